From an optimization exercise on the open Yosys and OpenROAD flow, aimed at small area and a short achievable clock period; shortcuts taken in it are not production practice.
RTL that was checked went through simulation tests only; none was proved equivalent to the original.
Order is by start time. A run may have started before the one above it ended, and the first run may already hold edits.
The series may have gaps, and a smaller design here may also do less where the tests do not look.
No functional check of the RTL was part of runs 3 to 8, 10, 11, 19 and 22.
The clock cells of runs 15 to 32 come from the design's own scripts or RTL, not from TritonCTS.
No driver is modelled on the clock port, so clock power and skew are understated where the tree is cut down; a real chip needs a root buffer or a tree.

===== flow/config.mk =====
export PLATFORM = sky130hd
export DESIGN_NAME = router_top
export DESIGN_NICKNAME = router_top
export VERILOG_FILES = /design/flow/design.v
export SDC_FILE = /design/flow/constraint.sdc
export NUM_CORES = 4
export LEC_CHECK = 0
export CAP_MARGIN = 20
export CORE_MARGIN = 2
export CORE_UTILIZATION = 40
export SLEW_MARGIN = 20

===== flow/constraint.sdc =====
create_clock -name core_clock -period 5.0 [get_ports {clk}]
set_input_delay 1.0000 -clock core_clock [delete_from_list [all_inputs] [get_ports {clk}]]
set_output_delay 1.0000 -clock core_clock [all_outputs]
set_load 0.01 [all_outputs]

===== flow/design.v =====
module fifo #(parameter D=16, W=9,A=4,T=7)
	(input clk,rstn,sftrst,we,re,lfd_state,
	input[W-2:0]data_in,
	output reg [W-2:0]data_out,
	output full,empty); 
reg[W-1:0] mem [0:D-1];
reg [A-1:0]wptr,rptr;
reg[T-1:0]temp;
integer i;
reg lfd;
always@(posedge clk)
begin
	if(!rstn)
		lfd<=0;
	else
		lfd<=lfd_state;
end
always@(posedge clk)
begin
	if(~rstn)
	begin
		for(i=0;i<D;i=i+1)
		begin
			mem[i]<=0;
		   wptr<=0;
		end	
	end
	else if(sftrst)
	begin
		for(i=0;i<D;i=i+1)
		begin
			mem[i]<=0; 
		end	
		wptr<=0;
	end
	else if(we && !full)
	begin
		mem[wptr]<={lfd,data_in};
		wptr<=wptr+1'b1;
	end
end
always@(posedge clk)
begin
	if(~rstn)
	begin
		data_out<=0;
		rptr<=0;
	end
	else if(sftrst)
	begin
		data_out<=8'b0;
		rptr<=0;
	end
   else if(temp == 0 && data_out!=0)
		data_out<=8'b0;
	else if(re && !empty)
	begin
		data_out<=mem[rptr[A-1:0]][7:0];
		rptr<=rptr+1'b1;
	end
end
always@(posedge clk)
begin
	if(~rstn)
	begin
		temp<=0;
	end
	else if(sftrst)
	begin
		temp<=0;
	end
   else if(re && ~empty)
       	       begin
	       	       if(mem[rptr[A-1:0]][W-1] == 1'b1)
						 temp<=mem[rptr[A-1:0]][7:2]+1'b1;
						 else 
						 begin
						 if(temp!= 0)
						 temp<=temp-1'b1;
						 else
						 temp<=temp; 
						 end
					 end
	       else
		       temp<=temp;
end
assign empty=(wptr==rptr);
assign full=(wptr+1==rptr);
endmodule 
module fsm(input clk,rstn,pkt_valid,parity_done,sft_rst_0,sft_rst_1,sft_rst_2,fifo_full,low_pkt_valid,empty_0,empty_1,empty_2,
	      input[1:0] data_in,
	      output detect_addr,ld_state,laf_state,full_state,we_reg,rst_int_reg,lfd_state,busy);
parameter DECODE_ADDRESS=3'b000,
	  LOAD_FRST_DATA=3'b001,
	  WAIT_TILL_EMPTY=3'b010,
	  LOAD_DATA=3'b011,
	  FIFO_FULL_STATE=3'b100,
	  LOAD_PARITY=3'b101,
	  LOAD_AFTER_FULL=3'b110,
	  CHECK_PARITY_ERROR=3'b111;
reg[2:0]s,ns;
reg[1:0]addr;
always@(posedge clk)
begin
	if(~rstn)
		s<= DECODE_ADDRESS;
	else if(sft_rst_0||sft_rst_1||sft_rst_2)
		s<= DECODE_ADDRESS;
	else 
		s<=ns;
end
always@(posedge clk)
begin
	if(~rstn)
		addr<=0;
	else
		addr<=data_in;
end
always@(*)
begin
	case(s)
		 DECODE_ADDRESS:
			 if((pkt_valid && data_in[1:0]==0 && empty_0)|
			   (pkt_valid && data_in[1:0]==1 && empty_1)|
			   (pkt_valid && data_in[1:0]==2 && empty_2))
			   ns=LOAD_FRST_DATA;
			 else if((pkt_valid && data_in[1:0]==0 && !empty_0)|
			   (pkt_valid && data_in[1:0]==1 && !empty_1)|
			   (pkt_valid && data_in[1:0]==2 && !empty_2))
			   ns= WAIT_TILL_EMPTY;
			 else
				 ns=DECODE_ADDRESS;
		LOAD_FRST_DATA:
			ns=LOAD_DATA;
		WAIT_TILL_EMPTY:
			 if((empty_0 && (addr==0))||
			   (empty_1 && (addr==1))||
			   (empty_2 && (addr==2)))
			   ns=LOAD_FRST_DATA;
			 else
				 ns=WAIT_TILL_EMPTY;
		 LOAD_DATA:
			if(fifo_full)
				ns=FIFO_FULL_STATE;
			else if(!fifo_full && !pkt_valid)
				ns=LOAD_PARITY;
			else
				ns= LOAD_DATA;
		FIFO_FULL_STATE: 
			if(!fifo_full)
				ns=LOAD_AFTER_FULL;
			else
				ns=FIFO_FULL_STATE;
		LOAD_PARITY:
			ns=CHECK_PARITY_ERROR;
		LOAD_AFTER_FULL:
			if(!parity_done && !low_pkt_valid)
				ns= LOAD_DATA;
			else if(!parity_done && low_pkt_valid)
				ns=LOAD_PARITY;
			else if(parity_done)
				ns=DECODE_ADDRESS;
			else 
				ns=LOAD_AFTER_FULL;
		CHECK_PARITY_ERROR:
			if(!fifo_full)
				ns= DECODE_ADDRESS;
			else if(fifo_full)
				ns=FIFO_FULL_STATE;
			else 
				ns=CHECK_PARITY_ERROR;
		default:
					ns= DECODE_ADDRESS;
	endcase
end
assign detect_addr=(s==DECODE_ADDRESS);
assign ld_state=(s==LOAD_DATA);
assign laf_state=(s==LOAD_AFTER_FULL);
assign full_state=(s==FIFO_FULL_STATE);
assign we_reg=(s==LOAD_DATA || s==LOAD_PARITY || s==LOAD_AFTER_FULL);
assign rst_int_reg=(s==CHECK_PARITY_ERROR);
assign lfd_state=(s==LOAD_FRST_DATA);
assign busy=(s== LOAD_FRST_DATA || s== WAIT_TILL_EMPTY || s== FIFO_FULL_STATE || s==LOAD_PARITY || s==LOAD_AFTER_FULL || s==CHECK_PARITY_ERROR);
endmodule
module register(input clk,rstn,pkt_valid,fifo_full,detect_addr,ld_state,laf_state,full_state,rst_int_reg,lfd_state,
		input [7:0] data_in,
		output reg parity_done,low_pkt_valid,err,
		output reg [7:0] data_out);
reg [7:0] header,fifo_full_st_byte,int_parity,pkt_parity;
always@(posedge clk)
begin
	if(!rstn)
		header<=0;
	else if(detect_addr && pkt_valid && data_in[1:0]!=2'd3)
		header<=data_in;
	else
		header<=header;
end
always@(posedge clk)
begin
	if(!rstn)
		fifo_full_st_byte<=0;
   else if(fifo_full)
		fifo_full_st_byte<=data_in;
	else
		fifo_full_st_byte<=fifo_full_st_byte;
end
always@(posedge clk)
begin
	if(!rstn)
		int_parity<=0;
	else if(detect_addr)
		int_parity<=0;
	else
	begin
		if(lfd_state)
			int_parity<=int_parity^header;
		else
		begin
			if(pkt_valid && ld_state && !full_state)
				int_parity<=int_parity ^ data_in;
			else
				int_parity<=int_parity;
		end
	end
end
always@(posedge clk)
begin
	if(!rstn)
		pkt_parity<=0;
	else if(detect_addr)
		pkt_parity<=0;
	else
	begin
		if(ld_state && !pkt_valid)
			pkt_parity<=data_in;
		else
			pkt_parity<=pkt_parity;
	end
end
always@(posedge clk)
begin
	if(!rstn)
		parity_done<=0;
		else if(detect_addr)
		parity_done <= 0;
	else if(laf_state && low_pkt_valid && !parity_done)
		parity_done<=1'b1;
	else if(ld_state && !fifo_full && !pkt_valid)
		parity_done<=1'b1;
end
always@(posedge clk)
begin
	if(!rstn || rst_int_reg)
		low_pkt_valid<=0;
	else if(ld_state && !pkt_valid)
		low_pkt_valid<=1;
end
always@(posedge clk)
begin
	if(!rstn)
		err<=0;
		else if(rst_int_reg)
		begin
	 if(pkt_parity !=int_parity)
			err<=1;
	else
			err<=0;  end
end
always@(posedge clk)
begin
	if(!rstn)
		data_out<=0;
	else if(detect_addr && pkt_valid && data_in[1:0]!=2'd3)
		data_out<=data_out;
	else if(lfd_state)
		data_out<=header;
	else if(ld_state && !fifo_full)
		data_out<=data_in;
	else if(ld_state && fifo_full)
		data_out<=data_out;
	else if(laf_state)
		data_out<=fifo_full_st_byte;
	else
		data_out<=data_out;
end
endmodule
module synchronizer(input clk,rstn,detect_addr,we_reg,re_0,re_1,re_2,empty_0,empty_1,empty_2,full_0,full_1,full_2,
			input[1:0]data_in,
			output vld_out_0,vld_out_1,vld_out_2,
			output reg sft_rst_0,sft_rst_1,sft_rst_2,fifo_full,
			output reg[2:0]we);
reg[1:0]addr;
reg[4:0]cnt_0,cnt_1,cnt_2;
always@(posedge clk)
begin
	if(~rstn)
		addr<=0;
	else if(detect_addr)
		addr<=data_in;
end
always@(*)
begin
	if(we_reg)
	begin
		case(addr)
			2'b00:we=3'b1;
			2'b01:we=3'b10;
			2'b10:we=3'b100;
			default:we=3'b0;
		endcase
	end
	else
		we=3'b0;
end
always@(*)
begin
	case(addr)
		2'b00:fifo_full=full_0;
		2'b01:fifo_full=full_1;
		2'b10:fifo_full=full_2;
		default:fifo_full=0;
	endcase
end
assign vld_out_0= ~empty_0;
assign vld_out_1= ~empty_1;
assign vld_out_2= ~empty_2;
always@(posedge clk)
begin
	if(~rstn)
	begin
		cnt_0<=5'b1;
		sft_rst_0<=0;
	end
	else if(~vld_out_0)
	begin
		cnt_0<=5'b1;
		sft_rst_0<=0;
	end
	else if(re_0)
	begin
		cnt_0<=5'b1;
		sft_rst_0<=0;
	end
	else
	begin
		if(cnt_0==5'd30)
		begin
			cnt_0<=5'b1;
			sft_rst_0<=1'b1;
		end
		else
		begin
			sft_rst_0<=0;
			cnt_0<=cnt_0+1'b1;
		end
	end
end
always@(posedge clk)
begin
	if(~rstn)
	begin
		cnt_1<=5'b1;
		sft_rst_1<=0;
	end
	else if(~vld_out_1)
	begin
		cnt_1<=5'b1;
		sft_rst_1<=0;
	end
	else if(re_1)
	begin
		cnt_1<=5'b1;
		sft_rst_1<=0;
	end
	else
	begin
		if(cnt_1==5'd30)
		begin
			cnt_1<=5'b1;
			sft_rst_1<=1'b1;
		end
		else
		begin
			sft_rst_1<=0;
			cnt_1<=cnt_1+1'b1;
		end
	end
end
always@(posedge clk)
begin
	if(~rstn)
	begin
		cnt_2<=5'b1;
		sft_rst_2<=0;
	end
	else if(~vld_out_2)
	begin
		cnt_2<=5'b1;
		sft_rst_2<=0;
	end
	else if(re_2)
	begin
		cnt_2<=5'b1;
		sft_rst_2<=0;
	end
	else
	begin
		if(cnt_2==5'd30)
		begin
			cnt_2<=5'b1;
			sft_rst_2<=1'b1;
		end
		else
		begin
			sft_rst_2<=0;
			cnt_2<=cnt_2+1'b1;
		end
	end
end
endmodule
module router_top(input clk,rstn,re_0,re_1,re_2,pkt_valid,
	      input[7:0]data_in,
	      output vld_out_0,vld_out_1,vld_out_2,err,busy,
	      output[7:0]data_out_0,data_out_1,data_out_2);
wire [2:0]wri_enb;
wire[7:0]reg_dout;
wire sft_rst_0,sft_rst_1,sft_rst_2,lfd_state,full_0,full_1,full_2,empty_0,empty_1,empty_2,fifo_full;
wire detect_addr,ld_state,laf_state,full_state,rst_int_reg,parity_done,low_pkt_valid;
wire we_reg;
fifo z0(clk,rstn,sft_rst_0,wri_enb[0],re_0,lfd_state,reg_dout,data_out_0,full_0,empty_0);
fifo z2(clk,rstn,sft_rst_1,wri_enb[1],re_1,lfd_state,reg_dout,data_out_1,full_1,empty_1);
fifo z3(clk,rstn,sft_rst_2,wri_enb[2],re_2,lfd_state,reg_dout,data_out_2,full_2,empty_2);
register z4(clk,rstn,pkt_valid,fifo_full,detect_addr,ld_state,laf_state,full_state,rst_int_reg,lfd_state,data_in,parity_done,low_pkt_valid,err,reg_dout);
synchronizer z5(clk,rstn,detect_addr,we_reg,re_0,re_1,re_2,empty_0,empty_1,empty_2,full_0,full_1,full_2,data_in[1:0],vld_out_0,vld_out_1,vld_out_2,
			sft_rst_0,sft_rst_1,sft_rst_2,fifo_full,wri_enb);
fsm z6(clk,rstn,pkt_valid,parity_done,sft_rst_0,sft_rst_1,sft_rst_2,fifo_full,low_pkt_valid,empty_0,empty_1,empty_2,data_in[1:0],detect_addr,ld_state,
		laf_state,full_state,we_reg,rst_int_reg,lfd_state,busy);
endmodule

===== flow/run.sh =====
#!/bin/bash
# synth_recipe.tcl (not shown) runs the flow's synth.tcl, then flattens the netlist and writes it again
# the make line also repeats each setting of config.mk as NAME=value (left out here)
make -C /OpenROAD-flow-scripts/flow DESIGN_CONFIG=/design/flow/config.mk WORK_HOME=/design/flow/orfs CLKGATE_MAP_FILE= SYNTH_SCRIPT=/design/flow/synth_recipe.tcl finish

==> results of run 1 <==
[layer usage]
layer	global-route usage, %	part of all wire [%]	vias up	wire length, um
met4	5.01	2.3	0	1540
met1	26.6	45	8386	29800
li1	-	-	7636	-
met3	2.63	4.6	95	3040
met5	0	0	-	0
met2	31.4	48	450	31300
[logic make-up after synthesis]
| kind of cell | synth area share, % |
|---|---|
| multiplexers | 11.3 |
| buffers and inverters | 2.26 |
| XOR/XNOR | 2.46 |
| AND/OR/NAND/NOR | 18.0 |
| adder cells (fa/ha/maj) | 1.39 |
| AO/OA/AOI/OAI | 5.45 |
| flip-flops | 59.1 |
[synthesized netlist by cell type, types with 5 or more instances]
library cell  count
a211o_1           9
a211oi_1          5
a21boi_0          8
a21oi_1          52
a221oi_1          7
a22oi_1          29
a32o_1            8
and2_1          439
and3_1            7
buf_1             7
buf_2            20
clkbuf_1         95
dfxtp_1         150
edfxtp_1        432
ha_1             30
inv_1            25
mux2i_1          26
mux4_2          124
nand2_1         107
nand2b_1         35
nand3_1          30
nand3b_1          5
nand4_1          16
nor2_1          131
nor2_2           12
nor2b_1          18
nor3_1           20
nor4_1           10
o21a_1           10
o21ai_0          64
or3_1            13
xnor2_1          40
xor2_1           36
[final timing paths]
kind | startpoint | endpoint | slack (ns) | depth (start not counted)
hold reg to reg | z4.data_out[4]$_SDFFE_PN0P_ | z4.data_out[4]$_SDFFE_PN0P_ | 0.46 | 1
setup / recovery | z3.wptr[3]$_SDFFE_PP0N_ | z3.mem[1][3]$_SDFFCE_PN0P_ | 1.18 | 7
hold / removal | z4.data_out[4]$_SDFFE_PN0P_ | z4.data_out[4]$_SDFFE_PN0P_ | 0.46 | 1
setup reg to reg | z3.wptr[3]$_SDFFE_PP0N_ | z3.mem[1][3]$_SDFFCE_PN0P_ | 1.18 | 7
[stage by stage]
step | area (um2) | instances | hold slack, ns | util, % | setup WS [ns]
global route | 30600 | 3050 | 0.472 | 45.6 | 0.851
detailed placement | 28600 | 2936 | 0.453 | 42.6 | 1.13
global placement | 28600 | 2936 | 0.447 | 42.6 | 1.20
floorplan | 27000 | 2077 | 0.441 | - | 1.89
CTS | 30600 | 3050 | 0.468 | 45.6 | 1.12
finish | 30600 | 3050 | 0.460 | 45.6 | 1.18
[cell type report]
type | count | share of cell area [%]
sequential | 582 | 52.3
timing repair buffer | 112 | 3.14
inverter | 25 | 0.307
clock buffer | 84 | 5.65
tap | 873 | 3.57
multi-input combinational | 1344 | 34.2
clock inverter | 30 | 0.823
==> metrics.csv, run 1 <==
stage,metric,value,unit
outcome,status,timing/DRC/antenna clean,
worst_setup_path,CP Max Fanout,10,
synth,number of synthesized register bits,582,
sta,clk_skew,0.0161,ns
worst_setup_path,Crit path buffers/inverters,0,
synth,Ys Warns,4,
clock_tree,CTS tree,yes,
synth,post-synth top area share,48.0,%
sta,RSZ-0062 raised after global routing,false,
sta,pins over their slew limit,0,
synth,syn avg cell area,13.0,um2
sta,final setup vio count,0,
clock_tree,post-CTS resize count,0,
synth,post-synthesis net count,2121,
layout,layout cell share with drive strength beyond 1,14.9,%
grt,largest net degree at the start of global routing,50,
sta,Slew @ Worst Pin,1.13,ns
drt,Detail Route Antenna Nets,0,
floorplanning,Die Wd,264,um
drt,DR DRC count,0,
synth,"Top FF cell, synth",edfxtp_1,
grt,global-route wire length before repair,101,mm
hold_path,min-delay worst type,register to register,
drt,starting DRC count in detailed routing,1522,
sta,Period minus WS final,3.82,ns
drt,WL/cell,21.5,um
layout,synthesis-to-layout area growth,13.1,%
floorplanning,Initial Util,40.3,%
placement,Routability Congestion,0.822,
grt,total gr overflow,0,
drt,number of detailed-route iterations in the first pass,5,
clock_tree,CTS root buffer,clkbuf_16,
layout,area occupied by multi-input gates,10400,um2
layout,sequential cell area,16000,um2
layout,"most common cell after layout, fill and taps aside",and2_1,
worst_setup_path,cell family with most CP delay,simple AND/OR/NAND/NOR gates,
clock_tree,clock sink count,582,
drt,routed wire length,65.7,mm
floorplanning,die area,69700,um2
synth,register area share after synthesis,59.1,%
sta,Setup TNS,0,ns
synth,Mapped Area,27000,um2
drt,routed vias,16567,
grt,Total GRT Usage,19.0,%
floorplanning,Chip Height,264,um
job,MaxCap Viol Count,0,
worst_setup_path,worst path arrival time,4.10,ns
worst_setup_path,Worst setup EP type,register,
clock_tree,CTS hold repair buffers,0,
clock_tree,post-CTS setup buffers,0,
synth,largest area contributor in the netlist,edfxtp_1,
grt,vias in the first global route,16811,
worst_setup_path,critical-path cell list,"nand2b_1, mux2i_1, o2111a_1, nor4b_4, nand3_4, nor3_4, nand2b_1",
clock_tree,clock tree buffer depth,3,
drt,vias per inst,5.43,
floorplanning,Std-Cell Rows,95,
synth,asr flop ratio synth,0,%
synth,post-synthesis cell type count,66,
worst_setup_path,slowest CP cell,nor4b_4,
floorplanning,core area,67000,um2
clock_tree,Num CTS Buffers,61,
layout,Fillers,5998,
sta,Max-slew headroom,24.4,%
sta,"Period Utilization, post-route",76.3,%
floorplanning,num ports,43,
synth,Synth Instances,2077,
worst_setup_path,"Data required, critical path",5.28,ns
worst_setup_path,critical setup path kind,register to register,
clock_tree,H-Tree Level Count,2,
worst_setup_path,crit path launch type,register,
synth,"EDFF count, synth",432,
placement,Detail Placement HPWL,43.8,mm
placement,Port Buffers,42,
synth,"top cells by area, synth","edfxtp_1, dfxtp_1, mux4_2, and2_1, nor2_1",
worst_setup_path,slowest cell delay on critical path,0.86,ns
layout,most frequent cells in the layout,"and2_1, edfxtp_1, dfxtp_1, nor2_1, mux4_2",
grt,initial antenna violation count,1,
layout,Final nets,2170,
sta,fmax,262,MHz
layout,top flop regs,"z0.mem x144, z2.mem x144, z3.mem x144",
layout,ANT cells,0,
worst_setup_path,Most common cell on crit path,nand2b_1,
sta,Final Hold Fails,0,
clock_tree,worst skew pair latency,0.63,ns
clock_tree,Clock transition at path regs,0.06,ns
Power of run 1 is not shown: the default activity estimate is doubtful for this run.
==> run 2: changes to the inputs <==
==> flow/design.v (replaced) <==
module router_top(input clk,rstn,re_0,re_1,re_2,pkt_valid,
	      input[7:0]data_in,
	      output vld_out_0,vld_out_1,vld_out_2,err,busy,
	      output[7:0]data_out_0,data_out_1,data_out_2);
reg st_da, st_lfd, st_wte, st_ld, st_ffs, st_lp, st_laf, st_cpe;
reg [1:0] addr_q;       
reg [1:0] dst;          
reg       lfd;          
reg [7:0] rdata;        
reg [7:0] fbyte;        
reg [7:0] par;          
reg       parity_done, low_pkt_valid, err_q;
wire [2:0] sft;
wire [2:0] vld;
wire [2:0] full;
wire fifo_full = (dst == 2'd0) ? full[0] : (dst == 2'd1) ? full[1] : (dst == 2'd2) ? full[2] : 1'b0;
wire we_reg = st_ld | st_lp | st_laf;
wire rst_all = ~rstn | (|sft);
wire hdr_ok = pkt_valid & ~(data_in[1] & data_in[0]);
wire hdr_empty = (data_in[1:0] == 2'd0) ? ~vld[0] : (data_in[1:0] == 2'd1) ? ~vld[1] : ~vld[2];
wire wait_empty = (addr_q == 2'd0) ? ~vld[0] : (addr_q == 2'd1) ? ~vld[1] : (addr_q == 2'd2) ? ~vld[2] : 1'b0;
always @(posedge clk) begin
	if (rst_all) begin
		st_da <= 1'b1; st_lfd <= 1'b0; st_wte <= 1'b0; st_ld <= 1'b0;
		st_ffs <= 1'b0; st_lp <= 1'b0; st_laf <= 1'b0; st_cpe <= 1'b0;
	end else begin
		st_da  <= (st_da & ~hdr_ok) | (st_laf & parity_done) | (st_cpe & ~fifo_full);
		st_lfd <= (st_da & hdr_ok & hdr_empty) | (st_wte & wait_empty);
		st_wte <= (st_da & hdr_ok & ~hdr_empty) | (st_wte & ~wait_empty);
		st_ld  <= st_lfd | (st_ld & ~fifo_full & pkt_valid) | (st_laf & ~parity_done & ~low_pkt_valid);
		st_ffs <= fifo_full & (st_ld | st_ffs | st_cpe);
		st_lp  <= (st_ld & ~fifo_full & ~pkt_valid) | (st_laf & ~parity_done & low_pkt_valid);
		st_laf <= st_ffs & ~fifo_full;
		st_cpe <= st_lp;
	end
end
assign busy = ~(st_da | st_ld);
always @(posedge clk) begin
	if (~rstn) begin
		addr_q <= 2'd0;
		dst <= 2'd0;
		lfd <= 1'b0;
	end else begin
		addr_q <= data_in[1:0];
		if (st_da) dst <= data_in[1:0];
		lfd <= st_lfd;
	end
end
always @(posedge clk) begin
	if (~rstn) begin
		rdata <= 8'd0;
		fbyte <= 8'd0;
		par <= 8'd0;
		parity_done <= 1'b0;
		low_pkt_valid <= 1'b0;
		err_q <= 1'b0;
	end else begin
		if (st_da | (st_ld & ~fifo_full))
			rdata <= data_in;
		else if (st_laf)
			rdata <= fbyte;
		if (fifo_full)
			fbyte <= data_in;
		if (st_da)
			par <= data_in;
		else if (st_ld)
			par <= par ^ data_in;
		if (st_da)
			parity_done <= 1'b0;
		else if ((st_laf & low_pkt_valid & ~parity_done) | (st_ld & ~fifo_full & ~pkt_valid))
			parity_done <= 1'b1;
		if (st_cpe)
			low_pkt_valid <= 1'b0;
		else if (st_ld & ~pkt_valid)
			low_pkt_valid <= 1'b1;
		if (st_cpe)
			err_q <= |par;
	end
end
assign err = err_q;
wire [2:0] re = {re_2, re_1, re_0};
wire [7:0] dout [0:2];
genvar g;
generate for (g = 0; g < 3; g = g + 1) begin : q
	reg [134:0] mem;         
	reg [3:0]   idx;         
	reg [3:0]   wptr;        
	reg         nempty, nfull;
	reg [7:0]   data_out;
	reg [5:0]   cnt;         
	reg         cnt_zero;    
	reg [4:0]   tmo;         
	reg         sft_rst;
	reg [8:0] head;
	integer k;
	always @(*) begin
		head = mem[8:0];
		for (k = 1; k < 15; k = k + 1)
			if (idx == k) head = mem[9*k +: 9];
	end
	wire rd_try = re[g] & nempty;
	wire clr = cnt_zero & (|data_out);
	wire rd = rd_try & ~clr & ~sft_rst;
	wire wr = we_reg & (dst == g) & ~nfull & ~sft_rst;
	always @(posedge clk)
		if (wr) mem <= {mem[125:0], lfd, rdata};
	always @(posedge clk) begin
		if (~rstn | sft_rst) begin
			idx <= 4'd15;
			wptr <= 4'd0;
			nempty <= 1'b0;
			nfull <= 1'b0;
		end else begin
			if (wr)
				wptr <= wptr + 4'd1;
			if (wr & ~rd) begin
				idx <= idx + 4'd1;
				nempty <= (idx != 4'd14);
				nfull <= (idx == 4'd13) & (wptr != 4'd14);
			end else if (rd & ~wr) begin
				idx <= idx - 4'd1;
				nempty <= (idx != 4'd0);
				nfull <= 1'b0;
			end else if (rd & wr) begin
				nfull <= (idx == 4'd14) & (wptr != 4'd14);
			end
		end
	end
	always @(posedge clk) begin
		if (~rstn | sft_rst)
			data_out <= 8'd0;
		else if (clr)
			data_out <= 8'd0;
		else if (rd_try)
			data_out <= head[7:0];
	end
	always @(posedge clk) begin
		if (~rstn | sft_rst) begin
			cnt <= 6'd0;
			cnt_zero <= 1'b1;
		end else if (rd_try) begin
			if (head[8]) begin
				cnt <= head[7:2];
				cnt_zero <= 1'b0;
			end else if (~cnt_zero) begin
				cnt <= cnt - 6'd1;
				cnt_zero <= (cnt == 6'd0);
			end
		end
	end
	always @(posedge clk) begin
		if (~rstn | ~nempty | re[g]) begin
			tmo <= 5'd1;
			sft_rst <= 1'b0;
		end else if (tmo == 5'd30) begin
			tmo <= 5'd1;
			sft_rst <= 1'b1;
		end else begin
			tmo <= tmo + 5'd1;
			sft_rst <= 1'b0;
		end
	end
	assign vld[g] = nempty;
	assign full[g] = nfull;
	assign sft[g] = sft_rst;
	assign dout[g] = data_out;
end endgenerate
assign vld_out_0 = vld[0];
assign vld_out_1 = vld[1];
assign vld_out_2 = vld[2];
assign data_out_0 = dout[0];
assign data_out_1 = dout[1];
assign data_out_2 = dout[2];
endmodule
==> metrics.csv, run 2 <==
stage,metric,value,unit,change
placement,Port Buffers,42,,unchanged
drt,number of detailed-route iterations in the first pass,7,,+2
sta,Period minus WS final,3.35,ns,-0.463 ns
grt,vias in the first global route,15605,,-7.2%
clock_tree,Num CTS Buffers,57,,-6.6%
layout,top flop regs,"q.mem x405, q.data_out x24, q.cnt x18",,
grt,global-route wire length before repair,88.8,mm,-12%
grt,initial antenna violation count,2,,+1
floorplanning,Chip Height,247,um,-6.4%
clock_tree,post-CTS resize count,0,,unchanged
synth,most common cell in the synthesized netlist,edfxtp_1,,
drt,vias per inst,5.77,,+6.2%
sta,"Period Utilization, post-route",67.0,%,-9.3 points
synth,Mapped Area,23600,um2,-13%
job,MaxCap Viol Count,0,,unchanged
sta,fmax,298,MHz,+14%
synth,post-synth top area share,51.4,%,+3.4 points
sta,final setup vio count,0,,unchanged
clock_tree,clock sink count,538,,-7.6%
clock_tree,post-CTS setup buffers,0,,unchanged
synth,number of synthesized register bits,538,,-7.6%
worst_setup_path,CP Max Fanout,29,,+19
sta,Slew @ Worst Pin,1.10,ns,-0.0362 ns
drt,WL/cell,20.4,um,-5.1%
grt,largest net degree at the start of global routing,136,,+170%
synth,"top cells by area, synth","edfxtp_1, dfxtp_1, nand2_1, a21oi_1, nor2_1",,
clock_tree,Clock transition at path regs,0.06,ns,about the same
floorplanning,num ports,43,,unchanged
synth,Synth Instances,1975,,-4.9%
layout,Final nets,2027,,-6.6%
synth,post-synthesis cell type count,101,,+53%
layout,Largest register FFs,405,,
floorplanning,Std-Cell Rows,89,,-6.3%
drt,starting DRC count in detailed routing,1680,,+10%
layout,layout cell share with drive strength beyond 1,8.43,%,-6.5 points
synth,largest area contributor in the netlist,edfxtp_1,,
clock_tree,H-Tree Level Count,2,,unchanged
synth,syn avg cell area,12.0,um2,-8.0%
synth,"EDFF count, synth",405,,-6.3%
synth,Ys Warns,1,,-3
clock_tree,CTS root buffer,clkbuf_16,,
placement,dpl ws,1.49,ns,+0.354 ns
placement,Detail Placement HPWL,37.4,mm,-15%
synth,Synth top cells by count,"edfxtp_1, nand2_1, nor2_1, dfxtp_1, a21oi_1",,
worst_setup_path,crit path launch type,register,,
synth,"Top FF cell, synth",edfxtp_1,,
layout,"most common cell after layout, fill and taps aside",edfxtp_1,,
synth,register area share after synthesis,62.7,%,+3.6 points
synth,asr flop ratio synth,0,%,unchanged
layout,most frequent cells in the layout,"edfxtp_1, nand2_1, nor2_1, dfxtp_1, a21oi_1",,
floorplanning,core area,58700,um2,-12%
placement,Routability Congestion,0.846,,+2.9%
sta,RSZ-0062 raised after global routing,false,,
layout,largest register by flop count,q.mem,,
sta,post-route setup slack,1.65,ns,+0.463 ns
sta,pins over their slew limit,0,,unchanged
drt,routed wire length,57.0,mm,-13%
hold_path,min-delay worst type,register to register,,
outcome,status,timing/DRC/antenna clean,,
worst_setup_path,Worst setup EP type,register,,
worst_setup_path,critical setup path kind,register to register,,
drt,routed vias,16090,,-2.9%
synth,post-synthesis net count,2028,,-4.4%
clock_tree,clock tree buffer depth,3,,unchanged
sta,clk_skew,0.0464,ns,+0.0303 ns
floorplanning,die area,61100,um2,-12%
floorplanning,Die Wd,247,um,-6.4%
sta,Final Hold Fails,0,,unchanged
clock_tree,CTS tree,yes,,
sta,Max-slew headroom,26.8,%,+2.4 points
clock_tree,worst skew pair latency,0.63,ns,about the same
floorplanning,Initial Util,40.3,%,about the same
worst_setup_path,worst path arrival time,3.87,ns,-0.23 ns
drt,DR DRC count,0,,unchanged
grt,Total GRT Usage,18.4,%,-0.66 points
grt,total gr overflow,0,,unchanged
layout,synthesis-to-layout area growth,12.2,%,
layout,Fillers,5267,,-12%
drt,Detail Route Antenna Nets,0,,unchanged
clock_tree,CTS hold repair buffers,0,,unchanged
worst_setup_path,"Data required, critical path",5.52,ns,+0.24 ns
-- run 2: changes by cell type in the layout (fill, tap and decap cells not counted), moves of 41 or more --
cell	before	now
and2_1	439	11
buf_4	69	28
a21oi_1	52	110
nand2_1	107	159
mux4_2	124	0
-- run 2: final timing paths --
kind | from | endpoint | slack [ns] | cells past startpoint
setup / recovery | q[2].idx[0]$_SDFFE_PP1P_ | q[2].cnt[5]$_SDFFE_PP0P_ | 1.65 | 9
hold / removal | q[2].mem[48]$_DFFE_PP_ | q[2].mem[57]$_DFFE_PP_ | 0.41 | 0
setup reg to reg | q[2].idx[0]$_SDFFE_PP1P_ | q[2].cnt[5]$_SDFFE_PP0P_ | 1.65 | 9
hold reg to reg | q[2].mem[48]$_DFFE_PP_ | q[2].mem[57]$_DFFE_PP_ | 0.41 | 0
-- run 2: worst max-delay path, cell delays in order, from the launching register on --
cell and delay, ns:
dfxtp_1 0.36, inv_1 0.12, ha_1 0.63, buf_12 0.27, or3b_4 0.48, and3_1 0.18, o32a_1 0.37, o21ai_1 0.40
mux2i_1 0.15, a221oi_1 0.29
-- run 2: kinds of logic after synthesis --
family / Yosys count / synth area share [%]
buf+inv: 185 / 3.58
simple gates: 608 / 13.2
fa+ha+maj: 39 / 2.06
xor+xnor: 27 / 1.00
compound gates: 538 / 15.7
mux: 40 / 1.74
flops: 538 / 62.7
-- run 2: layout make-up --
cell class	instances	area, um2	share of cell area [%]
repair buffers	73	691	2.60
flip-flops and latches	538	14800	55.9
clock inverters	25	262	0.986
multi-input cells	1252	8040	30.3
diodes	1	2.50	0.00943
well taps	773	967	3.65
inverters	52	195	0.736
clock buffers	76	1550	5.84
-- run 2: metal layers --
layer / vias up / GRT usage, % / share of wire (%) / wire, um
met3: 103 / 3.28 / 6.6 / 3780
met1: 7920 / 26.1 / 46 / 26200
met5: - / 0 / 0.047 / 27
met2: 567 / 28.5 / 45 / 25400
li1: 7496 / - / - / -
met4: 4 / 5.88 / 2.8 / 1580
-- run 2: metrics by stage --
stage,area (um2),utilization (%),TNS (ns),hold slack (ns),instances
4_1_cts,26500,45.2,0,0.413,2789
2_1_floorplan,23700,-,-136.93,0.417,1975
5_1_grt,26500,45.2,0,0.437,2789
3_3_place_gp,24700,42.1,0,0.423,2688
3_5_place_dp,24700,42.1,0,0.430,2688
6_report,26500,45.2,0,0.405,2790
Power of run 2 is not shown: the default activity estimate is doubtful for this run.
==> run 3: changes to the inputs <==
==> flow/design.v (replaced) <==
module fifo(input clk, rstn, re, we_reg, sel, lfd,
	input [7:0] rdata,
	output vld, full, sft,
	output [7:0] dout);
	reg [134:0] mem;         
	reg [3:0]   idx;         
	reg [3:0]   wptr;        
	reg         nempty, nfull;
	reg [7:0]   data_out;
	reg [5:0]   cnt;         
	reg         cnt_zero;    
	reg [4:0]   tmo;         
	reg         sft_rst;
	reg [8:0] head;
	integer k;
	always @(*) begin
		head = 9'd0;
		for (k = 0; k < 15; k = k + 1)
			head = head | ({9{idx == k}} & mem[9*k +: 9]);
	end
	wire rd_try = re & nempty;
	wire clr = cnt_zero & (|data_out);
	wire rd = rd_try & ~clr & ~sft_rst;
	wire wr = we_reg & sel & ~nfull & ~sft_rst;
	always @(posedge clk)
		if (wr) mem <= {mem[125:0], lfd, rdata};
	always @(posedge clk) begin
		if (~rstn | sft_rst) begin
			idx <= 4'd15;
			wptr <= 4'd0;
			nempty <= 1'b0;
			nfull <= 1'b0;
		end else begin
			if (wr)
				wptr <= wptr + 4'd1;
			if (wr & ~rd) begin
				idx <= idx + 4'd1;
				nempty <= (idx != 4'd14);
				nfull <= (idx == 4'd13) & (wptr != 4'd14);
			end else if (rd & ~wr) begin
				idx <= idx - 4'd1;
				nempty <= (idx != 4'd0);
				nfull <= 1'b0;
			end else if (rd & wr) begin
				nfull <= (idx == 4'd14) & (wptr != 4'd14);
			end
		end
	end
	always @(posedge clk) begin
		if (~rstn | sft_rst)
			data_out <= 8'd0;
		else if (clr)
			data_out <= 8'd0;
		else if (rd_try)
			data_out <= head[7:0];
	end
	always @(posedge clk) begin
		if (~rstn | sft_rst) begin
			cnt <= 6'd0;
			cnt_zero <= 1'b1;
		end else if (rd_try) begin
			if (head[8]) begin
				cnt <= head[7:2];
				cnt_zero <= 1'b0;
			end else if (~cnt_zero) begin
				cnt <= cnt - 6'd1;
				cnt_zero <= (cnt == 6'd0);
			end
		end
	end
	always @(posedge clk) begin
		if (~rstn | ~nempty | re) begin
			tmo <= 5'd1;
			sft_rst <= 1'b0;
		end else if (tmo == 5'd30) begin
			tmo <= 5'd1;
			sft_rst <= 1'b1;
		end else begin
			tmo <= tmo + 5'd1;
			sft_rst <= 1'b0;
		end
	end
	assign vld = nempty;
	assign full = nfull;
	assign sft = sft_rst;
	assign dout = data_out;
endmodule
module router_top(input clk,rstn,re_0,re_1,re_2,pkt_valid,
	      input[7:0]data_in,
	      output vld_out_0,vld_out_1,vld_out_2,err,busy,
	      output[7:0]data_out_0,data_out_1,data_out_2);
reg st_da, st_lfd, st_wte, st_ld, st_ffs, st_lp, st_laf, st_cpe;
reg [1:0] addr_q;       
reg [1:0] dst;          
reg       lfd;          
reg [7:0] rdata;        
reg [7:0] fbyte;        
reg [7:0] par;          
reg       parity_done, low_pkt_valid, err_q;
wire [2:0] sft;
wire [2:0] vld;
wire [2:0] full;
wire fifo_full = (dst == 2'd0) ? full[0] : (dst == 2'd1) ? full[1] : (dst == 2'd2) ? full[2] : 1'b0;
wire we_reg = st_ld | st_lp | st_laf;
wire rst_all = ~rstn | (|sft);
wire hdr_ok = pkt_valid & ~(data_in[1] & data_in[0]);
wire hdr_empty = (data_in[1:0] == 2'd0) ? ~vld[0] : (data_in[1:0] == 2'd1) ? ~vld[1] : ~vld[2];
wire wait_empty = (addr_q == 2'd0) ? ~vld[0] : (addr_q == 2'd1) ? ~vld[1] : (addr_q == 2'd2) ? ~vld[2] : 1'b0;
always @(posedge clk) begin
	if (rst_all) begin
		st_da <= 1'b1; st_lfd <= 1'b0; st_wte <= 1'b0; st_ld <= 1'b0;
		st_ffs <= 1'b0; st_lp <= 1'b0; st_laf <= 1'b0; st_cpe <= 1'b0;
	end else begin
		st_da  <= (st_da & ~hdr_ok) | (st_laf & parity_done) | (st_cpe & ~fifo_full);
		st_lfd <= (st_da & hdr_ok & hdr_empty) | (st_wte & wait_empty);
		st_wte <= (st_da & hdr_ok & ~hdr_empty) | (st_wte & ~wait_empty);
		st_ld  <= st_lfd | (st_ld & ~fifo_full & pkt_valid) | (st_laf & ~parity_done & ~low_pkt_valid);
		st_ffs <= fifo_full & (st_ld | st_ffs | st_cpe);
		st_lp  <= (st_ld & ~fifo_full & ~pkt_valid) | (st_laf & ~parity_done & low_pkt_valid);
		st_laf <= st_ffs & ~fifo_full;
		st_cpe <= st_lp;
	end
end
assign busy = ~(st_da | st_ld);
always @(posedge clk) begin
	if (~rstn) begin
		addr_q <= 2'd0;
		dst <= 2'd0;
		lfd <= 1'b0;
	end else begin
		addr_q <= data_in[1:0];
		if (st_da) dst <= data_in[1:0];
		lfd <= st_lfd;
	end
end
always @(posedge clk) begin
	if (~rstn) begin
		rdata <= 8'd0;
		fbyte <= 8'd0;
		par <= 8'd0;
		parity_done <= 1'b0;
		low_pkt_valid <= 1'b0;
		err_q <= 1'b0;
	end else begin
		if (st_da | (st_ld & ~fifo_full))
			rdata <= data_in;
		else if (st_laf)
			rdata <= fbyte;
		if (fifo_full)
			fbyte <= data_in;
		if (st_da)
			par <= data_in;
		else if (st_ld)
			par <= par ^ data_in;
		if (st_da)
			parity_done <= 1'b0;
		else if ((st_laf & low_pkt_valid & ~parity_done) | (st_ld & ~fifo_full & ~pkt_valid))
			parity_done <= 1'b1;
		if (st_cpe)
			low_pkt_valid <= 1'b0;
		else if (st_ld & ~pkt_valid)
			low_pkt_valid <= 1'b1;
		if (st_cpe)
			err_q <= |par;
	end
end
assign err = err_q;
fifo q0(.clk(clk), .rstn(rstn), .re(re_0), .we_reg(we_reg), .sel(dst == 2'd0), .lfd(lfd),
	.rdata(rdata), .vld(vld[0]), .full(full[0]), .sft(sft[0]), .dout(data_out_0));
fifo q1(.clk(clk), .rstn(rstn), .re(re_1), .we_reg(we_reg), .sel(dst == 2'd1), .lfd(lfd),
	.rdata(rdata), .vld(vld[1]), .full(full[1]), .sft(sft[1]), .dout(data_out_1));
fifo q2(.clk(clk), .rstn(rstn), .re(re_2), .we_reg(we_reg), .sel(dst == 2'd2), .lfd(lfd),
	.rdata(rdata), .vld(vld[2]), .full(full[2]), .sft(sft[2]), .dout(data_out_2));
assign vld_out_0 = vld[0];
assign vld_out_1 = vld[1];
assign vld_out_2 = vld[2];
endmodule
--- a/flow/config.mk
+++ b/flow/config.mk
@@ -8,4 +8,5 @@
 export CAP_MARGIN = 20
 export CORE_MARGIN = 2
 export CORE_UTILIZATION = 40
+export SETUP_SLACK_MARGIN = 3.0
 export SLEW_MARGIN = 20
==> metrics.csv, run 3 <==
stage,metric,value,unit,change
drt,WL/cell,22.0,um,+7.6%
layout,most frequent cells in the layout,"edfxtp_1, nand2_1, buf_4, dfxtp_1, nor2_1",,
grt,vias in the first global route,14033,,-10%
clock_tree,worst skew pair latency,0.61,ns,-0.02 ns
drt,vias per inst,5.80,,+0.58%
worst_setup_path,worst path arrival time,2.75,ns,-1.12 ns
floorplanning,Die Wd,238,um,-3.8%
synth,post-synth top area share,55.7,%,+4.2 points
synth,Synth Instances,1620,,-18%
layout,layout cell share with drive strength beyond 1,29.0,%,+21 points
sta,Final Hold Fails,0,,unchanged
layout,Finished Layout Cells,2534,,-9.2%
synth,syn avg cell area,13.5,um2,+13%
worst_setup_path,Crit path depth,8,,-1
drt,routed wire length,55.7,mm,-2.2%
sta,pins over their slew limit,0,,unchanged
clock_tree,H-Tree Level Count,2,,unchanged
clock_tree,Num CTS Buffers,54,,-5.3%
synth,"EDFF count, synth",405,,unchanged
placement,dpl cells,2270,,-16%
grt,largest net degree at the start of global routing,72,,-47%
sta,clk_skew,0.0241,ns,-0.0223 ns
worst_setup_path,Worst Setup SP,q1.idx[0]$_SDFFE_PP1P_,,
worst_setup_path,slowest CP cell,a2111oi_4,,
worst_setup_path,critical setup path kind,register to register,,
synth,post-synthesis net count,1676,,-17%
worst_setup_path,worst flop-to-flop path startpoint,q1.idx[0]$_SDFFE_PP1P_,,
synth,number of synthesized register bits,538,,unchanged
synth,register area share after synthesis,67.9,%,+5.1 points
sta,RSZ-0062 raised after global routing,true,,
layout,ANT cells,0,,-1
floorplanning,Initial Util,40.5,%,+0.23 points
grt,initial antenna violation count,2,,unchanged
worst_setup_path,critical-path cell list,"inv_6, ha_4, a222oi_1, o211ai_1, a2111oi_4, buf_6, mux2i_1, o32ai_2",,
clock_tree,clock tree buffer depth,3,,unchanged
placement,Routability Congestion,0.798,,-5.8%
worst_setup_path,Worst setup EP type,register,,
sta,"Period Utilization, post-route",45.3,%,-22 points
sta,final setup vio count,0,,unchanged
placement,Detail Placement HPWL,27.8,mm,-26%
clock_tree,CTS tree,yes,,
synth,post-synthesis cell type count,78,,-23%
clock_tree,CTS hold repair buffers,0,,unchanged
drt,starting DRC count in detailed routing,1386,,-18%
worst_setup_path,slowest cell delay on critical path,0.44,ns,-0.19 ns
outcome,status,timing/DRC/antenna clean,,
layout,Final nets,1851,,-8.7%
grt,global-route wire length before repair,83.3,mm,-6.2%
worst_setup_path,Crit path buffers/inverters,2,,unchanged
layout,top flop regs,"q0.mem x135, q1.mem x135, q2.mem x135",,
synth,largest area contributor in the netlist,edfxtp_1,,
clock_tree,CTS root buffer,clkbuf_16,,
drt,routed vias,14699,,-8.6%
job,MaxCap Viol Count,0,,unchanged
layout,synthesis-to-layout area growth,27.2,%,
sta,fmax,442,MHz,+48%
floorplanning,num ports,43,,unchanged
floorplanning,core area,53900,um2,-8.1%
hold_path,min-delay src,q0.mem[78]$_DFFE_PP_,,
synth,most common cell in the synthesized netlist,edfxtp_1,,
floorplanning,Std-Cell Rows,85,,-4.5%
sta,Max-slew headroom,45.5,%,+19 points
worst_setup_path,cell family with most CP delay,compound AO/OA/AOI/OAI gates,,
synth,Mapped Area,21800,um2,-7.6%
synth,asr flop ratio synth,0,%,unchanged
grt,total gr overflow,0,,unchanged
hold_path,hold path depth,0,,unchanged
worst_setup_path,crit path launch type,register,,
layout,"most common cell after layout, fill and taps aside",edfxtp_1,,
synth,"top cells by area, synth","edfxtp_1, dfxtp_1, ha_1, a22oi_1, nand2_1",,
clock_tree,Clock transition at path regs,0.07,ns,about the same
drt,Detail Route Antenna Nets,0,,unchanged
drt,DR DRC count,0,,unchanged
worst_setup_path,"Data required, critical path",5.49,ns,-0.03 ns
synth,Synth top cells by count,"edfxtp_1, dfxtp_1, nand2_1, nor2_1, a21oi_1",,
grt,Total GRT Usage,19.0,%,+0.57 points
synth,Ys Warns,2,,+1
hold_path,min-delay worst type,register to register,,
worst_setup_path,Reg2Reg Depth,8,,-1
floorplanning,die area,56500,um2,-7.5%
floorplanning,Chip Height,238,um,-3.8%
clock_tree,clock sink count,538,,unchanged
placement,Port Buffers,42,,unchanged
synth,"Top FF cell, synth",edfxtp_1,,
sta,Period minus WS final,2.26,ns,-1.09 ns
sta,Slew @ Worst Pin,0.817,ns,-0.281 ns
worst_setup_path,CP Max Fanout,5,,-83%
drt,number of detailed-route iterations in the first pass,8,,+1
==> run 3: cell count changes in the layout (fill, tap and decap cells not counted), sizes merged, moves of 32 or more <==
cell           before  now
buf                31  206
nand2             159  121
clkdlybuf4s50      42    9
nor2              141   92
a22oi              23   67
o21ai             104   57
nor2b              54   22
o22ai              41    9
a21oi             113   74
==> run 3: cell type report <==
type / count / area, um2
multi-input combinational: 945 / 7440
clock inverter: 28 / 335
inverter: 31 / 146
timing repair buffer: 225 / 2460
clock buffer: 71 / 1570
tap: 696 / 871
sequential: 538 / 15000
fill: 4414 / 26100
==> run 3: stage by stage <==
step                utilization [%]  cell area, um2  hold slack (ns)  TNS (ns)  worst slack (ns)
finish                         51.5           27800            0.444         0              2.74
global route                   51.5           27800            0.451         0              2.68
CTS                            50.0           26900            0.442         0              2.76
detailed placement             42.8           23100            0.431         0              1.59
global placement               42.8           23100            0.425         0              1.68
floorplan                         -           22200            0.418   -144.58             -1.38
==> run 3: kinds of logic after synthesis <==
kind of cell	count (synthesis)	synth area share (%)
fa+ha+maj	42	2.41
simple gates	421	9.55
mux	51	2.66
compound gates	402	13.5
flops	538	67.9
buf+inv	139	2.94
xor+xnor	27	1.08
==> run 3: path summary, 6_finish.rpt <==
kind	to	slack (ns)
setup / recovery	q1.cnt[0]$_SDFFE_PP0P_	2.74
setup reg to reg	q1.cnt[0]$_SDFFE_PP0P_	2.74
hold reg to reg	q0.mem[87]$_DFFE_PP_	0.44
hold / removal	q0.mem[87]$_DFFE_PP_	0.44
==> run 3: routing by layer <==
layer | track usage [%] | wire length [um] | vias to the layer above
met3 | 3.40 | 3740 | 98
met1 | 27.5 | 25300 | 7389
li1 | - | - | 6647
met4 | 6.69 | 1520 | 0
met5 | 0 | 0 | -
met2 | 28.6 | 25100 | 565
==> run 3: timing repair <==
item,in CTS,in global routing
setup buffers,109,41
gates cloned,13,2
endpoints found under the setup margin,533,96
gates resized for setup,340,140
pin swaps,64,82
Power of run 3 is not shown: the default activity estimate is doubtful for this run.
==> run 4: changes to the inputs <==
--- a/flow/config.mk
+++ b/flow/config.mk
@@ -8,5 +8,5 @@
 export CAP_MARGIN = 20
 export CORE_MARGIN = 2
 export CORE_UTILIZATION = 40
-export SETUP_SLACK_MARGIN = 3.0
+export SETUP_SLACK_MARGIN = 2.5
 export SLEW_MARGIN = 20
==> metrics.csv, run 4 <==
stage,metric,value,unit,change
worst_setup_path,CP Max Fanout,6,,+1
synth,Post-Synth Adder-Cell Area,2.41,%,unchanged
clock_tree,CTS root buffer,clkbuf_16,,
layout,Final nets,1735,,-6.3%
sta,Final Hold Fails,0,,unchanged
floorplanning,core area,53900,um2,unchanged
sta,Slew @ Worst Pin,0.861,ns,+0.0438 ns
layout,top flop regs,"q0.mem x135, q1.mem x135, q2.mem x135",,
synth,register area share after synthesis,67.9,%,unchanged
worst_setup_path,crit path launch type,register,,
sta,pins over their slew limit,0,,unchanged
synth,"Top FF cell, synth",edfxtp_1,,
synth,asr flop ratio synth,0,%,unchanged
floorplanning,Initial Util,40.5,%,unchanged
drt,number of detailed-route iterations in the first pass,6,,-2
sta,RSZ-0062 raised after global routing,true,,
synth,Synth Instances,1620,,unchanged
worst_setup_path,Crit path depth,2,,-6
grt,initial antenna violation count,3,,+1
synth,post-synthesis net count,1676,,unchanged
sta,post-route setup slack,2.54,ns,-0.194 ns
synth,most common cell in the synthesized netlist,edfxtp_1,,
worst_setup_path,Worst Setup EP,vld_out_2,,
floorplanning,die area,56500,um2,unchanged
synth,syn avg cell area,13.5,um2,unchanged
clock_tree,CTS hold repair buffers,0,,unchanged
drt,vias per inst,5.73,,-1.3%
floorplanning,Die Wd,238,um,unchanged
drt,Detail Route Antenna Nets,0,,unchanged
worst_setup_path,critical-path cell list,"buf_6, dlygate4sd2_1",,
synth,"top cells by area, synth","edfxtp_1, dfxtp_1, ha_1, a22oi_1, nand2_1",,
sta,Period minus WS final,2.46,ns,+0.194 ns
worst_setup_path,"Data required, critical path",4.00,ns,-1.49 ns
layout,synthesis-to-layout area growth,16.5,%,
layout,"most common cell after layout, fill and taps aside",edfxtp_1,,
worst_setup_path,Worst R2R Setup Slack,2.58,ns,-0.16 ns
worst_setup_path,Crit path buffers/inverters,2,,unchanged
clock_tree,clock sink count,538,,unchanged
synth,Synth top cells by count,"edfxtp_1, dfxtp_1, nand2_1, nor2_1, a21oi_1",,
clock_tree,clock tree buffer depth,3,,unchanged
grt,total gr overflow,0,,unchanged
grt,global-route wire length before repair,76.8,mm,-7.8%
layout,layout cell share with drive strength beyond 1,15.0,%,-14 points
synth,Post-Synth Simple-Gate Area,9.55,%,unchanged
sta,clk_skew,0.0164,ns,-0.00768 ns
grt,vias in the first global route,13366,,-4.8%
drt,DR DRC count,0,,unchanged
job,MaxCap Viol Count,0,,unchanged
floorplanning,Chip Height,238,um,unchanged
layout,most frequent cells in the layout,"edfxtp_1, nand2_1, dfxtp_1, nor2_1, a21oi_1",,
synth,Mapped Area,21800,um2,unchanged
outcome,status,timing/DRC/antenna clean,,
placement,Detail Placement HPWL,28.5,mm,+2.7%
sta,Setup TNS,0,ns,unchanged
hold_path,min-delay worst type,register to register,,
placement,Port Buffers,42,,unchanged
worst_setup_path,cell family with most CP delay,buffers and inverters,,
grt,largest net degree at the start of global routing,136,,+89%
placement,Routability Congestion,0.787,,-1.3%
synth,post-synthesis mux area share,2.66,%,unchanged
sta,"Period Utilization, post-route",49.2,%,+3.9 points
worst_setup_path,worst path arrival time,1.46,ns,-1.29 ns
drt,starting DRC count in detailed routing,1408,,+1.6%
drt,routed wire length,49.6,mm,-11%
worst_setup_path,Reg2Reg Capture Point,q2.cnt[1]$_SDFFE_PP0P_,,
synth,Synth Area in Compound Gates,13.5,%,unchanged
worst_setup_path,Worst Setup SP,q2.nempty$_SDFFE_PP0P_,,
worst_setup_path,worst flop-to-flop path startpoint,q2.idx[0]$_SDFFE_PP1P_,,
synth,largest area contributor in the netlist,edfxtp_1,,
synth,post-synth top area share,55.7,%,unchanged
layout,ANT cells,0,,unchanged
synth,post-synthesis cell type count,78,,unchanged
drt,DRT met1 WL,23.4,mm,-7.7%
worst_setup_path,Reg2Reg Depth,9,,+1
clock_tree,H-Tree Level Count,2,,unchanged
grt,Total GRT Usage,17.1,%,-1.8 points
clock_tree,Clock transition at path regs,0.06,ns,about the same
sta,Max-slew headroom,42.6,%,-2.9 points
drt,Max Used Layer,met4,,
synth,XOR/XNOR Fraction of Synth Area,1.08,%,unchanged
drt,met2 wire len,21.9,mm,-13%
worst_setup_path,Worst setup EP type,output pin,,
placement,dpl ws,1.62,ns,+0.0244 ns
drt,routed vias,13849,,-5.8%
synth,largest family of logic cells by synthesized area,compound AO/OA/AOI/OAI gates,,
synth,Ys Warns,2,,unchanged
drt,WL/cell,20.5,um,-6.8%
synth,"EDFF count, synth",405,,unchanged
clock_tree,worst skew pair latency,0.61,ns,about the same
synth,number of synthesized register bits,538,,unchanged
clock_tree,CTS tree,yes,,
sta,final setup vio count,0,,unchanged
floorplanning,num ports,43,,unchanged
clock_tree,Num CTS Buffers,55,,+1.9%
worst_setup_path,slowest CP cell,dfxtp_1,,
sta,fmax,407,MHz,-7.9%
drt,met3 wire length,3.09,mm,-18%
floorplanning,Std-Cell Rows,85,,unchanged
worst_setup_path,slowest cell delay on critical path,0.38,ns,-0.06 ns
worst_setup_path,critical setup path kind,register to output pin,,
## run 4: cell counts after synthesis
Identical to the previous run, type by type.
## run 4: final cells by class
cell class / count / area [um2]
Clock inverter: 25 / 269
Sequential cell: 538 / 14900
Multi-Input combinational cell: 945 / 6760
Fill cell: 4662 / 28500
Tap cell: 696 / 871
Inverter: 31 / 131
Clock buffer: 76 / 1550
Timing Repair Buffer: 108 / 998
## run 4: logic make-up (layout without fill, tap and decap cells)
group / count (synthesis) / after routing
adder cells (fa/ha/maj): 42 / 42
XOR/XNOR: 27 / 27
buffers and inverters: 139 / 240
flip-flops: 538 / 538
multiplexers: 51 / 51
AO/OA/AOI/OAI: 402 / 402
AND/OR/NAND/NOR: 421 / 423
## run 4: worst min path at each step
stage,start,to,cells past startpoint
floorplan,q0.mem[26]$_DFFE_PP_,q0.mem[35]$_DFFE_PP_,0
global placement,q1.mem[115]$_DFFE_PP_,q1.mem[124]$_DFFE_PP_,0
detailed placement,q0.mem[42]$_DFFE_PP_,q0.mem[51]$_DFFE_PP_,0
CTS,q0.mem[42]$_DFFE_PP_,q0.mem[51]$_DFFE_PP_,0
global route,q0.mem[42]$_DFFE_PP_,q0.mem[51]$_DFFE_PP_,0
finish,q2.mem[26]$_DFFE_PP_,q2.mem[35]$_DFFE_PP_,0
## run 4: per-layer routing
metal	track usage, %	up-vias
li1	-	6388
met1	25.3	6975
met2	25.7	398
met3	2.76	88
met4	5.64	0
met5	0	-
## run 4: through the flow
step                      hold WS, ns  instance area [um2]  cells  util [%]
after detailed placement        0.430                22900   2278      42.5
after floorplan                 0.418                22000   1620         -
after CTS                       0.439                25100   2393      46.6
after global routing            0.445                25500   2419      47.2
after global placement          0.426                22900   2278      42.5
final                           0.435                25500   2419      47.2
## run 4: what timing repair did
| item | in CTS | in global routing |
|---|---|---|
| endpoints found under the setup margin | 160 | 161 |
| buffers inserted | 10 | 25 |
| cloned | 4 | 1 |
| gates resized for setup | 92 | 36 |
| pin swaps | 3 | 10 |
## run 4: worst reg2reg max path: cells and delay by family, from the launching register on
family                   cells  cell delay [ns]
adder cells (fa/ha/maj)      1             0.27
flip-flops                   1             0.40
buffers and inverters        2             0.40
AND/OR/NAND/NOR              1             0.30
AO/OA/AOI/OAI                5             0.93
Power of run 4 is not shown: the default activity estimate is doubtful for this run.
==> run 5: changes to the inputs <==
==> flow/design.v (replaced) <==
module fifo(input clk, rstn, re, we_reg, sel, lfd,
	input [7:0] rdata,
	output vld, vo, full, sft,
	output [7:0] dout);
	reg [134:0] mem;         
	reg [3:0]   idx;         
	reg [3:0]   wptr;        
	reg         nempty, nfull;
	reg         vld_q;       
	reg [7:0]   data_out;
	reg [5:0]   cnt;         
	reg         cnt_zero;    
	reg [4:0]   tmo;         
	reg         sft_rst;
	wire [3:0] lo = 4'b0001 << idx[1:0];
	wire [3:0] hi = 4'b0001 << idx[3:2];
	reg [8:0] head;
	integer k;
	always @(*) begin
		head = 9'd0;
		for (k = 0; k < 15; k = k + 1)
			head = head | ({9{lo[k % 4] & hi[k / 4]}} & mem[9*k +: 9]);
	end
	wire clr = cnt_zero & (|data_out);
	wire kill = ~rstn | sft_rst;
	wire wr = we_reg & sel & ~nfull & ~sft_rst;
	wire rd_ok = nempty & ~clr;
	always @(posedge clk)
		if (wr) mem <= {mem[125:0], lfd, rdata};
	wire [3:0] idx_nr = wr ? idx + 4'd1 : idx;
	wire       ne_nr  = wr ? (idx != 4'd14) : nempty;
	wire       nf_nr  = wr ? (idx == 4'd13) & (wptr != 4'd14) : nfull;
	wire [3:0] idx_r  = rd_ok ? (wr ? idx : idx - 4'd1) : idx_nr;
	wire       ne_r   = rd_ok ? (wr | (idx != 4'd0)) : ne_nr;
	wire       nf_r   = rd_ok ? (wr & (idx == 4'd14) & (wptr != 4'd14)) : nf_nr;
	always @(posedge clk) begin
		if (kill) begin
			idx <= 4'd15;
			wptr <= 4'd0;
			nempty <= 1'b0;
			vld_q <= 1'b0;
			nfull <= 1'b0;
		end else begin
			if (wr)
				wptr <= wptr + 4'd1;
			idx <= re ? idx_r : idx_nr;
			nempty <= re ? ne_r : ne_nr;
			vld_q <= re ? (rd_ok ? (wr | (idx != 4'd0)) : (wr ? (idx != 4'd14) : vld_q))
			            : (wr ? (idx != 4'd14) : vld_q);
			nfull <= re ? nf_r : nf_nr;
		end
	end
	always @(posedge clk) begin
		if (kill | clr)
			data_out <= 8'd0;
		else if (re & nempty)
			data_out <= head[7:0];
	end
	wire [5:0] cnt_h = head[8] ? head[7:2] : (cnt_zero ? cnt : cnt - 6'd1);
	wire       cz_h  = head[8] ? 1'b0 : (cnt_zero | (cnt == 6'd0));
	always @(posedge clk) begin
		if (kill) begin
			cnt <= 6'd0;
			cnt_zero <= 1'b1;
		end else if (re & nempty) begin
			cnt <= cnt_h;
			cnt_zero <= cz_h;
		end
	end
	always @(posedge clk) begin
		if (~rstn | ~nempty | re) begin
			tmo <= 5'd1;
			sft_rst <= 1'b0;
		end else if (tmo == 5'd30) begin
			tmo <= 5'd1;
			sft_rst <= 1'b1;
		end else begin
			tmo <= tmo + 5'd1;
			sft_rst <= 1'b0;
		end
	end
	assign vld = nempty;
	assign vo = vld_q;
	assign full = nfull;
	assign sft = sft_rst;
	assign dout = data_out;
endmodule
module router_top(input clk,rstn,re_0,re_1,re_2,pkt_valid,
	      input[7:0]data_in,
	      output vld_out_0,vld_out_1,vld_out_2,err,busy,
	      output[7:0]data_out_0,data_out_1,data_out_2);
reg st_da, st_lfd, st_wte, st_ld, st_ffs, st_lp, st_laf, st_cpe;
reg [1:0] addr_q;       
reg [1:0] dst;          
reg       lfd;          
reg [7:0] rdata;        
reg [7:0] fbyte;        
reg [7:0] par;          
reg       parity_done, low_pkt_valid, err_q;
wire [2:0] sft;
wire [2:0] vld;
wire [2:0] vo;
wire [2:0] full;
wire fifo_full = (dst == 2'd0) ? full[0] : (dst == 2'd1) ? full[1] : (dst == 2'd2) ? full[2] : 1'b0;
wire we_reg = st_ld | st_lp | st_laf;
wire rst_all = ~rstn | (|sft);
wire hdr_ok = pkt_valid & ~(data_in[1] & data_in[0]);
wire hdr_empty = (data_in[1:0] == 2'd0) ? ~vld[0] : (data_in[1:0] == 2'd1) ? ~vld[1] : ~vld[2];
wire wait_empty = (addr_q == 2'd0) ? ~vld[0] : (addr_q == 2'd1) ? ~vld[1] : (addr_q == 2'd2) ? ~vld[2] : 1'b0;
wire da_n  = (st_da & ~hdr_ok) | (st_laf & parity_done) | (st_cpe & ~fifo_full);
wire lfd_n = (st_da & hdr_ok & hdr_empty) | (st_wte & wait_empty);
wire wte_n = (st_da & hdr_ok & ~hdr_empty) | (st_wte & ~wait_empty);
wire ld_n  = st_lfd | (st_ld & ~fifo_full & pkt_valid) | (st_laf & ~parity_done & ~low_pkt_valid);
wire ffs_n = fifo_full & (st_ld | st_ffs | st_cpe);
wire lp_n  = (st_ld & ~fifo_full & ~pkt_valid) | (st_laf & ~parity_done & low_pkt_valid);
reg busy_q;              
always @(posedge clk) begin
	if (rst_all) begin
		st_da <= 1'b1; st_lfd <= 1'b0; st_wte <= 1'b0; st_ld <= 1'b0;
		st_ffs <= 1'b0; st_lp <= 1'b0; st_laf <= 1'b0; st_cpe <= 1'b0;
		busy_q <= 1'b0;
	end else begin
		st_da  <= da_n;
		st_lfd <= lfd_n;
		st_wte <= wte_n;
		st_ld  <= ld_n;
		st_ffs <= ffs_n;
		st_lp  <= lp_n;
		st_laf <= st_ffs & ~fifo_full;
		st_cpe <= st_lp;
		busy_q <= ~(da_n | ld_n);
	end
end
assign busy = busy_q;
always @(posedge clk) begin
	if (~rstn) begin
		addr_q <= 2'd0;
		dst <= 2'd0;
		lfd <= 1'b0;
	end else begin
		addr_q <= data_in[1:0];
		if (st_da) dst <= data_in[1:0];
		lfd <= st_lfd;
	end
end
always @(posedge clk) begin
	if (~rstn) begin
		rdata <= 8'd0;
		fbyte <= 8'd0;
		par <= 8'd0;
		parity_done <= 1'b0;
		low_pkt_valid <= 1'b0;
		err_q <= 1'b0;
	end else begin
		if (st_da | (st_ld & ~fifo_full))
			rdata <= data_in;
		else if (st_laf)
			rdata <= fbyte;
		if (fifo_full)
			fbyte <= data_in;
		if (st_da)
			par <= data_in;
		else if (st_ld)
			par <= par ^ data_in;
		if (st_da)
			parity_done <= 1'b0;
		else if ((st_laf & low_pkt_valid & ~parity_done) | (st_ld & ~fifo_full & ~pkt_valid))
			parity_done <= 1'b1;
		if (st_cpe)
			low_pkt_valid <= 1'b0;
		else if (st_ld & ~pkt_valid)
			low_pkt_valid <= 1'b1;
		if (st_cpe)
			err_q <= |par;
	end
end
assign err = err_q;
fifo q0(.clk(clk), .rstn(rstn), .re(re_0), .we_reg(we_reg), .sel(dst == 2'd0), .lfd(lfd),
	.rdata(rdata), .vld(vld[0]), .vo(vo[0]), .full(full[0]), .sft(sft[0]), .dout(data_out_0));
fifo q1(.clk(clk), .rstn(rstn), .re(re_1), .we_reg(we_reg), .sel(dst == 2'd1), .lfd(lfd),
	.rdata(rdata), .vld(vld[1]), .vo(vo[1]), .full(full[1]), .sft(sft[1]), .dout(data_out_1));
fifo q2(.clk(clk), .rstn(rstn), .re(re_2), .we_reg(we_reg), .sel(dst == 2'd2), .lfd(lfd),
	.rdata(rdata), .vld(vld[2]), .vo(vo[2]), .full(full[2]), .sft(sft[2]), .dout(data_out_2));
assign vld_out_0 = vo[0];
assign vld_out_1 = vo[1];
assign vld_out_2 = vo[2];
endmodule
--- a/flow/config.mk
+++ b/flow/config.mk
@@ -7,6 +7,6 @@
 export LEC_CHECK = 0
 export CAP_MARGIN = 20
 export CORE_MARGIN = 2
-export CORE_UTILIZATION = 40
-export SETUP_SLACK_MARGIN = 2.5
+export CORE_UTILIZATION = 60
+export SETUP_SLACK_MARGIN = 3.0
 export SLEW_MARGIN = 20
==> metrics.csv, run 5 <==
stage,metric,value,unit,change
outcome,status,timing/DRC/antenna clean,,
floorplanning,die area,37900,um2,-33%
synth,"EDFF count, synth",405,,unchanged
synth,"Top FF cell, synth",edfxtp_1,,
synth,Mapped Area,21800,um2,-0.18%
layout,most frequent cells in the layout,"edfxtp_1, nand2_1, buf_4, dfxtp_1, nor2_1",,
layout,"Core Util, Final",77.3,%,+30 points
synth,number of synthesized register bits,542,,+0.74%
hold_path,hold path depth,0,,unchanged
drt,number of detailed-route iterations in the first pass,5,,-1
hold_path,min-delay worst type,register to register,,
layout,Final nets,1874,,+8.0%
sta,Max-slew headroom,48.4,%,+5.7 points
layout,"most common cell after layout, fill and taps aside",edfxtp_1,,
placement,Detail Placement HPWL,28.7,mm,+0.42%
grt,initial antenna violation count,2,,-1
worst_setup_path,Crit path depth,11,,+9
grt,total gr overflow,0,,unchanged
grt,Total GRT Usage,28.4,%,+11 points
clock_tree,H-Tree Level Count,2,,unchanged
worst_setup_path,Worst setup EP type,register,,
synth,asr flop ratio synth,0,%,unchanged
synth,largest area contributor in the netlist,edfxtp_1,,
placement,Routability Congestion,0.841,,+6.8%
hold_path,Worst Hold End,q2.mem[83]$_DFFE_PP_,,
floorplanning,num ports,43,,unchanged
worst_setup_path,Reg2Reg Depth,11,,+2
sta,hold_ws,0.437,ns,+0.00232 ns
synth,register area share after synthesis,68.3,%,+0.49 points
drt,routed wire length,55.1,mm,+11%
sta,Period minus WS final,2.20,ns,-0.261 ns
sta,post-route setup slack,2.80,ns,+0.261 ns
layout,top flop regs,"q0.mem x135, q1.mem x135, q2.mem x135",,
clock_tree,CTS tree,yes,,
sta,RSZ-0062 raised after global routing,true,,
worst_setup_path,"Data required, critical path",5.49,ns,+1.49 ns
worst_setup_path,Worst R2R Setup Slack,2.80,ns,+0.22 ns
grt,vias in the first global route,14344,,+7.3%
layout,ANT cells,0,,unchanged
sta,pins over their slew limit,0,,unchanged
worst_setup_path,CP Max Fanout,5,,-1
worst_setup_path,Reg2Reg Capture Point,q1.cnt[0]$_SDFFE_PP0P_,,
floorplanning,Die Wd,195,um,-18%
placement,Port Buffers,42,,unchanged
clock_tree,clock tree buffer depth,3,,unchanged
drt,routed vias,14970,,+8.1%
synth,Synth top cells by count,"edfxtp_1, dfxtp_1, nand2_1, nor2_1, a22oi_1",,
worst_setup_path,crit path launch type,register,,
layout,layout cell share with drive strength beyond 1,29.3,%,+14 points
drt,Detail Route Antenna Nets,0,,unchanged
floorplanning,Initial Util,61.2,%,+21 points
floorplanning,core area,35700,um2,-34%
synth,post-synth top area share,55.8,%,+0.099 points
hold_path,min-delay src,q2.mem[74]$_DFFE_PP_,,
synth,syn avg cell area,13.5,um2,-0.24%
drt,DR DRC count,0,,unchanged
clock_tree,clock sink count,542,,+0.74%
placement,dpl ws,1.48,ns,-0.135 ns
job,MaxCap Viol Count,0,,unchanged
sta,fmax,455,MHz,+12%
worst_setup_path,worst flop-to-flop path startpoint,q1.idx[0]$_SDFFE_PP1P_,,
worst_setup_path,critical-path cell list,"inv_6, ha_4, buf_12, buf_4, buf_6, nor2b_4, a21o_1, o22ai_1, a32oi_2, or3b_1, o311ai_1",,
synth,most common cell in the synthesized netlist,edfxtp_1,,
sta,"Period Utilization, post-route",43.9,%,-5.2 points
clock_tree,CTS root buffer,clkbuf_16,,
drt,starting DRC count in detailed routing,1864,,+32%
synth,Synth Instances,1621,,+0.062%
sta,final setup vio count,0,,unchanged
floorplanning,Std-Cell Rows,69,,-19%
synth,post-synthesis net count,1668,,-0.48%
synth,Ys Warns,2,,unchanged
drt,vias per inst,6.41,,+12%
drt,WL/cell,23.6,um,+15%
sta,clk_skew,0.0182,ns,+0.00184 ns
synth,"top cells by area, synth","edfxtp_1, dfxtp_1, a22oi_1, nand2_1, ha_1",,
clock_tree,Clock transition at path regs,0.07,ns,about the same
worst_setup_path,slowest cell delay on critical path,0.38,ns,about the same
clock_tree,worst skew pair latency,0.60,ns,about the same
grt,largest net degree at the start of global routing,113,,-17%
sta,Setup TNS,0,ns,unchanged
worst_setup_path,cell family with most CP delay,compound AO/OA/AOI/OAI gates,,
worst_setup_path,slowest CP cell,dfxtp_4,,
grt,global-route wire length before repair,83.2,mm,+8.3%
worst_setup_path,Crit path buffers/inverters,4,,+2
layout,synthesis-to-layout area growth,26.3,%,
floorplanning,Chip Height,195,um,-18%
clock_tree,Num CTS Buffers,54,,-1.8%
sta,Final Hold Fails,0,,unchanged
sta,Slew @ Worst Pin,0.774,ns,-0.0869 ns
worst_setup_path,worst path arrival time,2.68,ns,+1.22 ns
synth,post-synthesis cell type count,78,,unchanged
worst_setup_path,critical setup path kind,register to register,,
run 5: cell types whose count changed after synthesis, moves of 9 or more:
cell,previous run,this run
ha_1,42,33
nor2b_1,22,31
nand2_1,121,133
a31oi_1,8,20
a22o_1,27,14
nand3b_1,16,4
a21boi_0,20,8
run 5: final cells by class:
cell class | instances | area, um2
flip-flops and latches | 542 | 15000
fillers | 2136 | 8100
multi-input cells | 948 | 7270
repair buffers | 243 | 2730
clock buffers | 80 | 1570
well taps | 461 | 577
inverters | 34 | 193
clock inverters | 22 | 169
repair inverters | 4 | 40.0
run 5: cells by family after synthesis:
family                   count (synthesis)  share of synthesized area, %
AO/OA/AOI/OAI                          395                          13.2
multiplexers                            59                          3.09
AND/OR/NAND/NOR                        424                          9.47
XOR/XNOR                                30                          1.20
flip-flops                             542                          68.3
adder cells (fa/ha/maj)                 37                          2.08
buffers and inverters                  134                          2.63
run 5: through the flow:
step | cell area, um2 | instances
after floorplan | 22100 | 1621
after global placement | 22700 | 2047
after detailed placement | 22700 | 2047
after CTS | 26700 | 2292
after global routing | 27600 | 2334
final | 27600 | 2334
run 5: repair_timing:
action	CTS	global route
hold buffers	0	0
cloned	16	4
setup endpoints to repair	536	275
resized for setup	405	109
pin swaps	84	76
setup buffers	127	38
run 5: worst max path at each step:
| stage | startpoint | to | slack [ns] |
|---|---|---|---|
| 3_5_place_dp | rstn | q2.cnt[1]$_SDFFE_PP0P_ | 1.48 |
| 6_report | q1.idx[0]$_SDFFE_PP1P_ | q1.cnt[0]$_SDFFE_PP0P_ | 2.80 |
| 5_1_grt | q1.idx[1]$_SDFFE_PP1P_ | q1.cnt[5]$_SDFFE_PP0P_ | 2.71 |
| 4_1_cts | q1.idx[0]$_SDFFE_PP1P_ | q1.cnt[3]$_SDFFE_PP0P_ | 2.81 |
| 2_1_floorplan | dst[0]$_SDFFE_PN0P_ | q0.wptr[3]$_SDFFE_PP0P_ | 2.96 |
| 3_3_place_gp | rstn | q2.data_out[1]$_SDFFE_PP0P_ | 1.53 |
run 5: worst reg2reg max path, delay by kind of cell (launching register included):
kind	cells	cell delay (ns)
buffers and inverters	4	0.41
AO/OA/AOI/OAI	4	0.62
AND/OR/NAND/NOR	2	0.54
flip-flops	1	0.38
adder cells (fa/ha/maj)	1	0.14
run 5: routing by layer:
layer | part of all wire (%) | routed length, um | GRT usage [%] | vias to the layer above
li1 | - | - | - | 6721
met1 | 43 | 23800 | 41.6 | 7431
met2 | 45 | 25000 | 42.5 | 700
met3 | 8.6 | 4760 | 6.54 | 114
met4 | 2.9 | 1580 | 9.03 | 4
met5 | 0.054 | 30 | 0 | -
Power of run 5 is not shown: the default activity estimate is doubtful for this run.
==> run 6: changes to the inputs <==
--- a/flow/config.mk
+++ b/flow/config.mk
@@ -8,5 +8,7 @@
 export CAP_MARGIN = 20
 export CORE_MARGIN = 2
 export CORE_UTILIZATION = 60
+export CTS_CLUSTER_DIAMETER = 60
+export CTS_CLUSTER_SIZE = 30
 export SETUP_SLACK_MARGIN = 3.0
 export SLEW_MARGIN = 20
==> metrics.csv, run 6 <==
stage,metric,value,unit,change
outcome,status,timing/DRC/antenna clean,,
synth,post-synth top area share,55.8,%,unchanged
synth,Post-Synth Adder-Cell Area,2.08,%,unchanged
grt,largest net degree at the start of global routing,113,,unchanged
synth,largest area contributor in the netlist,edfxtp_1,,
floorplanning,Initial Util,61.2,%,unchanged
clock_tree,CTS hold repair buffers,0,,unchanged
sta,final setup vio count,0,,unchanged
placement,Routability Congestion,0.841,,unchanged
synth,post-synthesis net count,1668,,unchanged
synth,largest family of logic cells by synthesized area,compound AO/OA/AOI/OAI gates,,
floorplanning,num ports,43,,unchanged
layout,Final nets,1870,,-0.21%
sta,Setup TNS,0,ns,unchanged
floorplanning,Die Wd,195,um,unchanged
worst_setup_path,Crit path buffers/inverters,3,,-1
synth,syn avg cell area,13.5,um2,unchanged
worst_setup_path,critical setup path kind,register to register,,
synth,Synth top cells by count,"edfxtp_1, dfxtp_1, nand2_1, nor2_1, a22oi_1",,
clock_tree,clock tree buffer depth,3,,unchanged
floorplanning,Chip Height,195,um,unchanged
clock_tree,clock sink count,542,,unchanged
drt,vias per inst,6.41,,about the same
worst_setup_path,worst path arrival time,2.66,ns,-0.02 ns
worst_setup_path,worst flop-to-flop path startpoint,q1.idx[0]$_SDFFE_PP1P_,,
sta,clk_skew,0.0186,ns,+0.000319 ns
synth,Synth Instances,1621,,unchanged
clock_tree,Num CTS Buffers,37,,-31%
worst_setup_path,Worst Setup EP,q1.cnt[0]$_SDFFE_PP0P_,,
layout,Finished Layout Cells,2311,,-0.99%
synth,Synth Area in Compound Gates,13.2,%,unchanged
worst_setup_path,Worst setup EP type,register,,
sta,"Period Utilization, post-route",43.9,%,-0.047 points
floorplanning,die area,37900,um2,unchanged
worst_setup_path,"Data required, critical path",5.47,ns,-0.02 ns
layout,top flop regs,"q0.mem x135, q1.mem x135, q2.mem x135",,
worst_setup_path,CP Max Fanout,5,,unchanged
synth,post-synthesis cell type count,78,,unchanged
synth,"EDFF count, synth",405,,unchanged
sta,Period minus WS final,2.19,ns,-0.00237 ns
clock_tree,CTS tree,yes,,
grt,vias in the first global route,14177,,-1.2%
sta,Final Hold Fails,0,,unchanged
worst_setup_path,critical-path cell list,"inv_6, ha_4, buf_12, buf_4, nor2b_2, a21o_1, o22ai_1, a32oi_2, or3b_1, o311ai_1",,
layout,synthesis-to-layout area growth,24.3,%,
synth,post-synthesis mux area share,3.09,%,unchanged
synth,number of synthesized register bits,542,,unchanged
synth,asr flop ratio synth,0,%,unchanged
layout,"most common cell after layout, fill and taps aside",edfxtp_1,,
sta,hold_ws,0.441,ns,+0.00314 ns
drt,routed wire length,53.8,mm,-2.5%
placement,Port Buffers,42,,unchanged
synth,XOR/XNOR Fraction of Synth Area,1.20,%,unchanged
sta,Max-slew headroom,49.4,%,+1.1 points
worst_setup_path,cell family with most CP delay,compound AO/OA/AOI/OAI gates,,
drt,WL/cell,23.3,um,-1.5%
worst_setup_path,Reg2Reg Depth,10,,-1
grt,global-route wire length before repair,82.2,mm,-1.3%
sta,RSZ-0062 raised after global routing,true,,
worst_setup_path,Worst Setup SP,q1.idx[0]$_SDFFE_PP1P_,,
clock_tree,Clock transition at path regs,0.10,ns,+0.03 ns
worst_setup_path,slowest CP cell,dfxtp_4,,
layout,layout cell share with drive strength beyond 1,29.6,%,+0.38 points
grt,initial antenna violation count,3,,+1
worst_setup_path,Worst R2R Setup Slack,2.81,ns,about the same
clock_tree,H-Tree Level Count,2,,unchanged
drt,Detail Route Antenna Nets,0,,unchanged
synth,"Top FF cell, synth",edfxtp_1,,
synth,Post-Synth Simple-Gate Area,9.47,%,unchanged
drt,starting DRC count in detailed routing,1692,,-9.2%
worst_setup_path,crit path launch type,register,,
sta,fmax,456,MHz,+0.11%
grt,total gr overflow,0,,unchanged
worst_setup_path,Crit path depth,10,,-1
clock_tree,CTS root buffer,clkbuf_16,,
floorplanning,core area,35700,um2,unchanged
hold_path,min-delay worst type,register to register,,
job,MaxCap Viol Count,0,,unchanged
placement,Detail Placement HPWL,28.7,mm,unchanged
sta,pins over their slew limit,0,,unchanged
placement,dpl cells,2047,,unchanged
synth,most common cell in the synthesized netlist,edfxtp_1,,
floorplanning,Std-Cell Rows,69,,unchanged
drt,DR DRC count,0,,unchanged
synth,Ys Warns,2,,unchanged
drt,routed vias,14821,,-1.0%
grt,Total GRT Usage,27.9,%,-0.56 points
layout,"Core Util, Final",76.0,%,-1.3 points
worst_setup_path,Reg2Reg Capture Point,q1.cnt[0]$_SDFFE_PP0P_,,
layout,most frequent cells in the layout,"edfxtp_1, buf_4, nand2_1, dfxtp_1, nor2_1",,
synth,"top cells by area, synth","edfxtp_1, dfxtp_1, a22oi_1, nand2_1, ha_1",,
synth,register area share after synthesis,68.3,%,unchanged
clock_tree,worst skew pair latency,0.57,ns,-0.03 ns
sta,Slew @ Worst Pin,0.758,ns,-0.0161 ns
synth,Mapped Area,21800,um2,unchanged
worst_setup_path,slowest cell delay on critical path,0.38,ns,about the same
drt,number of detailed-route iterations in the first pass,6,,+1
-- run 6: layout make-up --
type | instances | area, um2
Fill cell | 2199 | 8550
Inverter | 34 | 195
Clock inverter | 27 | 338
Clock buffer | 38 | 930
Sequential cell | 542 | 15000
Tap cell | 461 | 577
Antenna cell | 1 | 2.50
Multi-Input combinational cell | 948 | 7260
Timing Repair Buffer | 255 | 2750
Timing Repair inverter | 5 | 48.8
-- run 6: repair_timing --
action                     in CTS  in global routing
cloned                         15                  4
pin swaps                      76                 77
setup endpoints to repair     537                222
buffers inserted              134                 45
resized for setup             387                112
-- run 6: cell families after synthesis --
logic type,count (synthesis)
AO/OA/AOI/OAI,395
multiplexers,59
adder cells (fa/ha/maj),37
AND/OR/NAND/NOR,424
flip-flops,542
XOR/XNOR,30
buffers and inverters,134
-- run 6: worst min path at each step --
stage	slack, ns	from	to	depth (start not counted)
global route	0.45	q1.mem[102]$_DFFE_PP_	q1.mem[111]$_DFFE_PP_	0
CTS	0.44	q1.mem[102]$_DFFE_PP_	q1.mem[111]$_DFFE_PP_	0
floorplan	0.42	q1.mem[11]$_DFFE_PP_	q1.mem[20]$_DFFE_PP_	0
detailed placement	0.43	q1.mem[52]$_DFFE_PP_	q1.mem[61]$_DFFE_PP_	0
finish	0.44	q1.mem[97]$_DFFE_PP_	q1.mem[106]$_DFFE_PP_	0
global placement	0.42	q1.mem[124]$_DFFE_PP_	q1.mem[133]$_DFFE_PP_	0
-- run 6: layer usage --
metal	GRT usage, %	vias up	part of all wire [%]
li1	-	6696	-
met1	42.0	7389	44
met2	42.3	628	45
met3	4.89	106	8.1
met4	7.26	2	3.0
met5	0	-	0.030
-- run 6: metrics by stage --
| step | setup WS [ns] | area [um2] |
|---|---|---|
| 6_report | 2.81 | 27100 |
| 5_1_grt | 2.70 | 27100 |
| 4_1_cts | 2.84 | 26200 |
| 3_5_place_dp | 1.48 | 22700 |
| 3_3_place_gp | 1.53 | 22700 |
| 2_1_floorplan | 2.96 | 22100 |
Power of run 6 is not shown: the default activity estimate is doubtful for this run.
==> run 7: changes to the inputs <==
--- a/flow/design.v
+++ b/flow/design.v
@@ -3,7 +3,7 @@
 	output vld, vo, full, sft,
 	output [7:0] dout);
 	reg [134:0] mem;         
-	reg [3:0]   idx;         
+	reg [15:0]  pos;         
 	reg [3:0]   wptr;        
 	reg         nempty, nfull;
 	reg         vld_q;       
@@ -12,14 +12,12 @@
 	reg         cnt_zero;    
 	reg [4:0]   tmo;         
 	reg         sft_rst;
-	wire [3:0] lo = 4'b0001 << idx[1:0];
-	wire [3:0] hi = 4'b0001 << idx[3:2];
 	reg [8:0] head;
 	integer k;
 	always @(*) begin
 		head = 9'd0;
 		for (k = 0; k < 15; k = k + 1)
-			head = head | ({9{lo[k % 4] & hi[k / 4]}} & mem[9*k +: 9]);
+			head = head | ({9{pos[k]}} & mem[9*k +: 9]);
 	end
 	wire clr = cnt_zero & (|data_out);
 	wire kill = ~rstn | sft_rst;
@@ -27,15 +25,17 @@
 	wire rd_ok = nempty & ~clr;
 	always @(posedge clk)
 		if (wr) mem <= {mem[125:0], lfd, rdata};
-	wire [3:0] idx_nr = wr ? idx + 4'd1 : idx;
-	wire       ne_nr  = wr ? (idx != 4'd14) : nempty;
-	wire       nf_nr  = wr ? (idx == 4'd13) & (wptr != 4'd14) : nfull;
-	wire [3:0] idx_r  = rd_ok ? (wr ? idx : idx - 4'd1) : idx_nr;
-	wire       ne_r   = rd_ok ? (wr | (idx != 4'd0)) : ne_nr;
-	wire       nf_r   = rd_ok ? (wr & (idx == 4'd14) & (wptr != 4'd14)) : nf_nr;
+	wire [15:0] up = {pos[14:0], pos[15]};
+	wire [15:0] dn = {pos[0], pos[15:1]};
+	wire [15:0] pos_nr = wr ? up : pos;
+	wire        ne_nr  = wr ? ~pos[14] : nempty;
+	wire        nf_nr  = wr ? pos[13] & (wptr != 4'd14) : nfull;
+	wire [15:0] pos_r  = rd_ok ? (wr ? pos : dn) : pos_nr;
+	wire        ne_r   = rd_ok ? (wr | ~pos[0]) : ne_nr;
+	wire        nf_r   = rd_ok ? (wr & pos[14] & (wptr != 4'd14)) : nf_nr;
 	always @(posedge clk) begin
 		if (kill) begin
-			idx <= 4'd15;
+			pos <= 16'h8000;
 			wptr <= 4'd0;
 			nempty <= 1'b0;
 			vld_q <= 1'b0;
@@ -43,10 +43,10 @@
 		end else begin
 			if (wr)
 				wptr <= wptr + 4'd1;
-			idx <= re ? idx_r : idx_nr;
+			pos <= re ? pos_r : pos_nr;
 			nempty <= re ? ne_r : ne_nr;
-			vld_q <= re ? (rd_ok ? (wr | (idx != 4'd0)) : (wr ? (idx != 4'd14) : vld_q))
-			            : (wr ? (idx != 4'd14) : vld_q);
+			vld_q <= re ? (rd_ok ? (wr | ~pos[0]) : (wr ? ~pos[14] : vld_q))
+			            : (wr ? ~pos[14] : vld_q);
 			nfull <= re ? nf_r : nf_nr;
 		end
 	end
--- a/flow/config.mk
+++ b/flow/config.mk
@@ -8,7 +8,5 @@
 export CAP_MARGIN = 20
 export CORE_MARGIN = 2
 export CORE_UTILIZATION = 60
-export CTS_CLUSTER_DIAMETER = 60
-export CTS_CLUSTER_SIZE = 30
 export SETUP_SLACK_MARGIN = 3.0
 export SLEW_MARGIN = 20
==> metrics.csv, run 7 <==
stage,metric,value,unit,change
outcome,status,timing/DRC/antenna clean,,
floorplanning,die area,38200,um2,+0.77%
worst_setup_path,CP Max Fanout,5,,unchanged
placement,Routability Congestion,0.895,,+6.4%
sta,Setup TNS,0,ns,unchanged
floorplanning,num ports,43,,unchanged
grt,initial antenna violation count,1,,-2
synth,syn avg cell area,14.0,um2,+3.9%
drt,number of detailed-route iterations in the first pass,8,,+2
grt,largest net degree at the start of global routing,75,,-34%
clock_tree,H-Tree Level Count,2,,unchanged
synth,"EDFF count, synth",405,,unchanged
layout,most frequent cells in the layout,"edfxtp_1, a22oi_1, dfxtp_1, nand2_1, nor2_1",,
synth,asr flop ratio synth,0,%,unchanged
layout,layout cell share with drive strength beyond 1,22.0,%,-7.6 points
worst_setup_path,critical setup path kind,register to register,,
sta,pins over their slew limit,0,,unchanged
job,MaxCap Viol Count,0,,unchanged
grt,global-route wire length before repair,80.4,mm,-2.2%
worst_setup_path,"Data required, critical path",5.47,ns,about the same
worst_setup_path,Worst setup EP type,register,,
placement,Detail Placement HPWL,31.0,mm,+8.1%
synth,Synth top cells by count,"edfxtp_1, dfxtp_1, a22oi_1, nand2_1, nor2_1",,
drt,routed vias,14478,,-2.3%
sta,Max-slew headroom,49.5,%,+0.10 points
clock_tree,clock tree buffer depth,3,,unchanged
floorplanning,Std-Cell Rows,70,,+1.4%
synth,Synth Instances,1572,,-3.0%
synth,most common cell in the synthesized netlist,edfxtp_1,,
drt,vias per inst,6.63,,+3.3%
sta,"Period Utilization, post-route",43.1,%,-0.74 points
layout,top flop regs,"q0.mem x135, q1.mem x135, q2.mem x135",,
drt,starting DRC count in detailed routing,1771,,+4.7%
floorplanning,core area,36300,um2,+1.9%
worst_setup_path,worst path arrival time,2.63,ns,-0.03 ns
placement,dpl cells,2010,,-1.8%
clock_tree,CTS root buffer,clkbuf_16,,
synth,post-synth top area share,55.3,%,-0.43 points
sta,Slew @ Worst Pin,0.756,ns,-0.00152 ns
clock_tree,Clock transition at path regs,0.06,ns,-0.04 ns
sta,Final Hold Fails,0,,unchanged
grt,total gr overflow,0,,unchanged
synth,largest area contributor in the netlist,edfxtp_1,,
placement,dpl ws,1.73,ns,+0.251 ns
sta,final setup vio count,0,,unchanged
sta,RSZ-0062 raised after global routing,true,,
hold_path,min-delay worst type,register to register,,
layout,"most common cell after layout, fill and taps aside",edfxtp_1,,
layout,Finished Layout Cells,2185,,-5.5%
floorplanning,Die Wd,195,um,+0.39%
drt,WL/cell,24.7,um,+6.2%
sta,Period minus WS final,2.16,ns,-0.0368 ns
floorplanning,Chip Height,195,um,+0.39%
drt,DR DRC count,0,,unchanged
synth,"top cells by area, synth","edfxtp_1, dfxtp_1, a22oi_1, nand2_1, nand3_1",,
worst_setup_path,crit path launch type,register,,
synth,Mapped Area,22000,um2,+0.79%
synth,post-synthesis net count,1604,,-3.8%
layout,Final nets,1701,,-9.0%
clock_tree,CTS tree,yes,,
clock_tree,CTS hold repair buffers,0,,unchanged
synth,register area share after synthesis,71.1,%,+2.7 points
placement,Port Buffers,42,,unchanged
grt,vias in the first global route,13497,,-4.8%
sta,hold_ws,0.436,ns,-0.00414 ns
drt,Detail Route Antenna Nets,0,,unchanged
synth,Ys Warns,2,,unchanged
layout,Fillers,2355,,+7.1%
drt,routed wire length,54.0,mm,+0.41%
sta,post-route setup slack,2.84,ns,+0.0368 ns
synth,number of synthesized register bits,578,,+6.6%
synth,"Top FF cell, synth",edfxtp_1,,
clock_tree,worst skew pair latency,0.61,ns,+0.04 ns
clock_tree,clock sink count,578,,+6.6%
layout,ANT cells,0,,-1
layout,synthesis-to-layout area growth,18.7,%,
synth,post-synthesis cell type count,68,,-13%
sta,clk_skew,0.0186,ns,+0.0000495 ns
clock_tree,Num CTS Buffers,57,,+54%
grt,Total GRT Usage,27.7,%,-0.14 points
floorplanning,Initial Util,60.5,%,-0.69 points
sta,fmax,464,MHz,+1.7%
## run 7: metal layers
layer	vias to the layer above	track usage, %	part of all wire [%]
met5	-	0	0
met4	0	10.9	3.2
met3	116	4.72	8.4
met2	670	42.1	46
met1	7261	40.3	42
li1	6431	-	-
## run 7: critical path: stages (launching register included)
cell	delay (ns)
dfxtp_2	0.33
buf_6	0.11
or4_4	0.52
o21a_4	0.23
or3_4	0.45
buf_6	0.15
nand4_1	0.10
o221ai_1	0.13
## run 7: worst paths after layout
check | startpoint | endpoint | slack, ns | cells past startpoint
min reg2reg | st_ffs$_SDFF_PP0_ | st_laf$_SDFF_PP0_ | 0.44 | 2
max | q0.data_out[1]$_SDFFE_PP0P_ | q0.pos[0]$_SDFFE_PP0P_ | 2.84 | 7
min | st_ffs$_SDFF_PP0_ | st_laf$_SDFF_PP0_ | 0.44 | 2
max reg2reg | q0.data_out[1]$_SDFFE_PP0P_ | q0.pos[0]$_SDFFE_PP0P_ | 2.84 | 7
## run 7: cells by family (layout without fill, tap and decap cells)
kind of cell,Yosys count,count (layout),share of synthesized area [%]
DFF,578,578,71.1
and+or+nand+nor,421,426,9.57
AOI/OAI and AO/OA,387,387,13.7
buffers and inverters,114,254,2.28
muxes,36,36,1.67
adders and majority gates,18,18,1.02
xor gates and xnor gates,18,18,0.717
## run 7: what timing repair did
item,CTS,global route
pin swaps,14,40
cloned,6,4
setup buffers,44,14
setup endpoints to repair,542,200
gates resized for setup,258,82
## run 7: per-stage QoR
stage / utilization (%) / area (um2)
after floorplan: - / 22100
after global placement: 62.8 / 22800
after detailed placement: 62.8 / 22800
after CTS: 70.4 / 25600
after global routing: 71.8 / 26100
final: 71.8 / 26100
## run 7: cell type report
cell class | count | area (um2) | area share [%]
Inverter | 19 | 87.6 | 0.336
Clock buffer | 80 | 1580 | 6.07
Sequential cell | 578 | 15700 | 60.3
Timing Repair Buffer | 126 | 1390 | 5.31
Timing Repair inverter | 2 | 20.0 | 0.0767
Clock inverter | 27 | 288 | 1.10
Multi-Input combinational cell | 885 | 6420 | 24.6
Tap cell | 468 | 586 | 2.24
Power of run 7 is not shown: the default activity estimate is doubtful for this run.
==> run 8: changes to the inputs <==
--- a/flow/config.mk
+++ b/flow/config.mk
@@ -5,8 +5,9 @@
 export SDC_FILE = /design/flow/constraint.sdc
 export NUM_CORES = 4
 export LEC_CHECK = 0
-export CAP_MARGIN = 20
+export CAP_MARGIN = 0
 export CORE_MARGIN = 2
 export CORE_UTILIZATION = 60
+export CTS_BUF_LIST = sky130_fd_sc_hd__clkbuf_8
 export SETUP_SLACK_MARGIN = 3.0
-export SLEW_MARGIN = 20
+export SLEW_MARGIN = 0
==> metrics.csv, run 8 <==
stage,metric,value,unit,change
job,MaxCap Viol Count,0,,unchanged
worst_setup_path,worst path arrival time,2.67,ns,+0.04 ns
synth,Ys Warns,2,,unchanged
sta,Slew @ Worst Pin,0.770,ns,+0.0138 ns
sta,Final Hold Fails,0,,unchanged
sta,clk_skew,0.0204,ns,+0.00174 ns
drt,routed wire length,53.9,mm,-0.26%
synth,"Top FF cell, synth",edfxtp_1,,
layout,Fillers,2435,,+3.4%
drt,WL/cell,24.0,um,-3.0%
clock_tree,H-Tree Level Count,3,,+1
drt,number of detailed-route iterations in the first pass,5,,-3
grt,vias in the first global route,13860,,+2.7%
clock_tree,Clock transition at path regs,0.06,ns,about the same
drt,vias per inst,6.45,,-2.6%
placement,Routability Congestion,0.895,,unchanged
drt,DR DRC count,0,,unchanged
layout,layout cell share with drive strength beyond 1,21.9,%,-0.15 points
layout,top flop regs,"q0.mem x135, q1.mem x135, q2.mem x135",,
synth,number of synthesized register bits,578,,unchanged
worst_setup_path,Reg2Reg Depth,7,,unchanged
layout,area occupied by multi-input gates,6360,um2,-0.97%
floorplanning,die area,38200,um2,unchanged
layout,ANT cells,0,,unchanged
synth,Synth top cells by count,"edfxtp_1, dfxtp_1, a22oi_1, nand2_1, nor2_1",,
clock_tree,Num CTS Buffers,92,,+61%
floorplanning,Chip Height,195,um,unchanged
worst_setup_path,Worst setup EP type,register,,
synth,syn avg cell area,14.0,um2,unchanged
floorplanning,Initial Util,60.5,%,unchanged
sta,fmax,461,MHz,-0.54%
worst_setup_path,worst flop-to-flop path startpoint,q0.data_out[7]$_SDFFE_PP0P_,,
floorplanning,Die Wd,195,um,unchanged
synth,post-synthesis cell type count,68,,unchanged
sta,final setup vio count,0,,unchanged
placement,Port Buffers,42,,unchanged
floorplanning,num ports,43,,unchanged
layout,Final nets,1734,,+1.9%
synth,post-synthesis net count,1604,,unchanged
layout,most frequent cells in the layout,"edfxtp_1, a22oi_1, dfxtp_1, nand2_1, clkbuf_8",,
outcome,status,timing/DRC/antenna clean,,
grt,total gr overflow,0,,unchanged
worst_setup_path,crit path launch type,register,,
drt,routed vias,14503,,+0.17%
sta,pins over their slew limit,0,,unchanged
grt,initial antenna violation count,1,,unchanged
synth,largest area contributor in the netlist,edfxtp_1,,
layout,sequential cell area,15700,um2,about the same
floorplanning,Std-Cell Rows,70,,unchanged
clock_tree,CTS root buffer,clkbuf_8,,
sta,"Period Utilization, post-route",43.4,%,+0.23 points
synth,asr flop ratio synth,0,%,unchanged
worst_setup_path,Worst R2R Setup Slack,2.83,ns,about the same
drt,Detail Route Antenna Nets,0,,unchanged
hold_path,min-delay src,st_ffs$_SDFF_PP0_,,
grt,largest net degree at the start of global routing,75,,unchanged
hold_path,min-delay worst type,register to register,,
layout,synthesis-to-layout area growth,17.5,%,
grt,global-route wire length before repair,81.1,mm,+0.87%
worst_setup_path,CP Max Fanout,8,,+3
synth,most common cell in the synthesized netlist,edfxtp_1,,
worst_setup_path,Reg2Reg Capture Point,q0.pos[9]$_SDFFE_PP0P_,,
placement,Detail Placement HPWL,31.0,mm,unchanged
worst_setup_path,Worst Setup EP,q0.pos[9]$_SDFFE_PP0P_,,
sta,Period minus WS final,2.17,ns,+0.0117 ns
grt,Total GRT Usage,28.0,%,+0.30 points
worst_setup_path,"Data required, critical path",5.50,ns,+0.03 ns
drt,starting DRC count in detailed routing,1590,,-10%
clock_tree,clock sink count,578,,unchanged
clock_tree,clock tree buffer depth,3,,unchanged
synth,register area share after synthesis,71.1,%,unchanged
sta,Setup TNS,0,ns,unchanged
synth,Synth Instances,1572,,unchanged
worst_setup_path,Worst Setup SP,q0.data_out[7]$_SDFFE_PP0P_,,
synth,"top cells by area, synth","edfxtp_1, dfxtp_1, a22oi_1, nand2_1, nand3_1",,
synth,Mapped Area,22000,um2,unchanged
clock_tree,CTS hold repair buffers,0,,unchanged
worst_setup_path,critical setup path kind,register to register,,
synth,"EDFF count, synth",405,,unchanged
sta,RSZ-0062 raised after global routing,true,,
synth,post-synth top area share,55.3,%,unchanged
sta,Max-slew headroom,48.6,%,-0.92 points
clock_tree,CTS tree,yes,,
clock_tree,worst skew pair latency,0.65,ns,+0.04 ns
floorplanning,core area,36300,um2,unchanged
layout,"most common cell after layout, fill and taps aside",edfxtp_1,,
run 8: cell types whose count changed in the layout (fill, tap and decap cells not counted), moves of 6 or more:
cell / previous run / this run
clkinv_1: 6 / 22
clkbuf_16: 57 / 2
clkbuf_8: 7 / 101
clkinv_2: 11 / 4
dfxtp_2: 53 / 47
bufinv_16: 6 / 0
inv_1: 18 / 61
clkbuf_1: 16 / 0
run 8: kinds of logic (layout without fill, tap and decap cells):
logic type,Yosys count,in the layout,share of synthesized area [%]
AOI/OAI and AO/OA,387,387,13.7
xor gates and xnor gates,18,18,0.717
adders and majority gates,18,18,1.02
buffers and inverters,114,319,2.28
DFF,578,578,71.1
muxes,36,36,1.67
and+or+nand+nor,421,423,9.57
run 8: area by class of cell:
cell class / count / area share, %
clock buffers: 101 / 5.38
clock inverters: 70 / 1.05
inverters: 19 / 0.339
multi-input cells: 882 / 24.6
flip-flops and latches: 578 / 60.9
well taps: 468 / 2.27
repair buffers: 127 / 5.39
repair inverters: 2 / 0.0969
run 8: what timing repair did:
action	in CTS	in global routing
endpoints found under the setup margin	540	265
cloned	6	3
resized for setup	259	70
setup buffers	37	20
hold endpoints to repair	0	0
pin swaps	11	32
run 8: metrics by stage:
| stage | cell area, um2 | instances | setup slack, ns | hold slack [ns] | utilization, % |
|---|---|---|---|---|---|
| floorplan | 22100 | 1572 | 2.97 | 0.400 | - |
| global placement | 22800 | 2010 | 1.72 | 0.408 | 62.8 |
| detailed placement | 22800 | 2010 | 1.73 | 0.426 | 62.8 |
| CTS | 25300 | 2224 | 2.82 | 0.424 | 69.6 |
| global route | 25800 | 2247 | 2.79 | 0.442 | 71.0 |
| finish | 25800 | 2247 | 2.83 | 0.427 | 71.0 |
run 8: per-layer routing:
metal | up-vias | track usage [%] | part of all wire, %
met2 | 673 | 41.7 | 46
li1 | 6516 | - | -
met4 | 0 | 13.1 | 3.5
met5 | - | 0 | 0
met1 | 7187 | 40.2 | 42
met3 | 127 | 5.42 | 8.6
run 8: worst min-delay path by stage:
stage / to / slack (ns) / cells after the start
6_report: st_laf$_SDFF_PP0_ / 0.43 / 2
3_3_place_gp: st_laf$_SDFF_PP0_ / 0.41 / 2
2_1_floorplan: st_laf$_SDFF_PP0_ / 0.40 / 2
4_1_cts: q0.mem[49]$_DFFE_PP_ / 0.42 / 0
3_5_place_dp: st_laf$_SDFF_PP0_ / 0.43 / 2
5_1_grt: q0.mem[31]$_DFFE_PP_ / 0.44 / 0
run 8: worst max-delay path, stage by stage (launching register included):
cell	delay [ns]
dfxtp_2	0.34
buf_6	0.11
or4_4	0.51
o21a_4	0.23
or3_4	0.46
buf_6	0.18
nand4_1	0.09
o221ai_1	0.11
Power of run 8 is not shown: the default activity estimate is doubtful for this run.
==> run 9: changes to the inputs <==
--- a/flow/design.v
+++ b/flow/design.v
@@ -12,6 +12,7 @@
 	reg         cnt_zero;    
 	reg [4:0]   tmo;         
 	reg         sft_rst;
+	reg         clr;         
 	reg [8:0] head;
 	integer k;
 	always @(*) begin
@@ -19,7 +20,6 @@
 		for (k = 0; k < 15; k = k + 1)
 			head = head | ({9{pos[k]}} & mem[9*k +: 9]);
 	end
-	wire clr = cnt_zero & (|data_out);
 	wire kill = ~rstn | sft_rst;
 	wire wr = we_reg & sel & ~nfull & ~sft_rst;
 	wire rd_ok = nempty & ~clr;
@@ -56,6 +56,8 @@
 		else if (re & nempty)
 			data_out <= head[7:0];
 	end
+	always @(posedge clk)
+		clr <= ~kill & ~clr & re & nempty & ~head[8] & (cnt_zero | (cnt == 6'd0)) & (|head[7:0]);
 	wire [5:0] cnt_h = head[8] ? head[7:2] : (cnt_zero ? cnt : cnt - 6'd1);
 	wire       cz_h  = head[8] ? 1'b0 : (cnt_zero | (cnt == 6'd0));
 	always @(posedge clk) begin
--- a/flow/config.mk
+++ b/flow/config.mk
@@ -8,6 +8,5 @@
 export CAP_MARGIN = 0
 export CORE_MARGIN = 2
 export CORE_UTILIZATION = 60
-export CTS_BUF_LIST = sky130_fd_sc_hd__clkbuf_8
-export SETUP_SLACK_MARGIN = 3.0
+export SETUP_SLACK_MARGIN = 3.3
 export SLEW_MARGIN = 0
==> metrics.csv, run 9 <==
stage,metric,value,unit,change
synth,number of synthesized register bits,581,,+0.52%
placement,dpl ws,1.77,ns,+0.0341 ns
clock_tree,CTS root buffer,clkbuf_16,,
floorplanning,num ports,43,,unchanged
worst_setup_path,Worst setup EP type,register,,
synth,post-synthesis cell type count,66,,-2.9%
synth,largest area contributor in the netlist,edfxtp_1,,
floorplanning,Chip Height,195,um,about the same
sta,"Period Utilization, post-route",42.4,%,-0.97 points
worst_setup_path,worst path arrival time,2.66,ns,about the same
drt,number of detailed-route iterations in the first pass,9,,+4
layout,synthesis-to-layout area growth,32.6,%,
sta,Max-slew headroom,47.7,%,-0.88 points
sta,post-route setup slack,2.88,ns,+0.0487 ns
drt,starting DRC count in detailed routing,1763,,+11%
placement,Port Buffers,42,,unchanged
floorplanning,Die Wd,195,um,about the same
worst_setup_path,Reg2Reg Depth,9,,+2
grt,vias in the first global route,14483,,+4.5%
layout,Final nets,1883,,+8.6%
clock_tree,Clock transition at path regs,0.07,ns,about the same
floorplanning,core area,36300,um2,unchanged
placement,Detail Placement HPWL,30.0,mm,-3.1%
grt,Total GRT Usage,29.4,%,+1.4 points
sta,hold_ws,0.432,ns,+0.00504 ns
layout,top flop regs,"q0.mem x135, q1.mem x135, q2.mem x135",,
worst_setup_path,crit path launch type,register,,
sta,Period minus WS final,2.12,ns,-0.0487 ns
grt,global-route wire length before repair,85.2,mm,+5.2%
drt,WL/cell,26.3,um,+9.9%
synth,post-synthesis net count,1623,,+1.2%
sta,final setup vio count,0,,unchanged
job,MaxCap Viol Count,0,,unchanged
drt,DR DRC count,0,,unchanged
floorplanning,die area,38200,um2,about the same
synth,Synth top cells by count,"edfxtp_1, a22oi_1, dfxtp_1, nand2_1, nor2_1",,
hold_path,min-delay worst type,register to register,,
sta,pins over their slew limit,0,,unchanged
layout,most frequent cells in the layout,"edfxtp_1, a22oi_1, buf_4, nand2_1, dfxtp_1",,
clock_tree,H-Tree Level Count,2,,-1
drt,vias per inst,6.65,,+3.0%
sta,Setup TNS,0,ns,unchanged
floorplanning,Std-Cell Rows,70,,unchanged
sta,clk_skew,0.0305,ns,+0.0102 ns
hold_path,hold path depth,0,,-2
layout,"Core Util, Final",80.2,%,+9.2 points
drt,Detail Route Antenna Nets,0,,unchanged
clock_tree,clock sink count,581,,+0.52%
drt,routed vias,15733,,+8.5%
sta,Slew @ Worst Pin,0.784,ns,+0.0143 ns
layout,layout cell share with drive strength beyond 1,34.3,%,+12 points
clock_tree,CTS tree,yes,,
worst_setup_path,critical setup path kind,register to register,,
synth,register area share after synthesis,71.3,%,+0.22 points
synth,Mapped Area,22000,um2,about the same
grt,total gr overflow,0,,unchanged
synth,Ys Warns,2,,unchanged
placement,Routability Congestion,0.818,,-8.6%
clock_tree,Num CTS Buffers,57,,-38%
worst_setup_path,CP Max Fanout,4,,-4
synth,"Top FF cell, synth",edfxtp_1,,
synth,post-synth top area share,55.3,%,about the same
clock_tree,CTS hold repair buffers,0,,unchanged
synth,asr flop ratio synth,0,%,unchanged
outcome,status,timing/DRC/antenna clean,,
synth,"EDFF count, synth",405,,unchanged
synth,syn avg cell area,13.8,um2,-1.1%
sta,Final Hold Fails,0,,unchanged
grt,largest net degree at the start of global routing,73,,-2.7%
synth,most common cell in the synthesized netlist,edfxtp_1,,
floorplanning,Initial Util,60.5,%,about the same
worst_setup_path,"Data required, critical path",5.54,ns,+0.04 ns
clock_tree,worst skew pair latency,0.63,ns,-0.02 ns
sta,RSZ-0062 raised after global routing,true,,
drt,routed wire length,62.4,mm,+16%
layout,"most common cell after layout, fill and taps aside",edfxtp_1,,
sta,fmax,472,MHz,+2.3%
synth,Synth Instances,1591,,+1.2%
synth,"top cells by area, synth","edfxtp_1, dfxtp_1, a22oi_1, nand2_1, mux2i_1",,
grt,initial antenna violation count,2,,+1
clock_tree,clock tree buffer depth,3,,unchanged
run 9: cell types whose count changed after synthesis, moves of 9 or more:
cell | previous run | this run
a22oi_1 | 165 | 205
o221ai_1 | 36 | 1
nand2_1 | 112 | 122
nand3_1 | 67 | 35
nand4_1 | 37 | 24
o22ai_1 | 12 | 3
a21oi_1 | 23 | 62
o221ai_2 | 10 | 0
run 9: critical path: stages, from the launching register on:
cell and delay [ns]:
dfxtp_4 0.36, buf_6 0.12, buf_6 0.11, or4b_4 0.52, nor3_4 0.31, buf_4 0.17, buf_6 0.10, buf_16 0.11
a22oi_2 0.07, a21oi_1 0.17
run 9: routing by layer:
layer  track usage (%)  routed length [um]  vias up
li1                  -                   -     6772
met5                 0                   0        -
met1              41.9               23800     7844
met4              11.2                2440        0
met2              45.8               29600      938
met3              5.22                6450      179
run 9: cells by family after synthesis:
logic type / Yosys count / share of synthesized area [%]
buffers and inverters: 117 / 2.22
AOI/OAI and AO/OA: 422 / 13.9
xor gates and xnor gates: 18 / 0.717
adders and majority gates: 18 / 1.02
and+or+nand+nor: 397 / 9.06
DFF: 581 / 71.3
muxes: 38 / 1.75
run 9: worst paths after layout:
kind	from	end	slack [ns]
max	dst[0]$_SDFFE_PN0P_	q2.pos[11]$_SDFFE_PP0P_	2.88
min	q2.mem[17]$_DFFE_PP_	q2.mem[26]$_DFFE_PP_	0.43
max reg2reg	dst[0]$_SDFFE_PN0P_	q2.pos[11]$_SDFFE_PP0P_	2.88
min reg2reg	q2.mem[17]$_DFFE_PP_	q2.mem[26]$_DFFE_PP_	0.43
run 9: per-stage QoR:
stage / area [um2] / instances
finish: 29200 / 2367
detailed placement: 23000 / 2006
floorplan: 22600 / 1591
global route: 29200 / 2366
CTS: 27000 / 2240
global placement: 23000 / 2006
run 9: timing repair:
item,CTS,global route
gates resized for setup,414,213
setup buffers,95,81
gates cloned,33,45
setup endpoints to repair,575,506
pin swaps,77,79
run 9: area by class of cell:
cell class              count  area, um2
inverters                  20        154
diodes                      1       2.50
clock inverters            19        164
flip-flops and latches    581      15900
clock buffers              87       1640
repair inverters           64       1160
repair buffers            229       2590
multi-input cells         898       6970
fillers                  1869       7180
well taps                 468        586
Power of run 9 is not shown: the default activity estimate is doubtful for this run.
==> run 10: changes to the inputs <==
--- a/flow/design.v
+++ b/flow/design.v
@@ -58,29 +58,22 @@
 	end
 	always @(posedge clk)
 		clr <= ~kill & ~clr & re & nempty & ~head[8] & (cnt_zero | (cnt == 6'd0)) & (|head[7:0]);
-	wire [5:0] cnt_h = head[8] ? head[7:2] : (cnt_zero ? cnt : cnt - 6'd1);
-	wire       cz_h  = head[8] ? 1'b0 : (cnt_zero | (cnt == 6'd0));
+	always @(posedge clk)
+		if (re & nempty)
+			cnt <= head[8] ? head[7:2] : cnt - 6'd1;
 	always @(posedge clk) begin
-		if (kill) begin
-			cnt <= 6'd0;
+		if (kill)
 			cnt_zero <= 1'b1;
-		end else if (re & nempty) begin
-			cnt <= cnt_h;
-			cnt_zero <= cz_h;
-		end
+		else if (re & nempty)
+			cnt_zero <= ~head[8] & (cnt_zero | (cnt == 6'd0));
 	end
-	always @(posedge clk) begin
-		if (~rstn | ~nempty | re) begin
+	always @(posedge clk)
+		if (~nempty | re | (tmo == 5'd30))
 			tmo <= 5'd1;
-			sft_rst <= 1'b0;
-		end else if (tmo == 5'd30) begin
-			tmo <= 5'd1;
-			sft_rst <= 1'b1;
-		end else begin
+		else
 			tmo <= tmo + 5'd1;
-			sft_rst <= 1'b0;
-		end
-	end
+	always @(posedge clk)
+		sft_rst <= rstn & nempty & ~re & (tmo == 5'd30);
 	assign vld = nempty;
 	assign vo = vld_q;
 	assign full = nfull;
@@ -135,39 +128,31 @@
 end
 assign busy = busy_q;
 always @(posedge clk) begin
-	if (~rstn) begin
-		addr_q <= 2'd0;
-		dst <= 2'd0;
-		lfd <= 1'b0;
-	end else begin
-		addr_q <= data_in[1:0];
-		if (st_da) dst <= data_in[1:0];
-		lfd <= st_lfd;
-	end
+	addr_q <= data_in[1:0];
+	if (st_da) dst <= data_in[1:0];
+	lfd <= st_lfd;
+end
+always @(posedge clk) begin
+	if (st_da | (st_ld & ~fifo_full))
+		rdata <= data_in;
+	else if (st_laf)
+		rdata <= fbyte;
+	if (fifo_full)
+		fbyte <= data_in;
+	if (st_da)
+		par <= data_in;
+	else if (st_ld)
+		par <= par ^ data_in;
+	if (st_da)
+		parity_done <= 1'b0;
+	else if ((st_laf & low_pkt_valid & ~parity_done) | (st_ld & ~fifo_full & ~pkt_valid))
+		parity_done <= 1'b1;
 end
 always @(posedge clk) begin
 	if (~rstn) begin
-		rdata <= 8'd0;
-		fbyte <= 8'd0;
-		par <= 8'd0;
-		parity_done <= 1'b0;
 		low_pkt_valid <= 1'b0;
 		err_q <= 1'b0;
 	end else begin
-		if (st_da | (st_ld & ~fifo_full))
-			rdata <= data_in;
-		else if (st_laf)
-			rdata <= fbyte;
-		if (fifo_full)
-			fbyte <= data_in;
-		if (st_da)
-			par <= data_in;
-		else if (st_ld)
-			par <= par ^ data_in;
-		if (st_da)
-			parity_done <= 1'b0;
-		else if ((st_laf & low_pkt_valid & ~parity_done) | (st_ld & ~fifo_full & ~pkt_valid))
-			parity_done <= 1'b1;
 		if (st_cpe)
 			low_pkt_valid <= 1'b0;
 		else if (st_ld & ~pkt_valid)
--- a/flow/config.mk
+++ b/flow/config.mk
@@ -8,5 +8,5 @@
 export CAP_MARGIN = 0
 export CORE_MARGIN = 2
 export CORE_UTILIZATION = 60
-export SETUP_SLACK_MARGIN = 3.3
+export SETUP_SLACK_MARGIN = 3.0
 export SLEW_MARGIN = 0
==> metrics.csv, run 10 <==
stage,metric,value,unit,change
synth,"Top FF cell, synth",edfxtp_1,,
synth,"top cells by area, synth","edfxtp_1, dfxtp_1, a22oi_1, nor2_1, nand2_1",,
drt,routed wire length,51.2,mm,-18%
layout,top flop regs,"q0.mem x135, q1.mem x135, q2.mem x135",,
placement,dpl cell area,22400,um2,-2.5%
synth,post-synthesis net count,1475,,-9.1%
worst_setup_path,cell family with most CP delay,flip-flops,,
job,MaxCap Viol Count,0,,unchanged
layout,Fillers,2238,,+20%
worst_setup_path,critical setup path kind,register to output pin,,
drt,DR DRC count,0,,unchanged
layout,"most common cell after layout, fill and taps aside",edfxtp_1,,
synth,post-synth top area share,62.4,%,+7.1 points
grt,initial antenna violation count,1,,-1
hold_path,hold path depth,0,,unchanged
drt,Detail Route Antenna Nets,0,,unchanged
synth,number of synthesized register bits,581,,unchanged
hold_path,min-delay src,st_lfd$_SDFF_PP0_,,
sta,pins over their slew limit,0,,unchanged
sta,Slew @ Worst Pin,0.847,ns,+0.0631 ns
worst_setup_path,slowest CP cell,dfxtp_4,,
clock_tree,CTS root buffer,clkbuf_16,,
clock_tree,H-Tree Level Count,2,,unchanged
sta,Final Hold Fails,0,,unchanged
floorplanning,Chip Height,194,um,-0.87%
grt,global-route wire length before repair,77.4,mm,-9.2%
sta,"Period Utilization, post-route",41.6,%,-0.80 points
worst_setup_path,Reg2Reg Depth,7,,-2
synth,largest area contributor in the netlist,edfxtp_1,,
layout,most frequent cells in the layout,"edfxtp_1, a22oi_1, dfxtp_1, nor2_1, nand2_1",,
layout,Final nets,1581,,-16%
placement,Port Buffers,42,,unchanged
clock_tree,worst skew pair latency,0.61,ns,-0.02 ns
floorplanning,Initial Util,60.9,%,+0.38 points
clock_tree,clock sink count,581,,unchanged
synth,Synth Instances,1443,,-9.3%
synth,"EDFF count, synth",449,,+11%
clock_tree,clock tree buffer depth,3,,unchanged
sta,Period minus WS final,2.08,ns,-0.0401 ns
worst_setup_path,CP Max Fanout,2,,-2
floorplanning,core area,35500,um2,-2.4%
layout,"Core Util, Final",72.4,%,-7.8 points
drt,WL/cell,24.9,um,-5.6%
synth,syn avg cell area,15.0,um2,+8.3%
grt,largest net degree at the start of global routing,72,,-1.4%
worst_setup_path,Worst setup EP type,output pin,,
floorplanning,die area,37500,um2,-1.7%
worst_setup_path,Crit path buffers/inverters,1,,-4
sta,Setup TNS,0,ns,unchanged
worst_setup_path,worst flop-to-flop path startpoint,dst[1]$_DFFE_PP_,,
worst_setup_path,"Data required, critical path",4.00,ns,-1.54 ns
worst_setup_path,worst path arrival time,1.08,ns,-1.58 ns
sta,Max-slew headroom,43.4,%,-4.3 points
drt,vias per inst,6.49,,-2.3%
grt,vias in the first global route,13037,,-10%
worst_setup_path,Worst R2R Setup Slack,2.96,ns,+0.08 ns
layout,cell area after layout,25700,um2,-12%
sta,hold_ws,0.362,ns,-0.0697 ns
sta,clk_skew,0.0119,ns,-0.0186 ns
synth,Mapped Area,21600,um2,-1.8%
synth,register area share after synthesis,74.6,%,+3.3 points
synth,most common cell in the synthesized netlist,edfxtp_1,,
sta,final setup vio count,0,,unchanged
clock_tree,CTS tree,yes,,
floorplanning,Std-Cell Rows,69,,-1.4%
worst_setup_path,crit path launch type,register,,
synth,post-synthesis cell type count,59,,-11%
drt,number of detailed-route iterations in the first pass,6,,-3
drt,routed vias,13365,,-15%
synth,asr flop ratio synth,0,%,unchanged
layout,synthesis-to-layout area growth,19.0,%,
clock_tree,Num CTS Buffers,57,,unchanged
synth,Synth top cells by count,"edfxtp_1, a22oi_1, dfxtp_1, nor2_1, nand2_1",,
grt,total gr overflow,0,,unchanged
hold_path,min-delay worst type,register to register,,
hold_path,Worst Hold End,lfd$_DFF_P_,,
placement,Detail Placement HPWL,28.4,mm,-5.4%
worst_setup_path,critical-path cell list,buf_6,,
worst_setup_path,Crit path depth,1,,-8
grt,Total GRT Usage,26.9,%,-2.5 points
drt,starting DRC count in detailed routing,1469,,-17%
floorplanning,Die Wd,194,um,-0.87%
layout,ANT cells,0,,-1
clock_tree,Clock transition at path regs,0.06,ns,about the same
layout,layout cell share with drive strength beyond 1,20.5,%,-14 points
synth,Ys Warns,2,,unchanged
floorplanning,num ports,43,,unchanged
placement,Routability Congestion,0.789,,-3.6%
worst_setup_path,Reg2Reg Capture Point,q0.pos[6]$_SDFFE_PP0P_,,
outcome,status,timing/DRC/antenna clean,,
sta,fmax,481,MHz,+1.9%
worst_setup_path,slowest cell delay on critical path,0.36,ns,-0.16 ns
sta,RSZ-0062 raised after global routing,true,,
## run 10: cell types whose count changed in the layout (fill, tap and decap cells not counted), moves of 19 or more
cell / previous run / this run
buf_4: 111 / 41
edfxtp_1: 405 / 449
dfxtp_4: 45 / 2
clkinv_8: 44 / 3
a22oi_1: 171 / 193
nand2_1: 95 / 73
o21ai_0: 25 / 4
buf_12: 34 / 14
a22oi_2: 34 / 15
## run 10: routing by layer
layer	vias up	wire [um]	GRT usage, %
li1	5916	-	-
met1	6758	22400	41.5
met2	611	23000	39.7
met3	80	4610	4.61
met4	0	1140	7.75
met5	-	0	0
## run 10: cell families (layout without fill, tap and decap cells)
logic type / Yosys count / count (layout) / synth area share [%]
XOR/XNOR: 38 / 38 / 1.54
AO/OA/AOI/OAI: 361 / 361 / 12.2
buffers and inverters: 102 / 256 / 2.03
adder cells (fa/ha/maj): 18 / 18 / 1.04
AND/OR/NAND/NOR: 312 / 313 / 7.07
multiplexers: 31 / 31 / 1.49
flip-flops: 581 / 581 / 74.6
## run 10: area by class of cell
type	count	area, um2	area share [%]
multi-input cells	761	5380	20.9
flip-flops and latches	581	16200	62.9
well taps	461	577	2.24
clock inverters	35	344	1.34
repair buffers	119	1400	5.43
clock buffers	73	1580	6.14
inverters	24	146	0.570
repair inverters	5	109	0.423
## run 10: worst max path at each step
stage | from | end
global placement | rstn | q0.clr$_DFF_P_
CTS | q2.vld_q$_SDFF_PP0_ | vld_out_2
finish | q2.vld_q$_SDFF_PP0_ | vld_out_2
global route | q2.vld_q$_SDFF_PP0_ | vld_out_2
detailed placement | rstn | q0.clr$_DFF_P_
floorplan | dst[1]$_DFFE_PP_ | q0.wptr[3]$_SDFFE_PP0P_
## run 10: timing repair
action / 4_1_cts / 5_1_grt
hold buffers: 0 / 0
cloned: 9 / 7
buffers inserted: 44 / 17
pin swaps: 19 / 40
endpoints found under the setup margin: 566 / 432
resized for setup: 224 / 63
## run 10: stage by stage
step	cells	setup WS (ns)
4_1_cts	2035	2.89
3_5_place_dp	1874	1.80
6_report	2059	2.92
2_1_floorplan	1443	0.0843
5_1_grt	2059	2.89
3_3_place_gp	1874	1.89
Power of run 10 is not shown: the default activity estimate is doubtful for this run.
==> run 11: changes to the inputs <==
--- a/flow/config.mk
+++ b/flow/config.mk
@@ -8,5 +8,5 @@
 export CAP_MARGIN = 0
 export CORE_MARGIN = 2
 export CORE_UTILIZATION = 60
-export SETUP_SLACK_MARGIN = 3.0
+export SETUP_SLACK_MARGIN = 2.8
 export SLEW_MARGIN = 0
==> metrics.csv, run 11 <==
stage,metric,value,unit,change
outcome,status,timing/DRC/antenna clean,,
drt,DRT met1 WL,21.1,mm,-5.8%
sta,RSZ-0062 raised after global routing,true,,
grt,total gr overflow,0,,unchanged
drt,WL/cell,23.9,um,-3.8%
sta,hold_ws,0.361,ns,-0.00145 ns
sta,pins over their slew limit,0,,unchanged
clock_tree,Num CTS Buffers,55,,-3.5%
layout,"most common cell after layout, fill and taps aside",edfxtp_1,,
grt,vias in the first global route,12278,,-5.8%
clock_tree,Clock transition at path regs,0.06,ns,about the same
drt,met3 wire length,3.85,mm,-16%
sta,final setup vio count,0,,unchanged
worst_setup_path,Crit path buffers/inverters,1,,unchanged
drt,met2 wire len,21.5,mm,-6.7%
floorplanning,Chip Height,194,um,unchanged
sta,Period minus WS final,2.15,ns,+0.0727 ns
synth,Ys Warns,2,,unchanged
grt,largest net degree at the start of global routing,144,,+100%
synth,post-synthesis cell type count,59,,unchanged
layout,layout cell share with drive strength beyond 1,12.1,%,-8.4 points
worst_setup_path,critical setup path kind,register to output pin,,
sta,Final Hold Fails,0,,unchanged
synth,"EDFF count, synth",449,,unchanged
worst_setup_path,CP Max Fanout,2,,unchanged
floorplanning,core area,35500,um2,unchanged
drt,DR DRC count,0,,unchanged
worst_setup_path,worst path arrival time,1.15,ns,+0.07 ns
drt,starting DRC count in detailed routing,1488,,+1.3%
worst_setup_path,crit path launch type,register,,
worst_setup_path,Worst setup EP type,output pin,,
worst_setup_path,slowest CP cell,dfxtp_2,,
layout,synthesis-to-layout area growth,13.4,%,
synth,number of synthesized register bits,581,,unchanged
grt,Total GRT Usage,25.3,%,-1.6 points
sta,Setup TNS,0,ns,unchanged
layout,Final nets,1525,,-3.5%
sta,clk_skew,0.0203,ns,+0.00840 ns
sta,fmax,465,MHz,-3.4%
clock_tree,CTS root buffer,clkbuf_16,,
placement,Detail Placement HPWL,27.5,mm,-3.3%
floorplanning,Std-Cell Rows,69,,unchanged
synth,largest area contributor in the netlist,edfxtp_1,,
clock_tree,H-Tree Level Count,2,,unchanged
synth,Mapped Area,21600,um2,unchanged
floorplanning,Initial Util,60.9,%,unchanged
grt,global-route wire length before repair,72.6,mm,-6.2%
layout,Fillers,2426,,+8.4%
sta,Slew @ Worst Pin,0.840,ns,-0.00734 ns
drt,number of detailed-route iterations in the first pass,8,,+2
layout,sequential cell area,16100,um2,-0.23%
synth,"top cells by area, synth","edfxtp_1, dfxtp_1, a22oi_1, nor2_1, nand2_1",,
drt,Detail Route Antenna Nets,0,,unchanged
hold_path,Worst Hold End,lfd$_DFF_P_,,
worst_setup_path,critical-path cell list,clkdlybuf4s15_2,,
sta,"Period Utilization, post-route",43.1,%,+1.5 points
clock_tree,worst skew pair latency,0.59,ns,-0.02 ns
synth,most common cell in the synthesized netlist,edfxtp_1,,
worst_setup_path,Worst R2R Setup Slack,2.85,ns,-0.11 ns
floorplanning,Die Wd,194,um,unchanged
sta,Max-slew headroom,43.7,%,+0.26 points
synth,syn avg cell area,15.0,um2,unchanged
job,MaxCap Viol Count,0,,unchanged
worst_setup_path,Reg2Reg Depth,3,,-4
layout,area occupied by multi-input gates,5200,um2,-3.4%
synth,Synth Instances,1443,,unchanged
clock_tree,clock tree buffer depth,3,,unchanged
clock_tree,clock sink count,581,,unchanged
drt,Max Used Layer,met4,,
synth,Synth top cells by count,"edfxtp_1, a22oi_1, dfxtp_1, nor2_1, nand2_1",,
worst_setup_path,"Data required, critical path",4.00,ns,about the same
synth,post-synth top area share,62.4,%,unchanged
synth,asr flop ratio synth,0,%,unchanged
floorplanning,die area,37500,um2,unchanged
worst_setup_path,worst flop-to-flop path startpoint,dst[1]$_DFFE_PP_,,
layout,top flop regs,"q0.mem x135, q1.mem x135, q2.mem x135",,
hold_path,min-delay worst type,register to register,,
synth,"Top FF cell, synth",edfxtp_1,,
worst_setup_path,cell family with most CP delay,flip-flops,,
synth,post-synthesis net count,1475,,unchanged
clock_tree,CTS tree,yes,,
drt,routed vias,12753,,-4.6%
hold_path,hold path depth,0,,unchanged
layout,most frequent cells in the layout,"edfxtp_1, a22oi_1, dfxtp_1, nor2_1, nand2_1",,
placement,Port Buffers,42,,unchanged
drt,routed wire length,47.9,mm,-6.4%
synth,register area share after synthesis,74.6,%,unchanged
grt,initial antenna violation count,2,,+1
floorplanning,num ports,43,,unchanged
clock_tree,CTS hold repair buffers,0,,unchanged
hold_path,min-delay src,st_lfd$_SDFF_PP0_,,
drt,vias per inst,6.37,,-1.9%
worst_setup_path,Reg2Reg Capture Point,q2.mem[76]$_DFFE_PP_,,
worst_setup_path,slowest cell delay on critical path,0.34,ns,-0.02 ns
placement,Routability Congestion,0.787,,-0.23%
==> run 11: cell counts after synthesis <==
Identical to the previous run, type by type.
==> run 11: kinds of logic after synthesis <==
family / Yosys count / share of synthesized area [%]
flops: 581 / 74.6
compound gates: 361 / 12.2
simple gates: 312 / 7.07
buf+inv: 102 / 2.03
xor+xnor: 38 / 1.54
mux: 31 / 1.49
fa+ha+maj: 18 / 1.04
==> run 11: timing repair <==
action / in CTS / in global routing
setup buffers: 8 / 5
endpoints found under the setup margin: 512 / 166
pin swaps: 5 / 5
gates cloned: 4 / 3
gates resized for setup: 89 / 32
==> run 11: worst max path at each step <==
| stage | from | endpoint | slack (ns) | cells after the start |
|---|---|---|---|---|
| after detailed placement | rstn | q0.clr$_DFF_P_ | 1.71 | 5 |
| after global routing | dst[1]$_DFFE_PP_ | q2.wptr[1]$_SDFFE_PP0P_ | 2.74 | 5 |
| after global placement | rstn | q0.clr$_DFF_P_ | 1.78 | 5 |
| final | q1.data_out[6]$_SDFFE_PP0P_ | data_out_1[6] | 2.85 | 1 |
| after floorplan | dst[1]$_DFFE_PP_ | q0.wptr[3]$_SDFFE_PP0P_ | 0.08 | 5 |
| after CTS | re_1 | q1.pos[12]$_SDFFE_PP0P_ | 2.72 | 6 |
==> run 11: through the flow <==
step,worst slack [ns],instances,instance area (um2),util [%]
3_5_place_dp,1.71,1877,22400,63.1
5_1_grt,2.74,2002,24500,69.0
6_report,2.85,2002,24500,69.0
4_1_cts,2.72,1992,24400,68.8
2_1_floorplan,0.0843,1443,21700,-
3_3_place_gp,1.78,1877,22400,63.1
==> run 11: area by class of cell <==
| class | instances | area share [%] |
|---|---|---|
| Antenna cell | 2 | 0.0204 |
| Clock buffer | 77 | 6.37 |
| Clock inverter | 26 | 0.986 |
| Inverter | 24 | 0.628 |
| Multi-Input combinational cell | 765 | 21.2 |
| Sequential cell | 581 | 65.9 |
| Tap cell | 461 | 2.35 |
| Timing Repair Buffer | 64 | 2.38 |
| Timing Repair inverter | 2 | 0.169 |
==> run 11: metal layers <==
metal	vias up	GRT usage, %
li1	5805	-
met5	-	0
met2	507	37.1
met1	6370	37.5
met3	71	5.67
met4	0	9.61
Power of run 11 is not shown: the default activity estimate is doubtful for this run.
==> run 12: changes to the inputs <==
==> flow/design.v: back to that of run 9 <==
--- a/flow/config.mk
+++ b/flow/config.mk
@@ -8,5 +8,5 @@
 export CAP_MARGIN = 0
 export CORE_MARGIN = 2
 export CORE_UTILIZATION = 60
-export SETUP_SLACK_MARGIN = 2.8
+export SETUP_SLACK_MARGIN = 3.0
 export SLEW_MARGIN = 0
==> metrics.csv, run 12 <==
stage,metric,value,unit,change
outcome,status,timing/DRC/antenna clean,,
sta,Period minus WS final,2.08,ns,-0.0727 ns
clock_tree,Clock transition at path regs,0.06,ns,about the same
synth,Ys Warns,2,,unchanged
clock_tree,H-Tree Level Count,2,,unchanged
floorplanning,num ports,43,,unchanged
synth,"top cells by area, synth","edfxtp_1, dfxtp_1, a22oi_1, nand2_1, mux2i_1",,
clock_tree,Num CTS Buffers,57,,+3.6%
floorplanning,Std-Cell Rows,70,,+1.4%
worst_setup_path,Crit path buffers/inverters,1,,unchanged
drt,DR DRC count,0,,unchanged
worst_setup_path,worst path arrival time,1.08,ns,-0.07 ns
sta,"Period Utilization, post-route",41.6,%,-1.5 points
layout,ANT cells,0,,-2
hold_path,min-delay worst type,register to register,,
layout,synthesis-to-layout area growth,15.9,%,
grt,global-route wire length before repair,78.7,mm,+8.4%
layout,layout cell share with drive strength beyond 1,18.5,%,+6.4 points
clock_tree,CTS tree,yes,,
clock_tree,clock tree buffer depth,3,,unchanged
grt,initial antenna violation count,4,,+2
layout,top flop regs,"q0.mem x135, q1.mem x135, q2.mem x135",,
grt,vias in the first global route,13400,,+9.1%
synth,register area share after synthesis,71.3,%,-3.3 points
worst_setup_path,critical-path cell list,buf_6,,
worst_setup_path,Worst setup EP type,output pin,,
placement,dpl cells,2010,,+7.1%
synth,asr flop ratio synth,0,%,unchanged
drt,vias per inst,6.50,,+2.1%
worst_setup_path,CP Max Fanout,2,,unchanged
floorplanning,Initial Util,60.5,%,-0.38 points
floorplanning,die area,38200,um2,+1.8%
layout,"Core Util, Final",70.1,%,+1.1 points
layout,Fillers,2503,,+3.2%
grt,total gr overflow,0,,unchanged
synth,"Top FF cell, synth",edfxtp_1,,
worst_setup_path,critical setup path kind,register to output pin,,
sta,fmax,481,MHz,+3.5%
placement,Port Buffers,42,,unchanged
clock_tree,clock sink count,581,,unchanged
sta,Max-slew headroom,50.5,%,+6.8 points
clock_tree,CTS root buffer,clkbuf_16,,
worst_setup_path,slowest CP cell,dfxtp_2,,
worst_setup_path,Worst R2R Setup Slack,3.04,ns,+0.19 ns
worst_setup_path,crit path launch type,register,,
worst_setup_path,"Data required, critical path",4.00,ns,about the same
layout,Final nets,1679,,+10%
synth,post-synth top area share,55.3,%,-7.1 points
placement,Detail Placement HPWL,29.8,mm,+8.4%
sta,clk_skew,0.0157,ns,-0.00456 ns
synth,Synth Instances,1591,,+10%
synth,most common cell in the synthesized netlist,edfxtp_1,,
layout,"most common cell after layout, fill and taps aside",edfxtp_1,,
drt,number of detailed-route iterations in the first pass,6,,-2
clock_tree,worst skew pair latency,0.61,ns,+0.02 ns
synth,Mapped Area,22000,um2,+1.8%
sta,Final Hold Fails,0,,unchanged
floorplanning,core area,36300,um2,+2.4%
synth,syn avg cell area,13.8,um2,-7.7%
worst_setup_path,cell family with most CP delay,flip-flops,,
drt,routed wire length,51.8,mm,+8.0%
worst_setup_path,slowest cell delay on critical path,0.36,ns,+0.02 ns
placement,Routability Congestion,0.848,,+7.7%
placement,dpl ws,1.69,ns,-0.0214 ns
floorplanning,Chip Height,195,um,+0.88%
sta,Slew @ Worst Pin,0.741,ns,-0.0990 ns
synth,post-synthesis cell type count,66,,+12%
synth,"EDFF count, synth",405,,-9.8%
clock_tree,CTS hold repair buffers,0,,unchanged
synth,Synth top cells by count,"edfxtp_1, a22oi_1, dfxtp_1, nand2_1, nor2_1",,
synth,largest area contributor in the netlist,edfxtp_1,,
drt,routed vias,14076,,+10%
synth,post-synthesis net count,1623,,+10%
layout,most frequent cells in the layout,"edfxtp_1, a22oi_1, nand2_1, dfxtp_1, nor2_1",,
grt,largest net degree at the start of global routing,73,,-49%
sta,RSZ-0062 raised after global routing,true,,
drt,Detail Route Antenna Nets,0,,unchanged
job,MaxCap Viol Count,0,,unchanged
floorplanning,Die Wd,195,um,+0.88%
synth,number of synthesized register bits,581,,unchanged
drt,WL/cell,23.9,um,about the same
sta,Setup TNS,0,ns,unchanged
sta,post-route setup slack,2.92,ns,+0.0727 ns
drt,starting DRC count in detailed routing,1578,,+6.0%
sta,pins over their slew limit,0,,unchanged
grt,Total GRT Usage,27.2,%,+1.8 points
layout,Finished Layout Cells,2164,,+8.1%
sta,final setup vio count,0,,unchanged
## run 12: cell types whose count changed after synthesis, moves of 15 or more
cell	previous run	this run
dfxtp_1	132	176
edfxtp_1	449	405
nand2_1	81	122
o21ai_0	4	32
clkbuf_1	49	74
nor3_1	13	29
a32o_1	0	15
## run 12: final timing paths
path,from,endpoint,cells past startpoint
setup / recovery,q0.vld_q$_SDFF_PP0_,vld_out_0,1
hold / removal,st_ffs$_SDFF_PP0_,st_laf$_SDFF_PP0_,2
setup reg to reg,q0.pos[7]$_SDFFE_PP0P_,q0.clr$_DFF_P_,5
hold reg to reg,st_ffs$_SDFF_PP0_,st_laf$_SDFF_PP0_,2
## run 12: worst register-to-register path, delay by kind of cell, from the launching register on
family	cells	cell delay, ns
compound gates	2	0.67
simple gates	3	0.66
flops	1	0.52
## run 12: cell type report
cell class	count	area [um2]	share of cell area [%]
Sequential cell	581	15800	61.9
Multi-Input combinational cell	893	6060	23.8
Clock buffer	81	1670	6.56
Timing Repair Buffer	88	860	3.37
Tap cell	468	586	2.30
Clock inverter	27	260	1.02
Inverter	20	154	0.604
Timing Repair inverter	6	108	0.422
## run 12: routing by layer
layer | vias up | wire (um) | track usage (%)
li1 | 6329 | - | -
met2 | 612 | 24100 | 42.4
met3 | 92 | 4180 | 4.97
met1 | 7043 | 22100 | 38.8
met4 | 0 | 1350 | 9.53
met5 | - | 0 | 0
## run 12: cell families after synthesis
kind of cell               share of synthesized area (%)
DFF                                                 71.3
AOI/OAI and AO/OA                                   13.9
and+or+nand+nor                                     9.06
xor gates and xnor gates                           0.717
adders and majority gates                           1.02
buffers and inverters                               2.22
muxes                                               1.75
## run 12: per-stage QoR
stage | hold slack, ns | area, um2
4_1_cts | 0.425 | 25300
2_1_floorplan | 0.409 | 22200
6_report | 0.423 | 25500
5_1_grt | 0.444 | 25500
3_3_place_gp | 0.413 | 22800
3_5_place_dp | 0.429 | 22800
## run 12: repair_timing
action                                 CTS  global route
pin swaps                               11             5
cloned                                   5             1
gates resized for setup                242            36
setup buffers                           27            13
endpoints found under the hold margin    0             0
setup endpoints to repair              575           153
Power of run 12 is not shown: the default activity estimate is doubtful for this run.
==> run 13: changes to the inputs <==
==> flow/flow/run.sh (new file) <==
#!/bin/bash
# The standard layout, with clock tree synthesis using larger sink clusters
# and no dummy balancing loads. Each tool's output goes to its own log here.
set -euo pipefail
export CTS_ARGS="-sink_clustering_enable -repair_clock_nets -sink_clustering_size 30 -sink_clustering_max_diameter 60 -dont_use_dummy_load"
bash standard.sh > standard.log 2>&1
==> flow/standard.sh (new file) <==
#!/bin/bash
# synth_recipe.tcl (not shown) runs the flow's synth.tcl, then flattens the netlist and writes it again
# the make line also repeats each setting of config.mk as NAME=value (left out here)
make -C /OpenROAD-flow-scripts/flow DESIGN_CONFIG=/design/flow/config.mk WORK_HOME=/design/flow/orfs CLKGATE_MAP_FILE= SYNTH_SCRIPT=/design/flow/synth_recipe.tcl "${@:-finish}"
removed: flow/run.sh
==> metrics.csv, run 13 <==
stage,metric,value,unit,change
job,MaxCap Viol Count,0,,unchanged
drt,Detail Route Antenna Nets,0,,unchanged
worst_setup_path,Crit path buffers/inverters,1,,unchanged
sta,Slew @ Worst Pin,0.834,ns,+0.0927 ns
synth,largest area contributor in the netlist,edfxtp_1,,
sta,fmax,502,MHz,+4.3%
placement,Routability Congestion,0.848,,unchanged
layout,top flop regs,"q0.mem x135, q1.mem x135, q2.mem x135",,
drt,routed wire length,51.0,mm,-1.4%
hold_path,min-delay src,q2.mem[42]$_DFFE_PP_,,
synth,post-synthesis net count,1623,,unchanged
drt,starting DRC count in detailed routing,1561,,-1.1%
worst_setup_path,critical-path cell list,buf_6,,
worst_setup_path,cell family with most CP delay,flip-flops,,
layout,synthesis-to-layout area growth,11.4,%,
layout,ANT cells,0,,unchanged
drt,number of detailed-route iterations in the first pass,7,,+1
floorplanning,Initial Util,60.5,%,unchanged
placement,Detail Placement HPWL,29.8,mm,unchanged
clock_tree,CTS root buffer,clkbuf_16,,
floorplanning,core area,36300,um2,unchanged
worst_setup_path,worst path arrival time,0.99,ns,-0.09 ns
worst_setup_path,CP Max Fanout,2,,unchanged
drt,routed vias,13767,,-2.2%
hold_path,hold path depth,0,,-2
clock_tree,worst skew pair latency,0.56,ns,-0.05 ns
synth,most common cell in the synthesized netlist,edfxtp_1,,
sta,"Period Utilization, post-route",39.9,%,-1.7 points
drt,WL/cell,24.4,um,+2.1%
worst_setup_path,worst flop-to-flop path startpoint,q1.pos[7]$_SDFFE_PP0P_,,
worst_setup_path,slowest cell delay on critical path,0.35,ns,about the same
sta,Final Hold Fails,0,,unchanged
layout,"most common cell after layout, fill and taps aside",edfxtp_1,,
grt,Total GRT Usage,26.7,%,-0.45 points
clock_tree,clock tree buffer depth,3,,unchanged
hold_path,Worst Hold End,q2.mem[51]$_DFFE_PP_,,
synth,Synth top cells by count,"edfxtp_1, a22oi_1, dfxtp_1, nand2_1, nor2_1",,
layout,most frequent cells in the layout,"edfxtp_1, a22oi_1, nand2_1, dfxtp_1, nor2_1",,
hold_path,min-delay worst type,register to register,,
drt,DR DRC count,0,,unchanged
sta,clk_skew,0.0447,ns,+0.0290 ns
synth,"Top FF cell, synth",edfxtp_1,,
sta,pins over their slew limit,0,,unchanged
sta,Period minus WS final,1.99,ns,-0.0867 ns
grt,initial antenna violation count,4,,unchanged
layout,layout cell share with drive strength beyond 1,15.8,%,-2.7 points
worst_setup_path,Worst setup EP type,output pin,,
outcome,status,timing/DRC/antenna clean,,
worst_setup_path,slowest CP cell,dfxtp_2,,
synth,register area share after synthesis,71.3,%,unchanged
synth,post-synth top area share,55.3,%,unchanged
grt,total gr overflow,0,,unchanged
synth,post-synthesis cell type count,66,,unchanged
synth,syn avg cell area,13.8,um2,unchanged
synth,"top cells by area, synth","edfxtp_1, dfxtp_1, a22oi_1, nand2_1, mux2i_1",,
worst_setup_path,Reg2Reg Capture Point,q1.cnt[2]$_SDFFE_PP0P_,,
synth,Synth Instances,1591,,unchanged
synth,"EDFF count, synth",405,,unchanged
clock_tree,H-Tree Level Count,2,,unchanged
worst_setup_path,Worst R2R Setup Slack,3.04,ns,about the same
grt,largest net degree at the start of global routing,73,,unchanged
clock_tree,CTS hold repair buffers,0,,unchanged
grt,global-route wire length before repair,77.5,mm,-1.6%
placement,Port Buffers,42,,unchanged
worst_setup_path,"Data required, critical path",4.00,ns,about the same
drt,vias per inst,6.59,,+1.3%
clock_tree,CTS tree,yes,,
synth,number of synthesized register bits,581,,unchanged
synth,Mapped Area,22000,um2,unchanged
clock_tree,clock sink count,581,,unchanged
floorplanning,num ports,43,,unchanged
sta,RSZ-0062 raised after global routing,true,,
clock_tree,Num CTS Buffers,37,,-35%
floorplanning,Chip Height,195,um,unchanged
sta,final setup vio count,0,,unchanged
floorplanning,Die Wd,195,um,unchanged
floorplanning,die area,38200,um2,unchanged
worst_setup_path,Reg2Reg Depth,5,,unchanged
sta,Max-slew headroom,44.4,%,-6.2 points
worst_setup_path,crit path launch type,register,,
sta,Setup TNS,0,ns,unchanged
synth,asr flop ratio synth,0,%,unchanged
floorplanning,Std-Cell Rows,70,,unchanged
clock_tree,Clock transition at path regs,0.10,ns,+0.04 ns
worst_setup_path,critical setup path kind,register to output pin,,
grt,vias in the first global route,13003,,-3.0%
layout,Final nets,1655,,-1.4%
synth,Ys Warns,2,,unchanged
## run 13: cell counts after synthesis
Identical to the previous run, type by type.
## run 13: kinds of logic after synthesis
logic type               Yosys count  share of synthesized area [%]
buffers and inverters            117                           2.22
AO/OA/AOI/OAI                    422                           13.9
XOR/XNOR                          18                          0.717
multiplexers                      38                           1.75
adder cells (fa/ha/maj)           18                           1.02
flip-flops                       581                           71.3
AND/OR/NAND/NOR                  397                           9.06
## run 13: stage by stage
stage	setup slack [ns]	hold WS (ns)	utilization [%]	cells	instance area, um2
2_1_floorplan	2.80	0.409	-	1591	22200
3_3_place_gp	1.76	0.413	62.7	2010	22800
3_5_place_dp	1.69	0.429	62.7	2010	22800
4_1_cts	2.92	0.426	66.8	2076	24300
5_1_grt	2.95	0.429	67.4	2089	24500
6_report	3.01	0.424	67.4	2089	24500
## run 13: how the worst max path moves through the flow
| stage | cells past startpoint | from | slack (ns) | to |
|---|---|---|---|---|
| floorplan | 6 | re_0 | 2.80 | q0.pos[11]$_SDFFE_PP0P_ |
| global placement | 5 | rstn | 1.76 | q1.clr$_DFF_P_ |
| detailed placement | 5 | rstn | 1.69 | q1.clr$_DFF_P_ |
| CTS | 5 | rstn | 2.92 | q1.clr$_DFF_P_ |
| global route | 5 | q1.pos[13]$_SDFFE_PP0P_ | 2.95 | q1.clr$_DFF_P_ |
| finish | 1 | q2.vld_q$_SDFF_PP0_ | 3.01 | vld_out_2 |
## run 13: final cells by class
class	count	area [um2]
Sequential cell	581	15800
Fill cell	2570	11800
Multi-Input combinational cell	894	6080
Clock buffer	37	926
Timing Repair Buffer	82	860
Tap cell	468	586
Inverter	20	154
Timing Repair inverter	7	110
## run 13: per-layer routing
layer	vias up	track usage, %	routed length, um
li1	6225	-	-
met1	6895	39.0	22200
met2	569	42.4	23800
met3	78	4.32	3970
met4	0	6.79	1080
met5	-	0	0
## run 13: timing repair
| item | CTS | global route |
|---|---|---|
| pin swaps | 10 | 4 |
| buffers inserted | 22 | 12 |
| hold endpoints to repair | 0 | 0 |
| endpoints found under the setup margin | 581 | 268 |
| gates cloned | 7 | 1 |
| resized for setup | 245 | 36 |
Power of run 13 is not shown: the default activity estimate is doubtful for this run.
==> run 14: changes to the inputs <==
--- a/flow/design.v
+++ b/flow/design.v
@@ -69,17 +69,13 @@
 			cnt_zero <= cz_h;
 		end
 	end
+	wire tmo_end = (tmo == 5'd8);
 	always @(posedge clk) begin
-		if (~rstn | ~nempty | re) begin
+		if (~rstn | ~nempty | re | tmo_end)
 			tmo <= 5'd1;
-			sft_rst <= 1'b0;
-		end else if (tmo == 5'd30) begin
-			tmo <= 5'd1;
-			sft_rst <= 1'b1;
-		end else begin
-			tmo <= tmo + 5'd1;
-			sft_rst <= 1'b0;
-		end
+		else
+			tmo <= {tmo[3:0], tmo[4] ^ tmo[2]};
+		sft_rst <= rstn & nempty & ~re & tmo_end;
 	end
 	assign vld = nempty;
 	assign vo = vld_q;
--- a/flow/config.mk
+++ b/flow/config.mk
@@ -10,3 +10,4 @@
 export CORE_UTILIZATION = 60
 export SETUP_SLACK_MARGIN = 3.0
 export SLEW_MARGIN = 0
+export TNS_END_PERCENT = 5
==> metrics.csv, run 14 <==
stage,metric,value,unit,change
floorplanning,Initial Util,61.2,%,+0.69 points
clock_tree,worst skew pair latency,0.58,ns,+0.02 ns
layout,cell area after layout,24100,um2,-1.7%
layout,Fillers,2570,,unchanged
drt,Detail Route Antenna Nets,0,,unchanged
clock_tree,Clock transition at path regs,0.10,ns,about the same
synth,largest family of logic cells by synthesized area,compound AO/OA/AOI/OAI gates,,
synth,Synth top cells by count,"edfxtp_1, a22oi_1, dfxtp_1, nand2_1, clkbuf_1",,
sta,"Period Utilization, post-route",41.5,%,+1.6 points
worst_setup_path,CP Max Fanout,2,,unchanged
layout,layout cell share with drive strength beyond 1,13.6,%,-2.2 points
sta,pins over their slew limit,0,,unchanged
synth,XOR/XNOR Fraction of Synth Area,0.480,%,-0.24 points
synth,syn avg cell area,13.9,um2,+0.41%
worst_setup_path,crit path launch type,register,,
clock_tree,clock sink count,581,,unchanged
sta,Final Hold Fails,0,,unchanged
placement,dpl cell area,22600,um2,-0.78%
placement,dpl cells,1987,,-1.1%
placement,Routability Congestion,0.848,,about the same
worst_setup_path,Worst R2R Setup Slack,2.99,ns,-0.05 ns
worst_setup_path,critical-path cell list,buf_6,,
grt,busiest grt layer,met2,,
grt,initial antenna violation count,2,,-2
floorplanning,die area,38000,um2,-0.53%
hold_path,min-delay worst type,register to register,,
worst_setup_path,cell family with most CP delay,flip-flops,,
synth,largest area contributor in the netlist,edfxtp_1,,
drt,number of detailed-route iterations in the first pass,8,,+1
layout,synthesis-to-layout area growth,10.1,%,
synth,"Top FF cell, synth",edfxtp_1,,
layout,most frequent cells in the layout,"edfxtp_1, a22oi_1, nand2_1, dfxtp_1, nor2_1",,
drt,vias per inst,6.59,,about the same
layout,Final nets,1628,,-1.6%
worst_setup_path,"Data required, critical path",4.00,ns,about the same
grt,global-route wire length before repair,77.7,mm,+0.24%
grt,met3 Track Usage GR,3.38,%,-0.93 points
floorplanning,num ports,43,,unchanged
sta,fmax,482,MHz,-3.9%
synth,Post-Synth Adder-Cell Area,0.686,%,-0.34 points
floorplanning,core area,35700,um2,-1.7%
sta,Setup TNS,0,ns,unchanged
synth,Synth Area in Compound Gates,14.0,%,+0.093 points
clock_tree,H-Tree Level Count,2,,unchanged
clock_tree,Num CTS Buffers,37,,unchanged
job,MaxCap Viol Count,0,,unchanged
sta,Max-slew headroom,46.9,%,+2.5 points
layout,top flop regs,"q0.mem x135, q1.mem x135, q2.mem x135",,
sta,final setup vio count,0,,unchanged
grt,vias in the first global route,13176,,+1.3%
placement,Port Buffers,42,,unchanged
synth,register area share after synthesis,71.7,%,+0.39 points
worst_setup_path,slowest CP cell,dfxtp_4,,
worst_setup_path,slowest cell delay on critical path,0.37,ns,+0.02 ns
synth,"EDFF count, synth",405,,unchanged
worst_setup_path,Worst setup EP type,output pin,,
synth,Synth Instances,1576,,-0.94%
grt,Total GRT Usage,26.6,%,-0.14 points
synth,post-synth top area share,55.6,%,+0.30 points
drt,routed wire length,50.4,mm,-1.2%
synth,Mapped Area,21900,um2,-0.54%
drt,DR DRC count,0,,unchanged
clock_tree,CTS root buffer,clkbuf_16,,
synth,asr flop ratio synth,0,%,unchanged
synth,Ys Warns,2,,unchanged
drt,WL/cell,24.5,um,+0.13%
worst_setup_path,Reg2Reg Capture Point,q2.pos[7]$_SDFFE_PP0P_,,
sta,Period minus WS final,2.07,ns,+0.0801 ns
worst_setup_path,Reg2Reg Depth,5,,unchanged
clock_tree,CTS tree,yes,,
grt,largest net degree at the start of global routing,73,,unchanged
floorplanning,Die Wd,195,um,-0.27%
layout,"most common cell after layout, fill and taps aside",edfxtp_1,,
drt,starting DRC count in detailed routing,1547,,-0.90%
synth,"top cells by area, synth","edfxtp_1, dfxtp_1, a22oi_1, nand2_1, mux2i_1",,
synth,post-synthesis mux area share,1.76,%,+0.0095 points
placement,Detail Placement HPWL,29.3,mm,-1.5%
layout,ANT cells,0,,unchanged
worst_setup_path,critical setup path kind,register to output pin,,
grt,met2 global-route usage,42.3,%,-0.066 points
synth,most common cell in the synthesized netlist,edfxtp_1,,
outcome,status,timing/DRC/antenna clean,,
worst_setup_path,Worst Setup SP,q1.data_out[3]$_SDFFE_PP0P_,,
worst_setup_path,worst flop-to-flop path startpoint,q2.sft_rst$_DFF_P_,,
synth,number of synthesized register bits,581,,unchanged
worst_setup_path,Crit path depth,1,,unchanged
synth,Post-Synth Simple-Gate Area,9.20,%,+0.14 points
floorplanning,Std-Cell Rows,69,,-1.4%
clock_tree,clock tree buffer depth,3,,unchanged
floorplanning,Chip Height,195,um,-0.27%
worst_setup_path,Worst Setup EP,data_out_1[3],,
worst_setup_path,Crit path buffers/inverters,1,,unchanged
sta,clk_skew,0.0389,ns,-0.00582 ns
layout,Finished Layout Cells,2061,,-1.3%
sta,Slew @ Worst Pin,0.796,ns,-0.0375 ns
grt,total gr overflow,0,,unchanged
worst_setup_path,worst path arrival time,1.07,ns,+0.08 ns
synth,post-synthesis cell type count,65,,-1.5%
drt,routed vias,13587,,-1.3%
grt,met1 GRT Util,38.3,%,-0.65 points
synth,post-synthesis net count,1602,,-1.3%
sta,RSZ-0062 raised after global routing,true,,
## run 14: per-stage QoR
stage	utilization (%)	hold WS [ns]	worst slack (ns)
after CTS	66.9	0.435	2.89
after floorplan	-	0.409	2.79
final	67.4	0.433	2.93
after global routing	67.4	0.446	2.88
after global placement	63.2	0.417	1.80
after detailed placement	63.2	0.434	1.73
## run 14: final cells by class
| type | count | area [um2] | share of cell area (%) |
|---|---|---|---|
| tap | 461 | 577 | 2.39 |
| multi-input combinational | 881 | 5930 | 24.6 |
| clock buffer | 37 | 926 | 3.84 |
| inverter | 17 | 133 | 0.550 |
| sequential | 581 | 15800 | 65.4 |
| timing repair inverter | 7 | 73.8 | 0.306 |
| timing repair buffer | 77 | 698 | 2.90 |
## run 14: logic make-up (layout without fill, tap and decap cells)
group / after synthesis / in the layout
flip-flops: 581 / 581
AO/OA/AOI/OAI: 422 / 422
AND/OR/NAND/NOR: 397 / 397
buffers and inverters: 114 / 138
multiplexers: 38 / 38
adder cells (fa/ha/maj): 12 / 12
XOR/XNOR: 12 / 12
## run 14: worst min-delay path by stage
stage / startpoint / to / slack [ns] / cells past startpoint
final: q0.tmo[3]$_SDFF_PP0_ / q0.tmo[4]$_SDFF_PP0_ / 0.43 / 1
after global routing: q0.mem[6]$_DFFE_PP_ / q0.mem[15]$_DFFE_PP_ / 0.45 / 0
after CTS: q0.tmo[3]$_SDFF_PP0_ / q0.tmo[4]$_SDFF_PP0_ / 0.44 / 1
after detailed placement: q1.mem[116]$_DFFE_PP_ / q1.mem[125]$_DFFE_PP_ / 0.43 / 0
after global placement: st_ffs$_SDFF_PP0_ / st_laf$_SDFF_PP0_ / 0.42 / 2
after floorplan: st_ffs$_SDFF_PP0_ / st_laf$_SDFF_PP0_ / 0.41 / 2
## run 14: timing repair
item,CTS,global route
setup buffers,21,7
pin swaps,8,3
gates cloned,8,1
resized for setup,197,33
endpoints found under the setup margin,562,119
hold buffers,0,0
## run 14: layer usage
metal,part of all wire (%),vias to the layer above
met4,2.7,0
met5,0,-
met1,43,6764
met3,7.9,85
li1,-,6153
met2,46,585
Power of run 14 is not shown: the default activity estimate is doubtful for this run.
==> run 15: changes to the inputs <==
==> flow/flow/run.sh (replaced) <==
#!/bin/bash
# The standard layout, except that the clock tree is built by flow/manual_cts.tcl:
# the clock port drives four root buffers, each driving the leaf buffers of
# about 28 flip-flops apiece. Each tool's output goes to its own log here.
set -euo pipefail
export PRE_CTS_TCL="$PWD/flow/pre_cts.tcl"
export MCTS_PER=28
export MCTS_ROOTS=4
bash standard.sh > standard.log 2>&1
==> flow/flow/manual_cts.tcl (new file) <==
# Two-level clock tree: the clock port drives one root buffer, which drives
# one leaf buffer per cluster of about 28 flip-flops (k-means on position).
proc mcts_build {} {
  set block [ord::get_db_block]
  set db [ord::get_db]
  set clk [$block findNet clk]
  set master [$db findMaster sky130_fd_sc_hd__clkbuf_16]
  set sinks {}
  foreach it [$clk getITerms] {
    if {[$it isInputSignal] || [[$it getMTerm] getSigType] eq "CLOCK" || [[$it getMTerm] getName] eq "CLK"} {
      set inst [$it getInst]
      set b [$inst getBBox]
      lappend sinks [list $it [expr {([$b xMin]+[$b xMax])/2.0}] [expr {([$b yMin]+[$b yMax])/2.0}]]
    }
  }
  set n [llength $sinks]
  set per $::env(MCTS_PER)
  set k [expr {int(ceil(double($n)/$per))}]
  # k-means, seeded along a serpentine order
  set sorted [lsort -real -index 2 $sinks]
  set cx {}; set cy {}
  for {set i 0} {$i < $k} {incr i} {
    set s [lindex $sorted [expr {int(($i + 0.5) * $n / $k)}]]
    lappend cx [lindex $s 1]; lappend cy [lindex $s 2]
  }
  set cap [expr {int(ceil(double($n)/$k * 1.15))}]
  for {set iter 0} {$iter < 30} {incr iter} {
    # capacity-limited assignment: sinks in order of their best distance
    set pairs {}
    set si 0
    foreach s $sinks {
      set x [lindex $s 1]; set y [lindex $s 2]
      for {set c 0} {$c < $k} {incr c} {
        set d [expr {abs($x - [lindex $cx $c]) + abs($y - [lindex $cy $c])}]
        lappend pairs [list $d $si $c]
      }
      incr si
    }
    set pairs [lsort -real -index 0 $pairs]
    set assign [lrepeat $n -1]
    set cnt [lrepeat $k 0]
    foreach p $pairs {
      lassign $p d si c
      if {[lindex $assign $si] >= 0} continue
      if {[lindex $cnt $c] >= $cap} continue
      lset assign $si $c
      lset cnt $c [expr {[lindex $cnt $c] + 1}]
    }
    set sx [lrepeat $k 0.0]; set sy [lrepeat $k 0.0]
    for {set si 0} {$si < $n} {incr si} {
      set c [lindex $assign $si]
      lset sx $c [expr {[lindex $sx $c] + [lindex $sinks $si 1]}]
      lset sy $c [expr {[lindex $sy $c] + [lindex $sinks $si 2]}]
    }
    for {set c 0} {$c < $k} {incr c} {
      if {[lindex $cnt $c] > 0} {
        lset cx $c [expr {[lindex $sx $c] / [lindex $cnt $c]}]
        lset cy $c [expr {[lindex $sy $c] / [lindex $cnt $c]}]
      }
    }
  }
  puts "MCTS: $n sinks, $k clusters, sizes $cnt"
  set xs [lsort -real $cx]; set ys [lsort -real $cy]
  set mxc [lindex $xs [expr {$k / 2}]]; set myc [lindex $ys [expr {$k / 2}]]
  set groups [dict create]
  for {set c 0} {$c < $k} {incr c} {
    set g [expr {([lindex $cx $c] >= $mxc ? 1 : 0) + ([lindex $cy $c] >= $myc ? 2 : 0)}]
    if {$::env(MCTS_ROOTS) == 1} { set g 0 }
    dict lappend groups $g $c
  }
  set leaves [lrepeat $k {}]
  foreach g [dict keys $groups] {
    set cl [dict get $groups $g]
    set rx 0.0; set ry 0.0
    foreach c $cl { set rx [expr {$rx + [lindex $cx $c]}]; set ry [expr {$ry + [lindex $cy $c]}] }
    set rx [expr {int($rx / [llength $cl])}]; set ry [expr {int($ry / [llength $cl])}]
    set root [odb::dbInst_create $block $master clkbuf_root_$g]
    $root setLocation $rx $ry
    $root setPlacementStatus PLACED
    set rnet [odb::dbNet_create $block clknet_root_$g]
    $rnet setSigType CLOCK
    [$root findITerm A] connect $clk
    [$root findITerm X] connect $rnet
    foreach c $cl {
      set leaf [odb::dbInst_create $block $master clkbuf_leaf_$c]
      $leaf setLocation [expr {int([lindex $cx $c])}] [expr {int([lindex $cy $c])}]
      $leaf setPlacementStatus PLACED
      set lnet [odb::dbNet_create $block clknet_leaf_$c]
      $lnet setSigType CLOCK
      [$leaf findITerm A] connect $rnet
      [$leaf findITerm X] connect $lnet
      lset leaves $c $lnet
    }
  }
  for {set si 0} {$si < $n} {incr si} {
    set it [lindex $sinks $si 0]
    $it disconnect
    $it connect [lindex $leaves [lindex $assign $si]]
  }
  $clk setSigType CLOCK
}
==> flow/flow/pre_cts.tcl (new file) <==
# Runs before ORFS's clock tree synthesis step: builds the clock tree by hand
# (manual_cts.tcl) and turns clock_tree_synthesis into a no-op for this step.
source [file join [file dirname [info script]] manual_cts.tcl]
mcts_build
set_propagated_clock [all_clocks]
proc clock_tree_synthesis {args} { puts "clock tree already built by manual_cts.tcl" }
--- a/flow/config.mk
+++ b/flow/config.mk
@@ -8,6 +8,5 @@
 export CAP_MARGIN = 0
 export CORE_MARGIN = 2
 export CORE_UTILIZATION = 60
-export SETUP_SLACK_MARGIN = 3.0
+export SETUP_SLACK_MARGIN = 3.25
 export SLEW_MARGIN = 0
-export TNS_END_PERCENT = 5
==> metrics.csv, run 15 <==
stage,metric,value,unit,change
synth,post-synth top area share,55.6,%,unchanged
layout,cell area after layout,26700,um2,+11%
worst_setup_path,"Data required, critical path",5.27,ns,+1.27 ns
worst_setup_path,crit path launch type,register,,
placement,dpl cell area,22700,um2,+0.47%
clock_tree,Clock transition at path regs,0.11,ns,about the same
sta,"Period Utilization, post-route",38.7,%,-2.8 points
synth,register area share after synthesis,71.7,%,unchanged
hold_path,Worst Hold End,st_laf$_SDFF_PP0_,,
synth,asr flop ratio synth,0,%,unchanged
grt,global-route wire length before repair,83.0,mm,+6.8%
sta,fmax,517,MHz,+7.1%
synth,syn avg cell area,13.9,um2,unchanged
grt,Total GRT Usage,28.1,%,+1.5 points
worst_setup_path,critical-path cell list,"or3_4, buf_6, buf_6, nor4_4, buf_12, buf_12, a22oi_1, a21oi_1",,
sta,RSZ-0062 raised after global routing,true,,
synth,"Top FF cell, synth",edfxtp_1,,
worst_setup_path,worst flop-to-flop path startpoint,q0.sft_rst$_DFF_P_,,
grt,initial antenna violation count,0,,-2
layout,synthesis-to-layout area growth,22.0,%,
synth,"EDFF count, synth",405,,unchanged
layout,Final nets,1766,,+8.5%
drt,met3 wire length,4.48,mm,+13%
drt,WL/cell,25.7,um,+5.2%
layout,ANT cells,0,,unchanged
worst_setup_path,Reg2Reg Depth,8,,+3
drt,Max Used Layer,met4,,
layout,Fillers,2249,,-12%
synth,post-synthesis cell type count,65,,unchanged
sta,final setup vio count,0,,unchanged
floorplanning,die area,38000,um2,unchanged
layout,top flop regs,"q0.mem x135, q1.mem x135, q2.mem x135",,
job,MaxCap Viol Count,0,,unchanged
synth,Mapped Area,21900,um2,unchanged
sta,Slew @ Worst Pin,0.680,ns,-0.116 ns
sta,hold_ws,0.425,ns,-0.00739 ns
worst_setup_path,critical setup path kind,register to register,,
sta,Period minus WS final,1.94,ns,-0.138 ns
hold_path,min-delay src,st_ffs$_SDFF_PP0_,,
drt,Detail Route Antenna Nets,0,,unchanged
floorplanning,num ports,43,,unchanged
outcome,status,timing/DRC/antenna clean,,
drt,DR DRC count,0,,unchanged
sta,Final Hold Fails,0,,unchanged
layout,"Core Util, Final",74.7,%,+7.3 points
hold_path,min-delay worst type,register to register,,
synth,Synth top cells by count,"edfxtp_1, a22oi_1, dfxtp_1, nand2_1, clkbuf_1",,
worst_setup_path,slowest CP cell,dfxtp_2,,
sta,pins over their slew limit,0,,unchanged
floorplanning,Chip Height,195,um,unchanged
floorplanning,Std-Cell Rows,69,,unchanged
drt,vias per inst,6.65,,+0.82%
grt,largest net degree at the start of global routing,73,,unchanged
worst_setup_path,CP Max Fanout,6,,+4
clock_tree,worst skew pair latency,0.37,ns,-0.21 ns
floorplanning,Die Wd,195,um,unchanged
sta,Max-slew headroom,54.6,%,+7.8 points
worst_setup_path,slowest cell delay on critical path,0.38,ns,about the same
synth,number of synthesized register bits,581,,unchanged
synth,most common cell in the synthesized netlist,edfxtp_1,,
worst_setup_path,cell family with most CP delay,simple AND/OR/NAND/NOR gates,,
worst_setup_path,Crit path buffers/inverters,4,,+3
drt,number of detailed-route iterations in the first pass,6,,-2
worst_setup_path,Worst R2R Setup Slack,3.06,ns,+0.07 ns
worst_setup_path,Crit path depth,8,,+7
placement,Routability Congestion,0.826,,-2.6%
synth,"top cells by area, synth","edfxtp_1, dfxtp_1, a22oi_1, nand2_1, mux2i_1",,
synth,Ys Warns,2,,unchanged
drt,routed wire length,56.6,mm,+12%
floorplanning,Initial Util,61.2,%,unchanged
drt,DRT met1 WL,23.1,mm,+6.4%
synth,Synth Instances,1576,,unchanged
drt,routed vias,14616,,+7.6%
layout,most frequent cells in the layout,"edfxtp_1, a22oi_1, nand2_1, dfxtp_1, buf_4",,
sta,Setup TNS,0,ns,unchanged
worst_setup_path,worst path arrival time,2.21,ns,+1.14 ns
grt,vias in the first global route,13994,,+6.2%
worst_setup_path,Worst setup EP type,register,,
synth,largest area contributor in the netlist,edfxtp_1,,
placement,Detail Placement HPWL,30.3,mm,+3.3%
worst_setup_path,Reg2Reg Capture Point,q0.pos[3]$_SDFFE_PP0P_,,
layout,layout cell share with drive strength beyond 1,28.7,%,+15 points
layout,"most common cell after layout, fill and taps aside",edfxtp_1,,
placement,Port Buffers,42,,unchanged
sta,clk_skew,0.0466,ns,+0.00769 ns
synth,post-synthesis net count,1602,,unchanged
grt,total gr overflow,0,,unchanged
drt,starting DRC count in detailed routing,1662,,+7.4%
floorplanning,core area,35700,um2,unchanged
hold_path,hold path depth,2,,+1
drt,met2 wire len,27.1,mm,+16%
run 15: cell counts after synthesis:
No cell type changed its count.
run 15: worst register-to-register path, cell delays in order (launching register included):
cell	delay, ns
dfxtp_2	0.38
or3_4	0.35
buf_6	0.13
buf_6	0.11
nor4_4	0.30
buf_12	0.17
buf_12	0.11
a22oi_1	0.07
a21oi_1	0.21
run 15: worst max-delay path by stage:
stage                        from  slack, ns                      end
6_report       q0.sft_rst$_DFF_P_       3.06   q0.pos[3]$_SDFFE_PP0P_
5_1_grt        q0.sft_rst$_DFF_P_       3.02  q0.pos[14]$_SDFFE_PP0P_
4_1_cts                      re_0       3.09  q0.pos[13]$_SDFFE_PP0P_
3_5_place_dp                 rstn       1.66   q0.cnt[5]$_SDFFE_PP0P_
3_3_place_gp                 rstn       1.73   q0.cnt[4]$_SDFFE_PP0P_
2_1_floorplan                re_0       2.80   q0.pos[8]$_SDFFE_PP0P_
run 15: final cells by class:
type / instances / area, um2 / area share [%]
Buffer: 25 / 626 / 2.34
Inverter: 17 / 133 / 0.497
Multi-Input combinational cell: 882 / 6580 / 24.7
Sequential cell: 581 / 15900 / 59.5
Tap cell: 461 / 577 / 2.16
Timing Repair Buffer: 200 / 2320 / 8.68
Timing Repair inverter: 33 / 581 / 2.17
run 15: kinds of logic (layout without fill, tap and decap cells):
kind of cell | Yosys count | in the layout | share of synthesized area (%)
compound gates | 422 | 422 | 14.0
simple gates | 397 | 398 | 9.20
flops | 581 | 581 | 71.7
mux | 38 | 38 | 1.76
buf+inv | 114 | 275 | 2.17
fa+ha+maj | 12 | 12 | 0.686
xor+xnor | 12 | 12 | 0.480
run 15: what timing repair did:
action	CTS	global route
cloned	32	12
pin swaps	71	79
buffers inserted	96	49
endpoints found under the setup margin	609	416
gates resized for setup	459	126
hold buffers	0	0
run 15: stage by stage:
step           worst slack (ns)  cells
3_5_place_dp               1.66   1985
2_1_floorplan              2.80   1576
6_report                   3.06   2199
5_1_grt                    3.02   2199
4_1_cts                    3.09   2138
3_3_place_gp               1.73   1985
run 15: metal layers:
layer	global-route usage, %	vias to the layer above
met4	8.26	0
li1	-	6471
met2	46.2	706
met5	0	-
met3	2.59	100
met1	40.4	7339
Power of run 15 is not shown: the default activity estimate is doubtful for this run.
==> run 16: changes to the inputs <==
--- a/flow/config.mk
+++ b/flow/config.mk
@@ -8,5 +8,5 @@
 export CAP_MARGIN = 0
 export CORE_MARGIN = 2
 export CORE_UTILIZATION = 60
-export SETUP_SLACK_MARGIN = 3.25
+export SETUP_SLACK_MARGIN = 3.4
 export SLEW_MARGIN = 0
==> metrics.csv, run 16 <==
stage,metric,value,unit,change
drt,routed wire length,58.4,mm,+3.2%
synth,XOR/XNOR Fraction of Synth Area,0.480,%,unchanged
clock_tree,worst skew pair latency,0.38,ns,about the same
sta,Setup TNS,0,ns,unchanged
hold_path,min-delay src,q2.mem[92]$_DFFE_PP_,,
sta,clk_skew,0.0502,ns,+0.00365 ns
drt,DR DRC count,0,,unchanged
layout,most frequent cells in the layout,"edfxtp_1, a22oi_1, buf_4, dfxtp_1, nand2_1",,
placement,dpl ws,1.63,ns,-0.0336 ns
floorplanning,core area,35700,um2,unchanged
drt,WL/cell,25.9,um,+0.64%
floorplanning,num ports,43,,unchanged
worst_setup_path,Worst Setup SP,dst[0]$_SDFFE_PN0P_,,
layout,Final nets,1820,,+3.1%
grt,global-route wire length before repair,82.8,mm,-0.24%
job,MaxCap Viol Count,0,,unchanged
layout,Fillers,2060,,-8.4%
layout,Finished Layout Cells,2254,,+2.5%
floorplanning,Std-Cell Rows,69,,unchanged
synth,"top cells by area, synth","edfxtp_1, dfxtp_1, a22oi_1, nand2_1, mux2i_1",,
layout,layout cell share with drive strength beyond 1,35.1,%,+6.4 points
layout,"most common cell after layout, fill and taps aside",edfxtp_1,,
placement,Routability Congestion,0.834,,+0.96%
synth,Ys Warns,2,,unchanged
placement,Port Buffers,42,,unchanged
worst_setup_path,Worst setup EP type,register,,
sta,fmax,516,MHz,-0.15%
drt,Detail Route Antenna Nets,0,,unchanged
synth,largest family of logic cells by synthesized area,compound AO/OA/AOI/OAI gates,,
sta,Final Hold Fails,0,,unchanged
worst_setup_path,CP Max Fanout,8,,+2
synth,largest area contributor in the netlist,edfxtp_1,,
worst_setup_path,crit path launch type,register,,
worst_setup_path,worst path arrival time,2.18,ns,-0.03 ns
sta,post-route setup slack,3.06,ns,-0.00296 ns
drt,routed vias,14967,,+2.4%
sta,final setup vio count,0,,unchanged
grt,vias in the first global route,14092,,+0.70%
synth,asr flop ratio synth,0,%,unchanged
synth,Post-Synth Simple-Gate Area,9.20,%,unchanged
outcome,status,timing/DRC/antenna clean,,
synth,post-synthesis cell type count,65,,unchanged
grt,initial antenna violation count,1,,+1
grt,Total GRT Usage,28.2,%,+0.063 points
sta,pins over their slew limit,0,,unchanged
sta,RSZ-0062 raised after global routing,true,,
synth,post-synthesis mux area share,1.76,%,unchanged
synth,Synth Area in Compound Gates,14.0,%,unchanged
drt,starting DRC count in detailed routing,1625,,-2.2%
sta,"Period Utilization, post-route",38.8,%,+0.059 points
drt,number of detailed-route iterations in the first pass,6,,unchanged
hold_path,min-delay worst type,register to register,,
placement,dpl cells,1985,,unchanged
placement,dpl cell area,23000,um2,+1.2%
floorplanning,die area,38000,um2,unchanged
floorplanning,Initial Util,61.2,%,unchanged
synth,Synth top cells by count,"edfxtp_1, a22oi_1, dfxtp_1, nand2_1, clkbuf_1",,
synth,post-synth top area share,55.6,%,unchanged
worst_setup_path,critical setup path kind,register to register,,
placement,Detail Placement HPWL,29.3,mm,-3.3%
synth,register area share after synthesis,71.7,%,unchanged
synth,"EDFF count, synth",405,,unchanged
worst_setup_path,"Data required, critical path",5.24,ns,-0.03 ns
synth,post-synthesis net count,1602,,unchanged
grt,largest net degree at the start of global routing,72,,-1.4%
layout,cell area after layout,27800,um2,+4.2%
synth,number of synthesized register bits,581,,unchanged
synth,"Top FF cell, synth",edfxtp_1,,
sta,Max-slew headroom,55.2,%,+0.61 points
synth,Post-Synth Adder-Cell Area,0.686,%,unchanged
synth,most common cell in the synthesized netlist,edfxtp_1,,
floorplanning,Chip Height,195,um,unchanged
drt,vias per inst,6.64,,about the same
floorplanning,Die Wd,195,um,unchanged
sta,Slew @ Worst Pin,0.670,ns,-0.00914 ns
sta,Period minus WS final,1.94,ns,+0.00296 ns
grt,total gr overflow,0,,unchanged
synth,syn avg cell area,13.9,um2,unchanged
layout,top flop regs,"q0.mem x135, q1.mem x135, q2.mem x135",,
synth,Synth Instances,1576,,unchanged
layout,synthesis-to-layout area growth,27.1,%,
synth,Mapped Area,21900,um2,unchanged
clock_tree,Clock transition at path regs,0.11,ns,about the same
worst_setup_path,worst flop-to-flop path startpoint,dst[0]$_SDFFE_PN0P_,,
[run 16: changes by cell type in the layout (fill, tap and decap cells not counted), sizes merged]
| cell | change |
|---|---|
| clkdlybuf4s18 | +1 |
| inv | -1 |
| buf | +49 |
| nand2 | +1 |
| diode | +1 |
| clkdlybuf4s50 | -1 |
| clkinv | +4 |
| dlymetal6s2s | +1 |
| clkbuf | -3 |
| bufbuf | +1 |
| o21a | +1 |
| nor2 | +1 |
[run 16: final timing paths]
path / end / slack [ns] / cells past startpoint
setup / recovery: q1.pos[3]$_SDFFE_PP0P_ / 3.06 / 9
setup reg to reg: q1.pos[3]$_SDFFE_PP0P_ / 3.06 / 9
hold / removal: q2.mem[101]$_DFFE_PP_ / 0.44 / 0
hold reg to reg: q2.mem[101]$_DFFE_PP_ / 0.44 / 0
[run 16: repair_timing]
item                       CTS  global route
pin swaps                   79           101
setup buffers              121            71
hold buffers                 0             0
cloned                      26            25
hold endpoints to repair     0             0
gates resized for setup    476           201
setup endpoints to repair  610           551
[run 16: logic make-up (layout without fill, tap and decap cells)]
family	after synthesis	after routing
other cells	0	1
buf+inv	114	326
compound gates	422	423
simple gates	397	400
fa+ha+maj	12	12
xor+xnor	12	12
mux	38	38
flops	581	581
[run 16: cell type report]
| type | instances | area [um2] | area share [%] |
|---|---|---|---|
| flip-flops and latches | 581 | 15900 | 57.1 |
| well taps | 461 | 577 | 2.07 |
| multi-input cells | 885 | 7050 | 25.4 |
| inverters | 17 | 113 | 0.405 |
| repair buffers | 248 | 2850 | 10.3 |
| plain buffers | 25 | 626 | 2.25 |
| repair inverters | 36 | 701 | 2.52 |
| diodes | 1 | 2.50 | 0.00900 |
[run 16: metal layers]
| metal | wire length, um | track usage [%] | up-vias |
|---|---|---|---|
| li1 | - | - | 6575 |
| met1 | 23400 | 39.5 | 7489 |
| met2 | 27700 | 45.4 | 812 |
| met3 | 5900 | 5.99 | 91 |
| met4 | 1390 | 7.10 | 0 |
| met5 | 0 | 0 | - |
[run 16: worst max-delay path, cell delays in order (launching register included)]
cell and delay, ns:
dfxtp_4 0.40, buf_6 0.10, or4b_4 0.47, nor3_4 0.26, buf_6 0.14, buf_6 0.10, nor2_4 0.04, buf_12 0.16
nand2_2 0.08, a21oi_2 0.06
[run 16: through the flow]
step | util (%) | hold WS [ns]
final | 77.8 | 0.437
after global routing | 77.8 | 0.453
after CTS | 72.7 | 0.435
after detailed placement | 64.3 | 0.428
after global placement | 64.3 | 0.416
after floorplan | - | 0.409
Power of run 16 is not shown: the default activity estimate is doubtful for this run.
==> run 17: changes to the inputs <==
--- a/flow/config.mk
+++ b/flow/config.mk
@@ -8,5 +8,5 @@
 export CAP_MARGIN = 0
 export CORE_MARGIN = 2
 export CORE_UTILIZATION = 60
-export SETUP_SLACK_MARGIN = 3.4
+export SETUP_SLACK_MARGIN = 3.15
 export SLEW_MARGIN = 0
==> metrics.csv, run 17 <==
stage,metric,value,unit,change
grt,Total GRT Usage,26.1,%,-2.1 points
floorplanning,num ports,43,,unchanged
synth,Mapped Area,21900,um2,unchanged
outcome,status,timing/DRC/antenna clean,,
synth,register area share after synthesis,71.7,%,unchanged
synth,syn avg cell area,13.9,um2,unchanged
worst_setup_path,Worst Setup SP,re_2,,
synth,largest area contributor in the netlist,edfxtp_1,,
job,MaxCap Viol Count,0,,unchanged
drt,number of detailed-route iterations in the first pass,5,,-1
drt,routed vias,13848,,-7.5%
synth,post-synthesis cell type count,65,,unchanged
hold_path,min-delay worst type,register to register,,
layout,Finished Layout Cells,2111,,-6.3%
drt,routed wire length,51.1,mm,-12%
grt,vias in the first global route,13182,,-6.5%
grt,largest net degree at the start of global routing,73,,+1.4%
worst_setup_path,critical setup path kind,input pin to register,,
layout,most frequent cells in the layout,"edfxtp_1, a22oi_1, nand2_1, dfxtp_1, nor2_1",,
placement,Routability Congestion,0.793,,-4.9%
drt,Detail Route Antenna Nets,0,,unchanged
sta,"Period Utilization, post-route",37.2,%,-1.6 points
layout,synthesis-to-layout area growth,13.8,%,
drt,WL/cell,24.2,um,-6.5%
worst_setup_path,Reg2Reg Capture Point,q2.cnt[1]$_SDFFE_PP0P_,,
worst_setup_path,Worst setup EP type,register,,
drt,DR DRC count,0,,unchanged
worst_setup_path,Worst Setup EP,q2.pos[6]$_SDFFE_PP0P_,,
worst_setup_path,Reg2Reg Depth,5,,-4
worst_setup_path,CP Max Fanout,11,,+3
synth,"Top FF cell, synth",edfxtp_1,,
synth,Synth Instances,1576,,unchanged
synth,post-synthesis net count,1602,,unchanged
sta,RSZ-0062 raised after global routing,true,,
drt,starting DRC count in detailed routing,1527,,-6.0%
synth,"top cells by area, synth","edfxtp_1, dfxtp_1, a22oi_1, nand2_1, mux2i_1",,
worst_setup_path,"Data required, critical path",5.28,ns,+0.04 ns
layout,ANT cells,0,,-1
sta,pins over their slew limit,0,,unchanged
worst_setup_path,crit path launch type,input pin,,
grt,initial antenna violation count,2,,+1
floorplanning,core area,35700,um2,unchanged
layout,Final nets,1678,,-7.8%
sta,hold_ws,0.439,ns,+0.00206 ns
sta,clk_skew,0.0392,ns,-0.0110 ns
synth,"EDFF count, synth",405,,unchanged
sta,Period minus WS final,1.86,ns,-0.0797 ns
drt,vias per inst,6.56,,-1.2%
sta,Setup TNS,0,ns,unchanged
synth,asr flop ratio synth,0,%,unchanged
clock_tree,Clock transition at path regs,0.11,ns,about the same
sta,Max-slew headroom,56.4,%,+1.2 points
synth,most common cell in the synthesized netlist,edfxtp_1,,
sta,fmax,538,MHz,+4.3%
synth,Ys Warns,2,,unchanged
worst_setup_path,worst path arrival time,2.14,ns,-0.04 ns
layout,"Core Util, Final",69.7,%,-8.1 points
synth,number of synthesized register bits,581,,unchanged
floorplanning,die area,38000,um2,unchanged
placement,Port Buffers,42,,unchanged
floorplanning,Die Wd,195,um,unchanged
floorplanning,Initial Util,61.2,%,unchanged
grt,global-route wire length before repair,77.2,mm,-6.8%
floorplanning,Chip Height,195,um,unchanged
sta,Final Hold Fails,0,,unchanged
layout,layout cell share with drive strength beyond 1,21.6,%,-13 points
synth,post-synth top area share,55.6,%,unchanged
layout,top flop regs,"q0.mem x135, q1.mem x135, q2.mem x135",,
synth,Synth top cells by count,"edfxtp_1, a22oi_1, dfxtp_1, nand2_1, clkbuf_1",,
placement,Detail Placement HPWL,29.2,mm,-0.42%
clock_tree,worst skew pair latency,0.36,ns,-0.02 ns
floorplanning,Std-Cell Rows,69,,unchanged
grt,total gr overflow,0,,unchanged
placement,dpl cells,1985,,unchanged
sta,Slew @ Worst Pin,0.652,ns,-0.0181 ns
layout,Fillers,2442,,+19%
sta,final setup vio count,0,,unchanged
worst_setup_path,worst flop-to-flop path startpoint,q2.pos[9]$_SDFFE_PP0P_,,
layout,"most common cell after layout, fill and taps aside",edfxtp_1,,
worst_setup_path,Worst R2R Setup Slack,3.15,ns,+0.09 ns
[run 17: logic make-up (layout without fill, tap and decap cells)]
logic type | after synthesis | after routing | synth area share [%]
compound gates | 422 | 423 | 14.0
fa+ha+maj | 12 | 12 | 0.686
simple gates | 397 | 399 | 9.20
xor+xnor | 12 | 12 | 0.480
mux | 38 | 38 | 1.76
flops | 581 | 581 | 71.7
buf+inv | 114 | 185 | 2.17
[run 17: repair_timing]
| action | 4_1_cts | 5_1_grt |
|---|---|---|
| endpoints found under the setup margin | 609 | 281 |
| setup buffers | 62 | 24 |
| resized for setup | 304 | 90 |
| hold buffers | 0 | 0 |
| pin swaps | 21 | 24 |
| cloned | 14 | 1 |
[run 17: per-layer routing]
layer	wire length (um)	vias to the layer above	global-route usage (%)
met4	1220	0	5.71
li1	-	6268	-
met3	3550	81	2.59
met5	0	-	0
met1	22400	6964	38.8
met2	23900	535	42.2
[run 17: layout make-up]
class                   instances  area, um2  area share (%)
repair inverters                9        171           0.689
well taps                     461        577            2.32
inverters                      17        123           0.493
plain buffers                  25        626            2.51
repair buffers                134       1300            5.22
flip-flops and latches        581      15900            63.7
multi-input cells             884       6240            25.1
[run 17: worst min-delay path by stage]
stage                              start  slack [ns]  cells past startpoint              endpoint
finish              q0.mem[63]$_DFFE_PP_        0.44                      0  q0.mem[72]$_DFFE_PP_
global route         q2.mem[9]$_DFFE_PP_        0.46                      0  q2.mem[18]$_DFFE_PP_
CTS                 q0.mem[63]$_DFFE_PP_        0.44                      0  q0.mem[72]$_DFFE_PP_
detailed placement   q1.mem[6]$_DFFE_PP_        0.44                      0  q1.mem[15]$_DFFE_PP_
global placement       st_ffs$_SDFF_PP0_        0.42                      2     st_laf$_SDFF_PP0_
floorplan              st_ffs$_SDFF_PP0_        0.41                      2     st_laf$_SDFF_PP0_
[run 17: worst max-delay path: stages]
cell and delay, ns:
buf_8 0.08, and3b_2 0.23, buf_6 0.12, a21boi_4 0.30
buf_12 0.18, a22oi_1 0.07, a21oi_1 0.16
[run 17: per-stage QoR]
step	cell area, um2	setup slack (ns)
6_report	24900	3.14
5_1_grt	24900	3.10
4_1_cts	24300	3.12
3_5_place_dp	22700	1.82
3_3_place_gp	22700	1.86
2_1_floorplan	22100	2.80
Power of run 17 is not shown: the default activity estimate is doubtful for this run.
==> run 18: changes to the inputs <==
--- a/flow/config.mk
+++ b/flow/config.mk
@@ -8,5 +8,5 @@
 export CAP_MARGIN = 0
 export CORE_MARGIN = 2
 export CORE_UTILIZATION = 60
-export SETUP_SLACK_MARGIN = 3.15
+export SETUP_SLACK_MARGIN = 3.1
 export SLEW_MARGIN = 0
==> metrics.csv, run 18 <==
stage,metric,value,unit,change
worst_setup_path,Worst R2R Setup Slack,3.12,ns,-0.03 ns
worst_setup_path,critical-path cell list,"buf_12, buf_12, nand2b_4, buf_12, or3_4, a21oi_2, o221ai_2, nor2_1",,
grt,initial antenna violation count,2,,unchanged
drt,starting DRC count in detailed routing,1675,,+9.7%
drt,DR DRC count,0,,unchanged
synth,Synth top cells by count,"edfxtp_1, a22oi_1, dfxtp_1, nand2_1, clkbuf_1",,
synth,"Top FF cell, synth",edfxtp_1,,
outcome,status,timing/DRC/antenna clean,,
layout,Final nets,1660,,-1.1%
synth,largest area contributor in the netlist,edfxtp_1,,
floorplanning,Std-Cell Rows,69,,unchanged
worst_setup_path,Reg2Reg Depth,4,,-1
floorplanning,Initial Util,61.2,%,unchanged
synth,most common cell in the synthesized netlist,edfxtp_1,,
synth,post-synthesis cell type count,65,,unchanged
worst_setup_path,CP Max Fanout,8,,-3
synth,number of synthesized register bits,581,,unchanged
grt,global-route wire length before repair,79.8,mm,+3.4%
worst_setup_path,Worst Setup SP,rstn,,
worst_setup_path,worst path arrival time,2.16,ns,+0.02 ns
worst_setup_path,Reg2Reg Capture Point,q0.mem[125]$_DFFE_PP_,,
layout,synthesis-to-layout area growth,12.0,%,
synth,syn avg cell area,13.9,um2,unchanged
worst_setup_path,"Data required, critical path",5.27,ns,about the same
worst_setup_path,Worst setup EP type,register,,
drt,routed wire length,52.7,mm,+3.1%
worst_setup_path,Crit path buffers/inverters,3,,unchanged
layout,most frequent cells in the layout,"edfxtp_1, a22oi_1, nand2_1, dfxtp_1, nor2_1",,
layout,top flop regs,"q0.mem x135, q1.mem x135, q2.mem x135",,
layout,Fillers,2529,,+3.6%
worst_setup_path,critical setup path kind,input pin to register,,
job,MaxCap Viol Count,0,,unchanged
drt,WL/cell,25.2,um,+4.0%
placement,dpl cells,1985,,unchanged
worst_setup_path,Most common cell on crit path,buf_12,,
worst_setup_path,slowest CP cell,or3_4,,
grt,Total GRT Usage,27.3,%,+1.2 points
sta,final setup vio count,0,,unchanged
placement,Port Buffers,42,,unchanged
layout,layout cell share with drive strength beyond 1,19.1,%,-2.5 points
clock_tree,worst skew pair latency,0.37,ns,about the same
clock_tree,CTS hold repair buffers,0,,unchanged
sta,fmax,528,MHz,-1.9%
hold_path,min-delay worst type,register to register,,
sta,RSZ-0062 raised after global routing,true,,
synth,"EDFF count, synth",405,,unchanged
layout,Finished Layout Cells,2094,,-0.81%
floorplanning,die area,38000,um2,unchanged
sta,pins over their slew limit,0,,unchanged
drt,routed vias,13847,,-0.0072%
synth,asr flop ratio synth,0,%,unchanged
sta,Max-slew headroom,57.6,%,+1.1 points
floorplanning,Die Wd,195,um,unchanged
worst_setup_path,worst flop-to-flop path startpoint,dst[0]$_SDFFE_PN0P_,,
placement,Detail Placement HPWL,30.8,mm,+5.5%
placement,Routability Congestion,0.845,,+6.6%
drt,Detail Route Antenna Nets,0,,unchanged
layout,"most common cell after layout, fill and taps aside",edfxtp_1,,
synth,Ys Warns,2,,unchanged
sta,Final Hold Fails,0,,unchanged
worst_setup_path,Crit path depth,8,,+1
floorplanning,core area,35700,um2,unchanged
drt,number of detailed-route iterations in the first pass,6,,+1
synth,post-synth top area share,55.6,%,unchanged
synth,Synth Instances,1576,,unchanged
grt,largest net degree at the start of global routing,73,,unchanged
sta,Setup TNS,0,ns,unchanged
sta,clk_skew,0.0600,ns,+0.0207 ns
clock_tree,Clock transition at path regs,0.11,ns,about the same
sta,Slew @ Worst Pin,0.635,ns,-0.0172 ns
grt,total gr overflow,0,,unchanged
worst_setup_path,slowest cell delay on critical path,0.39,ns,+0.09 ns
floorplanning,Chip Height,195,um,unchanged
sta,Period minus WS final,1.89,ns,+0.0355 ns
sta,"Period Utilization, post-route",37.9,%,+0.71 points
drt,vias per inst,6.61,,+0.80%
sta,hold_ws,0.428,ns,-0.0110 ns
synth,Mapped Area,21900,um2,unchanged
grt,vias in the first global route,13268,,+0.65%
synth,"top cells by area, synth","edfxtp_1, dfxtp_1, a22oi_1, nand2_1, mux2i_1",,
worst_setup_path,crit path launch type,input pin,,
worst_setup_path,cell family with most CP delay,simple AND/OR/NAND/NOR gates,,
floorplanning,num ports,43,,unchanged
synth,post-synthesis net count,1602,,unchanged
worst_setup_path,Worst Setup EP,busy_q$_SDFF_PP0_,,
synth,register area share after synthesis,71.7,%,unchanged
==> run 18: cell counts after synthesis <==
Identical to the previous run, type by type.
==> run 18: kinds of logic after synthesis <==
group | Yosys count | synth area share (%)
buffers and inverters | 114 | 2.17
multiplexers | 38 | 1.76
adder cells (fa/ha/maj) | 12 | 0.686
AO/OA/AOI/OAI | 422 | 14.0
AND/OR/NAND/NOR | 397 | 9.20
XOR/XNOR | 12 | 0.480
flip-flops | 581 | 71.7
==> run 18: layer usage <==
| metal | part of all wire (%) | track usage, % | up-vias | routed length (um) |
|---|---|---|---|---|
| li1 | - | - | 6227 | - |
| met1 | 42 | 39.5 | 6949 | 22000 |
| met2 | 47 | 44.7 | 602 | 25000 |
| met3 | 8.4 | 3.77 | 69 | 4420 |
| met4 | 2.5 | 5.48 | 0 | 1320 |
| met5 | 0 | 0 | - | 0 |
==> run 18: cell type report <==
cell class / count / area (um2) / area share, %
Antenna cell: 1 / 2.50 / 0.0102
Buffer: 25 / 626 / 2.55
Inverter: 17 / 133 / 0.541
Multi-Input combinational cell: 881 / 6120 / 25.0
Sequential cell: 581 / 15800 / 64.5
Tap cell: 461 / 577 / 2.35
Timing Repair Buffer: 117 / 1100 / 4.50
Timing Repair inverter: 11 / 146 / 0.597
==> run 18: worst min-delay path by stage <==
| stage | end | slack, ns | cells after the start | startpoint |
|---|---|---|---|---|
| 4_1_cts | q1.mem[64]$_DFFE_PP_ | 0.43 | 0 | q1.mem[55]$_DFFE_PP_ |
| 6_report | q1.mem[64]$_DFFE_PP_ | 0.43 | 0 | q1.mem[55]$_DFFE_PP_ |
| 5_1_grt | q1.mem[64]$_DFFE_PP_ | 0.44 | 0 | q1.mem[55]$_DFFE_PP_ |
| 3_5_place_dp | st_laf$_SDFF_PP0_ | 0.43 | 2 | st_ffs$_SDFF_PP0_ |
| 3_3_place_gp | st_laf$_SDFF_PP0_ | 0.42 | 2 | st_ffs$_SDFF_PP0_ |
| 2_1_floorplan | st_laf$_SDFF_PP0_ | 0.41 | 2 | st_ffs$_SDFF_PP0_ |
==> run 18: stage by stage <==
stage	utilization [%]	cell area, um2	setup slack, ns
2_1_floorplan	-	22100	2.80
3_3_place_gp	63.4	22700	1.54
3_5_place_dp	63.4	22700	1.46
4_1_cts	67.8	24200	3.08
5_1_grt	68.6	24500	3.03
6_report	68.6	24500	3.11
==> run 18: repair_timing <==
item                       in CTS  in global routing
pin swaps                      16                 16
setup endpoints to repair     609                166
gates cloned                   14                  0
buffers inserted               46                 23
resized for setup             300                 40
Power of run 18 is not shown: the default activity estimate is doubtful for this run.
==> run 19: changes to the inputs <==
--- a/flow/design.v
+++ b/flow/design.v
@@ -3,7 +3,7 @@
 	output vld, vo, full, sft,
 	output [7:0] dout);
 	reg [134:0] mem;         
-	reg [15:0]  pos;         
+	reg [3:0]   plo, phi;    
 	reg [3:0]   wptr;        
 	reg         nempty, nfull;
 	reg         vld_q;       
@@ -13,6 +13,11 @@
 	reg [4:0]   tmo;         
 	reg         sft_rst;
 	reg         clr;         
+	wire [15:0] pos;         
+	genvar gi;
+	generate for (gi = 0; gi < 16; gi = gi + 1) begin : dec
+		assign pos[gi] = plo[gi % 4] & phi[gi / 4];
+	end endgenerate
 	reg [8:0] head;
 	integer k;
 	always @(*) begin
@@ -25,17 +30,22 @@
 	wire rd_ok = nempty & ~clr;
 	always @(posedge clk)
 		if (wr) mem <= {mem[125:0], lfd, rdata};
-	wire [15:0] up = {pos[14:0], pos[15]};
-	wire [15:0] dn = {pos[0], pos[15:1]};
-	wire [15:0] pos_nr = wr ? up : pos;
+	wire [3:0] lo_up = {plo[2:0], plo[3]};
+	wire [3:0] lo_dn = {plo[0], plo[3:1]};
+	wire [3:0] hi_up = plo[3] ? {phi[2:0], phi[3]} : phi;
+	wire [3:0] hi_dn = plo[0] ? {phi[0], phi[3:1]} : phi;
+	wire [3:0] lo_nr = wr ? lo_up : plo;
+	wire [3:0] hi_nr = wr ? hi_up : phi;
+	wire [3:0] lo_r  = rd_ok ? (wr ? plo : lo_dn) : lo_nr;
+	wire [3:0] hi_r  = rd_ok ? (wr ? phi : hi_dn) : hi_nr;
 	wire        ne_nr  = wr ? ~pos[14] : nempty;
 	wire        nf_nr  = wr ? pos[13] & (wptr != 4'd14) : nfull;
-	wire [15:0] pos_r  = rd_ok ? (wr ? pos : dn) : pos_nr;
 	wire        ne_r   = rd_ok ? (wr | ~pos[0]) : ne_nr;
 	wire        nf_r   = rd_ok ? (wr & pos[14] & (wptr != 4'd14)) : nf_nr;
 	always @(posedge clk) begin
 		if (kill) begin
-			pos <= 16'h8000;
+			plo <= 4'b1000;
+			phi <= 4'b1000;
 			wptr <= 4'd0;
 			nempty <= 1'b0;
 			vld_q <= 1'b0;
@@ -43,7 +53,8 @@
 		end else begin
 			if (wr)
 				wptr <= wptr + 4'd1;
-			pos <= re ? pos_r : pos_nr;
+			plo <= re ? lo_r : lo_nr;
+			phi <= re ? hi_r : hi_nr;
 			nempty <= re ? ne_r : ne_nr;
 			vld_q <= re ? (rd_ok ? (wr | ~pos[0]) : (wr ? ~pos[14] : vld_q))
 			            : (wr ? ~pos[14] : vld_q);
==> metrics.csv, run 19 <==
stage,metric,value,unit,change
outcome,status,timing/DRC/antenna clean,,
drt,routed wire length,52.4,mm,-0.62%
floorplanning,Chip Height,195,um,about the same
sta,Setup TNS,0,ns,unchanged
sta,pins over their slew limit,0,,unchanged
sta,Final Hold Fails,0,,unchanged
worst_setup_path,Reg2Reg Depth,8,,+4
synth,Synth top cells by count,"edfxtp_1, dfxtp_1, nor2_1, a22oi_1, a22o_1",,
sta,Max-slew headroom,50.7,%,-6.9 points
synth,Ys Warns,2,,unchanged
layout,Fillers,2436,,-3.7%
sta,RSZ-0062 raised after global routing,true,,
sta,final setup vio count,0,,unchanged
synth,number of synthesized register bits,557,,-4.1%
synth,asr flop ratio synth,0,%,unchanged
floorplanning,Std-Cell Rows,69,,unchanged
synth,"top cells by area, synth","edfxtp_1, dfxtp_1, a22o_1, a22oi_1, nor2_1",,
grt,initial antenna violation count,1,,-1
synth,Synth Instances,1630,,+3.4%
floorplanning,Die Wd,195,um,about the same
floorplanning,num ports,43,,unchanged
layout,area occupied by multi-input gates,6690,um2,+9.4%
drt,Detail Route Antenna Nets,0,,unchanged
placement,dpl ws,1.63,ns,+0.177 ns
sta,Slew @ Worst Pin,0.739,ns,+0.104 ns
clock_tree,Clock transition at path regs,0.12,ns,about the same
sta,fmax,454,MHz,-14%
synth,register area share after synthesis,69.6,%,-2.1 points
grt,vias in the first global route,13649,,+2.9%
synth,"Top FF cell, synth",edfxtp_1,,
layout,layout cell share with drive strength beyond 1,21.5,%,+2.4 points
sta,"Period Utilization, post-route",44.1,%,+6.2 points
sta,clk_skew,0.0685,ns,+0.00855 ns
floorplanning,Initial Util,61.1,%,-0.063 points
worst_setup_path,crit path launch type,register,,
synth,most common cell in the synthesized netlist,edfxtp_1,,
drt,WL/cell,23.7,um,-5.8%
drt,vias per inst,6.55,,-0.92%
drt,starting DRC count in detailed routing,1373,,-18%
sta,hold_ws,0.421,ns,-0.00711 ns
floorplanning,core area,35700,um2,unchanged
placement,Routability Congestion,0.855,,+1.1%
worst_setup_path,Worst Setup SP,q2.plo[2]$_SDFFE_PP0P_,,
layout,most frequent cells in the layout,"edfxtp_1, dfxtp_1, nor2_1, a22o_1",,
worst_setup_path,CP Max Fanout,10,,+2
worst_setup_path,slowest cell delay on critical path,0.62,ns,+0.23 ns
layout,sequential cell area,15300,um2,-3.2%
grt,largest net degree at the start of global routing,73,,unchanged
worst_setup_path,slowest CP cell,or4_4,,
layout,synthesis-to-layout area growth,16.1,%,
synth,syn avg cell area,13.4,um2,-3.4%
drt,routed vias,14473,,+4.5%
synth,post-synthesis net count,1656,,+3.4%
clock_tree,CTS hold repair buffers,0,,unchanged
floorplanning,die area,38000,um2,-0.10%
grt,Total GRT Usage,26.1,%,-1.1 points
clock_tree,worst skew pair latency,0.37,ns,about the same
worst_setup_path,worst flop-to-flop path startpoint,q2.plo[2]$_SDFFE_PP0P_,,
worst_setup_path,Worst setup EP type,register,,
grt,global-route wire length before repair,79.1,mm,-0.98%
synth,Mapped Area,21900,um2,-0.10%
placement,Detail Placement HPWL,29.0,mm,-5.7%
hold_path,min-delay worst type,register to register,,
synth,largest area contributor in the netlist,edfxtp_1,,
worst_setup_path,critical setup path kind,register to register,,
grt,total gr overflow,0,,unchanged
sta,post-route setup slack,2.80,ns,-0.309 ns
synth,post-synth top area share,55.6,%,+0.057 points
job,MaxCap Viol Count,0,,unchanged
drt,number of detailed-route iterations in the first pass,6,,unchanged
drt,DR DRC count,0,,unchanged
worst_setup_path,worst path arrival time,2.43,ns,+0.27 ns
placement,Port Buffers,42,,unchanged
worst_setup_path,"Data required, critical path",5.23,ns,-0.04 ns
worst_setup_path,Worst Setup EP,q2.cnt[5]$_SDFFE_PP0P_,,
sta,Period minus WS final,2.20,ns,+0.309 ns
synth,"EDFF count, synth",405,,unchanged
synth,post-synthesis cell type count,66,,+1.5%
layout,top flop regs,"q0.mem x135, q1.mem x135, q2.mem x135",,
worst_setup_path,critical-path cell list,"buf_12, a222oi_1, nor2_1, or4_4, buf_6, mux2_2, nand2_1, a21oi_1",,
worst_setup_path,Worst R2R Setup Slack,2.80,ns,-0.32 ns
layout,"most common cell after layout, fill and taps aside",edfxtp_1,,
worst_setup_path,Reg2Reg Capture Point,q2.cnt[5]$_SDFFE_PP0P_,,
layout,Final nets,1774,,+6.9%
==> run 19: cell count changes after synthesis, moves of 13 or more <==
cell and change:
a22oi_1 -103, a22o_1 +95, nand2_1 -51, nor2_1 +39
dfxtp_1 -24, nand3_1 +23, o21ai_0 +21, inv_1 +18
a32o_1 -15, and3_1 +14, nor2b_1 +13
==> run 19: how the worst min path moves through the flow <==
stage	end	startpoint	cells past startpoint
after floorplan	st_laf$_SDFF_PP0_	st_ffs$_SDFF_PP0_	2
after global placement	st_laf$_SDFF_PP0_	st_ffs$_SDFF_PP0_	2
after detailed placement	st_laf$_SDFF_PP0_	st_ffs$_SDFF_PP0_	2
after CTS	q2.mem[13]$_DFFE_PP_	q2.mem[4]$_DFFE_PP_	0
after global routing	q2.mem[13]$_DFFE_PP_	q2.mem[4]$_DFFE_PP_	0
final	q2.mem[13]$_DFFE_PP_	q2.mem[4]$_DFFE_PP_	0
==> run 19: logic make-up after synthesis <==
kind of cell,after synthesis,share of synthesized area [%]
AO/OA/AOI/OAI,435,14.7
XOR/XNOR,12,0.481
flip-flops,557,69.6
multiplexers,36,1.74
adder cells (fa/ha/maj),12,0.687
AND/OR/NAND/NOR,437,10.2
buffers and inverters,141,2.64
==> run 19: final cells by class <==
| cell class | count | area share, % |
|---|---|---|
| Buffer | 24 | 2.37 |
| Inverter | 35 | 0.730 |
| Antenna cell | 2 | 0.0197 |
| Timing Repair Buffer | 189 | 7.65 |
| Sequential cell | 557 | 60.3 |
| Tap cell | 461 | 2.27 |
| Multi-Input combinational cell | 936 | 26.4 |
| Timing Repair inverter | 5 | 0.276 |
==> run 19: critical path: cells and delay by family, from the launching register on <==
| family | cells | cell delay [ns] |
|---|---|---|
| and+or+nand+nor | 3 | 0.76 |
| muxes | 1 | 0.26 |
| AOI/OAI and AO/OA | 2 | 0.36 |
| buffers and inverters | 2 | 0.32 |
| DFF | 1 | 0.37 |
==> run 19: layer usage <==
layer / up-vias / share of wire (%) / global-route usage [%]
li1: 6539 / - / -
met1: 7237 / 43 / 39.0
met5: - / 0 / 0
met2: 612 / 48 / 42.4
met3: 85 / 6.7 / 2.05
met4: 0 / 2.6 / 6.08
==> run 19: what timing repair did <==
action	in CTS	in global routing
pin swaps	33	58
resized for setup	299	116
gates cloned	11	9
setup endpoints to repair	584	193
buffers inserted	61	46
==> run 19: through the flow <==
stage	cell area, um2	utilization (%)	instances
6_report	25400	71.0	2209
3_5_place_dp	22800	63.7	2056
4_1_cts	24500	68.5	2152
3_3_place_gp	22800	63.7	2056
5_1_grt	25400	71.0	2207
2_1_floorplan	22100	-	1630
Power of run 19 is not shown: the default activity estimate is doubtful for this run.
==> run 20: changes to the inputs <==
--- a/flow/design.v
+++ b/flow/design.v
@@ -3,7 +3,7 @@
 	output vld, vo, full, sft,
 	output [7:0] dout);
 	reg [134:0] mem;         
-	reg [3:0]   plo, phi;    
+	reg [15:0]  pos;         
 	reg [3:0]   wptr;        
 	reg         nempty, nfull;
 	reg         vld_q;       
@@ -13,11 +13,6 @@
 	reg [4:0]   tmo;         
 	reg         sft_rst;
 	reg         clr;         
-	wire [15:0] pos;         
-	genvar gi;
-	generate for (gi = 0; gi < 16; gi = gi + 1) begin : dec
-		assign pos[gi] = plo[gi % 4] & phi[gi / 4];
-	end endgenerate
 	reg [8:0] head;
 	integer k;
 	always @(*) begin
@@ -30,22 +25,17 @@
 	wire rd_ok = nempty & ~clr;
 	always @(posedge clk)
 		if (wr) mem <= {mem[125:0], lfd, rdata};
-	wire [3:0] lo_up = {plo[2:0], plo[3]};
-	wire [3:0] lo_dn = {plo[0], plo[3:1]};
-	wire [3:0] hi_up = plo[3] ? {phi[2:0], phi[3]} : phi;
-	wire [3:0] hi_dn = plo[0] ? {phi[0], phi[3:1]} : phi;
-	wire [3:0] lo_nr = wr ? lo_up : plo;
-	wire [3:0] hi_nr = wr ? hi_up : phi;
-	wire [3:0] lo_r  = rd_ok ? (wr ? plo : lo_dn) : lo_nr;
-	wire [3:0] hi_r  = rd_ok ? (wr ? phi : hi_dn) : hi_nr;
+	wire [15:0] up = {pos[14:0], pos[15]};
+	wire [15:0] dn = {pos[0], pos[15:1]};
+	wire [15:0] pos_nr = wr ? up : pos;
 	wire        ne_nr  = wr ? ~pos[14] : nempty;
 	wire        nf_nr  = wr ? pos[13] & (wptr != 4'd14) : nfull;
+	wire [15:0] pos_r  = rd_ok ? (wr ? pos : dn) : pos_nr;
 	wire        ne_r   = rd_ok ? (wr | ~pos[0]) : ne_nr;
 	wire        nf_r   = rd_ok ? (wr & pos[14] & (wptr != 4'd14)) : nf_nr;
 	always @(posedge clk) begin
 		if (kill) begin
-			plo <= 4'b1000;
-			phi <= 4'b1000;
+			pos <= 16'h8000;
 			wptr <= 4'd0;
 			nempty <= 1'b0;
 			vld_q <= 1'b0;
@@ -53,8 +43,7 @@
 		end else begin
 			if (wr)
 				wptr <= wptr + 4'd1;
-			plo <= re ? lo_r : lo_nr;
-			phi <= re ? hi_r : hi_nr;
+			pos <= re ? pos_r : pos_nr;
 			nempty <= re ? ne_r : ne_nr;
 			vld_q <= re ? (rd_ok ? (wr | ~pos[0]) : (wr ? ~pos[14] : vld_q))
 			            : (wr ? ~pos[14] : vld_q);
--- a/flow/config.mk
+++ b/flow/config.mk
@@ -7,6 +7,7 @@
 export LEC_CHECK = 0
 export CAP_MARGIN = 0
 export CORE_MARGIN = 2
-export CORE_UTILIZATION = 60
+export CORE_UTILIZATION = 70
+export PLACE_DENSITY = 0.75
 export SETUP_SLACK_MARGIN = 3.1
 export SLEW_MARGIN = 0
==> metrics.csv, run 20 <==
stage,metric,value,unit,change
drt,starting DRC count in detailed routing,2128,,+55%
sta,pins over their slew limit,0,,unchanged
worst_setup_path,crit path launch type,input pin,,
floorplanning,Chip Height,181,um,-7.2%
floorplanning,die area,32700,um2,-14%
placement,dpl ws,1.71,ns,+0.0747 ns
worst_setup_path,Worst setup EP type,register,,
sta,Period minus WS final,1.91,ns,-0.291 ns
synth,post-synth top area share,55.6,%,-0.057 points
drt,DR DRC count,0,,unchanged
sta,"Period Utilization, post-route",38.2,%,-5.8 points
outcome,status,timing/DRC/antenna clean,,
floorplanning,num ports,43,,unchanged
worst_setup_path,cell family with most CP delay,simple AND/OR/NAND/NOR gates,,
worst_setup_path,Crit path depth,6,,-2
grt,Total GRT Usage,30.0,%,+3.9 points
synth,Synth top cells by count,"edfxtp_1, a22oi_1, dfxtp_1, nand2_1, clkbuf_1",,
hold_path,hold path depth,0,,unchanged
layout,top flop regs,"q0.mem x135, q1.mem x135, q2.mem x135",,
worst_setup_path,CP Max Fanout,7,,-3
worst_setup_path,slowest CP cell,nor4_4,,
placement,dpl cell area,22600,um2,-0.86%
drt,vias per inst,6.96,,+6.3%
floorplanning,core area,30700,um2,-14%
placement,Routability Congestion,0.873,,+2.1%
grt,vias in the first global route,13373,,-2.0%
worst_setup_path,Crit path buffers/inverters,2,,unchanged
layout,"most common cell after layout, fill and taps aside",edfxtp_1,,
synth,largest area contributor in the netlist,edfxtp_1,,
worst_setup_path,critical setup path kind,input pin to register,,
synth,syn avg cell area,13.9,um2,+3.5%
synth,"EDFF count, synth",405,,unchanged
worst_setup_path,Reg2Reg Depth,6,,-2
sta,final setup vio count,0,,unchanged
synth,register area share after synthesis,71.7,%,+2.1 points
hold_path,min-delay worst type,register to register,,
placement,dpl cells,1921,,-6.6%
floorplanning,Std-Cell Rows,64,,-7.2%
layout,most frequent cells in the layout,"edfxtp_1, a22oi_1, nand2_1, dfxtp_1, nor2_1",,
drt,number of detailed-route iterations in the first pass,6,,unchanged
grt,global-route wire length before repair,77.0,mm,-2.6%
placement,Port Buffers,42,,unchanged
synth,Ys Warns,2,,unchanged
sta,Slew @ Worst Pin,0.769,ns,+0.0305 ns
layout,synthesis-to-layout area growth,10.8,%,
layout,ANT cells,0,,-2
floorplanning,Initial Util,71.3,%,+10 points
layout,Final nets,1654,,-6.8%
sta,clk_skew,0.0597,ns,-0.00882 ns
sta,fmax,523,MHz,+15%
layout,cell area after layout,24200,um2,-4.4%
drt,Detail Route Antenna Nets,0,,unchanged
sta,post-route setup slack,3.09,ns,+0.291 ns
synth,asr flop ratio synth,0,%,unchanged
sta,Max-slew headroom,48.6,%,-2.0 points
grt,largest net degree at the start of global routing,73,,unchanged
layout,Finished Layout Cells,2022,,-8.5%
synth,Mapped Area,21900,um2,+0.10%
sta,Final Hold Fails,0,,unchanged
grt,initial antenna violation count,1,,unchanged
synth,post-synthesis cell type count,65,,-1.5%
layout,layout cell share with drive strength beyond 1,18.6,%,-2.9 points
worst_setup_path,"Data required, critical path",5.26,ns,+0.03 ns
placement,Detail Placement HPWL,29.1,mm,+0.42%
drt,routed vias,14076,,-2.7%
synth,"top cells by area, synth","edfxtp_1, dfxtp_1, a22oi_1, nand2_1, mux2i_1",,
grt,total gr overflow,0,,unchanged
sta,RSZ-0062 raised after global routing,true,,
worst_setup_path,slowest cell delay on critical path,0.28,ns,-0.34 ns
synth,number of synthesized register bits,581,,+4.3%
sta,Setup TNS,0,ns,unchanged
job,MaxCap Viol Count,0,,unchanged
synth,most common cell in the synthesized netlist,edfxtp_1,,
synth,Synth Instances,1576,,-3.3%
clock_tree,worst skew pair latency,0.37,ns,about the same
synth,post-synthesis net count,1602,,-3.3%
worst_setup_path,worst path arrival time,2.17,ns,-0.26 ns
worst_setup_path,critical-path cell list,"buf_2, and3b_2, nor4_4, buf_6, a22oi_1, a21oi_1",,
drt,WL/cell,25.3,um,+6.9%
floorplanning,Die Wd,181,um,-7.2%
drt,routed wire length,51.3,mm,-2.2%
clock_tree,Clock transition at path regs,0.10,ns,-0.02 ns
synth,"Top FF cell, synth",edfxtp_1,,
[run 20: area by class of cell]
class                   instances  area [um2]
plain buffers                  25         626
fillers                      1732        6430
inverters                      17         133
multi-input cells             882        6120
flip-flops and latches        581       15800
well taps                     396         495
repair buffers                112         926
repair inverters                9         108
[run 20: layer usage]
| metal | GRT usage (%) | vias up | share of wire, % |
|---|---|---|---|
| met5 | 0 | - | 0 |
| met4 | 7.68 | 0 | 2.9 |
| met3 | 4.13 | 107 | 11 |
| met2 | 48.1 | 874 | 47 |
| met1 | 44.3 | 6886 | 40 |
| li1 | - | 6209 | - |
[run 20: kinds of logic (layout without fill, tap and decap cells)]
kind of cell               after synthesis  count (layout)  share of synthesized area [%]
adders and majority gates               12              12                          0.686
DFF                                    581             581                           71.7
muxes                                   38              38                           1.76
AOI/OAI and AO/OA                      422             422                           14.0
and+or+nand+nor                        397             398                           9.20
buffers and inverters                  114             163                           2.17
xor gates and xnor gates                12              12                          0.480
[run 20: worst register-to-register path, cell delays in order (launching register included)]
cell	delay, ns
dfxtp_2	0.57
a22oi_1	0.16
and4_1	0.26
nand4_1	0.21
buf_4	0.19
o21ai_1	0.07
a32o_1	0.28
[run 20: path summary, 6_finish.rpt]
kind,startpoint,end,slack (ns)
worst max-delay path,re_0,q0.pos[11]$_SDFFE_PP0P_,3.09
worst min-delay path,q1.mem[4]$_DFFE_PP_,q1.mem[13]$_DFFE_PP_,0.43
worst max register to register,q1.pos[3]$_SDFFE_PP0P_,q1.cnt[4]$_SDFFE_PP0P_,3.11
worst min register to register,q1.mem[4]$_DFFE_PP_,q1.mem[13]$_DFFE_PP_,0.43
[run 20: timing repair]
item,CTS,global route
pin swaps,13,17
resized for setup,253,68
setup buffers,39,26
endpoints found under the setup margin,606,256
gates cloned,11,0
hold buffers,0,0
[run 20: per-stage QoR]
stage,hold WS (ns),utilization [%]
2_1_floorplan,0.409,-
3_3_place_gp,0.416,73.6
3_5_place_dp,0.434,73.6
4_1_cts,0.429,77.9
5_1_grt,0.446,79.0
6_report,0.431,79.0
Power of run 20 is not shown: the default activity estimate is doubtful for this run.
==> run 21: changes to the inputs <==
==> flow/flow/run.sh (replaced) <==
#!/bin/bash
# The standard layout, except that the clock tree is built by flow/manual_cts.tcl:
# the clock port drives four root buffers, each driving the leaf buffers of
# about 22 flip-flops apiece. Each tool's output goes to its own log here.
set -euo pipefail
export PRE_CTS_TCL="$PWD/flow/pre_cts.tcl"
export MCTS_PER=22
export MCTS_ROOTS=4
bash standard.sh > standard.log 2>&1
--- a/flow/config.mk
+++ b/flow/config.mk
@@ -7,7 +7,6 @@
 export LEC_CHECK = 0
 export CAP_MARGIN = 0
 export CORE_MARGIN = 2
-export CORE_UTILIZATION = 70
-export PLACE_DENSITY = 0.75
+export CORE_UTILIZATION = 60
 export SETUP_SLACK_MARGIN = 3.1
 export SLEW_MARGIN = 0
==> metrics.csv, run 21 <==
stage,metric,value,unit,change
outcome,status,timing/DRC/antenna clean,,
grt,total gr overflow,0,,unchanged
grt,largest net degree at the start of global routing,73,,unchanged
placement,dpl cell area,22700,um2,+0.33%
drt,number of detailed-route iterations in the first pass,5,,-1
clock_tree,Clock transition at path regs,0.09,ns,about the same
worst_setup_path,Most common cell on crit path,buf_12,,
placement,Routability Congestion,0.845,,-3.1%
clock_tree,worst skew pair latency,0.38,ns,about the same
sta,RSZ-0062 raised after global routing,true,,
synth,Synth Instances,1576,,unchanged
grt,vias in the first global route,13401,,+0.21%
synth,"EDFF count, synth",405,,unchanged
placement,Port Buffers,42,,unchanged
drt,DR DRC count,0,,unchanged
hold_path,Worst Hold End,q0.mem[63]$_DFFE_PP_,,
drt,DRT met1 WL,22.5,mm,+11%
sta,"Period Utilization, post-route",40.4,%,+2.2 points
synth,"top cells by area, synth","edfxtp_1, dfxtp_1, a22oi_1, nand2_1, mux2i_1",,
drt,met2 wire len,24.8,mm,+3.3%
synth,XOR/XNOR Fraction of Synth Area,0.480,%,unchanged
worst_setup_path,critical-path cell list,"buf_12, buf_8, or4b_4, nor3_4, buf_12, nor2_4, clkbuf_16, nand2_2, a21oi_1",,
placement,Detail Placement HPWL,30.8,mm,+5.6%
synth,number of synthesized register bits,581,,unchanged
synth,Ys Warns,2,,unchanged
sta,final setup vio count,0,,unchanged
worst_setup_path,slowest cell delay on critical path,0.52,ns,+0.24 ns
layout,top flop regs,"q0.mem x135, q1.mem x135, q2.mem x135",,
synth,post-synth top area share,55.6,%,unchanged
drt,Max Used Layer,met4,,
synth,Synth Area in Compound Gates,14.0,%,unchanged
sta,Slew @ Worst Pin,0.665,ns,-0.104 ns
sta,fmax,495,MHz,-5.4%
drt,vias per inst,6.66,,-4.3%
sta,Max-slew headroom,55.6,%,+6.9 points
drt,routed vias,13975,,-0.72%
synth,register area share after synthesis,71.7,%,unchanged
sta,Final Hold Fails,0,,unchanged
floorplanning,Chip Height,195,um,+7.8%
layout,Final nets,1662,,+0.48%
synth,largest family of logic cells by synthesized area,compound AO/OA/AOI/OAI gates,,
worst_setup_path,Reg2Reg Capture Point,q2.pos[5]$_SDFFE_PP0P_,,
grt,initial antenna violation count,1,,unchanged
floorplanning,num ports,43,,unchanged
synth,asr flop ratio synth,0,%,unchanged
sta,Period minus WS final,2.02,ns,+0.110 ns
worst_setup_path,Worst setup EP type,register,,
worst_setup_path,"Data required, critical path",5.24,ns,-0.02 ns
synth,post-synthesis net count,1602,,unchanged
sta,clk_skew,0.0558,ns,-0.00385 ns
worst_setup_path,worst path arrival time,2.27,ns,+0.10 ns
layout,"most common cell after layout, fill and taps aside",edfxtp_1,,
layout,area occupied by multi-input gates,6290,um2,+2.8%
drt,met3 wire length,4.43,mm,-19%
synth,post-synthesis cell type count,65,,unchanged
layout,cell area after layout,24800,um2,+2.5%
sta,Setup TNS,0,ns,unchanged
drt,starting DRC count in detailed routing,1812,,-15%
synth,"Top FF cell, synth",edfxtp_1,,
hold_path,hold path depth,0,,unchanged
layout,Fillers,2478,,+43%
worst_setup_path,Worst R2R Setup Slack,2.98,ns,-0.13 ns
floorplanning,Initial Util,61.2,%,-10 points
worst_setup_path,CP Max Fanout,8,,+1
drt,Detail Route Antenna Nets,0,,unchanged
layout,layout cell share with drive strength beyond 1,21.4,%,+2.8 points
synth,Mapped Area,21900,um2,unchanged
hold_path,min-delay worst type,register to register,,
worst_setup_path,Reg2Reg Depth,9,,+3
worst_setup_path,worst flop-to-flop path startpoint,dst[0]$_SDFFE_PN0P_,,
job,MaxCap Viol Count,0,,unchanged
layout,most frequent cells in the layout,"edfxtp_1, a22oi_1, nand2_1, dfxtp_1, nor2_1",,
synth,post-synthesis mux area share,1.76,%,unchanged
layout,synthesis-to-layout area growth,13.6,%,
drt,WL/cell,25.4,um,about the same
synth,largest area contributor in the netlist,edfxtp_1,,
hold_path,min-delay src,q0.mem[54]$_DFFE_PP_,,
worst_setup_path,slowest CP cell,or4b_4,,
drt,routed wire length,53.2,mm,+3.7%
layout,sequential cell area,15800,um2,-0.17%
synth,Post-Synth Adder-Cell Area,0.686,%,unchanged
floorplanning,Std-Cell Rows,69,,+7.8%
worst_setup_path,Crit path buffers/inverters,4,,+2
worst_setup_path,cell family with most CP delay,simple AND/OR/NAND/NOR gates,,
synth,Synth top cells by count,"edfxtp_1, a22oi_1, dfxtp_1, nand2_1, clkbuf_1",,
floorplanning,core area,35700,um2,+17%
synth,most common cell in the synthesized netlist,edfxtp_1,,
worst_setup_path,crit path launch type,register,,
synth,syn avg cell area,13.9,um2,unchanged
grt,global-route wire length before repair,80.1,mm,+4.1%
sta,pins over their slew limit,0,,unchanged
floorplanning,die area,38000,um2,+16%
grt,Total GRT Usage,27.4,%,-2.7 points
worst_setup_path,critical setup path kind,register to register,,
floorplanning,Die Wd,195,um,+7.8%
synth,Post-Synth Simple-Gate Area,9.20,%,unchanged
-- run 21: cell counts after synthesis --
Identical to the previous run, type by type.
-- run 21: what timing repair did --
action                                 in CTS  in global routing
setup endpoints to repair                 609                202
hold buffers                                0                  0
gates cloned                               12                  1
pin swaps                                  17                 35
buffers inserted                           51                 15
endpoints found under the hold margin       0                  0
resized for setup                         282                107
-- run 21: metrics by stage --
stage	instances	hold WS, ns	util (%)	setup WS, ns
2_1_floorplan	1576	0.409	-	2.80
3_3_place_gp	1985	0.418	63.4	1.54
3_5_place_dp	1985	0.428	63.4	1.46
4_1_cts	2079	0.423	68.1	3.08
5_1_grt	2095	0.437	69.5	2.93
6_report	2097	0.427	69.5	2.98
-- run 21: how the worst max path moves through the flow --
stage                              startpoint  cells past startpoint  slack, ns                      to
after floorplan                          re_0                      6       2.80  q0.pos[8]$_SDFFE_PP0P_
after global placement                   rstn                      5       1.54  q0.cnt[5]$_SDFFE_PP0P_
after detailed placement                 rstn                      5       1.46  q2.cnt[1]$_SDFFE_PP0P_
after CTS                 dst[0]$_SDFFE_PN0P_                      7       3.08  q0.pos[5]$_SDFFE_PP0P_
after global routing      dst[0]$_SDFFE_PN0P_                      9       2.93  q2.pos[5]$_SDFFE_PP0P_
final                     dst[0]$_SDFFE_PN0P_                      9       2.98  q2.pos[5]$_SDFFE_PP0P_
-- run 21: cell families (layout without fill, tap and decap cells) --
family	after synthesis	count (layout)
AO/OA/AOI/OAI	422	422
other	0	2
multiplexers	38	38
adder cells (fa/ha/maj)	12	12
buffers and inverters	114	172
AND/OR/NAND/NOR	397	397
flip-flops	581	581
XOR/XNOR	12	12
-- run 21: per-layer routing --
layer,track usage [%],vias up
met2,43.5,634
met3,3.83,86
met4,7.80,0
met5,0,-
li1,-,6239
met1,39.9,7016
-- run 21: cell type report --
type	instances	area share, %
sequential	581	63.6
timing repair inverter	8	0.443
multi-input combinational	881	25.3
inverter	17	0.453
antenna	2	0.0201
tap	461	2.32
timing repair buffer	116	4.70
buffer	31	3.12
Power of run 21 is not shown: the default activity estimate is doubtful for this run.
==> run 22: changes to the inputs <==
--- a/flow/design.v
+++ b/flow/design.v
@@ -5,7 +5,7 @@
 	reg [134:0] mem;         
 	reg [15:0]  pos;         
 	reg [3:0]   wptr;        
-	reg         nempty, nfull;
+	reg         nfull;
 	reg         vld_q;       
 	reg [7:0]   data_out;
 	reg [5:0]   cnt;         
@@ -20,6 +20,7 @@
 		for (k = 0; k < 15; k = k + 1)
 			head = head | ({9{pos[k]}} & mem[9*k +: 9]);
 	end
+	wire nempty = ~pos[15];
 	wire kill = ~rstn | sft_rst;
 	wire wr = we_reg & sel & ~nfull & ~sft_rst;
 	wire rd_ok = nempty & ~clr;
@@ -28,23 +29,19 @@
 	wire [15:0] up = {pos[14:0], pos[15]};
 	wire [15:0] dn = {pos[0], pos[15:1]};
 	wire [15:0] pos_nr = wr ? up : pos;
-	wire        ne_nr  = wr ? ~pos[14] : nempty;
 	wire        nf_nr  = wr ? pos[13] & (wptr != 4'd14) : nfull;
 	wire [15:0] pos_r  = rd_ok ? (wr ? pos : dn) : pos_nr;
-	wire        ne_r   = rd_ok ? (wr | ~pos[0]) : ne_nr;
 	wire        nf_r   = rd_ok ? (wr & pos[14] & (wptr != 4'd14)) : nf_nr;
 	always @(posedge clk) begin
 		if (kill) begin
 			pos <= 16'h8000;
 			wptr <= 4'd0;
-			nempty <= 1'b0;
 			vld_q <= 1'b0;
 			nfull <= 1'b0;
 		end else begin
 			if (wr)
 				wptr <= wptr + 4'd1;
 			pos <= re ? pos_r : pos_nr;
-			nempty <= re ? ne_r : ne_nr;
 			vld_q <= re ? (rd_ok ? (wr | ~pos[0]) : (wr ? ~pos[14] : vld_q))
 			            : (wr ? ~pos[14] : vld_q);
 			nfull <= re ? nf_r : nf_nr;
@@ -71,7 +68,7 @@
 	end
 	wire tmo_end = (tmo == 5'd8);
 	always @(posedge clk) begin
-		if (~rstn | ~nempty | re | tmo_end)
+		if (~nempty | re | tmo_end)
 			tmo <= 5'd1;
 		else
 			tmo <= {tmo[3:0], tmo[4] ^ tmo[2]};
@@ -131,15 +128,14 @@
 end
 assign busy = busy_q;
 always @(posedge clk) begin
-	if (~rstn) begin
-		addr_q <= 2'd0;
+	addr_q <= data_in[1:0];
+	lfd <= st_lfd;
+end
+always @(posedge clk) begin
+	if (~rstn)
 		dst <= 2'd0;
-		lfd <= 1'b0;
-	end else begin
-		addr_q <= data_in[1:0];
-		if (st_da) dst <= data_in[1:0];
-		lfd <= st_lfd;
-	end
+	else if (st_da)
+		dst <= data_in[1:0];
 end
 always @(posedge clk) begin
 	if (~rstn) begin
==> flow/flow/run.sh (replaced) <==
#!/bin/bash
# The standard layout, except that the clock tree is built by flow/manual_cts.tcl:
# the clock port drives four root buffers, each driving the leaf buffers of
# about 28 flip-flops apiece. Each tool's output goes to its own log here.
set -euo pipefail
export PRE_CTS_TCL="$PWD/flow/pre_cts.tcl"
export MCTS_PER=28
export MCTS_ROOTS=4
bash standard.sh > standard.log 2>&1
==> metrics.csv, run 22 <==
stage,metric,value,unit,change
clock_tree,Clock transition at path regs,0.11,ns,+0.02 ns
worst_setup_path,Most common cell on crit path,buf_12,,
synth,post-synth top area share,56.0,%,+0.45 points
worst_setup_path,cell family with most CP delay,simple AND/OR/NAND/NOR gates,,
worst_setup_path,critical setup path kind,register to register,,
hold_path,min-delay worst type,register to register,,
synth,post-synthesis net count,1567,,-2.2%
floorplanning,Chip Height,194,um,-0.39%
layout,Fillers,2422,,-2.3%
sta,Final Hold Fails,0,,unchanged
placement,Routability Congestion,0.827,,-2.2%
layout,"most common cell after layout, fill and taps aside",edfxtp_1,,
drt,number of detailed-route iterations in the first pass,6,,+1
drt,starting DRC count in detailed routing,1643,,-9.3%
synth,Synth top cells by count,"edfxtp_1, a22oi_1, dfxtp_1, nand2_1, nor2_1",,
synth,most common cell in the synthesized netlist,edfxtp_1,,
synth,number of synthesized register bits,578,,-0.52%
sta,pins over their slew limit,0,,unchanged
sta,Period minus WS final,1.92,ns,-0.104 ns
worst_setup_path,Reg2Reg Depth,5,,-4
clock_tree,worst skew pair latency,0.38,ns,about the same
worst_setup_path,Crit path buffers/inverters,3,,-1
floorplanning,Std-Cell Rows,69,,unchanged
drt,Detail Route Antenna Nets,0,,unchanged
layout,Final nets,1642,,-1.2%
layout,layout cell share with drive strength beyond 1,20.6,%,-0.85 points
sta,clk_skew,0.0624,ns,+0.00657 ns
worst_setup_path,critical-path cell list,"or4b_4, nor2_4, buf_12, buf_12, buf_16",,
synth,largest area contributor in the netlist,edfxtp_1,,
hold_path,hold path depth,0,,unchanged
worst_setup_path,Reg2Reg Capture Point,q2.mem[92]$_DFFE_PP_,,
worst_setup_path,worst path arrival time,1.97,ns,-0.30 ns
worst_setup_path,Worst setup EP type,register,,
placement,Detail Placement HPWL,30.2,mm,-1.8%
drt,DR DRC count,0,,unchanged
sta,Slew @ Worst Pin,0.671,ns,+0.00552 ns
sta,Setup TNS,0,ns,unchanged
drt,WL/cell,24.8,um,-2.2%
worst_setup_path,worst flop-to-flop path startpoint,dst[0]$_SDFFE_PN0P_,,
grt,total gr overflow,0,,unchanged
worst_setup_path,slowest cell delay on critical path,0.58,ns,+0.06 ns
sta,fmax,522,MHz,+5.4%
sta,final setup vio count,0,,unchanged
grt,Total GRT Usage,26.1,%,-1.2 points
hold_path,min-delay src,st_lfd$_SDFF_PP0_,,
drt,routed wire length,51.5,mm,-3.2%
layout,top flop regs,"q0.mem x135, q1.mem x135, q2.mem x135",,
worst_setup_path,CP Max Fanout,39,,+31
floorplanning,die area,37700,um2,-0.78%
synth,register area share after synthesis,72.0,%,+0.30 points
synth,Synth Instances,1541,,-2.2%
job,MaxCap Viol Count,0,,unchanged
floorplanning,core area,35600,um2,-0.48%
synth,asr flop ratio synth,0,%,unchanged
worst_setup_path,crit path launch type,register,,
synth,"Top FF cell, synth",edfxtp_1,,
grt,vias in the first global route,12959,,-3.3%
worst_setup_path,Worst R2R Setup Slack,3.08,ns,+0.10 ns
synth,"EDFF count, synth",405,,unchanged
grt,global-route wire length before repair,76.9,mm,-4.0%
sta,Max-slew headroom,55.2,%,-0.37 points
floorplanning,Die Wd,194,um,-0.39%
placement,Port Buffers,42,,unchanged
worst_setup_path,"Data required, critical path",5.05,ns,-0.19 ns
synth,Mapped Area,21700,um2,-0.80%
worst_setup_path,slowest CP cell,or4b_4,,
drt,vias per inst,6.60,,-1.0%
synth,syn avg cell area,14.1,um2,+1.5%
layout,most frequent cells in the layout,"edfxtp_1, a22oi_1, nand2_1, dfxtp_1, nor2_1",,
grt,largest net degree at the start of global routing,62,,-15%
sta,RSZ-0062 raised after global routing,true,,
drt,routed vias,13692,,-2.0%
floorplanning,Initial Util,61.0,%,-0.20 points
layout,synthesis-to-layout area growth,13.7,%,about the same
synth,Ys Warns,2,,unchanged
sta,"Period Utilization, post-route",38.4,%,-2.1 points
hold_path,Worst Hold End,lfd$_DFF_P_,,
grt,initial antenna violation count,0,,-1
synth,"top cells by area, synth","edfxtp_1, dfxtp_1, a22oi_1, nand2_1, mux2i_1",,
floorplanning,num ports,43,,unchanged
synth,post-synthesis cell type count,62,,-4.6%
outcome,status,timing/DRC/antenna clean,,
run 22: worst max path at each step:
| stage | from | end | slack [ns] | cells past startpoint |
|---|---|---|---|---|
| global route | st_ld$_SDFF_PP0_ | q0.pos[0]$_SDFFE_PP0P_ | 3.02 | 7 |
| detailed placement | rstn | q0.cnt[3]$_SDFFE_PP0P_ | 1.58 | 4 |
| global placement | rstn | q0.cnt[4]$_SDFFE_PP0P_ | 1.67 | 4 |
| finish | dst[0]$_SDFFE_PN0P_ | q2.mem[92]$_DFFE_PP_ | 3.08 | 5 |
| floorplan | dst[0]$_SDFFE_PN0P_ | q0.pos[0]$_SDFFE_PP0P_ | 0.17 | 4 |
| CTS | re_0 | q0.pos[14]$_SDFFE_PP0P_ | 3.08 | 8 |
run 22: area by class of cell:
class | count | area, um2 | share of cell area [%]
flip-flops and latches | 578 | 15800 | 63.9
multi-input cells | 858 | 6040 | 24.5
repair buffers | 137 | 1610 | 6.52
plain buffers | 25 | 626 | 2.54
well taps | 461 | 577 | 2.34
inverters | 16 | 60.1 | 0.243
diodes | 1 | 2.50 | 0.0101
run 22: kinds of logic after synthesis:
kind of cell / Yosys count / share of synthesized area [%]
AO/OA/AOI/OAI: 411 / 13.9
XOR/XNOR: 12 / 0.484
adder cells (fa/ha/maj): 12 / 0.692
buffers and inverters: 108 / 2.13
flip-flops: 578 / 72.0
multiplexers: 39 / 1.81
AND/OR/NAND/NOR: 381 / 9.01
run 22: per-layer routing:
layer	up-vias	part of all wire (%)	track usage (%)	wire length, um
li1	6154	-	-	-
met1	6875	41	38.0	21400
met2	580	48	42.6	24500
met3	83	7.8	2.64	4030
met4	0	3.1	7.15	1600
met5	-	0	0	0
run 22: stage by stage:
step           hold slack [ns]  util, %  cells  setup slack, ns  cell area, um2
2_1_floorplan            0.331        -   1541            0.165           21900
3_3_place_gp             0.359     63.3   1964             1.67           22500
3_5_place_dp             0.358     63.3   1964             1.58           22500
4_1_cts                  0.373     67.7   2048             3.08           24100
5_1_grt                  0.380     69.4   2075             3.02           24700
6_report                 0.370     69.4   2076             3.08           24700
run 22: repair_timing:
item / CTS / global route
gates resized for setup: 274 / 78
setup buffers: 47 / 22
pin swaps: 24 / 31
hold buffers: 0 / 0
gates cloned: 12 / 5
setup endpoints to repair: 581 / 236
Power of run 22 is not shown: the default activity estimate is doubtful for this run.
==> run 23: changes to the inputs <==
--- a/flow/design.v
+++ b/flow/design.v
@@ -86,7 +86,8 @@
 	      output[7:0]data_out_0,data_out_1,data_out_2);
 reg st_da, st_lfd, st_wte, st_ld, st_ffs, st_lp, st_laf, st_cpe;
 reg [1:0] addr_q;       
-reg [1:0] dst;          
+reg [2:0] dsel;         
+reg       we_q;         
 reg       lfd;          
 reg [7:0] rdata;        
 reg [7:0] fbyte;        
@@ -96,8 +97,8 @@
 wire [2:0] vld;
 wire [2:0] vo;
 wire [2:0] full;
-wire fifo_full = (dst == 2'd0) ? full[0] : (dst == 2'd1) ? full[1] : (dst == 2'd2) ? full[2] : 1'b0;
-wire we_reg = st_ld | st_lp | st_laf;
+wire fifo_full = |(dsel & full);
+wire we_reg = we_q;
 wire rst_all = ~rstn | (|sft);
 wire hdr_ok = pkt_valid & ~(data_in[1] & data_in[0]);
 wire hdr_empty = (data_in[1:0] == 2'd0) ? ~vld[0] : (data_in[1:0] == 2'd1) ? ~vld[1] : ~vld[2];
@@ -114,6 +115,7 @@
 		st_da <= 1'b1; st_lfd <= 1'b0; st_wte <= 1'b0; st_ld <= 1'b0;
 		st_ffs <= 1'b0; st_lp <= 1'b0; st_laf <= 1'b0; st_cpe <= 1'b0;
 		busy_q <= 1'b0;
+		we_q <= 1'b0;
 	end else begin
 		st_da  <= da_n;
 		st_lfd <= lfd_n;
@@ -124,6 +126,7 @@
 		st_laf <= st_ffs & ~fifo_full;
 		st_cpe <= st_lp;
 		busy_q <= ~(da_n | ld_n);
+		we_q <= ld_n | lp_n | (st_ffs & ~fifo_full);
 	end
 end
 assign busy = busy_q;
@@ -133,9 +136,9 @@
 end
 always @(posedge clk) begin
 	if (~rstn)
-		dst <= 2'd0;
+		dsel <= 3'b001;
 	else if (st_da)
-		dst <= data_in[1:0];
+		dsel <= {data_in[1:0] == 2'd2, data_in[1:0] == 2'd1, data_in[1:0] == 2'd0};
 end
 always @(posedge clk) begin
 	if (~rstn) begin
@@ -169,11 +172,11 @@
 	end
 end
 assign err = err_q;
-fifo q0(.clk(clk), .rstn(rstn), .re(re_0), .we_reg(we_reg), .sel(dst == 2'd0), .lfd(lfd),
+fifo q0(.clk(clk), .rstn(rstn), .re(re_0), .we_reg(we_reg), .sel(dsel[0]), .lfd(lfd),
 	.rdata(rdata), .vld(vld[0]), .vo(vo[0]), .full(full[0]), .sft(sft[0]), .dout(data_out_0));
-fifo q1(.clk(clk), .rstn(rstn), .re(re_1), .we_reg(we_reg), .sel(dst == 2'd1), .lfd(lfd),
+fifo q1(.clk(clk), .rstn(rstn), .re(re_1), .we_reg(we_reg), .sel(dsel[1]), .lfd(lfd),
 	.rdata(rdata), .vld(vld[1]), .vo(vo[1]), .full(full[1]), .sft(sft[1]), .dout(data_out_1));
-fifo q2(.clk(clk), .rstn(rstn), .re(re_2), .we_reg(we_reg), .sel(dst == 2'd2), .lfd(lfd),
+fifo q2(.clk(clk), .rstn(rstn), .re(re_2), .we_reg(we_reg), .sel(dsel[2]), .lfd(lfd),
 	.rdata(rdata), .vld(vld[2]), .vo(vo[2]), .full(full[2]), .sft(sft[2]), .dout(data_out_2));
 assign vld_out_0 = vo[0];
 assign vld_out_1 = vo[1];
==> metrics.csv, run 23 <==
stage,metric,value,unit,change
outcome,status,timing/DRC/antenna clean,,
placement,Routability Congestion,0.847,,+2.4%
drt,WL/cell,24.8,um,about the same
synth,Synth Instances,1547,,+0.39%
floorplanning,Initial Util,60.9,%,-0.085 points
drt,routed wire length,50.4,mm,-2.1%
worst_setup_path,CP Max Fanout,7,,-82%
layout,layout cell share with drive strength beyond 1,16.6,%,-4.0 points
worst_setup_path,"Data required, critical path",5.28,ns,+0.23 ns
worst_setup_path,Worst R2R Setup Slack,3.16,ns,+0.08 ns
layout,Finished Layout Cells,2031,,-2.2%
synth,Ys Warns,2,,unchanged
synth,post-synthesis cell type count,58,,-6.5%
drt,routed vias,13522,,-1.2%
hold_path,Worst Hold End,lfd$_DFF_P_,,
worst_setup_path,crit path launch type,input pin,,
sta,fmax,533,MHz,+2.3%
worst_setup_path,worst path arrival time,2.15,ns,+0.18 ns
floorplanning,Die Wd,194,um,about the same
synth,Synth top cells by count,"edfxtp_1, a22oi_1, dfxtp_1, nand2_1, clkbuf_1",,
worst_setup_path,slowest cell delay on critical path,0.33,ns,-0.25 ns
hold_path,min-delay src,st_lfd$_SDFF_PP0_,,
synth,post-synthesis net count,1573,,+0.38%
sta,Setup TNS,0,ns,unchanged
sta,Period minus WS final,1.87,ns,-0.0427 ns
synth,Mapped Area,21700,um2,+0.10%
drt,number of detailed-route iterations in the first pass,20,,+14
worst_setup_path,Worst setup EP type,register,,
placement,dpl cells,1960,,-0.20%
worst_setup_path,Reg2Reg Capture Point,q2.cnt[1]$_SDFFE_PP0P_,,
sta,Final Hold Fails,0,,unchanged
worst_setup_path,worst flop-to-flop path startpoint,q2.pos[0]$_SDFFE_PP0P_,,
floorplanning,core area,35700,um2,+0.24%
synth,asr flop ratio synth,0,%,unchanged
sta,RSZ-0062 raised after global routing,true,,
sta,Max-slew headroom,43.3,%,-12 points
sta,Slew @ Worst Pin,0.849,ns,+0.178 ns
sta,clk_skew,0.0657,ns,+0.00328 ns
sta,pins over their slew limit,0,,unchanged
grt,global-route wire length before repair,77.0,mm,about the same
layout,"most common cell after layout, fill and taps aside",edfxtp_1,,
hold_path,hold path depth,0,,unchanged
worst_setup_path,critical setup path kind,input pin to register,,
drt,DR DRC count,0,,unchanged
drt,Detail Route Antenna Nets,0,,unchanged
floorplanning,Chip Height,194,um,about the same
worst_setup_path,critical-path cell list,"buf_2, nor3b_4, nor2_4, buf_4, a21oi_1, a21boi_0",,
worst_setup_path,Reg2Reg Depth,6,,+1
grt,vias in the first global route,12869,,-0.69%
placement,Port Buffers,42,,unchanged
synth,post-synth top area share,56.0,%,-0.058 points
sta,final setup vio count,0,,unchanged
grt,largest net degree at the start of global routing,73,,+18%
synth,"EDFF count, synth",405,,unchanged
synth,syn avg cell area,14.0,um2,-0.28%
synth,"top cells by area, synth","edfxtp_1, dfxtp_1, a22oi_1, nand2_1, mux2i_1",,
synth,"Top FF cell, synth",edfxtp_1,,
sta,"Period Utilization, post-route",37.5,%,-0.85 points
synth,most common cell in the synthesized netlist,edfxtp_1,,
drt,vias per inst,6.66,,+0.95%
grt,total gr overflow,0,,unchanged
hold_path,min-delay worst type,register to register,,
synth,register area share after synthesis,72.1,%,+0.11 points
job,MaxCap Viol Count,0,,unchanged
floorplanning,Std-Cell Rows,69,,unchanged
drt,starting DRC count in detailed routing,1449,,-12%
grt,initial antenna violation count,1,,+1
layout,Final nets,1597,,-2.7%
layout,most frequent cells in the layout,"edfxtp_1, a22oi_1, nand2_1, dfxtp_1, dfxtp_2",,
clock_tree,worst skew pair latency,0.37,ns,about the same
layout,synthesis-to-layout area growth,9.81,%,
synth,largest area contributor in the netlist,edfxtp_1,,
floorplanning,num ports,43,,unchanged
worst_setup_path,slowest CP cell,nor3b_4,,
grt,Total GRT Usage,26.2,%,+0.057 points
placement,Detail Placement HPWL,29.5,mm,-2.4%
floorplanning,die area,37700,um2,+0.10%
clock_tree,Clock transition at path regs,0.11,ns,about the same
synth,number of synthesized register bits,580,,+0.35%
layout,top flop regs,"q0.mem x135, q1.mem x135, q2.mem x135",,
## run 23: cell families (layout without fill, tap and decap cells)
group	count (synthesis)	count (layout)	synth area share [%]
multiplexers	39	39	1.81
AO/OA/AOI/OAI	414	414	14.1
other	0	1	0
adder cells (fa/ha/maj)	12	12	0.691
flip-flops	580	580	72.1
AND/OR/NAND/NOR	383	385	8.94
buffers and inverters	110	130	2.04
XOR/XNOR	9	9	0.363
## run 23: how the worst max path moves through the flow
stage,end,depth (start not counted),from,slack (ns)
after detailed placement,q0.cnt[5]$_SDFFE_PP0P_,4,rstn,1.42
after global routing,q2.pos[0]$_SDFFE_PP0P_,8,q2.sft_rst$_DFF_P_,3.05
after global placement,q0.cnt[5]$_SDFFE_PP0P_,4,rstn,1.47
final,q0.vld_q$_SDFF_PP0_,6,re_0,3.13
after CTS,q1.pos[0]$_SDFFE_PP0P_,6,q1.sft_rst$_DFF_P_,3.10
after floorplan,busy_q$_SDFF_PP0_,6,rstn,3.01
## run 23: area by class of cell
class	instances	area, um2
plain buffers	25	626
flip-flops and latches	580	15800
inverters	16	139
repair buffers	83	617
diodes	1	2.50
repair inverters	6	101
well taps	461	577
fillers	2502	11800
multi-input cells	859	6040
## run 23: metal layers
layer	global-route usage [%]	share of wire (%)
met1	38.1	42
met2	43.6	48
met3	1.94	7.5
met4	6.64	2.8
met5	0	0
## run 23: what timing repair did
| item | in CTS | in global routing |
|---|---|---|
| setup endpoints to repair | 321 | 74 |
| cloned | 6 | 2 |
| hold buffers | 0 | 0 |
| gates resized for setup | 252 | 34 |
| buffers inserted | 24 | 13 |
| pin swaps | 12 | 11 |
## run 23: worst max-delay path: cells and delay by family
| family | cells | cell delay, ns |
|---|---|---|
| buf+inv | 2 | 0.34 |
| compound gates | 2 | 0.36 |
| simple gates | 2 | 0.46 |
## run 23: stage by stage
stage	hold slack, ns	setup slack, ns	cell area, um2	utilization, %
CTS	0.357	3.10	23600	66.3
detailed placement	0.339	1.42	22500	63.2
finish	0.358	3.13	23900	66.9
global placement	0.338	1.47	22500	63.2
floorplan	0.331	3.01	22000	-
global route	0.371	3.05	23900	66.9
Power of run 23 is not shown: the default activity estimate is doubtful for this run.
==> run 24: changes to the inputs <==
--- a/flow/config.mk
+++ b/flow/config.mk
@@ -8,5 +8,5 @@
 export CAP_MARGIN = 0
 export CORE_MARGIN = 2
 export CORE_UTILIZATION = 60
-export SETUP_SLACK_MARGIN = 3.1
+export SETUP_SLACK_MARGIN = 3.2
 export SLEW_MARGIN = 0
==> metrics.csv, run 24 <==
stage,metric,value,unit,change
sta,pins over their slew limit,0,,unchanged
worst_setup_path,Crit path buffers/inverters,1,,-1
drt,vias per inst,6.52,,-2.1%
synth,most common cell in the synthesized netlist,edfxtp_1,,
placement,Routability Congestion,0.853,,+0.70%
layout,most frequent cells in the layout,"edfxtp_1, a22oi_1, nand2_1, dfxtp_1, buf_4",,
synth,post-synthesis cell type count,58,,unchanged
sta,fmax,540,MHz,+1.3%
clock_tree,Clock transition at path regs,0.11,ns,about the same
hold_path,hold path depth,0,,unchanged
synth,largest area contributor in the netlist,edfxtp_1,,
synth,Synth Area in Compound Gates,14.1,%,unchanged
grt,initial antenna violation count,3,,+2
worst_setup_path,Worst setup EP type,output pin,,
grt,largest net degree at the start of global routing,73,,unchanged
synth,"top cells by area, synth","edfxtp_1, dfxtp_1, a22oi_1, nand2_1, mux2i_1",,
sta,Slew @ Worst Pin,0.901,ns,+0.0526 ns
placement,Port Buffers,42,,unchanged
grt,global-route wire length before repair,77.6,mm,+0.76%
drt,routed wire length,51.9,mm,+3.0%
drt,WL/cell,24.8,um,-0.17%
worst_setup_path,critical setup path kind,register to output pin,,
layout,layout cell share with drive strength beyond 1,23.6,%,+7.0 points
drt,routed vias,13657,,+1.0%
drt,number of detailed-route iterations in the first pass,7,,-65%
sta,RSZ-0062 raised after global routing,true,,
synth,"Top FF cell, synth",edfxtp_1,,
floorplanning,Chip Height,194,um,unchanged
sta,Setup TNS,0,ns,unchanged
grt,Total GRT Usage,26.4,%,+0.17 points
worst_setup_path,worst path arrival time,0.85,ns,-1.30 ns
floorplanning,Die Wd,194,um,unchanged
synth,Synth top cells by count,"edfxtp_1, a22oi_1, dfxtp_1, nand2_1, clkbuf_1",,
worst_setup_path,Crit path depth,1,,-5
synth,XOR/XNOR Fraction of Synth Area,0.363,%,unchanged
layout,Final nets,1661,,+4.0%
outcome,status,timing/DRC/antenna clean,,
placement,Detail Placement HPWL,30.0,mm,+1.5%
worst_setup_path,critical-path cell list,buf_6,,
grt,vias in the first global route,13109,,+1.9%
synth,Post-Synth Adder-Cell Area,0.691,%,unchanged
worst_setup_path,cell family with most CP delay,flip-flops,,
layout,"most common cell after layout, fill and taps aside",edfxtp_1,,
worst_setup_path,slowest cell delay on critical path,0.37,ns,+0.04 ns
synth,post-synthesis mux area share,1.81,%,unchanged
drt,starting DRC count in detailed routing,1476,,+1.9%
synth,register area share after synthesis,72.1,%,unchanged
layout,top flop regs,"q0.mem x135, q1.mem x135, q2.mem x135",,
sta,Period minus WS final,1.85,ns,-0.0240 ns
synth,largest family of logic cells by synthesized area,compound AO/OA/AOI/OAI gates,,
synth,Synth Instances,1547,,unchanged
worst_setup_path,crit path launch type,register,,
synth,Mapped Area,21700,um2,unchanged
synth,asr flop ratio synth,0,%,unchanged
sta,clk_skew,0.0459,ns,-0.0198 ns
floorplanning,Initial Util,60.9,%,unchanged
floorplanning,die area,37700,um2,unchanged
sta,final setup vio count,0,,unchanged
synth,post-synth top area share,56.0,%,unchanged
job,MaxCap Viol Count,0,,unchanged
drt,Detail Route Antenna Nets,0,,unchanged
hold_path,min-delay worst type,register to register,,
synth,Post-Synth Simple-Gate Area,8.94,%,unchanged
drt,DR DRC count,0,,unchanged
floorplanning,Std-Cell Rows,69,,unchanged
worst_setup_path,Reg2Reg Depth,5,,-1
synth,syn avg cell area,14.0,um2,unchanged
floorplanning,num ports,43,,unchanged
synth,Ys Warns,2,,unchanged
sta,Final Hold Fails,0,,unchanged
layout,synthesis-to-layout area growth,15.4,%,
clock_tree,CTS hold repair buffers,0,,unchanged
sta,Max-slew headroom,39.8,%,-3.5 points
grt,total gr overflow,0,,unchanged
worst_setup_path,slowest CP cell,dfxtp_4,,
synth,"EDFF count, synth",405,,unchanged
clock_tree,worst skew pair latency,0.36,ns,about the same
worst_setup_path,CP Max Fanout,1,,-6
synth,number of synthesized register bits,580,,unchanged
floorplanning,core area,35700,um2,unchanged
synth,post-synthesis net count,1573,,unchanged
sta,"Period Utilization, post-route",37.0,%,-0.48 points
worst_setup_path,"Data required, critical path",4.00,ns,-1.28 ns
## run 24: cell counts after synthesis
Identical to the previous run, type by type.
## run 24: cells by family after synthesis
| kind of cell | after synthesis |
|---|---|
| simple gates | 383 |
| buf+inv | 110 |
| xor+xnor | 9 |
| compound gates | 414 |
| flops | 580 |
| fa+ha+maj | 12 |
| mux | 39 |
## run 24: final timing paths
kind | startpoint | end | slack [ns]
setup / recovery | busy_q$_SDFF_PP0_ | busy | 3.15
hold / removal | st_lfd$_SDFF_PP0_ | lfd$_DFF_P_ | 0.37
setup reg to reg | q1.mem[8]$_DFFE_PP_ | q1.cnt[1]$_SDFFE_PP0P_ | 3.19
hold reg to reg | st_lfd$_SDFF_PP0_ | lfd$_DFF_P_ | 0.37
## run 24: per-stage QoR
step,util (%),hold WS [ns],std cells,area (um2),setup WS [ns]
6_report,70.3,0.372,2095,25100,3.15
3_5_place_dp,64.0,0.356,1962,22800,1.61
5_1_grt,70.3,0.382,2095,25100,3.10
4_1_cts,68.4,0.372,2043,24400,3.14
3_3_place_gp,64.0,0.353,1962,22800,1.66
2_1_floorplan,-,0.331,1547,22300,3.01
## run 24: repair_timing
action / in CTS / in global routing
setup buffers: 46 / 47
setup endpoints to repair: 319 / 112
gates resized for setup: 312 / 85
endpoints found under the hold margin: 0 / 0
gates cloned: 10 / 4
pin swaps: 22 / 61
## run 24: per-layer routing
layer / vias up / global-route usage (%) / share of wire, %
met3: 83 / 3.23 / 6.8
met4: 0 / 7.09 / 2.8
met5: - / 0 / 0
met1: 6872 / 37.0 / 41
li1: 6185 / - / -
met2: 517 / 44.2 / 49
## run 24: layout make-up
class | instances | area (um2)
Sequential cell | 580 | 15800
Fill cell | 2359 | 10600
Multi-Input combinational cell | 862 | 6370
Timing Repair Buffer | 142 | 1390
Buffer | 25 | 626
Tap cell | 461 | 577
Inverter | 16 | 139
Timing Repair inverter | 8 | 115
Antenna cell | 1 | 2.50
Power of run 24 is not shown: the default activity estimate is doubtful for this run.
==> run 25: changes to the inputs <==
--- a/flow/design.v
+++ b/flow/design.v
@@ -55,7 +55,7 @@
 	end
 	always @(posedge clk)
 		clr <= ~kill & ~clr & re & nempty & ~head[8] & (cnt_zero | (cnt == 6'd0)) & (|head[7:0]);
-	wire [5:0] cnt_h = head[8] ? head[7:2] : (cnt_zero ? cnt : cnt - 6'd1);
+	wire [5:0] cnt_h = head[8] ? head[7:2] : cnt - 6'd1;
 	wire       cz_h  = head[8] ? 1'b0 : (cnt_zero | (cnt == 6'd0));
 	always @(posedge clk) begin
 		if (kill) begin
--- a/flow/config.mk
+++ b/flow/config.mk
@@ -8,5 +8,5 @@
 export CAP_MARGIN = 0
 export CORE_MARGIN = 2
 export CORE_UTILIZATION = 60
-export SETUP_SLACK_MARGIN = 3.2
+export SETUP_SLACK_MARGIN = 3.1
 export SLEW_MARGIN = 0
==> metrics.csv, run 25 <==
stage,metric,value,unit,change
outcome,status,timing/DRC/antenna clean,,
synth,largest area contributor in the netlist,edfxtp_1,,
hold_path,min-delay worst type,register to register,,
drt,number of detailed-route iterations in the first pass,8,,+1
sta,Final Hold Fails,0,,unchanged
layout,synthesis-to-layout area growth,9.77,%,
drt,routed wire length,48.8,mm,-5.9%
worst_setup_path,critical setup path kind,register to register,,
layout,layout cell share with drive strength beyond 1,16.0,%,-7.5 points
grt,global-route wire length before repair,74.8,mm,-3.6%
drt,vias per inst,6.54,,+0.26%
sta,Period minus WS final,1.86,ns,+0.0114 ns
floorplanning,Chip Height,194,um,-0.35%
synth,post-synthesis cell type count,54,,-6.9%
sta,Max-slew headroom,45.5,%,+5.6 points
worst_setup_path,Worst R2R Setup Slack,3.14,ns,-0.05 ns
clock_tree,worst skew pair latency,0.36,ns,about the same
worst_setup_path,Reg2Reg Depth,5,,unchanged
layout,most frequent cells in the layout,"edfxtp_1, a22oi_1, nand2_1, dfxtp_1, dfxtp_2",,
drt,starting DRC count in detailed routing,1261,,-15%
floorplanning,Initial Util,60.8,%,-0.14 points
sta,Slew @ Worst Pin,0.817,ns,-0.0845 ns
synth,asr flop ratio synth,0,%,unchanged
worst_setup_path,Reg2Reg Capture Point,q0.cnt[1]$_SDFFE_PP0P_,,
layout,Final nets,1592,,-4.2%
sta,RSZ-0062 raised after global routing,true,,
floorplanning,Std-Cell Rows,69,,unchanged
placement,Port Buffers,42,,unchanged
synth,Synth top cells by count,"edfxtp_1, a22oi_1, dfxtp_1, nand2_1, clkbuf_1",,
placement,Routability Congestion,0.788,,-7.6%
synth,"Top FF cell, synth",edfxtp_1,,
synth,syn avg cell area,14.1,um2,+0.19%
floorplanning,die area,37500,um2,-0.70%
worst_setup_path,Worst Setup SP,q0.mem[26]$_DFFE_PP_,,
grt,Total GRT Usage,25.3,%,-1.0 points
grt,largest net degree at the start of global routing,72,,-1.4%
synth,post-synth top area share,56.4,%,+0.40 points
synth,number of synthesized register bits,580,,unchanged
hold_path,hold path depth,0,,unchanged
grt,initial antenna violation count,1,,-2
worst_setup_path,crit path launch type,register,,
synth,Mapped Area,21600,um2,-0.71%
synth,"top cells by area, synth","edfxtp_1, dfxtp_1, a22oi_1, nand2_1, mux2i_1",,
hold_path,min-delay src,st_lfd$_SDFF_PP0_,,
synth,register area share after synthesis,72.6,%,+0.52 points
drt,routed vias,13261,,-2.9%
placement,Detail Placement HPWL,28.5,mm,-4.9%
sta,final setup vio count,0,,unchanged
job,MaxCap Viol Count,0,,unchanged
worst_setup_path,CP Max Fanout,3,,+2
drt,Detail Route Antenna Nets,0,,unchanged
worst_setup_path,Worst setup EP type,register,,
sta,"Period Utilization, post-route",37.2,%,+0.23 points
drt,WL/cell,24.1,um,-2.8%
sta,Setup TNS,0,ns,unchanged
floorplanning,core area,35500,um2,-0.48%
synth,post-synthesis net count,1559,,-0.89%
floorplanning,Die Wd,194,um,-0.35%
sta,fmax,537,MHz,-0.61%
clock_tree,Clock transition at path regs,0.11,ns,about the same
layout,"Core Util, Final",66.7,%,-3.6 points
worst_setup_path,"Data required, critical path",5.29,ns,+1.29 ns
hold_path,Worst Hold End,lfd$_DFF_P_,,
layout,top flop regs,"q0.mem x135, q1.mem x135, q2.mem x135",,
synth,Ys Warns,2,,unchanged
layout,"most common cell after layout, fill and taps aside",edfxtp_1,,
drt,DR DRC count,0,,unchanged
floorplanning,num ports,43,,unchanged
grt,vias in the first global route,12612,,-3.8%
synth,"EDFF count, synth",405,,unchanged
worst_setup_path,worst flop-to-flop path startpoint,q0.mem[26]$_DFFE_PP_,,
grt,total gr overflow,0,,unchanged
worst_setup_path,worst path arrival time,2.15,ns,+1.30 ns
synth,most common cell in the synthesized netlist,edfxtp_1,,
sta,pins over their slew limit,0,,unchanged
synth,Synth Instances,1533,,-0.90%
sta,clk_skew,0.0345,ns,-0.0114 ns
## run 25: cell types whose count changed after synthesis, sizes merged, moves of 4 or more
cell / delta
nor2: +5
a21oi: +8
and4: -6
o211a: +4
and3: -4
a32o: -6
buf: -4
nor3: -4
nand4: +4
## run 25: kinds of logic after synthesis
logic type | after synthesis | share of synthesized area, %
xor gates and xnor gates | 9 | 0.365
buffers and inverters | 106 | 1.94
AOI/OAI and AO/OA | 416 | 14.0
adders and majority gates | 12 | 0.696
DFF | 580 | 72.6
muxes | 36 | 1.69
and+or+nand+nor | 374 | 8.67
## run 25: layout make-up
type	count	area, um2
sequential	580	15800
fill	2538	11800
multi-input combinational	849	5860
timing repair buffer	88	651
buffer	25	626
tap	461	577
inverter	16	129
timing repair inverter	6	52.6
antenna	4	10.0
## run 25: what timing repair did
| action | 4_1_cts | 5_1_grt |
|---|---|---|
| resized for setup | 249 | 29 |
| setup endpoints to repair | 313 | 67 |
| cloned | 7 | 1 |
| pin swaps | 15 | 8 |
| setup buffers | 32 | 10 |
| hold buffers | 0 | 0 |
## run 25: routing by layer
metal / up-vias / wire length, um / GRT usage [%]
li1: 6012 / - / -
met3: 90 / 4040 / 3.21
met4: 0 / 1640 / 7.46
met2: 580 / 21600 / 38.3
met1: 6579 / 21600 / 38.9
met5: - / 0 / 0
## run 25: worst max path at each step
| stage | end | slack (ns) |
|---|---|---|
| 3_5_place_dp | q2.cnt[4]$_SDFFE_PP0P_ | 1.65 |
| 6_report | q0.cnt[1]$_SDFFE_PP0P_ | 3.14 |
| 5_1_grt | q0.cnt[1]$_SDFFE_PP0P_ | 3.06 |
| 2_1_floorplan | busy_q$_SDFF_PP0_ | 3.01 |
| 3_3_place_gp | q2.cnt[4]$_SDFFE_PP0P_ | 1.68 |
| 4_1_cts | busy_q$_SDFF_PP0_ | 3.07 |
## run 25: critical path: stages, from the launching register on
cell,delay [ns]
edfxtp_1,0.40
a222oi_1,0.37
nand3_2,0.24
or2_4,0.34
mux2_4,0.31
o21ai_2,0.12
## run 25: metrics by stage
| step | std cells | worst slack, ns | hold slack (ns) | area [um2] |
|---|---|---|---|---|
| 6_report | 2029 | 3.14 | 0.375 | 23700 |
| 5_1_grt | 2025 | 3.06 | 0.381 | 23700 |
| 4_1_cts | 2014 | 3.07 | 0.382 | 23500 |
| 3_5_place_dp | 1950 | 1.65 | 0.367 | 22400 |
| 3_3_place_gp | 1950 | 1.68 | 0.367 | 22400 |
| 2_1_floorplan | 1533 | 3.01 | 0.331 | 21800 |
Power of run 25 is not shown: the default activity estimate is doubtful for this run.
==> run 26: changes to the inputs <==
--- a/flow/config.mk
+++ b/flow/config.mk
@@ -8,5 +8,5 @@
 export CAP_MARGIN = 0
 export CORE_MARGIN = 2
 export CORE_UTILIZATION = 60
-export SETUP_SLACK_MARGIN = 3.1
+export SETUP_SLACK_MARGIN = 3.15
 export SLEW_MARGIN = 0
==> metrics.csv, run 26 <==
stage,metric,value,unit,change
outcome,status,timing/DRC/antenna clean,,
clock_tree,CTS hold repair buffers,0,,unchanged
floorplanning,Std-Cell Rows,69,,unchanged
floorplanning,Chip Height,194,um,unchanged
worst_setup_path,"Data required, critical path",5.28,ns,about the same
drt,number of detailed-route iterations in the first pass,7,,-1
sta,RSZ-0062 raised after global routing,true,,
drt,vias per inst,6.56,,+0.38%
floorplanning,num ports,43,,unchanged
synth,number of synthesized register bits,580,,unchanged
grt,met2 global-route usage,40.5,%,+2.2 points
synth,post-synthesis cell type count,54,,unchanged
placement,Detail Placement HPWL,28.9,mm,+1.6%
worst_setup_path,Worst setup EP type,register,,
sta,"Period Utilization, post-route",37.2,%,-0.039 points
floorplanning,Initial Util,60.8,%,unchanged
worst_setup_path,crit path launch type,register,,
sta,Slew @ Worst Pin,0.847,ns,+0.0306 ns
floorplanning,core area,35500,um2,unchanged
hold_path,min-delay worst type,register to register,,
synth,Mapped Area,21600,um2,unchanged
layout,synthesis-to-layout area growth,12.3,%,
grt,global-route wire length before repair,75.9,mm,+1.4%
sta,Period minus WS final,1.86,ns,-0.00197 ns
grt,total gr overflow,0,,unchanged
placement,Routability Congestion,0.804,,+2.1%
synth,most common cell in the synthesized netlist,edfxtp_1,,
grt,met3 Track Usage GR,2.67,%,-0.54 points
layout,"most common cell after layout, fill and taps aside",edfxtp_1,,
grt,largest net degree at the start of global routing,72,,unchanged
synth,largest area contributor in the netlist,edfxtp_1,,
layout,most frequent cells in the layout,"edfxtp_1, a22oi_1, nand2_1, dfxtp_1, dfxtp_2",,
layout,Final nets,1619,,+1.7%
layout,ANT cells,0,,-4
sta,final setup vio count,0,,unchanged
drt,WL/cell,24.3,um,+1.0%
worst_setup_path,worst path arrival time,2.14,ns,about the same
floorplanning,Die Wd,194,um,unchanged
grt,initial antenna violation count,2,,+1
sta,post-route setup slack,3.14,ns,+0.00197 ns
sta,clk_skew,0.0436,ns,+0.00907 ns
drt,routed vias,13462,,+1.5%
synth,post-synthesis net count,1559,,unchanged
grt,busiest grt layer,met2,,
synth,asr flop ratio synth,0,%,unchanged
layout,top flop regs,"q0.mem x135, q1.mem x135, q2.mem x135",,
synth,Synth top cells by count,"edfxtp_1, a22oi_1, dfxtp_1, nand2_1, clkbuf_1",,
layout,layout cell share with drive strength beyond 1,20.2,%,+4.2 points
drt,starting DRC count in detailed routing,1356,,+7.5%
clock_tree,worst skew pair latency,0.37,ns,about the same
placement,dpl ws,1.68,ns,+0.0337 ns
placement,Port Buffers,42,,unchanged
synth,"EDFF count, synth",405,,unchanged
synth,"Top FF cell, synth",edfxtp_1,,
grt,vias in the first global route,12879,,+2.1%
drt,DR DRC count,0,,unchanged
sta,Final Hold Fails,0,,unchanged
synth,syn avg cell area,14.1,um2,unchanged
grt,met1 GRT Util,38.0,%,-0.95 points
synth,Synth Instances,1533,,unchanged
synth,"top cells by area, synth","edfxtp_1, dfxtp_1, a22oi_1, nand2_1, mux2i_1",,
sta,pins over their slew limit,0,,unchanged
grt,Total GRT Usage,25.6,%,+0.29 points
drt,routed wire length,49.9,mm,+2.2%
floorplanning,die area,37500,um2,unchanged
clock_tree,Clock transition at path regs,0.11,ns,about the same
worst_setup_path,Worst R2R Setup Slack,3.14,ns,about the same
worst_setup_path,CP Max Fanout,4,,+1
sta,Max-slew headroom,43.4,%,-2.0 points
synth,post-synth top area share,56.4,%,unchanged
synth,register area share after synthesis,72.6,%,unchanged
worst_setup_path,critical setup path kind,register to register,,
synth,Ys Warns,2,,unchanged
sta,Setup TNS,0,ns,unchanged
drt,Detail Route Antenna Nets,0,,unchanged
sta,fmax,538,MHz,+0.11%
job,MaxCap Viol Count,0,,unchanged
==> run 26: final cells by class <==
cell class | count | area [um2]
well taps | 461 | 577
repair inverters | 8 | 70.1
plain buffers | 25 | 626
fillers | 2494 | 11300
repair buffers | 112 | 955
multi-input cells | 850 | 6100
inverters | 16 | 109
flip-flops and latches | 580 | 15800
==> run 26: metrics by stage <==
step | utilization (%) | std cells | hold WS [ns] | area (um2)
detailed placement | 63.7 | 1951 | 0.379 | 22600
CTS | 66.9 | 2011 | 0.408 | 23700
floorplan | - | 1533 | 0.331 | 22100
finish | 68.2 | 2052 | 0.399 | 24200
global placement | 63.7 | 1951 | 0.372 | 22600
global route | 68.2 | 2052 | 0.423 | 24200
==> run 26: critical path, cell delays in order, from the launching register on <==
cell	delay [ns]
edfxtp_1	0.45
a222oi_1	0.36
nand3_2	0.23
or2_4	0.32
mux2_4	0.31
o21ai_2	0.10
==> run 26: kinds of logic after synthesis <==
kind of cell | after synthesis | share of synthesized area, %
muxes | 36 | 1.69
and+or+nand+nor | 374 | 8.67
adders and majority gates | 12 | 0.696
buffers and inverters | 106 | 1.94
xor gates and xnor gates | 9 | 0.365
DFF | 580 | 72.6
AOI/OAI and AO/OA | 416 | 14.0
==> run 26: final timing paths <==
path | endpoint | cells after the start | start
worst min register to register | lfd$_DFF_P_ | 0 | st_lfd$_SDFF_PP0_
worst min-delay path | lfd$_DFF_P_ | 0 | st_lfd$_SDFF_PP0_
worst max-delay path | q0.cnt[1]$_SDFFE_PP0P_ | 5 | q0.mem[80]$_DFFE_PP_
worst max register to register | q0.cnt[1]$_SDFFE_PP0P_ | 5 | q0.mem[80]$_DFFE_PP_
==> run 26: what timing repair did <==
| item | CTS | global route |
|---|---|---|
| setup endpoints to repair | 411 | 82 |
| gates cloned | 8 | 3 |
| setup buffers | 27 | 38 |
| pin swaps | 18 | 25 |
| gates resized for setup | 273 | 45 |
==> run 26: layer usage <==
layer / vias up / wire (um)
met5: - / 11
met4: 2 / 1690
met3: 87 / 3760
met2: 536 / 23200
met1: 6768 / 21300
li1: 6069 / -
Power of run 26 is not shown: the default activity estimate is doubtful for this run.
==> run 27: changes to the inputs <==
--- a/flow/config.mk
+++ b/flow/config.mk
@@ -8,5 +8,6 @@
 export CAP_MARGIN = 0
 export CORE_MARGIN = 2
 export CORE_UTILIZATION = 60
-export SETUP_SLACK_MARGIN = 3.15
+export PLACE_DENSITY = 0.68
+export SETUP_SLACK_MARGIN = 3.1
 export SLEW_MARGIN = 0
==> metrics.csv, run 27 <==
stage,metric,value,unit,change
drt,number of detailed-route iterations in the first pass,7,,unchanged
worst_setup_path,slowest cell delay on critical path,0.31,ns,-0.14 ns
grt,initial antenna violation count,2,,unchanged
sta,hold_ws,0.401,ns,+0.00249 ns
job,MaxCap Viol Count,0,,unchanged
drt,DR DRC count,0,,unchanged
drt,WL/cell,24.1,um,-0.77%
layout,"most common cell after layout, fill and taps aside",edfxtp_1,,
synth,Ys Warns,2,,unchanged
sta,Max-slew headroom,42.3,%,-1.1 points
synth,Synth top cells by count,"edfxtp_1, a22oi_1, dfxtp_1, nand2_1, clkbuf_1",,
outcome,status,timing/DRC/antenna clean,,
clock_tree,worst skew pair latency,0.35,ns,-0.02 ns
worst_setup_path,worst path arrival time,2.15,ns,about the same
layout,"Core Util, Final",67.3,%,-0.92 points
floorplanning,Initial Util,60.8,%,unchanged
floorplanning,Std-Cell Rows,69,,unchanged
drt,starting DRC count in detailed routing,1622,,+20%
hold_path,min-delay src,st_lfd$_SDFF_PP0_,,
sta,clk_skew,0.0337,ns,-0.00986 ns
layout,cell area after layout,23900,um2,-1.3%
drt,routed vias,13294,,-1.2%
synth,largest area contributor in the netlist,edfxtp_1,,
layout,most frequent cells in the layout,"edfxtp_1, a22oi_1, nand2_1, dfxtp_1, dfxtp_2",,
clock_tree,Clock transition at path regs,0.09,ns,-0.02 ns
drt,vias per inst,6.49,,-1.1%
sta,"Period Utilization, post-route",38.8,%,+1.6 points
worst_setup_path,Crit path buffers/inverters,2,,+2
worst_setup_path,crit path launch type,input pin,,
floorplanning,core area,35500,um2,unchanged
drt,Detail Route Antenna Nets,0,,unchanged
sta,final setup vio count,0,,unchanged
worst_setup_path,Reg2Reg Depth,5,,unchanged
synth,"EDFF count, synth",405,,unchanged
grt,total gr overflow,0,,unchanged
worst_setup_path,"Data required, critical path",5.21,ns,-0.07 ns
worst_setup_path,critical setup path kind,input pin to register,,
layout,top flop regs,"q0.mem x135, q1.mem x135, q2.mem x135",,
grt,largest net degree at the start of global routing,72,,unchanged
placement,dpl cell area,22400,um2,-0.74%
hold_path,Worst Hold End,lfd$_DFF_P_,,
synth,post-synthesis cell type count,54,,unchanged
worst_setup_path,Worst R2R Setup Slack,3.11,ns,-0.03 ns
worst_setup_path,critical-path cell list,"buf_2, nand2b_4, nor3_4, nor2_4, buf_4, a222oi_1, nor2_1",,
synth,syn avg cell area,14.1,um2,unchanged
floorplanning,die area,37500,um2,unchanged
synth,most common cell in the synthesized netlist,edfxtp_1,,
placement,Routability Congestion,0.806,,+0.25%
synth,"top cells by area, synth","edfxtp_1, dfxtp_1, a22oi_1, nand2_1, mux2i_1",,
sta,RSZ-0062 raised after global routing,true,,
layout,layout cell share with drive strength beyond 1,17.7,%,-2.6 points
synth,number of synthesized register bits,580,,unchanged
worst_setup_path,Reg2Reg Capture Point,q0.cnt[1]$_SDFFE_PP0P_,,
grt,global-route wire length before repair,75.2,mm,-0.85%
sta,Final Hold Fails,0,,unchanged
worst_setup_path,worst flop-to-flop path startpoint,q0.mem[26]$_DFFE_PP_,,
placement,Detail Placement HPWL,28.5,mm,-1.4%
synth,post-synthesis net count,1559,,unchanged
floorplanning,num ports,43,,unchanged
sta,pins over their slew limit,0,,unchanged
grt,Total GRT Usage,25.5,%,-0.10 points
synth,"Top FF cell, synth",edfxtp_1,,
synth,post-synth top area share,56.4,%,unchanged
layout,Fillers,2494,,unchanged
sta,Period minus WS final,1.94,ns,+0.0783 ns
synth,register area share after synthesis,72.6,%,unchanged
drt,routed wire length,49.4,mm,-0.92%
layout,Final nets,1614,,-0.31%
layout,synthesis-to-layout area growth,10.7,%,
sta,Slew @ Worst Pin,0.864,ns,+0.0167 ns
floorplanning,Die Wd,194,um,unchanged
worst_setup_path,cell family with most CP delay,simple AND/OR/NAND/NOR gates,,
grt,vias in the first global route,12789,,-0.70%
synth,Mapped Area,21600,um2,unchanged
sta,fmax,516,MHz,-4.0%
worst_setup_path,CP Max Fanout,8,,+4
placement,Port Buffers,42,,unchanged
synth,Synth Instances,1533,,unchanged
hold_path,min-delay worst type,register to register,,
sta,Setup TNS,0,ns,unchanged
worst_setup_path,Worst setup EP type,register,,
floorplanning,Chip Height,194,um,unchanged
synth,asr flop ratio synth,0,%,unchanged
worst_setup_path,slowest CP cell,a222oi_1,,
hold_path,hold path depth,0,,unchanged
==> run 27: cells by family (layout without fill, tap and decap cells) <==
logic type,after synthesis,in the layout,share of synthesized area [%]
xor+xnor,9,9,0.365
buf+inv,106,158,1.94
fa+ha+maj,12,12,0.696
other cells,0,2,0
mux,36,36,1.69
compound gates,416,416,14.0
simple gates,374,375,8.67
flops,580,580,72.6
==> run 27: timing repair <==
item	CTS	global route
setup endpoints to repair	214	72
gates resized for setup	243	42
setup buffers	37	26
hold buffers	0	0
pin swaps	16	15
cloned	8	0
==> run 27: metrics by stage <==
step | setup WS, ns | cells
2_1_floorplan | 3.01 | 1533
3_3_place_gp | 1.91 | 1951
3_5_place_dp | 1.83 | 1951
4_1_cts | 3.10 | 2021
5_1_grt | 3.05 | 2049
6_report | 3.06 | 2049
==> run 27: worst max path at each step <==
| stage | start | endpoint | slack [ns] | cells after the start |
|---|---|---|---|---|
| floorplan | rstn | busy_q$_SDFF_PP0_ | 3.01 | 6 |
| global route | re_1 | q1.pos[0]$_SDFFE_PP0P_ | 3.05 | 7 |
| CTS | re_1 | q1.pos[0]$_SDFFE_PP0P_ | 3.10 | 7 |
| detailed placement | rstn | q0.clr$_DFF_P_ | 1.83 | 6 |
| finish | re_1 | q1.pos[0]$_SDFFE_PP0P_ | 3.06 | 7 |
| global placement | rstn | q0.clr$_DFF_P_ | 1.91 | 6 |
==> run 27: worst reg2reg max path: cells and delay by family, from the launching register on <==
family | cells | cell delay [ns]
and+or+nand+nor | 2 | 0.55
DFF | 1 | 0.40
muxes | 1 | 0.31
AOI/OAI and AO/OA | 2 | 0.54
==> run 27: area by class of cell <==
type                       count  area [um2]  share of cell area (%)
antenna                        2        5.00                  0.0210
buffer                        25         626                    2.62
inverter                      16         129                   0.539
multi-input combinational    848        5870                    24.6
sequential                   580       15800                    66.0
tap                          461         577                    2.41
timing repair buffer         111         857                    3.59
timing repair inverter         6        52.6                   0.220
==> run 27: layer usage <==
metal	vias up	GRT usage [%]	routed length (um)	share of wire, %
met5	-	0	0	0
met4	0	5.57	986	2.0
met3	58	3.71	3910	7.9
met2	519	40.7	23200	47
met1	6655	37.8	21400	43
li1	6062	-	-	-
Power of run 27 is not shown: the default activity estimate is doubtful for this run.
==> run 28: changes to the inputs <==
--- a/flow/config.mk
+++ b/flow/config.mk
@@ -8,6 +8,5 @@
 export CAP_MARGIN = 0
 export CORE_MARGIN = 2
 export CORE_UTILIZATION = 60
-export PLACE_DENSITY = 0.68
-export SETUP_SLACK_MARGIN = 3.1
+export SETUP_SLACK_MARGIN = 3.05
 export SLEW_MARGIN = 0
==> metrics.csv, run 28 <==
stage,metric,value,unit,change
drt,number of detailed-route iterations in the first pass,6,,-1
layout,synthesis-to-layout area growth,9.70,%,
floorplanning,Chip Height,194,um,unchanged
synth,largest area contributor in the netlist,edfxtp_1,,
drt,Detail Route Antenna Nets,0,,unchanged
synth,syn avg cell area,14.1,um2,unchanged
sta,Final Hold Fails,0,,unchanged
synth,post-synthesis cell type count,54,,unchanged
floorplanning,Initial Util,60.8,%,unchanged
grt,largest net degree at the start of global routing,72,,unchanged
sta,Setup TNS,0,ns,unchanged
worst_setup_path,crit path launch type,register,,
synth,Ys Warns,2,,unchanged
synth,asr flop ratio synth,0,%,unchanged
grt,Total GRT Usage,25.9,%,+0.42 points
grt,vias in the first global route,12684,,-0.82%
worst_setup_path,slowest cell delay on critical path,0.35,ns,+0.04 ns
sta,RSZ-0062 raised after global routing,false,,
layout,top flop regs,"q0.mem x135, q1.mem x135, q2.mem x135",,
layout,layout cell share with drive strength beyond 1,14.5,%,-3.1 points
drt,WL/cell,24.7,um,+2.4%
floorplanning,Die Wd,194,um,unchanged
synth,"EDFF count, synth",405,,unchanged
worst_setup_path,Worst setup EP type,output pin,,
placement,Port Buffers,42,,unchanged
clock_tree,Clock transition at path regs,0.11,ns,+0.02 ns
synth,number of synthesized register bits,580,,unchanged
drt,routed wire length,50.0,mm,+1.1%
synth,most common cell in the synthesized netlist,edfxtp_1,,
grt,total gr overflow,0,,unchanged
layout,Final nets,1585,,-1.8%
job,MaxCap Viol Count,0,,unchanged
floorplanning,core area,35500,um2,unchanged
drt,DR DRC count,0,,unchanged
synth,post-synth top area share,56.4,%,unchanged
synth,Mapped Area,21600,um2,unchanged
drt,routed vias,13226,,-0.51%
floorplanning,Std-Cell Rows,69,,unchanged
worst_setup_path,"Data required, critical path",4.00,ns,-1.21 ns
sta,post-route setup slack,3.08,ns,+0.0181 ns
layout,most frequent cells in the layout,"edfxtp_1, a22oi_1, nand2_1, dfxtp_1, nor2_1",,
floorplanning,num ports,43,,unchanged
layout,"most common cell after layout, fill and taps aside",edfxtp_1,,
worst_setup_path,worst path arrival time,0.92,ns,-1.23 ns
clock_tree,worst skew pair latency,0.36,ns,about the same
sta,clk_skew,0.0424,ns,+0.00869 ns
sta,Period minus WS final,1.92,ns,-0.0181 ns
worst_setup_path,critical-path cell list,clkdlybuf4s15_1,,
synth,"Top FF cell, synth",edfxtp_1,,
synth,Synth Instances,1533,,unchanged
sta,fmax,521,MHz,+0.94%
sta,Max-slew headroom,45.9,%,+3.5 points
grt,initial antenna violation count,4,,+2
synth,Synth top cells by count,"edfxtp_1, a22oi_1, dfxtp_1, nand2_1, clkbuf_1",,
sta,pins over their slew limit,0,,unchanged
worst_setup_path,cell family with most CP delay,flip-flops,,
placement,dpl ws,1.53,ns,-0.295 ns
grt,global-route wire length before repair,76.4,mm,+1.5%
synth,post-synthesis net count,1559,,unchanged
worst_setup_path,CP Max Fanout,1,,-7
worst_setup_path,critical setup path kind,register to output pin,,
sta,final setup vio count,0,,unchanged
outcome,status,timing/DRC/antenna clean,,
clock_tree,CTS hold repair buffers,0,,unchanged
worst_setup_path,Crit path buffers/inverters,1,,-1
synth,register area share after synthesis,72.6,%,unchanged
hold_path,min-delay worst type,register to register,,
placement,Detail Placement HPWL,29.1,mm,+1.8%
synth,"top cells by area, synth","edfxtp_1, dfxtp_1, a22oi_1, nand2_1, mux2i_1",,
drt,vias per inst,6.54,,+0.82%
sta,"Period Utilization, post-route",38.4,%,-0.36 points
placement,Routability Congestion,0.782,,-2.9%
floorplanning,die area,37500,um2,unchanged
drt,starting DRC count in detailed routing,1454,,-10%
worst_setup_path,slowest CP cell,dfxtp_1,,
sta,Slew @ Worst Pin,0.811,ns,-0.0530 ns
==> run 28: changes by cell type in the layout (fill, tap and decap cells not counted), sizes merged <==
cell           delta
buf              -49
clkbuf           +10
clkdlybuf4s15     +9
diode             +2
nor2              +2
bufbuf            -1
dlygate4sd2       -1
dlymetal6s2s      +1
==> run 28: cell type report <==
cell class | instances | area, um2
Fill cell | 2573 | 11800
Sequential cell | 580 | 15700
Tap cell | 461 | 577
Buffer | 25 | 626
Timing Repair Buffer | 80 | 672
Antenna cell | 4 | 10.0
Timing Repair inverter | 6 | 52.6
Multi-Input combinational cell | 850 | 5850
Inverter | 16 | 129
==> run 28: final timing paths <==
path,cells after the start,to,start,slack [ns]
setup / recovery,1,busy,busy_q$_SDFF_PP0_,3.08
hold / removal,1,st_cpe$_SDFF_PP0_,st_lp$_SDFF_PP0_,0.41
setup reg to reg,5,q0.cnt[4]$_SDFFE_PP0P_,q0.pos[8]$_SDFFE_PP0P_,3.13
hold reg to reg,1,st_cpe$_SDFF_PP0_,st_lp$_SDFF_PP0_,0.41
==> run 28: cell families after synthesis <==
logic type	after synthesis	share of synthesized area, %
flip-flops	580	72.6
AO/OA/AOI/OAI	416	14.0
XOR/XNOR	9	0.365
buffers and inverters	106	1.94
AND/OR/NAND/NOR	374	8.67
adder cells (fa/ha/maj)	12	0.696
multiplexers	36	1.69
==> run 28: metal layers <==
layer / GRT usage [%] / part of all wire [%]
met1: 39.3 / 44
met4: 6.45 / 2.6
met5: 0 / 0
met2: 40.1 / 45
met3: 3.68 / 8.1
==> run 28: repair_timing <==
item                       4_1_cts  5_1_grt
gates cloned                     9        0
buffers inserted                27        6
pin swaps                       13        7
setup endpoints to repair      169       88
resized for setup              182       66
==> run 28: per-stage QoR <==
step | cells | util (%) | area (um2) | hold WS [ns]
2_1_floorplan | 1533 | - | 21700 | 0.331
3_3_place_gp | 1951 | 63.1 | 22400 | 0.385
3_5_place_dp | 1951 | 63.1 | 22400 | 0.382
4_1_cts | 2012 | 66.6 | 23600 | 0.415
5_1_grt | 2018 | 66.7 | 23700 | 0.432
6_report | 2022 | 66.7 | 23700 | 0.412
Power of run 28 is not shown: the default activity estimate is doubtful for this run.
==> run 29: changes to the inputs <==
==> flow/flow/run.sh (replaced) <==
#!/bin/bash
# The standard layout, except that the clock tree is built by flow/manual_cts.tcl:
# the clock port drives four root buffers, each driving the leaf buffers of
# about 25 flip-flops apiece. Each tool's output goes to its own log here.
set -euo pipefail
export PRE_CTS_TCL="$PWD/flow/pre_cts.tcl"
export MCTS_PER=25
export MCTS_ROOTS=4
bash standard.sh > standard.log 2>&1
--- a/flow/config.mk
+++ b/flow/config.mk
@@ -8,5 +8,5 @@
 export CAP_MARGIN = 0
 export CORE_MARGIN = 2
 export CORE_UTILIZATION = 60
-export SETUP_SLACK_MARGIN = 3.05
+export SETUP_SLACK_MARGIN = 3.1
 export SLEW_MARGIN = 0
==> metrics.csv, run 29 <==
stage,metric,value,unit,change
grt,total gr overflow,0,,unchanged
synth,register area share after synthesis,72.6,%,unchanged
grt,initial antenna violation count,1,,-3
layout,layout cell share with drive strength beyond 1,16.3,%,+1.8 points
worst_setup_path,worst flop-to-flop path startpoint,q0.pos[12]$_SDFFE_PP0P_,,
synth,Synth top cells by count,"edfxtp_1, a22oi_1, dfxtp_1, nand2_1, clkbuf_1",,
worst_setup_path,critical-path cell list,"a222oi_1, nand3_1, nor3_2, nand4_1, o211a_1",,
hold_path,min-delay src,st_lfd$_SDFF_PP0_,,
worst_setup_path,"Data required, critical path",5.25,ns,+1.25 ns
sta,clk_skew,0.0282,ns,-0.0142 ns
synth,"top cells by area, synth","edfxtp_1, dfxtp_1, a22oi_1, nand2_1, mux2i_1",,
grt,vias in the first global route,12651,,-0.26%
floorplanning,Initial Util,60.8,%,unchanged
worst_setup_path,Worst setup EP type,register,,
sta,final setup vio count,0,,unchanged
synth,syn avg cell area,14.1,um2,unchanged
layout,"most common cell after layout, fill and taps aside",edfxtp_1,,
synth,Mapped Area,21600,um2,unchanged
worst_setup_path,Worst R2R Setup Slack,3.11,ns,-0.02 ns
hold_path,min-delay worst type,register to register,,
layout,area occupied by multi-input gates,5870,um2,+0.30%
layout,synthesis-to-layout area growth,10.0,%,
layout,"Core Util, Final",66.9,%,+0.19 points
sta,pins over their slew limit,0,,unchanged
sta,RSZ-0062 raised after global routing,true,,
synth,"Top FF cell, synth",edfxtp_1,,
sta,Setup TNS,0,ns,unchanged
grt,largest net degree at the start of global routing,72,,unchanged
outcome,status,timing/DRC/antenna clean,,
layout,cell area after layout,23700,um2,+0.28%
synth,post-synthesis cell type count,54,,unchanged
clock_tree,worst skew pair latency,0.36,ns,about the same
sta,hold_ws,0.376,ns,-0.0362 ns
floorplanning,Die Wd,194,um,unchanged
drt,DR DRC count,0,,unchanged
placement,dpl cell area,22400,um2,+0.22%
drt,starting DRC count in detailed routing,1418,,-2.5%
floorplanning,num ports,43,,unchanged
worst_setup_path,CP Max Fanout,12,,+11
clock_tree,Clock transition at path regs,0.09,ns,-0.02 ns
placement,Port Buffers,42,,unchanged
sta,"Period Utilization, post-route",37.8,%,-0.62 points
grt,global-route wire length before repair,74.7,mm,-2.2%
drt,routed vias,13380,,+1.2%
worst_setup_path,crit path launch type,register,,
layout,ANT cells,0,,-4
layout,Final nets,1595,,+0.63%
layout,most frequent cells in the layout,"edfxtp_1, a22oi_1, nand2_1, dfxtp_1",,
synth,"EDFF count, synth",405,,unchanged
worst_setup_path,critical setup path kind,register to register,,
floorplanning,Chip Height,194,um,unchanged
synth,Ys Warns,2,,unchanged
synth,asr flop ratio synth,0,%,unchanged
placement,Routability Congestion,0.788,,+0.69%
worst_setup_path,slowest CP cell,dfxtp_1,,
drt,routed wire length,49.0,mm,-2.0%
synth,number of synthesized register bits,580,,unchanged
clock_tree,CTS hold repair buffers,0,,unchanged
synth,Synth Instances,1533,,unchanged
worst_setup_path,Worst Setup SP,q0.pos[12]$_SDFFE_PP0P_,,
synth,post-synth top area share,56.4,%,unchanged
synth,post-synthesis net count,1559,,unchanged
placement,Detail Placement HPWL,28.5,mm,-1.9%
worst_setup_path,slowest cell delay on critical path,0.54,ns,+0.19 ns
sta,Max-slew headroom,45.3,%,-0.55 points
layout,Fillers,2523,,-1.9%
grt,Total GRT Usage,25.4,%,-0.59 points
sta,Slew @ Worst Pin,0.819,ns,+0.00823 ns
synth,most common cell in the synthesized netlist,edfxtp_1,,
floorplanning,core area,35500,um2,unchanged
drt,Detail Route Antenna Nets,0,,unchanged
worst_setup_path,worst path arrival time,2.14,ns,+1.22 ns
drt,number of detailed-route iterations in the first pass,7,,+1
floorplanning,die area,37500,um2,unchanged
synth,largest area contributor in the netlist,edfxtp_1,,
layout,sequential cell area,15800,um2,+0.15%
sta,Period minus WS final,1.89,ns,-0.0311 ns
floorplanning,Std-Cell Rows,69,,unchanged
drt,WL/cell,24.2,um,-2.3%
drt,vias per inst,6.60,,+0.87%
layout,top flop regs,"q0.mem x135, q1.mem x135, q2.mem x135",,
sta,Final Hold Fails,0,,unchanged
sta,fmax,529,MHz,+1.6%
job,MaxCap Viol Count,0,,unchanged
-- run 29: changes by cell type in the layout (fill, tap and decap cells not counted), sizes merged --
| cell | delta |
|---|---|
| nor2 | -2 |
| clkdlybuf4s15 | -10 |
| buf | +28 |
| dlymetal6s2s | -1 |
| clkbuf | -5 |
| diode | -4 |
-- run 29: layout make-up --
type | count | area share [%]
Tap cell | 461 | 2.43
Multi-Input combinational cell | 848 | 24.7
Inverter | 16 | 0.543
Timing Repair inverter | 6 | 0.221
Sequential cell | 580 | 66.4
Timing Repair Buffer | 89 | 2.66
Buffer | 28 | 2.95
-- run 29: metal layers --
metal | track usage [%] | wire (um)
met4 | 8.34 | 1740
met3 | 3.02 | 4080
met5 | 0 | 32
met1 | 38.7 | 21400
met2 | 38.3 | 21700
-- run 29: worst paths after layout --
| kind | end | cells past startpoint |
|---|---|---|
| worst max-delay path | q0.clr$_DFF_P_ | 5 |
| worst max register to register | q0.clr$_DFF_P_ | 5 |
| worst min-delay path | lfd$_DFF_P_ | 0 |
| worst min register to register | lfd$_DFF_P_ | 0 |
-- run 29: critical path: cells and delay by family, from the launching register on --
kind	cells	cell delay [ns]
flops	1	0.54
compound gates	2	0.59
simple gates	3	0.69
-- run 29: what timing repair did --
action                     4_1_cts  5_1_grt
gates resized for setup        238       40
pin swaps                       15       12
setup buffers                   29       14
cloned                           7        0
setup endpoints to repair      306      137
-- run 29: through the flow --
| step | setup WS, ns | cells |
|---|---|---|
| 3_3_place_gp | 1.68 | 1950 |
| 2_1_floorplan | 3.01 | 1533 |
| 6_report | 3.11 | 2028 |
| 3_5_place_dp | 1.65 | 1950 |
| 4_1_cts | 3.01 | 2014 |
| 5_1_grt | 3.04 | 2028 |
-- run 29: cell families after synthesis --
| family | count (synthesis) | synth area share, % |
|---|---|---|
| xor gates and xnor gates | 9 | 0.365 |
| and+or+nand+nor | 374 | 8.67 |
| AOI/OAI and AO/OA | 416 | 14.0 |
| DFF | 580 | 72.6 |
| buffers and inverters | 106 | 1.94 |
| adders and majority gates | 12 | 0.696 |
| muxes | 36 | 1.69 |
Power of run 29 is not shown: the default activity estimate is doubtful for this run.
==> run 30: changes to the inputs <==
==> flow/flow/run.sh (replaced) <==
#!/bin/bash
# The standard layout, except that the clock tree is built by flow/manual_cts.tcl:
# the clock port drives four root buffers, each driving the leaf buffers of
# about 28 flip-flops apiece. Each tool's output goes to its own log here.
set -euo pipefail
export PRE_CTS_TCL="$PWD/flow/pre_cts.tcl"
export MCTS_PER=28
export MCTS_ROOTS=4
bash standard.sh > standard.log 2>&1
--- a/flow/config.mk
+++ b/flow/config.mk
@@ -8,5 +8,6 @@
 export CAP_MARGIN = 0
 export CORE_MARGIN = 2
 export CORE_UTILIZATION = 60
+export GPL_ROUTABILITY_DRIVEN = 0
 export SETUP_SLACK_MARGIN = 3.1
 export SLEW_MARGIN = 0
==> metrics.csv, run 30 <==
stage,metric,value,unit,change
placement,Port Buffers,42,,unchanged
layout,synthesis-to-layout area growth,9.77,%,
drt,routed vias,13261,,-0.89%
synth,register area share after synthesis,72.6,%,unchanged
placement,Detail Placement HPWL,28.5,mm,unchanged
synth,post-synthesis net count,1559,,unchanged
drt,met2 wire len,21.6,mm,-0.76%
sta,pins over their slew limit,0,,unchanged
synth,"top cells by area, synth","edfxtp_1, dfxtp_1, a22oi_1, nand2_1, mux2i_1",,
drt,DR DRC count,0,,unchanged
clock_tree,CTS hold repair buffers,0,,unchanged
clock_tree,Clock transition at path regs,0.11,ns,+0.02 ns
drt,starting DRC count in detailed routing,1261,,-11%
drt,vias per inst,6.54,,-0.94%
drt,met3 wire length,4.04,mm,-0.88%
floorplanning,die area,37500,um2,unchanged
outcome,status,timing/DRC/antenna clean,,
synth,largest area contributor in the netlist,edfxtp_1,,
sta,Max-slew headroom,45.5,%,+0.17 points
floorplanning,Initial Util,60.8,%,unchanged
synth,syn avg cell area,14.1,um2,unchanged
floorplanning,Std-Cell Rows,69,,unchanged
drt,number of detailed-route iterations in the first pass,8,,+1
grt,largest net degree at the start of global routing,72,,unchanged
worst_setup_path,slowest cell delay on critical path,0.40,ns,-0.14 ns
grt,global-route wire length before repair,74.8,mm,+0.16%
sta,fmax,537,MHz,+1.5%
sta,clk_skew,0.0345,ns,+0.00631 ns
grt,Total GRT Usage,25.3,%,about the same
synth,Synth top cells by count,"edfxtp_1, a22oi_1, dfxtp_1, nand2_1, clkbuf_1",,
grt,total gr overflow,0,,unchanged
clock_tree,worst skew pair latency,0.36,ns,about the same
layout,layout cell share with drive strength beyond 1,16.0,%,-0.29 points
worst_setup_path,Worst R2R Setup Slack,3.14,ns,+0.03 ns
worst_setup_path,worst path arrival time,2.15,ns,about the same
drt,routed wire length,48.8,mm,-0.29%
worst_setup_path,critical-path cell list,"a222oi_1, nand3_2, or2_4, mux2_4, o21ai_2",,
floorplanning,core area,35500,um2,unchanged
worst_setup_path,crit path launch type,register,,
floorplanning,Chip Height,194,um,unchanged
drt,DRT met1 WL,21.6,mm,+0.87%
grt,initial antenna violation count,1,,unchanged
worst_setup_path,slowest CP cell,edfxtp_1,,
sta,"Period Utilization, post-route",37.2,%,-0.54 points
sta,RSZ-0062 raised after global routing,true,,
worst_setup_path,Worst setup EP type,register,,
layout,top flop regs,"q0.mem x135, q1.mem x135, q2.mem x135",,
hold_path,min-delay worst type,register to register,,
synth,Mapped Area,21600,um2,unchanged
sta,Final Hold Fails,0,,unchanged
worst_setup_path,"Data required, critical path",5.29,ns,+0.04 ns
worst_setup_path,critical setup path kind,register to register,,
synth,"Top FF cell, synth",edfxtp_1,,
layout,Final nets,1592,,-0.19%
sta,Slew @ Worst Pin,0.817,ns,-0.00261 ns
layout,"most common cell after layout, fill and taps aside",edfxtp_1,,
drt,Max Used Layer,met4,,
sta,Setup TNS,0,ns,unchanged
drt,WL/cell,24.1,um,-0.34%
synth,Synth Instances,1533,,unchanged
synth,post-synthesis cell type count,54,,unchanged
sta,final setup vio count,0,,unchanged
sta,Period minus WS final,1.86,ns,-0.0271 ns
synth,most common cell in the synthesized netlist,edfxtp_1,,
synth,Ys Warns,2,,unchanged
synth,number of synthesized register bits,580,,unchanged
worst_setup_path,CP Max Fanout,3,,-9
layout,most frequent cells in the layout,"edfxtp_1, a22oi_1, nand2_1, dfxtp_1, dfxtp_2",,
floorplanning,Die Wd,194,um,unchanged
synth,asr flop ratio synth,0,%,unchanged
drt,Detail Route Antenna Nets,0,,unchanged
job,MaxCap Viol Count,0,,unchanged
synth,"EDFF count, synth",405,,unchanged
synth,post-synth top area share,56.4,%,unchanged
floorplanning,num ports,43,,unchanged
grt,vias in the first global route,12612,,-0.31%
## run 30: layer usage
metal	up-vias	GRT usage [%]
met5	-	0
met4	0	7.46
met3	90	3.21
met2	580	38.3
met1	6579	38.9
li1	6012	-
## run 30: path summary, 6_finish.rpt
kind,cells past startpoint,startpoint,to
worst max-delay path,5,q0.mem[26]$_DFFE_PP_,q0.cnt[1]$_SDFFE_PP0P_
worst min register to register,0,st_lfd$_SDFF_PP0_,lfd$_DFF_P_
worst min-delay path,0,st_lfd$_SDFF_PP0_,lfd$_DFF_P_
worst max register to register,5,q0.mem[26]$_DFFE_PP_,q0.cnt[1]$_SDFFE_PP0P_
## run 30: metrics by stage
step                area [um2]  std cells  worst slack, ns  utilization, %  hold slack, ns
floorplan                21800       1533             3.01               -           0.331
global placement         22400       1950             1.68            63.2           0.367
detailed placement       22400       1950             1.65            63.2           0.367
CTS                      23500       2014             3.07            66.3           0.382
global route             23700       2025             3.06            66.7           0.381
finish                   23700       2029             3.14            66.7           0.375
## run 30: layout make-up
| class | count | area [um2] |
|---|---|---|
| Antenna cell | 4 | 10.0 |
| Tap cell | 461 | 577 |
| Sequential cell | 580 | 15800 |
| Timing Repair Buffer | 88 | 651 |
| Buffer | 25 | 626 |
| Inverter | 16 | 129 |
| Fill cell | 2538 | 11800 |
| Multi-Input combinational cell | 849 | 5860 |
| Timing Repair inverter | 6 | 52.6 |
## run 30: cells by family (layout without fill, tap and decap cells)
family	Yosys count	after routing	share of synthesized area, %
xor+xnor	9	9	0.365
other cells	0	4	0
mux	36	36	1.69
compound gates	416	416	14.0
flops	580	580	72.6
buf+inv	106	135	1.94
fa+ha+maj	12	12	0.696
simple gates	374	376	8.67
## run 30: timing repair
action | CTS | global route
setup buffers | 32 | 10
gates resized for setup | 249 | 29
pin swaps | 15 | 8
setup endpoints to repair | 313 | 67
cloned | 7 | 1
## run 30: critical path, delay by kind of cell (launching register included)
kind               cells  cell delay [ns]
and+or+nand+nor        2             0.58
AOI/OAI and AO/OA      2             0.49
DFF                    1             0.40
muxes                  1             0.31
Power of run 30 is not shown: the default activity estimate is doubtful for this run.
==> run 31: changes to the inputs <==
--- a/flow/config.mk
+++ b/flow/config.mk
@@ -7,7 +7,6 @@
 export LEC_CHECK = 0
 export CAP_MARGIN = 0
 export CORE_MARGIN = 2
-export CORE_UTILIZATION = 60
-export GPL_ROUTABILITY_DRIVEN = 0
+export CORE_UTILIZATION = 65
 export SETUP_SLACK_MARGIN = 3.1
 export SLEW_MARGIN = 0
==> metrics.csv, run 31 <==
stage,metric,value,unit,change
worst_setup_path,"Data required, critical path",5.29,ns,about the same
drt,routed vias,13369,,+0.81%
grt,total gr overflow,0,,unchanged
worst_setup_path,critical setup path kind,register to register,,
drt,DR DRC count,0,,unchanged
sta,Period minus WS final,1.88,ns,+0.0194 ns
worst_setup_path,worst path arrival time,2.18,ns,+0.03 ns
synth,"EDFF count, synth",405,,unchanged
synth,post-synthesis net count,1559,,unchanged
sta,clk_skew,0.0533,ns,+0.0188 ns
layout,ANT cells,0,,-4
grt,Total GRT Usage,27.7,%,+2.4 points
clock_tree,worst skew pair latency,0.38,ns,+0.02 ns
sta,pins over their slew limit,0,,unchanged
synth,Synth Area in Compound Gates,14.0,%,unchanged
grt,global-route wire length before repair,73.3,mm,-2.1%
hold_path,min-delay src,st_lfd$_SDFF_PP0_,,
layout,layout cell share with drive strength beyond 1,15.9,%,-0.11 points
synth,Post-Synth Adder-Cell Area,0.696,%,unchanged
clock_tree,CTS hold repair buffers,0,,unchanged
clock_tree,Clock transition at path regs,0.09,ns,-0.02 ns
sta,fmax,531,MHz,-1.0%
synth,number of synthesized register bits,580,,unchanged
synth,register area share after synthesis,72.6,%,unchanged
job,MaxCap Viol Count,0,,unchanged
sta,Max-slew headroom,42.9,%,-2.6 points
layout,Final nets,1590,,-0.13%
floorplanning,Chip Height,186,um,-3.8%
hold_path,Worst Hold End,lfd$_DFF_P_,,
layout,most frequent cells in the layout,"edfxtp_1, a22oi_1, nand2_1, dfxtp_1, dfxtp_2",,
sta,RSZ-0062 raised after global routing,true,,
floorplanning,Std-Cell Rows,66,,-4.3%
drt,starting DRC count in detailed routing,1563,,+24%
placement,Port Buffers,42,,unchanged
synth,Synth top cells by count,"edfxtp_1, a22oi_1, dfxtp_1, nand2_1, clkbuf_1",,
hold_path,hold path depth,0,,unchanged
synth,largest family of logic cells by synthesized area,compound AO/OA/AOI/OAI gates,,
worst_setup_path,Reg2Reg Capture Point,q0.cnt[4]$_SDFFE_PP0P_,,
drt,routed wire length,48.5,mm,-0.73%
drt,WL/cell,24.2,um,+0.51%
synth,post-synthesis mux area share,1.69,%,unchanged
grt,largest net degree at the start of global routing,72,,unchanged
sta,final setup vio count,0,,unchanged
worst_setup_path,worst flop-to-flop path startpoint,q0.pos[14]$_SDFFE_PP0P_,,
sta,Final Hold Fails,0,,unchanged
placement,Detail Placement HPWL,28.3,mm,-0.66%
outcome,status,timing/DRC/antenna clean,,
worst_setup_path,Worst setup EP type,register,,
synth,"top cells by area, synth","edfxtp_1, dfxtp_1, a22oi_1, nand2_1, mux2i_1",,
grt,initial antenna violation count,3,,+2
floorplanning,num ports,43,,unchanged
synth,post-synth top area share,56.4,%,unchanged
sta,"Period Utilization, post-route",37.6,%,+0.39 points
placement,Routability Congestion,0.803,,
grt,vias in the first global route,12641,,+0.23%
synth,Post-Synth Simple-Gate Area,8.67,%,unchanged
synth,Synth Instances,1533,,unchanged
floorplanning,Die Wd,186,um,-3.8%
hold_path,min-delay worst type,register to register,,
synth,XOR/XNOR Fraction of Synth Area,0.365,%,unchanged
layout,"most common cell after layout, fill and taps aside",edfxtp_1,,
synth,most common cell in the synthesized netlist,edfxtp_1,,
synth,Ys Warns,2,,unchanged
layout,Fillers,2188,,-14%
worst_setup_path,Worst R2R Setup Slack,3.12,ns,-0.02 ns
worst_setup_path,crit path launch type,register,,
synth,largest area contributor in the netlist,edfxtp_1,,
drt,vias per inst,6.67,,+2.1%
drt,Detail Route Antenna Nets,0,,unchanged
synth,"Top FF cell, synth",edfxtp_1,,
sta,Slew @ Worst Pin,0.856,ns,+0.0391 ns
floorplanning,Initial Util,66.1,%,+5.3 points
worst_setup_path,CP Max Fanout,13,,+10
floorplanning,core area,32600,um2,-8.1%
synth,Mapped Area,21600,um2,unchanged
placement,dpl cells,1931,,-0.97%
layout,Finished Layout Cells,2004,,-1.2%
floorplanning,die area,34700,um2,-7.5%
layout,top flop regs,"q0.mem x135, q1.mem x135, q2.mem x135",,
synth,asr flop ratio synth,0,%,unchanged
synth,post-synthesis cell type count,54,,unchanged
worst_setup_path,Reg2Reg Depth,5,,unchanged
drt,number of detailed-route iterations in the first pass,9,,+1
layout,synthesis-to-layout area growth,9.49,%,
sta,Setup TNS,0,ns,unchanged
synth,syn avg cell area,14.1,um2,unchanged
[run 31: cell count changes in the layout (fill, tap and decap cells not counted), sizes merged]
cell,change
buf,-3
diode,-4
dlygate4sd2,-1
dlymetal6s2s,+1
clkbuf,+1
[run 31: cell families (layout without fill, tap and decap cells)]
kind of cell	after synthesis	in the layout
AOI/OAI and AO/OA	416	416
and+or+nand+nor	374	376
adders and majority gates	12	12
buffers and inverters	106	133
xor gates and xnor gates	9	9
DFF	580	580
muxes	36	36
[run 31: worst max-delay path: stages (launching register included)]
cell	delay, ns
dfxtp_1	0.57
a22oi_1	0.33
nand3_2	0.20
nor2_4	0.27
mux2_4	0.33
o22ai_1	0.13
[run 31: through the flow]
stage	worst slack, ns	cell area [um2]	util (%)	hold slack, ns
detailed placement	1.73	22400	68.7	0.366
CTS	3.10	23400	71.9	0.378
global route	3.06	23600	72.4	0.384
global placement	1.78	22400	68.7	0.371
finish	3.12	23600	72.4	0.381
floorplan	3.01	21800	-	0.331
[run 31: worst max path at each step]
stage / start / endpoint / cells after the start
6_report: q0.pos[14]$_SDFFE_PP0P_ / q0.cnt[4]$_SDFFE_PP0P_ / 5
5_1_grt: rstn / busy_q$_SDFF_PP0_ / 5
4_1_cts: pkt_valid / busy_q$_SDFF_PP0_ / 6
3_5_place_dp: rstn / q0.clr$_DFF_P_ / 5
3_3_place_gp: rstn / q0.clr$_DFF_P_ / 5
2_1_floorplan: rstn / busy_q$_SDFF_PP0_ / 6
[run 31: layout make-up]
class / count / area (um2) / area share, %
multi-input combinational: 849 / 5860 / 24.8
inverter: 16 / 129 / 0.546
sequential: 580 / 15800 / 66.8
timing repair inverter: 6 / 55.1 / 0.233
buffer: 25 / 626 / 2.65
tap: 442 / 553 / 2.34
timing repair buffer: 86 / 629 / 2.66
[run 31: metal layers]
layer  global-route usage, %  up-vias  routed length, um
li1                        -     6014                  -
met1                    41.0     6607              20100
met2                    43.7      658              22400
met3                    3.93       90               4490
met4                    7.72        0               1510
met5                       0        -                  0
[run 31: timing repair]
action                     4_1_cts  5_1_grt
pin swaps                       15       15
resized for setup              243       34
gates cloned                     8        0
buffers inserted                28       12
setup endpoints to repair      422       51
Power of run 31 is not shown: the default activity estimate is doubtful for this run.
==> run 32: changes to the inputs <==
==> flow/flow/run.sh (replaced) <==
#!/bin/bash
# The standard layout, except that:
# - synthesis maps logic with flow/synth_abc.tcl (Yosys's default ABC script);
# - the clock tree is built by flow/manual_cts.tcl: the clock port drives four
#   root buffers, each driving the leaf buffers of about 28 flip-flops apiece.
# Each tool's output goes to its own log here (and ORFS's logs under orfs/logs).
set -euo pipefail
export PRE_CTS_TCL="$PWD/flow/pre_cts.tcl"
export MCTS_PER=28
export MCTS_ROOTS=4
sed "s#SYNTH_SCRIPT=[^ ]*#SYNTH_SCRIPT=$PWD/flow/synth_abc.tcl#" standard.sh > standard_abc.sh
grep -q "SYNTH_SCRIPT=$PWD/flow/synth_abc.tcl" standard_abc.sh
bash standard_abc.sh > standard.log 2>&1
==> flow/flow/synth_abc.tcl (new file) <==
# The standard flow's synthesis script (synth_recipe.tcl), except that ABC maps the logic
# with Yosys's default, area-oriented ABC script in place of ORFS's speed
# script, which buffers and upsizes for the 5 ns clock; the timing repair
# after placement sizes the cells instead. Registers are mapped before ABC
# runs, so they are the standard synthesis's.
proc synth {args} { yosys synth -nofsm -noshare {*}$args }
proc abc {args} {
  set kept {}
  set skip 0
  foreach a $args {
    if {$skip} { set skip 0; continue }
    if {$a in {-script -D -constr}} { set skip 1; continue }
    lappend kept $a
  }
  yosys abc {*}$kept
}
source $::env(SCRIPTS_DIR)/synth.tcl
# left out here: clear keep_hierarchy, flatten, clean up, hide names made inside functions, write 1_2_yosys.v
--- a/flow/config.mk
+++ b/flow/config.mk
@@ -7,6 +7,6 @@
 export LEC_CHECK = 0
 export CAP_MARGIN = 0
 export CORE_MARGIN = 2
-export CORE_UTILIZATION = 65
+export CORE_UTILIZATION = 60
 export SETUP_SLACK_MARGIN = 3.1
 export SLEW_MARGIN = 0
==> metrics.csv, run 32 <==
stage,metric,value,unit,change
outcome,status,timing/DRC/antenna clean,,
sta,"Period Utilization, post-route",38.4,%,+0.76 points
synth,syn avg cell area,14.8,um2,+5.3%
grt,initial antenna violation count,0,,-3
synth,Synth Instances,1428,,-6.8%
grt,largest net degree at the start of global routing,81,,+13%
clock_tree,Clock transition at path regs,0.11,ns,+0.02 ns
drt,routed vias,13293,,-0.57%
worst_setup_path,worst flop-to-flop path startpoint,q2.pos[11]$_SDFFE_PP0P_,,
sta,clk_skew,0.0503,ns,-0.00304 ns
grt,Total GRT Usage,26.0,%,-1.7 points
worst_setup_path,Reg2Reg Capture Point,q2.clr$_DFF_P_,,
grt,total gr overflow,0,,unchanged
drt,vias per inst,6.67,,about the same
synth,asr flop ratio synth,0,%,unchanged
synth,Ys Warns,2,,unchanged
synth,register area share after synthesis,74.0,%,+1.4 points
synth,post-synthesis cell type count,50,,-7.4%
synth,Mapped Area,21200,um2,-1.9%
synth,largest area contributor in the netlist,edfxtp_1,,
synth,post-synthesis net count,1454,,-6.7%
placement,Port Buffers,42,,unchanged
drt,DR DRC count,0,,unchanged
layout,"most common cell after layout, fill and taps aside",edfxtp_1,,
worst_setup_path,"Data required, critical path",5.25,ns,-0.04 ns
layout,most frequent cells in the layout,"edfxtp_1, dfxtp_1, a21oi_1, a22oi_1, a222oi_1",,
worst_setup_path,worst path arrival time,2.17,ns,about the same
drt,WL/cell,24.5,um,+1.4%
drt,Detail Route Antenna Nets,0,,unchanged
worst_setup_path,Reg2Reg Depth,6,,+1
floorplanning,Die Wd,192,um,+3.0%
layout,ANT cells,0,,unchanged
sta,Slew @ Worst Pin,0.652,ns,-0.204 ns
worst_setup_path,Worst setup EP type,register,,
hold_path,min-delay worst type,register to register,,
sta,fmax,521,MHz,-2.0%
hold_path,min-delay src,st_lfd$_SDFF_PP0_,,
sta,final setup vio count,0,,unchanged
sta,Max-slew headroom,56.4,%,+14 points
job,MaxCap Viol Count,0,,unchanged
synth,number of synthesized register bits,580,,unchanged
floorplanning,Chip Height,192,um,+3.0%
grt,global-route wire length before repair,73.3,mm,about the same
hold_path,Worst Hold End,lfd$_DFF_P_,,
sta,hold_ws,0.377,ns,-0.00363 ns
grt,vias in the first global route,12525,,-0.92%
layout,Final nets,1567,,-1.4%
clock_tree,worst skew pair latency,0.36,ns,-0.02 ns
sta,Setup TNS,0,ns,unchanged
hold_path,hold path depth,0,,unchanged
floorplanning,Std-Cell Rows,68,,+3.0%
drt,number of detailed-route iterations in the first pass,8,,-1
layout,layout cell share with drive strength beyond 1,14.9,%,-1.0 points
drt,routed wire length,48.9,mm,+0.92%
floorplanning,Initial Util,61.1,%,-5.0 points
layout,synthesis-to-layout area growth,11.3,%,
floorplanning,num ports,43,,unchanged
synth,post-synth top area share,57.5,%,+1.1 points
clock_tree,CTS hold repair buffers,0,,unchanged
sta,Final Hold Fails,0,,unchanged
synth,"Top FF cell, synth",edfxtp_1,,
worst_setup_path,Worst Setup SP,q2.pos[11]$_SDFFE_PP0P_,,
worst_setup_path,Worst R2R Setup Slack,3.08,ns,-0.04 ns
worst_setup_path,slowest cell delay on critical path,0.54,ns,-0.03 ns
worst_setup_path,critical setup path kind,register to register,,
layout,top flop regs,"q0.mem x135, q1.mem x135, q2.mem x135",,
synth,"EDFF count, synth",405,,unchanged
synth,"top cells by area, synth","edfxtp_1, dfxtp_1, a222oi_1, a22oi_1, mux2i_1",,
sta,pins over their slew limit,0,,unchanged
drt,starting DRC count in detailed routing,1788,,+14%
sta,Period minus WS final,1.92,ns,+0.0380 ns
worst_setup_path,slowest CP cell,or4_4,,
floorplanning,die area,36800,um2,+6.2%
worst_setup_path,critical-path cell list,"buf_4, a222oi_1, nand2_1, or4_4, nor4_4, a31oi_1",,
placement,Routability Congestion,0.799,,-0.47%
synth,Synth top cells by count,"edfxtp_1, dfxtp_1, a21oi_1, a22oi_1, nor2_1",,
sta,RSZ-0062 raised after global routing,true,,
worst_setup_path,crit path launch type,register,,
synth,most common cell in the synthesized netlist,edfxtp_1,,
floorplanning,core area,34600,um2,+6.2%
worst_setup_path,CP Max Fanout,11,,-2
placement,Detail Placement HPWL,28.0,mm,-1.2%
run 32: worst max-delay path, delay by kind of cell, from the launching register on:
kind | cells | cell delay [ns]
DFF | 1 | 0.32
AOI/OAI and AO/OA | 2 | 0.42
and+or+nand+nor | 3 | 0.90
buffers and inverters | 1 | 0.19
run 32: repair_timing:
| item | 4_1_cts | 5_1_grt |
|---|---|---|
| resized for setup | 219 | 52 |
| buffers inserted | 20 | 12 |
| cloned | 5 | 2 |
| endpoints found under the setup margin | 453 | 121 |
| pin swaps | 7 | 6 |
run 32: cells by family after synthesis:
group                    Yosys count  synth area share [%]
adder cells (fa/ha/maj)           12                 0.709
XOR/XNOR                           8                 0.331
AND/OR/NAND/NOR                  333                  7.86
multiplexers                      58                  2.77
AO/OA/AOI/OAI                    420                  14.0
flip-flops                       580                  74.0
buffers and inverters             17                 0.301
run 32: area by class of cell:
type | count | area, um2
multi-input cells | 835 | 5810
flip-flops and latches | 580 | 15800
fillers | 2437 | 11100
inverters | 17 | 143
repair buffers | 79 | 598
well taps | 455 | 569
repair inverters | 3 | 48.8
plain buffers | 25 | 626
run 32: metal layers:
layer / track usage [%] / share of wire, % / vias to the layer above
met5: 0 / 0 / -
met4: 8.43 / 3.2 / 0
met3: 2.91 / 7.7 / 85
met2: 40.6 / 46 / 567
met1: 38.7 / 43 / 6660
li1: - / - / 5981
run 32: how the worst max path moves through the flow:
stage / cells after the start / endpoint / slack, ns
2_1_floorplan: 4 / rdata[0]$_SDFFE_PN0P_ / 2.44
6_report: 6 / q2.clr$_DFF_P_ / 3.08
4_1_cts: 6 / q0.nfull$_SDFF_PP0_ / 3.04
3_5_place_dp: 4 / q0.vld_q$_SDFF_PP0_ / 1.78
3_3_place_gp: 4 / q0.pos[15]$_SDFFE_PP1P_ / 1.85
5_1_grt: 5 / q2.clr$_DFF_P_ / 2.96
run 32: through the flow:
stage	cells	utilization [%]	cell area (um2)	worst slack [ns]
after floorplan	1428	-	21300	2.44
after global placement	1930	64.6	22400	1.85
after detailed placement	1930	64.6	22400	1.78
after CTS	1980	67.5	23400	3.04
after global routing	1994	68.1	23600	2.96
final	1994	68.1	23600	3.08
Power of run 32 is not shown: the default activity estimate is doubtful for this run.

re-timing with driven ports:
How much do the figures lean on ideal ports? The routed layouts below were timed once more, with nothing changed but the port constraints. Step 1, drivers: a clkbuf_16 drives clk and a buf_2 each remaining input, both assumed. Step 2, shift: input delay + t, output delay - t, t = (earliest + latest rising clock arrival at the registers) / 2. This alone moves slack from input paths to output paths. Three values: ideal ports, drivers, drivers and shift; two values: the first two.
run	shift t [ns]	slack for setup (ns)	hold slack, ns	latest minus earliest clock arrival (ns)
run 1	0.686	1.184 / 1.184 / 1.084	0.460 / 0.460 / 0.460	0.017 / 0.016
run 2	0.661	1.648 / 1.648 / 1.439	0.405 / 0.405 / 0.405	0.048 / 0.047
run 3	0.655	2.736 / 2.736 / 2.322	0.444 / 0.444 / 0.444	0.028 / 0.027
run 4	0.655	2.542 / 2.486 / 1.992	0.435 / 0.435 / 0.435	0.017 / 0.017
run 5	0.645	2.804 / 2.804 / 2.397	0.437 / 0.437 / 0.437	0.018 / 0.018
run 6	0.609	2.806 / 2.806 / 2.452	0.441 / 0.441 / 0.441	0.022 / 0.023
run 7	0.653	2.843 / 2.843 / 2.239	0.436 / 0.436 / 0.436	0.021 / 0.021
run 8	0.684	2.831 / 2.817 / 2.227	0.427 / 0.427 / 0.427	0.024 / 0.024
run 9	0.666	2.880 / 2.847 / 2.322	0.432 / 0.432 / 0.432	0.033 / 0.032
run 10	0.655	2.920 / 2.866 / 2.503	0.362 / 0.362 / 0.362	0.017 / 0.017
run 11	0.643	2.847 / 2.789 / 2.241	0.361 / 0.361 / 0.361	0.020 / 0.021
run 12	0.663	2.920 / 2.862 / 2.530	0.423 / 0.423 / 0.423	0.018 / 0.017
run 13	0.593	3.007 / 2.949 / 2.532	0.424 / 0.424 / 0.424	0.052 / 0.051
run 14	0.605	2.927 / 2.871 / 2.460	0.433 / 0.433 / 0.433	0.059 / 0.059
run 15	0.470	3.065 / 3.025 / 2.668	0.425 / 0.425 / 0.425	0.048 / 0.047
run 16	0.472	3.062 / 3.026 / 2.660	0.437 / 0.437 / 0.437	0.053 / 0.052
run 17	0.469	3.141 / 3.027 / 2.743	0.439 / 0.439 / 0.439	0.047 / 0.047
run 18	0.459	3.106 / 3.012 / 2.703	0.428 / 0.428 / 0.428	0.061 / 0.061
run 19	0.456	2.797 / 2.797 / 2.653	0.421 / 0.421 / 0.421	0.069 / 0.068
run 20	0.464	3.088 / 3.010 / 2.721	0.431 / 0.431 / 0.431	0.065 / 0.065
run 21	0.477	2.978 / 2.978 / 2.640	0.427 / 0.427 / 0.427	0.056 / 0.056
run 22	0.457	3.083 / 3.022 / 2.696	0.370 / 0.370 / 0.370	0.066 / 0.066
run 23	0.452	3.125 / 3.026 / 2.765	0.358 / 0.358 / 0.358	0.071 / 0.070
run 24	0.455	3.149 / 3.036 / 2.823	0.372 / 0.372 / 0.372	0.046 / 0.046
run 25	0.459	3.138 / 3.030 / 2.791	0.375 / 0.375 / 0.375	0.035 / 0.035
run 26	0.463	3.140 / 3.046 / 2.809	0.399 / 0.399 / 0.399	0.051 / 0.051
run 27	0.454	3.061 / 3.021 / 2.697	0.401 / 0.401 / 0.401	0.046 / 0.046
run 28	0.462	3.080 / 2.962 / 2.737	0.412 / 0.412 / 0.412	0.059 / 0.059
run 29	0.458	3.111 / 3.026 / 2.775	0.376 / 0.376 / 0.376	0.038 / 0.037
run 30	0.459	3.138 / 3.030 / 2.791	0.375 / 0.375 / 0.375	0.035 / 0.035
run 31	0.472	3.118 / 3.023 / 2.763	0.381 / 0.381 / 0.381	0.058 / 0.058
run 32	0.464	3.080 / 3.024 / 2.764	0.377 / 0.377 / 0.377	0.052 / 0.052
After both steps every run listed still meets setup and hold. The setup slack of run 11, which loses most, moves by -0.058 ns with the drivers and by -0.606 ns with both steps.
